From an optimization exercise on the open Yosys and OpenROAD flow, aimed at small area and a short achievable clock period; shortcuts taken in it are not production practice.
At most, simulation tests tie the RTL to the original design; equivalence was not proved.
Runs are listed by start time; runs that overlapped did not see each other's results, and the first one shown may already differ from the original design.
Some runs may be left out. An edit can pass the tests and still lose a function that they never use.
The RTL of runs 3 to 11, 15 and 17 was laid out without a check of its function.

`flow/design.v`:
```
module adder(
    input  [15:0] A,
    input  [15:0] B,
    output [31:0] Result
);
    assign Result = A + B;
endmodule
module subtractor(
    input  [15:0] A,
    input  [15:0] B,
    output [31:0] Result
);
    assign Result = A - B;
endmodule
module multiplier(
    input  [15:0] A,
    input  [15:0] B,
    output [31:0] Result
);
    assign Result = A * B;
endmodule
module dividor(
    input  [15:0] A,
    input  [15:0] B,
    output [31:0] Result
);
    assign Result = (B != 0) ? A / B : 32'b0;   
endmodule
module modolu(
    input  [15:0] A,
    input  [15:0] B,
    output [31:0] Result
);
    assign Result = (B != 0) ? A % B : 32'b0;   
endmodule
module andoperation(
    input  [15:0] A,
    input  [15:0] B,
    output [31:0] Result
);
    assign Result = A & B;
endmodule
module leftshift(
    input  [15:0] A,
    input  [15:0] B,
    output [31:0] Result
);
    assign Result = A << B;
endmodule
module rightshift(
    input  [15:0] A,
    input  [15:0] B,
    output [31:0] Result
);
    assign Result = A >> B;
endmodule
`timescale 1ns / 1ps
module Verticle_Partition_ALU(
input [15:0] A, B,
input [2:0] op, 
input clk, 
input reset, 
output reg [31:0] sol 
    );
    wire [31:0] add_result;
    wire [31:0] sub_result;
    wire [31:0] mul_result;
    wire [31:0] div_result;
    wire [31:0] mod_result;
    wire [31:0] and_result;
    wire [31:0] lshift_result;
    wire [31:0] rshift_result;
    adder       u_adder      (.A(A), .B(B), .Result(add_result));
    subtractor  u_subtractor (.A(A), .B(B), .Result(sub_result));
    multiplier  u_multiplier (.A(A), .B(B), .Result(mul_result));
    dividor     u_dividor    (.A(A), .B(B), .Result(div_result));
    modolu      u_modolu     (.A(A), .B(B), .Result(mod_result));
    andoperation u_and       (.A(A), .B(B), .Result(and_result));
    leftshift   u_leftshift  (.A(A), .B(B), .Result(lshift_result));
    rightshift  u_rightshift (.A(A), .B(B), .Result(rshift_result));
 reg [31:0] temp_sol; 
    always @(posedge clk)
    begin 
    if(reset) 
        begin 
        sol <= 32'b0;
        end 
     else begin 
     case(op)
        3'b000: sol <= add_result;
        3'b001: sol <= sub_result;
        3'b010: sol <= mul_result;
        3'b011: sol <= rshift_result;
        3'b100: sol <= lshift_result;
        3'b101: sol <= mod_result;
        3'b110: sol <= div_result;
        3'b111: sol <= and_result;
        default: sol <= 32'b0;
     endcase
     end 
     end 
endmodule
```
`flow/run.sh`:
```
#!/bin/bash
# synth_recipe.tcl (not shown) runs the flow's synth.tcl, then flattens the netlist and writes it again
# the make line also repeats each setting of config.mk as NAME=value (left out here)
make -C /OpenROAD-flow-scripts/flow DESIGN_CONFIG=/design/flow/config.mk WORK_HOME=/design/flow/orfs CLKGATE_MAP_FILE= SYNTH_SCRIPT=/design/flow/synth_recipe.tcl finish
```
`flow/config.mk`:
```
export PLATFORM = sky130hd
export DESIGN_NAME = Verticle_Partition_ALU
export DESIGN_NICKNAME = Verticle_Partition_ALU
export VERILOG_FILES = /design/flow/design.v
export SDC_FILE = /design/flow/constraint.sdc
export NUM_CORES = 4
export LEC_CHECK = 0
export CAP_MARGIN = 20
export CORE_MARGIN = 2
export CORE_UTILIZATION = 40
export SLEW_MARGIN = 20
```
`flow/constraint.sdc`:
```
create_clock -name core_clock -period 110.0 [get_ports {clk}]
set_input_delay 22.0000 -clock core_clock [delete_from_list [all_inputs] [get_ports {clk}]]
set_output_delay 22.0000 -clock core_clock [all_outputs]
set_load 0.01 [all_outputs]
```
==> metrics.cfg, run 1 <==
[route]
viasPerCell=6.13
route.detailed.drc=0
vias=38714
routedWlPerCell_um=22.0
dr.pass1.iters=6
antenna_left=0
drt_iter0_drc=3155
wirelength_um=139000

[timing]
post-route-period-util_pct=96.3
finalSetupViolations=0
slew_headroom_pct=25.4
period_minus_slack_ns=105.92
hold_slack_ns=22.69
drv_slew=0
worst_pin_slew_ns=1.11
fmax_mhz=9.44
hold_violations=0

[setup_path]
critPathRequiredTime_ns=110.21
cp_top_family=compound AO/OA/AOI/OAI gates
path_class=primary input to flip-flop
cpPeakStageDelay_ns=0.61
crit_slowest_cell=or4_4
worstPathMaxFanout=34
end_kind=flip-flop
crit_top_cell=o21a_1
path_buf_inv=19
startpoint_type=primary input
arrival_ns=106.13

[logic_synthesis]
synthTopCellsByCount=nand2_1, ha_1, nor2_1
yosysMostFrequentCell=nand2_1
seq_area_frac_synth_pct=1.79
synthesis.area_um2=35800
yosys-top-cells-area=ha_1, fa_1, nand2_1
synth_flop_cell=dfxtp_1
synth_cells=4966
yosysTopAreaCellShare_pct=18.5
synth.distinct_cells=129
yosysTopAreaCell=ha_1
ys_ff_latch=32
synthArstFlopShare_pct=0
synth_warnings=1
synth-edff-count=0
synth.avg_cell_area_um2=7.21

[global_routing]
grt_pass1_vias=36043
grt_overflow=0
grt_start_max_net_pins=54
antenna_found_initial=2
grt_pass1_wl_um=210000
grt_use_total_pct=29.0

[min_path]
hold_class=primary input to flip-flop

[clock_tree]
cts_tree=yes
h-tree-depth=2
numCtsBuffers=5
clock-sinks=32
clk_pin_slew_worst_paths_ns=0.06
cts_buffer_depth=2
cts_root_buf=clkbuf_16

[placed_design]
port-buffer-count=68
dp_hpwl_um=109000
routabilityCongestion=1.01

[floorplanning]
die_w_um=303
io_pins=69
rows=109
dieArea_um2=92000
fp.dieH_um=303
core_um2=88500
start_util_pct=40.5

[finish]
fin_nets=5913
regMostFlops=sol
syn_to_final_growth_pct=14.2
reg_top3=sol x32
fillCellCount=9119
diodes=0
drive_gt1_share_pct=13.7
largest_register_ffs=32

[run_status]
status=complete, no violations

[flow_run]
cap_viol_max_count=0

through the flow:
| step | utilization, % | setup WS [ns] | setup TNS [ns] | instance area [um2] | instances |
|---|---|---|---|---|---|
| 6_report | 46.2 | 4.08 | 0 | 40900 | 6315 |
| 5_1_grt | 46.2 | -0.555 | -4.72 | 40900 | 6315 |
| 2_1_floorplan | - | 0.0551 | 0 | 36000 | 4981 |
| 4_1_cts | 44.4 | 0.0367 | 0 | 39300 | 6243 |
| 3_5_place_dp | 44.0 | -2.21 | -51.71 | 38900 | 6226 |
| 3_3_place_gp | 44.0 | -0.788 | -6.78 | 38900 | 6226 |
per-layer routing:
| metal | global-route usage, % | up-vias | wire, um | part of all wire, % |
|---|---|---|---|---|
| li1 | - | 18482 | - | - |
| met1 | 39.9 | 18650 | 62600 | 45 |
| met2 | 47.4 | 1371 | 62100 | 45 |
| met3 | 3.85 | 209 | 9890 | 7.1 |
| met4 | 8.27 | 2 | 4560 | 3.3 |
| met5 | 0 | - | 13 | 0.0093 |
worst min-delay path, stage by stage:
cell and delay (ns):
clkdlybuf4s50_1 0.46, buf_4 0.27, a221o_1 0.16, a21oi_1 0.04
what timing repair did:
action / 4_1_cts / 5_1_grt
gates resized for setup: 39 / 240
buffers inserted: 8 / 71
hold buffers: 0 / 0
gates cloned: 1 / 1
endpoints found under the setup margin: 32 / 32
pin swaps: 7 / 81
final cells by class:
class / instances / area (um2) / area share (%)
multi-input cells: 4397 / 34400 / 84.0
repair buffers: 369 / 2990 / 7.31
well taps: 1165 / 1460 / 3.56
inverters: 344 / 1290 / 3.16
flip-flops and latches: 32 / 641 / 1.57
clock buffers: 5 / 125 / 0.306
clock inverters: 3 / 42.5 / 0.104
layout by cell type (no fill, tap or decap), types with 50 or more instances in the layout:
| master | instances |
|---|---|
| o31ai_1 | 129 |
| nand2_1 | 548 |
| xor2_1 | 91 |
| nand2b_1 | 50 |
| inv_1 | 331 |
| a21oi_1 | 319 |
| or3_1 | 52 |
| buf_4 | 290 |
| o21ai_0 | 180 |
| mux2_2 | 80 |
| mux2i_1 | 52 |
| nor2_1 | 426 |
| o21a_1 | 186 |
| and2_1 | 68 |
| xnor2_1 | 161 |
| fa_1 | 197 |
| clkdlybuf4s50_1 | 61 |
| nand3_1 | 82 |
| a21o_1 | 100 |
| nor3_1 | 227 |
| ha_1 | 514 |
path summary, 6_finish.rpt:
check,slack [ns],end,startpoint,depth (start not counted)
hold / removal,22.69,sol[5],reset,4
setup / recovery,4.08,sol[31],B[4],410
logic make-up after synthesis:
group,synth area share [%]
fa+ha+maj,29.6
buf+inv,5.93
mux,4.39
flops,1.79
simple gates,24.0
xor+xnor,6.25
other cells,0.0105
compound gates,28.1
Power of run 1 is left out: the tool's default activity adds up to more than one toggle a clock period on the data nets, which glitch-free logic cannot reach.
==> run 2: changes to the inputs <==
==> flow/design.v (replaced) <==
module dividor(
    input  [15:0] A,
    input  [15:0] B,
    output [15:0] Q,
    output [15:0] R
);
    wire [15:0] r [0:16];
    assign r[16] = A;
    genvar i, j;
    generate
        for (i = 15; i >= 0; i = i - 1) begin : row
            localparam W = 16 - i;
            wire [W-1:0] x = r[i+1][15:i];
            wire [W:0]   d = {1'b0, x} - {1'b0, B[W-1:0]};
            wire hz;
            if (i == 0) begin : g0
                assign hz = 1'b1;
            end else begin : gn
                assign hz = ~|B[15:W];
            end
            assign Q[i] = hz & ~d[W];
            for (j = 0; j < 16; j = j + 1) begin : col
                if (j < i) begin : lo
                    assign r[i][j] = r[i+1][j];
                end else begin : hi
                    assign r[i][j] = Q[i] ? d[j-i] : r[i+1][j];
                end
            end
        end
    endgenerate
    assign R = r[0];
endmodule
`timescale 1ns / 1ps
module Verticle_Partition_ALU(
input [15:0] A, B,
input [2:0] op,
input clk,
input reset,
output reg [31:0] sol
    );
    wire        sub = (op == 3'b001);
    wire [16:0] as  = {1'b0, A} + {1'b0, B ^ {16{sub}}} + {16'd0, sub};
    wire        shl = (op == 3'b100);
    wire        shr = (op == 3'b011);
    wire [3:0]  sa  = shr ? (4'd0 - B[3:0]) : B[3:0];
    wire [15:0] mb  = (shl | shr) ? (16'd1 << sa) : B;
    wire [31:0] p   = A * mb;
    wire [31:0] shl_res = (|B[15:5]) ? 32'd0 : (B[4] ? {p[15:0], 16'd0} : p);
    wire [15:0] shr_res = (|B[15:4]) ? 16'd0 : ((B[3:0] == 4'd0) ? A : p[31:16]);
    wire [15:0] q, r;
    dividor u_div (.A(A), .B(B), .Q(q), .R(r));
    wire        nz = |B;
    always @(posedge clk) begin
        if (reset)
            sol <= 32'b0;
        else begin
            case (op)
                3'b000: sol <= {15'd0, as};
                3'b001: sol <= {{16{~as[16]}}, as[15:0]};
                3'b010: sol <= p;
                3'b011: sol <= {16'd0, shr_res};
                3'b100: sol <= shl_res;
                3'b101: sol <= {16'd0, nz ? r : 16'd0};
                3'b110: sol <= {16'd0, nz ? q : 16'd0};
                3'b111: sol <= {16'd0, A & B};
            endcase
        end
    end
endmodule
==> run 2 against run 1 <==
Against the previous run: sequential share of layout area increased by 1.5 points; routed wire length fell by 47%; critical path depth is 297 lower; largest cell class unchanged.
==> metrics.cfg, run 2 <==
[run_status]
status=complete, no violations

[floorplanning]
io_pins=69
rows=80
fp.dieH_um=225
die_w_um=225
start_util_pct=40.7
dieArea_um2=50500
core_um2=47800

[route]
viasPerCell=6.08
dr.pass1.iters=6
routedWlPerCell_um=23.1
route.detailed.drc=0
drt_iter0_drc=2120
antenna_left=0
wirelength_um=74100
vias=19541

[logic_synthesis]
yosysTopAreaCell=fa_1
synth_cells=2571
yosysMostFrequentCell=nand2_1
synth.avg_cell_area_um2=7.57
ys_ff_latch=32
yosysTopAreaCellShare_pct=21.6
synthTopCellsByCount=nand2_1, inv_1, ha_1
synthesis.area_um2=19500
synth.distinct_cells=81
synth_warnings=2
synth-edff-count=0
synth_flop_cell=dfxtp_1
seq_area_frac_synth_pct=3.29
yosys-top-cells-area=fa_1, ha_1, nand2_1
synthArstFlopShare_pct=0

[global_routing]
grt_overflow=0
grt_pass1_wl_um=114000
grt_start_max_net_pins=29
grt_use_total_pct=29.4
grt_pass1_vias=18914
antenna_found_initial=1

[timing]
hold_violations=0
drv_slew=0
slew_headroom_pct=30.2
fin_tns_setup_ns=0
worst_pin_slew_ns=1.05
rsz0062_at_grt=false
period_minus_slack_ns=55.44
finalSetupViolations=0
fmax_mhz=18.0
post-route-period-util_pct=50.4

[clock_tree]
cts_resized=0
clk_pin_slew_worst_paths_ns=0.06
postCtsSetupBuffers=0
cts_buffer_depth=2
numCtsBuffers=5
cts_root_buf=clkbuf_16
h-tree-depth=2
cts_tree=yes
clock-sinks=32
postCtsHoldBufs=0

[finish]
reg_top3=sol x32
fillCellCount=4917
drive_gt1_share_pct=4.20
mostFrequentLayoutCells=nand2_1, inv_1, ha_1, fa_1, a21oi_1
syn_to_final_growth_pct=8.46
largest_register_ffs=32
final_common_cell=nand2_1
diodes=0
fin_nets=3101
regMostFlops=sol

[setup_path]
critPathRequiredTime_ns=110.14
cp_top_family=compound AO/OA/AOI/OAI gates
crit_slowest_cell=or4_1
crit_top_cell=ha_1
path_buf_inv=7
end_kind=flip-flop
cpPeakStageDelay_ns=0.84
arrival_ns=55.59
path_class=primary input to flip-flop
worstPathMaxFanout=21
startpoint_type=primary input

[placed_design]
dp_hpwl_um=58300
port-buffer-count=68
routabilityCongestion=0.965

[flow_run]
cap_viol_max_count=0

[min_path]
hold_class=primary input to flip-flop

[power]
peakVddDrop_mv=0.0452
p_per_area_nw_per_um2=24.8
total_leakage_power_nw=9.73
finalPower_w=0.000523

==> run 2: per-layer routing <==
| metal | up-vias | wire, um | global-route usage (%) |
|---|---|---|---|
| met5 | - | 13 | 0 |
| met4 | 2 | 2310 | 8.37 |
| met3 | 155 | 7380 | 4.68 |
| met2 | 967 | 31100 | 44.6 |
| met1 | 9492 | 33300 | 43.0 |
| li1 | 8925 | - | - |
==> run 2: logic make-up (layout without fill, tap and decap cells) <==
kind of cell,Yosys count,in the layout,share of synthesized area (%)
compound gates,689,689,23.6
xor+xnor,123,123,5.53
fa+ha+maj,468,468,38.2
buf+inv,405,431,7.88
flops,32,32,3.29
mux,29,29,1.56
simple gates,825,825,19.9
==> run 2: report_power, final <==
part	total, W	switching, W	internal, W
clock	0.0000167	0.00000605	0.0000107
sequential	0.0000160	0.00000166	0.0000143
combinational	0.000491	0.000315	0.000176
==> run 2: final timing paths <==
path,start,to,slack (ns),cells past startpoint
hold / removal,reset,sol[8],22.58,3
setup / recovery,B[12],sol[12],54.56,113
==> run 2: area by class of cell <==
type / instances / area [um2] / share of cell area [%]
inverters: 305 / 1140 / 5.42
clock buffers: 5 / 125 / 0.593
multi-input cells: 2134 / 17300 / 82.1
flip-flops and latches: 32 / 641 / 3.03
repair buffers: 118 / 1060 / 5.00
clock inverters: 3 / 42.5 / 0.201
well taps: 615 / 769 / 3.64
==> run 2: worst min-delay path, cell delays in order <==
cell             delay [ns]
clkdlybuf4s50_1        0.46
buf_4                  0.26
a211oi_1               0.08
==> run 2: per-stage QoR <==
| step | cell area, um2 | std cells | util (%) | hold slack [ns] | setup slack (ns) |
|---|---|---|---|---|---|
| global placement | 20900 | 3204 | 43.8 | 22.74 | 56.16 |
| CTS | 21100 | 3212 | 44.1 | 22.55 | 55.37 |
| floorplan | 19500 | 2571 | - | 22.25 | 60.98 |
| finish | 21100 | 3212 | 44.1 | 22.58 | 54.56 |
| global route | 21100 | 3212 | 44.1 | 22.60 | 52.05 |
| detailed placement | 20900 | 3204 | 43.8 | 22.74 | 55.13 |
==> run 3: changes to the inputs <==
--- a/flow/design.v
+++ b/flow/design.v
@@ -1,2 +1,56 @@
+module adder(input [15:0] A, input [15:0] B, input sub, output [16:0] S);
+    wire [16:0] c;
+    assign c[0] = sub;
+    genvar k;
+    generate
+        for (k = 0; k < 16; k = k + 1) begin : fa
+            wire b = B[k] ^ sub;
+            assign S[k]   = A[k] ^ b ^ c[k];
+            assign c[k+1] = (A[k] & b) | (A[k] & c[k]) | (b & c[k]);
+        end
+    endgenerate
+    assign S[16] = c[16];
+endmodule
+module multiplier(input [15:0] A, input [15:0] B, output [31:0] P);
+    wire [31:0] S [0:15];
+    wire [32:0] C [0:15];
+    genvar i, j, k;
+    generate
+        for (k = 0; k < 32; k = k + 1) begin : r0
+            if (k < 16) begin : in
+                assign S[0][k] = A[k] & B[0];
+            end else begin : out
+                assign S[0][k] = 1'b0;
+            end
+        end
+        assign C[0] = 33'd0;
+        for (j = 1; j < 16; j = j + 1) begin : row
+            for (k = 0; k < 33; k = k + 1) begin : col
+                if (k < 32 && (k < j || k > j + 15)) begin : pass
+                    assign S[j][k] = S[j-1][k];
+                end
+                if (k <= j || k > j + 16) begin : pc
+                    assign C[j][k] = (k <= j) ? 1'b0 : C[j-1][k];
+                end
+                if (k >= j && k <= j + 15) begin : add
+                    wire a = A[k-j] & B[j];
+                    wire b = S[j-1][k];
+                    wire c = C[j-1][k];
+                    assign S[j][k]   = a ^ b ^ c;
+                    assign C[j][k+1] = (a & b) | (a & c) | (b & c);
+                end
+            end
+        end
+        wire [16:0] rc;
+        assign rc[0] = 1'b0;
+        for (k = 0; k < 16; k = k + 1) begin : fin
+            assign P[k] = S[15][k];
+            wire a = S[15][k+16];
+            wire b = C[15][k+16];
+            assign P[k+16] = a ^ b ^ rc[k];
+            assign rc[k+1] = (a & b) | (a & rc[k]) | (b & rc[k]);
+        end
+    endgenerate
+endmodule
 module dividor(
     input  [15:0] A,
@@ -40,10 +94,10 @@
     );
     wire        sub = (op == 3'b001);
-    wire [16:0] as  = {1'b0, A} + {1'b0, B ^ {16{sub}}} + {16'd0, sub};
+    wire [16:0] as; adder u_add(.A(A), .B(B), .sub(sub), .S(as));
     wire        shl = (op == 3'b100);
     wire        shr = (op == 3'b011);
     wire [3:0]  sa  = shr ? (4'd0 - B[3:0]) : B[3:0];
     wire [15:0] mb  = (shl | shr) ? (16'd1 << sa) : B;
-    wire [31:0] p   = A * mb;
+    wire [31:0] p; multiplier u_mul(.A(A), .B(mb), .P(p));
     wire [31:0] shl_res = (|B[15:5]) ? 32'd0 : (B[4] ? {p[15:0], 16'd0} : p);
     wire [15:0] shr_res = (|B[15:4]) ? 16'd0 : ((B[3:0] == 4'd0) ? A : p[31:16]);
--- a/flow/config.mk
+++ b/flow/config.mk
@@ -6,6 +6,6 @@
 export NUM_CORES = 4
 export LEC_CHECK = 0
-export CAP_MARGIN = 20
+export CAP_MARGIN = 80
 export CORE_MARGIN = 2
 export CORE_UTILIZATION = 40
-export SLEW_MARGIN = 20
+export SLEW_MARGIN = 80
==> run 3 against run 2 <==
Against the previous run: still clean on timing, DRC and antenna; synthesized cell count decreased by 18%; non-clock buffer count increased by 86; via count decreased by 16%; first-iteration DRC count decreased by 37%; routed wire length decreased by 16%; count of clock-buffer cells in the layout unchanged; critical endpoint is now sol[15]; largest cell class unchanged; highest routed layer unchanged.
==> metrics.cfg, run 3 <==
[run_status]
status=complete, no violations

[floorplanning]
io_pins=69
dieArea_um2=44300
fp.dieH_um=210
die_w_um=210
rows=75
core_um2=41900
start_util_pct=40.6

[setup_path]
end_kind=flip-flop
cp_top_family=compound AO/OA/AOI/OAI gates
startpoint_type=primary input
path_buf_inv=27
crit_path_end=sol[15]
crit_top_cell=ha_1
crit_slowest_cell=clkdlybuf4s50_1
critPathLaunch=A[15]
arrival_ns=54.14
cpPeakStageDelay_ns=0.60
critPathRequiredTime_ns=110.20
cp_num_cells=130
path_class=primary input to flip-flop
worstPathMaxFanout=21

[global_routing]
antenna_found_initial=2
top_usage_layer=met2
grt_start_max_net_pins=31
grt_overflow=0
grtUsageMet2_pct=49.4
grt_pass1_vias=16674
grt_use_total_pct=28.4
grt_pass1_wl_um=97000
met3_usage_pct=2.21
met1_usage_pct=36.4

[clock_tree]
numCtsBuffers=5
cts_resized=0
cts_root_buf=clkbuf_16
cts_buffer_depth=2
cts_tree=yes
postCtsSetupBuffers=0
clk_pin_slew_worst_paths_ns=0.06
postCtsHoldBufs=0
clock-sinks=32
h-tree-depth=2

[logic_synthesis]
synth-edff-count=0
synth-simple-area-share_pct=21.1
synthMuxAreaShare_pct=3.00
yosysTopAreaCellShare_pct=29.8
synth_warnings=3
yosysMostFrequentCell=fa_1
synth_top_family_by_area=adder cells
yosysTopAreaCell=fa_1
seq_area_frac_synth_pct=3.76
ys_ff_latch=32
synthTopCellsByCount=fa_1, nor2_1, inv_1
synth.avg_cell_area_um2=8.07
synth_cells=2112
synthesis.area_um2=17000
synthArstFlopShare_pct=0
synth-adder-area-share_pct=41.2
yosys-top-cells-area=fa_1, ha_1, and2_1
synth-xor-area-share_pct=4.94
synth_flop_cell=dfxtp_1
synth.distinct_cells=78
synth_compound_area_share_pct=19.3

[finish]
seq_area_um2=641
largest_register_ffs=32
regMostFlops=sol
diodes=0
final_core_util_pct=49.9
reg_top3=sol x32
fin_nets=2679
drive_gt1_share_pct=17.3
syn_to_final_growth_pct=22.9
final_common_cell=fa_1
mostFrequentLayoutCells=fa_1, inv_1, nor2_1, and2_1, nand2_1
multi_input_area_um2=16900
fillCellCount=4049

[placed_design]
routabilityCongestion=0.986
port-buffer-count=68
dp_hpwl_um=49700

[timing]
fmax_mhz=18.5
drv_slew=0
post-route-period-util_pct=49.0
rsz0062_at_grt=false
slew_headroom_pct=79.1
period_minus_slack_ns=53.94
worst_pin_slew_ns=0.311
finalSetupViolations=0
fin_tns_setup_ns=0
hold_violations=0

[route]
routedWlPerCell_um=22.6
viasPerCell=5.89
vias=16340
drt_iter0_drc=1335
route.detailed.drc=0
dr.pass1.iters=6
antenna_left=0
wirelength_um=62500

[min_path]
hold_class=primary input to flip-flop

[flow_run]
cap_viol_max_count=0

-- run 3: cell types whose count changed after synthesis, sizes merged, moves of 22 or more --
cell / before / now
ha: 258 / 155
a21o: 43 / 21
fa: 210 / 254
nor2: 166 / 215
and2: 102 / 181
inv: 305 / 209
nand2: 323 / 164
o21ai: 141 / 118
a21oi: 169 / 108
a211oi: 39 / 16
o21a: 60 / 37
-- run 3: final cells by class --
type	count	area share (%)
Sequential cell	32	3.06
Inverter	209	3.76
Clock inverter	3	0.203
Clock buffer	5	0.598
Multi-Input combinational cell	1781	80.9
Timing Repair Buffer	204	8.23
Tap cell	539	3.22
-- run 3: worst min-delay path by stage --
stage                     cells past startpoint  slack [ns]       to  startpoint
after global placement                        1       22.74   sol[0]      sol[0]
after CTS                                     2       22.05  sol[16]       reset
final                                         2       22.05  sol[12]       reset
after global routing                          2       22.07  sol[12]       reset
after detailed placement                      2       22.34  sol[16]       reset
after floorplan                               2       22.26   sol[0]        B[0]
-- run 3: kinds of logic (layout without fill, tap and decap cells) --
kind of cell             after synthesis  in the layout
AND/OR/NAND/NOR                      732            732
adder cells (fa/ha/maj)              409            409
flip-flops                            32             32
XOR/XNOR                              96             96
multiplexers                          48             48
buffers and inverters                299            421
AO/OA/AOI/OAI                        496            496
-- run 3: metrics by stage --
stage / worst slack, ns / area [um2] / cells / hold WS (ns)
global placement: 55.63 / 18400 / 2678 / 22.74
detailed placement: 55.52 / 20100 / 2752 / 22.34
CTS: 55.70 / 20300 / 2760 / 22.05
finish: 56.06 / 20900 / 2773 / 22.05
floorplan: 61.02 / 17000 / 2112 / 22.26
global route: 54.49 / 20900 / 2773 / 22.07
-- run 3: per-layer routing --
| metal | share of wire (%) | vias to the layer above |
|---|---|---|
| met5 | 0.040 | - |
| met4 | 5.1 | 4 |
| met3 | 5.2 | 167 |
| met2 | 48 | 588 |
| met1 | 42 | 8126 |
| li1 | - | 7455 |
Power of run 3 is left out: the tool's default activity adds up to more than one toggle a clock period on the data nets, which glitch-free logic cannot reach.
==> run 4: changes to the inputs <==
--- a/flow/config.mk
+++ b/flow/config.mk
@@ -6,5 +6,5 @@
 export NUM_CORES = 4
 export LEC_CHECK = 0
-export CAP_MARGIN = 80
+export CAP_MARGIN = 20
 export CORE_MARGIN = 2
 export CORE_UTILIZATION = 40
==> run 4 against run 3 <==
Against the previous run: still clean; via count down 0.26%; global-route usage up 0.085 points; core utilization down 0.093 points; synthesized area unchanged; design area down 0.19%; final cell count up 0.11%; count of clock-buffer cells in the layout unchanged; non-clock buffer count up 3; sequential share of layout area about the same; first-iteration DRC count down 11%; flip-flop and latch count unchanged.
==> metrics.cfg, run 4 <==
[logic_synthesis]
yosys-top-cells-area=fa_1, ha_1, and2_1
synth_compound_area_share_pct=19.3
synth-edff-count=0
synthMuxAreaShare_pct=3.00
synth_top_family_by_area=adder cells
synth-adder-area-share_pct=41.2
synth.distinct_cells=78
synth.avg_cell_area_um2=8.07
yosysMostFrequentCell=fa_1
synthArstFlopShare_pct=0
synth-simple-area-share_pct=21.1
seq_area_frac_synth_pct=3.76
synth_cells=2112
yosysTopAreaCellShare_pct=29.8
synthesis.area_um2=17000
ys_ff_latch=32
yosysTopAreaCell=fa_1
synth_flop_cell=dfxtp_1
synth_warnings=3
synth-xor-area-share_pct=4.94
synthTopCellsByCount=fa_1, nor2_1, inv_1

[setup_path]
arrival_ns=56.76
worstPathMaxFanout=18
critPathLaunch=B[12]
path_class=primary input to flip-flop
cpPeakStageDelay_ns=0.59
startpoint_type=primary input
end_kind=flip-flop
critPathRequiredTime_ns=110.18
crit_slowest_cell=clkdlybuf4s50_1

[global_routing]
grt_start_max_net_pins=31
grt_overflow=0
grt_pass1_wl_um=97300
grt_use_total_pct=28.4
grt_pass1_vias=16882
antenna_found_initial=0

[finish]
final_common_cell=fa_1
mostFrequentLayoutCells=fa_1, inv_1, nor2_1, and2_1, nand2_1
syn_to_final_growth_pct=22.7
fillCellCount=4016
regMostFlops=sol
seq_area_um2=641
largest_register_ffs=32
reg_top3=sol x32
drive_gt1_share_pct=17.0
fin_nets=2682
multi_input_area_um2=16900
diodes=0

[timing]
worst_slack_ns=53.41
finalSetupViolations=0
post-route-period-util_pct=51.4
hold_violations=0
worst_pin_slew_ns=0.333
fmax_mhz=17.7
slew_headroom_pct=77.7
drv_slew=0
period_minus_slack_ns=56.59
fin_tns_setup_ns=0
rsz0062_at_grt=false

[clock_tree]
postCtsSetupBuffers=0
clk_pin_slew_worst_paths_ns=0.06
numCtsBuffers=5
cts_root_buf=clkbuf_16
h-tree-depth=2
cts_tree=yes
clock-sinks=32
cts_resized=0
cts_buffer_depth=2
postCtsHoldBufs=0

[placed_design]
routabilityCongestion=0.986
dp_hpwl_um=49900
port-buffer-count=68
dp_slack_ns=52.93

[route]
viasPerCell=5.87
wirelength_um=62100
dr.pass1.iters=6
antenna_left=0
route.detailed.drc=0
vias=16297
drt_iter0_drc=1182
routedWlPerCell_um=22.4

[floorplanning]
dieArea_um2=44300
core_um2=41900
io_pins=69
die_w_um=210
rows=75
start_util_pct=40.6
fp.dieH_um=210

[min_path]
hold_path_depth=2
worstHoldStart=reset
hold_class=primary input to flip-flop
worstHoldEndpoint=sol[12]

[run_status]
status=complete, no violations

[flow_run]
cap_viol_max_count=0

==> run 4: cell count changes in the layout (fill, tap and decap cells not counted), moves of 3 or more <==
cell | before | now
clkdlybuf4s50_1 | 65 | 72
a21oi_2 | 18 | 21
buf_2 | 31 | 28
o21ai_2 | 13 | 10
==> run 4: cell families after synthesis <==
kind of cell | after synthesis
xor gates and xnor gates | 96
DFF | 32
adders and majority gates | 409
AOI/OAI and AO/OA | 496
buffers and inverters | 299
and+or+nand+nor | 732
muxes | 48
==> run 4: layout make-up <==
cell class,instances,area share [%]
Multi-Input combinational cell,1781,80.7
Timing Repair Buffer,207,8.39
Inverter,209,3.77
Tap cell,539,3.23
Sequential cell,32,3.06
Clock buffer,5,0.599
Clock inverter,3,0.204
==> run 4: worst max-delay path: cells and delay by family <==
kind	cells	cell delay [ns]
multiplexers	5	1.46
AO/OA/AOI/OAI	58	11.27
AND/OR/NAND/NOR	30	5.57
adder cells (fa/ha/maj)	15	5.15
buffers and inverters	34	11.26
==> run 4: layer usage <==
metal | up-vias | wire length, um | GRT usage, %
met5 | - | 0 | 0
met4 | 0 | 3250 | 12.3
met3 | 172 | 3030 | 2.23
met2 | 556 | 30000 | 49.2
met1 | 8113 | 25900 | 36.5
li1 | 7456 | - | -
==> run 4: worst max path at each step <==
stage | to | slack [ns] | cells past startpoint
final | sol[10] | 53.41 | 142
after global routing | sol[10] | 51.81 | 140
after CTS | sol[10] | 53.12 | 135
after detailed placement | sol[10] | 52.93 | 135
after global placement | sol[10] | 55.63 | 113
after floorplan | sol[4] | 61.02 | 128
==> run 4: stage by stage <==
stage	cell area, um2	util, %	instances	hold slack (ns)
after floorplan	17000	-	2112	22.26
after global placement	18400	44.0	2678	22.74
after detailed placement	20200	48.2	2758	22.34
after CTS	20400	48.6	2766	22.05
after global routing	20900	49.8	2776	22.07
final	20900	49.8	2776	22.05
Power of run 4 is left out for the same reason.
==> run 5: changes to the inputs <==
--- a/flow/config.mk
+++ b/flow/config.mk
@@ -9,3 +9,3 @@
 export CORE_MARGIN = 2
 export CORE_UTILIZATION = 40
-export SLEW_MARGIN = 80
+export SLEW_MARGIN = 20
==> run 5 against run 4 <==
Against the previous run: still clean; count of clock-buffer cells in the layout stayed put; synthesized cell count stayed put; flip-flop and latch count stayed put; first-iteration DRC count is 2.4% lower; hold slack better by 0.51 ns; critical path type unchanged; critical endpoint unchanged; largest cell class unchanged.
==> metrics.cfg, run 5 <==
[clock_tree]
cts_tree=yes
clk_pin_slew_worst_paths_ns=0.06
cts_buffer_depth=2
cts_root_buf=clkbuf_16
postCtsHoldBufs=0
h-tree-depth=2
clock-sinks=32
postCtsSetupBuffers=0
cts_resized=0
numCtsBuffers=5

[logic_synthesis]
ys_ff_latch=32
synth_warnings=3
synth-edff-count=0
yosysTopAreaCell=fa_1
seq_area_frac_synth_pct=3.76
synth_cells=2112
synth.distinct_cells=78
yosys-top-cells-area=fa_1, ha_1, and2_1
synth.avg_cell_area_um2=8.07
synthTopCellsByCount=fa_1, nor2_1, inv_1
yosysMostFrequentCell=fa_1
synth_flop_cell=dfxtp_1
synthesis.area_um2=17000
synthArstFlopShare_pct=0
yosysTopAreaCellShare_pct=29.8

[finish]
mostFrequentLayoutCells=fa_1, nor2_1, inv_1, and2_1, nand2_1
syn_to_final_growth_pct=9.25
diodes=0
largest_register_ffs=32
reg_top3=sol x32
fin_nets=2592
drive_gt1_share_pct=4.94
regMostFlops=sol
final_common_cell=fa_1

[global_routing]
grt_overflow=0
top_usage_layer=met2
grt_pass1_vias=16169
grtUsageMet2_pct=48.0
met3_usage_pct=1.82
grt_start_max_net_pins=31
grt_pass1_wl_um=94200
grt_use_total_pct=27.6
antenna_found_initial=0
met1_usage_pct=35.7

[timing]
worst_pin_slew_ns=1.05
finalSetupViolations=0
slew_headroom_pct=29.7
period_minus_slack_ns=55.08
rsz0062_at_grt=false
fin_tns_setup_ns=0
drv_slew=0
hold_violations=0
fmax_mhz=18.2
post-route-period-util_pct=50.1

[floorplanning]
io_pins=69
die_w_um=210
core_um2=41900
fp.dieH_um=210
start_util_pct=40.6
rows=75
dieArea_um2=44300

[min_path]
hold_path_depth=4
hold_class=primary input to flip-flop
worstHoldEndpoint=sol[0]
worstHoldStart=A[0]

[setup_path]
worstPathMaxFanout=22
end_kind=flip-flop
crit_slowest_cell=nor4b_1
cpPeakStageDelay_ns=0.77
startpoint_type=primary input
critPathRequiredTime_ns=110.14
path_class=primary input to flip-flop
arrival_ns=55.22

[route]
viasPerCell=5.89
dr.pass1.iters=5
wirelength_um=60200
vias=15812
route.detailed.drc=0
drt_iter0_drc=1154
antenna_left=0
routedWlPerCell_um=22.4

[run_status]
status=complete, no violations

[placed_design]
routabilityCongestion=0.986
port-buffer-count=68
dp_hpwl_um=48100

[flow_run]
cap_viol_max_count=0

[run 5: cell counts after synthesis]
Identical to the previous run, type by type.
[run 5: worst max-delay path by stage]
stage	startpoint	to	slack, ns	cells past startpoint
CTS	B[15]	sol[10]	55.11	110
global route	B[15]	sol[7]	52.03	116
detailed placement	B[15]	sol[10]	54.90	110
floorplan	A[15]	sol[4]	61.02	128
global placement	B[15]	sol[10]	55.63	113
finish	B[15]	sol[10]	54.92	110
[run 5: stage by stage]
| step | setup WS, ns | util [%] | hold slack, ns | instances | area, um2 |
|---|---|---|---|---|---|
| 2_1_floorplan | 61.02 | - | 22.26 | 2112 | 17000 |
| 3_3_place_gp | 55.63 | 44.0 | 22.74 | 2678 | 18400 |
| 3_5_place_dp | 54.90 | 44.0 | 22.74 | 2678 | 18400 |
| 4_1_cts | 55.11 | 44.4 | 22.56 | 2686 | 18600 |
| 5_1_grt | 52.03 | 44.4 | 22.60 | 2686 | 18600 |
| 6_report | 54.92 | 44.4 | 22.56 | 2686 | 18600 |
[run 5: cell families (layout without fill, tap and decap cells)]
kind of cell | Yosys count | after routing | share of synthesized area [%]
mux | 48 | 48 | 3.00
fa+ha+maj | 409 | 409 | 41.2
simple gates | 732 | 732 | 21.1
flops | 32 | 32 | 3.76
xor+xnor | 96 | 96 | 4.94
compound gates | 496 | 496 | 19.3
buf+inv | 299 | 334 | 6.65
[run 5: cell type report]
class	instances	area, um2
Clock inverter	3	42.5
Clock buffer	5	125
Tap cell	539	674
Fill cell	4212	23300
Multi-Input combinational cell	1781	15300
Timing Repair Buffer	117	1050
Inverter	209	785
Sequential cell	32	641
[run 5: metal layers]
metal	vias to the layer above	share of wire (%)
met5	-	0
met2	593	48
li1	7275	-
met1	7798	42
met4	0	5.0
met3	146	5.4
[run 5: critical path, delay by kind of cell]
| kind | cells | cell delay, ns |
|---|---|---|
| fa+ha+maj | 15 | 5.26 |
| simple gates | 26 | 7.22 |
| compound gates | 58 | 17.49 |
| mux | 6 | 2.02 |
| buf+inv | 5 | 1.10 |
Power of run 5 is left out for the same reason.
==> run 6: changes to the inputs <==
==> flow/flow/run.sh (new file) <==
#!/bin/bash
# Standard layout (standard.sh), with repair_timing aiming for
# 60 ns of setup slack instead of 0, so that it sizes the critical paths.
set -e
bash standard.sh SETUP_SLACK_MARGIN=60 finish > standard.log 2>&1
==> flow/standard.sh (new file) <==
#!/bin/bash
# synth_recipe.tcl (not shown) runs the flow's synth.tcl, then flattens the netlist and writes it again
# the make line also repeats each setting of config.mk as NAME=value (left out here)
make -C /OpenROAD-flow-scripts/flow DESIGN_CONFIG=/design/flow/config.mk WORK_HOME=/design/flow/orfs CLKGATE_MAP_FILE= SYNTH_SCRIPT=/design/flow/synth_recipe.tcl "${@:-finish}"
removed: flow/run.sh
==> run 6 against run 5 <==
Against the previous run: non-clock buffer count is 62 higher; first-iteration DRC count is 0.52% higher; critical path type unchanged; still clean on timing, DRC and antenna; sequential share of layout area is 0.20 points lower.
==> metrics.cfg, run 6 <==
[run_status]
status=complete, no violations

[global_routing]
grt_use_total_pct=27.8
antenna_found_initial=0
grt_overflow=0
grt_pass1_vias=16411
grt_pass1_wl_um=95000
grt_start_max_net_pins=31

[placed_design]
placed_cell_area_um2=18400
port-buffer-count=68
dp_hpwl_um=48100
routabilityCongestion=0.986

[finish]
mostFrequentLayoutCells=fa_1, inv_1, nor2_1, and2_1, nand2_1
largest_register_ffs=32
drive_gt1_share_pct=11.6
regMostFlops=sol
diodes=0
reg_top3=sol x32
fin_nets=2656
stdcell_area_um2=19700
final_common_cell=fa_1
syn_to_final_growth_pct=15.8

[min_path]
hold_class=primary input to flip-flop
worstHoldStart=A[0]
hold_path_depth=4
worstHoldEndpoint=sol[0]

[route]
antenna_left=0
drt_iter0_drc=1160
dr.pass1.iters=7
routedWlPerCell_um=22.5
viasPerCell=5.87
route.detailed.drc=0
wirelength_um=61800
vias=16154

[setup_path]
cpPeakStageDelay_ns=0.67
path_buf_inv=7
critPathRequiredTime_ns=110.15
crit_top_cell=ha_1
arrival_ns=49.17
startpoint_type=primary input
crit_slowest_cell=clkdlybuf4s50_1
end_kind=flip-flop
cp_top_family=compound AO/OA/AOI/OAI gates
worstPathMaxFanout=15
path_class=primary input to flip-flop

[logic_synthesis]
seq_area_frac_synth_pct=3.76
synthTopCellsByCount=fa_1, nor2_1, inv_1
ys_ff_latch=32
synth_cells=2112
synthArstFlopShare_pct=0
yosysTopAreaCell=fa_1
yosysTopAreaCellShare_pct=29.8
yosysMostFrequentCell=fa_1
synth_warnings=3
synthesis.area_um2=17000
synth.avg_cell_area_um2=8.07
synth.distinct_cells=78
yosys-top-cells-area=fa_1, ha_1, and2_1
synth_flop_cell=dfxtp_1
synth-edff-count=0

[clock_tree]
h-tree-depth=2
cts_tree=yes
cts_buffer_depth=2
cts_root_buf=clkbuf_16
clk_pin_slew_worst_paths_ns=0.06
postCtsHoldBufs=0
numCtsBuffers=5
clock-sinks=32

[timing]
finalSetupViolations=0
post-route-period-util_pct=44.6
fin_tns_setup_ns=0
hold_violations=0
fmax_mhz=20.4
slew_headroom_pct=26.4
worst_pin_slew_ns=1.10
rsz0062_at_grt=false
period_minus_slack_ns=49.02
drv_slew=0

[flow_run]
cap_viol_max_count=0

[floorplanning]
rows=75
fp.dieH_um=210
dieArea_um2=44300
die_w_um=210
start_util_pct=40.6
core_um2=41900
io_pins=69

==> run 6: logic make-up (layout without fill, tap and decap cells) <==
| logic type | after synthesis | after routing | synth area share (%) |
|---|---|---|---|
| AO/OA/AOI/OAI | 496 | 497 | 19.3 |
| buffers and inverters | 299 | 396 | 6.65 |
| AND/OR/NAND/NOR | 732 | 733 | 21.1 |
| multiplexers | 48 | 48 | 3.00 |
| adder cells (fa/ha/maj) | 409 | 409 | 41.2 |
| XOR/XNOR | 96 | 96 | 4.94 |
| flip-flops | 32 | 32 | 3.76 |
==> run 6: timing repair <==
| action | CTS | global route |
|---|---|---|
| resized for setup | 56 | 98 |
| buffers inserted | 10 | 50 |
| setup endpoints to repair | 16 | 16 |
| gates cloned | 0 | 4 |
| pin swaps | 7 | 35 |
==> run 6: area by class of cell <==
cell class / instances / area [um2]
fillers: 4140 / 22200
clock buffers: 5 / 125
clock inverters: 3 / 42.5
inverters: 209 / 785
well taps: 539 / 674
multi-input cells: 1783 / 15900
repair buffers: 179 / 1560
flip-flops and latches: 32 / 641
==> run 6: worst max path at each step <==
stage,startpoint,endpoint,cells past startpoint
finish,B[7],sol[1],109
global route,B[12],sol[1],123
CTS,B[6],sol[14],115
detailed placement,B[15],sol[10],110
global placement,B[15],sol[10],113
floorplan,A[15],sol[4],128
==> run 6: metrics by stage <==
step / setup slack (ns) / hold WS, ns / cells / utilization [%]
final: 60.98 / 22.56 / 2750 / 47.0
after global routing: 59.75 / 22.60 / 2750 / 47.0
after CTS: 60.00 / 22.56 / 2696 / 45.1
after detailed placement: 54.90 / 22.74 / 2678 / 44.0
after global placement: 55.63 / 22.74 / 2678 / 44.0
after floorplan: 61.02 / 22.26 / 2112 / -
==> run 6: metal layers <==
layer  vias up  track usage [%]  wire length, um
met5         -                0                0
met4         0             12.1             3210
met3       176             2.35             3440
met2       611             48.0            29500
met1      7951             35.7            25700
li1       7416                -                -
==> run 6: worst min-delay path: cells and delay by family <==
family / cells / cell delay [ns]
buffers and inverters: 2 / 0.60
AND/OR/NAND/NOR: 1 / 0.09
AO/OA/AOI/OAI: 1 / 0.08
Power of run 6 is not shown: the default activity estimate is doubtful for this run.
==> run 7: changes to the inputs <==
==> flow/flow/run.sh (replaced) <==
#!/bin/bash
# Standard layout (standard.sh), with repair_timing aiming for
# 90 ns of setup slack instead of 0, so that it sizes the critical paths.
set -e
bash standard.sh SETUP_SLACK_MARGIN=90 finish > standard.log 2>&1
==> run 7 against run 6 <==
Against the previous run: flip-flop and latch count unchanged; count of clock-buffer cells in the layout increased by 2; hold slack worse by 0.10 ns; global-route usage increased by 2.9 points; sequential share of layout area decreased by 0.37 points; routed wire length increased by 11%; core utilization up 9.5 points; via count up 10%; worst setup slack better by 2.3 ns.
==> metrics.cfg, run 7 <==
[min_path]
worstHoldStart=op[2]
worstHoldEndpoint=sol[16]
hold_path_depth=3
hold_class=primary input to flip-flop

[clock_tree]
h-tree-depth=2
clk_pin_slew_worst_paths_ns=0.06
cts_root_buf=clkbuf_16
cts_buffer_depth=2
numCtsBuffers=5
clock-sinks=32
cts_tree=yes

[logic_synthesis]
yosys-top-cells-area=fa_1, ha_1, and2_1
synth_warnings=3
synth_cells=2112
synth-edff-count=0
synthesis.area_um2=17000
yosysTopAreaCellShare_pct=29.8
synthArstFlopShare_pct=0
yosysTopAreaCell=fa_1
seq_area_frac_synth_pct=3.76
yosysMostFrequentCell=fa_1
synthTopCellsByCount=fa_1, nor2_1, inv_1
synth.distinct_cells=78
synth.avg_cell_area_um2=8.07
synth_flop_cell=dfxtp_1
ys_ff_latch=32

[finish]
drive_gt1_share_pct=33.0
fin_nets=2880
mostFrequentLayoutCells=buf_4, fa_1, inv_1, nor2_1, and2_1
regMostFlops=sol
final_common_cell=buf_4
multi_input_area_um2=17800
seq_area_um2=682
reg_top3=sol x32
final_core_util_pct=56.5
syn_to_final_growth_pct=39.2
fillCellCount=3637
largest_register_ffs=32

[timing]
fin_tns_setup_ns=0
fmax_mhz=21.4
finalSetupViolations=0
rsz0062_at_grt=true
slew_headroom_pct=8.72
post-route-period-util_pct=42.4
hold_violations=0
worst_slack_ns=63.32
drv_slew=0
worst_pin_slew_ns=1.36
period_minus_slack_ns=46.68

[run_status]
status=complete, no violations

[global_routing]
grt_use_total_pct=30.7
grt_pass1_vias=18340
grt_overflow=0
grt_start_max_net_pins=31
antenna_found_initial=1
grt_pass1_wl_um=105000

[floorplanning]
core_um2=41900
dieArea_um2=44300
rows=75
start_util_pct=40.6
fp.dieH_um=210
die_w_um=210
io_pins=69

[setup_path]
end_kind=flip-flop
startpoint_type=primary input
critPathLaunch=B[5]
cp_top_family=compound AO/OA/AOI/OAI gates
crit_top_cell=buf_4
path_buf_inv=20
path_class=primary input to flip-flop
cpPeakStageDelay_ns=0.52
arrival_ns=46.81
critPathRequiredTime_ns=110.13
crit_slowest_cell=or4_4
worstPathMaxFanout=6

[route]
vias=17792
route.detailed.drc=0
routedWlPerCell_um=23.0
viasPerCell=5.98
dr.pass1.iters=6
drt_iter0_drc=1509
wirelength_um=68500
antenna_left=0

[placed_design]
routabilityCongestion=1.00
dp_slack_ns=56.74
dp_hpwl_um=47300
port-buffer-count=68

[flow_run]
cap_viol_max_count=0

-- run 7: cell types whose count changed in the layout (fill, tap and decap cells not counted), moves of 30 or more --
cell / before / now
buf_6: 4 / 60
buf_4: 102 / 283
dfxtp_1: 32 / 1
ha_1: 153 / 107
dfxtp_2: 0 / 30
ha_4: 0 / 39
clkdlybuf4s50_1: 63 / 15
-- run 7: through the flow --
stage               instance area (um2)  std cells  hold WS (ns)
floorplan                         17800       2112         22.25
global placement                  18900       2662         22.74
detailed placement                18900       2662         22.74
CTS                               22600       2912         22.42
global route                      23700       2975         22.48
finish                            23700       2975         22.45
-- run 7: area by class of cell --
class / count / share of cell area [%]
clock inverters: 1 / 0.127
inverters: 209 / 3.38
repair buffers: 398 / 15.1
multi-input cells: 1787 / 75.0
flip-flops and latches: 32 / 2.88
well taps: 539 / 2.84
clock buffers: 7 / 0.644
diodes: 1 / 0.0106
repair inverters: 1 / 0.0317
-- run 7: layer usage --
metal	track usage, %	vias up	wire length [um]
li1	-	7884	-
met1	38.3	8897	26700
met2	53.4	780	32700
met3	3.11	231	4720
met4	14.4	0	4430
met5	0	-	0
-- run 7: kinds of logic after synthesis --
kind of cell	synth area share [%]
flip-flops	3.76
multiplexers	3.00
adder cells (fa/ha/maj)	41.2
XOR/XNOR	4.94
AO/OA/AOI/OAI	19.3
buffers and inverters	6.65
AND/OR/NAND/NOR	21.1
-- run 7: how the worst max path moves through the flow --
stage / end / slack, ns / cells after the start
CTS: sol[12] / 64.37 / 118
detailed placement: sol[7] / 56.74 / 112
floorplan: sol[7] / 64.33 / 121
global route: sol[3] / 62.62 / 127
finish: sol[3] / 63.32 / 121
global placement: sol[7] / 57.27 / 110
-- run 7: timing repair --
| item | CTS | global route |
|---|---|---|
| cloned | 14 | 0 |
| resized for setup | 536 | 153 |
| buffers inserted | 228 | 62 |
| pin swaps | 159 | 117 |
| setup endpoints to repair | 64 | 64 |
| hold buffers | 0 | 0 |
Power of run 7 is not shown: the default activity estimate is doubtful for this run.
==> run 8: changes to the inputs <==
==> flow/flow/run.sh (replaced) <==
#!/bin/bash
# Standard layout (standard.sh), with repair_timing aiming for
# 75 ns of setup slack instead of 0, so that it sizes the critical paths.
set -e
bash standard.sh SETUP_SLACK_MARGIN=75 finish > standard.log 2>&1
==> run 8 against run 7 <==
Against the previous run: first-iteration DRC count decreased by 7.7%; hold slack got worse by 0.025 ns; non-clock buffer count rose by 2; via count shrank 0.42%; final cell count about the same; synthesized cell count is the same; design area increased by 0.63%; critical endpoint is now sol[14]; count of clock-buffer cells in the layout shrank 1; critical path depth increased by 21; global-route usage up 0.45 points; still clean; flip-flop and latch count stayed put; die area is the same.
==> metrics.cfg, run 8 <==
[run_status]
status=complete, no violations

[logic_synthesis]
synth_flop_cell=dfxtp_1
synth.distinct_cells=78
synthTopCellsByCount=fa_1, nor2_1, inv_1
seq_area_frac_synth_pct=3.76
synthArstFlopShare_pct=0
yosys-top-cells-area=fa_1, ha_1, and2_1
synthesis.area_um2=17000
synth-edff-count=0
yosysTopAreaCell=fa_1
yosysTopAreaCellShare_pct=29.8
synth_warnings=3
yosysMostFrequentCell=fa_1
synth.avg_cell_area_um2=8.07
synth_cells=2112
ys_ff_latch=32

[timing]
post-route-period-util_pct=42.2
hold_slack_ns=22.43
finalSetupViolations=0
fmax_mhz=21.5
period_minus_slack_ns=46.45
rsz0062_at_grt=true
fin_tns_setup_ns=0
drv_slew=0
slew_headroom_pct=23.6
worst_pin_slew_ns=1.13
hold_violations=0

[finish]
regMostFlops=sol
fin_cells=2976
syn_to_final_growth_pct=40.1
largest_register_ffs=32
fin_nets=2881
fillCellCount=3683
final_common_cell=buf_4
drive_gt1_share_pct=31.3
mostFrequentLayoutCells=buf_4, fa_1, inv_1, nor2_1, and2_1
reg_top3=sol x32
final_core_util_pct=56.9

[global_routing]
grt_pass1_vias=18446
grt_pass1_wl_um=106000
grt_use_total_pct=31.1
grt_start_max_net_pins=29
grtUsageMet2_pct=52.5
top_usage_layer=met2
met3_usage_pct=4.07
met1_usage_pct=38.4
antenna_found_initial=1
grt_overflow=0

[clock_tree]
cts_buffer_depth=2
postCtsHoldBufs=0
cts_root_buf=clkbuf_16
clock-sinks=32
h-tree-depth=2
cts_tree=yes
numCtsBuffers=5
clk_pin_slew_worst_paths_ns=0.06

[route]
routedWlPerCell_um=23.3
wirelength_um=69200
viasPerCell=5.95
dr.pass1.iters=5
drt_iter0_drc=1393
route.detailed.drc=0
vias=17717
antenna_left=0

[floorplanning]
io_pins=69
rows=75
core_um2=41900
dieArea_um2=44300
die_w_um=210
start_util_pct=40.6
fp.dieH_um=210

[min_path]
hold_path_depth=4
worstHoldEndpoint=sol[16]
worstHoldStart=B[4]
hold_class=primary input to flip-flop

[setup_path]
path_buf_inv=47
crit_top_cell=buf_4
startpoint_type=primary input
cp_top_family=compound AO/OA/AOI/OAI gates
crit_slowest_cell=or4_4
end_kind=flip-flop
cpPeakStageDelay_ns=0.51
critPathRequiredTime_ns=110.24
arrival_ns=46.69
worstPathMaxFanout=7
path_class=primary input to flip-flop

[flow_run]
cap_viol_max_count=0

[placed_design]
port-buffer-count=68
dp_hpwl_um=47800
routabilityCongestion=0.953
placed_cells=2667

==> run 8: cell counts after synthesis <==
No cell type changed its count.
==> run 8: through the flow <==
step                worst slack [ns]  area (um2)
detailed placement             56.55       18900
global placement               56.96       18900
global route                   62.69       23900
CTS                            64.47       22700
floorplan                      64.33       17800
finish                         63.55       23900
==> run 8: kinds of logic (layout without fill, tap and decap cells) <==
| group | count (synthesis) | after routing | synth area share [%] |
|---|---|---|---|
| multiplexers | 48 | 48 | 3.00 |
| flip-flops | 32 | 32 | 3.76 |
| AO/OA/AOI/OAI | 496 | 501 | 19.3 |
| buffers and inverters | 299 | 617 | 6.65 |
| other | 0 | 1 | 0 |
| AND/OR/NAND/NOR | 732 | 733 | 21.1 |
| XOR/XNOR | 96 | 96 | 4.94 |
| adder cells (fa/ha/maj) | 409 | 409 | 41.2 |
==> run 8: routing by layer <==
metal | share of wire (%) | up-vias | wire length (um)
met4 | 7.5 | 0 | 5190
met2 | 47 | 830 | 32500
met1 | 39 | 8745 | 26700
met5 | 0 | - | 0
li1 | - | 7877 | -
met3 | 7.0 | 265 | 4860
==> run 8: timing repair <==
item / CTS / global route
buffers inserted: 222 / 64
resized for setup: 429 / 140
gates cloned: 14 / 0
pin swaps: 163 / 128
endpoints found under the setup margin: 25 / 24
==> run 8: layout make-up <==
| class | instances | area [um2] | area share [%] |
|---|---|---|---|
| Tap cell | 539 | 674 | 2.83 |
| Sequential cell | 32 | 641 | 2.68 |
| Timing Repair Buffer | 400 | 3560 | 14.9 |
| Inverter | 209 | 806 | 3.38 |
| Clock buffer | 6 | 129 | 0.540 |
| Antenna cell | 1 | 2.50 | 0.0105 |
| Clock inverter | 2 | 35.0 | 0.147 |
| Multi-Input combinational cell | 1787 | 18000 | 75.5 |
==> run 8: how the worst max path moves through the flow <==
stage	start	end	slack, ns	cells past startpoint
6_report	B[5]	sol[14]	63.55	142
5_1_grt	B[13]	sol[12]	62.69	129
4_1_cts	B[15]	sol[2]	64.47	137
3_5_place_dp	B[6]	sol[7]	56.55	112
3_3_place_gp	B[6]	sol[7]	56.96	113
2_1_floorplan	B[12]	sol[7]	64.33	121
Power of run 8 is not shown: the default activity estimate is doubtful for this run.
==> run 9: changes to the inputs <==
==> flow/design.v (replaced) <==
module adder(input [15:0] A, input [15:0] B, input sub, output [16:0] S);
    wire [16:0] c;
    assign c[0] = sub;
    genvar k;
    generate
        for (k = 0; k < 16; k = k + 1) begin : fa
            wire b = B[k] ^ sub;
            assign S[k]   = A[k] ^ b ^ c[k];
            assign c[k+1] = (A[k] & b) | (A[k] & c[k]) | (b & c[k]);
        end
    endgenerate
    assign S[16] = c[16];
endmodule
module multiplier(input [15:0] A, input [15:0] B, output [31:0] P);
    wire [31:0] S [0:15];
    wire [32:0] C [0:15];
    genvar i, j, k;
    generate
        for (k = 0; k < 32; k = k + 1) begin : r0
            if (k < 16) begin : in
                assign S[0][k] = A[k] & B[0];
            end else begin : out
                assign S[0][k] = 1'b0;
            end
        end
        assign C[0] = 33'd0;
        for (j = 1; j < 16; j = j + 1) begin : row
            for (k = 0; k < 33; k = k + 1) begin : col
                if (k < 32 && (k < j || k > j + 15)) begin : pass
                    assign S[j][k] = S[j-1][k];
                end
                if (k <= j || k > j + 16) begin : pc
                    assign C[j][k] = (k <= j) ? 1'b0 : C[j-1][k];
                end
                if (k >= j && k <= j + 15) begin : add
                    wire a = A[k-j] & B[j];
                    wire b = S[j-1][k];
                    wire c = C[j-1][k];
                    assign S[j][k]   = a ^ b ^ c;
                    assign C[j][k+1] = (a & b) | (a & c) | (b & c);
                end
            end
        end
        wire [16:0] rc;
        assign rc[0] = 1'b0;
        for (k = 0; k < 16; k = k + 1) begin : fin
            assign P[k] = S[15][k];
            wire a = S[15][k+16];
            wire b = C[15][k+16];
            assign P[k+16] = a ^ b ^ rc[k];
            assign rc[k+1] = (a & b) | (a & rc[k]) | (b & rc[k]);
        end
    endgenerate
endmodule
module dividor(
    input  [15:0] A,
    input  [15:0] B,
    output [15:0] Q,
    output [15:0] R
);
    wire [15:0] nb = ~B;
    wire [15:0] r16 = A;
    wire [0:0] x15 = r16[15:15];
    wire [0:0] p15 = x15 ^ nb[0:0];
    wire [0:0] g15_0;
    assign g15_0[0] = x15[0] | nb[0];
    wire [0:0] d15;
    assign d15[0] = ~p15[0];
    assign Q[15] = ~|B[15:1] & g15_0[0];
    wire [15:0] r15 = {Q[15] ? d15 : x15, r16[14:0]};
    wire [1:0] x14 = r15[15:14];
    wire [1:0] p14 = x14 ^ nb[1:0];
    wire [1:0] g14_0;
    assign g14_0[0] = x14[0] | nb[0];
    assign g14_0[1:1] = x14[1:1] & nb[1:1];
    wire G14_0 = g14_0[1] | (p14[1] & g14_0[0]);
    wire [1:0] d14;
    assign d14[0] = ~p14[0];
    assign d14[1] = p14[1] ^ g14_0[0];
    assign Q[14] = ~|B[15:2] & G14_0;
    wire [15:0] r14 = {Q[14] ? d14 : x14, r15[13:0]};
    wire [2:0] x13 = r14[15:13];
    wire [2:0] p13 = x13 ^ nb[2:0];
    wire [2:0] g13_0;
    assign g13_0[0] = x13[0] | nb[0];
    assign g13_0[2:1] = x13[2:1] & nb[2:1];
    wire G13_0 = g13_0[1] | (p13[1] & g13_0[0]);
    wire G13_1 = g13_0[2] | (p13[2] & g13_0[1]);
    wire P13_1 = p13[2] & p13[1];
    wire G13_2 = G13_1 | (P13_1 & g13_0[0]);
    wire [2:0] d13;
    assign d13[0] = ~p13[0];
    assign d13[1] = p13[1] ^ g13_0[0];
    assign d13[2] = p13[2] ^ G13_0;
    assign Q[13] = ~|B[15:3] & G13_2;
    wire [15:0] r13 = {Q[13] ? d13 : x13, r14[12:0]};
    wire [3:0] x12 = r13[15:12];
    wire [3:0] p12 = x12 ^ nb[3:0];
    wire [3:0] g12_0;
    assign g12_0[0] = x12[0] | nb[0];
    assign g12_0[3:1] = x12[3:1] & nb[3:1];
    wire G12_0 = g12_0[1] | (p12[1] & g12_0[0]);
    wire G12_1 = g12_0[2] | (p12[2] & g12_0[1]);
    wire P12_1 = p12[2] & p12[1];
    wire G12_2 = g12_0[3] | (p12[3] & g12_0[2]);
    wire P12_2 = p12[3] & p12[2];
    wire G12_3 = G12_1 | (P12_1 & g12_0[0]);
    wire G12_4 = G12_2 | (P12_2 & G12_0);
    wire [3:0] d12;
    assign d12[0] = ~p12[0];
    assign d12[1] = p12[1] ^ g12_0[0];
    assign d12[2] = p12[2] ^ G12_0;
    assign d12[3] = p12[3] ^ G12_3;
    assign Q[12] = ~|B[15:4] & G12_4;
    wire [15:0] r12 = {Q[12] ? d12 : x12, r13[11:0]};
    wire [4:0] x11 = r12[15:11];
    wire [4:0] p11 = x11 ^ nb[4:0];
    wire [4:0] g11_0;
    assign g11_0[0] = x11[0] | nb[0];
    assign g11_0[4:1] = x11[4:1] & nb[4:1];
    wire G11_0 = g11_0[1] | (p11[1] & g11_0[0]);
    wire G11_1 = g11_0[2] | (p11[2] & g11_0[1]);
    wire P11_1 = p11[2] & p11[1];
    wire G11_2 = g11_0[3] | (p11[3] & g11_0[2]);
    wire P11_2 = p11[3] & p11[2];
    wire G11_3 = g11_0[4] | (p11[4] & g11_0[3]);
    wire P11_3 = p11[4] & p11[3];
    wire G11_4 = G11_1 | (P11_1 & g11_0[0]);
    wire G11_5 = G11_2 | (P11_2 & G11_0);
    wire G11_6 = G11_3 | (P11_3 & G11_1);
    wire P11_6 = P11_3 & P11_1;
    wire G11_7 = G11_6 | (P11_6 & g11_0[0]);
    wire [4:0] d11;
    assign d11[0] = ~p11[0];
    assign d11[1] = p11[1] ^ g11_0[0];
    assign d11[2] = p11[2] ^ G11_0;
    assign d11[3] = p11[3] ^ G11_4;
    assign d11[4] = p11[4] ^ G11_5;
    assign Q[11] = ~|B[15:5] & G11_7;
    wire [15:0] r11 = {Q[11] ? d11 : x11, r12[10:0]};
    wire [5:0] x10 = r11[15:10];
    wire [5:0] p10 = x10 ^ nb[5:0];
    wire [5:0] g10_0;
    assign g10_0[0] = x10[0] | nb[0];
    assign g10_0[5:1] = x10[5:1] & nb[5:1];
    wire G10_0 = g10_0[1] | (p10[1] & g10_0[0]);
    wire G10_1 = g10_0[2] | (p10[2] & g10_0[1]);
    wire P10_1 = p10[2] & p10[1];
    wire G10_2 = g10_0[3] | (p10[3] & g10_0[2]);
    wire P10_2 = p10[3] & p10[2];
    wire G10_3 = g10_0[4] | (p10[4] & g10_0[3]);
    wire P10_3 = p10[4] & p10[3];
    wire G10_4 = g10_0[5] | (p10[5] & g10_0[4]);
    wire P10_4 = p10[5] & p10[4];
    wire G10_5 = G10_1 | (P10_1 & g10_0[0]);
    wire G10_6 = G10_2 | (P10_2 & G10_0);
    wire G10_7 = G10_3 | (P10_3 & G10_1);
    wire P10_7 = P10_3 & P10_1;
    wire G10_8 = G10_4 | (P10_4 & G10_2);
    wire P10_8 = P10_4 & P10_2;
    wire G10_9 = G10_7 | (P10_7 & g10_0[0]);
    wire G10_10 = G10_8 | (P10_8 & G10_0);
    wire [5:0] d10;
    assign d10[0] = ~p10[0];
    assign d10[1] = p10[1] ^ g10_0[0];
    assign d10[2] = p10[2] ^ G10_0;
    assign d10[3] = p10[3] ^ G10_5;
    assign d10[4] = p10[4] ^ G10_6;
    assign d10[5] = p10[5] ^ G10_9;
    assign Q[10] = ~|B[15:6] & G10_10;
    wire [15:0] r10 = {Q[10] ? d10 : x10, r11[9:0]};
    wire [6:0] x9 = r10[15:9];
    wire [6:0] p9 = x9 ^ nb[6:0];
    wire [6:0] g9_0;
    assign g9_0[0] = x9[0] | nb[0];
    assign g9_0[6:1] = x9[6:1] & nb[6:1];
    wire G9_0 = g9_0[1] | (p9[1] & g9_0[0]);
    wire G9_1 = g9_0[2] | (p9[2] & g9_0[1]);
    wire P9_1 = p9[2] & p9[1];
    wire G9_2 = g9_0[3] | (p9[3] & g9_0[2]);
    wire P9_2 = p9[3] & p9[2];
    wire G9_3 = g9_0[4] | (p9[4] & g9_0[3]);
    wire P9_3 = p9[4] & p9[3];
    wire G9_4 = g9_0[5] | (p9[5] & g9_0[4]);
    wire P9_4 = p9[5] & p9[4];
    wire G9_5 = g9_0[6] | (p9[6] & g9_0[5]);
    wire P9_5 = p9[6] & p9[5];
    wire G9_6 = G9_1 | (P9_1 & g9_0[0]);
    wire G9_7 = G9_2 | (P9_2 & G9_0);
    wire G9_8 = G9_3 | (P9_3 & G9_1);
    wire P9_8 = P9_3 & P9_1;
    wire G9_9 = G9_4 | (P9_4 & G9_2);
    wire P9_9 = P9_4 & P9_2;
    wire G9_10 = G9_5 | (P9_5 & G9_3);
    wire P9_10 = P9_5 & P9_3;
    wire G9_11 = G9_8 | (P9_8 & g9_0[0]);
    wire G9_12 = G9_9 | (P9_9 & G9_0);
    wire G9_13 = G9_10 | (P9_10 & G9_6);
    wire [6:0] d9;
    assign d9[0] = ~p9[0];
    assign d9[1] = p9[1] ^ g9_0[0];
    assign d9[2] = p9[2] ^ G9_0;
    assign d9[3] = p9[3] ^ G9_6;
    assign d9[4] = p9[4] ^ G9_7;
    assign d9[5] = p9[5] ^ G9_11;
    assign d9[6] = p9[6] ^ G9_12;
    assign Q[9] = ~|B[15:7] & G9_13;
    wire [15:0] r9 = {Q[9] ? d9 : x9, r10[8:0]};
    wire [7:0] x8 = r9[15:8];
    wire [7:0] p8 = x8 ^ nb[7:0];
    wire [7:0] g8_0;
    assign g8_0[0] = x8[0] | nb[0];
    assign g8_0[7:1] = x8[7:1] & nb[7:1];
    wire G8_0 = g8_0[1] | (p8[1] & g8_0[0]);
    wire G8_1 = g8_0[2] | (p8[2] & g8_0[1]);
    wire P8_1 = p8[2] & p8[1];
    wire G8_2 = g8_0[3] | (p8[3] & g8_0[2]);
    wire P8_2 = p8[3] & p8[2];
    wire G8_3 = g8_0[4] | (p8[4] & g8_0[3]);
    wire P8_3 = p8[4] & p8[3];
    wire G8_4 = g8_0[5] | (p8[5] & g8_0[4]);
    wire P8_4 = p8[5] & p8[4];
    wire G8_5 = g8_0[6] | (p8[6] & g8_0[5]);
    wire P8_5 = p8[6] & p8[5];
    wire G8_6 = g8_0[7] | (p8[7] & g8_0[6]);
    wire P8_6 = p8[7] & p8[6];
    wire G8_7 = G8_1 | (P8_1 & g8_0[0]);
    wire G8_8 = G8_2 | (P8_2 & G8_0);
    wire G8_9 = G8_3 | (P8_3 & G8_1);
    wire P8_9 = P8_3 & P8_1;
    wire G8_10 = G8_4 | (P8_4 & G8_2);
    wire P8_10 = P8_4 & P8_2;
    wire G8_11 = G8_5 | (P8_5 & G8_3);
    wire P8_11 = P8_5 & P8_3;
    wire G8_12 = G8_6 | (P8_6 & G8_4);
    wire P8_12 = P8_6 & P8_4;
    wire G8_13 = G8_9 | (P8_9 & g8_0[0]);
    wire G8_14 = G8_10 | (P8_10 & G8_0);
    wire G8_15 = G8_11 | (P8_11 & G8_7);
    wire G8_16 = G8_12 | (P8_12 & G8_8);
    wire [7:0] d8;
    assign d8[0] = ~p8[0];
    assign d8[1] = p8[1] ^ g8_0[0];
    assign d8[2] = p8[2] ^ G8_0;
    assign d8[3] = p8[3] ^ G8_7;
    assign d8[4] = p8[4] ^ G8_8;
    assign d8[5] = p8[5] ^ G8_13;
    assign d8[6] = p8[6] ^ G8_14;
    assign d8[7] = p8[7] ^ G8_15;
    assign Q[8] = ~|B[15:8] & G8_16;
    wire [15:0] r8 = {Q[8] ? d8 : x8, r9[7:0]};
    wire [8:0] x7 = r8[15:7];
    wire [8:0] p7 = x7 ^ nb[8:0];
    wire [8:0] g7_0;
    assign g7_0[0] = x7[0] | nb[0];
    assign g7_0[8:1] = x7[8:1] & nb[8:1];
    wire G7_0 = g7_0[1] | (p7[1] & g7_0[0]);
    wire G7_1 = g7_0[2] | (p7[2] & g7_0[1]);
    wire P7_1 = p7[2] & p7[1];
    wire G7_2 = g7_0[3] | (p7[3] & g7_0[2]);
    wire P7_2 = p7[3] & p7[2];
    wire G7_3 = g7_0[4] | (p7[4] & g7_0[3]);
    wire P7_3 = p7[4] & p7[3];
    wire G7_4 = g7_0[5] | (p7[5] & g7_0[4]);
    wire P7_4 = p7[5] & p7[4];
    wire G7_5 = g7_0[6] | (p7[6] & g7_0[5]);
    wire P7_5 = p7[6] & p7[5];
    wire G7_6 = g7_0[7] | (p7[7] & g7_0[6]);
    wire P7_6 = p7[7] & p7[6];
    wire G7_7 = g7_0[8] | (p7[8] & g7_0[7]);
    wire P7_7 = p7[8] & p7[7];
    wire G7_8 = G7_1 | (P7_1 & g7_0[0]);
    wire G7_9 = G7_2 | (P7_2 & G7_0);
    wire G7_10 = G7_3 | (P7_3 & G7_1);
    wire P7_10 = P7_3 & P7_1;
    wire G7_11 = G7_4 | (P7_4 & G7_2);
    wire P7_11 = P7_4 & P7_2;
    wire G7_12 = G7_5 | (P7_5 & G7_3);
    wire P7_12 = P7_5 & P7_3;
    wire G7_13 = G7_6 | (P7_6 & G7_4);
    wire P7_13 = P7_6 & P7_4;
    wire G7_14 = G7_7 | (P7_7 & G7_5);
    wire P7_14 = P7_7 & P7_5;
    wire G7_15 = G7_10 | (P7_10 & g7_0[0]);
    wire G7_16 = G7_11 | (P7_11 & G7_0);
    wire G7_17 = G7_12 | (P7_12 & G7_8);
    wire G7_18 = G7_13 | (P7_13 & G7_9);
    wire G7_19 = G7_14 | (P7_14 & G7_10);
    wire P7_19 = P7_14 & P7_10;
    wire G7_20 = G7_19 | (P7_19 & g7_0[0]);
    wire [8:0] d7;
    assign d7[0] = ~p7[0];
    assign d7[1] = p7[1] ^ g7_0[0];
    assign d7[2] = p7[2] ^ G7_0;
    assign d7[3] = p7[3] ^ G7_8;
    assign d7[4] = p7[4] ^ G7_9;
    assign d7[5] = p7[5] ^ G7_15;
    assign d7[6] = p7[6] ^ G7_16;
    assign d7[7] = p7[7] ^ G7_17;
    assign d7[8] = p7[8] ^ G7_18;
    assign Q[7] = ~|B[15:9] & G7_20;
    wire [15:0] r7 = {Q[7] ? d7 : x7, r8[6:0]};
    wire [9:0] x6 = r7[15:6];
    wire [9:0] p6 = x6 ^ nb[9:0];
    wire [9:0] g6_0;
    assign g6_0[0] = x6[0] | nb[0];
    assign g6_0[9:1] = x6[9:1] & nb[9:1];
    wire G6_0 = g6_0[1] | (p6[1] & g6_0[0]);
    wire G6_1 = g6_0[2] | (p6[2] & g6_0[1]);
    wire P6_1 = p6[2] & p6[1];
    wire G6_2 = g6_0[3] | (p6[3] & g6_0[2]);
    wire P6_2 = p6[3] & p6[2];
    wire G6_3 = g6_0[4] | (p6[4] & g6_0[3]);
    wire P6_3 = p6[4] & p6[3];
    wire G6_4 = g6_0[5] | (p6[5] & g6_0[4]);
    wire P6_4 = p6[5] & p6[4];
    wire G6_5 = g6_0[6] | (p6[6] & g6_0[5]);
    wire P6_5 = p6[6] & p6[5];
    wire G6_6 = g6_0[7] | (p6[7] & g6_0[6]);
    wire P6_6 = p6[7] & p6[6];
    wire G6_7 = g6_0[8] | (p6[8] & g6_0[7]);
    wire P6_7 = p6[8] & p6[7];
    wire G6_8 = g6_0[9] | (p6[9] & g6_0[8]);
    wire P6_8 = p6[9] & p6[8];
    wire G6_9 = G6_1 | (P6_1 & g6_0[0]);
    wire G6_10 = G6_2 | (P6_2 & G6_0);
    wire G6_11 = G6_3 | (P6_3 & G6_1);
    wire P6_11 = P6_3 & P6_1;
    wire G6_12 = G6_4 | (P6_4 & G6_2);
    wire P6_12 = P6_4 & P6_2;
    wire G6_13 = G6_5 | (P6_5 & G6_3);
    wire P6_13 = P6_5 & P6_3;
    wire G6_14 = G6_6 | (P6_6 & G6_4);
    wire P6_14 = P6_6 & P6_4;
    wire G6_15 = G6_7 | (P6_7 & G6_5);
    wire P6_15 = P6_7 & P6_5;
    wire G6_16 = G6_8 | (P6_8 & G6_6);
    wire P6_16 = P6_8 & P6_6;
    wire G6_17 = G6_11 | (P6_11 & g6_0[0]);
    wire G6_18 = G6_12 | (P6_12 & G6_0);
    wire G6_19 = G6_13 | (P6_13 & G6_9);
    wire G6_20 = G6_14 | (P6_14 & G6_10);
    wire G6_21 = G6_15 | (P6_15 & G6_11);
    wire P6_21 = P6_15 & P6_11;
    wire G6_22 = G6_16 | (P6_16 & G6_12);
    wire P6_22 = P6_16 & P6_12;
    wire G6_23 = G6_21 | (P6_21 & g6_0[0]);
    wire G6_24 = G6_22 | (P6_22 & G6_0);
    wire [9:0] d6;
    assign d6[0] = ~p6[0];
    assign d6[1] = p6[1] ^ g6_0[0];
    assign d6[2] = p6[2] ^ G6_0;
    assign d6[3] = p6[3] ^ G6_9;
    assign d6[4] = p6[4] ^ G6_10;
    assign d6[5] = p6[5] ^ G6_17;
    assign d6[6] = p6[6] ^ G6_18;
    assign d6[7] = p6[7] ^ G6_19;
    assign d6[8] = p6[8] ^ G6_20;
    assign d6[9] = p6[9] ^ G6_23;
    assign Q[6] = ~|B[15:10] & G6_24;
    wire [15:0] r6 = {Q[6] ? d6 : x6, r7[5:0]};
    wire [10:0] x5 = r6[15:5];
    wire [10:0] p5 = x5 ^ nb[10:0];
    wire [10:0] g5_0;
    assign g5_0[0] = x5[0] | nb[0];
    assign g5_0[10:1] = x5[10:1] & nb[10:1];
    wire G5_0 = g5_0[1] | (p5[1] & g5_0[0]);
    wire G5_1 = g5_0[2] | (p5[2] & g5_0[1]);
    wire P5_1 = p5[2] & p5[1];
    wire G5_2 = g5_0[3] | (p5[3] & g5_0[2]);
    wire P5_2 = p5[3] & p5[2];
    wire G5_3 = g5_0[4] | (p5[4] & g5_0[3]);
    wire P5_3 = p5[4] & p5[3];
    wire G5_4 = g5_0[5] | (p5[5] & g5_0[4]);
    wire P5_4 = p5[5] & p5[4];
    wire G5_5 = g5_0[6] | (p5[6] & g5_0[5]);
    wire P5_5 = p5[6] & p5[5];
    wire G5_6 = g5_0[7] | (p5[7] & g5_0[6]);
    wire P5_6 = p5[7] & p5[6];
    wire G5_7 = g5_0[8] | (p5[8] & g5_0[7]);
    wire P5_7 = p5[8] & p5[7];
    wire G5_8 = g5_0[9] | (p5[9] & g5_0[8]);
    wire P5_8 = p5[9] & p5[8];
    wire G5_9 = g5_0[10] | (p5[10] & g5_0[9]);
    wire P5_9 = p5[10] & p5[9];
    wire G5_10 = G5_1 | (P5_1 & g5_0[0]);
    wire G5_11 = G5_2 | (P5_2 & G5_0);
    wire G5_12 = G5_3 | (P5_3 & G5_1);
    wire P5_12 = P5_3 & P5_1;
    wire G5_13 = G5_4 | (P5_4 & G5_2);
    wire P5_13 = P5_4 & P5_2;
    wire G5_14 = G5_5 | (P5_5 & G5_3);
    wire P5_14 = P5_5 & P5_3;
    wire G5_15 = G5_6 | (P5_6 & G5_4);
    wire P5_15 = P5_6 & P5_4;
    wire G5_16 = G5_7 | (P5_7 & G5_5);
    wire P5_16 = P5_7 & P5_5;
    wire G5_17 = G5_8 | (P5_8 & G5_6);
    wire P5_17 = P5_8 & P5_6;
    wire G5_18 = G5_9 | (P5_9 & G5_7);
    wire P5_18 = P5_9 & P5_7;
    wire G5_19 = G5_12 | (P5_12 & g5_0[0]);
    wire G5_20 = G5_13 | (P5_13 & G5_0);
    wire G5_21 = G5_14 | (P5_14 & G5_10);
    wire G5_22 = G5_15 | (P5_15 & G5_11);
    wire G5_23 = G5_16 | (P5_16 & G5_12);
    wire P5_23 = P5_16 & P5_12;
    wire G5_24 = G5_17 | (P5_17 & G5_13);
    wire P5_24 = P5_17 & P5_13;
    wire G5_25 = G5_18 | (P5_18 & G5_14);
    wire P5_25 = P5_18 & P5_14;
    wire G5_26 = G5_23 | (P5_23 & g5_0[0]);
    wire G5_27 = G5_24 | (P5_24 & G5_0);
    wire G5_28 = G5_25 | (P5_25 & G5_10);
    wire [10:0] d5;
    assign d5[0] = ~p5[0];
    assign d5[1] = p5[1] ^ g5_0[0];
    assign d5[2] = p5[2] ^ G5_0;
    assign d5[3] = p5[3] ^ G5_10;
    assign d5[4] = p5[4] ^ G5_11;
    assign d5[5] = p5[5] ^ G5_19;
    assign d5[6] = p5[6] ^ G5_20;
    assign d5[7] = p5[7] ^ G5_21;
    assign d5[8] = p5[8] ^ G5_22;
    assign d5[9] = p5[9] ^ G5_26;
    assign d5[10] = p5[10] ^ G5_27;
    assign Q[5] = ~|B[15:11] & G5_28;
    wire [15:0] r5 = {Q[5] ? d5 : x5, r6[4:0]};
    wire [11:0] x4 = r5[15:4];
    wire [11:0] p4 = x4 ^ nb[11:0];
    wire [11:0] g4_0;
    assign g4_0[0] = x4[0] | nb[0];
    assign g4_0[11:1] = x4[11:1] & nb[11:1];
    wire G4_0 = g4_0[1] | (p4[1] & g4_0[0]);
    wire G4_1 = g4_0[2] | (p4[2] & g4_0[1]);
    wire P4_1 = p4[2] & p4[1];
    wire G4_2 = g4_0[3] | (p4[3] & g4_0[2]);
    wire P4_2 = p4[3] & p4[2];
    wire G4_3 = g4_0[4] | (p4[4] & g4_0[3]);
    wire P4_3 = p4[4] & p4[3];
    wire G4_4 = g4_0[5] | (p4[5] & g4_0[4]);
    wire P4_4 = p4[5] & p4[4];
    wire G4_5 = g4_0[6] | (p4[6] & g4_0[5]);
    wire P4_5 = p4[6] & p4[5];
    wire G4_6 = g4_0[7] | (p4[7] & g4_0[6]);
    wire P4_6 = p4[7] & p4[6];
    wire G4_7 = g4_0[8] | (p4[8] & g4_0[7]);
    wire P4_7 = p4[8] & p4[7];
    wire G4_8 = g4_0[9] | (p4[9] & g4_0[8]);
    wire P4_8 = p4[9] & p4[8];
    wire G4_9 = g4_0[10] | (p4[10] & g4_0[9]);
    wire P4_9 = p4[10] & p4[9];
    wire G4_10 = g4_0[11] | (p4[11] & g4_0[10]);
    wire P4_10 = p4[11] & p4[10];
    wire G4_11 = G4_1 | (P4_1 & g4_0[0]);
    wire G4_12 = G4_2 | (P4_2 & G4_0);
    wire G4_13 = G4_3 | (P4_3 & G4_1);
    wire P4_13 = P4_3 & P4_1;
    wire G4_14 = G4_4 | (P4_4 & G4_2);
    wire P4_14 = P4_4 & P4_2;
    wire G4_15 = G4_5 | (P4_5 & G4_3);
    wire P4_15 = P4_5 & P4_3;
    wire G4_16 = G4_6 | (P4_6 & G4_4);
    wire P4_16 = P4_6 & P4_4;
    wire G4_17 = G4_7 | (P4_7 & G4_5);
    wire P4_17 = P4_7 & P4_5;
    wire G4_18 = G4_8 | (P4_8 & G4_6);
    wire P4_18 = P4_8 & P4_6;
    wire G4_19 = G4_9 | (P4_9 & G4_7);
    wire P4_19 = P4_9 & P4_7;
    wire G4_20 = G4_10 | (P4_10 & G4_8);
    wire P4_20 = P4_10 & P4_8;
    wire G4_21 = G4_13 | (P4_13 & g4_0[0]);
    wire G4_22 = G4_14 | (P4_14 & G4_0);
    wire G4_23 = G4_15 | (P4_15 & G4_11);
    wire G4_24 = G4_16 | (P4_16 & G4_12);
    wire G4_25 = G4_17 | (P4_17 & G4_13);
    wire P4_25 = P4_17 & P4_13;
    wire G4_26 = G4_18 | (P4_18 & G4_14);
    wire P4_26 = P4_18 & P4_14;
    wire G4_27 = G4_19 | (P4_19 & G4_15);
    wire P4_27 = P4_19 & P4_15;
    wire G4_28 = G4_20 | (P4_20 & G4_16);
    wire P4_28 = P4_20 & P4_16;
    wire G4_29 = G4_25 | (P4_25 & g4_0[0]);
    wire G4_30 = G4_26 | (P4_26 & G4_0);
    wire G4_31 = G4_27 | (P4_27 & G4_11);
    wire G4_32 = G4_28 | (P4_28 & G4_12);
    wire [11:0] d4;
    assign d4[0] = ~p4[0];
    assign d4[1] = p4[1] ^ g4_0[0];
    assign d4[2] = p4[2] ^ G4_0;
    assign d4[3] = p4[3] ^ G4_11;
    assign d4[4] = p4[4] ^ G4_12;
    assign d4[5] = p4[5] ^ G4_21;
    assign d4[6] = p4[6] ^ G4_22;
    assign d4[7] = p4[7] ^ G4_23;
    assign d4[8] = p4[8] ^ G4_24;
    assign d4[9] = p4[9] ^ G4_29;
    assign d4[10] = p4[10] ^ G4_30;
    assign d4[11] = p4[11] ^ G4_31;
    assign Q[4] = ~|B[15:12] & G4_32;
    wire [15:0] r4 = {Q[4] ? d4 : x4, r5[3:0]};
    wire [12:0] x3 = r4[15:3];
    wire [12:0] p3 = x3 ^ nb[12:0];
    wire [12:0] g3_0;
    assign g3_0[0] = x3[0] | nb[0];
    assign g3_0[12:1] = x3[12:1] & nb[12:1];
    wire G3_0 = g3_0[1] | (p3[1] & g3_0[0]);
    wire G3_1 = g3_0[2] | (p3[2] & g3_0[1]);
    wire P3_1 = p3[2] & p3[1];
    wire G3_2 = g3_0[3] | (p3[3] & g3_0[2]);
    wire P3_2 = p3[3] & p3[2];
    wire G3_3 = g3_0[4] | (p3[4] & g3_0[3]);
    wire P3_3 = p3[4] & p3[3];
    wire G3_4 = g3_0[5] | (p3[5] & g3_0[4]);
    wire P3_4 = p3[5] & p3[4];
    wire G3_5 = g3_0[6] | (p3[6] & g3_0[5]);
    wire P3_5 = p3[6] & p3[5];
    wire G3_6 = g3_0[7] | (p3[7] & g3_0[6]);
    wire P3_6 = p3[7] & p3[6];
    wire G3_7 = g3_0[8] | (p3[8] & g3_0[7]);
    wire P3_7 = p3[8] & p3[7];
    wire G3_8 = g3_0[9] | (p3[9] & g3_0[8]);
    wire P3_8 = p3[9] & p3[8];
    wire G3_9 = g3_0[10] | (p3[10] & g3_0[9]);
    wire P3_9 = p3[10] & p3[9];
    wire G3_10 = g3_0[11] | (p3[11] & g3_0[10]);
    wire P3_10 = p3[11] & p3[10];
    wire G3_11 = g3_0[12] | (p3[12] & g3_0[11]);
    wire P3_11 = p3[12] & p3[11];
    wire G3_12 = G3_1 | (P3_1 & g3_0[0]);
    wire G3_13 = G3_2 | (P3_2 & G3_0);
    wire G3_14 = G3_3 | (P3_3 & G3_1);
    wire P3_14 = P3_3 & P3_1;
    wire G3_15 = G3_4 | (P3_4 & G3_2);
    wire P3_15 = P3_4 & P3_2;
    wire G3_16 = G3_5 | (P3_5 & G3_3);
    wire P3_16 = P3_5 & P3_3;
    wire G3_17 = G3_6 | (P3_6 & G3_4);
    wire P3_17 = P3_6 & P3_4;
    wire G3_18 = G3_7 | (P3_7 & G3_5);
    wire P3_18 = P3_7 & P3_5;
    wire G3_19 = G3_8 | (P3_8 & G3_6);
    wire P3_19 = P3_8 & P3_6;
    wire G3_20 = G3_9 | (P3_9 & G3_7);
    wire P3_20 = P3_9 & P3_7;
    wire G3_21 = G3_10 | (P3_10 & G3_8);
    wire P3_21 = P3_10 & P3_8;
    wire G3_22 = G3_11 | (P3_11 & G3_9);
    wire P3_22 = P3_11 & P3_9;
    wire G3_23 = G3_14 | (P3_14 & g3_0[0]);
    wire G3_24 = G3_15 | (P3_15 & G3_0);
    wire G3_25 = G3_16 | (P3_16 & G3_12);
    wire G3_26 = G3_17 | (P3_17 & G3_13);
    wire G3_27 = G3_18 | (P3_18 & G3_14);
    wire P3_27 = P3_18 & P3_14;
    wire G3_28 = G3_19 | (P3_19 & G3_15);
    wire P3_28 = P3_19 & P3_15;
    wire G3_29 = G3_20 | (P3_20 & G3_16);
    wire P3_29 = P3_20 & P3_16;
    wire G3_30 = G3_21 | (P3_21 & G3_17);
    wire P3_30 = P3_21 & P3_17;
    wire G3_31 = G3_22 | (P3_22 & G3_18);
    wire P3_31 = P3_22 & P3_18;
    wire G3_32 = G3_27 | (P3_27 & g3_0[0]);
    wire G3_33 = G3_28 | (P3_28 & G3_0);
    wire G3_34 = G3_29 | (P3_29 & G3_12);
    wire G3_35 = G3_30 | (P3_30 & G3_13);
    wire G3_36 = G3_31 | (P3_31 & G3_23);
    wire [12:0] d3;
    assign d3[0] = ~p3[0];
    assign d3[1] = p3[1] ^ g3_0[0];
    assign d3[2] = p3[2] ^ G3_0;
    assign d3[3] = p3[3] ^ G3_12;
    assign d3[4] = p3[4] ^ G3_13;
    assign d3[5] = p3[5] ^ G3_23;
    assign d3[6] = p3[6] ^ G3_24;
    assign d3[7] = p3[7] ^ G3_25;
    assign d3[8] = p3[8] ^ G3_26;
    assign d3[9] = p3[9] ^ G3_32;
    assign d3[10] = p3[10] ^ G3_33;
    assign d3[11] = p3[11] ^ G3_34;
    assign d3[12] = p3[12] ^ G3_35;
    assign Q[3] = ~|B[15:13] & G3_36;
    wire [15:0] r3 = {Q[3] ? d3 : x3, r4[2:0]};
    wire [13:0] x2 = r3[15:2];
    wire [13:0] p2 = x2 ^ nb[13:0];
    wire [13:0] g2_0;
    assign g2_0[0] = x2[0] | nb[0];
    assign g2_0[13:1] = x2[13:1] & nb[13:1];
    wire G2_0 = g2_0[1] | (p2[1] & g2_0[0]);
    wire G2_1 = g2_0[2] | (p2[2] & g2_0[1]);
    wire P2_1 = p2[2] & p2[1];
    wire G2_2 = g2_0[3] | (p2[3] & g2_0[2]);
    wire P2_2 = p2[3] & p2[2];
    wire G2_3 = g2_0[4] | (p2[4] & g2_0[3]);
    wire P2_3 = p2[4] & p2[3];
    wire G2_4 = g2_0[5] | (p2[5] & g2_0[4]);
    wire P2_4 = p2[5] & p2[4];
    wire G2_5 = g2_0[6] | (p2[6] & g2_0[5]);
    wire P2_5 = p2[6] & p2[5];
    wire G2_6 = g2_0[7] | (p2[7] & g2_0[6]);
    wire P2_6 = p2[7] & p2[6];
    wire G2_7 = g2_0[8] | (p2[8] & g2_0[7]);
    wire P2_7 = p2[8] & p2[7];
    wire G2_8 = g2_0[9] | (p2[9] & g2_0[8]);
    wire P2_8 = p2[9] & p2[8];
    wire G2_9 = g2_0[10] | (p2[10] & g2_0[9]);
    wire P2_9 = p2[10] & p2[9];
    wire G2_10 = g2_0[11] | (p2[11] & g2_0[10]);
    wire P2_10 = p2[11] & p2[10];
    wire G2_11 = g2_0[12] | (p2[12] & g2_0[11]);
    wire P2_11 = p2[12] & p2[11];
    wire G2_12 = g2_0[13] | (p2[13] & g2_0[12]);
    wire P2_12 = p2[13] & p2[12];
    wire G2_13 = G2_1 | (P2_1 & g2_0[0]);
    wire G2_14 = G2_2 | (P2_2 & G2_0);
    wire G2_15 = G2_3 | (P2_3 & G2_1);
    wire P2_15 = P2_3 & P2_1;
    wire G2_16 = G2_4 | (P2_4 & G2_2);
    wire P2_16 = P2_4 & P2_2;
    wire G2_17 = G2_5 | (P2_5 & G2_3);
    wire P2_17 = P2_5 & P2_3;
    wire G2_18 = G2_6 | (P2_6 & G2_4);
    wire P2_18 = P2_6 & P2_4;
    wire G2_19 = G2_7 | (P2_7 & G2_5);
    wire P2_19 = P2_7 & P2_5;
    wire G2_20 = G2_8 | (P2_8 & G2_6);
    wire P2_20 = P2_8 & P2_6;
    wire G2_21 = G2_9 | (P2_9 & G2_7);
    wire P2_21 = P2_9 & P2_7;
    wire G2_22 = G2_10 | (P2_10 & G2_8);
    wire P2_22 = P2_10 & P2_8;
    wire G2_23 = G2_11 | (P2_11 & G2_9);
    wire P2_23 = P2_11 & P2_9;
    wire G2_24 = G2_12 | (P2_12 & G2_10);
    wire P2_24 = P2_12 & P2_10;
    wire G2_25 = G2_15 | (P2_15 & g2_0[0]);
    wire G2_26 = G2_16 | (P2_16 & G2_0);
    wire G2_27 = G2_17 | (P2_17 & G2_13);
    wire G2_28 = G2_18 | (P2_18 & G2_14);
    wire G2_29 = G2_19 | (P2_19 & G2_15);
    wire P2_29 = P2_19 & P2_15;
    wire G2_30 = G2_20 | (P2_20 & G2_16);
    wire P2_30 = P2_20 & P2_16;
    wire G2_31 = G2_21 | (P2_21 & G2_17);
    wire P2_31 = P2_21 & P2_17;
    wire G2_32 = G2_22 | (P2_22 & G2_18);
    wire P2_32 = P2_22 & P2_18;
    wire G2_33 = G2_23 | (P2_23 & G2_19);
    wire P2_33 = P2_23 & P2_19;
    wire G2_34 = G2_24 | (P2_24 & G2_20);
    wire P2_34 = P2_24 & P2_20;
    wire G2_35 = G2_29 | (P2_29 & g2_0[0]);
    wire G2_36 = G2_30 | (P2_30 & G2_0);
    wire G2_37 = G2_31 | (P2_31 & G2_13);
    wire G2_38 = G2_32 | (P2_32 & G2_14);
    wire G2_39 = G2_33 | (P2_33 & G2_25);
    wire G2_40 = G2_34 | (P2_34 & G2_26);
    wire [13:0] d2;
    assign d2[0] = ~p2[0];
    assign d2[1] = p2[1] ^ g2_0[0];
    assign d2[2] = p2[2] ^ G2_0;
    assign d2[3] = p2[3] ^ G2_13;
    assign d2[4] = p2[4] ^ G2_14;
    assign d2[5] = p2[5] ^ G2_25;
    assign d2[6] = p2[6] ^ G2_26;
    assign d2[7] = p2[7] ^ G2_27;
    assign d2[8] = p2[8] ^ G2_28;
    assign d2[9] = p2[9] ^ G2_35;
    assign d2[10] = p2[10] ^ G2_36;
    assign d2[11] = p2[11] ^ G2_37;
    assign d2[12] = p2[12] ^ G2_38;
    assign d2[13] = p2[13] ^ G2_39;
    assign Q[2] = ~|B[15:14] & G2_40;
    wire [15:0] r2 = {Q[2] ? d2 : x2, r3[1:0]};
    wire [14:0] x1 = r2[15:1];
    wire [14:0] p1 = x1 ^ nb[14:0];
    wire [14:0] g1_0;
    assign g1_0[0] = x1[0] | nb[0];
    assign g1_0[14:1] = x1[14:1] & nb[14:1];
    wire G1_0 = g1_0[1] | (p1[1] & g1_0[0]);
    wire G1_1 = g1_0[2] | (p1[2] & g1_0[1]);
    wire P1_1 = p1[2] & p1[1];
    wire G1_2 = g1_0[3] | (p1[3] & g1_0[2]);
    wire P1_2 = p1[3] & p1[2];
    wire G1_3 = g1_0[4] | (p1[4] & g1_0[3]);
    wire P1_3 = p1[4] & p1[3];
    wire G1_4 = g1_0[5] | (p1[5] & g1_0[4]);
    wire P1_4 = p1[5] & p1[4];
    wire G1_5 = g1_0[6] | (p1[6] & g1_0[5]);
    wire P1_5 = p1[6] & p1[5];
    wire G1_6 = g1_0[7] | (p1[7] & g1_0[6]);
    wire P1_6 = p1[7] & p1[6];
    wire G1_7 = g1_0[8] | (p1[8] & g1_0[7]);
    wire P1_7 = p1[8] & p1[7];
    wire G1_8 = g1_0[9] | (p1[9] & g1_0[8]);
    wire P1_8 = p1[9] & p1[8];
    wire G1_9 = g1_0[10] | (p1[10] & g1_0[9]);
    wire P1_9 = p1[10] & p1[9];
    wire G1_10 = g1_0[11] | (p1[11] & g1_0[10]);
    wire P1_10 = p1[11] & p1[10];
    wire G1_11 = g1_0[12] | (p1[12] & g1_0[11]);
    wire P1_11 = p1[12] & p1[11];
    wire G1_12 = g1_0[13] | (p1[13] & g1_0[12]);
    wire P1_12 = p1[13] & p1[12];
    wire G1_13 = g1_0[14] | (p1[14] & g1_0[13]);
    wire P1_13 = p1[14] & p1[13];
    wire G1_14 = G1_1 | (P1_1 & g1_0[0]);
    wire G1_15 = G1_2 | (P1_2 & G1_0);
    wire G1_16 = G1_3 | (P1_3 & G1_1);
    wire P1_16 = P1_3 & P1_1;
    wire G1_17 = G1_4 | (P1_4 & G1_2);
    wire P1_17 = P1_4 & P1_2;
    wire G1_18 = G1_5 | (P1_5 & G1_3);
    wire P1_18 = P1_5 & P1_3;
    wire G1_19 = G1_6 | (P1_6 & G1_4);
    wire P1_19 = P1_6 & P1_4;
    wire G1_20 = G1_7 | (P1_7 & G1_5);
    wire P1_20 = P1_7 & P1_5;
    wire G1_21 = G1_8 | (P1_8 & G1_6);
    wire P1_21 = P1_8 & P1_6;
    wire G1_22 = G1_9 | (P1_9 & G1_7);
    wire P1_22 = P1_9 & P1_7;
    wire G1_23 = G1_10 | (P1_10 & G1_8);
    wire P1_23 = P1_10 & P1_8;
    wire G1_24 = G1_11 | (P1_11 & G1_9);
    wire P1_24 = P1_11 & P1_9;
    wire G1_25 = G1_12 | (P1_12 & G1_10);
    wire P1_25 = P1_12 & P1_10;
    wire G1_26 = G1_13 | (P1_13 & G1_11);
    wire P1_26 = P1_13 & P1_11;
    wire G1_27 = G1_16 | (P1_16 & g1_0[0]);
    wire G1_28 = G1_17 | (P1_17 & G1_0);
    wire G1_29 = G1_18 | (P1_18 & G1_14);
    wire G1_30 = G1_19 | (P1_19 & G1_15);
    wire G1_31 = G1_20 | (P1_20 & G1_16);
    wire P1_31 = P1_20 & P1_16;
    wire G1_32 = G1_21 | (P1_21 & G1_17);
    wire P1_32 = P1_21 & P1_17;
    wire G1_33 = G1_22 | (P1_22 & G1_18);
    wire P1_33 = P1_22 & P1_18;
    wire G1_34 = G1_23 | (P1_23 & G1_19);
    wire P1_34 = P1_23 & P1_19;
    wire G1_35 = G1_24 | (P1_24 & G1_20);
    wire P1_35 = P1_24 & P1_20;
    wire G1_36 = G1_25 | (P1_25 & G1_21);
    wire P1_36 = P1_25 & P1_21;
    wire G1_37 = G1_26 | (P1_26 & G1_22);
    wire P1_37 = P1_26 & P1_22;
    wire G1_38 = G1_31 | (P1_31 & g1_0[0]);
    wire G1_39 = G1_32 | (P1_32 & G1_0);
    wire G1_40 = G1_33 | (P1_33 & G1_14);
    wire G1_41 = G1_34 | (P1_34 & G1_15);
    wire G1_42 = G1_35 | (P1_35 & G1_27);
    wire G1_43 = G1_36 | (P1_36 & G1_28);
    wire G1_44 = G1_37 | (P1_37 & G1_29);
    wire [14:0] d1;
    assign d1[0] = ~p1[0];
    assign d1[1] = p1[1] ^ g1_0[0];
    assign d1[2] = p1[2] ^ G1_0;
    assign d1[3] = p1[3] ^ G1_14;
    assign d1[4] = p1[4] ^ G1_15;
    assign d1[5] = p1[5] ^ G1_27;
    assign d1[6] = p1[6] ^ G1_28;
    assign d1[7] = p1[7] ^ G1_29;
    assign d1[8] = p1[8] ^ G1_30;
    assign d1[9] = p1[9] ^ G1_38;
    assign d1[10] = p1[10] ^ G1_39;
    assign d1[11] = p1[11] ^ G1_40;
    assign d1[12] = p1[12] ^ G1_41;
    assign d1[13] = p1[13] ^ G1_42;
    assign d1[14] = p1[14] ^ G1_43;
    assign Q[1] = ~|B[15:15] & G1_44;
    wire [15:0] r1 = {Q[1] ? d1 : x1, r2[0:0]};
    wire [15:0] x0 = r1[15:0];
    wire [15:0] p0 = x0 ^ nb[15:0];
    wire [15:0] g0_0;
    assign g0_0[0] = x0[0] | nb[0];
    assign g0_0[15:1] = x0[15:1] & nb[15:1];
    wire G0_0 = g0_0[1] | (p0[1] & g0_0[0]);
    wire G0_1 = g0_0[2] | (p0[2] & g0_0[1]);
    wire P0_1 = p0[2] & p0[1];
    wire G0_2 = g0_0[3] | (p0[3] & g0_0[2]);
    wire P0_2 = p0[3] & p0[2];
    wire G0_3 = g0_0[4] | (p0[4] & g0_0[3]);
    wire P0_3 = p0[4] & p0[3];
    wire G0_4 = g0_0[5] | (p0[5] & g0_0[4]);
    wire P0_4 = p0[5] & p0[4];
    wire G0_5 = g0_0[6] | (p0[6] & g0_0[5]);
    wire P0_5 = p0[6] & p0[5];
    wire G0_6 = g0_0[7] | (p0[7] & g0_0[6]);
    wire P0_6 = p0[7] & p0[6];
    wire G0_7 = g0_0[8] | (p0[8] & g0_0[7]);
    wire P0_7 = p0[8] & p0[7];
    wire G0_8 = g0_0[9] | (p0[9] & g0_0[8]);
    wire P0_8 = p0[9] & p0[8];
    wire G0_9 = g0_0[10] | (p0[10] & g0_0[9]);
    wire P0_9 = p0[10] & p0[9];
    wire G0_10 = g0_0[11] | (p0[11] & g0_0[10]);
    wire P0_10 = p0[11] & p0[10];
    wire G0_11 = g0_0[12] | (p0[12] & g0_0[11]);
    wire P0_11 = p0[12] & p0[11];
    wire G0_12 = g0_0[13] | (p0[13] & g0_0[12]);
    wire P0_12 = p0[13] & p0[12];
    wire G0_13 = g0_0[14] | (p0[14] & g0_0[13]);
    wire P0_13 = p0[14] & p0[13];
    wire G0_14 = g0_0[15] | (p0[15] & g0_0[14]);
    wire P0_14 = p0[15] & p0[14];
    wire G0_15 = G0_1 | (P0_1 & g0_0[0]);
    wire G0_16 = G0_2 | (P0_2 & G0_0);
    wire G0_17 = G0_3 | (P0_3 & G0_1);
    wire P0_17 = P0_3 & P0_1;
    wire G0_18 = G0_4 | (P0_4 & G0_2);
    wire P0_18 = P0_4 & P0_2;
    wire G0_19 = G0_5 | (P0_5 & G0_3);
    wire P0_19 = P0_5 & P0_3;
    wire G0_20 = G0_6 | (P0_6 & G0_4);
    wire P0_20 = P0_6 & P0_4;
    wire G0_21 = G0_7 | (P0_7 & G0_5);
    wire P0_21 = P0_7 & P0_5;
    wire G0_22 = G0_8 | (P0_8 & G0_6);
    wire P0_22 = P0_8 & P0_6;
    wire G0_23 = G0_9 | (P0_9 & G0_7);
    wire P0_23 = P0_9 & P0_7;
    wire G0_24 = G0_10 | (P0_10 & G0_8);
    wire P0_24 = P0_10 & P0_8;
    wire G0_25 = G0_11 | (P0_11 & G0_9);
    wire P0_25 = P0_11 & P0_9;
    wire G0_26 = G0_12 | (P0_12 & G0_10);
    wire P0_26 = P0_12 & P0_10;
    wire G0_27 = G0_13 | (P0_13 & G0_11);
    wire P0_27 = P0_13 & P0_11;
    wire G0_28 = G0_14 | (P0_14 & G0_12);
    wire P0_28 = P0_14 & P0_12;
    wire G0_29 = G0_17 | (P0_17 & g0_0[0]);
    wire G0_30 = G0_18 | (P0_18 & G0_0);
    wire G0_31 = G0_19 | (P0_19 & G0_15);
    wire G0_32 = G0_20 | (P0_20 & G0_16);
    wire G0_33 = G0_21 | (P0_21 & G0_17);
    wire P0_33 = P0_21 & P0_17;
    wire G0_34 = G0_22 | (P0_22 & G0_18);
    wire P0_34 = P0_22 & P0_18;
    wire G0_35 = G0_23 | (P0_23 & G0_19);
    wire P0_35 = P0_23 & P0_19;
    wire G0_36 = G0_24 | (P0_24 & G0_20);
    wire P0_36 = P0_24 & P0_20;
    wire G0_37 = G0_25 | (P0_25 & G0_21);
    wire P0_37 = P0_25 & P0_21;
    wire G0_38 = G0_26 | (P0_26 & G0_22);
    wire P0_38 = P0_26 & P0_22;
    wire G0_39 = G0_27 | (P0_27 & G0_23);
    wire P0_39 = P0_27 & P0_23;
    wire G0_40 = G0_28 | (P0_28 & G0_24);
    wire P0_40 = P0_28 & P0_24;
    wire G0_41 = G0_33 | (P0_33 & g0_0[0]);
    wire G0_42 = G0_34 | (P0_34 & G0_0);
    wire G0_43 = G0_35 | (P0_35 & G0_15);
    wire G0_44 = G0_36 | (P0_36 & G0_16);
    wire G0_45 = G0_37 | (P0_37 & G0_29);
    wire G0_46 = G0_38 | (P0_38 & G0_30);
    wire G0_47 = G0_39 | (P0_39 & G0_31);
    wire G0_48 = G0_40 | (P0_40 & G0_32);
    wire [15:0] d0;
    assign d0[0] = ~p0[0];
    assign d0[1] = p0[1] ^ g0_0[0];
    assign d0[2] = p0[2] ^ G0_0;
    assign d0[3] = p0[3] ^ G0_15;
    assign d0[4] = p0[4] ^ G0_16;
    assign d0[5] = p0[5] ^ G0_29;
    assign d0[6] = p0[6] ^ G0_30;
    assign d0[7] = p0[7] ^ G0_31;
    assign d0[8] = p0[8] ^ G0_32;
    assign d0[9] = p0[9] ^ G0_41;
    assign d0[10] = p0[10] ^ G0_42;
    assign d0[11] = p0[11] ^ G0_43;
    assign d0[12] = p0[12] ^ G0_44;
    assign d0[13] = p0[13] ^ G0_45;
    assign d0[14] = p0[14] ^ G0_46;
    assign d0[15] = p0[15] ^ G0_47;
    assign Q[0] = 1'b1 & G0_48;
    wire [15:0] r0 = Q[0] ? d0 : x0;
    assign R = r0;
endmodule
`timescale 1ns / 1ps
module Verticle_Partition_ALU(
input [15:0] A, B,
input [2:0] op,
input clk,
input reset,
output reg [31:0] sol
    );
    wire op_add = (op == 3'b000);
    wire op_sub = (op == 3'b001);
    wire op_mul = (op == 3'b010);
    wire op_shr = (op == 3'b011);
    wire op_shl = (op == 3'b100);
    wire op_mod = (op == 3'b101);
    wire op_div = (op == 3'b110);
    wire op_and = (op == 3'b111);
    wire [16:0] as;
    adder u_add (.A(A), .B(B), .sub(op_sub), .S(as));
    wire        sh   = op_shl | op_shr;
    wire [3:0]  sa   = op_shr ? (4'd0 - B[3:0]) : B[3:0];
    wire [15:0] mb   = sh ? (16'd1 << sa) : B;
    wire [31:0] p;
    multiplier u_mul (.A(A), .B(mb), .P(p));
    wire [15:0] q, r;
    dividor u_div (.A(A), .B(B), .Q(q), .R(r));
    wire b_lt16 = ~|B[15:4];
    wire b_lt32 = ~|B[15:5];
    wire s_zero = ~|B[3:0];
    wire b_nz   = ~(b_lt16 & s_zero);
    wire run    = ~reset;
    wire lo_as  = run & (op_add | op_sub);
    wire lo_plo = run & (op_mul | (op_shl & b_lt32 & ~B[4]) | (op_shr & b_lt16 & s_zero));
    wire lo_phi = run & op_shr & b_lt16 & ~s_zero;
    wire lo_r   = run & op_mod & b_nz;
    wire lo_q   = run & op_div & b_nz;
    wire lo_and = run & op_and;
    wire hi_add = run & op_add;
    wire hi_sub = run & op_sub & ~as[16];
    wire hi_phi = run & (op_mul | (op_shl & b_lt32 & ~B[4]));
    wire hi_plo = run & op_shl & b_lt32 & B[4];
    wire [31:0] d;
    assign d[15:0]  = ({16{lo_as}}  & as[15:0])
                    | ({16{lo_plo}} & p[15:0])
                    | ({16{lo_phi}} & p[31:16])
                    | ({16{lo_r}}   & r)
                    | ({16{lo_q}}   & q)
                    | ({16{lo_and}} & (A & B));
    assign d[16]    = (hi_add & as[16]) | hi_sub | (hi_phi & p[16]) | (hi_plo & p[0]);
    assign d[31:17] = {15{hi_sub}} | ({15{hi_phi}} & p[31:17]) | ({15{hi_plo}} & p[15:1]);
    always @(posedge clk)
        sol <= d;
endmodule
==> flow/flow/run.sh (replaced) <==
#!/bin/bash
# Standard layout (standard.sh), with repair_timing aiming for
# 60 ns of setup slack instead of 0, so that it sizes the critical paths.
set -e
bash standard.sh SETUP_SLACK_MARGIN=60 finish > standard.log 2>&1
==> run 9 against run 8 <==
Against the previous run: worst setup slack got worse by 2.2 ns; core utilization fell by 11 points; flip-flop and latch count did not move; critical endpoint is now sol[8]; routed wire length fell by 21%; synthesized area fell by 3.0%; count of clock-buffer cells in the layout fell by 1; fmax fell by 4.5%; hold slack improved by 0.34 ns; critical path type unchanged; sequential share of layout area rose by 0.74 points.
==> metrics.cfg, run 9 <==
[run_status]
status=complete, no violations

[setup_path]
critPathLaunch=B[8]
critPathRequiredTime_ns=110.16
worstPathMaxFanout=16
crit_path_end=sol[8]
cpPeakStageDelay_ns=0.61
end_kind=flip-flop
path_class=primary input to flip-flop
crit_top_cell=ha_1
startpoint_type=primary input
crit_slowest_cell=clkdlybuf4s50_1
arrival_ns=48.80

[floorplanning]
dieArea_um2=43000
core_um2=40800
die_w_um=207
io_pins=69
rows=74
start_util_pct=40.5
fp.dieH_um=207

[finish]
fin_nets=2450
largest_register_ffs=32
mostFrequentLayoutCells=fa_1, inv_1, and2_1, ha_1, nor2_1
syn_to_final_growth_pct=13.3
regMostFlops=sol
final_common_cell=fa_1
reg_top3=sol x32
drive_gt1_share_pct=10.3

[logic_synthesis]
yosys-top-cells-area=fa_1, ha_1, and2_1
synthesis.area_um2=16500
synth.distinct_cells=84
synth-edff-count=0
synthArstFlopShare_pct=0
synth_flop_cell=dfxtp_1
yosysTopAreaCell=fa_1
synth.avg_cell_area_um2=8.54
synth_warnings=2
synth_cells=1935
ys_ff_latch=32
yosysTopAreaCellShare_pct=30.8
synthTopCellsByCount=fa_1, inv_1, and2_1
seq_area_frac_synth_pct=3.88
yosysMostFrequentCell=fa_1

[placed_design]
dp_hpwl_um=44200
port-buffer-count=68
routabilityCongestion=0.964

[min_path]
hold_class=primary input to flip-flop
worstHoldStart=op[0]

[clock_tree]
cts_tree=yes
h-tree-depth=2
clock-sinks=32
cts_buffer_depth=2
numCtsBuffers=5
cts_root_buf=clkbuf_16
clk_pin_slew_worst_paths_ns=0.06

[route]
drt_iter0_drc=1175
antenna_left=0
route.detailed.drc=0
vias=14770
dr.pass1.iters=5
viasPerCell=5.82
wirelength_um=54800
routedWlPerCell_um=21.6

[global_routing]
grt_use_total_pct=25.3
grt_start_max_net_pins=31
met3_usage_pct=1.57
grt_pass1_wl_um=85900
grtUsageMet2_pct=44.0
top_usage_layer=met2
grt_overflow=0
met1_usage_pct=33.4
antenna_found_initial=1
grt_pass1_vias=15113

[timing]
slew_headroom_pct=35.1
hold_violations=0
worst_pin_slew_ns=0.973
rsz0062_at_grt=false
post-route-period-util_pct=44.2
finalSetupViolations=0
fin_tns_setup_ns=0
drv_slew=0
fmax_mhz=20.6
period_minus_slack_ns=48.64

[flow_run]
cap_viol_max_count=0

==> run 9: worst min-delay path by stage <==
| stage | to | depth (start not counted) | slack [ns] |
|---|---|---|---|
| 2_1_floorplan | sol[16] | 3 | 22.20 |
| 3_3_place_gp | sol[2] | 1 | 22.74 |
| 3_5_place_dp | sol[2] | 1 | 22.74 |
| 4_1_cts | sol[16] | 4 | 22.76 |
| 5_1_grt | sol[14] | 4 | 22.77 |
| 6_report | sol[16] | 4 | 22.77 |
==> run 9: cell type report <==
| type | instances | area (um2) |
|---|---|---|
| fillers | 4019 | 22100 |
| well taps | 532 | 666 |
| clock buffers | 5 | 125 |
| diodes | 2 | 5.00 |
| multi-input cells | 1623 | 15300 |
| repair buffers | 134 | 1210 |
| clock inverters | 3 | 18.8 |
| inverters | 208 | 783 |
| flip-flops and latches | 32 | 641 |
==> run 9: cell families after synthesis <==
kind of cell | share of synthesized area, %
adder cells (fa/ha/maj) | 42.5
flip-flops | 3.88
multiplexers | 3.22
buffers and inverters | 6.47
AND/OR/NAND/NOR | 19.4
XOR/XNOR | 5.25
AO/OA/AOI/OAI | 19.2
==> run 9: per-stage QoR <==
stage / area (um2) / instances / hold WS (ns) / util, % / worst slack, ns
2_1_floorplan: 16500 / 1935 / 22.20 / - / 61.19
3_3_place_gp: 17800 / 2484 / 22.74 / 43.6 / 57.39
3_5_place_dp: 17800 / 2484 / 22.74 / 43.6 / 56.55
4_1_cts: 18200 / 2511 / 22.76 / 44.5 / 60.03
5_1_grt: 18700 / 2537 / 22.77 / 45.8 / 59.88
6_report: 18700 / 2539 / 22.77 / 45.8 / 61.36
==> run 9: critical path: cells and delay by family <==
| kind | cells | cell delay [ns] |
|---|---|---|
| AOI/OAI and AO/OA | 49 | 10.29 |
| and+or+nand+nor | 30 | 6.58 |
| adders and majority gates | 15 | 4.72 |
| muxes | 9 | 2.93 |
| buffers and inverters | 11 | 2.15 |
| xor gates and xnor gates | 1 | 0.11 |
==> run 9: repair_timing <==
action                     in CTS  in global routing
gates resized for setup        29                 74
gates cloned                    0                  2
setup endpoints to repair      16                 16
pin swaps                       6                 13
buffers inserted               19                 24
hold buffers                    0                  0
==> run 9: routing by layer <==
| metal | vias to the layer above | wire length [um] |
|---|---|---|
| met1 | 7437 | 23600 |
| li1 | 6808 | - |
| met3 | 99 | 2540 |
| met2 | 426 | 26400 |
| met4 | 0 | 2180 |
| met5 | - | 0 |
Power of run 9 is not shown: the default activity estimate is doubtful for this run.
==> run 10: changes to the inputs <==
==> flow/design.v (replaced) <==
module adder(input [15:0] A, input [15:0] B, input sub, output [16:0] S);
    wire [16:0] c;
    assign c[0] = sub;
    genvar k;
    generate
        for (k = 0; k < 16; k = k + 1) begin : fa
            wire b = B[k] ^ sub;
            assign S[k]   = A[k] ^ b ^ c[k];
            assign c[k+1] = (A[k] & b) | (A[k] & c[k]) | (b & c[k]);
        end
    endgenerate
    assign S[16] = c[16];
endmodule
module multiplier(input [15:0] A, input [15:0] B, output [31:0] P);
    wire [31:0] S [0:15];
    wire [32:0] C [0:15];
    genvar i, j, k;
    generate
        for (k = 0; k < 32; k = k + 1) begin : r0
            if (k < 16) begin : in
                assign S[0][k] = A[k] & B[0];
            end else begin : out
                assign S[0][k] = 1'b0;
            end
        end
        assign C[0] = 33'd0;
        for (j = 1; j < 16; j = j + 1) begin : row
            for (k = 0; k < 33; k = k + 1) begin : col
                if (k < 32 && (k < j || k > j + 15)) begin : pass
                    assign S[j][k] = S[j-1][k];
                end
                if (k <= j || k > j + 16) begin : pc
                    assign C[j][k] = (k <= j) ? 1'b0 : C[j-1][k];
                end
                if (k >= j && k <= j + 15) begin : add
                    wire a = A[k-j] & B[j];
                    wire b = S[j-1][k];
                    wire c = C[j-1][k];
                    assign S[j][k]   = a ^ b ^ c;
                    assign C[j][k+1] = (a & b) | (a & c) | (b & c);
                end
            end
        end
        wire [16:0] rc;
        assign rc[0] = 1'b0;
        for (k = 0; k < 16; k = k + 1) begin : fin
            assign P[k] = S[15][k];
            wire a = S[15][k+16];
            wire b = C[15][k+16];
            assign P[k+16] = a ^ b ^ rc[k];
            assign rc[k+1] = (a & b) | (a & rc[k]) | (b & rc[k]);
        end
    endgenerate
endmodule
module dividor(
    input  [15:0] A,
    input  [15:0] B,
    output [15:0] Q,
    output [15:0] R
);
    wire [15:0] nb = ~B;
    wire [15:0] r16 = A;
    wire [0:0] x15 = r16[15:15];
    wire [0:0] p15 = x15 ^ nb[0:0];
    wire [0:0] g15_0;
    assign g15_0[0] = x15[0] | nb[0];
    wire [0:0] d15;
    assign d15[0] = ~p15[0];
    assign Q[15] = ~|B[15:1] & g15_0[0];
    wire [15:0] r15 = {Q[15] ? d15 : x15, r16[14:0]};
    wire [1:0] x14 = r15[15:14];
    wire [1:0] p14 = x14 ^ nb[1:0];
    wire [1:0] g14_0;
    assign g14_0[0] = x14[0] | nb[0];
    assign g14_0[1:1] = x14[1:1] & nb[1:1];
    wire G14_0 = g14_0[1] | (p14[1] & g14_0[0]);
    wire [1:0] d14;
    assign d14[0] = ~p14[0];
    assign d14[1] = p14[1] ^ g14_0[0];
    assign Q[14] = ~|B[15:2] & G14_0;
    wire [15:0] r14 = {Q[14] ? d14 : x14, r15[13:0]};
    wire [2:0] x13 = r14[15:13];
    wire [2:0] p13 = x13 ^ nb[2:0];
    wire [2:0] g13_0;
    assign g13_0[0] = x13[0] | nb[0];
    assign g13_0[2:1] = x13[2:1] & nb[2:1];
    wire G13_0 = g13_0[1] | (p13[1] & g13_0[0]);
    wire G13_1 = g13_0[2] | (p13[2] & G13_0);
    wire [2:0] d13;
    assign d13[0] = ~p13[0];
    assign d13[1] = p13[1] ^ g13_0[0];
    assign d13[2] = p13[2] ^ G13_0;
    assign Q[13] = ~|B[15:3] & G13_1;
    wire [15:0] r13 = {Q[13] ? d13 : x13, r14[12:0]};
    wire [3:0] x12 = r13[15:12];
    wire [3:0] p12 = x12 ^ nb[3:0];
    wire [3:0] g12_0;
    assign g12_0[0] = x12[0] | nb[0];
    assign g12_0[3:1] = x12[3:1] & nb[3:1];
    wire G12_0 = g12_0[1] | (p12[1] & g12_0[0]);
    wire G12_1 = g12_0[3] | (p12[3] & g12_0[2]);
    wire P12_1 = p12[3] & p12[2];
    wire G12_2 = g12_0[2] | (p12[2] & G12_0);
    wire G12_3 = G12_1 | (P12_1 & G12_0);
    wire [3:0] d12;
    assign d12[0] = ~p12[0];
    assign d12[1] = p12[1] ^ g12_0[0];
    assign d12[2] = p12[2] ^ G12_0;
    assign d12[3] = p12[3] ^ G12_2;
    assign Q[12] = ~|B[15:4] & G12_3;
    wire [15:0] r12 = {Q[12] ? d12 : x12, r13[11:0]};
    wire [4:0] x11 = r12[15:11];
    wire [4:0] p11 = x11 ^ nb[4:0];
    wire [4:0] g11_0;
    assign g11_0[0] = x11[0] | nb[0];
    assign g11_0[4:1] = x11[4:1] & nb[4:1];
    wire G11_0 = g11_0[1] | (p11[1] & g11_0[0]);
    wire G11_1 = g11_0[3] | (p11[3] & g11_0[2]);
    wire P11_1 = p11[3] & p11[2];
    wire G11_2 = g11_0[2] | (p11[2] & G11_0);
    wire G11_3 = G11_1 | (P11_1 & G11_0);
    wire G11_4 = g11_0[4] | (p11[4] & G11_3);
    wire [4:0] d11;
    assign d11[0] = ~p11[0];
    assign d11[1] = p11[1] ^ g11_0[0];
    assign d11[2] = p11[2] ^ G11_0;
    assign d11[3] = p11[3] ^ G11_2;
    assign d11[4] = p11[4] ^ G11_3;
    assign Q[11] = ~|B[15:5] & G11_4;
    wire [15:0] r11 = {Q[11] ? d11 : x11, r12[10:0]};
    wire [5:0] x10 = r11[15:10];
    wire [5:0] p10 = x10 ^ nb[5:0];
    wire [5:0] g10_0;
    assign g10_0[0] = x10[0] | nb[0];
    assign g10_0[5:1] = x10[5:1] & nb[5:1];
    wire G10_0 = g10_0[1] | (p10[1] & g10_0[0]);
    wire G10_1 = g10_0[3] | (p10[3] & g10_0[2]);
    wire P10_1 = p10[3] & p10[2];
    wire G10_2 = g10_0[5] | (p10[5] & g10_0[4]);
    wire P10_2 = p10[5] & p10[4];
    wire G10_3 = g10_0[2] | (p10[2] & G10_0);
    wire G10_4 = G10_1 | (P10_1 & G10_0);
    wire G10_5 = g10_0[4] | (p10[4] & G10_4);
    wire G10_6 = G10_2 | (P10_2 & G10_4);
    wire [5:0] d10;
    assign d10[0] = ~p10[0];
    assign d10[1] = p10[1] ^ g10_0[0];
    assign d10[2] = p10[2] ^ G10_0;
    assign d10[3] = p10[3] ^ G10_3;
    assign d10[4] = p10[4] ^ G10_4;
    assign d10[5] = p10[5] ^ G10_5;
    assign Q[10] = ~|B[15:6] & G10_6;
    wire [15:0] r10 = {Q[10] ? d10 : x10, r11[9:0]};
    wire [6:0] x9 = r10[15:9];
    wire [6:0] p9 = x9 ^ nb[6:0];
    wire [6:0] g9_0;
    assign g9_0[0] = x9[0] | nb[0];
    assign g9_0[6:1] = x9[6:1] & nb[6:1];
    wire G9_0 = g9_0[1] | (p9[1] & g9_0[0]);
    wire G9_1 = g9_0[3] | (p9[3] & g9_0[2]);
    wire P9_1 = p9[3] & p9[2];
    wire G9_2 = g9_0[5] | (p9[5] & g9_0[4]);
    wire P9_2 = p9[5] & p9[4];
    wire G9_3 = g9_0[2] | (p9[2] & G9_0);
    wire G9_4 = G9_1 | (P9_1 & G9_0);
    wire G9_5 = g9_0[6] | (p9[6] & G9_2);
    wire P9_5 = p9[6] & P9_2;
    wire G9_6 = g9_0[4] | (p9[4] & G9_4);
    wire G9_7 = G9_2 | (P9_2 & G9_4);
    wire G9_8 = G9_5 | (P9_5 & G9_4);
    wire [6:0] d9;
    assign d9[0] = ~p9[0];
    assign d9[1] = p9[1] ^ g9_0[0];
    assign d9[2] = p9[2] ^ G9_0;
    assign d9[3] = p9[3] ^ G9_3;
    assign d9[4] = p9[4] ^ G9_4;
    assign d9[5] = p9[5] ^ G9_6;
    assign d9[6] = p9[6] ^ G9_7;
    assign Q[9] = ~|B[15:7] & G9_8;
    wire [15:0] r9 = {Q[9] ? d9 : x9, r10[8:0]};
    wire [7:0] x8 = r9[15:8];
    wire [7:0] p8 = x8 ^ nb[7:0];
    wire [7:0] g8_0;
    assign g8_0[0] = x8[0] | nb[0];
    assign g8_0[7:1] = x8[7:1] & nb[7:1];
    wire G8_0 = g8_0[1] | (p8[1] & g8_0[0]);
    wire G8_1 = g8_0[3] | (p8[3] & g8_0[2]);
    wire P8_1 = p8[3] & p8[2];
    wire G8_2 = g8_0[5] | (p8[5] & g8_0[4]);
    wire P8_2 = p8[5] & p8[4];
    wire G8_3 = g8_0[7] | (p8[7] & g8_0[6]);
    wire P8_3 = p8[7] & p8[6];
    wire G8_4 = g8_0[2] | (p8[2] & G8_0);
    wire G8_5 = G8_1 | (P8_1 & G8_0);
    wire G8_6 = g8_0[6] | (p8[6] & G8_2);
    wire P8_6 = p8[6] & P8_2;
    wire G8_7 = G8_3 | (P8_3 & G8_2);
    wire P8_7 = P8_3 & P8_2;
    wire G8_8 = g8_0[4] | (p8[4] & G8_5);
    wire G8_9 = G8_2 | (P8_2 & G8_5);
    wire G8_10 = G8_6 | (P8_6 & G8_5);
    wire G8_11 = G8_7 | (P8_7 & G8_5);
    wire [7:0] d8;
    assign d8[0] = ~p8[0];
    assign d8[1] = p8[1] ^ g8_0[0];
    assign d8[2] = p8[2] ^ G8_0;
    assign d8[3] = p8[3] ^ G8_4;
    assign d8[4] = p8[4] ^ G8_5;
    assign d8[5] = p8[5] ^ G8_8;
    assign d8[6] = p8[6] ^ G8_9;
    assign d8[7] = p8[7] ^ G8_10;
    assign Q[8] = ~|B[15:8] & G8_11;
    wire [15:0] r8 = {Q[8] ? d8 : x8, r9[7:0]};
    wire [8:0] x7 = r8[15:7];
    wire [8:0] p7 = x7 ^ nb[8:0];
    wire [8:0] g7_0;
    assign g7_0[0] = x7[0] | nb[0];
    assign g7_0[8:1] = x7[8:1] & nb[8:1];
    wire G7_0 = g7_0[1] | (p7[1] & g7_0[0]);
    wire G7_1 = g7_0[3] | (p7[3] & g7_0[2]);
    wire P7_1 = p7[3] & p7[2];
    wire G7_2 = g7_0[5] | (p7[5] & g7_0[4]);
    wire P7_2 = p7[5] & p7[4];
    wire G7_3 = g7_0[7] | (p7[7] & g7_0[6]);
    wire P7_3 = p7[7] & p7[6];
    wire G7_4 = g7_0[2] | (p7[2] & G7_0);
    wire G7_5 = G7_1 | (P7_1 & G7_0);
    wire G7_6 = g7_0[6] | (p7[6] & G7_2);
    wire P7_6 = p7[6] & P7_2;
    wire G7_7 = G7_3 | (P7_3 & G7_2);
    wire P7_7 = P7_3 & P7_2;
    wire G7_8 = g7_0[4] | (p7[4] & G7_5);
    wire G7_9 = G7_2 | (P7_2 & G7_5);
    wire G7_10 = G7_6 | (P7_6 & G7_5);
    wire G7_11 = G7_7 | (P7_7 & G7_5);
    wire G7_12 = g7_0[8] | (p7[8] & G7_11);
    wire [8:0] d7;
    assign d7[0] = ~p7[0];
    assign d7[1] = p7[1] ^ g7_0[0];
    assign d7[2] = p7[2] ^ G7_0;
    assign d7[3] = p7[3] ^ G7_4;
    assign d7[4] = p7[4] ^ G7_5;
    assign d7[5] = p7[5] ^ G7_8;
    assign d7[6] = p7[6] ^ G7_9;
    assign d7[7] = p7[7] ^ G7_10;
    assign d7[8] = p7[8] ^ G7_11;
    assign Q[7] = ~|B[15:9] & G7_12;
    wire [15:0] r7 = {Q[7] ? d7 : x7, r8[6:0]};
    wire [9:0] x6 = r7[15:6];
    wire [9:0] p6 = x6 ^ nb[9:0];
    wire [9:0] g6_0;
    assign g6_0[0] = x6[0] | nb[0];
    assign g6_0[9:1] = x6[9:1] & nb[9:1];
    wire G6_0 = g6_0[1] | (p6[1] & g6_0[0]);
    wire G6_1 = g6_0[3] | (p6[3] & g6_0[2]);
    wire P6_1 = p6[3] & p6[2];
    wire G6_2 = g6_0[5] | (p6[5] & g6_0[4]);
    wire P6_2 = p6[5] & p6[4];
    wire G6_3 = g6_0[7] | (p6[7] & g6_0[6]);
    wire P6_3 = p6[7] & p6[6];
    wire G6_4 = g6_0[9] | (p6[9] & g6_0[8]);
    wire P6_4 = p6[9] & p6[8];
    wire G6_5 = g6_0[2] | (p6[2] & G6_0);
    wire G6_6 = G6_1 | (P6_1 & G6_0);
    wire G6_7 = g6_0[6] | (p6[6] & G6_2);
    wire P6_7 = p6[6] & P6_2;
    wire G6_8 = G6_3 | (P6_3 & G6_2);
    wire P6_8 = P6_3 & P6_2;
    wire G6_9 = g6_0[4] | (p6[4] & G6_6);
    wire G6_10 = G6_2 | (P6_2 & G6_6);
    wire G6_11 = G6_7 | (P6_7 & G6_6);
    wire G6_12 = G6_8 | (P6_8 & G6_6);
    wire G6_13 = g6_0[8] | (p6[8] & G6_12);
    wire G6_14 = G6_4 | (P6_4 & G6_12);
    wire [9:0] d6;
    assign d6[0] = ~p6[0];
    assign d6[1] = p6[1] ^ g6_0[0];
    assign d6[2] = p6[2] ^ G6_0;
    assign d6[3] = p6[3] ^ G6_5;
    assign d6[4] = p6[4] ^ G6_6;
    assign d6[5] = p6[5] ^ G6_9;
    assign d6[6] = p6[6] ^ G6_10;
    assign d6[7] = p6[7] ^ G6_11;
    assign d6[8] = p6[8] ^ G6_12;
    assign d6[9] = p6[9] ^ G6_13;
    assign Q[6] = ~|B[15:10] & G6_14;
    wire [15:0] r6 = {Q[6] ? d6 : x6, r7[5:0]};
    wire [10:0] x5 = r6[15:5];
    wire [10:0] p5 = x5 ^ nb[10:0];
    wire [10:0] g5_0;
    assign g5_0[0] = x5[0] | nb[0];
    assign g5_0[10:1] = x5[10:1] & nb[10:1];
    wire G5_0 = g5_0[1] | (p5[1] & g5_0[0]);
    wire G5_1 = g5_0[3] | (p5[3] & g5_0[2]);
    wire P5_1 = p5[3] & p5[2];
    wire G5_2 = g5_0[5] | (p5[5] & g5_0[4]);
    wire P5_2 = p5[5] & p5[4];
    wire G5_3 = g5_0[7] | (p5[7] & g5_0[6]);
    wire P5_3 = p5[7] & p5[6];
    wire G5_4 = g5_0[9] | (p5[9] & g5_0[8]);
    wire P5_4 = p5[9] & p5[8];
    wire G5_5 = g5_0[2] | (p5[2] & G5_0);
    wire G5_6 = G5_1 | (P5_1 & G5_0);
    wire G5_7 = g5_0[6] | (p5[6] & G5_2);
    wire P5_7 = p5[6] & P5_2;
    wire G5_8 = G5_3 | (P5_3 & G5_2);
    wire P5_8 = P5_3 & P5_2;
    wire G5_9 = g5_0[10] | (p5[10] & G5_4);
    wire P5_9 = p5[10] & P5_4;
    wire G5_10 = g5_0[4] | (p5[4] & G5_6);
    wire G5_11 = G5_2 | (P5_2 & G5_6);
    wire G5_12 = G5_7 | (P5_7 & G5_6);
    wire G5_13 = G5_8 | (P5_8 & G5_6);
    wire G5_14 = g5_0[8] | (p5[8] & G5_13);
    wire G5_15 = G5_4 | (P5_4 & G5_13);
    wire G5_16 = G5_9 | (P5_9 & G5_13);
    wire [10:0] d5;
    assign d5[0] = ~p5[0];
    assign d5[1] = p5[1] ^ g5_0[0];
    assign d5[2] = p5[2] ^ G5_0;
    assign d5[3] = p5[3] ^ G5_5;
    assign d5[4] = p5[4] ^ G5_6;
    assign d5[5] = p5[5] ^ G5_10;
    assign d5[6] = p5[6] ^ G5_11;
    assign d5[7] = p5[7] ^ G5_12;
    assign d5[8] = p5[8] ^ G5_13;
    assign d5[9] = p5[9] ^ G5_14;
    assign d5[10] = p5[10] ^ G5_15;
    assign Q[5] = ~|B[15:11] & G5_16;
    wire [15:0] r5 = {Q[5] ? d5 : x5, r6[4:0]};
    wire [11:0] x4 = r5[15:4];
    wire [11:0] p4 = x4 ^ nb[11:0];
    wire [11:0] g4_0;
    assign g4_0[0] = x4[0] | nb[0];
    assign g4_0[11:1] = x4[11:1] & nb[11:1];
    wire G4_0 = g4_0[1] | (p4[1] & g4_0[0]);
    wire G4_1 = g4_0[3] | (p4[3] & g4_0[2]);
    wire P4_1 = p4[3] & p4[2];
    wire G4_2 = g4_0[5] | (p4[5] & g4_0[4]);
    wire P4_2 = p4[5] & p4[4];
    wire G4_3 = g4_0[7] | (p4[7] & g4_0[6]);
    wire P4_3 = p4[7] & p4[6];
    wire G4_4 = g4_0[9] | (p4[9] & g4_0[8]);
    wire P4_4 = p4[9] & p4[8];
    wire G4_5 = g4_0[11] | (p4[11] & g4_0[10]);
    wire P4_5 = p4[11] & p4[10];
    wire G4_6 = g4_0[2] | (p4[2] & G4_0);
    wire G4_7 = G4_1 | (P4_1 & G4_0);
    wire G4_8 = g4_0[6] | (p4[6] & G4_2);
    wire P4_8 = p4[6] & P4_2;
    wire G4_9 = G4_3 | (P4_3 & G4_2);
    wire P4_9 = P4_3 & P4_2;
    wire G4_10 = g4_0[10] | (p4[10] & G4_4);
    wire P4_10 = p4[10] & P4_4;
    wire G4_11 = G4_5 | (P4_5 & G4_4);
    wire P4_11 = P4_5 & P4_4;
    wire G4_12 = g4_0[4] | (p4[4] & G4_7);
    wire G4_13 = G4_2 | (P4_2 & G4_7);
    wire G4_14 = G4_8 | (P4_8 & G4_7);
    wire G4_15 = G4_9 | (P4_9 & G4_7);
    wire G4_16 = g4_0[8] | (p4[8] & G4_15);
    wire G4_17 = G4_4 | (P4_4 & G4_15);
    wire G4_18 = G4_10 | (P4_10 & G4_15);
    wire G4_19 = G4_11 | (P4_11 & G4_15);
    wire [11:0] d4;
    assign d4[0] = ~p4[0];
    assign d4[1] = p4[1] ^ g4_0[0];
    assign d4[2] = p4[2] ^ G4_0;
    assign d4[3] = p4[3] ^ G4_6;
    assign d4[4] = p4[4] ^ G4_7;
    assign d4[5] = p4[5] ^ G4_12;
    assign d4[6] = p4[6] ^ G4_13;
    assign d4[7] = p4[7] ^ G4_14;
    assign d4[8] = p4[8] ^ G4_15;
    assign d4[9] = p4[9] ^ G4_16;
    assign d4[10] = p4[10] ^ G4_17;
    assign d4[11] = p4[11] ^ G4_18;
    assign Q[4] = ~|B[15:12] & G4_19;
    wire [15:0] r4 = {Q[4] ? d4 : x4, r5[3:0]};
    wire [12:0] x3 = r4[15:3];
    wire [12:0] p3 = x3 ^ nb[12:0];
    wire [12:0] g3_0;
    assign g3_0[0] = x3[0] | nb[0];
    assign g3_0[12:1] = x3[12:1] & nb[12:1];
    wire G3_0 = g3_0[1] | (p3[1] & g3_0[0]);
    wire G3_1 = g3_0[3] | (p3[3] & g3_0[2]);
    wire P3_1 = p3[3] & p3[2];
    wire G3_2 = g3_0[5] | (p3[5] & g3_0[4]);
    wire P3_2 = p3[5] & p3[4];
    wire G3_3 = g3_0[7] | (p3[7] & g3_0[6]);
    wire P3_3 = p3[7] & p3[6];
    wire G3_4 = g3_0[9] | (p3[9] & g3_0[8]);
    wire P3_4 = p3[9] & p3[8];
    wire G3_5 = g3_0[11] | (p3[11] & g3_0[10]);
    wire P3_5 = p3[11] & p3[10];
    wire G3_6 = g3_0[2] | (p3[2] & G3_0);
    wire G3_7 = G3_1 | (P3_1 & G3_0);
    wire G3_8 = g3_0[6] | (p3[6] & G3_2);
    wire P3_8 = p3[6] & P3_2;
    wire G3_9 = G3_3 | (P3_3 & G3_2);
    wire P3_9 = P3_3 & P3_2;
    wire G3_10 = g3_0[10] | (p3[10] & G3_4);
    wire P3_10 = p3[10] & P3_4;
    wire G3_11 = G3_5 | (P3_5 & G3_4);
    wire P3_11 = P3_5 & P3_4;
    wire G3_12 = g3_0[4] | (p3[4] & G3_7);
    wire G3_13 = G3_2 | (P3_2 & G3_7);
    wire G3_14 = G3_8 | (P3_8 & G3_7);
    wire G3_15 = G3_9 | (P3_9 & G3_7);
    wire G3_16 = g3_0[12] | (p3[12] & G3_11);
    wire P3_16 = p3[12] & P3_11;
    wire G3_17 = g3_0[8] | (p3[8] & G3_15);
    wire G3_18 = G3_4 | (P3_4 & G3_15);
    wire G3_19 = G3_10 | (P3_10 & G3_15);
    wire G3_20 = G3_11 | (P3_11 & G3_15);
    wire G3_21 = G3_16 | (P3_16 & G3_15);
    wire [12:0] d3;
    assign d3[0] = ~p3[0];
    assign d3[1] = p3[1] ^ g3_0[0];
    assign d3[2] = p3[2] ^ G3_0;
    assign d3[3] = p3[3] ^ G3_6;
    assign d3[4] = p3[4] ^ G3_7;
    assign d3[5] = p3[5] ^ G3_12;
    assign d3[6] = p3[6] ^ G3_13;
    assign d3[7] = p3[7] ^ G3_14;
    assign d3[8] = p3[8] ^ G3_15;
    assign d3[9] = p3[9] ^ G3_17;
    assign d3[10] = p3[10] ^ G3_18;
    assign d3[11] = p3[11] ^ G3_19;
    assign d3[12] = p3[12] ^ G3_20;
    assign Q[3] = ~|B[15:13] & G3_21;
    wire [15:0] r3 = {Q[3] ? d3 : x3, r4[2:0]};
    wire [13:0] x2 = r3[15:2];
    wire [13:0] p2 = x2 ^ nb[13:0];
    wire [13:0] g2_0;
    assign g2_0[0] = x2[0] | nb[0];
    assign g2_0[13:1] = x2[13:1] & nb[13:1];
    wire G2_0 = g2_0[1] | (p2[1] & g2_0[0]);
    wire G2_1 = g2_0[3] | (p2[3] & g2_0[2]);
    wire P2_1 = p2[3] & p2[2];
    wire G2_2 = g2_0[5] | (p2[5] & g2_0[4]);
    wire P2_2 = p2[5] & p2[4];
    wire G2_3 = g2_0[7] | (p2[7] & g2_0[6]);
    wire P2_3 = p2[7] & p2[6];
    wire G2_4 = g2_0[9] | (p2[9] & g2_0[8]);
    wire P2_4 = p2[9] & p2[8];
    wire G2_5 = g2_0[11] | (p2[11] & g2_0[10]);
    wire P2_5 = p2[11] & p2[10];
    wire G2_6 = g2_0[13] | (p2[13] & g2_0[12]);
    wire P2_6 = p2[13] & p2[12];
    wire G2_7 = g2_0[2] | (p2[2] & G2_0);
    wire G2_8 = G2_1 | (P2_1 & G2_0);
    wire G2_9 = g2_0[6] | (p2[6] & G2_2);
    wire P2_9 = p2[6] & P2_2;
    wire G2_10 = G2_3 | (P2_3 & G2_2);
    wire P2_10 = P2_3 & P2_2;
    wire G2_11 = g2_0[10] | (p2[10] & G2_4);
    wire P2_11 = p2[10] & P2_4;
    wire G2_12 = G2_5 | (P2_5 & G2_4);
    wire P2_12 = P2_5 & P2_4;
    wire G2_13 = g2_0[4] | (p2[4] & G2_8);
    wire G2_14 = G2_2 | (P2_2 & G2_8);
    wire G2_15 = G2_9 | (P2_9 & G2_8);
    wire G2_16 = G2_10 | (P2_10 & G2_8);
    wire G2_17 = g2_0[12] | (p2[12] & G2_12);
    wire P2_17 = p2[12] & P2_12;
    wire G2_18 = G2_6 | (P2_6 & G2_12);
    wire P2_18 = P2_6 & P2_12;
    wire G2_19 = g2_0[8] | (p2[8] & G2_16);
    wire G2_20 = G2_4 | (P2_4 & G2_16);
    wire G2_21 = G2_11 | (P2_11 & G2_16);
    wire G2_22 = G2_12 | (P2_12 & G2_16);
    wire G2_23 = G2_17 | (P2_17 & G2_16);
    wire G2_24 = G2_18 | (P2_18 & G2_16);
    wire [13:0] d2;
    assign d2[0] = ~p2[0];
    assign d2[1] = p2[1] ^ g2_0[0];
    assign d2[2] = p2[2] ^ G2_0;
    assign d2[3] = p2[3] ^ G2_7;
    assign d2[4] = p2[4] ^ G2_8;
    assign d2[5] = p2[5] ^ G2_13;
    assign d2[6] = p2[6] ^ G2_14;
    assign d2[7] = p2[7] ^ G2_15;
    assign d2[8] = p2[8] ^ G2_16;
    assign d2[9] = p2[9] ^ G2_19;
    assign d2[10] = p2[10] ^ G2_20;
    assign d2[11] = p2[11] ^ G2_21;
    assign d2[12] = p2[12] ^ G2_22;
    assign d2[13] = p2[13] ^ G2_23;
    assign Q[2] = ~|B[15:14] & G2_24;
    wire [15:0] r2 = {Q[2] ? d2 : x2, r3[1:0]};
    wire [14:0] x1 = r2[15:1];
    wire [14:0] p1 = x1 ^ nb[14:0];
    wire [14:0] g1_0;
    assign g1_0[0] = x1[0] | nb[0];
    assign g1_0[14:1] = x1[14:1] & nb[14:1];
    wire G1_0 = g1_0[1] | (p1[1] & g1_0[0]);
    wire G1_1 = g1_0[3] | (p1[3] & g1_0[2]);
    wire P1_1 = p1[3] & p1[2];
    wire G1_2 = g1_0[5] | (p1[5] & g1_0[4]);
    wire P1_2 = p1[5] & p1[4];
    wire G1_3 = g1_0[7] | (p1[7] & g1_0[6]);
    wire P1_3 = p1[7] & p1[6];
    wire G1_4 = g1_0[9] | (p1[9] & g1_0[8]);
    wire P1_4 = p1[9] & p1[8];
    wire G1_5 = g1_0[11] | (p1[11] & g1_0[10]);
    wire P1_5 = p1[11] & p1[10];
    wire G1_6 = g1_0[13] | (p1[13] & g1_0[12]);
    wire P1_6 = p1[13] & p1[12];
    wire G1_7 = g1_0[2] | (p1[2] & G1_0);
    wire G1_8 = G1_1 | (P1_1 & G1_0);
    wire G1_9 = g1_0[6] | (p1[6] & G1_2);
    wire P1_9 = p1[6] & P1_2;
    wire G1_10 = G1_3 | (P1_3 & G1_2);
    wire P1_10 = P1_3 & P1_2;
    wire G1_11 = g1_0[10] | (p1[10] & G1_4);
    wire P1_11 = p1[10] & P1_4;
    wire G1_12 = G1_5 | (P1_5 & G1_4);
    wire P1_12 = P1_5 & P1_4;
    wire G1_13 = g1_0[14] | (p1[14] & G1_6);
    wire P1_13 = p1[14] & P1_6;
    wire G1_14 = g1_0[4] | (p1[4] & G1_8);
    wire G1_15 = G1_2 | (P1_2 & G1_8);
    wire G1_16 = G1_9 | (P1_9 & G1_8);
    wire G1_17 = G1_10 | (P1_10 & G1_8);
    wire G1_18 = g1_0[12] | (p1[12] & G1_12);
    wire P1_18 = p1[12] & P1_12;
    wire G1_19 = G1_6 | (P1_6 & G1_12);
    wire P1_19 = P1_6 & P1_12;
    wire G1_20 = G1_13 | (P1_13 & G1_12);
    wire P1_20 = P1_13 & P1_12;
    wire G1_21 = g1_0[8] | (p1[8] & G1_17);
    wire G1_22 = G1_4 | (P1_4 & G1_17);
    wire G1_23 = G1_11 | (P1_11 & G1_17);
    wire G1_24 = G1_12 | (P1_12 & G1_17);
    wire G1_25 = G1_18 | (P1_18 & G1_17);
    wire G1_26 = G1_19 | (P1_19 & G1_17);
    wire G1_27 = G1_20 | (P1_20 & G1_17);
    wire [14:0] d1;
    assign d1[0] = ~p1[0];
    assign d1[1] = p1[1] ^ g1_0[0];
    assign d1[2] = p1[2] ^ G1_0;
    assign d1[3] = p1[3] ^ G1_7;
    assign d1[4] = p1[4] ^ G1_8;
    assign d1[5] = p1[5] ^ G1_14;
    assign d1[6] = p1[6] ^ G1_15;
    assign d1[7] = p1[7] ^ G1_16;
    assign d1[8] = p1[8] ^ G1_17;
    assign d1[9] = p1[9] ^ G1_21;
    assign d1[10] = p1[10] ^ G1_22;
    assign d1[11] = p1[11] ^ G1_23;
    assign d1[12] = p1[12] ^ G1_24;
    assign d1[13] = p1[13] ^ G1_25;
    assign d1[14] = p1[14] ^ G1_26;
    assign Q[1] = ~|B[15:15] & G1_27;
    wire [15:0] r1 = {Q[1] ? d1 : x1, r2[0:0]};
    wire [15:0] x0 = r1[15:0];
    wire [15:0] p0 = x0 ^ nb[15:0];
    wire [15:0] g0_0;
    assign g0_0[0] = x0[0] | nb[0];
    assign g0_0[15:1] = x0[15:1] & nb[15:1];
    wire G0_0 = g0_0[1] | (p0[1] & g0_0[0]);
    wire G0_1 = g0_0[3] | (p0[3] & g0_0[2]);
    wire P0_1 = p0[3] & p0[2];
    wire G0_2 = g0_0[5] | (p0[5] & g0_0[4]);
    wire P0_2 = p0[5] & p0[4];
    wire G0_3 = g0_0[7] | (p0[7] & g0_0[6]);
    wire P0_3 = p0[7] & p0[6];
    wire G0_4 = g0_0[9] | (p0[9] & g0_0[8]);
    wire P0_4 = p0[9] & p0[8];
    wire G0_5 = g0_0[11] | (p0[11] & g0_0[10]);
    wire P0_5 = p0[11] & p0[10];
    wire G0_6 = g0_0[13] | (p0[13] & g0_0[12]);
    wire P0_6 = p0[13] & p0[12];
    wire G0_7 = g0_0[15] | (p0[15] & g0_0[14]);
    wire P0_7 = p0[15] & p0[14];
    wire G0_8 = g0_0[2] | (p0[2] & G0_0);
    wire G0_9 = G0_1 | (P0_1 & G0_0);
    wire G0_10 = g0_0[6] | (p0[6] & G0_2);
    wire P0_10 = p0[6] & P0_2;
    wire G0_11 = G0_3 | (P0_3 & G0_2);
    wire P0_11 = P0_3 & P0_2;
    wire G0_12 = g0_0[10] | (p0[10] & G0_4);
    wire P0_12 = p0[10] & P0_4;
    wire G0_13 = G0_5 | (P0_5 & G0_4);
    wire P0_13 = P0_5 & P0_4;
    wire G0_14 = g0_0[14] | (p0[14] & G0_6);
    wire P0_14 = p0[14] & P0_6;
    wire G0_15 = G0_7 | (P0_7 & G0_6);
    wire P0_15 = P0_7 & P0_6;
    wire G0_16 = g0_0[4] | (p0[4] & G0_9);
    wire G0_17 = G0_2 | (P0_2 & G0_9);
    wire G0_18 = G0_10 | (P0_10 & G0_9);
    wire G0_19 = G0_11 | (P0_11 & G0_9);
    wire G0_20 = g0_0[12] | (p0[12] & G0_13);
    wire P0_20 = p0[12] & P0_13;
    wire G0_21 = G0_6 | (P0_6 & G0_13);
    wire P0_21 = P0_6 & P0_13;
    wire G0_22 = G0_14 | (P0_14 & G0_13);
    wire P0_22 = P0_14 & P0_13;
    wire G0_23 = G0_15 | (P0_15 & G0_13);
    wire P0_23 = P0_15 & P0_13;
    wire G0_24 = g0_0[8] | (p0[8] & G0_19);
    wire G0_25 = G0_4 | (P0_4 & G0_19);
    wire G0_26 = G0_12 | (P0_12 & G0_19);
    wire G0_27 = G0_13 | (P0_13 & G0_19);
    wire G0_28 = G0_20 | (P0_20 & G0_19);
    wire G0_29 = G0_21 | (P0_21 & G0_19);
    wire G0_30 = G0_22 | (P0_22 & G0_19);
    wire G0_31 = G0_23 | (P0_23 & G0_19);
    wire [15:0] d0;
    assign d0[0] = ~p0[0];
    assign d0[1] = p0[1] ^ g0_0[0];
    assign d0[2] = p0[2] ^ G0_0;
    assign d0[3] = p0[3] ^ G0_8;
    assign d0[4] = p0[4] ^ G0_9;
    assign d0[5] = p0[5] ^ G0_16;
    assign d0[6] = p0[6] ^ G0_17;
    assign d0[7] = p0[7] ^ G0_18;
    assign d0[8] = p0[8] ^ G0_19;
    assign d0[9] = p0[9] ^ G0_24;
    assign d0[10] = p0[10] ^ G0_25;
    assign d0[11] = p0[11] ^ G0_26;
    assign d0[12] = p0[12] ^ G0_27;
    assign d0[13] = p0[13] ^ G0_28;
    assign d0[14] = p0[14] ^ G0_29;
    assign d0[15] = p0[15] ^ G0_30;
    assign Q[0] = 1'b1 & G0_31;
    wire [15:0] r0 = Q[0] ? d0 : x0;
    assign R = r0;
endmodule
`timescale 1ns / 1ps
module Verticle_Partition_ALU(
input [15:0] A, B,
input [2:0] op,
input clk,
input reset,
output reg [31:0] sol
    );
    wire op_add = (op == 3'b000);
    wire op_sub = (op == 3'b001);
    wire op_mul = (op == 3'b010);
    wire op_shr = (op == 3'b011);
    wire op_shl = (op == 3'b100);
    wire op_mod = (op == 3'b101);
    wire op_div = (op == 3'b110);
    wire op_and = (op == 3'b111);
    wire [16:0] as;
    adder u_add (.A(A), .B(B), .sub(op_sub), .S(as));
    wire        sh   = op_shl | op_shr;
    wire [3:0]  sa   = op_shr ? (4'd0 - B[3:0]) : B[3:0];
    wire [15:0] mb   = sh ? (16'd1 << sa) : B;
    wire [31:0] p;
    multiplier u_mul (.A(A), .B(mb), .P(p));
    wire [15:0] q, r;
    dividor u_div (.A(A), .B(B), .Q(q), .R(r));
    wire b_lt16 = ~|B[15:4];
    wire b_lt32 = ~|B[15:5];
    wire s_zero = ~|B[3:0];
    wire b_nz   = ~(b_lt16 & s_zero);
    wire run    = ~reset;
    wire lo_as  = run & (op_add | op_sub);
    wire lo_plo = run & (op_mul | (op_shl & b_lt32 & ~B[4]) | (op_shr & b_lt16 & s_zero));
    wire lo_phi = run & op_shr & b_lt16 & ~s_zero;
    wire lo_r   = run & op_mod & b_nz;
    wire lo_q   = run & op_div & b_nz;
    wire lo_and = run & op_and;
    wire hi_add = run & op_add;
    wire hi_sub = run & op_sub & ~as[16];
    wire hi_phi = run & (op_mul | (op_shl & b_lt32 & ~B[4]));
    wire hi_plo = run & op_shl & b_lt32 & B[4];
    wire [31:0] d;
    assign d[15:0]  = ({16{lo_as}}  & as[15:0])
                    | ({16{lo_plo}} & p[15:0])
                    | ({16{lo_phi}} & p[31:16])
                    | ({16{lo_r}}   & r)
                    | ({16{lo_q}}   & q)
                    | ({16{lo_and}} & (A & B));
    assign d[16]    = (hi_add & as[16]) | hi_sub | (hi_phi & p[16]) | (hi_plo & p[0]);
    assign d[31:17] = {15{hi_sub}} | ({15{hi_phi}} & p[31:17]) | ({15{hi_plo}} & p[15:1]);
    always @(posedge clk)
        sol <= d;
endmodule
==> run 10 against run 9 <==
Against the previous run: still clean; design area rose by 2.5%; final cell count shrank 2.5%; core utilization grew 2.1 points; global-route usage rose by 1.4 points; synthesized cell count fell by 5.6%; fmax fell by 1.1%; flip-flop and latch count unchanged; critical path type unchanged; critical endpoint is now sol[9]; largest cell class unchanged.
==> metrics.cfg, run 10 <==
[logic_synthesis]
yosys-top-cells-area=fa_1, ha_1, and2_1
yosysTopAreaCellShare_pct=35.3
synthesis.area_um2=16300
synth.distinct_cells=89
synth-edff-count=0
ys_ff_latch=32
synth_warnings=2
yosysMostFrequentCell=fa_1
yosysTopAreaCell=fa_1
seq_area_frac_synth_pct=3.93
synth.avg_cell_area_um2=8.93
synth_cells=1827
synthTopCellsByCount=fa_1, inv_1, and2_1
synthArstFlopShare_pct=0
synth_flop_cell=dfxtp_1

[global_routing]
grt_pass1_wl_um=86800
grt_use_total_pct=26.7
grt_overflow=0
antenna_found_initial=2
grt_start_max_net_pins=22
grt_pass1_vias=15157

[finish]
stdcell_area_um2=19200
largest_register_ffs=32
mostFrequentLayoutCells=fa_1, inv_1, and2_1, ha_1, nor2_1
fin_nets=2411
regMostFlops=sol
fillCellCount=3885
reg_top3=sol x32
drive_gt1_share_pct=16.6
syn_to_final_growth_pct=17.6
final_common_cell=fa_1

[floorplanning]
die_w_um=206
rows=73
start_util_pct=40.8
dieArea_um2=42400
fp.dieH_um=206
io_pins=69
core_um2=40000

[route]
route.detailed.drc=0
wirelength_um=55900
viasPerCell=5.97
dr.pass1.iters=5
vias=14779
routedWlPerCell_um=22.6
drt_iter0_drc=1022
antenna_left=0

[timing]
period_minus_slack_ns=49.18
post-route-period-util_pct=44.7
slew_headroom_pct=31.0
fmax_mhz=20.3
hold_violations=0
worst_pin_slew_ns=1.03
drv_slew=0
hold_slack_ns=22.41
rsz0062_at_grt=false
fin_tns_setup_ns=0
finalSetupViolations=0

[setup_path]
worstPathMaxFanout=8
critPathLaunch=B[6]
path_class=primary input to flip-flop
cpPeakStageDelay_ns=0.59
crit_slowest_cell=o211ai_1
startpoint_type=primary input
end_kind=flip-flop
critPathRequiredTime_ns=110.21
arrival_ns=49.39
crit_top_cell=ha_1

[placed_design]
port-buffer-count=68
routabilityCongestion=0.959
placed_cell_area_um2=17500
dp_hpwl_um=42800

[clock_tree]
h-tree-depth=2
numCtsBuffers=5
cts_root_buf=clkbuf_16
cts_buffer_depth=2
clk_pin_slew_worst_paths_ns=0.06
cts_tree=yes
clock-sinks=32

[min_path]
worstHoldStart=B[15]
worstHoldEndpoint=sol[15]
hold_path_depth=3
hold_class=primary input to flip-flop

[run_status]
status=complete, no violations

[flow_run]
cap_viol_max_count=0

-- run 10: logic make-up (layout without fill, tap and decap cells) --
group	count (synthesis)	count (layout)	share of synthesized area (%)
xor+xnor	72	72	3.87
buf+inv	272	392	6.85
compound gates	424	426	19.1
other cells	0	2	0
simple gates	567	567	18.0
flops	32	32	3.93
mux	34	34	2.26
fa+ha+maj	426	426	45.9
-- run 10: worst max-delay path, delay by kind of cell --
family | cells | cell delay (ns)
AO/OA/AOI/OAI | 49 | 10.07
adder cells (fa/ha/maj) | 20 | 7.04
AND/OR/NAND/NOR | 33 | 6.63
multiplexers | 6 | 1.88
buffers and inverters | 8 | 1.59
XOR/XNOR | 1 | 0.19
-- run 10: how the worst max path moves through the flow --
stage | slack, ns | depth (start not counted) | endpoint
after floorplan | 60.03 | 125 | sol[10]
after global placement | 55.77 | 119 | sol[10]
after detailed placement | 55.18 | 119 | sol[10]
after CTS | 60.03 | 127 | sol[10]
after global routing | 59.78 | 123 | sol[0]
final | 60.82 | 117 | sol[9]
-- run 10: metrics by stage --
| step | util, % | setup slack (ns) | std cells |
|---|---|---|---|
| final | 47.9 | 60.82 | 2476 |
| after global routing | 47.9 | 59.78 | 2475 |
| after CTS | 45.7 | 60.03 | 2418 |
| after detailed placement | 43.8 | 55.18 | 2372 |
| after global placement | 43.8 | 55.77 | 2372 |
| after floorplan | - | 60.03 | 1827 |
-- run 10: cell type report --
cell class	count	area, um2	share of cell area (%)
flip-flops and latches	32	641	3.34
clock inverters	3	18.8	0.0979
inverters	195	736	3.84
diodes	2	5.00	0.0261
repair buffers	189	1630	8.51
multi-input cells	1525	15400	80.1
clock buffers	5	125	0.652
well taps	525	657	3.43
-- run 10: what timing repair did --
action | in CTS | in global routing
buffers inserted | 36 | 55
endpoints found under the setup margin | 16 | 16
hold buffers | 0 | 0
pin swaps | 16 | 45
gates cloned | 2 | 1
gates resized for setup | 100 | 107
-- run 10: metal layers --
| metal | routed length [um] | GRT usage [%] | share of wire, % |
|---|---|---|---|
| met5 | 13 | 0 | 0.023 |
| met3 | 3240 | 2.35 | 5.8 |
| met1 | 22500 | 34.2 | 40 |
| met4 | 2890 | 10.8 | 5.2 |
| met2 | 27200 | 46.5 | 49 |
Power of run 10 is not shown: the default activity estimate is doubtful for this run.
==> run 11: changes to the inputs <==
==> flow/design.v (replaced) <==
module adder(input [15:0] A, input [15:0] B, input sub, output [16:0] S);
    wire [16:0] c;
    assign c[0] = sub;
    genvar k;
    generate
        for (k = 0; k < 16; k = k + 1) begin : fa
            wire b = B[k] ^ sub;
            assign S[k]   = A[k] ^ b ^ c[k];
            assign c[k+1] = (A[k] & b) | (A[k] & c[k]) | (b & c[k]);
        end
    endgenerate
    assign S[16] = c[16];
endmodule
module multiplier(input [15:0] A, input [15:0] B, output [31:0] P);
    wire [31:0] S [0:15];
    wire [32:0] C [0:15];
    genvar i, j, k;
    generate
        for (k = 0; k < 32; k = k + 1) begin : r0
            if (k < 16) begin : in
                assign S[0][k] = A[k] & B[0];
            end else begin : out
                assign S[0][k] = 1'b0;
            end
        end
        assign C[0] = 33'd0;
        for (j = 1; j < 16; j = j + 1) begin : row
            for (k = 0; k < 33; k = k + 1) begin : col
                if (k < 32 && (k < j || k > j + 15)) begin : pass
                    assign S[j][k] = S[j-1][k];
                end
                if (k <= j || k > j + 16) begin : pc
                    assign C[j][k] = (k <= j) ? 1'b0 : C[j-1][k];
                end
                if (k >= j && k <= j + 15) begin : add
                    wire a = A[k-j] & B[j];
                    wire b = S[j-1][k];
                    wire c = C[j-1][k];
                    assign S[j][k]   = a ^ b ^ c;
                    assign C[j][k+1] = (a & b) | (a & c) | (b & c);
                end
            end
        end
        wire [16:0] rc;
        assign rc[0] = 1'b0;
        for (k = 0; k < 16; k = k + 1) begin : fin
            assign P[k] = S[15][k];
            wire a = S[15][k+16];
            wire b = C[15][k+16];
            assign P[k+16] = a ^ b ^ rc[k];
            assign rc[k+1] = (a & b) | (a & rc[k]) | (b & rc[k]);
        end
    endgenerate
endmodule
module dividor(
    input  [15:0] A,
    input  [15:0] B,
    output [15:0] Q,
    output [15:0] R
);
    wire [17:0] b1 = {2'b00, B};
    wire [17:0] b2 = {1'b0, B, 1'b0};
    wire [17:0] b3 = b1 + b2;
    wire [17:0] nb1 = ~b1;
    wire [17:0] nb2 = ~b2;
    wire [17:0] nb3 = ~b3;
    wire [15:0] r16 = A;
    wire [1:0] x14 = r16[15:14];
    wire [1:0] y14m1 = nb1[1:0];
    wire [1:0] p14m1 = x14 ^ y14m1;
    wire [1:0] g14m1;
    assign g14m1[0] = x14[0] | y14m1[0];
    assign g14m1[1:1] = x14[1:1] & y14m1[1:1];
    wire G14m1_0 = g14m1[1] | (p14m1[1] & g14m1[0]);
    wire [1:0] d14m1;
    assign d14m1[0] = ~p14m1[0];
    assign d14m1[1] = p14m1[1] ^ g14m1[0];
    wire ge14m1 = (B <= 16'd3) & G14m1_0;
    wire [1:0] y14m2 = nb2[1:0];
    wire [1:0] p14m2 = x14 ^ y14m2;
    wire [1:0] g14m2;
    assign g14m2[0] = x14[0] | y14m2[0];
    assign g14m2[1:1] = x14[1:1] & y14m2[1:1];
    wire G14m2_0 = g14m2[1] | (p14m2[1] & g14m2[0]);
    wire [1:0] d14m2;
    assign d14m2[0] = ~p14m2[0];
    assign d14m2[1] = p14m2[1] ^ g14m2[0];
    wire ge14m2 = (B <= 16'd1) & G14m2_0;
    wire [1:0] y14m3 = nb3[1:0];
    wire [1:0] p14m3 = x14 ^ y14m3;
    wire [1:0] g14m3;
    assign g14m3[0] = x14[0] | y14m3[0];
    assign g14m3[1:1] = x14[1:1] & y14m3[1:1];
    wire G14m3_0 = g14m3[1] | (p14m3[1] & g14m3[0]);
    wire [1:0] d14m3;
    assign d14m3[0] = ~p14m3[0];
    assign d14m3[1] = p14m3[1] ^ g14m3[0];
    wire ge14m3 = (B <= 16'd1) & G14m3_0;
    wire s14m3 = ge14m3;
    wire s14m2 = ge14m2 & ~ge14m3;
    wire s14m1 = ge14m1 & ~ge14m2;
    wire s14m0 = ~ge14m1;
    assign Q[15] = ge14m2;
    assign Q[14] = ge14m3 | s14m1;
    wire [1:0] n14 = ({2{s14m3}} & d14m3) | ({2{s14m2}} & d14m2) | ({2{s14m1}} & d14m1) | ({2{s14m0}} & x14);
    wire [15:0] r14 = {n14, r16[13:0]};
    wire [3:0] x12 = r14[15:12];
    wire [3:0] y12m1 = nb1[3:0];
    wire [3:0] p12m1 = x12 ^ y12m1;
    wire [3:0] g12m1;
    assign g12m1[0] = x12[0] | y12m1[0];
    assign g12m1[3:1] = x12[3:1] & y12m1[3:1];
    wire G12m1_0 = g12m1[1] | (p12m1[1] & g12m1[0]);
    wire G12m1_1 = g12m1[2] | (p12m1[2] & g12m1[1]);
    wire P12m1_1 = p12m1[2] & p12m1[1];
    wire G12m1_2 = g12m1[3] | (p12m1[3] & g12m1[2]);
    wire P12m1_2 = p12m1[3] & p12m1[2];
    wire G12m1_3 = G12m1_1 | (P12m1_1 & g12m1[0]);
    wire G12m1_4 = G12m1_2 | (P12m1_2 & G12m1_0);
    wire [3:0] d12m1;
    assign d12m1[0] = ~p12m1[0];
    assign d12m1[1] = p12m1[1] ^ g12m1[0];
    assign d12m1[2] = p12m1[2] ^ G12m1_0;
    assign d12m1[3] = p12m1[3] ^ G12m1_3;
    wire ge12m1 = (B <= 16'd15) & G12m1_4;
    wire [3:0] y12m2 = nb2[3:0];
    wire [3:0] p12m2 = x12 ^ y12m2;
    wire [3:0] g12m2;
    assign g12m2[0] = x12[0] | y12m2[0];
    assign g12m2[3:1] = x12[3:1] & y12m2[3:1];
    wire G12m2_0 = g12m2[1] | (p12m2[1] & g12m2[0]);
    wire G12m2_1 = g12m2[2] | (p12m2[2] & g12m2[1]);
    wire P12m2_1 = p12m2[2] & p12m2[1];
    wire G12m2_2 = g12m2[3] | (p12m2[3] & g12m2[2]);
    wire P12m2_2 = p12m2[3] & p12m2[2];
    wire G12m2_3 = G12m2_1 | (P12m2_1 & g12m2[0]);
    wire G12m2_4 = G12m2_2 | (P12m2_2 & G12m2_0);
    wire [3:0] d12m2;
    assign d12m2[0] = ~p12m2[0];
    assign d12m2[1] = p12m2[1] ^ g12m2[0];
    assign d12m2[2] = p12m2[2] ^ G12m2_0;
    assign d12m2[3] = p12m2[3] ^ G12m2_3;
    wire ge12m2 = (B <= 16'd7) & G12m2_4;
    wire [3:0] y12m3 = nb3[3:0];
    wire [3:0] p12m3 = x12 ^ y12m3;
    wire [3:0] g12m3;
    assign g12m3[0] = x12[0] | y12m3[0];
    assign g12m3[3:1] = x12[3:1] & y12m3[3:1];
    wire G12m3_0 = g12m3[1] | (p12m3[1] & g12m3[0]);
    wire G12m3_1 = g12m3[2] | (p12m3[2] & g12m3[1]);
    wire P12m3_1 = p12m3[2] & p12m3[1];
    wire G12m3_2 = g12m3[3] | (p12m3[3] & g12m3[2]);
    wire P12m3_2 = p12m3[3] & p12m3[2];
    wire G12m3_3 = G12m3_1 | (P12m3_1 & g12m3[0]);
    wire G12m3_4 = G12m3_2 | (P12m3_2 & G12m3_0);
    wire [3:0] d12m3;
    assign d12m3[0] = ~p12m3[0];
    assign d12m3[1] = p12m3[1] ^ g12m3[0];
    assign d12m3[2] = p12m3[2] ^ G12m3_0;
    assign d12m3[3] = p12m3[3] ^ G12m3_3;
    wire ge12m3 = (B <= 16'd5) & G12m3_4;
    wire s12m3 = ge12m3;
    wire s12m2 = ge12m2 & ~ge12m3;
    wire s12m1 = ge12m1 & ~ge12m2;
    wire s12m0 = ~ge12m1;
    assign Q[13] = ge12m2;
    assign Q[12] = ge12m3 | s12m1;
    wire [3:0] n12 = ({4{s12m3}} & d12m3) | ({4{s12m2}} & d12m2) | ({4{s12m1}} & d12m1) | ({4{s12m0}} & x12);
    wire [15:0] r12 = {n12, r14[11:0]};
    wire [5:0] x10 = r12[15:10];
    wire [5:0] y10m1 = nb1[5:0];
    wire [5:0] p10m1 = x10 ^ y10m1;
    wire [5:0] g10m1;
    assign g10m1[0] = x10[0] | y10m1[0];
    assign g10m1[5:1] = x10[5:1] & y10m1[5:1];
    wire G10m1_0 = g10m1[1] | (p10m1[1] & g10m1[0]);
    wire G10m1_1 = g10m1[2] | (p10m1[2] & g10m1[1]);
    wire P10m1_1 = p10m1[2] & p10m1[1];
    wire G10m1_2 = g10m1[3] | (p10m1[3] & g10m1[2]);
    wire P10m1_2 = p10m1[3] & p10m1[2];
    wire G10m1_3 = g10m1[4] | (p10m1[4] & g10m1[3]);
    wire P10m1_3 = p10m1[4] & p10m1[3];
    wire G10m1_4 = g10m1[5] | (p10m1[5] & g10m1[4]);
    wire P10m1_4 = p10m1[5] & p10m1[4];
    wire G10m1_5 = G10m1_1 | (P10m1_1 & g10m1[0]);
    wire G10m1_6 = G10m1_2 | (P10m1_2 & G10m1_0);
    wire G10m1_7 = G10m1_3 | (P10m1_3 & G10m1_1);
    wire P10m1_7 = P10m1_3 & P10m1_1;
    wire G10m1_8 = G10m1_4 | (P10m1_4 & G10m1_2);
    wire P10m1_8 = P10m1_4 & P10m1_2;
    wire G10m1_9 = G10m1_7 | (P10m1_7 & g10m1[0]);
    wire G10m1_10 = G10m1_8 | (P10m1_8 & G10m1_0);
    wire [5:0] d10m1;
    assign d10m1[0] = ~p10m1[0];
    assign d10m1[1] = p10m1[1] ^ g10m1[0];
    assign d10m1[2] = p10m1[2] ^ G10m1_0;
    assign d10m1[3] = p10m1[3] ^ G10m1_5;
    assign d10m1[4] = p10m1[4] ^ G10m1_6;
    assign d10m1[5] = p10m1[5] ^ G10m1_9;
    wire ge10m1 = (B <= 16'd63) & G10m1_10;
    wire [5:0] y10m2 = nb2[5:0];
    wire [5:0] p10m2 = x10 ^ y10m2;
    wire [5:0] g10m2;
    assign g10m2[0] = x10[0] | y10m2[0];
    assign g10m2[5:1] = x10[5:1] & y10m2[5:1];
    wire G10m2_0 = g10m2[1] | (p10m2[1] & g10m2[0]);
    wire G10m2_1 = g10m2[2] | (p10m2[2] & g10m2[1]);
    wire P10m2_1 = p10m2[2] & p10m2[1];
    wire G10m2_2 = g10m2[3] | (p10m2[3] & g10m2[2]);
    wire P10m2_2 = p10m2[3] & p10m2[2];
    wire G10m2_3 = g10m2[4] | (p10m2[4] & g10m2[3]);
    wire P10m2_3 = p10m2[4] & p10m2[3];
    wire G10m2_4 = g10m2[5] | (p10m2[5] & g10m2[4]);
    wire P10m2_4 = p10m2[5] & p10m2[4];
    wire G10m2_5 = G10m2_1 | (P10m2_1 & g10m2[0]);
    wire G10m2_6 = G10m2_2 | (P10m2_2 & G10m2_0);
    wire G10m2_7 = G10m2_3 | (P10m2_3 & G10m2_1);
    wire P10m2_7 = P10m2_3 & P10m2_1;
    wire G10m2_8 = G10m2_4 | (P10m2_4 & G10m2_2);
    wire P10m2_8 = P10m2_4 & P10m2_2;
    wire G10m2_9 = G10m2_7 | (P10m2_7 & g10m2[0]);
    wire G10m2_10 = G10m2_8 | (P10m2_8 & G10m2_0);
    wire [5:0] d10m2;
    assign d10m2[0] = ~p10m2[0];
    assign d10m2[1] = p10m2[1] ^ g10m2[0];
    assign d10m2[2] = p10m2[2] ^ G10m2_0;
    assign d10m2[3] = p10m2[3] ^ G10m2_5;
    assign d10m2[4] = p10m2[4] ^ G10m2_6;
    assign d10m2[5] = p10m2[5] ^ G10m2_9;
    wire ge10m2 = (B <= 16'd31) & G10m2_10;
    wire [5:0] y10m3 = nb3[5:0];
    wire [5:0] p10m3 = x10 ^ y10m3;
    wire [5:0] g10m3;
    assign g10m3[0] = x10[0] | y10m3[0];
    assign g10m3[5:1] = x10[5:1] & y10m3[5:1];
    wire G10m3_0 = g10m3[1] | (p10m3[1] & g10m3[0]);
    wire G10m3_1 = g10m3[2] | (p10m3[2] & g10m3[1]);
    wire P10m3_1 = p10m3[2] & p10m3[1];
    wire G10m3_2 = g10m3[3] | (p10m3[3] & g10m3[2]);
    wire P10m3_2 = p10m3[3] & p10m3[2];
    wire G10m3_3 = g10m3[4] | (p10m3[4] & g10m3[3]);
    wire P10m3_3 = p10m3[4] & p10m3[3];
    wire G10m3_4 = g10m3[5] | (p10m3[5] & g10m3[4]);
    wire P10m3_4 = p10m3[5] & p10m3[4];
    wire G10m3_5 = G10m3_1 | (P10m3_1 & g10m3[0]);
    wire G10m3_6 = G10m3_2 | (P10m3_2 & G10m3_0);
    wire G10m3_7 = G10m3_3 | (P10m3_3 & G10m3_1);
    wire P10m3_7 = P10m3_3 & P10m3_1;
    wire G10m3_8 = G10m3_4 | (P10m3_4 & G10m3_2);
    wire P10m3_8 = P10m3_4 & P10m3_2;
    wire G10m3_9 = G10m3_7 | (P10m3_7 & g10m3[0]);
    wire G10m3_10 = G10m3_8 | (P10m3_8 & G10m3_0);
    wire [5:0] d10m3;
    assign d10m3[0] = ~p10m3[0];
    assign d10m3[1] = p10m3[1] ^ g10m3[0];
    assign d10m3[2] = p10m3[2] ^ G10m3_0;
    assign d10m3[3] = p10m3[3] ^ G10m3_5;
    assign d10m3[4] = p10m3[4] ^ G10m3_6;
    assign d10m3[5] = p10m3[5] ^ G10m3_9;
    wire ge10m3 = (B <= 16'd21) & G10m3_10;
    wire s10m3 = ge10m3;
    wire s10m2 = ge10m2 & ~ge10m3;
    wire s10m1 = ge10m1 & ~ge10m2;
    wire s10m0 = ~ge10m1;
    assign Q[11] = ge10m2;
    assign Q[10] = ge10m3 | s10m1;
    wire [5:0] n10 = ({6{s10m3}} & d10m3) | ({6{s10m2}} & d10m2) | ({6{s10m1}} & d10m1) | ({6{s10m0}} & x10);
    wire [15:0] r10 = {n10, r12[9:0]};
    wire [7:0] x8 = r10[15:8];
    wire [7:0] y8m1 = nb1[7:0];
    wire [7:0] p8m1 = x8 ^ y8m1;
    wire [7:0] g8m1;
    assign g8m1[0] = x8[0] | y8m1[0];
    assign g8m1[7:1] = x8[7:1] & y8m1[7:1];
    wire G8m1_0 = g8m1[1] | (p8m1[1] & g8m1[0]);
    wire G8m1_1 = g8m1[2] | (p8m1[2] & g8m1[1]);
    wire P8m1_1 = p8m1[2] & p8m1[1];
    wire G8m1_2 = g8m1[3] | (p8m1[3] & g8m1[2]);
    wire P8m1_2 = p8m1[3] & p8m1[2];
    wire G8m1_3 = g8m1[4] | (p8m1[4] & g8m1[3]);
    wire P8m1_3 = p8m1[4] & p8m1[3];
    wire G8m1_4 = g8m1[5] | (p8m1[5] & g8m1[4]);
    wire P8m1_4 = p8m1[5] & p8m1[4];
    wire G8m1_5 = g8m1[6] | (p8m1[6] & g8m1[5]);
    wire P8m1_5 = p8m1[6] & p8m1[5];
    wire G8m1_6 = g8m1[7] | (p8m1[7] & g8m1[6]);
    wire P8m1_6 = p8m1[7] & p8m1[6];
    wire G8m1_7 = G8m1_1 | (P8m1_1 & g8m1[0]);
    wire G8m1_8 = G8m1_2 | (P8m1_2 & G8m1_0);
    wire G8m1_9 = G8m1_3 | (P8m1_3 & G8m1_1);
    wire P8m1_9 = P8m1_3 & P8m1_1;
    wire G8m1_10 = G8m1_4 | (P8m1_4 & G8m1_2);
    wire P8m1_10 = P8m1_4 & P8m1_2;
    wire G8m1_11 = G8m1_5 | (P8m1_5 & G8m1_3);
    wire P8m1_11 = P8m1_5 & P8m1_3;
    wire G8m1_12 = G8m1_6 | (P8m1_6 & G8m1_4);
    wire P8m1_12 = P8m1_6 & P8m1_4;
    wire G8m1_13 = G8m1_9 | (P8m1_9 & g8m1[0]);
    wire G8m1_14 = G8m1_10 | (P8m1_10 & G8m1_0);
    wire G8m1_15 = G8m1_11 | (P8m1_11 & G8m1_7);
    wire G8m1_16 = G8m1_12 | (P8m1_12 & G8m1_8);
    wire [7:0] d8m1;
    assign d8m1[0] = ~p8m1[0];
    assign d8m1[1] = p8m1[1] ^ g8m1[0];
    assign d8m1[2] = p8m1[2] ^ G8m1_0;
    assign d8m1[3] = p8m1[3] ^ G8m1_7;
    assign d8m1[4] = p8m1[4] ^ G8m1_8;
    assign d8m1[5] = p8m1[5] ^ G8m1_13;
    assign d8m1[6] = p8m1[6] ^ G8m1_14;
    assign d8m1[7] = p8m1[7] ^ G8m1_15;
    wire ge8m1 = (B <= 16'd255) & G8m1_16;
    wire [7:0] y8m2 = nb2[7:0];
    wire [7:0] p8m2 = x8 ^ y8m2;
    wire [7:0] g8m2;
    assign g8m2[0] = x8[0] | y8m2[0];
    assign g8m2[7:1] = x8[7:1] & y8m2[7:1];
    wire G8m2_0 = g8m2[1] | (p8m2[1] & g8m2[0]);
    wire G8m2_1 = g8m2[2] | (p8m2[2] & g8m2[1]);
    wire P8m2_1 = p8m2[2] & p8m2[1];
    wire G8m2_2 = g8m2[3] | (p8m2[3] & g8m2[2]);
    wire P8m2_2 = p8m2[3] & p8m2[2];
    wire G8m2_3 = g8m2[4] | (p8m2[4] & g8m2[3]);
    wire P8m2_3 = p8m2[4] & p8m2[3];
    wire G8m2_4 = g8m2[5] | (p8m2[5] & g8m2[4]);
    wire P8m2_4 = p8m2[5] & p8m2[4];
    wire G8m2_5 = g8m2[6] | (p8m2[6] & g8m2[5]);
    wire P8m2_5 = p8m2[6] & p8m2[5];
    wire G8m2_6 = g8m2[7] | (p8m2[7] & g8m2[6]);
    wire P8m2_6 = p8m2[7] & p8m2[6];
    wire G8m2_7 = G8m2_1 | (P8m2_1 & g8m2[0]);
    wire G8m2_8 = G8m2_2 | (P8m2_2 & G8m2_0);
    wire G8m2_9 = G8m2_3 | (P8m2_3 & G8m2_1);
    wire P8m2_9 = P8m2_3 & P8m2_1;
    wire G8m2_10 = G8m2_4 | (P8m2_4 & G8m2_2);
    wire P8m2_10 = P8m2_4 & P8m2_2;
    wire G8m2_11 = G8m2_5 | (P8m2_5 & G8m2_3);
    wire P8m2_11 = P8m2_5 & P8m2_3;
    wire G8m2_12 = G8m2_6 | (P8m2_6 & G8m2_4);
    wire P8m2_12 = P8m2_6 & P8m2_4;
    wire G8m2_13 = G8m2_9 | (P8m2_9 & g8m2[0]);
    wire G8m2_14 = G8m2_10 | (P8m2_10 & G8m2_0);
    wire G8m2_15 = G8m2_11 | (P8m2_11 & G8m2_7);
    wire G8m2_16 = G8m2_12 | (P8m2_12 & G8m2_8);
    wire [7:0] d8m2;
    assign d8m2[0] = ~p8m2[0];
    assign d8m2[1] = p8m2[1] ^ g8m2[0];
    assign d8m2[2] = p8m2[2] ^ G8m2_0;
    assign d8m2[3] = p8m2[3] ^ G8m2_7;
    assign d8m2[4] = p8m2[4] ^ G8m2_8;
    assign d8m2[5] = p8m2[5] ^ G8m2_13;
    assign d8m2[6] = p8m2[6] ^ G8m2_14;
    assign d8m2[7] = p8m2[7] ^ G8m2_15;
    wire ge8m2 = (B <= 16'd127) & G8m2_16;
    wire [7:0] y8m3 = nb3[7:0];
    wire [7:0] p8m3 = x8 ^ y8m3;
    wire [7:0] g8m3;
    assign g8m3[0] = x8[0] | y8m3[0];
    assign g8m3[7:1] = x8[7:1] & y8m3[7:1];
    wire G8m3_0 = g8m3[1] | (p8m3[1] & g8m3[0]);
    wire G8m3_1 = g8m3[2] | (p8m3[2] & g8m3[1]);
    wire P8m3_1 = p8m3[2] & p8m3[1];
    wire G8m3_2 = g8m3[3] | (p8m3[3] & g8m3[2]);
    wire P8m3_2 = p8m3[3] & p8m3[2];
    wire G8m3_3 = g8m3[4] | (p8m3[4] & g8m3[3]);
    wire P8m3_3 = p8m3[4] & p8m3[3];
    wire G8m3_4 = g8m3[5] | (p8m3[5] & g8m3[4]);
    wire P8m3_4 = p8m3[5] & p8m3[4];
    wire G8m3_5 = g8m3[6] | (p8m3[6] & g8m3[5]);
    wire P8m3_5 = p8m3[6] & p8m3[5];
    wire G8m3_6 = g8m3[7] | (p8m3[7] & g8m3[6]);
    wire P8m3_6 = p8m3[7] & p8m3[6];
    wire G8m3_7 = G8m3_1 | (P8m3_1 & g8m3[0]);
    wire G8m3_8 = G8m3_2 | (P8m3_2 & G8m3_0);
    wire G8m3_9 = G8m3_3 | (P8m3_3 & G8m3_1);
    wire P8m3_9 = P8m3_3 & P8m3_1;
    wire G8m3_10 = G8m3_4 | (P8m3_4 & G8m3_2);
    wire P8m3_10 = P8m3_4 & P8m3_2;
    wire G8m3_11 = G8m3_5 | (P8m3_5 & G8m3_3);
    wire P8m3_11 = P8m3_5 & P8m3_3;
    wire G8m3_12 = G8m3_6 | (P8m3_6 & G8m3_4);
    wire P8m3_12 = P8m3_6 & P8m3_4;
    wire G8m3_13 = G8m3_9 | (P8m3_9 & g8m3[0]);
    wire G8m3_14 = G8m3_10 | (P8m3_10 & G8m3_0);
    wire G8m3_15 = G8m3_11 | (P8m3_11 & G8m3_7);
    wire G8m3_16 = G8m3_12 | (P8m3_12 & G8m3_8);
    wire [7:0] d8m3;
    assign d8m3[0] = ~p8m3[0];
    assign d8m3[1] = p8m3[1] ^ g8m3[0];
    assign d8m3[2] = p8m3[2] ^ G8m3_0;
    assign d8m3[3] = p8m3[3] ^ G8m3_7;
    assign d8m3[4] = p8m3[4] ^ G8m3_8;
    assign d8m3[5] = p8m3[5] ^ G8m3_13;
    assign d8m3[6] = p8m3[6] ^ G8m3_14;
    assign d8m3[7] = p8m3[7] ^ G8m3_15;
    wire ge8m3 = (B <= 16'd85) & G8m3_16;
    wire s8m3 = ge8m3;
    wire s8m2 = ge8m2 & ~ge8m3;
    wire s8m1 = ge8m1 & ~ge8m2;
    wire s8m0 = ~ge8m1;
    assign Q[9] = ge8m2;
    assign Q[8] = ge8m3 | s8m1;
    wire [7:0] n8 = ({8{s8m3}} & d8m3) | ({8{s8m2}} & d8m2) | ({8{s8m1}} & d8m1) | ({8{s8m0}} & x8);
    wire [15:0] r8 = {n8, r10[7:0]};
    wire [9:0] x6 = r8[15:6];
    wire [9:0] y6m1 = nb1[9:0];
    wire [9:0] p6m1 = x6 ^ y6m1;
    wire [9:0] g6m1;
    assign g6m1[0] = x6[0] | y6m1[0];
    assign g6m1[9:1] = x6[9:1] & y6m1[9:1];
    wire G6m1_0 = g6m1[1] | (p6m1[1] & g6m1[0]);
    wire G6m1_1 = g6m1[2] | (p6m1[2] & g6m1[1]);
    wire P6m1_1 = p6m1[2] & p6m1[1];
    wire G6m1_2 = g6m1[3] | (p6m1[3] & g6m1[2]);
    wire P6m1_2 = p6m1[3] & p6m1[2];
    wire G6m1_3 = g6m1[4] | (p6m1[4] & g6m1[3]);
    wire P6m1_3 = p6m1[4] & p6m1[3];
    wire G6m1_4 = g6m1[5] | (p6m1[5] & g6m1[4]);
    wire P6m1_4 = p6m1[5] & p6m1[4];
    wire G6m1_5 = g6m1[6] | (p6m1[6] & g6m1[5]);
    wire P6m1_5 = p6m1[6] & p6m1[5];
    wire G6m1_6 = g6m1[7] | (p6m1[7] & g6m1[6]);
    wire P6m1_6 = p6m1[7] & p6m1[6];
    wire G6m1_7 = g6m1[8] | (p6m1[8] & g6m1[7]);
    wire P6m1_7 = p6m1[8] & p6m1[7];
    wire G6m1_8 = g6m1[9] | (p6m1[9] & g6m1[8]);
    wire P6m1_8 = p6m1[9] & p6m1[8];
    wire G6m1_9 = G6m1_1 | (P6m1_1 & g6m1[0]);
    wire G6m1_10 = G6m1_2 | (P6m1_2 & G6m1_0);
    wire G6m1_11 = G6m1_3 | (P6m1_3 & G6m1_1);
    wire P6m1_11 = P6m1_3 & P6m1_1;
    wire G6m1_12 = G6m1_4 | (P6m1_4 & G6m1_2);
    wire P6m1_12 = P6m1_4 & P6m1_2;
    wire G6m1_13 = G6m1_5 | (P6m1_5 & G6m1_3);
    wire P6m1_13 = P6m1_5 & P6m1_3;
    wire G6m1_14 = G6m1_6 | (P6m1_6 & G6m1_4);
    wire P6m1_14 = P6m1_6 & P6m1_4;
    wire G6m1_15 = G6m1_7 | (P6m1_7 & G6m1_5);
    wire P6m1_15 = P6m1_7 & P6m1_5;
    wire G6m1_16 = G6m1_8 | (P6m1_8 & G6m1_6);
    wire P6m1_16 = P6m1_8 & P6m1_6;
    wire G6m1_17 = G6m1_11 | (P6m1_11 & g6m1[0]);
    wire G6m1_18 = G6m1_12 | (P6m1_12 & G6m1_0);
    wire G6m1_19 = G6m1_13 | (P6m1_13 & G6m1_9);
    wire G6m1_20 = G6m1_14 | (P6m1_14 & G6m1_10);
    wire G6m1_21 = G6m1_15 | (P6m1_15 & G6m1_11);
    wire P6m1_21 = P6m1_15 & P6m1_11;
    wire G6m1_22 = G6m1_16 | (P6m1_16 & G6m1_12);
    wire P6m1_22 = P6m1_16 & P6m1_12;
    wire G6m1_23 = G6m1_21 | (P6m1_21 & g6m1[0]);
    wire G6m1_24 = G6m1_22 | (P6m1_22 & G6m1_0);
    wire [9:0] d6m1;
    assign d6m1[0] = ~p6m1[0];
    assign d6m1[1] = p6m1[1] ^ g6m1[0];
    assign d6m1[2] = p6m1[2] ^ G6m1_0;
    assign d6m1[3] = p6m1[3] ^ G6m1_9;
    assign d6m1[4] = p6m1[4] ^ G6m1_10;
    assign d6m1[5] = p6m1[5] ^ G6m1_17;
    assign d6m1[6] = p6m1[6] ^ G6m1_18;
    assign d6m1[7] = p6m1[7] ^ G6m1_19;
    assign d6m1[8] = p6m1[8] ^ G6m1_20;
    assign d6m1[9] = p6m1[9] ^ G6m1_23;
    wire ge6m1 = (B <= 16'd1023) & G6m1_24;
    wire [9:0] y6m2 = nb2[9:0];
    wire [9:0] p6m2 = x6 ^ y6m2;
    wire [9:0] g6m2;
    assign g6m2[0] = x6[0] | y6m2[0];
    assign g6m2[9:1] = x6[9:1] & y6m2[9:1];
    wire G6m2_0 = g6m2[1] | (p6m2[1] & g6m2[0]);
    wire G6m2_1 = g6m2[2] | (p6m2[2] & g6m2[1]);
    wire P6m2_1 = p6m2[2] & p6m2[1];
    wire G6m2_2 = g6m2[3] | (p6m2[3] & g6m2[2]);
    wire P6m2_2 = p6m2[3] & p6m2[2];
    wire G6m2_3 = g6m2[4] | (p6m2[4] & g6m2[3]);
    wire P6m2_3 = p6m2[4] & p6m2[3];
    wire G6m2_4 = g6m2[5] | (p6m2[5] & g6m2[4]);
    wire P6m2_4 = p6m2[5] & p6m2[4];
    wire G6m2_5 = g6m2[6] | (p6m2[6] & g6m2[5]);
    wire P6m2_5 = p6m2[6] & p6m2[5];
    wire G6m2_6 = g6m2[7] | (p6m2[7] & g6m2[6]);
    wire P6m2_6 = p6m2[7] & p6m2[6];
    wire G6m2_7 = g6m2[8] | (p6m2[8] & g6m2[7]);
    wire P6m2_7 = p6m2[8] & p6m2[7];
    wire G6m2_8 = g6m2[9] | (p6m2[9] & g6m2[8]);
    wire P6m2_8 = p6m2[9] & p6m2[8];
    wire G6m2_9 = G6m2_1 | (P6m2_1 & g6m2[0]);
    wire G6m2_10 = G6m2_2 | (P6m2_2 & G6m2_0);
    wire G6m2_11 = G6m2_3 | (P6m2_3 & G6m2_1);
    wire P6m2_11 = P6m2_3 & P6m2_1;
    wire G6m2_12 = G6m2_4 | (P6m2_4 & G6m2_2);
    wire P6m2_12 = P6m2_4 & P6m2_2;
    wire G6m2_13 = G6m2_5 | (P6m2_5 & G6m2_3);
    wire P6m2_13 = P6m2_5 & P6m2_3;
    wire G6m2_14 = G6m2_6 | (P6m2_6 & G6m2_4);
    wire P6m2_14 = P6m2_6 & P6m2_4;
    wire G6m2_15 = G6m2_7 | (P6m2_7 & G6m2_5);
    wire P6m2_15 = P6m2_7 & P6m2_5;
    wire G6m2_16 = G6m2_8 | (P6m2_8 & G6m2_6);
    wire P6m2_16 = P6m2_8 & P6m2_6;
    wire G6m2_17 = G6m2_11 | (P6m2_11 & g6m2[0]);
    wire G6m2_18 = G6m2_12 | (P6m2_12 & G6m2_0);
    wire G6m2_19 = G6m2_13 | (P6m2_13 & G6m2_9);
    wire G6m2_20 = G6m2_14 | (P6m2_14 & G6m2_10);
    wire G6m2_21 = G6m2_15 | (P6m2_15 & G6m2_11);
    wire P6m2_21 = P6m2_15 & P6m2_11;
    wire G6m2_22 = G6m2_16 | (P6m2_16 & G6m2_12);
    wire P6m2_22 = P6m2_16 & P6m2_12;
    wire G6m2_23 = G6m2_21 | (P6m2_21 & g6m2[0]);
    wire G6m2_24 = G6m2_22 | (P6m2_22 & G6m2_0);
    wire [9:0] d6m2;
    assign d6m2[0] = ~p6m2[0];
    assign d6m2[1] = p6m2[1] ^ g6m2[0];
    assign d6m2[2] = p6m2[2] ^ G6m2_0;
    assign d6m2[3] = p6m2[3] ^ G6m2_9;
    assign d6m2[4] = p6m2[4] ^ G6m2_10;
    assign d6m2[5] = p6m2[5] ^ G6m2_17;
    assign d6m2[6] = p6m2[6] ^ G6m2_18;
    assign d6m2[7] = p6m2[7] ^ G6m2_19;
    assign d6m2[8] = p6m2[8] ^ G6m2_20;
    assign d6m2[9] = p6m2[9] ^ G6m2_23;
    wire ge6m2 = (B <= 16'd511) & G6m2_24;
    wire [9:0] y6m3 = nb3[9:0];
    wire [9:0] p6m3 = x6 ^ y6m3;
    wire [9:0] g6m3;
    assign g6m3[0] = x6[0] | y6m3[0];
    assign g6m3[9:1] = x6[9:1] & y6m3[9:1];
    wire G6m3_0 = g6m3[1] | (p6m3[1] & g6m3[0]);
    wire G6m3_1 = g6m3[2] | (p6m3[2] & g6m3[1]);
    wire P6m3_1 = p6m3[2] & p6m3[1];
    wire G6m3_2 = g6m3[3] | (p6m3[3] & g6m3[2]);
    wire P6m3_2 = p6m3[3] & p6m3[2];
    wire G6m3_3 = g6m3[4] | (p6m3[4] & g6m3[3]);
    wire P6m3_3 = p6m3[4] & p6m3[3];
    wire G6m3_4 = g6m3[5] | (p6m3[5] & g6m3[4]);
    wire P6m3_4 = p6m3[5] & p6m3[4];
    wire G6m3_5 = g6m3[6] | (p6m3[6] & g6m3[5]);
    wire P6m3_5 = p6m3[6] & p6m3[5];
    wire G6m3_6 = g6m3[7] | (p6m3[7] & g6m3[6]);
    wire P6m3_6 = p6m3[7] & p6m3[6];
    wire G6m3_7 = g6m3[8] | (p6m3[8] & g6m3[7]);
    wire P6m3_7 = p6m3[8] & p6m3[7];
    wire G6m3_8 = g6m3[9] | (p6m3[9] & g6m3[8]);
    wire P6m3_8 = p6m3[9] & p6m3[8];
    wire G6m3_9 = G6m3_1 | (P6m3_1 & g6m3[0]);
    wire G6m3_10 = G6m3_2 | (P6m3_2 & G6m3_0);
    wire G6m3_11 = G6m3_3 | (P6m3_3 & G6m3_1);
    wire P6m3_11 = P6m3_3 & P6m3_1;
    wire G6m3_12 = G6m3_4 | (P6m3_4 & G6m3_2);
    wire P6m3_12 = P6m3_4 & P6m3_2;
    wire G6m3_13 = G6m3_5 | (P6m3_5 & G6m3_3);
    wire P6m3_13 = P6m3_5 & P6m3_3;
    wire G6m3_14 = G6m3_6 | (P6m3_6 & G6m3_4);
    wire P6m3_14 = P6m3_6 & P6m3_4;
    wire G6m3_15 = G6m3_7 | (P6m3_7 & G6m3_5);
    wire P6m3_15 = P6m3_7 & P6m3_5;
    wire G6m3_16 = G6m3_8 | (P6m3_8 & G6m3_6);
    wire P6m3_16 = P6m3_8 & P6m3_6;
    wire G6m3_17 = G6m3_11 | (P6m3_11 & g6m3[0]);
    wire G6m3_18 = G6m3_12 | (P6m3_12 & G6m3_0);
    wire G6m3_19 = G6m3_13 | (P6m3_13 & G6m3_9);
    wire G6m3_20 = G6m3_14 | (P6m3_14 & G6m3_10);
    wire G6m3_21 = G6m3_15 | (P6m3_15 & G6m3_11);
    wire P6m3_21 = P6m3_15 & P6m3_11;
    wire G6m3_22 = G6m3_16 | (P6m3_16 & G6m3_12);
    wire P6m3_22 = P6m3_16 & P6m3_12;
    wire G6m3_23 = G6m3_21 | (P6m3_21 & g6m3[0]);
    wire G6m3_24 = G6m3_22 | (P6m3_22 & G6m3_0);
    wire [9:0] d6m3;
    assign d6m3[0] = ~p6m3[0];
    assign d6m3[1] = p6m3[1] ^ g6m3[0];
    assign d6m3[2] = p6m3[2] ^ G6m3_0;
    assign d6m3[3] = p6m3[3] ^ G6m3_9;
    assign d6m3[4] = p6m3[4] ^ G6m3_10;
    assign d6m3[5] = p6m3[5] ^ G6m3_17;
    assign d6m3[6] = p6m3[6] ^ G6m3_18;
    assign d6m3[7] = p6m3[7] ^ G6m3_19;
    assign d6m3[8] = p6m3[8] ^ G6m3_20;
    assign d6m3[9] = p6m3[9] ^ G6m3_23;
    wire ge6m3 = (B <= 16'd341) & G6m3_24;
    wire s6m3 = ge6m3;
    wire s6m2 = ge6m2 & ~ge6m3;
    wire s6m1 = ge6m1 & ~ge6m2;
    wire s6m0 = ~ge6m1;
    assign Q[7] = ge6m2;
    assign Q[6] = ge6m3 | s6m1;
    wire [9:0] n6 = ({10{s6m3}} & d6m3) | ({10{s6m2}} & d6m2) | ({10{s6m1}} & d6m1) | ({10{s6m0}} & x6);
    wire [15:0] r6 = {n6, r8[5:0]};
    wire [11:0] x4 = r6[15:4];
    wire [11:0] y4m1 = nb1[11:0];
    wire [11:0] p4m1 = x4 ^ y4m1;
    wire [11:0] g4m1;
    assign g4m1[0] = x4[0] | y4m1[0];
    assign g4m1[11:1] = x4[11:1] & y4m1[11:1];
    wire G4m1_0 = g4m1[1] | (p4m1[1] & g4m1[0]);
    wire G4m1_1 = g4m1[2] | (p4m1[2] & g4m1[1]);
    wire P4m1_1 = p4m1[2] & p4m1[1];
    wire G4m1_2 = g4m1[3] | (p4m1[3] & g4m1[2]);
    wire P4m1_2 = p4m1[3] & p4m1[2];
    wire G4m1_3 = g4m1[4] | (p4m1[4] & g4m1[3]);
    wire P4m1_3 = p4m1[4] & p4m1[3];
    wire G4m1_4 = g4m1[5] | (p4m1[5] & g4m1[4]);
    wire P4m1_4 = p4m1[5] & p4m1[4];
    wire G4m1_5 = g4m1[6] | (p4m1[6] & g4m1[5]);
    wire P4m1_5 = p4m1[6] & p4m1[5];
    wire G4m1_6 = g4m1[7] | (p4m1[7] & g4m1[6]);
    wire P4m1_6 = p4m1[7] & p4m1[6];
    wire G4m1_7 = g4m1[8] | (p4m1[8] & g4m1[7]);
    wire P4m1_7 = p4m1[8] & p4m1[7];
    wire G4m1_8 = g4m1[9] | (p4m1[9] & g4m1[8]);
    wire P4m1_8 = p4m1[9] & p4m1[8];
    wire G4m1_9 = g4m1[10] | (p4m1[10] & g4m1[9]);
    wire P4m1_9 = p4m1[10] & p4m1[9];
    wire G4m1_10 = g4m1[11] | (p4m1[11] & g4m1[10]);
    wire P4m1_10 = p4m1[11] & p4m1[10];
    wire G4m1_11 = G4m1_1 | (P4m1_1 & g4m1[0]);
    wire G4m1_12 = G4m1_2 | (P4m1_2 & G4m1_0);
    wire G4m1_13 = G4m1_3 | (P4m1_3 & G4m1_1);
    wire P4m1_13 = P4m1_3 & P4m1_1;
    wire G4m1_14 = G4m1_4 | (P4m1_4 & G4m1_2);
    wire P4m1_14 = P4m1_4 & P4m1_2;
    wire G4m1_15 = G4m1_5 | (P4m1_5 & G4m1_3);
    wire P4m1_15 = P4m1_5 & P4m1_3;
    wire G4m1_16 = G4m1_6 | (P4m1_6 & G4m1_4);
    wire P4m1_16 = P4m1_6 & P4m1_4;
    wire G4m1_17 = G4m1_7 | (P4m1_7 & G4m1_5);
    wire P4m1_17 = P4m1_7 & P4m1_5;
    wire G4m1_18 = G4m1_8 | (P4m1_8 & G4m1_6);
    wire P4m1_18 = P4m1_8 & P4m1_6;
    wire G4m1_19 = G4m1_9 | (P4m1_9 & G4m1_7);
    wire P4m1_19 = P4m1_9 & P4m1_7;
    wire G4m1_20 = G4m1_10 | (P4m1_10 & G4m1_8);
    wire P4m1_20 = P4m1_10 & P4m1_8;
    wire G4m1_21 = G4m1_13 | (P4m1_13 & g4m1[0]);
    wire G4m1_22 = G4m1_14 | (P4m1_14 & G4m1_0);
    wire G4m1_23 = G4m1_15 | (P4m1_15 & G4m1_11);
    wire G4m1_24 = G4m1_16 | (P4m1_16 & G4m1_12);
    wire G4m1_25 = G4m1_17 | (P4m1_17 & G4m1_13);
    wire P4m1_25 = P4m1_17 & P4m1_13;
    wire G4m1_26 = G4m1_18 | (P4m1_18 & G4m1_14);
    wire P4m1_26 = P4m1_18 & P4m1_14;
    wire G4m1_27 = G4m1_19 | (P4m1_19 & G4m1_15);
    wire P4m1_27 = P4m1_19 & P4m1_15;
    wire G4m1_28 = G4m1_20 | (P4m1_20 & G4m1_16);
    wire P4m1_28 = P4m1_20 & P4m1_16;
    wire G4m1_29 = G4m1_25 | (P4m1_25 & g4m1[0]);
    wire G4m1_30 = G4m1_26 | (P4m1_26 & G4m1_0);
    wire G4m1_31 = G4m1_27 | (P4m1_27 & G4m1_11);
    wire G4m1_32 = G4m1_28 | (P4m1_28 & G4m1_12);
    wire [11:0] d4m1;
    assign d4m1[0] = ~p4m1[0];
    assign d4m1[1] = p4m1[1] ^ g4m1[0];
    assign d4m1[2] = p4m1[2] ^ G4m1_0;
    assign d4m1[3] = p4m1[3] ^ G4m1_11;
    assign d4m1[4] = p4m1[4] ^ G4m1_12;
    assign d4m1[5] = p4m1[5] ^ G4m1_21;
    assign d4m1[6] = p4m1[6] ^ G4m1_22;
    assign d4m1[7] = p4m1[7] ^ G4m1_23;
    assign d4m1[8] = p4m1[8] ^ G4m1_24;
    assign d4m1[9] = p4m1[9] ^ G4m1_29;
    assign d4m1[10] = p4m1[10] ^ G4m1_30;
    assign d4m1[11] = p4m1[11] ^ G4m1_31;
    wire ge4m1 = (B <= 16'd4095) & G4m1_32;
    wire [11:0] y4m2 = nb2[11:0];
    wire [11:0] p4m2 = x4 ^ y4m2;
    wire [11:0] g4m2;
    assign g4m2[0] = x4[0] | y4m2[0];
    assign g4m2[11:1] = x4[11:1] & y4m2[11:1];
    wire G4m2_0 = g4m2[1] | (p4m2[1] & g4m2[0]);
    wire G4m2_1 = g4m2[2] | (p4m2[2] & g4m2[1]);
    wire P4m2_1 = p4m2[2] & p4m2[1];
    wire G4m2_2 = g4m2[3] | (p4m2[3] & g4m2[2]);
    wire P4m2_2 = p4m2[3] & p4m2[2];
    wire G4m2_3 = g4m2[4] | (p4m2[4] & g4m2[3]);
    wire P4m2_3 = p4m2[4] & p4m2[3];
    wire G4m2_4 = g4m2[5] | (p4m2[5] & g4m2[4]);
    wire P4m2_4 = p4m2[5] & p4m2[4];
    wire G4m2_5 = g4m2[6] | (p4m2[6] & g4m2[5]);
    wire P4m2_5 = p4m2[6] & p4m2[5];
    wire G4m2_6 = g4m2[7] | (p4m2[7] & g4m2[6]);
    wire P4m2_6 = p4m2[7] & p4m2[6];
    wire G4m2_7 = g4m2[8] | (p4m2[8] & g4m2[7]);
    wire P4m2_7 = p4m2[8] & p4m2[7];
    wire G4m2_8 = g4m2[9] | (p4m2[9] & g4m2[8]);
    wire P4m2_8 = p4m2[9] & p4m2[8];
    wire G4m2_9 = g4m2[10] | (p4m2[10] & g4m2[9]);
    wire P4m2_9 = p4m2[10] & p4m2[9];
    wire G4m2_10 = g4m2[11] | (p4m2[11] & g4m2[10]);
    wire P4m2_10 = p4m2[11] & p4m2[10];
    wire G4m2_11 = G4m2_1 | (P4m2_1 & g4m2[0]);
    wire G4m2_12 = G4m2_2 | (P4m2_2 & G4m2_0);
    wire G4m2_13 = G4m2_3 | (P4m2_3 & G4m2_1);
    wire P4m2_13 = P4m2_3 & P4m2_1;
    wire G4m2_14 = G4m2_4 | (P4m2_4 & G4m2_2);
    wire P4m2_14 = P4m2_4 & P4m2_2;
    wire G4m2_15 = G4m2_5 | (P4m2_5 & G4m2_3);
    wire P4m2_15 = P4m2_5 & P4m2_3;
    wire G4m2_16 = G4m2_6 | (P4m2_6 & G4m2_4);
    wire P4m2_16 = P4m2_6 & P4m2_4;
    wire G4m2_17 = G4m2_7 | (P4m2_7 & G4m2_5);
    wire P4m2_17 = P4m2_7 & P4m2_5;
    wire G4m2_18 = G4m2_8 | (P4m2_8 & G4m2_6);
    wire P4m2_18 = P4m2_8 & P4m2_6;
    wire G4m2_19 = G4m2_9 | (P4m2_9 & G4m2_7);
    wire P4m2_19 = P4m2_9 & P4m2_7;
    wire G4m2_20 = G4m2_10 | (P4m2_10 & G4m2_8);
    wire P4m2_20 = P4m2_10 & P4m2_8;
    wire G4m2_21 = G4m2_13 | (P4m2_13 & g4m2[0]);
    wire G4m2_22 = G4m2_14 | (P4m2_14 & G4m2_0);
    wire G4m2_23 = G4m2_15 | (P4m2_15 & G4m2_11);
    wire G4m2_24 = G4m2_16 | (P4m2_16 & G4m2_12);
    wire G4m2_25 = G4m2_17 | (P4m2_17 & G4m2_13);
    wire P4m2_25 = P4m2_17 & P4m2_13;
    wire G4m2_26 = G4m2_18 | (P4m2_18 & G4m2_14);
    wire P4m2_26 = P4m2_18 & P4m2_14;
    wire G4m2_27 = G4m2_19 | (P4m2_19 & G4m2_15);
    wire P4m2_27 = P4m2_19 & P4m2_15;
    wire G4m2_28 = G4m2_20 | (P4m2_20 & G4m2_16);
    wire P4m2_28 = P4m2_20 & P4m2_16;
    wire G4m2_29 = G4m2_25 | (P4m2_25 & g4m2[0]);
    wire G4m2_30 = G4m2_26 | (P4m2_26 & G4m2_0);
    wire G4m2_31 = G4m2_27 | (P4m2_27 & G4m2_11);
    wire G4m2_32 = G4m2_28 | (P4m2_28 & G4m2_12);
    wire [11:0] d4m2;
    assign d4m2[0] = ~p4m2[0];
    assign d4m2[1] = p4m2[1] ^ g4m2[0];
    assign d4m2[2] = p4m2[2] ^ G4m2_0;
    assign d4m2[3] = p4m2[3] ^ G4m2_11;
    assign d4m2[4] = p4m2[4] ^ G4m2_12;
    assign d4m2[5] = p4m2[5] ^ G4m2_21;
    assign d4m2[6] = p4m2[6] ^ G4m2_22;
    assign d4m2[7] = p4m2[7] ^ G4m2_23;
    assign d4m2[8] = p4m2[8] ^ G4m2_24;
    assign d4m2[9] = p4m2[9] ^ G4m2_29;
    assign d4m2[10] = p4m2[10] ^ G4m2_30;
    assign d4m2[11] = p4m2[11] ^ G4m2_31;
    wire ge4m2 = (B <= 16'd2047) & G4m2_32;
    wire [11:0] y4m3 = nb3[11:0];
    wire [11:0] p4m3 = x4 ^ y4m3;
    wire [11:0] g4m3;
    assign g4m3[0] = x4[0] | y4m3[0];
    assign g4m3[11:1] = x4[11:1] & y4m3[11:1];
    wire G4m3_0 = g4m3[1] | (p4m3[1] & g4m3[0]);
    wire G4m3_1 = g4m3[2] | (p4m3[2] & g4m3[1]);
    wire P4m3_1 = p4m3[2] & p4m3[1];
    wire G4m3_2 = g4m3[3] | (p4m3[3] & g4m3[2]);
    wire P4m3_2 = p4m3[3] & p4m3[2];
    wire G4m3_3 = g4m3[4] | (p4m3[4] & g4m3[3]);
    wire P4m3_3 = p4m3[4] & p4m3[3];
    wire G4m3_4 = g4m3[5] | (p4m3[5] & g4m3[4]);
    wire P4m3_4 = p4m3[5] & p4m3[4];
    wire G4m3_5 = g4m3[6] | (p4m3[6] & g4m3[5]);
    wire P4m3_5 = p4m3[6] & p4m3[5];
    wire G4m3_6 = g4m3[7] | (p4m3[7] & g4m3[6]);
    wire P4m3_6 = p4m3[7] & p4m3[6];
    wire G4m3_7 = g4m3[8] | (p4m3[8] & g4m3[7]);
    wire P4m3_7 = p4m3[8] & p4m3[7];
    wire G4m3_8 = g4m3[9] | (p4m3[9] & g4m3[8]);
    wire P4m3_8 = p4m3[9] & p4m3[8];
    wire G4m3_9 = g4m3[10] | (p4m3[10] & g4m3[9]);
    wire P4m3_9 = p4m3[10] & p4m3[9];
    wire G4m3_10 = g4m3[11] | (p4m3[11] & g4m3[10]);
    wire P4m3_10 = p4m3[11] & p4m3[10];
    wire G4m3_11 = G4m3_1 | (P4m3_1 & g4m3[0]);
    wire G4m3_12 = G4m3_2 | (P4m3_2 & G4m3_0);
    wire G4m3_13 = G4m3_3 | (P4m3_3 & G4m3_1);
    wire P4m3_13 = P4m3_3 & P4m3_1;
    wire G4m3_14 = G4m3_4 | (P4m3_4 & G4m3_2);
    wire P4m3_14 = P4m3_4 & P4m3_2;
    wire G4m3_15 = G4m3_5 | (P4m3_5 & G4m3_3);
    wire P4m3_15 = P4m3_5 & P4m3_3;
    wire G4m3_16 = G4m3_6 | (P4m3_6 & G4m3_4);
    wire P4m3_16 = P4m3_6 & P4m3_4;
    wire G4m3_17 = G4m3_7 | (P4m3_7 & G4m3_5);
    wire P4m3_17 = P4m3_7 & P4m3_5;
    wire G4m3_18 = G4m3_8 | (P4m3_8 & G4m3_6);
    wire P4m3_18 = P4m3_8 & P4m3_6;
    wire G4m3_19 = G4m3_9 | (P4m3_9 & G4m3_7);
    wire P4m3_19 = P4m3_9 & P4m3_7;
    wire G4m3_20 = G4m3_10 | (P4m3_10 & G4m3_8);
    wire P4m3_20 = P4m3_10 & P4m3_8;
    wire G4m3_21 = G4m3_13 | (P4m3_13 & g4m3[0]);
    wire G4m3_22 = G4m3_14 | (P4m3_14 & G4m3_0);
    wire G4m3_23 = G4m3_15 | (P4m3_15 & G4m3_11);
    wire G4m3_24 = G4m3_16 | (P4m3_16 & G4m3_12);
    wire G4m3_25 = G4m3_17 | (P4m3_17 & G4m3_13);
    wire P4m3_25 = P4m3_17 & P4m3_13;
    wire G4m3_26 = G4m3_18 | (P4m3_18 & G4m3_14);
    wire P4m3_26 = P4m3_18 & P4m3_14;
    wire G4m3_27 = G4m3_19 | (P4m3_19 & G4m3_15);
    wire P4m3_27 = P4m3_19 & P4m3_15;
    wire G4m3_28 = G4m3_20 | (P4m3_20 & G4m3_16);
    wire P4m3_28 = P4m3_20 & P4m3_16;
    wire G4m3_29 = G4m3_25 | (P4m3_25 & g4m3[0]);
    wire G4m3_30 = G4m3_26 | (P4m3_26 & G4m3_0);
    wire G4m3_31 = G4m3_27 | (P4m3_27 & G4m3_11);
    wire G4m3_32 = G4m3_28 | (P4m3_28 & G4m3_12);
    wire [11:0] d4m3;
    assign d4m3[0] = ~p4m3[0];
    assign d4m3[1] = p4m3[1] ^ g4m3[0];
    assign d4m3[2] = p4m3[2] ^ G4m3_0;
    assign d4m3[3] = p4m3[3] ^ G4m3_11;
    assign d4m3[4] = p4m3[4] ^ G4m3_12;
    assign d4m3[5] = p4m3[5] ^ G4m3_21;
    assign d4m3[6] = p4m3[6] ^ G4m3_22;
    assign d4m3[7] = p4m3[7] ^ G4m3_23;
    assign d4m3[8] = p4m3[8] ^ G4m3_24;
    assign d4m3[9] = p4m3[9] ^ G4m3_29;
    assign d4m3[10] = p4m3[10] ^ G4m3_30;
    assign d4m3[11] = p4m3[11] ^ G4m3_31;
    wire ge4m3 = (B <= 16'd1365) & G4m3_32;
    wire s4m3 = ge4m3;
    wire s4m2 = ge4m2 & ~ge4m3;
    wire s4m1 = ge4m1 & ~ge4m2;
    wire s4m0 = ~ge4m1;
    assign Q[5] = ge4m2;
    assign Q[4] = ge4m3 | s4m1;
    wire [11:0] n4 = ({12{s4m3}} & d4m3) | ({12{s4m2}} & d4m2) | ({12{s4m1}} & d4m1) | ({12{s4m0}} & x4);
    wire [15:0] r4 = {n4, r6[3:0]};
    wire [13:0] x2 = r4[15:2];
    wire [13:0] y2m1 = nb1[13:0];
    wire [13:0] p2m1 = x2 ^ y2m1;
    wire [13:0] g2m1;
    assign g2m1[0] = x2[0] | y2m1[0];
    assign g2m1[13:1] = x2[13:1] & y2m1[13:1];
    wire G2m1_0 = g2m1[1] | (p2m1[1] & g2m1[0]);
    wire G2m1_1 = g2m1[2] | (p2m1[2] & g2m1[1]);
    wire P2m1_1 = p2m1[2] & p2m1[1];
    wire G2m1_2 = g2m1[3] | (p2m1[3] & g2m1[2]);
    wire P2m1_2 = p2m1[3] & p2m1[2];
    wire G2m1_3 = g2m1[4] | (p2m1[4] & g2m1[3]);
    wire P2m1_3 = p2m1[4] & p2m1[3];
    wire G2m1_4 = g2m1[5] | (p2m1[5] & g2m1[4]);
    wire P2m1_4 = p2m1[5] & p2m1[4];
    wire G2m1_5 = g2m1[6] | (p2m1[6] & g2m1[5]);
    wire P2m1_5 = p2m1[6] & p2m1[5];
    wire G2m1_6 = g2m1[7] | (p2m1[7] & g2m1[6]);
    wire P2m1_6 = p2m1[7] & p2m1[6];
    wire G2m1_7 = g2m1[8] | (p2m1[8] & g2m1[7]);
    wire P2m1_7 = p2m1[8] & p2m1[7];
    wire G2m1_8 = g2m1[9] | (p2m1[9] & g2m1[8]);
    wire P2m1_8 = p2m1[9] & p2m1[8];
    wire G2m1_9 = g2m1[10] | (p2m1[10] & g2m1[9]);
    wire P2m1_9 = p2m1[10] & p2m1[9];
    wire G2m1_10 = g2m1[11] | (p2m1[11] & g2m1[10]);
    wire P2m1_10 = p2m1[11] & p2m1[10];
    wire G2m1_11 = g2m1[12] | (p2m1[12] & g2m1[11]);
    wire P2m1_11 = p2m1[12] & p2m1[11];
    wire G2m1_12 = g2m1[13] | (p2m1[13] & g2m1[12]);
    wire P2m1_12 = p2m1[13] & p2m1[12];
    wire G2m1_13 = G2m1_1 | (P2m1_1 & g2m1[0]);
    wire G2m1_14 = G2m1_2 | (P2m1_2 & G2m1_0);
    wire G2m1_15 = G2m1_3 | (P2m1_3 & G2m1_1);
    wire P2m1_15 = P2m1_3 & P2m1_1;
    wire G2m1_16 = G2m1_4 | (P2m1_4 & G2m1_2);
    wire P2m1_16 = P2m1_4 & P2m1_2;
    wire G2m1_17 = G2m1_5 | (P2m1_5 & G2m1_3);
    wire P2m1_17 = P2m1_5 & P2m1_3;
    wire G2m1_18 = G2m1_6 | (P2m1_6 & G2m1_4);
    wire P2m1_18 = P2m1_6 & P2m1_4;
    wire G2m1_19 = G2m1_7 | (P2m1_7 & G2m1_5);
    wire P2m1_19 = P2m1_7 & P2m1_5;
    wire G2m1_20 = G2m1_8 | (P2m1_8 & G2m1_6);
    wire P2m1_20 = P2m1_8 & P2m1_6;
    wire G2m1_21 = G2m1_9 | (P2m1_9 & G2m1_7);
    wire P2m1_21 = P2m1_9 & P2m1_7;
    wire G2m1_22 = G2m1_10 | (P2m1_10 & G2m1_8);
    wire P2m1_22 = P2m1_10 & P2m1_8;
    wire G2m1_23 = G2m1_11 | (P2m1_11 & G2m1_9);
    wire P2m1_23 = P2m1_11 & P2m1_9;
    wire G2m1_24 = G2m1_12 | (P2m1_12 & G2m1_10);
    wire P2m1_24 = P2m1_12 & P2m1_10;
    wire G2m1_25 = G2m1_15 | (P2m1_15 & g2m1[0]);
    wire G2m1_26 = G2m1_16 | (P2m1_16 & G2m1_0);
    wire G2m1_27 = G2m1_17 | (P2m1_17 & G2m1_13);
    wire G2m1_28 = G2m1_18 | (P2m1_18 & G2m1_14);
    wire G2m1_29 = G2m1_19 | (P2m1_19 & G2m1_15);
    wire P2m1_29 = P2m1_19 & P2m1_15;
    wire G2m1_30 = G2m1_20 | (P2m1_20 & G2m1_16);
    wire P2m1_30 = P2m1_20 & P2m1_16;
    wire G2m1_31 = G2m1_21 | (P2m1_21 & G2m1_17);
    wire P2m1_31 = P2m1_21 & P2m1_17;
    wire G2m1_32 = G2m1_22 | (P2m1_22 & G2m1_18);
    wire P2m1_32 = P2m1_22 & P2m1_18;
    wire G2m1_33 = G2m1_23 | (P2m1_23 & G2m1_19);
    wire P2m1_33 = P2m1_23 & P2m1_19;
    wire G2m1_34 = G2m1_24 | (P2m1_24 & G2m1_20);
    wire P2m1_34 = P2m1_24 & P2m1_20;
    wire G2m1_35 = G2m1_29 | (P2m1_29 & g2m1[0]);
    wire G2m1_36 = G2m1_30 | (P2m1_30 & G2m1_0);
    wire G2m1_37 = G2m1_31 | (P2m1_31 & G2m1_13);
    wire G2m1_38 = G2m1_32 | (P2m1_32 & G2m1_14);
    wire G2m1_39 = G2m1_33 | (P2m1_33 & G2m1_25);
    wire G2m1_40 = G2m1_34 | (P2m1_34 & G2m1_26);
    wire [13:0] d2m1;
    assign d2m1[0] = ~p2m1[0];
    assign d2m1[1] = p2m1[1] ^ g2m1[0];
    assign d2m1[2] = p2m1[2] ^ G2m1_0;
    assign d2m1[3] = p2m1[3] ^ G2m1_13;
    assign d2m1[4] = p2m1[4] ^ G2m1_14;
    assign d2m1[5] = p2m1[5] ^ G2m1_25;
    assign d2m1[6] = p2m1[6] ^ G2m1_26;
    assign d2m1[7] = p2m1[7] ^ G2m1_27;
    assign d2m1[8] = p2m1[8] ^ G2m1_28;
    assign d2m1[9] = p2m1[9] ^ G2m1_35;
    assign d2m1[10] = p2m1[10] ^ G2m1_36;
    assign d2m1[11] = p2m1[11] ^ G2m1_37;
    assign d2m1[12] = p2m1[12] ^ G2m1_38;
    assign d2m1[13] = p2m1[13] ^ G2m1_39;
    wire ge2m1 = (B <= 16'd16383) & G2m1_40;
    wire [13:0] y2m2 = nb2[13:0];
    wire [13:0] p2m2 = x2 ^ y2m2;
    wire [13:0] g2m2;
    assign g2m2[0] = x2[0] | y2m2[0];
    assign g2m2[13:1] = x2[13:1] & y2m2[13:1];
    wire G2m2_0 = g2m2[1] | (p2m2[1] & g2m2[0]);
    wire G2m2_1 = g2m2[2] | (p2m2[2] & g2m2[1]);
    wire P2m2_1 = p2m2[2] & p2m2[1];
    wire G2m2_2 = g2m2[3] | (p2m2[3] & g2m2[2]);
    wire P2m2_2 = p2m2[3] & p2m2[2];
    wire G2m2_3 = g2m2[4] | (p2m2[4] & g2m2[3]);
    wire P2m2_3 = p2m2[4] & p2m2[3];
    wire G2m2_4 = g2m2[5] | (p2m2[5] & g2m2[4]);
    wire P2m2_4 = p2m2[5] & p2m2[4];
    wire G2m2_5 = g2m2[6] | (p2m2[6] & g2m2[5]);
    wire P2m2_5 = p2m2[6] & p2m2[5];
    wire G2m2_6 = g2m2[7] | (p2m2[7] & g2m2[6]);
    wire P2m2_6 = p2m2[7] & p2m2[6];
    wire G2m2_7 = g2m2[8] | (p2m2[8] & g2m2[7]);
    wire P2m2_7 = p2m2[8] & p2m2[7];
    wire G2m2_8 = g2m2[9] | (p2m2[9] & g2m2[8]);
    wire P2m2_8 = p2m2[9] & p2m2[8];
    wire G2m2_9 = g2m2[10] | (p2m2[10] & g2m2[9]);
    wire P2m2_9 = p2m2[10] & p2m2[9];
    wire G2m2_10 = g2m2[11] | (p2m2[11] & g2m2[10]);
    wire P2m2_10 = p2m2[11] & p2m2[10];
    wire G2m2_11 = g2m2[12] | (p2m2[12] & g2m2[11]);
    wire P2m2_11 = p2m2[12] & p2m2[11];
    wire G2m2_12 = g2m2[13] | (p2m2[13] & g2m2[12]);
    wire P2m2_12 = p2m2[13] & p2m2[12];
    wire G2m2_13 = G2m2_1 | (P2m2_1 & g2m2[0]);
    wire G2m2_14 = G2m2_2 | (P2m2_2 & G2m2_0);
    wire G2m2_15 = G2m2_3 | (P2m2_3 & G2m2_1);
    wire P2m2_15 = P2m2_3 & P2m2_1;
    wire G2m2_16 = G2m2_4 | (P2m2_4 & G2m2_2);
    wire P2m2_16 = P2m2_4 & P2m2_2;
    wire G2m2_17 = G2m2_5 | (P2m2_5 & G2m2_3);
    wire P2m2_17 = P2m2_5 & P2m2_3;
    wire G2m2_18 = G2m2_6 | (P2m2_6 & G2m2_4);
    wire P2m2_18 = P2m2_6 & P2m2_4;
    wire G2m2_19 = G2m2_7 | (P2m2_7 & G2m2_5);
    wire P2m2_19 = P2m2_7 & P2m2_5;
    wire G2m2_20 = G2m2_8 | (P2m2_8 & G2m2_6);
    wire P2m2_20 = P2m2_8 & P2m2_6;
    wire G2m2_21 = G2m2_9 | (P2m2_9 & G2m2_7);
    wire P2m2_21 = P2m2_9 & P2m2_7;
    wire G2m2_22 = G2m2_10 | (P2m2_10 & G2m2_8);
    wire P2m2_22 = P2m2_10 & P2m2_8;
    wire G2m2_23 = G2m2_11 | (P2m2_11 & G2m2_9);
    wire P2m2_23 = P2m2_11 & P2m2_9;
    wire G2m2_24 = G2m2_12 | (P2m2_12 & G2m2_10);
    wire P2m2_24 = P2m2_12 & P2m2_10;
    wire G2m2_25 = G2m2_15 | (P2m2_15 & g2m2[0]);
    wire G2m2_26 = G2m2_16 | (P2m2_16 & G2m2_0);
    wire G2m2_27 = G2m2_17 | (P2m2_17 & G2m2_13);
    wire G2m2_28 = G2m2_18 | (P2m2_18 & G2m2_14);
    wire G2m2_29 = G2m2_19 | (P2m2_19 & G2m2_15);
    wire P2m2_29 = P2m2_19 & P2m2_15;
    wire G2m2_30 = G2m2_20 | (P2m2_20 & G2m2_16);
    wire P2m2_30 = P2m2_20 & P2m2_16;
    wire G2m2_31 = G2m2_21 | (P2m2_21 & G2m2_17);
    wire P2m2_31 = P2m2_21 & P2m2_17;
    wire G2m2_32 = G2m2_22 | (P2m2_22 & G2m2_18);
    wire P2m2_32 = P2m2_22 & P2m2_18;
    wire G2m2_33 = G2m2_23 | (P2m2_23 & G2m2_19);
    wire P2m2_33 = P2m2_23 & P2m2_19;
    wire G2m2_34 = G2m2_24 | (P2m2_24 & G2m2_20);
    wire P2m2_34 = P2m2_24 & P2m2_20;
    wire G2m2_35 = G2m2_29 | (P2m2_29 & g2m2[0]);
    wire G2m2_36 = G2m2_30 | (P2m2_30 & G2m2_0);
    wire G2m2_37 = G2m2_31 | (P2m2_31 & G2m2_13);
    wire G2m2_38 = G2m2_32 | (P2m2_32 & G2m2_14);
    wire G2m2_39 = G2m2_33 | (P2m2_33 & G2m2_25);
    wire G2m2_40 = G2m2_34 | (P2m2_34 & G2m2_26);
    wire [13:0] d2m2;
    assign d2m2[0] = ~p2m2[0];
    assign d2m2[1] = p2m2[1] ^ g2m2[0];
    assign d2m2[2] = p2m2[2] ^ G2m2_0;
    assign d2m2[3] = p2m2[3] ^ G2m2_13;
    assign d2m2[4] = p2m2[4] ^ G2m2_14;
    assign d2m2[5] = p2m2[5] ^ G2m2_25;
    assign d2m2[6] = p2m2[6] ^ G2m2_26;
    assign d2m2[7] = p2m2[7] ^ G2m2_27;
    assign d2m2[8] = p2m2[8] ^ G2m2_28;
    assign d2m2[9] = p2m2[9] ^ G2m2_35;
    assign d2m2[10] = p2m2[10] ^ G2m2_36;
    assign d2m2[11] = p2m2[11] ^ G2m2_37;
    assign d2m2[12] = p2m2[12] ^ G2m2_38;
    assign d2m2[13] = p2m2[13] ^ G2m2_39;
    wire ge2m2 = (B <= 16'd8191) & G2m2_40;
    wire [13:0] y2m3 = nb3[13:0];
    wire [13:0] p2m3 = x2 ^ y2m3;
    wire [13:0] g2m3;
    assign g2m3[0] = x2[0] | y2m3[0];
    assign g2m3[13:1] = x2[13:1] & y2m3[13:1];
    wire G2m3_0 = g2m3[1] | (p2m3[1] & g2m3[0]);
    wire G2m3_1 = g2m3[2] | (p2m3[2] & g2m3[1]);
    wire P2m3_1 = p2m3[2] & p2m3[1];
    wire G2m3_2 = g2m3[3] | (p2m3[3] & g2m3[2]);
    wire P2m3_2 = p2m3[3] & p2m3[2];
    wire G2m3_3 = g2m3[4] | (p2m3[4] & g2m3[3]);
    wire P2m3_3 = p2m3[4] & p2m3[3];
    wire G2m3_4 = g2m3[5] | (p2m3[5] & g2m3[4]);
    wire P2m3_4 = p2m3[5] & p2m3[4];
    wire G2m3_5 = g2m3[6] | (p2m3[6] & g2m3[5]);
    wire P2m3_5 = p2m3[6] & p2m3[5];
    wire G2m3_6 = g2m3[7] | (p2m3[7] & g2m3[6]);
    wire P2m3_6 = p2m3[7] & p2m3[6];
    wire G2m3_7 = g2m3[8] | (p2m3[8] & g2m3[7]);
    wire P2m3_7 = p2m3[8] & p2m3[7];
    wire G2m3_8 = g2m3[9] | (p2m3[9] & g2m3[8]);
    wire P2m3_8 = p2m3[9] & p2m3[8];
    wire G2m3_9 = g2m3[10] | (p2m3[10] & g2m3[9]);
    wire P2m3_9 = p2m3[10] & p2m3[9];
    wire G2m3_10 = g2m3[11] | (p2m3[11] & g2m3[10]);
    wire P2m3_10 = p2m3[11] & p2m3[10];
    wire G2m3_11 = g2m3[12] | (p2m3[12] & g2m3[11]);
    wire P2m3_11 = p2m3[12] & p2m3[11];
    wire G2m3_12 = g2m3[13] | (p2m3[13] & g2m3[12]);
    wire P2m3_12 = p2m3[13] & p2m3[12];
    wire G2m3_13 = G2m3_1 | (P2m3_1 & g2m3[0]);
    wire G2m3_14 = G2m3_2 | (P2m3_2 & G2m3_0);
    wire G2m3_15 = G2m3_3 | (P2m3_3 & G2m3_1);
    wire P2m3_15 = P2m3_3 & P2m3_1;
    wire G2m3_16 = G2m3_4 | (P2m3_4 & G2m3_2);
    wire P2m3_16 = P2m3_4 & P2m3_2;
    wire G2m3_17 = G2m3_5 | (P2m3_5 & G2m3_3);
    wire P2m3_17 = P2m3_5 & P2m3_3;
    wire G2m3_18 = G2m3_6 | (P2m3_6 & G2m3_4);
    wire P2m3_18 = P2m3_6 & P2m3_4;
    wire G2m3_19 = G2m3_7 | (P2m3_7 & G2m3_5);
    wire P2m3_19 = P2m3_7 & P2m3_5;
    wire G2m3_20 = G2m3_8 | (P2m3_8 & G2m3_6);
    wire P2m3_20 = P2m3_8 & P2m3_6;
    wire G2m3_21 = G2m3_9 | (P2m3_9 & G2m3_7);
    wire P2m3_21 = P2m3_9 & P2m3_7;
    wire G2m3_22 = G2m3_10 | (P2m3_10 & G2m3_8);
    wire P2m3_22 = P2m3_10 & P2m3_8;
    wire G2m3_23 = G2m3_11 | (P2m3_11 & G2m3_9);
    wire P2m3_23 = P2m3_11 & P2m3_9;
    wire G2m3_24 = G2m3_12 | (P2m3_12 & G2m3_10);
    wire P2m3_24 = P2m3_12 & P2m3_10;
    wire G2m3_25 = G2m3_15 | (P2m3_15 & g2m3[0]);
    wire G2m3_26 = G2m3_16 | (P2m3_16 & G2m3_0);
    wire G2m3_27 = G2m3_17 | (P2m3_17 & G2m3_13);
    wire G2m3_28 = G2m3_18 | (P2m3_18 & G2m3_14);
    wire G2m3_29 = G2m3_19 | (P2m3_19 & G2m3_15);
    wire P2m3_29 = P2m3_19 & P2m3_15;
    wire G2m3_30 = G2m3_20 | (P2m3_20 & G2m3_16);
    wire P2m3_30 = P2m3_20 & P2m3_16;
    wire G2m3_31 = G2m3_21 | (P2m3_21 & G2m3_17);
    wire P2m3_31 = P2m3_21 & P2m3_17;
    wire G2m3_32 = G2m3_22 | (P2m3_22 & G2m3_18);
    wire P2m3_32 = P2m3_22 & P2m3_18;
    wire G2m3_33 = G2m3_23 | (P2m3_23 & G2m3_19);
    wire P2m3_33 = P2m3_23 & P2m3_19;
    wire G2m3_34 = G2m3_24 | (P2m3_24 & G2m3_20);
    wire P2m3_34 = P2m3_24 & P2m3_20;
    wire G2m3_35 = G2m3_29 | (P2m3_29 & g2m3[0]);
    wire G2m3_36 = G2m3_30 | (P2m3_30 & G2m3_0);
    wire G2m3_37 = G2m3_31 | (P2m3_31 & G2m3_13);
    wire G2m3_38 = G2m3_32 | (P2m3_32 & G2m3_14);
    wire G2m3_39 = G2m3_33 | (P2m3_33 & G2m3_25);
    wire G2m3_40 = G2m3_34 | (P2m3_34 & G2m3_26);
    wire [13:0] d2m3;
    assign d2m3[0] = ~p2m3[0];
    assign d2m3[1] = p2m3[1] ^ g2m3[0];
    assign d2m3[2] = p2m3[2] ^ G2m3_0;
    assign d2m3[3] = p2m3[3] ^ G2m3_13;
    assign d2m3[4] = p2m3[4] ^ G2m3_14;
    assign d2m3[5] = p2m3[5] ^ G2m3_25;
    assign d2m3[6] = p2m3[6] ^ G2m3_26;
    assign d2m3[7] = p2m3[7] ^ G2m3_27;
    assign d2m3[8] = p2m3[8] ^ G2m3_28;
    assign d2m3[9] = p2m3[9] ^ G2m3_35;
    assign d2m3[10] = p2m3[10] ^ G2m3_36;
    assign d2m3[11] = p2m3[11] ^ G2m3_37;
    assign d2m3[12] = p2m3[12] ^ G2m3_38;
    assign d2m3[13] = p2m3[13] ^ G2m3_39;
    wire ge2m3 = (B <= 16'd5461) & G2m3_40;
    wire s2m3 = ge2m3;
    wire s2m2 = ge2m2 & ~ge2m3;
    wire s2m1 = ge2m1 & ~ge2m2;
    wire s2m0 = ~ge2m1;
    assign Q[3] = ge2m2;
    assign Q[2] = ge2m3 | s2m1;
    wire [13:0] n2 = ({14{s2m3}} & d2m3) | ({14{s2m2}} & d2m2) | ({14{s2m1}} & d2m1) | ({14{s2m0}} & x2);
    wire [15:0] r2 = {n2, r4[1:0]};
    wire [15:0] x0 = r2[15:0];
    wire [15:0] y0m1 = nb1[15:0];
    wire [15:0] p0m1 = x0 ^ y0m1;
    wire [15:0] g0m1;
    assign g0m1[0] = x0[0] | y0m1[0];
    assign g0m1[15:1] = x0[15:1] & y0m1[15:1];
    wire G0m1_0 = g0m1[1] | (p0m1[1] & g0m1[0]);
    wire G0m1_1 = g0m1[2] | (p0m1[2] & g0m1[1]);
    wire P0m1_1 = p0m1[2] & p0m1[1];
    wire G0m1_2 = g0m1[3] | (p0m1[3] & g0m1[2]);
    wire P0m1_2 = p0m1[3] & p0m1[2];
    wire G0m1_3 = g0m1[4] | (p0m1[4] & g0m1[3]);
    wire P0m1_3 = p0m1[4] & p0m1[3];
    wire G0m1_4 = g0m1[5] | (p0m1[5] & g0m1[4]);
    wire P0m1_4 = p0m1[5] & p0m1[4];
    wire G0m1_5 = g0m1[6] | (p0m1[6] & g0m1[5]);
    wire P0m1_5 = p0m1[6] & p0m1[5];
    wire G0m1_6 = g0m1[7] | (p0m1[7] & g0m1[6]);
    wire P0m1_6 = p0m1[7] & p0m1[6];
    wire G0m1_7 = g0m1[8] | (p0m1[8] & g0m1[7]);
    wire P0m1_7 = p0m1[8] & p0m1[7];
    wire G0m1_8 = g0m1[9] | (p0m1[9] & g0m1[8]);
    wire P0m1_8 = p0m1[9] & p0m1[8];
    wire G0m1_9 = g0m1[10] | (p0m1[10] & g0m1[9]);
    wire P0m1_9 = p0m1[10] & p0m1[9];
    wire G0m1_10 = g0m1[11] | (p0m1[11] & g0m1[10]);
    wire P0m1_10 = p0m1[11] & p0m1[10];
    wire G0m1_11 = g0m1[12] | (p0m1[12] & g0m1[11]);
    wire P0m1_11 = p0m1[12] & p0m1[11];
    wire G0m1_12 = g0m1[13] | (p0m1[13] & g0m1[12]);
    wire P0m1_12 = p0m1[13] & p0m1[12];
    wire G0m1_13 = g0m1[14] | (p0m1[14] & g0m1[13]);
    wire P0m1_13 = p0m1[14] & p0m1[13];
    wire G0m1_14 = g0m1[15] | (p0m1[15] & g0m1[14]);
    wire P0m1_14 = p0m1[15] & p0m1[14];
    wire G0m1_15 = G0m1_1 | (P0m1_1 & g0m1[0]);
    wire G0m1_16 = G0m1_2 | (P0m1_2 & G0m1_0);
    wire G0m1_17 = G0m1_3 | (P0m1_3 & G0m1_1);
    wire P0m1_17 = P0m1_3 & P0m1_1;
    wire G0m1_18 = G0m1_4 | (P0m1_4 & G0m1_2);
    wire P0m1_18 = P0m1_4 & P0m1_2;
    wire G0m1_19 = G0m1_5 | (P0m1_5 & G0m1_3);
    wire P0m1_19 = P0m1_5 & P0m1_3;
    wire G0m1_20 = G0m1_6 | (P0m1_6 & G0m1_4);
    wire P0m1_20 = P0m1_6 & P0m1_4;
    wire G0m1_21 = G0m1_7 | (P0m1_7 & G0m1_5);
    wire P0m1_21 = P0m1_7 & P0m1_5;
    wire G0m1_22 = G0m1_8 | (P0m1_8 & G0m1_6);
    wire P0m1_22 = P0m1_8 & P0m1_6;
    wire G0m1_23 = G0m1_9 | (P0m1_9 & G0m1_7);
    wire P0m1_23 = P0m1_9 & P0m1_7;
    wire G0m1_24 = G0m1_10 | (P0m1_10 & G0m1_8);
    wire P0m1_24 = P0m1_10 & P0m1_8;
    wire G0m1_25 = G0m1_11 | (P0m1_11 & G0m1_9);
    wire P0m1_25 = P0m1_11 & P0m1_9;
    wire G0m1_26 = G0m1_12 | (P0m1_12 & G0m1_10);
    wire P0m1_26 = P0m1_12 & P0m1_10;
    wire G0m1_27 = G0m1_13 | (P0m1_13 & G0m1_11);
    wire P0m1_27 = P0m1_13 & P0m1_11;
    wire G0m1_28 = G0m1_14 | (P0m1_14 & G0m1_12);
    wire P0m1_28 = P0m1_14 & P0m1_12;
    wire G0m1_29 = G0m1_17 | (P0m1_17 & g0m1[0]);
    wire G0m1_30 = G0m1_18 | (P0m1_18 & G0m1_0);
    wire G0m1_31 = G0m1_19 | (P0m1_19 & G0m1_15);
    wire G0m1_32 = G0m1_20 | (P0m1_20 & G0m1_16);
    wire G0m1_33 = G0m1_21 | (P0m1_21 & G0m1_17);
    wire P0m1_33 = P0m1_21 & P0m1_17;
    wire G0m1_34 = G0m1_22 | (P0m1_22 & G0m1_18);
    wire P0m1_34 = P0m1_22 & P0m1_18;
    wire G0m1_35 = G0m1_23 | (P0m1_23 & G0m1_19);
    wire P0m1_35 = P0m1_23 & P0m1_19;
    wire G0m1_36 = G0m1_24 | (P0m1_24 & G0m1_20);
    wire P0m1_36 = P0m1_24 & P0m1_20;
    wire G0m1_37 = G0m1_25 | (P0m1_25 & G0m1_21);
    wire P0m1_37 = P0m1_25 & P0m1_21;
    wire G0m1_38 = G0m1_26 | (P0m1_26 & G0m1_22);
    wire P0m1_38 = P0m1_26 & P0m1_22;
    wire G0m1_39 = G0m1_27 | (P0m1_27 & G0m1_23);
    wire P0m1_39 = P0m1_27 & P0m1_23;
    wire G0m1_40 = G0m1_28 | (P0m1_28 & G0m1_24);
    wire P0m1_40 = P0m1_28 & P0m1_24;
    wire G0m1_41 = G0m1_33 | (P0m1_33 & g0m1[0]);
    wire G0m1_42 = G0m1_34 | (P0m1_34 & G0m1_0);
    wire G0m1_43 = G0m1_35 | (P0m1_35 & G0m1_15);
    wire G0m1_44 = G0m1_36 | (P0m1_36 & G0m1_16);
    wire G0m1_45 = G0m1_37 | (P0m1_37 & G0m1_29);
    wire G0m1_46 = G0m1_38 | (P0m1_38 & G0m1_30);
    wire G0m1_47 = G0m1_39 | (P0m1_39 & G0m1_31);
    wire G0m1_48 = G0m1_40 | (P0m1_40 & G0m1_32);
    wire [15:0] d0m1;
    assign d0m1[0] = ~p0m1[0];
    assign d0m1[1] = p0m1[1] ^ g0m1[0];
    assign d0m1[2] = p0m1[2] ^ G0m1_0;
    assign d0m1[3] = p0m1[3] ^ G0m1_15;
    assign d0m1[4] = p0m1[4] ^ G0m1_16;
    assign d0m1[5] = p0m1[5] ^ G0m1_29;
    assign d0m1[6] = p0m1[6] ^ G0m1_30;
    assign d0m1[7] = p0m1[7] ^ G0m1_31;
    assign d0m1[8] = p0m1[8] ^ G0m1_32;
    assign d0m1[9] = p0m1[9] ^ G0m1_41;
    assign d0m1[10] = p0m1[10] ^ G0m1_42;
    assign d0m1[11] = p0m1[11] ^ G0m1_43;
    assign d0m1[12] = p0m1[12] ^ G0m1_44;
    assign d0m1[13] = p0m1[13] ^ G0m1_45;
    assign d0m1[14] = p0m1[14] ^ G0m1_46;
    assign d0m1[15] = p0m1[15] ^ G0m1_47;
    wire ge0m1 = 1'b1 & G0m1_48;
    wire [15:0] y0m2 = nb2[15:0];
    wire [15:0] p0m2 = x0 ^ y0m2;
    wire [15:0] g0m2;
    assign g0m2[0] = x0[0] | y0m2[0];
    assign g0m2[15:1] = x0[15:1] & y0m2[15:1];
    wire G0m2_0 = g0m2[1] | (p0m2[1] & g0m2[0]);
    wire G0m2_1 = g0m2[2] | (p0m2[2] & g0m2[1]);
    wire P0m2_1 = p0m2[2] & p0m2[1];
    wire G0m2_2 = g0m2[3] | (p0m2[3] & g0m2[2]);
    wire P0m2_2 = p0m2[3] & p0m2[2];
    wire G0m2_3 = g0m2[4] | (p0m2[4] & g0m2[3]);
    wire P0m2_3 = p0m2[4] & p0m2[3];
    wire G0m2_4 = g0m2[5] | (p0m2[5] & g0m2[4]);
    wire P0m2_4 = p0m2[5] & p0m2[4];
    wire G0m2_5 = g0m2[6] | (p0m2[6] & g0m2[5]);
    wire P0m2_5 = p0m2[6] & p0m2[5];
    wire G0m2_6 = g0m2[7] | (p0m2[7] & g0m2[6]);
    wire P0m2_6 = p0m2[7] & p0m2[6];
    wire G0m2_7 = g0m2[8] | (p0m2[8] & g0m2[7]);
    wire P0m2_7 = p0m2[8] & p0m2[7];
    wire G0m2_8 = g0m2[9] | (p0m2[9] & g0m2[8]);
    wire P0m2_8 = p0m2[9] & p0m2[8];
    wire G0m2_9 = g0m2[10] | (p0m2[10] & g0m2[9]);
    wire P0m2_9 = p0m2[10] & p0m2[9];
    wire G0m2_10 = g0m2[11] | (p0m2[11] & g0m2[10]);
    wire P0m2_10 = p0m2[11] & p0m2[10];
    wire G0m2_11 = g0m2[12] | (p0m2[12] & g0m2[11]);
    wire P0m2_11 = p0m2[12] & p0m2[11];
    wire G0m2_12 = g0m2[13] | (p0m2[13] & g0m2[12]);
    wire P0m2_12 = p0m2[13] & p0m2[12];
    wire G0m2_13 = g0m2[14] | (p0m2[14] & g0m2[13]);
    wire P0m2_13 = p0m2[14] & p0m2[13];
    wire G0m2_14 = g0m2[15] | (p0m2[15] & g0m2[14]);
    wire P0m2_14 = p0m2[15] & p0m2[14];
    wire G0m2_15 = G0m2_1 | (P0m2_1 & g0m2[0]);
    wire G0m2_16 = G0m2_2 | (P0m2_2 & G0m2_0);
    wire G0m2_17 = G0m2_3 | (P0m2_3 & G0m2_1);
    wire P0m2_17 = P0m2_3 & P0m2_1;
    wire G0m2_18 = G0m2_4 | (P0m2_4 & G0m2_2);
    wire P0m2_18 = P0m2_4 & P0m2_2;
    wire G0m2_19 = G0m2_5 | (P0m2_5 & G0m2_3);
    wire P0m2_19 = P0m2_5 & P0m2_3;
    wire G0m2_20 = G0m2_6 | (P0m2_6 & G0m2_4);
    wire P0m2_20 = P0m2_6 & P0m2_4;
    wire G0m2_21 = G0m2_7 | (P0m2_7 & G0m2_5);
    wire P0m2_21 = P0m2_7 & P0m2_5;
    wire G0m2_22 = G0m2_8 | (P0m2_8 & G0m2_6);
    wire P0m2_22 = P0m2_8 & P0m2_6;
    wire G0m2_23 = G0m2_9 | (P0m2_9 & G0m2_7);
    wire P0m2_23 = P0m2_9 & P0m2_7;
    wire G0m2_24 = G0m2_10 | (P0m2_10 & G0m2_8);
    wire P0m2_24 = P0m2_10 & P0m2_8;
    wire G0m2_25 = G0m2_11 | (P0m2_11 & G0m2_9);
    wire P0m2_25 = P0m2_11 & P0m2_9;
    wire G0m2_26 = G0m2_12 | (P0m2_12 & G0m2_10);
    wire P0m2_26 = P0m2_12 & P0m2_10;
    wire G0m2_27 = G0m2_13 | (P0m2_13 & G0m2_11);
    wire P0m2_27 = P0m2_13 & P0m2_11;
    wire G0m2_28 = G0m2_14 | (P0m2_14 & G0m2_12);
    wire P0m2_28 = P0m2_14 & P0m2_12;
    wire G0m2_29 = G0m2_17 | (P0m2_17 & g0m2[0]);
    wire G0m2_30 = G0m2_18 | (P0m2_18 & G0m2_0);
    wire G0m2_31 = G0m2_19 | (P0m2_19 & G0m2_15);
    wire G0m2_32 = G0m2_20 | (P0m2_20 & G0m2_16);
    wire G0m2_33 = G0m2_21 | (P0m2_21 & G0m2_17);
    wire P0m2_33 = P0m2_21 & P0m2_17;
    wire G0m2_34 = G0m2_22 | (P0m2_22 & G0m2_18);
    wire P0m2_34 = P0m2_22 & P0m2_18;
    wire G0m2_35 = G0m2_23 | (P0m2_23 & G0m2_19);
    wire P0m2_35 = P0m2_23 & P0m2_19;
    wire G0m2_36 = G0m2_24 | (P0m2_24 & G0m2_20);
    wire P0m2_36 = P0m2_24 & P0m2_20;
    wire G0m2_37 = G0m2_25 | (P0m2_25 & G0m2_21);
    wire P0m2_37 = P0m2_25 & P0m2_21;
    wire G0m2_38 = G0m2_26 | (P0m2_26 & G0m2_22);
    wire P0m2_38 = P0m2_26 & P0m2_22;
    wire G0m2_39 = G0m2_27 | (P0m2_27 & G0m2_23);
    wire P0m2_39 = P0m2_27 & P0m2_23;
    wire G0m2_40 = G0m2_28 | (P0m2_28 & G0m2_24);
    wire P0m2_40 = P0m2_28 & P0m2_24;
    wire G0m2_41 = G0m2_33 | (P0m2_33 & g0m2[0]);
    wire G0m2_42 = G0m2_34 | (P0m2_34 & G0m2_0);
    wire G0m2_43 = G0m2_35 | (P0m2_35 & G0m2_15);
    wire G0m2_44 = G0m2_36 | (P0m2_36 & G0m2_16);
    wire G0m2_45 = G0m2_37 | (P0m2_37 & G0m2_29);
    wire G0m2_46 = G0m2_38 | (P0m2_38 & G0m2_30);
    wire G0m2_47 = G0m2_39 | (P0m2_39 & G0m2_31);
    wire G0m2_48 = G0m2_40 | (P0m2_40 & G0m2_32);
    wire [15:0] d0m2;
    assign d0m2[0] = ~p0m2[0];
    assign d0m2[1] = p0m2[1] ^ g0m2[0];
    assign d0m2[2] = p0m2[2] ^ G0m2_0;
    assign d0m2[3] = p0m2[3] ^ G0m2_15;
    assign d0m2[4] = p0m2[4] ^ G0m2_16;
    assign d0m2[5] = p0m2[5] ^ G0m2_29;
    assign d0m2[6] = p0m2[6] ^ G0m2_30;
    assign d0m2[7] = p0m2[7] ^ G0m2_31;
    assign d0m2[8] = p0m2[8] ^ G0m2_32;
    assign d0m2[9] = p0m2[9] ^ G0m2_41;
    assign d0m2[10] = p0m2[10] ^ G0m2_42;
    assign d0m2[11] = p0m2[11] ^ G0m2_43;
    assign d0m2[12] = p0m2[12] ^ G0m2_44;
    assign d0m2[13] = p0m2[13] ^ G0m2_45;
    assign d0m2[14] = p0m2[14] ^ G0m2_46;
    assign d0m2[15] = p0m2[15] ^ G0m2_47;
    wire ge0m2 = (B <= 16'd32767) & G0m2_48;
    wire [15:0] y0m3 = nb3[15:0];
    wire [15:0] p0m3 = x0 ^ y0m3;
    wire [15:0] g0m3;
    assign g0m3[0] = x0[0] | y0m3[0];
    assign g0m3[15:1] = x0[15:1] & y0m3[15:1];
    wire G0m3_0 = g0m3[1] | (p0m3[1] & g0m3[0]);
    wire G0m3_1 = g0m3[2] | (p0m3[2] & g0m3[1]);
    wire P0m3_1 = p0m3[2] & p0m3[1];
    wire G0m3_2 = g0m3[3] | (p0m3[3] & g0m3[2]);
    wire P0m3_2 = p0m3[3] & p0m3[2];
    wire G0m3_3 = g0m3[4] | (p0m3[4] & g0m3[3]);
    wire P0m3_3 = p0m3[4] & p0m3[3];
    wire G0m3_4 = g0m3[5] | (p0m3[5] & g0m3[4]);
    wire P0m3_4 = p0m3[5] & p0m3[4];
    wire G0m3_5 = g0m3[6] | (p0m3[6] & g0m3[5]);
    wire P0m3_5 = p0m3[6] & p0m3[5];
    wire G0m3_6 = g0m3[7] | (p0m3[7] & g0m3[6]);
    wire P0m3_6 = p0m3[7] & p0m3[6];
    wire G0m3_7 = g0m3[8] | (p0m3[8] & g0m3[7]);
    wire P0m3_7 = p0m3[8] & p0m3[7];
    wire G0m3_8 = g0m3[9] | (p0m3[9] & g0m3[8]);
    wire P0m3_8 = p0m3[9] & p0m3[8];
    wire G0m3_9 = g0m3[10] | (p0m3[10] & g0m3[9]);
    wire P0m3_9 = p0m3[10] & p0m3[9];
    wire G0m3_10 = g0m3[11] | (p0m3[11] & g0m3[10]);
    wire P0m3_10 = p0m3[11] & p0m3[10];
    wire G0m3_11 = g0m3[12] | (p0m3[12] & g0m3[11]);
    wire P0m3_11 = p0m3[12] & p0m3[11];
    wire G0m3_12 = g0m3[13] | (p0m3[13] & g0m3[12]);
    wire P0m3_12 = p0m3[13] & p0m3[12];
    wire G0m3_13 = g0m3[14] | (p0m3[14] & g0m3[13]);
    wire P0m3_13 = p0m3[14] & p0m3[13];
    wire G0m3_14 = g0m3[15] | (p0m3[15] & g0m3[14]);
    wire P0m3_14 = p0m3[15] & p0m3[14];
    wire G0m3_15 = G0m3_1 | (P0m3_1 & g0m3[0]);
    wire G0m3_16 = G0m3_2 | (P0m3_2 & G0m3_0);
    wire G0m3_17 = G0m3_3 | (P0m3_3 & G0m3_1);
    wire P0m3_17 = P0m3_3 & P0m3_1;
    wire G0m3_18 = G0m3_4 | (P0m3_4 & G0m3_2);
    wire P0m3_18 = P0m3_4 & P0m3_2;
    wire G0m3_19 = G0m3_5 | (P0m3_5 & G0m3_3);
    wire P0m3_19 = P0m3_5 & P0m3_3;
    wire G0m3_20 = G0m3_6 | (P0m3_6 & G0m3_4);
    wire P0m3_20 = P0m3_6 & P0m3_4;
    wire G0m3_21 = G0m3_7 | (P0m3_7 & G0m3_5);
    wire P0m3_21 = P0m3_7 & P0m3_5;
    wire G0m3_22 = G0m3_8 | (P0m3_8 & G0m3_6);
    wire P0m3_22 = P0m3_8 & P0m3_6;
    wire G0m3_23 = G0m3_9 | (P0m3_9 & G0m3_7);
    wire P0m3_23 = P0m3_9 & P0m3_7;
    wire G0m3_24 = G0m3_10 | (P0m3_10 & G0m3_8);
    wire P0m3_24 = P0m3_10 & P0m3_8;
    wire G0m3_25 = G0m3_11 | (P0m3_11 & G0m3_9);
    wire P0m3_25 = P0m3_11 & P0m3_9;
    wire G0m3_26 = G0m3_12 | (P0m3_12 & G0m3_10);
    wire P0m3_26 = P0m3_12 & P0m3_10;
    wire G0m3_27 = G0m3_13 | (P0m3_13 & G0m3_11);
    wire P0m3_27 = P0m3_13 & P0m3_11;
    wire G0m3_28 = G0m3_14 | (P0m3_14 & G0m3_12);
    wire P0m3_28 = P0m3_14 & P0m3_12;
    wire G0m3_29 = G0m3_17 | (P0m3_17 & g0m3[0]);
    wire G0m3_30 = G0m3_18 | (P0m3_18 & G0m3_0);
    wire G0m3_31 = G0m3_19 | (P0m3_19 & G0m3_15);
    wire G0m3_32 = G0m3_20 | (P0m3_20 & G0m3_16);
    wire G0m3_33 = G0m3_21 | (P0m3_21 & G0m3_17);
    wire P0m3_33 = P0m3_21 & P0m3_17;
    wire G0m3_34 = G0m3_22 | (P0m3_22 & G0m3_18);
    wire P0m3_34 = P0m3_22 & P0m3_18;
    wire G0m3_35 = G0m3_23 | (P0m3_23 & G0m3_19);
    wire P0m3_35 = P0m3_23 & P0m3_19;
    wire G0m3_36 = G0m3_24 | (P0m3_24 & G0m3_20);
    wire P0m3_36 = P0m3_24 & P0m3_20;
    wire G0m3_37 = G0m3_25 | (P0m3_25 & G0m3_21);
    wire P0m3_37 = P0m3_25 & P0m3_21;
    wire G0m3_38 = G0m3_26 | (P0m3_26 & G0m3_22);
    wire P0m3_38 = P0m3_26 & P0m3_22;
    wire G0m3_39 = G0m3_27 | (P0m3_27 & G0m3_23);
    wire P0m3_39 = P0m3_27 & P0m3_23;
    wire G0m3_40 = G0m3_28 | (P0m3_28 & G0m3_24);
    wire P0m3_40 = P0m3_28 & P0m3_24;
    wire G0m3_41 = G0m3_33 | (P0m3_33 & g0m3[0]);
    wire G0m3_42 = G0m3_34 | (P0m3_34 & G0m3_0);
    wire G0m3_43 = G0m3_35 | (P0m3_35 & G0m3_15);
    wire G0m3_44 = G0m3_36 | (P0m3_36 & G0m3_16);
    wire G0m3_45 = G0m3_37 | (P0m3_37 & G0m3_29);
    wire G0m3_46 = G0m3_38 | (P0m3_38 & G0m3_30);
    wire G0m3_47 = G0m3_39 | (P0m3_39 & G0m3_31);
    wire G0m3_48 = G0m3_40 | (P0m3_40 & G0m3_32);
    wire [15:0] d0m3;
    assign d0m3[0] = ~p0m3[0];
    assign d0m3[1] = p0m3[1] ^ g0m3[0];
    assign d0m3[2] = p0m3[2] ^ G0m3_0;
    assign d0m3[3] = p0m3[3] ^ G0m3_15;
    assign d0m3[4] = p0m3[4] ^ G0m3_16;
    assign d0m3[5] = p0m3[5] ^ G0m3_29;
    assign d0m3[6] = p0m3[6] ^ G0m3_30;
    assign d0m3[7] = p0m3[7] ^ G0m3_31;
    assign d0m3[8] = p0m3[8] ^ G0m3_32;
    assign d0m3[9] = p0m3[9] ^ G0m3_41;
    assign d0m3[10] = p0m3[10] ^ G0m3_42;
    assign d0m3[11] = p0m3[11] ^ G0m3_43;
    assign d0m3[12] = p0m3[12] ^ G0m3_44;
    assign d0m3[13] = p0m3[13] ^ G0m3_45;
    assign d0m3[14] = p0m3[14] ^ G0m3_46;
    assign d0m3[15] = p0m3[15] ^ G0m3_47;
    wire ge0m3 = (B <= 16'd21845) & G0m3_48;
    wire s0m3 = ge0m3;
    wire s0m2 = ge0m2 & ~ge0m3;
    wire s0m1 = ge0m1 & ~ge0m2;
    wire s0m0 = ~ge0m1;
    assign Q[1] = ge0m2;
    assign Q[0] = ge0m3 | s0m1;
    wire [15:0] n0 = ({16{s0m3}} & d0m3) | ({16{s0m2}} & d0m2) | ({16{s0m1}} & d0m1) | ({16{s0m0}} & x0);
    wire [15:0] r0 = {n0};
    assign R = r0;
endmodule
`timescale 1ns / 1ps
module Verticle_Partition_ALU(
input [15:0] A, B,
input [2:0] op,
input clk,
input reset,
output reg [31:0] sol
    );
    wire op_add = (op == 3'b000);
    wire op_sub = (op == 3'b001);
    wire op_mul = (op == 3'b010);
    wire op_shr = (op == 3'b011);
    wire op_shl = (op == 3'b100);
    wire op_mod = (op == 3'b101);
    wire op_div = (op == 3'b110);
    wire op_and = (op == 3'b111);
    wire [16:0] as;
    adder u_add (.A(A), .B(B), .sub(op_sub), .S(as));
    wire        sh   = op_shl | op_shr;
    wire [3:0]  sa   = op_shr ? (4'd0 - B[3:0]) : B[3:0];
    wire [15:0] mb   = sh ? (16'd1 << sa) : B;
    wire [31:0] p;
    multiplier u_mul (.A(A), .B(mb), .P(p));
    wire [15:0] q, r;
    dividor u_div (.A(A), .B(B), .Q(q), .R(r));
    wire b_lt16 = ~|B[15:4];
    wire b_lt32 = ~|B[15:5];
    wire s_zero = ~|B[3:0];
    wire b_nz   = ~(b_lt16 & s_zero);
    wire run    = ~reset;
    wire lo_as  = run & (op_add | op_sub);
    wire lo_plo = run & (op_mul | (op_shl & b_lt32 & ~B[4]) | (op_shr & b_lt16 & s_zero));
    wire lo_phi = run & op_shr & b_lt16 & ~s_zero;
    wire lo_r   = run & op_mod & b_nz;
    wire lo_q   = run & op_div & b_nz;
    wire lo_and = run & op_and;
    wire hi_add = run & op_add;
    wire hi_sub = run & op_sub & ~as[16];
    wire hi_phi = run & (op_mul | (op_shl & b_lt32 & ~B[4]));
    wire hi_plo = run & op_shl & b_lt32 & B[4];
    wire [31:0] d;
    assign d[15:0]  = ({16{lo_as}}  & as[15:0])
                    | ({16{lo_plo}} & p[15:0])
                    | ({16{lo_phi}} & p[31:16])
                    | ({16{lo_r}}   & r)
                    | ({16{lo_q}}   & q)
                    | ({16{lo_and}} & (A & B));
    assign d[16]    = (hi_add & as[16]) | hi_sub | (hi_phi & p[16]) | (hi_plo & p[0]);
    assign d[31:17] = {15{hi_sub}} | ({15{hi_phi}} & p[31:17]) | ({15{hi_plo}} & p[15:1]);
    always @(posedge clk)
        sol <= d;
endmodule
==> flow/flow/run.sh (replaced) <==
#!/bin/bash
# Standard layout (standard.sh), with repair_timing aiming for
# 68 ns of setup slack instead of 0, so that it sizes the critical paths.
set -e
bash standard.sh SETUP_SLACK_MARGIN=68 finish > standard.log 2>&1
==> run 11 against run 10 <==
Against the previous run: worst setup slack better by 8.0 ns; hold slack gained 0.30 ns; flip-flop and latch count unchanged; synthesized area grew 25%; fmax is 19% higher; highest routed layer is now met4; core utilization fell by 3.0 points; synthesized cell count increased by 36%; die area is 24% higher; largest cell class unchanged; via count increased by 33%; still clean on timing, DRC and antenna; final cell count up 30%; global-route usage rose by 3.1 points; design area rose by 18%.
==> metrics.cfg, run 11 <==
[run_status]
status=complete, no violations

[logic_synthesis]
ys_ff_latch=32
seq_area_frac_synth_pct=3.14
synth_compound_area_share_pct=23.8
yosysTopAreaCell=fa_1
synth-adder-area-share_pct=41.3
synthTopCellsByCount=ha_1, fa_1, nor2_1
synth_flop_cell=dfxtp_1
yosys-top-cells-area=fa_1, ha_1, xnor2_1
synth-simple-area-share_pct=19.5
synth.distinct_cells=80
synth_top_family_by_area=adder cells
synth_cells=2481
synthesis.area_um2=20400
synth-xor-area-share_pct=6.62
yosysMostFrequentCell=ha_1
synthArstFlopShare_pct=0
yosysTopAreaCellShare_pct=25.2
synth_warnings=2
synthMuxAreaShare_pct=0.454
synth.avg_cell_area_um2=8.21
synth-edff-count=0

[route]
dr.pass1.iters=8
wl_met2_um=35400
route.detailed.drc=0
routedWlPerCell_um=24.8
antenna_left=0
topRoutingLayerUsed=met4
vias=19721
drt_iter0_drc=1711
wirelength_met1_um=34500
viasPerCell=6.12
met3WireLength_um=6200
wirelength_um=79800

[setup_path]
crit_top_cell=ha_1
path_class=primary input to flip-flop
crit_slowest_cell=clkdlybuf4s50_1
cpPeakStageDelay_ns=0.83
worstPathMaxFanout=11
arrival_ns=41.45
startpoint_type=primary input
end_kind=flip-flop
critPathRequiredTime_ns=110.22

[global_routing]
antenna_found_initial=2
grt_start_max_net_pins=24
grt_pass1_vias=19890
grt_overflow=0
grt_use_total_pct=29.8
grt_pass1_wl_um=121000

[floorplanning]
start_util_pct=40.6
io_pins=69
dieArea_um2=52800
die_w_um=230
core_um2=50200
fp.dieH_um=230
rows=82

[finish]
fin_nets=3104
regMostFlops=sol
mostFrequentLayoutCells=ha_1, fa_1, nor2_1, inv_1, nand2_1
final_common_cell=ha_1
largest_register_ffs=32
drive_gt1_share_pct=6.28
syn_to_final_growth_pct=10.8
reg_top3=sol x32
fin_cells=3223

[placed_design]
routabilityCongestion=0.992
placed_cells=3193
dp_hpwl_um=64200
port-buffer-count=68

[timing]
worst_pin_slew_ns=1.08
hold_violations=0
rsz0062_at_grt=false
fin_tns_setup_ns=0
slew_headroom_pct=27.4
finalSetupViolations=0
drv_slew=0
fmax_mhz=24.3
post-route-period-util_pct=37.5
period_minus_slack_ns=41.22

[clock_tree]
cts_tree=yes
clk_pin_slew_worst_paths_ns=0.06
cts_root_buf=clkbuf_16
clock-sinks=32
numCtsBuffers=5
cts_buffer_depth=2
h-tree-depth=2

[flow_run]
cap_viol_max_count=0

[min_path]
hold_class=primary input to flip-flop

-- run 11: cell count changes after synthesis, sizes merged, moves of 16 or more --
cell | previous run | this run
ha | 138 | 263
nor2 | 126 | 229
xnor2 | 45 | 112
o21ai | 69 | 131
nand2 | 117 | 168
a21oi | 77 | 124
fa | 288 | 256
nor2b | 13 | 45
and2 | 175 | 144
nand2b | 18 | 42
nor3 | 32 | 50
a22oi | 4 | 20
o21a | 34 | 50
-- run 11: timing repair --
action | CTS | global route
hold buffers | 0 | 0
buffers inserted | 15 | 5
gates resized for setup | 29 | 37
pin swaps | 1 | 1
cloned | 0 | 0
setup endpoints to repair | 16 | 16
-- run 11: final timing paths --
kind / start / end / depth (start not counted)
worst max-delay path: B[8] / sol[8] / 69
worst min-delay path: A[0] / sol[16] / 3
-- run 11: cell type report --
class	instances	area (um2)
multi-input combinational	2172	18900
sequential	32	641
clock inverter	3	42.5
clock buffer	5	125
inverter	206	810
tap	672	841
antenna	2	5.00
fill	5064	27600
timing repair buffer	131	1170
-- run 11: worst max-delay path: cells and delay by family --
family / cells / cell delay, ns
buffers and inverters: 5 / 1.54
AOI/OAI and AO/OA: 41 / 11.50
adders and majority gates: 8 / 2.77
and+or+nand+nor: 15 / 3.59
-- run 11: kinds of logic after synthesis --
group	Yosys count
AND/OR/NAND/NOR	803
AO/OA/AOI/OAI	687
adder cells (fa/ha/maj)	519
buffers and inverters	277
XOR/XNOR	154
flip-flops	32
multiplexers	9
-- run 11: stage by stage --
stage	area, um2	hold WS (ns)	setup WS, ns	utilization (%)
after floorplan	20400	22.14	72.02	-
after global placement	22000	22.74	64.91	43.8
after detailed placement	22000	22.73	65.25	43.8
after CTS	22400	22.72	68.02	44.6
after global routing	22600	22.71	68.02	45.0
final	22600	22.70	68.78	45.0
-- run 11: per-layer routing --
layer	GRT usage (%)	vias to the layer above
met5	0	-
met4	11.7	0
met3	3.55	178
met2	48.3	812
met1	40.6	9768
li1	-	8963
Power of run 11 is not shown: the default activity estimate is doubtful for this run.
==> run 12: changes to the inputs <==
==> flow/design.v (replaced) <==
module adder(input [15:0] A, input [15:0] B, input sub, output [16:0] S);
    wire [16:0] c;
    assign c[0] = sub;
    genvar k;
    generate
        for (k = 0; k < 16; k = k + 1) begin : fa
            wire b = B[k] ^ sub;
            assign S[k]   = A[k] ^ b ^ c[k];
            assign c[k+1] = (A[k] & b) | (A[k] & c[k]) | (b & c[k]);
        end
    endgenerate
    assign S[16] = c[16];
endmodule
module multiplier(input [15:0] A, input [15:0] B, output [31:0] P);
    wire [31:0] S [0:15];
    wire [32:0] C [0:15];
    genvar i, j, k;
    generate
        for (k = 0; k < 32; k = k + 1) begin : r0
            if (k < 16) begin : in
                assign S[0][k] = A[k] & B[0];
            end else begin : out
                assign S[0][k] = 1'b0;
            end
        end
        assign C[0] = 33'd0;
        for (j = 1; j < 16; j = j + 1) begin : row
            for (k = 0; k < 33; k = k + 1) begin : col
                if (k < 32 && (k < j || k > j + 15)) begin : pass
                    assign S[j][k] = S[j-1][k];
                end
                if (k <= j || k > j + 16) begin : pc
                    assign C[j][k] = (k <= j) ? 1'b0 : C[j-1][k];
                end
                if (k >= j && k <= j + 15) begin : add
                    wire a = A[k-j] & B[j];
                    wire b = S[j-1][k];
                    wire c = C[j-1][k];
                    assign S[j][k]   = a ^ b ^ c;
                    assign C[j][k+1] = (a & b) | (a & c) | (b & c);
                end
            end
        end
        wire [16:0] rc;
        assign rc[0] = 1'b0;
        for (k = 0; k < 16; k = k + 1) begin : fin
            assign P[k] = S[15][k];
            wire a = S[15][k+16];
            wire b = C[15][k+16];
            assign P[k+16] = a ^ b ^ rc[k];
            assign rc[k+1] = (a & b) | (a & rc[k]) | (b & rc[k]);
        end
    endgenerate
endmodule
module dividor(
    input  [15:0] A,
    input  [15:0] B,
    output [15:0] Q,
    output [15:0] R
);
    wire [17:0] b1 = {2'b00, B};
    wire [17:0] b2 = {1'b0, B, 1'b0};
    wire [17:0] b3 = b1 + b2;
    wire [17:0] nb1 = ~b1;
    wire [17:0] nb2 = ~b2;
    wire [17:0] nb3 = ~b3;
    wire [15:0] r16 = A;
    wire [1:0] x14 = r16[15:14];
    wire [1:0] y14m1 = nb1[1:0];
    wire [1:0] p14m1 = x14 ^ y14m1;
    wire [1:0] g14m1;
    assign g14m1[0] = x14[0] | y14m1[0];
    assign g14m1[1:1] = x14[1:1] & y14m1[1:1];
    wire G14m1_0 = g14m1[1] | (p14m1[1] & g14m1[0]);
    wire [1:0] d14m1;
    assign d14m1[0] = ~p14m1[0];
    assign d14m1[1] = p14m1[1] ^ g14m1[0];
    wire ge14m1 = (B <= 16'd3) & G14m1_0;
    wire [1:0] y14m2 = nb2[1:0];
    wire [1:0] p14m2 = x14 ^ y14m2;
    wire [1:0] g14m2;
    assign g14m2[0] = x14[0] | y14m2[0];
    assign g14m2[1:1] = x14[1:1] & y14m2[1:1];
    wire G14m2_0 = g14m2[1] | (p14m2[1] & g14m2[0]);
    wire [1:0] d14m2;
    assign d14m2[0] = ~p14m2[0];
    assign d14m2[1] = p14m2[1] ^ g14m2[0];
    wire ge14m2 = (B <= 16'd1) & G14m2_0;
    wire [1:0] y14m3 = nb3[1:0];
    wire [1:0] p14m3 = x14 ^ y14m3;
    wire [1:0] g14m3;
    assign g14m3[0] = x14[0] | y14m3[0];
    assign g14m3[1:1] = x14[1:1] & y14m3[1:1];
    wire G14m3_0 = g14m3[1] | (p14m3[1] & g14m3[0]);
    wire [1:0] d14m3;
    assign d14m3[0] = ~p14m3[0];
    assign d14m3[1] = p14m3[1] ^ g14m3[0];
    wire ge14m3 = (B <= 16'd1) & G14m3_0;
    wire s14m3 = ge14m3;
    wire s14m2 = ge14m2 & ~ge14m3;
    wire s14m1 = ge14m1 & ~ge14m2;
    wire s14m0 = ~ge14m1;
    assign Q[15] = ge14m2;
    assign Q[14] = ge14m3 | s14m1;
    wire [1:0] n14 = ({2{s14m3}} & d14m3) | ({2{s14m2}} & d14m2) | ({2{s14m1}} & d14m1) | ({2{s14m0}} & x14);
    wire [15:0] r14 = {n14, r16[13:0]};
    wire [3:0] x12 = r14[15:12];
    wire [3:0] y12m1 = nb1[3:0];
    wire [3:0] p12m1 = x12 ^ y12m1;
    wire [3:0] g12m1;
    assign g12m1[0] = x12[0] | y12m1[0];
    assign g12m1[3:1] = x12[3:1] & y12m1[3:1];
    wire G12m1_0 = g12m1[1] | (p12m1[1] & g12m1[0]);
    wire G12m1_1 = g12m1[3] | (p12m1[3] & g12m1[2]);
    wire P12m1_1 = p12m1[3] & p12m1[2];
    wire G12m1_2 = G12m1_1 | (P12m1_1 & G12m1_0);
    wire G12m1_3 = g12m1[2] | (p12m1[2] & G12m1_0);
    wire [3:0] d12m1;
    assign d12m1[0] = ~p12m1[0];
    assign d12m1[1] = p12m1[1] ^ g12m1[0];
    assign d12m1[2] = p12m1[2] ^ G12m1_0;
    assign d12m1[3] = p12m1[3] ^ G12m1_3;
    wire ge12m1 = (B <= 16'd15) & G12m1_2;
    wire [3:0] y12m2 = nb2[3:0];
    wire [3:0] p12m2 = x12 ^ y12m2;
    wire [3:0] g12m2;
    assign g12m2[0] = x12[0] | y12m2[0];
    assign g12m2[3:1] = x12[3:1] & y12m2[3:1];
    wire G12m2_0 = g12m2[1] | (p12m2[1] & g12m2[0]);
    wire G12m2_1 = g12m2[3] | (p12m2[3] & g12m2[2]);
    wire P12m2_1 = p12m2[3] & p12m2[2];
    wire G12m2_2 = G12m2_1 | (P12m2_1 & G12m2_0);
    wire G12m2_3 = g12m2[2] | (p12m2[2] & G12m2_0);
    wire [3:0] d12m2;
    assign d12m2[0] = ~p12m2[0];
    assign d12m2[1] = p12m2[1] ^ g12m2[0];
    assign d12m2[2] = p12m2[2] ^ G12m2_0;
    assign d12m2[3] = p12m2[3] ^ G12m2_3;
    wire ge12m2 = (B <= 16'd7) & G12m2_2;
    wire [3:0] y12m3 = nb3[3:0];
    wire [3:0] p12m3 = x12 ^ y12m3;
    wire [3:0] g12m3;
    assign g12m3[0] = x12[0] | y12m3[0];
    assign g12m3[3:1] = x12[3:1] & y12m3[3:1];
    wire G12m3_0 = g12m3[1] | (p12m3[1] & g12m3[0]);
    wire G12m3_1 = g12m3[3] | (p12m3[3] & g12m3[2]);
    wire P12m3_1 = p12m3[3] & p12m3[2];
    wire G12m3_2 = G12m3_1 | (P12m3_1 & G12m3_0);
    wire G12m3_3 = g12m3[2] | (p12m3[2] & G12m3_0);
    wire [3:0] d12m3;
    assign d12m3[0] = ~p12m3[0];
    assign d12m3[1] = p12m3[1] ^ g12m3[0];
    assign d12m3[2] = p12m3[2] ^ G12m3_0;
    assign d12m3[3] = p12m3[3] ^ G12m3_3;
    wire ge12m3 = (B <= 16'd5) & G12m3_2;
    wire s12m3 = ge12m3;
    wire s12m2 = ge12m2 & ~ge12m3;
    wire s12m1 = ge12m1 & ~ge12m2;
    wire s12m0 = ~ge12m1;
    assign Q[13] = ge12m2;
    assign Q[12] = ge12m3 | s12m1;
    wire [3:0] n12 = ({4{s12m3}} & d12m3) | ({4{s12m2}} & d12m2) | ({4{s12m1}} & d12m1) | ({4{s12m0}} & x12);
    wire [15:0] r12 = {n12, r14[11:0]};
    wire [5:0] x10 = r12[15:10];
    wire [5:0] y10m1 = nb1[5:0];
    wire [5:0] p10m1 = x10 ^ y10m1;
    wire [5:0] g10m1;
    assign g10m1[0] = x10[0] | y10m1[0];
    assign g10m1[5:1] = x10[5:1] & y10m1[5:1];
    wire G10m1_0 = g10m1[1] | (p10m1[1] & g10m1[0]);
    wire G10m1_1 = g10m1[3] | (p10m1[3] & g10m1[2]);
    wire P10m1_1 = p10m1[3] & p10m1[2];
    wire G10m1_2 = g10m1[5] | (p10m1[5] & g10m1[4]);
    wire P10m1_2 = p10m1[5] & p10m1[4];
    wire G10m1_3 = G10m1_1 | (P10m1_1 & G10m1_0);
    wire G10m1_4 = G10m1_2 | (P10m1_2 & G10m1_3);
    wire G10m1_5 = g10m1[2] | (p10m1[2] & G10m1_0);
    wire G10m1_6 = g10m1[4] | (p10m1[4] & G10m1_3);
    wire [5:0] d10m1;
    assign d10m1[0] = ~p10m1[0];
    assign d10m1[1] = p10m1[1] ^ g10m1[0];
    assign d10m1[2] = p10m1[2] ^ G10m1_0;
    assign d10m1[3] = p10m1[3] ^ G10m1_5;
    assign d10m1[4] = p10m1[4] ^ G10m1_3;
    assign d10m1[5] = p10m1[5] ^ G10m1_6;
    wire ge10m1 = (B <= 16'd63) & G10m1_4;
    wire [5:0] y10m2 = nb2[5:0];
    wire [5:0] p10m2 = x10 ^ y10m2;
    wire [5:0] g10m2;
    assign g10m2[0] = x10[0] | y10m2[0];
    assign g10m2[5:1] = x10[5:1] & y10m2[5:1];
    wire G10m2_0 = g10m2[1] | (p10m2[1] & g10m2[0]);
    wire G10m2_1 = g10m2[3] | (p10m2[3] & g10m2[2]);
    wire P10m2_1 = p10m2[3] & p10m2[2];
    wire G10m2_2 = g10m2[5] | (p10m2[5] & g10m2[4]);
    wire P10m2_2 = p10m2[5] & p10m2[4];
    wire G10m2_3 = G10m2_1 | (P10m2_1 & G10m2_0);
    wire G10m2_4 = G10m2_2 | (P10m2_2 & G10m2_3);
    wire G10m2_5 = g10m2[2] | (p10m2[2] & G10m2_0);
    wire G10m2_6 = g10m2[4] | (p10m2[4] & G10m2_3);
    wire [5:0] d10m2;
    assign d10m2[0] = ~p10m2[0];
    assign d10m2[1] = p10m2[1] ^ g10m2[0];
    assign d10m2[2] = p10m2[2] ^ G10m2_0;
    assign d10m2[3] = p10m2[3] ^ G10m2_5;
    assign d10m2[4] = p10m2[4] ^ G10m2_3;
    assign d10m2[5] = p10m2[5] ^ G10m2_6;
    wire ge10m2 = (B <= 16'd31) & G10m2_4;
    wire [5:0] y10m3 = nb3[5:0];
    wire [5:0] p10m3 = x10 ^ y10m3;
    wire [5:0] g10m3;
    assign g10m3[0] = x10[0] | y10m3[0];
    assign g10m3[5:1] = x10[5:1] & y10m3[5:1];
    wire G10m3_0 = g10m3[1] | (p10m3[1] & g10m3[0]);
    wire G10m3_1 = g10m3[3] | (p10m3[3] & g10m3[2]);
    wire P10m3_1 = p10m3[3] & p10m3[2];
    wire G10m3_2 = g10m3[5] | (p10m3[5] & g10m3[4]);
    wire P10m3_2 = p10m3[5] & p10m3[4];
    wire G10m3_3 = G10m3_1 | (P10m3_1 & G10m3_0);
    wire G10m3_4 = G10m3_2 | (P10m3_2 & G10m3_3);
    wire G10m3_5 = g10m3[2] | (p10m3[2] & G10m3_0);
    wire G10m3_6 = g10m3[4] | (p10m3[4] & G10m3_3);
    wire [5:0] d10m3;
    assign d10m3[0] = ~p10m3[0];
    assign d10m3[1] = p10m3[1] ^ g10m3[0];
    assign d10m3[2] = p10m3[2] ^ G10m3_0;
    assign d10m3[3] = p10m3[3] ^ G10m3_5;
    assign d10m3[4] = p10m3[4] ^ G10m3_3;
    assign d10m3[5] = p10m3[5] ^ G10m3_6;
    wire ge10m3 = (B <= 16'd21) & G10m3_4;
    wire s10m3 = ge10m3;
    wire s10m2 = ge10m2 & ~ge10m3;
    wire s10m1 = ge10m1 & ~ge10m2;
    wire s10m0 = ~ge10m1;
    assign Q[11] = ge10m2;
    assign Q[10] = ge10m3 | s10m1;
    wire [5:0] n10 = ({6{s10m3}} & d10m3) | ({6{s10m2}} & d10m2) | ({6{s10m1}} & d10m1) | ({6{s10m0}} & x10);
    wire [15:0] r10 = {n10, r12[9:0]};
    wire [7:0] x8 = r10[15:8];
    wire [7:0] y8m1 = nb1[7:0];
    wire [7:0] p8m1 = x8 ^ y8m1;
    wire [7:0] g8m1;
    assign g8m1[0] = x8[0] | y8m1[0];
    assign g8m1[7:1] = x8[7:1] & y8m1[7:1];
    wire G8m1_0 = g8m1[1] | (p8m1[1] & g8m1[0]);
    wire G8m1_1 = g8m1[3] | (p8m1[3] & g8m1[2]);
    wire P8m1_1 = p8m1[3] & p8m1[2];
    wire G8m1_2 = g8m1[5] | (p8m1[5] & g8m1[4]);
    wire P8m1_2 = p8m1[5] & p8m1[4];
    wire G8m1_3 = g8m1[7] | (p8m1[7] & g8m1[6]);
    wire P8m1_3 = p8m1[7] & p8m1[6];
    wire G8m1_4 = G8m1_1 | (P8m1_1 & G8m1_0);
    wire G8m1_5 = G8m1_3 | (P8m1_3 & G8m1_2);
    wire P8m1_5 = P8m1_3 & P8m1_2;
    wire G8m1_6 = G8m1_5 | (P8m1_5 & G8m1_4);
    wire G8m1_7 = G8m1_2 | (P8m1_2 & G8m1_4);
    wire G8m1_8 = g8m1[2] | (p8m1[2] & G8m1_0);
    wire G8m1_9 = g8m1[4] | (p8m1[4] & G8m1_4);
    wire G8m1_10 = g8m1[6] | (p8m1[6] & G8m1_7);
    wire [7:0] d8m1;
    assign d8m1[0] = ~p8m1[0];
    assign d8m1[1] = p8m1[1] ^ g8m1[0];
    assign d8m1[2] = p8m1[2] ^ G8m1_0;
    assign d8m1[3] = p8m1[3] ^ G8m1_8;
    assign d8m1[4] = p8m1[4] ^ G8m1_4;
    assign d8m1[5] = p8m1[5] ^ G8m1_9;
    assign d8m1[6] = p8m1[6] ^ G8m1_7;
    assign d8m1[7] = p8m1[7] ^ G8m1_10;
    wire ge8m1 = (B <= 16'd255) & G8m1_6;
    wire [7:0] y8m2 = nb2[7:0];
    wire [7:0] p8m2 = x8 ^ y8m2;
    wire [7:0] g8m2;
    assign g8m2[0] = x8[0] | y8m2[0];
    assign g8m2[7:1] = x8[7:1] & y8m2[7:1];
    wire G8m2_0 = g8m2[1] | (p8m2[1] & g8m2[0]);
    wire G8m2_1 = g8m2[3] | (p8m2[3] & g8m2[2]);
    wire P8m2_1 = p8m2[3] & p8m2[2];
    wire G8m2_2 = g8m2[5] | (p8m2[5] & g8m2[4]);
    wire P8m2_2 = p8m2[5] & p8m2[4];
    wire G8m2_3 = g8m2[7] | (p8m2[7] & g8m2[6]);
    wire P8m2_3 = p8m2[7] & p8m2[6];
    wire G8m2_4 = G8m2_1 | (P8m2_1 & G8m2_0);
    wire G8m2_5 = G8m2_3 | (P8m2_3 & G8m2_2);
    wire P8m2_5 = P8m2_3 & P8m2_2;
    wire G8m2_6 = G8m2_5 | (P8m2_5 & G8m2_4);
    wire G8m2_7 = G8m2_2 | (P8m2_2 & G8m2_4);
    wire G8m2_8 = g8m2[2] | (p8m2[2] & G8m2_0);
    wire G8m2_9 = g8m2[4] | (p8m2[4] & G8m2_4);
    wire G8m2_10 = g8m2[6] | (p8m2[6] & G8m2_7);
    wire [7:0] d8m2;
    assign d8m2[0] = ~p8m2[0];
    assign d8m2[1] = p8m2[1] ^ g8m2[0];
    assign d8m2[2] = p8m2[2] ^ G8m2_0;
    assign d8m2[3] = p8m2[3] ^ G8m2_8;
    assign d8m2[4] = p8m2[4] ^ G8m2_4;
    assign d8m2[5] = p8m2[5] ^ G8m2_9;
    assign d8m2[6] = p8m2[6] ^ G8m2_7;
    assign d8m2[7] = p8m2[7] ^ G8m2_10;
    wire ge8m2 = (B <= 16'd127) & G8m2_6;
    wire [7:0] y8m3 = nb3[7:0];
    wire [7:0] p8m3 = x8 ^ y8m3;
    wire [7:0] g8m3;
    assign g8m3[0] = x8[0] | y8m3[0];
    assign g8m3[7:1] = x8[7:1] & y8m3[7:1];
    wire G8m3_0 = g8m3[1] | (p8m3[1] & g8m3[0]);
    wire G8m3_1 = g8m3[3] | (p8m3[3] & g8m3[2]);
    wire P8m3_1 = p8m3[3] & p8m3[2];
    wire G8m3_2 = g8m3[5] | (p8m3[5] & g8m3[4]);
    wire P8m3_2 = p8m3[5] & p8m3[4];
    wire G8m3_3 = g8m3[7] | (p8m3[7] & g8m3[6]);
    wire P8m3_3 = p8m3[7] & p8m3[6];
    wire G8m3_4 = G8m3_1 | (P8m3_1 & G8m3_0);
    wire G8m3_5 = G8m3_3 | (P8m3_3 & G8m3_2);
    wire P8m3_5 = P8m3_3 & P8m3_2;
    wire G8m3_6 = G8m3_5 | (P8m3_5 & G8m3_4);
    wire G8m3_7 = G8m3_2 | (P8m3_2 & G8m3_4);
    wire G8m3_8 = g8m3[2] | (p8m3[2] & G8m3_0);
    wire G8m3_9 = g8m3[4] | (p8m3[4] & G8m3_4);
    wire G8m3_10 = g8m3[6] | (p8m3[6] & G8m3_7);
    wire [7:0] d8m3;
    assign d8m3[0] = ~p8m3[0];
    assign d8m3[1] = p8m3[1] ^ g8m3[0];
    assign d8m3[2] = p8m3[2] ^ G8m3_0;
    assign d8m3[3] = p8m3[3] ^ G8m3_8;
    assign d8m3[4] = p8m3[4] ^ G8m3_4;
    assign d8m3[5] = p8m3[5] ^ G8m3_9;
    assign d8m3[6] = p8m3[6] ^ G8m3_7;
    assign d8m3[7] = p8m3[7] ^ G8m3_10;
    wire ge8m3 = (B <= 16'd85) & G8m3_6;
    wire s8m3 = ge8m3;
    wire s8m2 = ge8m2 & ~ge8m3;
    wire s8m1 = ge8m1 & ~ge8m2;
    wire s8m0 = ~ge8m1;
    assign Q[9] = ge8m2;
    assign Q[8] = ge8m3 | s8m1;
    wire [7:0] n8 = ({8{s8m3}} & d8m3) | ({8{s8m2}} & d8m2) | ({8{s8m1}} & d8m1) | ({8{s8m0}} & x8);
    wire [15:0] r8 = {n8, r10[7:0]};
    wire [9:0] x6 = r8[15:6];
    wire [9:0] y6m1 = nb1[9:0];
    wire [9:0] p6m1 = x6 ^ y6m1;
    wire [9:0] g6m1;
    assign g6m1[0] = x6[0] | y6m1[0];
    assign g6m1[9:1] = x6[9:1] & y6m1[9:1];
    wire G6m1_0 = g6m1[1] | (p6m1[1] & g6m1[0]);
    wire G6m1_1 = g6m1[3] | (p6m1[3] & g6m1[2]);
    wire P6m1_1 = p6m1[3] & p6m1[2];
    wire G6m1_2 = g6m1[5] | (p6m1[5] & g6m1[4]);
    wire P6m1_2 = p6m1[5] & p6m1[4];
    wire G6m1_3 = g6m1[7] | (p6m1[7] & g6m1[6]);
    wire P6m1_3 = p6m1[7] & p6m1[6];
    wire G6m1_4 = g6m1[9] | (p6m1[9] & g6m1[8]);
    wire P6m1_4 = p6m1[9] & p6m1[8];
    wire G6m1_5 = G6m1_1 | (P6m1_1 & G6m1_0);
    wire G6m1_6 = G6m1_3 | (P6m1_3 & G6m1_2);
    wire P6m1_6 = P6m1_3 & P6m1_2;
    wire G6m1_7 = G6m1_6 | (P6m1_6 & G6m1_5);
    wire G6m1_8 = G6m1_2 | (P6m1_2 & G6m1_5);
    wire G6m1_9 = G6m1_4 | (P6m1_4 & G6m1_7);
    wire G6m1_10 = g6m1[2] | (p6m1[2] & G6m1_0);
    wire G6m1_11 = g6m1[4] | (p6m1[4] & G6m1_5);
    wire G6m1_12 = g6m1[6] | (p6m1[6] & G6m1_8);
    wire G6m1_13 = g6m1[8] | (p6m1[8] & G6m1_7);
    wire [9:0] d6m1;
    assign d6m1[0] = ~p6m1[0];
    assign d6m1[1] = p6m1[1] ^ g6m1[0];
    assign d6m1[2] = p6m1[2] ^ G6m1_0;
    assign d6m1[3] = p6m1[3] ^ G6m1_10;
    assign d6m1[4] = p6m1[4] ^ G6m1_5;
    assign d6m1[5] = p6m1[5] ^ G6m1_11;
    assign d6m1[6] = p6m1[6] ^ G6m1_8;
    assign d6m1[7] = p6m1[7] ^ G6m1_12;
    assign d6m1[8] = p6m1[8] ^ G6m1_7;
    assign d6m1[9] = p6m1[9] ^ G6m1_13;
    wire ge6m1 = (B <= 16'd1023) & G6m1_9;
    wire [9:0] y6m2 = nb2[9:0];
    wire [9:0] p6m2 = x6 ^ y6m2;
    wire [9:0] g6m2;
    assign g6m2[0] = x6[0] | y6m2[0];
    assign g6m2[9:1] = x6[9:1] & y6m2[9:1];
    wire G6m2_0 = g6m2[1] | (p6m2[1] & g6m2[0]);
    wire G6m2_1 = g6m2[3] | (p6m2[3] & g6m2[2]);
    wire P6m2_1 = p6m2[3] & p6m2[2];
    wire G6m2_2 = g6m2[5] | (p6m2[5] & g6m2[4]);
    wire P6m2_2 = p6m2[5] & p6m2[4];
    wire G6m2_3 = g6m2[7] | (p6m2[7] & g6m2[6]);
    wire P6m2_3 = p6m2[7] & p6m2[6];
    wire G6m2_4 = g6m2[9] | (p6m2[9] & g6m2[8]);
    wire P6m2_4 = p6m2[9] & p6m2[8];
    wire G6m2_5 = G6m2_1 | (P6m2_1 & G6m2_0);
    wire G6m2_6 = G6m2_3 | (P6m2_3 & G6m2_2);
    wire P6m2_6 = P6m2_3 & P6m2_2;
    wire G6m2_7 = G6m2_6 | (P6m2_6 & G6m2_5);
    wire G6m2_8 = G6m2_2 | (P6m2_2 & G6m2_5);
    wire G6m2_9 = G6m2_4 | (P6m2_4 & G6m2_7);
    wire G6m2_10 = g6m2[2] | (p6m2[2] & G6m2_0);
    wire G6m2_11 = g6m2[4] | (p6m2[4] & G6m2_5);
    wire G6m2_12 = g6m2[6] | (p6m2[6] & G6m2_8);
    wire G6m2_13 = g6m2[8] | (p6m2[8] & G6m2_7);
    wire [9:0] d6m2;
    assign d6m2[0] = ~p6m2[0];
    assign d6m2[1] = p6m2[1] ^ g6m2[0];
    assign d6m2[2] = p6m2[2] ^ G6m2_0;
    assign d6m2[3] = p6m2[3] ^ G6m2_10;
    assign d6m2[4] = p6m2[4] ^ G6m2_5;
    assign d6m2[5] = p6m2[5] ^ G6m2_11;
    assign d6m2[6] = p6m2[6] ^ G6m2_8;
    assign d6m2[7] = p6m2[7] ^ G6m2_12;
    assign d6m2[8] = p6m2[8] ^ G6m2_7;
    assign d6m2[9] = p6m2[9] ^ G6m2_13;
    wire ge6m2 = (B <= 16'd511) & G6m2_9;
    wire [9:0] y6m3 = nb3[9:0];
    wire [9:0] p6m3 = x6 ^ y6m3;
    wire [9:0] g6m3;
    assign g6m3[0] = x6[0] | y6m3[0];
    assign g6m3[9:1] = x6[9:1] & y6m3[9:1];
    wire G6m3_0 = g6m3[1] | (p6m3[1] & g6m3[0]);
    wire G6m3_1 = g6m3[3] | (p6m3[3] & g6m3[2]);
    wire P6m3_1 = p6m3[3] & p6m3[2];
    wire G6m3_2 = g6m3[5] | (p6m3[5] & g6m3[4]);
    wire P6m3_2 = p6m3[5] & p6m3[4];
    wire G6m3_3 = g6m3[7] | (p6m3[7] & g6m3[6]);
    wire P6m3_3 = p6m3[7] & p6m3[6];
    wire G6m3_4 = g6m3[9] | (p6m3[9] & g6m3[8]);
    wire P6m3_4 = p6m3[9] & p6m3[8];
    wire G6m3_5 = G6m3_1 | (P6m3_1 & G6m3_0);
    wire G6m3_6 = G6m3_3 | (P6m3_3 & G6m3_2);
    wire P6m3_6 = P6m3_3 & P6m3_2;
    wire G6m3_7 = G6m3_6 | (P6m3_6 & G6m3_5);
    wire G6m3_8 = G6m3_2 | (P6m3_2 & G6m3_5);
    wire G6m3_9 = G6m3_4 | (P6m3_4 & G6m3_7);
    wire G6m3_10 = g6m3[2] | (p6m3[2] & G6m3_0);
    wire G6m3_11 = g6m3[4] | (p6m3[4] & G6m3_5);
    wire G6m3_12 = g6m3[6] | (p6m3[6] & G6m3_8);
    wire G6m3_13 = g6m3[8] | (p6m3[8] & G6m3_7);
    wire [9:0] d6m3;
    assign d6m3[0] = ~p6m3[0];
    assign d6m3[1] = p6m3[1] ^ g6m3[0];
    assign d6m3[2] = p6m3[2] ^ G6m3_0;
    assign d6m3[3] = p6m3[3] ^ G6m3_10;
    assign d6m3[4] = p6m3[4] ^ G6m3_5;
    assign d6m3[5] = p6m3[5] ^ G6m3_11;
    assign d6m3[6] = p6m3[6] ^ G6m3_8;
    assign d6m3[7] = p6m3[7] ^ G6m3_12;
    assign d6m3[8] = p6m3[8] ^ G6m3_7;
    assign d6m3[9] = p6m3[9] ^ G6m3_13;
    wire ge6m3 = (B <= 16'd341) & G6m3_9;
    wire s6m3 = ge6m3;
    wire s6m2 = ge6m2 & ~ge6m3;
    wire s6m1 = ge6m1 & ~ge6m2;
    wire s6m0 = ~ge6m1;
    assign Q[7] = ge6m2;
    assign Q[6] = ge6m3 | s6m1;
    wire [9:0] n6 = ({10{s6m3}} & d6m3) | ({10{s6m2}} & d6m2) | ({10{s6m1}} & d6m1) | ({10{s6m0}} & x6);
    wire [15:0] r6 = {n6, r8[5:0]};
    wire [11:0] x4 = r6[15:4];
    wire [11:0] y4m1 = nb1[11:0];
    wire [11:0] p4m1 = x4 ^ y4m1;
    wire [11:0] g4m1;
    assign g4m1[0] = x4[0] | y4m1[0];
    assign g4m1[11:1] = x4[11:1] & y4m1[11:1];
    wire G4m1_0 = g4m1[1] | (p4m1[1] & g4m1[0]);
    wire G4m1_1 = g4m1[3] | (p4m1[3] & g4m1[2]);
    wire P4m1_1 = p4m1[3] & p4m1[2];
    wire G4m1_2 = g4m1[5] | (p4m1[5] & g4m1[4]);
    wire P4m1_2 = p4m1[5] & p4m1[4];
    wire G4m1_3 = g4m1[7] | (p4m1[7] & g4m1[6]);
    wire P4m1_3 = p4m1[7] & p4m1[6];
    wire G4m1_4 = g4m1[9] | (p4m1[9] & g4m1[8]);
    wire P4m1_4 = p4m1[9] & p4m1[8];
    wire G4m1_5 = g4m1[11] | (p4m1[11] & g4m1[10]);
    wire P4m1_5 = p4m1[11] & p4m1[10];
    wire G4m1_6 = G4m1_1 | (P4m1_1 & G4m1_0);
    wire G4m1_7 = G4m1_3 | (P4m1_3 & G4m1_2);
    wire P4m1_7 = P4m1_3 & P4m1_2;
    wire G4m1_8 = G4m1_5 | (P4m1_5 & G4m1_4);
    wire P4m1_8 = P4m1_5 & P4m1_4;
    wire G4m1_9 = G4m1_7 | (P4m1_7 & G4m1_6);
    wire G4m1_10 = G4m1_8 | (P4m1_8 & G4m1_9);
    wire G4m1_11 = G4m1_2 | (P4m1_2 & G4m1_6);
    wire G4m1_12 = G4m1_4 | (P4m1_4 & G4m1_9);
    wire G4m1_13 = g4m1[2] | (p4m1[2] & G4m1_0);
    wire G4m1_14 = g4m1[4] | (p4m1[4] & G4m1_6);
    wire G4m1_15 = g4m1[6] | (p4m1[6] & G4m1_11);
    wire G4m1_16 = g4m1[8] | (p4m1[8] & G4m1_9);
    wire G4m1_17 = g4m1[10] | (p4m1[10] & G4m1_12);
    wire [11:0] d4m1;
    assign d4m1[0] = ~p4m1[0];
    assign d4m1[1] = p4m1[1] ^ g4m1[0];
    assign d4m1[2] = p4m1[2] ^ G4m1_0;
    assign d4m1[3] = p4m1[3] ^ G4m1_13;
    assign d4m1[4] = p4m1[4] ^ G4m1_6;
    assign d4m1[5] = p4m1[5] ^ G4m1_14;
    assign d4m1[6] = p4m1[6] ^ G4m1_11;
    assign d4m1[7] = p4m1[7] ^ G4m1_15;
    assign d4m1[8] = p4m1[8] ^ G4m1_9;
    assign d4m1[9] = p4m1[9] ^ G4m1_16;
    assign d4m1[10] = p4m1[10] ^ G4m1_12;
    assign d4m1[11] = p4m1[11] ^ G4m1_17;
    wire ge4m1 = (B <= 16'd4095) & G4m1_10;
    wire [11:0] y4m2 = nb2[11:0];
    wire [11:0] p4m2 = x4 ^ y4m2;
    wire [11:0] g4m2;
    assign g4m2[0] = x4[0] | y4m2[0];
    assign g4m2[11:1] = x4[11:1] & y4m2[11:1];
    wire G4m2_0 = g4m2[1] | (p4m2[1] & g4m2[0]);
    wire G4m2_1 = g4m2[3] | (p4m2[3] & g4m2[2]);
    wire P4m2_1 = p4m2[3] & p4m2[2];
    wire G4m2_2 = g4m2[5] | (p4m2[5] & g4m2[4]);
    wire P4m2_2 = p4m2[5] & p4m2[4];
    wire G4m2_3 = g4m2[7] | (p4m2[7] & g4m2[6]);
    wire P4m2_3 = p4m2[7] & p4m2[6];
    wire G4m2_4 = g4m2[9] | (p4m2[9] & g4m2[8]);
    wire P4m2_4 = p4m2[9] & p4m2[8];
    wire G4m2_5 = g4m2[11] | (p4m2[11] & g4m2[10]);
    wire P4m2_5 = p4m2[11] & p4m2[10];
    wire G4m2_6 = G4m2_1 | (P4m2_1 & G4m2_0);
    wire G4m2_7 = G4m2_3 | (P4m2_3 & G4m2_2);
    wire P4m2_7 = P4m2_3 & P4m2_2;
    wire G4m2_8 = G4m2_5 | (P4m2_5 & G4m2_4);
    wire P4m2_8 = P4m2_5 & P4m2_4;
    wire G4m2_9 = G4m2_7 | (P4m2_7 & G4m2_6);
    wire G4m2_10 = G4m2_8 | (P4m2_8 & G4m2_9);
    wire G4m2_11 = G4m2_2 | (P4m2_2 & G4m2_6);
    wire G4m2_12 = G4m2_4 | (P4m2_4 & G4m2_9);
    wire G4m2_13 = g4m2[2] | (p4m2[2] & G4m2_0);
    wire G4m2_14 = g4m2[4] | (p4m2[4] & G4m2_6);
    wire G4m2_15 = g4m2[6] | (p4m2[6] & G4m2_11);
    wire G4m2_16 = g4m2[8] | (p4m2[8] & G4m2_9);
    wire G4m2_17 = g4m2[10] | (p4m2[10] & G4m2_12);
    wire [11:0] d4m2;
    assign d4m2[0] = ~p4m2[0];
    assign d4m2[1] = p4m2[1] ^ g4m2[0];
    assign d4m2[2] = p4m2[2] ^ G4m2_0;
    assign d4m2[3] = p4m2[3] ^ G4m2_13;
    assign d4m2[4] = p4m2[4] ^ G4m2_6;
    assign d4m2[5] = p4m2[5] ^ G4m2_14;
    assign d4m2[6] = p4m2[6] ^ G4m2_11;
    assign d4m2[7] = p4m2[7] ^ G4m2_15;
    assign d4m2[8] = p4m2[8] ^ G4m2_9;
    assign d4m2[9] = p4m2[9] ^ G4m2_16;
    assign d4m2[10] = p4m2[10] ^ G4m2_12;
    assign d4m2[11] = p4m2[11] ^ G4m2_17;
    wire ge4m2 = (B <= 16'd2047) & G4m2_10;
    wire [11:0] y4m3 = nb3[11:0];
    wire [11:0] p4m3 = x4 ^ y4m3;
    wire [11:0] g4m3;
    assign g4m3[0] = x4[0] | y4m3[0];
    assign g4m3[11:1] = x4[11:1] & y4m3[11:1];
    wire G4m3_0 = g4m3[1] | (p4m3[1] & g4m3[0]);
    wire G4m3_1 = g4m3[3] | (p4m3[3] & g4m3[2]);
    wire P4m3_1 = p4m3[3] & p4m3[2];
    wire G4m3_2 = g4m3[5] | (p4m3[5] & g4m3[4]);
    wire P4m3_2 = p4m3[5] & p4m3[4];
    wire G4m3_3 = g4m3[7] | (p4m3[7] & g4m3[6]);
    wire P4m3_3 = p4m3[7] & p4m3[6];
    wire G4m3_4 = g4m3[9] | (p4m3[9] & g4m3[8]);
    wire P4m3_4 = p4m3[9] & p4m3[8];
    wire G4m3_5 = g4m3[11] | (p4m3[11] & g4m3[10]);
    wire P4m3_5 = p4m3[11] & p4m3[10];
    wire G4m3_6 = G4m3_1 | (P4m3_1 & G4m3_0);
    wire G4m3_7 = G4m3_3 | (P4m3_3 & G4m3_2);
    wire P4m3_7 = P4m3_3 & P4m3_2;
    wire G4m3_8 = G4m3_5 | (P4m3_5 & G4m3_4);
    wire P4m3_8 = P4m3_5 & P4m3_4;
    wire G4m3_9 = G4m3_7 | (P4m3_7 & G4m3_6);
    wire G4m3_10 = G4m3_8 | (P4m3_8 & G4m3_9);
    wire G4m3_11 = G4m3_2 | (P4m3_2 & G4m3_6);
    wire G4m3_12 = G4m3_4 | (P4m3_4 & G4m3_9);
    wire G4m3_13 = g4m3[2] | (p4m3[2] & G4m3_0);
    wire G4m3_14 = g4m3[4] | (p4m3[4] & G4m3_6);
    wire G4m3_15 = g4m3[6] | (p4m3[6] & G4m3_11);
    wire G4m3_16 = g4m3[8] | (p4m3[8] & G4m3_9);
    wire G4m3_17 = g4m3[10] | (p4m3[10] & G4m3_12);
    wire [11:0] d4m3;
    assign d4m3[0] = ~p4m3[0];
    assign d4m3[1] = p4m3[1] ^ g4m3[0];
    assign d4m3[2] = p4m3[2] ^ G4m3_0;
    assign d4m3[3] = p4m3[3] ^ G4m3_13;
    assign d4m3[4] = p4m3[4] ^ G4m3_6;
    assign d4m3[5] = p4m3[5] ^ G4m3_14;
    assign d4m3[6] = p4m3[6] ^ G4m3_11;
    assign d4m3[7] = p4m3[7] ^ G4m3_15;
    assign d4m3[8] = p4m3[8] ^ G4m3_9;
    assign d4m3[9] = p4m3[9] ^ G4m3_16;
    assign d4m3[10] = p4m3[10] ^ G4m3_12;
    assign d4m3[11] = p4m3[11] ^ G4m3_17;
    wire ge4m3 = (B <= 16'd1365) & G4m3_10;
    wire s4m3 = ge4m3;
    wire s4m2 = ge4m2 & ~ge4m3;
    wire s4m1 = ge4m1 & ~ge4m2;
    wire s4m0 = ~ge4m1;
    assign Q[5] = ge4m2;
    assign Q[4] = ge4m3 | s4m1;
    wire [11:0] n4 = ({12{s4m3}} & d4m3) | ({12{s4m2}} & d4m2) | ({12{s4m1}} & d4m1) | ({12{s4m0}} & x4);
    wire [15:0] r4 = {n4, r6[3:0]};
    wire [13:0] x2 = r4[15:2];
    wire [13:0] y2m1 = nb1[13:0];
    wire [13:0] p2m1 = x2 ^ y2m1;
    wire [13:0] g2m1;
    assign g2m1[0] = x2[0] | y2m1[0];
    assign g2m1[13:1] = x2[13:1] & y2m1[13:1];
    wire G2m1_0 = g2m1[1] | (p2m1[1] & g2m1[0]);
    wire G2m1_1 = g2m1[3] | (p2m1[3] & g2m1[2]);
    wire P2m1_1 = p2m1[3] & p2m1[2];
    wire G2m1_2 = g2m1[5] | (p2m1[5] & g2m1[4]);
    wire P2m1_2 = p2m1[5] & p2m1[4];
    wire G2m1_3 = g2m1[7] | (p2m1[7] & g2m1[6]);
    wire P2m1_3 = p2m1[7] & p2m1[6];
    wire G2m1_4 = g2m1[9] | (p2m1[9] & g2m1[8]);
    wire P2m1_4 = p2m1[9] & p2m1[8];
    wire G2m1_5 = g2m1[11] | (p2m1[11] & g2m1[10]);
    wire P2m1_5 = p2m1[11] & p2m1[10];
    wire G2m1_6 = g2m1[13] | (p2m1[13] & g2m1[12]);
    wire P2m1_6 = p2m1[13] & p2m1[12];
    wire G2m1_7 = G2m1_1 | (P2m1_1 & G2m1_0);
    wire G2m1_8 = G2m1_3 | (P2m1_3 & G2m1_2);
    wire P2m1_8 = P2m1_3 & P2m1_2;
    wire G2m1_9 = G2m1_5 | (P2m1_5 & G2m1_4);
    wire P2m1_9 = P2m1_5 & P2m1_4;
    wire G2m1_10 = G2m1_8 | (P2m1_8 & G2m1_7);
    wire G2m1_11 = G2m1_9 | (P2m1_9 & G2m1_10);
    wire G2m1_12 = G2m1_2 | (P2m1_2 & G2m1_7);
    wire G2m1_13 = G2m1_4 | (P2m1_4 & G2m1_10);
    wire G2m1_14 = G2m1_6 | (P2m1_6 & G2m1_11);
    wire G2m1_15 = g2m1[2] | (p2m1[2] & G2m1_0);
    wire G2m1_16 = g2m1[4] | (p2m1[4] & G2m1_7);
    wire G2m1_17 = g2m1[6] | (p2m1[6] & G2m1_12);
    wire G2m1_18 = g2m1[8] | (p2m1[8] & G2m1_10);
    wire G2m1_19 = g2m1[10] | (p2m1[10] & G2m1_13);
    wire G2m1_20 = g2m1[12] | (p2m1[12] & G2m1_11);
    wire [13:0] d2m1;
    assign d2m1[0] = ~p2m1[0];
    assign d2m1[1] = p2m1[1] ^ g2m1[0];
    assign d2m1[2] = p2m1[2] ^ G2m1_0;
    assign d2m1[3] = p2m1[3] ^ G2m1_15;
    assign d2m1[4] = p2m1[4] ^ G2m1_7;
    assign d2m1[5] = p2m1[5] ^ G2m1_16;
    assign d2m1[6] = p2m1[6] ^ G2m1_12;
    assign d2m1[7] = p2m1[7] ^ G2m1_17;
    assign d2m1[8] = p2m1[8] ^ G2m1_10;
    assign d2m1[9] = p2m1[9] ^ G2m1_18;
    assign d2m1[10] = p2m1[10] ^ G2m1_13;
    assign d2m1[11] = p2m1[11] ^ G2m1_19;
    assign d2m1[12] = p2m1[12] ^ G2m1_11;
    assign d2m1[13] = p2m1[13] ^ G2m1_20;
    wire ge2m1 = (B <= 16'd16383) & G2m1_14;
    wire [13:0] y2m2 = nb2[13:0];
    wire [13:0] p2m2 = x2 ^ y2m2;
    wire [13:0] g2m2;
    assign g2m2[0] = x2[0] | y2m2[0];
    assign g2m2[13:1] = x2[13:1] & y2m2[13:1];
    wire G2m2_0 = g2m2[1] | (p2m2[1] & g2m2[0]);
    wire G2m2_1 = g2m2[3] | (p2m2[3] & g2m2[2]);
    wire P2m2_1 = p2m2[3] & p2m2[2];
    wire G2m2_2 = g2m2[5] | (p2m2[5] & g2m2[4]);
    wire P2m2_2 = p2m2[5] & p2m2[4];
    wire G2m2_3 = g2m2[7] | (p2m2[7] & g2m2[6]);
    wire P2m2_3 = p2m2[7] & p2m2[6];
    wire G2m2_4 = g2m2[9] | (p2m2[9] & g2m2[8]);
    wire P2m2_4 = p2m2[9] & p2m2[8];
    wire G2m2_5 = g2m2[11] | (p2m2[11] & g2m2[10]);
    wire P2m2_5 = p2m2[11] & p2m2[10];
    wire G2m2_6 = g2m2[13] | (p2m2[13] & g2m2[12]);
    wire P2m2_6 = p2m2[13] & p2m2[12];
    wire G2m2_7 = G2m2_1 | (P2m2_1 & G2m2_0);
    wire G2m2_8 = G2m2_3 | (P2m2_3 & G2m2_2);
    wire P2m2_8 = P2m2_3 & P2m2_2;
    wire G2m2_9 = G2m2_5 | (P2m2_5 & G2m2_4);
    wire P2m2_9 = P2m2_5 & P2m2_4;
    wire G2m2_10 = G2m2_8 | (P2m2_8 & G2m2_7);
    wire G2m2_11 = G2m2_9 | (P2m2_9 & G2m2_10);
    wire G2m2_12 = G2m2_2 | (P2m2_2 & G2m2_7);
    wire G2m2_13 = G2m2_4 | (P2m2_4 & G2m2_10);
    wire G2m2_14 = G2m2_6 | (P2m2_6 & G2m2_11);
    wire G2m2_15 = g2m2[2] | (p2m2[2] & G2m2_0);
    wire G2m2_16 = g2m2[4] | (p2m2[4] & G2m2_7);
    wire G2m2_17 = g2m2[6] | (p2m2[6] & G2m2_12);
    wire G2m2_18 = g2m2[8] | (p2m2[8] & G2m2_10);
    wire G2m2_19 = g2m2[10] | (p2m2[10] & G2m2_13);
    wire G2m2_20 = g2m2[12] | (p2m2[12] & G2m2_11);
    wire [13:0] d2m2;
    assign d2m2[0] = ~p2m2[0];
    assign d2m2[1] = p2m2[1] ^ g2m2[0];
    assign d2m2[2] = p2m2[2] ^ G2m2_0;
    assign d2m2[3] = p2m2[3] ^ G2m2_15;
    assign d2m2[4] = p2m2[4] ^ G2m2_7;
    assign d2m2[5] = p2m2[5] ^ G2m2_16;
    assign d2m2[6] = p2m2[6] ^ G2m2_12;
    assign d2m2[7] = p2m2[7] ^ G2m2_17;
    assign d2m2[8] = p2m2[8] ^ G2m2_10;
    assign d2m2[9] = p2m2[9] ^ G2m2_18;
    assign d2m2[10] = p2m2[10] ^ G2m2_13;
    assign d2m2[11] = p2m2[11] ^ G2m2_19;
    assign d2m2[12] = p2m2[12] ^ G2m2_11;
    assign d2m2[13] = p2m2[13] ^ G2m2_20;
    wire ge2m2 = (B <= 16'd8191) & G2m2_14;
    wire [13:0] y2m3 = nb3[13:0];
    wire [13:0] p2m3 = x2 ^ y2m3;
    wire [13:0] g2m3;
    assign g2m3[0] = x2[0] | y2m3[0];
    assign g2m3[13:1] = x2[13:1] & y2m3[13:1];
    wire G2m3_0 = g2m3[1] | (p2m3[1] & g2m3[0]);
    wire G2m3_1 = g2m3[3] | (p2m3[3] & g2m3[2]);
    wire P2m3_1 = p2m3[3] & p2m3[2];
    wire G2m3_2 = g2m3[5] | (p2m3[5] & g2m3[4]);
    wire P2m3_2 = p2m3[5] & p2m3[4];
    wire G2m3_3 = g2m3[7] | (p2m3[7] & g2m3[6]);
    wire P2m3_3 = p2m3[7] & p2m3[6];
    wire G2m3_4 = g2m3[9] | (p2m3[9] & g2m3[8]);
    wire P2m3_4 = p2m3[9] & p2m3[8];
    wire G2m3_5 = g2m3[11] | (p2m3[11] & g2m3[10]);
    wire P2m3_5 = p2m3[11] & p2m3[10];
    wire G2m3_6 = g2m3[13] | (p2m3[13] & g2m3[12]);
    wire P2m3_6 = p2m3[13] & p2m3[12];
    wire G2m3_7 = G2m3_1 | (P2m3_1 & G2m3_0);
    wire G2m3_8 = G2m3_3 | (P2m3_3 & G2m3_2);
    wire P2m3_8 = P2m3_3 & P2m3_2;
    wire G2m3_9 = G2m3_5 | (P2m3_5 & G2m3_4);
    wire P2m3_9 = P2m3_5 & P2m3_4;
    wire G2m3_10 = G2m3_8 | (P2m3_8 & G2m3_7);
    wire G2m3_11 = G2m3_9 | (P2m3_9 & G2m3_10);
    wire G2m3_12 = G2m3_2 | (P2m3_2 & G2m3_7);
    wire G2m3_13 = G2m3_4 | (P2m3_4 & G2m3_10);
    wire G2m3_14 = G2m3_6 | (P2m3_6 & G2m3_11);
    wire G2m3_15 = g2m3[2] | (p2m3[2] & G2m3_0);
    wire G2m3_16 = g2m3[4] | (p2m3[4] & G2m3_7);
    wire G2m3_17 = g2m3[6] | (p2m3[6] & G2m3_12);
    wire G2m3_18 = g2m3[8] | (p2m3[8] & G2m3_10);
    wire G2m3_19 = g2m3[10] | (p2m3[10] & G2m3_13);
    wire G2m3_20 = g2m3[12] | (p2m3[12] & G2m3_11);
    wire [13:0] d2m3;
    assign d2m3[0] = ~p2m3[0];
    assign d2m3[1] = p2m3[1] ^ g2m3[0];
    assign d2m3[2] = p2m3[2] ^ G2m3_0;
    assign d2m3[3] = p2m3[3] ^ G2m3_15;
    assign d2m3[4] = p2m3[4] ^ G2m3_7;
    assign d2m3[5] = p2m3[5] ^ G2m3_16;
    assign d2m3[6] = p2m3[6] ^ G2m3_12;
    assign d2m3[7] = p2m3[7] ^ G2m3_17;
    assign d2m3[8] = p2m3[8] ^ G2m3_10;
    assign d2m3[9] = p2m3[9] ^ G2m3_18;
    assign d2m3[10] = p2m3[10] ^ G2m3_13;
    assign d2m3[11] = p2m3[11] ^ G2m3_19;
    assign d2m3[12] = p2m3[12] ^ G2m3_11;
    assign d2m3[13] = p2m3[13] ^ G2m3_20;
    wire ge2m3 = (B <= 16'd5461) & G2m3_14;
    wire s2m3 = ge2m3;
    wire s2m2 = ge2m2 & ~ge2m3;
    wire s2m1 = ge2m1 & ~ge2m2;
    wire s2m0 = ~ge2m1;
    assign Q[3] = ge2m2;
    assign Q[2] = ge2m3 | s2m1;
    wire [13:0] n2 = ({14{s2m3}} & d2m3) | ({14{s2m2}} & d2m2) | ({14{s2m1}} & d2m1) | ({14{s2m0}} & x2);
    wire [15:0] r2 = {n2, r4[1:0]};
    wire [15:0] x0 = r2[15:0];
    wire [15:0] y0m1 = nb1[15:0];
    wire [15:0] p0m1 = x0 ^ y0m1;
    wire [15:0] g0m1;
    assign g0m1[0] = x0[0] | y0m1[0];
    assign g0m1[15:1] = x0[15:1] & y0m1[15:1];
    wire G0m1_0 = g0m1[1] | (p0m1[1] & g0m1[0]);
    wire G0m1_1 = g0m1[3] | (p0m1[3] & g0m1[2]);
    wire P0m1_1 = p0m1[3] & p0m1[2];
    wire G0m1_2 = g0m1[5] | (p0m1[5] & g0m1[4]);
    wire P0m1_2 = p0m1[5] & p0m1[4];
    wire G0m1_3 = g0m1[7] | (p0m1[7] & g0m1[6]);
    wire P0m1_3 = p0m1[7] & p0m1[6];
    wire G0m1_4 = g0m1[9] | (p0m1[9] & g0m1[8]);
    wire P0m1_4 = p0m1[9] & p0m1[8];
    wire G0m1_5 = g0m1[11] | (p0m1[11] & g0m1[10]);
    wire P0m1_5 = p0m1[11] & p0m1[10];
    wire G0m1_6 = g0m1[13] | (p0m1[13] & g0m1[12]);
    wire P0m1_6 = p0m1[13] & p0m1[12];
    wire G0m1_7 = g0m1[15] | (p0m1[15] & g0m1[14]);
    wire P0m1_7 = p0m1[15] & p0m1[14];
    wire G0m1_8 = G0m1_1 | (P0m1_1 & G0m1_0);
    wire G0m1_9 = G0m1_3 | (P0m1_3 & G0m1_2);
    wire P0m1_9 = P0m1_3 & P0m1_2;
    wire G0m1_10 = G0m1_5 | (P0m1_5 & G0m1_4);
    wire P0m1_10 = P0m1_5 & P0m1_4;
    wire G0m1_11 = G0m1_7 | (P0m1_7 & G0m1_6);
    wire P0m1_11 = P0m1_7 & P0m1_6;
    wire G0m1_12 = G0m1_9 | (P0m1_9 & G0m1_8);
    wire G0m1_13 = G0m1_11 | (P0m1_11 & G0m1_10);
    wire P0m1_13 = P0m1_11 & P0m1_10;
    wire G0m1_14 = G0m1_13 | (P0m1_13 & G0m1_12);
    wire G0m1_15 = G0m1_10 | (P0m1_10 & G0m1_12);
    wire G0m1_16 = G0m1_2 | (P0m1_2 & G0m1_8);
    wire G0m1_17 = G0m1_4 | (P0m1_4 & G0m1_12);
    wire G0m1_18 = G0m1_6 | (P0m1_6 & G0m1_15);
    wire G0m1_19 = g0m1[2] | (p0m1[2] & G0m1_0);
    wire G0m1_20 = g0m1[4] | (p0m1[4] & G0m1_8);
    wire G0m1_21 = g0m1[6] | (p0m1[6] & G0m1_16);
    wire G0m1_22 = g0m1[8] | (p0m1[8] & G0m1_12);
    wire G0m1_23 = g0m1[10] | (p0m1[10] & G0m1_17);
    wire G0m1_24 = g0m1[12] | (p0m1[12] & G0m1_15);
    wire G0m1_25 = g0m1[14] | (p0m1[14] & G0m1_18);
    wire [15:0] d0m1;
    assign d0m1[0] = ~p0m1[0];
    assign d0m1[1] = p0m1[1] ^ g0m1[0];
    assign d0m1[2] = p0m1[2] ^ G0m1_0;
    assign d0m1[3] = p0m1[3] ^ G0m1_19;
    assign d0m1[4] = p0m1[4] ^ G0m1_8;
    assign d0m1[5] = p0m1[5] ^ G0m1_20;
    assign d0m1[6] = p0m1[6] ^ G0m1_16;
    assign d0m1[7] = p0m1[7] ^ G0m1_21;
    assign d0m1[8] = p0m1[8] ^ G0m1_12;
    assign d0m1[9] = p0m1[9] ^ G0m1_22;
    assign d0m1[10] = p0m1[10] ^ G0m1_17;
    assign d0m1[11] = p0m1[11] ^ G0m1_23;
    assign d0m1[12] = p0m1[12] ^ G0m1_15;
    assign d0m1[13] = p0m1[13] ^ G0m1_24;
    assign d0m1[14] = p0m1[14] ^ G0m1_18;
    assign d0m1[15] = p0m1[15] ^ G0m1_25;
    wire ge0m1 = 1'b1 & G0m1_14;
    wire [15:0] y0m2 = nb2[15:0];
    wire [15:0] p0m2 = x0 ^ y0m2;
    wire [15:0] g0m2;
    assign g0m2[0] = x0[0] | y0m2[0];
    assign g0m2[15:1] = x0[15:1] & y0m2[15:1];
    wire G0m2_0 = g0m2[1] | (p0m2[1] & g0m2[0]);
    wire G0m2_1 = g0m2[3] | (p0m2[3] & g0m2[2]);
    wire P0m2_1 = p0m2[3] & p0m2[2];
    wire G0m2_2 = g0m2[5] | (p0m2[5] & g0m2[4]);
    wire P0m2_2 = p0m2[5] & p0m2[4];
    wire G0m2_3 = g0m2[7] | (p0m2[7] & g0m2[6]);
    wire P0m2_3 = p0m2[7] & p0m2[6];
    wire G0m2_4 = g0m2[9] | (p0m2[9] & g0m2[8]);
    wire P0m2_4 = p0m2[9] & p0m2[8];
    wire G0m2_5 = g0m2[11] | (p0m2[11] & g0m2[10]);
    wire P0m2_5 = p0m2[11] & p0m2[10];
    wire G0m2_6 = g0m2[13] | (p0m2[13] & g0m2[12]);
    wire P0m2_6 = p0m2[13] & p0m2[12];
    wire G0m2_7 = g0m2[15] | (p0m2[15] & g0m2[14]);
    wire P0m2_7 = p0m2[15] & p0m2[14];
    wire G0m2_8 = G0m2_1 | (P0m2_1 & G0m2_0);
    wire G0m2_9 = G0m2_3 | (P0m2_3 & G0m2_2);
    wire P0m2_9 = P0m2_3 & P0m2_2;
    wire G0m2_10 = G0m2_5 | (P0m2_5 & G0m2_4);
    wire P0m2_10 = P0m2_5 & P0m2_4;
    wire G0m2_11 = G0m2_7 | (P0m2_7 & G0m2_6);
    wire P0m2_11 = P0m2_7 & P0m2_6;
    wire G0m2_12 = G0m2_9 | (P0m2_9 & G0m2_8);
    wire G0m2_13 = G0m2_11 | (P0m2_11 & G0m2_10);
    wire P0m2_13 = P0m2_11 & P0m2_10;
    wire G0m2_14 = G0m2_13 | (P0m2_13 & G0m2_12);
    wire G0m2_15 = G0m2_10 | (P0m2_10 & G0m2_12);
    wire G0m2_16 = G0m2_2 | (P0m2_2 & G0m2_8);
    wire G0m2_17 = G0m2_4 | (P0m2_4 & G0m2_12);
    wire G0m2_18 = G0m2_6 | (P0m2_6 & G0m2_15);
    wire G0m2_19 = g0m2[2] | (p0m2[2] & G0m2_0);
    wire G0m2_20 = g0m2[4] | (p0m2[4] & G0m2_8);
    wire G0m2_21 = g0m2[6] | (p0m2[6] & G0m2_16);
    wire G0m2_22 = g0m2[8] | (p0m2[8] & G0m2_12);
    wire G0m2_23 = g0m2[10] | (p0m2[10] & G0m2_17);
    wire G0m2_24 = g0m2[12] | (p0m2[12] & G0m2_15);
    wire G0m2_25 = g0m2[14] | (p0m2[14] & G0m2_18);
    wire [15:0] d0m2;
    assign d0m2[0] = ~p0m2[0];
    assign d0m2[1] = p0m2[1] ^ g0m2[0];
    assign d0m2[2] = p0m2[2] ^ G0m2_0;
    assign d0m2[3] = p0m2[3] ^ G0m2_19;
    assign d0m2[4] = p0m2[4] ^ G0m2_8;
    assign d0m2[5] = p0m2[5] ^ G0m2_20;
    assign d0m2[6] = p0m2[6] ^ G0m2_16;
    assign d0m2[7] = p0m2[7] ^ G0m2_21;
    assign d0m2[8] = p0m2[8] ^ G0m2_12;
    assign d0m2[9] = p0m2[9] ^ G0m2_22;
    assign d0m2[10] = p0m2[10] ^ G0m2_17;
    assign d0m2[11] = p0m2[11] ^ G0m2_23;
    assign d0m2[12] = p0m2[12] ^ G0m2_15;
    assign d0m2[13] = p0m2[13] ^ G0m2_24;
    assign d0m2[14] = p0m2[14] ^ G0m2_18;
    assign d0m2[15] = p0m2[15] ^ G0m2_25;
    wire ge0m2 = (B <= 16'd32767) & G0m2_14;
    wire [15:0] y0m3 = nb3[15:0];
    wire [15:0] p0m3 = x0 ^ y0m3;
    wire [15:0] g0m3;
    assign g0m3[0] = x0[0] | y0m3[0];
    assign g0m3[15:1] = x0[15:1] & y0m3[15:1];
    wire G0m3_0 = g0m3[1] | (p0m3[1] & g0m3[0]);
    wire G0m3_1 = g0m3[3] | (p0m3[3] & g0m3[2]);
    wire P0m3_1 = p0m3[3] & p0m3[2];
    wire G0m3_2 = g0m3[5] | (p0m3[5] & g0m3[4]);
    wire P0m3_2 = p0m3[5] & p0m3[4];
    wire G0m3_3 = g0m3[7] | (p0m3[7] & g0m3[6]);
    wire P0m3_3 = p0m3[7] & p0m3[6];
    wire G0m3_4 = g0m3[9] | (p0m3[9] & g0m3[8]);
    wire P0m3_4 = p0m3[9] & p0m3[8];
    wire G0m3_5 = g0m3[11] | (p0m3[11] & g0m3[10]);
    wire P0m3_5 = p0m3[11] & p0m3[10];
    wire G0m3_6 = g0m3[13] | (p0m3[13] & g0m3[12]);
    wire P0m3_6 = p0m3[13] & p0m3[12];
    wire G0m3_7 = g0m3[15] | (p0m3[15] & g0m3[14]);
    wire P0m3_7 = p0m3[15] & p0m3[14];
    wire G0m3_8 = G0m3_1 | (P0m3_1 & G0m3_0);
    wire G0m3_9 = G0m3_3 | (P0m3_3 & G0m3_2);
    wire P0m3_9 = P0m3_3 & P0m3_2;
    wire G0m3_10 = G0m3_5 | (P0m3_5 & G0m3_4);
    wire P0m3_10 = P0m3_5 & P0m3_4;
    wire G0m3_11 = G0m3_7 | (P0m3_7 & G0m3_6);
    wire P0m3_11 = P0m3_7 & P0m3_6;
    wire G0m3_12 = G0m3_9 | (P0m3_9 & G0m3_8);
    wire G0m3_13 = G0m3_11 | (P0m3_11 & G0m3_10);
    wire P0m3_13 = P0m3_11 & P0m3_10;
    wire G0m3_14 = G0m3_13 | (P0m3_13 & G0m3_12);
    wire G0m3_15 = G0m3_10 | (P0m3_10 & G0m3_12);
    wire G0m3_16 = G0m3_2 | (P0m3_2 & G0m3_8);
    wire G0m3_17 = G0m3_4 | (P0m3_4 & G0m3_12);
    wire G0m3_18 = G0m3_6 | (P0m3_6 & G0m3_15);
    wire G0m3_19 = g0m3[2] | (p0m3[2] & G0m3_0);
    wire G0m3_20 = g0m3[4] | (p0m3[4] & G0m3_8);
    wire G0m3_21 = g0m3[6] | (p0m3[6] & G0m3_16);
    wire G0m3_22 = g0m3[8] | (p0m3[8] & G0m3_12);
    wire G0m3_23 = g0m3[10] | (p0m3[10] & G0m3_17);
    wire G0m3_24 = g0m3[12] | (p0m3[12] & G0m3_15);
    wire G0m3_25 = g0m3[14] | (p0m3[14] & G0m3_18);
    wire [15:0] d0m3;
    assign d0m3[0] = ~p0m3[0];
    assign d0m3[1] = p0m3[1] ^ g0m3[0];
    assign d0m3[2] = p0m3[2] ^ G0m3_0;
    assign d0m3[3] = p0m3[3] ^ G0m3_19;
    assign d0m3[4] = p0m3[4] ^ G0m3_8;
    assign d0m3[5] = p0m3[5] ^ G0m3_20;
    assign d0m3[6] = p0m3[6] ^ G0m3_16;
    assign d0m3[7] = p0m3[7] ^ G0m3_21;
    assign d0m3[8] = p0m3[8] ^ G0m3_12;
    assign d0m3[9] = p0m3[9] ^ G0m3_22;
    assign d0m3[10] = p0m3[10] ^ G0m3_17;
    assign d0m3[11] = p0m3[11] ^ G0m3_23;
    assign d0m3[12] = p0m3[12] ^ G0m3_15;
    assign d0m3[13] = p0m3[13] ^ G0m3_24;
    assign d0m3[14] = p0m3[14] ^ G0m3_18;
    assign d0m3[15] = p0m3[15] ^ G0m3_25;
    wire ge0m3 = (B <= 16'd21845) & G0m3_14;
    wire s0m3 = ge0m3;
    wire s0m2 = ge0m2 & ~ge0m3;
    wire s0m1 = ge0m1 & ~ge0m2;
    wire s0m0 = ~ge0m1;
    assign Q[1] = ge0m2;
    assign Q[0] = ge0m3 | s0m1;
    wire [15:0] n0 = ({16{s0m3}} & d0m3) | ({16{s0m2}} & d0m2) | ({16{s0m1}} & d0m1) | ({16{s0m0}} & x0);
    wire [15:0] r0 = {n0};
    assign R = r0;
endmodule
`timescale 1ns / 1ps
module Verticle_Partition_ALU(
input [15:0] A, B,
input [2:0] op,
input clk,
input reset,
output reg [31:0] sol
    );
    wire op_add = (op == 3'b000);
    wire op_sub = (op == 3'b001);
    wire op_mul = (op == 3'b010);
    wire op_shr = (op == 3'b011);
    wire op_shl = (op == 3'b100);
    wire op_mod = (op == 3'b101);
    wire op_div = (op == 3'b110);
    wire op_and = (op == 3'b111);
    wire [16:0] as;
    adder u_add (.A(A), .B(B), .sub(op_sub), .S(as));
    wire        sh   = op_shl | op_shr;
    wire [3:0]  sa   = op_shr ? (4'd0 - B[3:0]) : B[3:0];
    wire [15:0] mb   = sh ? (16'd1 << sa) : B;
    wire [31:0] p;
    multiplier u_mul (.A(A), .B(mb), .P(p));
    wire [15:0] q, r;
    dividor u_div (.A(A), .B(B), .Q(q), .R(r));
    wire b_lt16 = ~|B[15:4];
    wire b_lt32 = ~|B[15:5];
    wire s_zero = ~|B[3:0];
    wire b_nz   = ~(b_lt16 & s_zero);
    wire run    = ~reset;
    wire lo_as  = run & (op_add | op_sub);
    wire lo_plo = run & (op_mul | (op_shl & b_lt32 & ~B[4]) | (op_shr & b_lt16 & s_zero));
    wire lo_phi = run & op_shr & b_lt16 & ~s_zero;
    wire lo_r   = run & op_mod & b_nz;
    wire lo_q   = run & op_div & b_nz;
    wire lo_and = run & op_and;
    wire hi_add = run & op_add;
    wire hi_sub = run & op_sub & ~as[16];
    wire hi_phi = run & (op_mul | (op_shl & b_lt32 & ~B[4]));
    wire hi_plo = run & op_shl & b_lt32 & B[4];
    wire [31:0] d;
    assign d[15:0]  = ({16{lo_as}}  & as[15:0])
                    | ({16{lo_plo}} & p[15:0])
                    | ({16{lo_phi}} & p[31:16])
                    | ({16{lo_r}}   & r)
                    | ({16{lo_q}}   & q)
                    | ({16{lo_and}} & (A & B));
    assign d[16]    = (hi_add & as[16]) | hi_sub | (hi_phi & p[16]) | (hi_plo & p[0]);
    assign d[31:17] = {15{hi_sub}} | ({15{hi_phi}} & p[31:17]) | ({15{hi_plo}} & p[15:1]);
    always @(posedge clk)
        sol <= d;
endmodule
==> flow/flow/run.sh (replaced) <==
#!/bin/bash
# Standard layout (standard.sh), with repair_timing aiming for
# 66 ns of setup slack instead of 0, so that it sizes the critical paths.
set -e
bash standard.sh SETUP_SLACK_MARGIN=66 finish > standard.log 2>&1
--- a/flow/config.mk
+++ b/flow/config.mk
@@ -8,4 +8,5 @@
 export CAP_MARGIN = 20
 export CORE_MARGIN = 2
-export CORE_UTILIZATION = 40
+export CORE_UTILIZATION = 65
+export PLACE_DENSITY = 0.75
 export SLEW_MARGIN = 20
==> run 12 against run 11 <==
Against the previous run: still clean; final cell count is 17% lower; fmax is 3.8% lower; critical path depth is 3 lower; core utilization is 26 points higher; routed wire length is 9.6% lower; sequential share of layout area is 0.17 points higher; synthesized cell count is 11% lower; die area is 40% lower; highest routed layer unchanged.
==> metrics.cfg, run 12 <==
[route]
wl_met2_um=29700
vias=18564
wirelength_met1_um=27300
topRoutingLayerUsed=met4
antenna_left=0
routedWlPerCell_um=27.1
met3WireLength_um=10100
dr.pass1.iters=8
drt_iter0_drc=2348
viasPerCell=6.98
wirelength_um=72200
route.detailed.drc=0

[finish]
multi_input_area_um2=18000
final_core_util_pct=71.5
syn_to_final_growth_pct=7.58
fillCellCount=2260
mostFrequentLayoutCells=fa_1, ha_1, inv_1, nor2_1, and2_1
reg_top3=sol x32
diodes=0
drive_gt1_share_pct=4.98
final_common_cell=fa_1
fin_nets=2889
seq_area_um2=641
largest_register_ffs=32
regMostFlops=sol

[setup_path]
path_class=primary input to flip-flop
critPathRequiredTime_ns=110.17
cpPeakStageDelay_ns=0.65
crit_slowest_cell=a221oi_1
crit_path_end=sol[13]
end_kind=flip-flop
crit_top_cell=ha_1
critPathLaunch=B[6]
startpoint_type=primary input
arrival_ns=43.04
worstPathMaxFanout=20

[floorplanning]
start_util_pct=66.4
io_pins=69
core_um2=29800
rows=63
fp.dieH_um=179
die_w_um=179
dieArea_um2=31900

[run_status]
status=complete, no violations

[logic_synthesis]
seq_area_frac_synth_pct=3.24
synthTopCellsByCount=fa_1, ha_1, inv_1
yosys-top-cells-area=fa_1, ha_1, and2_1
synth.distinct_cells=89
yosysTopAreaCell=fa_1
synth.avg_cell_area_um2=8.94
synth_cells=2215
yosysMostFrequentCell=fa_1
synth_warnings=2
synth_flop_cell=dfxtp_1
synthArstFlopShare_pct=0
yosysTopAreaCellShare_pct=34.4
synth-edff-count=0
synthesis.area_um2=19800
ys_ff_latch=32

[timing]
hold_slack_ns=22.71
hold_violations=0
worst_slack_ns=67.13
fin_tns_setup_ns=0
worst_pin_slew_ns=1.12
period_minus_slack_ns=42.87
finalSetupViolations=0
rsz0062_at_grt=false
post-route-period-util_pct=39.0
drv_slew=0
fmax_mhz=23.3
slew_headroom_pct=24.9

[clock_tree]
cts_tree=yes
cts_buffer_depth=2
postCtsHoldBufs=0
h-tree-depth=2
clock-sinks=32
cts_root_buf=clkbuf_16
numCtsBuffers=5
clk_pin_slew_worst_paths_ns=0.06

[global_routing]
grt_pass1_vias=18651
grt_use_total_pct=46.1
grt_pass1_wl_um=109000
grt_start_max_net_pins=23
grt_overflow=0
antenna_found_initial=0

[placed_design]
dp_hpwl_um=58100
port-buffer-count=68
routabilityCongestion=1.09
dp_slack_ns=66.77

[min_path]
hold_class=primary input to flip-flop

[flow_run]
cap_viol_max_count=0

-- run 12: final cells by class --
type / count / area share [%]
multi-input combinational: 1876 / 84.7
timing repair buffer: 122 / 5.10
tap: 390 / 2.29
inverter: 233 / 4.12
clock inverter: 3 / 0.200
sequential: 32 / 3.01
clock buffer: 5 / 0.588
-- run 12: worst min path at each step --
stage / startpoint / endpoint / slack (ns) / cells past startpoint
after CTS: A[0] / sol[16] / 22.70 / 3
after global routing: A[0] / sol[16] / 22.75 / 3
after floorplan: A[0] / sol[16] / 22.14 / 2
after detailed placement: sol[2] / sol[2] / 22.74 / 1
after global placement: sol[1] / sol[1] / 22.74 / 1
final: A[0] / sol[16] / 22.71 / 3
-- run 12: what timing repair did --
action / 4_1_cts / 5_1_grt
buffers inserted: 0 / 4
endpoints found under the setup margin: 0 / 16
endpoints found under the hold margin: 0 / 0
gates resized for setup: 0 / 4
-- run 12: layer usage --
metal / up-vias / track usage (%)
met4: 0 / 25.7
met5: - / 0
met2: 1442 / 67.0
li1: 7780 / -
met1: 8973 / 61.9
met3: 369 / 13.3
-- run 12: critical path: cells and delay by family --
family | cells | cell delay, ns
fa+ha+maj | 8 | 2.46
mux | 1 | 0.19
compound gates | 31 | 10.70
buf+inv | 8 | 2.37
simple gates | 18 | 5.27
-- run 12: per-stage QoR --
step	cell area, um2	cells
finish	21300	2661
global route	21300	2661
CTS	21200	2656
detailed placement	21100	2648
global placement	21100	2648
floorplan	19800	2215
-- run 12: cells by family (layout without fill, tap and decap cells) --
kind of cell | Yosys count | in the layout | synth area share (%)
muxes | 10 | 10 | 0.518
adders and majority gates | 582 | 582 | 49.7
buffers and inverters | 307 | 363 | 5.99
xor gates and xnor gates | 115 | 115 | 5.09
and+or+nand+nor | 645 | 645 | 16.6
DFF | 32 | 32 | 3.24
AOI/OAI and AO/OA | 524 | 524 | 18.9
Power of run 12 is not shown: the default activity estimate is doubtful for this run.
==> run 13: changes to the inputs <==
==> flow/run.sh (new file) <==
#!/bin/bash
# synth_recipe.tcl (not shown) runs the flow's synth.tcl, then flattens the netlist and writes it again
# the make line also repeats each setting of config.mk as NAME=value (left out here)
make -C /OpenROAD-flow-scripts/flow DESIGN_CONFIG=/design/flow/config.mk WORK_HOME=/design/flow/orfs CLKGATE_MAP_FILE= SYNTH_SCRIPT=/design/flow/synth_recipe.tcl finish
removed: flow/flow/run.sh
removed: flow/standard.sh
==> run 13 against run 12 <==
Against the previous run: still clean; hold slack improved by 0.0049 ns; critical path depth rose by 3; synthesized cell count did not move; first-iteration DRC count fell by 2.2%; die area did not move; flip-flop and latch count did not move; worst setup slack got worse by 0.72 ns; routed wire length rose by 0.11%; via count rose by 0.20%; critical path type unchanged; critical endpoint unchanged; largest cell class unchanged; highest routed layer unchanged.
==> metrics.cfg, run 13 <==
[timing]
fin_tns_setup_ns=0
hold_violations=0
worst_pin_slew_ns=1.19
slew_headroom_pct=20.2
drv_slew=0
worst_slack_ns=66.41
post-route-period-util_pct=39.6
fmax_mhz=22.9
rsz0062_at_grt=false
finalSetupViolations=0
hold_slack_ns=22.71
period_minus_slack_ns=43.59

[finish]
regMostFlops=sol
reg_top3=sol x32
syn_to_final_growth_pct=7.31
fin_nets=2885
diodes=0
mostFrequentLayoutCells=fa_1, ha_1, inv_1, nor2_1, and2_1
drive_gt1_share_pct=4.72
largest_register_ffs=32
final_common_cell=fa_1
fillCellCount=2267
stdcell_area_um2=21200

[global_routing]
met3_usage_pct=13.3
antenna_found_initial=0
grt_pass1_wl_um=109000
top_usage_layer=met2
grt_pass1_vias=18651
grt_overflow=0
grt_use_total_pct=46.1
grtUsageMet2_pct=67.0
met1_usage_pct=61.9
grt_start_max_net_pins=23

[floorplanning]
rows=63
start_util_pct=66.4
core_um2=29800
fp.dieH_um=179
dieArea_um2=31900
die_w_um=179
io_pins=69

[clock_tree]
cts_resized=0
postCtsHoldBufs=0
h-tree-depth=2
cts_buffer_depth=2
numCtsBuffers=5
postCtsSetupBuffers=0
cts_tree=yes
clock-sinks=32
cts_root_buf=clkbuf_16
clk_pin_slew_worst_paths_ns=0.06

[logic_synthesis]
synth_top_family_by_area=adder cells
synthMuxAreaShare_pct=0.518
synth.distinct_cells=89
synthArstFlopShare_pct=0
yosysTopAreaCell=fa_1
ys_ff_latch=32
yosysMostFrequentCell=fa_1
synth_compound_area_share_pct=18.9
synth-simple-area-share_pct=16.6
synthesis.area_um2=19800
synth-xor-area-share_pct=5.09
synth.avg_cell_area_um2=8.94
synth-adder-area-share_pct=49.7
yosysTopAreaCellShare_pct=34.4
synth_flop_cell=dfxtp_1
yosys-top-cells-area=fa_1, ha_1, and2_1
synth_warnings=2
seq_area_frac_synth_pct=3.24
synth-edff-count=0
synthTopCellsByCount=fa_1, ha_1, inv_1
synth_cells=2215

[placed_design]
port-buffer-count=68
routabilityCongestion=1.09
dp_hpwl_um=58100
placed_cell_area_um2=21100
dp_slack_ns=66.77

[route]
drt_iter0_drc=2297
dr.pass1.iters=7
viasPerCell=7.00
routedWlPerCell_um=27.2
vias=18602
route.detailed.drc=0
wirelength_um=72300
antenna_left=0

[run_status]
status=complete, no violations

[flow_run]
cap_viol_max_count=0

[setup_path]
arrival_ns=43.76
crit_top_cell=ha_1
crit_slowest_cell=inv_1
path_class=primary input to flip-flop
startpoint_type=primary input
critPathRequiredTime_ns=110.17
end_kind=flip-flop
cpPeakStageDelay_ns=0.84
worstPathMaxFanout=14

[min_path]
hold_class=primary input to flip-flop

[run 13: changes by cell type in the layout (fill, tap and decap cells not counted), sizes merged]
cell | previous run | this run
buf | 54 | 50
clkinvlp | 2 | 1
inv | 232 | 233
[run 13: path summary, 6_finish.rpt]
kind	start	end	cells past startpoint
max	B[6]	sol[13]	69
min	A[0]	sol[16]	3
[run 13: per-layer routing]
layer	part of all wire, %	vias up
li1	-	7779
met1	38	9025
met2	41	1464
met3	14	334
met4	6.8	0
met5	0	-
[run 13: final cells by class]
class                      count  area, um2  area share (%)
timing repair buffer         118       1060            4.97
inverter                     233        875            4.12
clock inverter                 3       42.5           0.200
sequential                    32        641            3.02
tap                          390        488            2.30
multi-input combinational   1876      18000            84.8
clock buffer                   5        125           0.589
[run 13: logic make-up after synthesis]
| family | count (synthesis) |
|---|---|
| flip-flops | 32 |
| AND/OR/NAND/NOR | 645 |
| adder cells (fa/ha/maj) | 582 |
| multiplexers | 10 |
| XOR/XNOR | 115 |
| buffers and inverters | 307 |
| AO/OA/AOI/OAI | 524 |
[run 13: through the flow]
| step | instances | utilization (%) |
|---|---|---|
| 6_report | 2657 | 71.3 |
| 5_1_grt | 2657 | 71.3 |
| 4_1_cts | 2656 | 71.2 |
| 3_5_place_dp | 2648 | 70.7 |
| 3_3_place_gp | 2648 | 70.7 |
| 2_1_floorplan | 2215 | - |
[run 13: worst max-delay path: cells and delay by family]
kind | cells | cell delay [ns]
AO/OA/AOI/OAI | 36 | 11.64
adder cells (fa/ha/maj) | 8 | 2.60
buffers and inverters | 8 | 2.39
multiplexers | 1 | 0.19
AND/OR/NAND/NOR | 16 | 4.83
Power of run 13 is not shown: the default activity estimate is doubtful for this run.
==> run 14: changes to the inputs <==
==> flow/flow/run.sh (new file) <==
#!/bin/bash
# Standard layout (standard.sh), with repair_timing aiming for
# 71 ns of setup slack instead of 0, so that it sizes the critical paths.
set -e
bash standard.sh SETUP_SLACK_MARGIN=71 finish > standard.log 2>&1
==> flow/standard.sh (new file) <==
#!/bin/bash
# synth_recipe.tcl (not shown) runs the flow's synth.tcl, then flattens the netlist and writes it again
# the make line also repeats each setting of config.mk as NAME=value (left out here)
make -C /OpenROAD-flow-scripts/flow DESIGN_CONFIG=/design/flow/config.mk WORK_HOME=/design/flow/orfs CLKGATE_MAP_FILE= SYNTH_SCRIPT=/design/flow/synth_recipe.tcl "${@:-finish}"
--- a/flow/config.mk
+++ b/flow/config.mk
@@ -8,5 +8,4 @@
 export CAP_MARGIN = 20
 export CORE_MARGIN = 2
-export CORE_UTILIZATION = 65
-export PLACE_DENSITY = 0.75
+export CORE_UTILIZATION = 40
 export SLEW_MARGIN = 20
removed: flow/run.sh
==> run 14 against run 13 <==
Against the previous run: final cell count grew 14%; highest routed layer is now met5; count of clock-buffer cells in the layout increased by 2; routed wire length increased by 10%; sequential share of layout area decreased by 0.27 points; non-clock buffer count is 96 higher.
==> metrics.cfg, run 14 <==
[run_status]
status=complete, no violations

[timing]
drv_slew=0
worst_slack_ns=71.41
rsz0062_at_grt=false
finalSetupViolations=0
fmax_mhz=25.9
slew_headroom_pct=24.1
period_minus_slack_ns=38.59
worst_pin_slew_ns=1.13
post-route-period-util_pct=35.1
fin_tns_setup_ns=0
hold_violations=0

[finish]
diodes=0
regMostFlops=sol
final_common_cell=fa_1
fin_cells=3029
fin_nets=2983
syn_to_final_growth_pct=17.7
drive_gt1_share_pct=13.9
stdcell_area_um2=23300
largest_register_ffs=32
fillCellCount=4748
mostFrequentLayoutCells=fa_1, ha_1, inv_1, nor2_1, and2_1
reg_top3=sol x32

[placed_design]
port-buffer-count=68
dp_hpwl_um=62100
routabilityCongestion=1.01
dp_slack_ns=66.63
placed_cells=2930
placed_cell_area_um2=21500

[route]
dr.pass1.iters=5
vias=18545
wirelength_um=79500
route.detailed.drc=0
drt_iter0_drc=1964
viasPerCell=6.12
antenna_left=0
routedWlPerCell_um=26.2

[setup_path]
critPathRequiredTime_ns=110.18
crit_top_cell=ha_1
startpoint_type=primary input
cpPeakStageDelay_ns=0.56
path_class=primary input to flip-flop
crit_slowest_cell=or4_1
worstPathMaxFanout=11
end_kind=flip-flop
arrival_ns=38.77

[global_routing]
grt_overflow=0
grt_start_max_net_pins=23
grt_pass1_vias=18493
antenna_found_initial=2
grt_use_total_pct=31.0
grt_pass1_wl_um=117000

[logic_synthesis]
synth.avg_cell_area_um2=8.94
yosysTopAreaCell=fa_1
yosysTopAreaCellShare_pct=34.4
seq_area_frac_synth_pct=3.24
synth-edff-count=0
ys_ff_latch=32
synthesis.area_um2=19800
synthArstFlopShare_pct=0
synthTopCellsByCount=fa_1, ha_1, inv_1
synth_flop_cell=dfxtp_1
yosysMostFrequentCell=fa_1
synth.distinct_cells=89
synth_warnings=2
synth_cells=2215
yosys-top-cells-area=fa_1, ha_1, and2_1

[clock_tree]
h-tree-depth=2
cts_root_buf=clkbuf_16
clock-sinks=32
cts_buffer_depth=2
numCtsBuffers=5
clk_pin_slew_worst_paths_ns=0.05
cts_tree=yes

[floorplanning]
start_util_pct=40.5
dieArea_um2=51300
io_pins=69
rows=81
fp.dieH_um=226
core_um2=48800
die_w_um=226

[min_path]
hold_class=primary input to flip-flop

[flow_run]
cap_viol_max_count=0

run 14: cell counts after synthesis:
No cell type changed its count.
run 14: worst max-delay path: cells and delay by family:
kind	cells	cell delay, ns
fa+ha+maj	9	2.54
simple gates	21	5.25
compound gates	27	6.71
mux	2	0.54
xor+xnor	1	0.20
buf+inv	7	1.48
run 14: kinds of logic after synthesis:
logic type	share of synthesized area [%]
flops	3.24
xor+xnor	5.09
compound gates	18.9
mux	0.518
fa+ha+maj	49.7
simple gates	16.6
buf+inv	5.99
run 14: final cells by class:
cell class              instances  area [um2]  share of cell area, %
repair buffers                214        1940                   8.32
clock buffers                   7         153                  0.655
inverters                     233         907                   3.89
multi-input cells            1878       18800                   80.7
well taps                     664         831                   3.57
flip-flops and latches         32         641                   2.75
clock inverters                 1        30.0                  0.129
run 14: metrics by stage:
stage / util, % / hold slack, ns
3_5_place_dp: 44.0 / 22.74
2_1_floorplan: - / 22.14
5_1_grt: 47.7 / 22.76
6_report: 47.7 / 22.73
4_1_cts: 45.5 / 22.80
3_3_place_gp: 44.0 / 22.74
run 14: repair_timing:
| item | in CTS | in global routing |
|---|---|---|
| setup buffers | 30 | 58 |
| pin swaps | 13 | 24 |
| endpoints found under the setup margin | 16 | 16 |
| hold buffers | 0 | 0 |
| cloned | 0 | 3 |
| gates resized for setup | 79 | 137 |
run 14: final timing paths:
path,startpoint,endpoint,slack [ns],cells after the start
min,B[0],sol[0],22.73,5
max,B[11],sol[13],71.41,67
run 14: metal layers:
layer	vias up	track usage (%)	part of all wire [%]
li1	7976	-	-
met1	9401	43.7	43
met2	930	47.4	43
met3	234	5.35	9.2
met4	4	12.0	5.0
met5	-	0	0.029
Power of run 14 is not shown: the default activity estimate is doubtful for this run.
==> run 15: changes to the inputs <==
--- a/flow/design.v
+++ b/flow/design.v
@@ -37,6 +37,7 @@
                     wire b = S[j-1][k];
                     wire c = C[j-1][k];
-                    assign S[j][k]   = a ^ b ^ c;
-                    assign C[j][k+1] = (a & b) | (a & c) | (b & c);
+                    wire h = a ^ b;
+                    assign S[j][k]   = h ^ c;
+                    assign C[j][k+1] = (a & b) | (h & c);
                 end
             end
@@ -48,6 +49,7 @@
             wire a = S[15][k+16];
             wire b = C[15][k+16];
-            assign P[k+16] = a ^ b ^ rc[k];
-            assign rc[k+1] = (a & b) | (a & rc[k]) | (b & rc[k]);
+            wire h = a ^ b;
+            assign P[k+16] = h ^ rc[k];
+            assign rc[k+1] = (a & b) | (h & rc[k]);
         end
     endgenerate
==> flow/flow/run.sh (replaced) <==
#!/bin/bash
# Standard layout (standard.sh), with repair_timing aiming for
# 68 ns of setup slack instead of 0, so that it sizes the critical paths.
set -e
bash standard.sh SETUP_SLACK_MARGIN=68 finish > standard.log 2>&1
==> run 15 against run 14 <==
Against the previous run: sequential share of layout area up 0.24 points; via count down 3.4%; critical endpoint is now sol[6]; critical path depth up 3.
==> metrics.cfg, run 15 <==
[clock_tree]
postCtsHoldBufs=0
cts_buffer_depth=2
cts_root_buf=clkbuf_16
clk_pin_slew_worst_paths_ns=0.05
clock-sinks=32
cts_tree=yes
h-tree-depth=2
numCtsBuffers=5

[min_path]
hold_path_depth=4
worstHoldEndpoint=sol[16]
worstHoldStart=op[0]
hold_class=primary input to flip-flop

[timing]
rsz0062_at_grt=false
worst_slack_ns=69.04
period_minus_slack_ns=40.96
post-route-period-util_pct=37.2
worst_pin_slew_ns=1.16
fmax_mhz=24.4
finalSetupViolations=0
drv_slew=0
fin_tns_setup_ns=0
slew_headroom_pct=22.4
hold_violations=0

[logic_synthesis]
synth.avg_cell_area_um2=8.76
synthArstFlopShare_pct=0
yosysMostFrequentCell=fa_1
synthesis.area_um2=19500
yosysTopAreaCellShare_pct=35.0
synth-edff-count=0
synth.distinct_cells=84
yosysTopAreaCell=fa_1
synthTopCellsByCount=fa_1, nand2_1, ha_1
ys_ff_latch=32
synth_cells=2221
yosys-top-cells-area=fa_1, ha_1, nand2_1
seq_area_frac_synth_pct=3.29
synth_warnings=2
synth_flop_cell=dfxtp_1

[global_routing]
grt_pass1_vias=18365
antenna_found_initial=4
grt_pass1_wl_um=113000
grt_overflow=0
grt_use_total_pct=29.7
grt_start_max_net_pins=23

[route]
drt_iter0_drc=1211
topRoutingLayerUsed=met5
wl_met2_um=35000
routedWlPerCell_um=25.5
vias=17918
dr.pass1.iters=6
wirelength_met1_um=28500
met3WireLength_um=5120
wirelength_um=74100
antenna_left=0
viasPerCell=6.17
route.detailed.drc=0

[finish]
largest_register_ffs=32
syn_to_final_growth_pct=10.1
reg_top3=sol x32
multi_input_area_um2=17800
mostFrequentLayoutCells=fa_1, nand2_1, ha_1, inv_1, nor2_1
regMostFlops=sol
final_common_cell=fa_1
final_core_util_pct=44.8
seq_area_um2=641
fin_nets=2908
drive_gt1_share_pct=6.42
fillCellCount=4782

[setup_path]
crit_slowest_cell=o21ai_0
worstPathMaxFanout=15
cpPeakStageDelay_ns=0.57
crit_top_cell=ha_1
cp_top_family=compound AO/OA/AOI/OAI gates
path_class=primary input to flip-flop
arrival_ns=41.11
end_kind=flip-flop
path_buf_inv=8
critPathRequiredTime_ns=110.14
startpoint_type=primary input

[placed_design]
port-buffer-count=68
routabilityCongestion=1.04
dp_slack_ns=66.32
dp_hpwl_um=60200

[floorplanning]
start_util_pct=40.7
io_pins=69
core_um2=47800
dieArea_um2=50400
die_w_um=225
fp.dieH_um=225
rows=80

[flow_run]
cap_viol_max_count=0

[run_status]
status=complete, no violations

==> run 15: cell types whose count changed after synthesis, moves of 12 or more <==
cell and delta:
nand2_1 +156, and2_1 -87, nor2_1 -51, nand3_1 -16, o21ai_1 +15, nand2b_1 -14
a21oi_1 +12, inv_1 -12
==> run 15: cell type report <==
cell class	count	area share [%]
multi-input combinational	1888	83.1
timing repair buffer	141	5.75
inverter	221	3.94
tap	615	3.59
sequential	32	2.99
clock buffer	5	0.584
clock inverter	2	0.0584
antenna	1	0.0117
==> run 15: tightest hold or removal path: stages <==
cell and delay, ns:
clkdlybuf4s50_1 0.57, xor2_1 0.19, a22oi_1 0.08, o21ai_0 0.10
==> run 15: logic make-up after synthesis <==
kind of cell | count (synthesis) | synth area share [%]
AND/OR/NAND/NOR | 636 | 15.3
multiplexers | 3 | 0.167
flip-flops | 32 | 3.29
AO/OA/AOI/OAI | 552 | 19.7
adder cells (fa/ha/maj) | 582 | 50.5
buffers and inverters | 301 | 5.91
XOR/XNOR | 115 | 5.17
==> run 15: worst max-delay path by stage <==
| stage | start | end | slack, ns | cells past startpoint |
|---|---|---|---|---|
| floorplan | B[1] | sol[11] | 71.74 | 70 |
| global placement | B[10] | sol[11] | 66.84 | 63 |
| detailed placement | B[10] | sol[11] | 66.32 | 66 |
| CTS | B[15] | sol[11] | 68.04 | 68 |
| global route | B[8] | sol[14] | 67.98 | 67 |
| finish | B[12] | sol[6] | 69.04 | 70 |
==> run 15: timing repair <==
item                       4_1_cts  5_1_grt
gates resized for setup          6       26
pin swaps                        2        1
setup endpoints to repair       16       16
buffers inserted                 3        1
==> run 15: metrics by stage <==
stage | cells | hold slack (ns) | instance area [um2]
2_1_floorplan | 2221 | 22.14 | 19500
3_3_place_gp | 2890 | 22.75 | 21100
3_5_place_dp | 2893 | 22.74 | 21100
4_1_cts | 2903 | 22.68 | 21300
5_1_grt | 2904 | 22.73 | 21400
6_report | 2905 | 22.71 | 21400
==> run 15: per-layer routing <==
metal	up-vias	global-route usage, %
met5	-	0
met4	2	17.1
met3	261	4.22
met2	804	50.1
met1	9021	36.4
li1	7830	-
Power of run 15 is not shown: the default activity estimate is doubtful for this run.
==> run 16: changes to the inputs <==
--- a/flow/design.v
+++ b/flow/design.v
@@ -37,7 +37,6 @@
                     wire b = S[j-1][k];
                     wire c = C[j-1][k];
-                    wire h = a ^ b;
-                    assign S[j][k]   = h ^ c;
-                    assign C[j][k+1] = (a & b) | (h & c);
+                    assign S[j][k]   = a ^ b ^ c;
+                    assign C[j][k+1] = (a & b) | (a & c) | (b & c);
                 end
             end
@@ -49,7 +48,6 @@
             wire a = S[15][k+16];
             wire b = C[15][k+16];
-            wire h = a ^ b;
-            assign P[k+16] = h ^ rc[k];
-            assign rc[k+1] = (a & b) | (h & rc[k]);
+            assign P[k+16] = a ^ b ^ rc[k];
+            assign rc[k+1] = (a & b) | (a & rc[k]) | (b & rc[k]);
         end
     endgenerate
==> run 16 against run 15 <==
Against the previous run: global-route usage up 1.0 points; flip-flop and latch count unchanged; die area up 1.7%; fmax down 0.67%; design area up 2.2%; synthesized area up 1.7%; via count up 0.64%; sequential share of layout area down 0.064 points; hold slack better by 0.066 ns.
==> metrics.cfg, run 16 <==
[run_status]
status=complete, no violations

[logic_synthesis]
synth-edff-count=0
synth.avg_cell_area_um2=8.94
yosysMostFrequentCell=fa_1
synth_warnings=2
yosys-top-cells-area=fa_1, ha_1, and2_1
synth.distinct_cells=89
synth_cells=2215
seq_area_frac_synth_pct=3.24
synth-simple-area-share_pct=16.6
synth_flop_cell=dfxtp_1
synthArstFlopShare_pct=0
synth-adder-area-share_pct=49.7
synth-xor-area-share_pct=5.09
ys_ff_latch=32
synthMuxAreaShare_pct=0.518
synth_top_family_by_area=adder cells
synthesis.area_um2=19800
yosysTopAreaCell=fa_1
synth_compound_area_share_pct=18.9
yosysTopAreaCellShare_pct=34.4
synthTopCellsByCount=fa_1, ha_1, inv_1

[finish]
mostFrequentLayoutCells=fa_1, ha_1, inv_1, nor2_1, and2_1
reg_top3=sol x32
largest_register_ffs=32
stdcell_area_um2=21900
syn_to_final_growth_pct=10.6
drive_gt1_share_pct=6.61
fin_nets=2904
final_common_cell=fa_1
regMostFlops=sol
diodes=0

[timing]
worst_pin_slew_ns=1.15
period_minus_slack_ns=41.24
hold_violations=0
drv_slew=0
finalSetupViolations=0
fmax_mhz=24.2
post-route-period-util_pct=37.5
rsz0062_at_grt=false
fin_tns_setup_ns=0
slew_headroom_pct=22.4

[clock_tree]
clk_pin_slew_worst_paths_ns=0.08
h-tree-depth=2
cts_root_buf=clkbuf_16
cts_buffer_depth=2
cts_tree=yes
clock-sinks=32
numCtsBuffers=5

[floorplanning]
dieArea_um2=51300
die_w_um=226
core_um2=48800
fp.dieH_um=226
rows=81
start_util_pct=40.5
io_pins=69

[setup_path]
cpPeakStageDelay_ns=0.75
crit_slowest_cell=o21ai_0
crit_top_cell=ha_1
startpoint_type=primary input
path_class=primary input to flip-flop
worstPathMaxFanout=20
critPathRequiredTime_ns=110.18
arrival_ns=41.42
end_kind=flip-flop

[route]
drt_iter0_drc=2064
dr.pass1.iters=6
antenna_left=0
routedWlPerCell_um=26.3
viasPerCell=6.11
route.detailed.drc=0
wirelength_um=77600
vias=18033

[global_routing]
antenna_found_initial=2
top_usage_layer=met2
met1_usage_pct=43.4
grt_overflow=0
grtUsageMet2_pct=46.9
grt_pass1_vias=18211
grt_pass1_wl_um=116000
met3_usage_pct=5.31
grt_start_max_net_pins=23
grt_use_total_pct=30.7

[placed_design]
routabilityCongestion=1.01
dp_hpwl_um=62100
port-buffer-count=68
placed_cell_area_um2=21500

[min_path]
hold_class=primary input to flip-flop

[flow_run]
cap_viol_max_count=0

-- run 16: final timing paths --
check / cells after the start / start / endpoint
max: 68 / B[6] / sol[13]
min: 3 / A[0] / sol[16]
-- run 16: cell type report --
class                           count  area, um2
Fill cell                        4817      27000
Multi-Input combinational cell   1878      18200
Timing Repair Buffer              135       1180
Inverter                          233        890
Tap cell                          664        831
Sequential cell                    32        641
Clock buffer                        7        153
Clock inverter                      1       30.0
-- run 16: logic make-up after synthesis --
kind of cell    Yosys count
simple gates            645
fa+ha+maj               582
compound gates          524
buf+inv                 307
xor+xnor                115
flops                    32
mux                      10
-- run 16: metal layers --
metal  part of all wire [%]  vias up
met3                    9.4      186
li1                       -     7811
met4                    4.3        4
met1                     43     9133
met5                  0.031        -
met2                     44      899
-- run 16: per-stage QoR --
stage          hold WS [ns]  worst slack, ns  utilization, %  cells
2_1_floorplan         22.14            71.57               -   2215
3_3_place_gp          22.74            66.95            44.0   2930
3_5_place_dp          22.74            66.63            44.0   2930
4_1_cts               22.80            68.10            44.4   2939
5_1_grt               22.84            68.06            44.8   2950
6_report              22.77            68.76            44.8   2950
-- run 16: worst max-delay path, delay by kind of cell --
| kind | cells | cell delay, ns |
|---|---|---|
| fa+ha+maj | 8 | 2.34 |
| compound gates | 30 | 9.30 |
| buf+inv | 11 | 2.49 |
| simple gates | 17 | 4.73 |
| mux | 2 | 0.47 |
-- run 16: what timing repair did --
| action | in CTS | in global routing |
|---|---|---|
| endpoints found under the setup margin | 16 | 16 |
| hold buffers | 0 | 0 |
| pin swaps | 1 | 3 |
| setup buffers | 1 | 9 |
| cloned | 0 | 2 |
| resized for setup | 8 | 21 |
Power of run 16 is not shown: the default activity estimate is doubtful for this run.
==> run 17: changes to the inputs <==
--- a/flow/design.v
+++ b/flow/design.v
@@ -37,6 +37,7 @@
                     wire b = S[j-1][k];
                     wire c = C[j-1][k];
-                    assign S[j][k]   = a ^ b ^ c;
-                    assign C[j][k+1] = (a & b) | (a & c) | (b & c);
+                    wire h = a ^ b;
+                    assign S[j][k]   = h ^ c;
+                    assign C[j][k+1] = (a & b) | (h & c);
                 end
             end
@@ -48,6 +49,7 @@
             wire a = S[15][k+16];
             wire b = C[15][k+16];
-            assign P[k+16] = a ^ b ^ rc[k];
-            assign rc[k+1] = (a & b) | (a & rc[k]) | (b & rc[k]);
+            wire h = a ^ b;
+            assign P[k+16] = h ^ rc[k];
+            assign rc[k+1] = (a & b) | (h & rc[k]);
         end
     endgenerate
@@ -990,5 +992,5 @@
                     | ({16{lo_r}}   & r)
                     | ({16{lo_q}}   & q)
-                    | ({16{lo_and}} & (A & B));
+                    | ({16{lo_and}} & (A & mb));    
     assign d[16]    = (hi_add & as[16]) | hi_sub | (hi_phi & p[16]) | (hi_plo & p[0]);
     assign d[31:17] = {15{hi_sub}} | ({15{hi_phi}} & p[31:17]) | ({15{hi_plo}} & p[15:1]);
==> flow/flow/run.sh (replaced) <==
#!/bin/bash
# Standard layout (standard.sh) with two changes:
#  - repair_timing aims for 68 ns of setup slack instead of 0, so that it
#    sizes the critical paths;
#  - the port buffers are sky130_fd_sc_hd__buf_1 (every port still gets one).
set -e
bash standard.sh SETUP_SLACK_MARGIN=68 "BUFFER_PORTS_ARGS=-buffer_cell sky130_fd_sc_hd__buf_1" finish > standard.log 2>&1
==> run 17 against run 16 <==
Against the previous run: worst setup slack improved by 0.084 ns; flip-flop and latch count unchanged; first-iteration DRC count up 2.3%; sequential share of layout area is 0.079 points higher; critical endpoint is now sol[15]; count of clock-buffer cells in the layout shrank 2.
==> metrics.cfg, run 17 <==
[setup_path]
cp_top_family=compound AO/OA/AOI/OAI gates
path_class=primary input to flip-flop
worstPathMaxFanout=15
end_kind=flip-flop
arrival_ns=41.30
path_buf_inv=6
crit_slowest_cell=a2111oi_2
startpoint_type=primary input
cpPeakStageDelay_ns=0.63
critPathRequiredTime_ns=110.14

[route]
viasPerCell=6.03
dr.pass1.iters=6
wirelength_um=75900
topRoutingLayerUsed=met4
antenna_left=0
wl_met2_um=32900
routedWlPerCell_um=25.4
vias=18047
route.detailed.drc=0
drt_iter0_drc=2112
met3WireLength_um=7020
wirelength_met1_um=33200

[global_routing]
antenna_found_initial=2
grt_start_max_net_pins=26
grt_overflow=0
grt_use_total_pct=30.1
grt_pass1_vias=17894
grt_pass1_wl_um=114000

[run_status]
status=complete, no violations

[clock_tree]
clk_pin_slew_worst_paths_ns=0.06
cts_buffer_depth=2
numCtsBuffers=5
h-tree-depth=2
cts_root_buf=clkbuf_16
clock-sinks=32
cts_tree=yes
postCtsHoldBufs=0

[floorplanning]
start_util_pct=40.4
rows=81
core_um2=48800
die_w_um=226
fp.dieH_um=226
io_pins=69
dieArea_um2=51100

[placed_design]
dp_hpwl_um=61300
routabilityCongestion=0.982
port-buffer-count=68

[timing]
drv_slew=0
finalSetupViolations=0
fmax_mhz=24.3
rsz0062_at_grt=false
hold_violations=0
worst_pin_slew_ns=1.08
hold_slack_ns=22.26
post-route-period-util_pct=37.4
fin_tns_setup_ns=0
slew_headroom_pct=28.1
period_minus_slack_ns=41.16

[finish]
syn_to_final_growth_pct=8.03
fin_nets=2941
mostFrequentLayoutCells=fa_1, nand2_1, inv_1, ha_1, nor2_1
reg_top3=sol x32
final_common_cell=fa_1
largest_register_ffs=32
drive_gt1_share_pct=6.15
regMostFlops=sol

[logic_synthesis]
synth.avg_cell_area_um2=8.73
ys_ff_latch=32
yosysTopAreaCell=fa_1
synth_flop_cell=dfxtp_1
synthesis.area_um2=19700
synth.distinct_cells=95
synthArstFlopShare_pct=0
yosysTopAreaCellShare_pct=34.5
synthTopCellsByCount=fa_1, nand2_1, inv_1
yosys-top-cells-area=fa_1, ha_1, nand2_1
synth-edff-count=0
synth_cells=2261
synth_warnings=2
yosysMostFrequentCell=fa_1
seq_area_frac_synth_pct=3.25

[flow_run]
cap_viol_max_count=0

[min_path]
hold_class=primary input to flip-flop

## run 17: cell count changes in the layout (fill, tap and decap cells not counted), moves of 8 or more
cell and change:
and2_1 -83, clkdlybuf4s50_1 -68, nor3_1 +11, nand2b_1 -14, inv_1 +21, nand2_1 +141
o21ai_0 -11, a21oi_1 +17, nor2_1 -45, buf_1 +68, a211oi_1 +8
## run 17: path summary, 6_finish.rpt
path  start  slack, ns  cells after the start  endpoint
max    B[7]      68.84                     69   sol[15]
min   op[0]      22.26                      4   sol[16]
## run 17: timing repair
item                       CTS  global route
setup buffers                0             9
gates resized for setup     10            25
setup endpoints to repair   16            16
gates cloned                 0             0
pin swaps                    0             2
## run 17: cell type report
cell class                      count  area (um2)
Clock inverter                      3        18.8
Sequential cell                    32         641
Fill cell                        4962       27500
Tap cell                          664         831
Timing Repair Buffer              133         743
Antenna cell                        2        5.00
Inverter                          254         961
Clock buffer                        5         125
Multi-Input combinational cell   1898       18000
## run 17: cells by family (layout without fill, tap and decap cells)
| family | after synthesis | after routing | synth area share, % |
|---|---|---|---|
| AOI/OAI and AO/OA | 547 | 547 | 19.8 |
| and+or+nand+nor | 650 | 650 | 15.4 |
| other | 0 | 2 | 0 |
| xor gates and xnor gates | 114 | 114 | 5.06 |
| muxes | 7 | 7 | 0.368 |
| DFF | 32 | 32 | 3.25 |
| buffers and inverters | 331 | 395 | 6.44 |
| adders and majority gates | 580 | 580 | 49.7 |
## run 17: metrics by stage
step / cells / util (%) / cell area, um2 / setup slack, ns
after global placement: 2972 / 42.9 / 20900 / 66.54
after detailed placement: 2972 / 42.9 / 21000 / 66.05
after floorplan: 2261 / - / 19700 / 71.03
after CTS: 2980 / 43.3 / 21100 / 68.01
final: 2991 / 43.6 / 21300 / 68.84
after global routing: 2989 / 43.6 / 21300 / 68.06
## run 17: worst min-delay path: stages
cell and delay, ns:
buf_1 0.19, xor2_1 0.17, a22oi_1 0.08, o31ai_1 0.07
## run 17: per-layer routing
layer	up-vias	GRT usage, %
li1	7935	-
met1	9031	43.4
met2	925	46.6
met3	156	4.50
met4	0	8.62
met5	-	0
Power of run 17 is not shown: the default activity estimate is doubtful for this run.
==> run 18: changes to the inputs <==
--- a/flow/design.v
+++ b/flow/design.v
@@ -43,15 +43,80 @@
             end
         end
-        wire [16:0] rc;
-        assign rc[0] = 1'b0;
-        for (k = 0; k < 16; k = k + 1) begin : fin
+        for (k = 0; k < 16; k = k + 1) begin : lo
             assign P[k] = S[15][k];
-            wire a = S[15][k+16];
-            wire b = C[15][k+16];
-            wire h = a ^ b;
-            assign P[k+16] = h ^ rc[k];
-            assign rc[k+1] = (a & b) | (h & rc[k]);
         end
     endgenerate
+    wire [15:0] x = S[15][31:16];
+    wire [15:0] y = C[15][31:16];
+    wire [15:0] g = x & y;
+    wire [15:0] p = x ^ y;
+    wire G0 = g[1] | (p[1] & g[0]);
+    wire Q0 = p[1] & p[0];
+    wire G1 = g[3] | (p[3] & g[2]);
+    wire Q1 = p[3] & p[2];
+    wire G2 = g[5] | (p[5] & g[4]);
+    wire Q2 = p[5] & p[4];
+    wire G3 = g[7] | (p[7] & g[6]);
+    wire Q3 = p[7] & p[6];
+    wire G4 = g[9] | (p[9] & g[8]);
+    wire Q4 = p[9] & p[8];
+    wire G5 = g[11] | (p[11] & g[10]);
+    wire Q5 = p[11] & p[10];
+    wire G6 = g[13] | (p[13] & g[12]);
+    wire Q6 = p[13] & p[12];
+    wire G7 = g[15] | (p[15] & g[14]);
+    wire Q7 = p[15] & p[14];
+    wire G8 = G1 | (Q1 & G0);
+    wire Q8 = Q1 & Q0;
+    wire G9 = G3 | (Q3 & G2);
+    wire Q9 = Q3 & Q2;
+    wire G10 = G5 | (Q5 & G4);
+    wire Q10 = Q5 & Q4;
+    wire G11 = G7 | (Q7 & G6);
+    wire Q11 = Q7 & Q6;
+    wire G12 = G9 | (Q9 & G8);
+    wire Q12 = Q9 & Q8;
+    wire G13 = G11 | (Q11 & G10);
+    wire Q13 = Q11 & Q10;
+    wire G14 = G13 | (Q13 & G12);
+    wire Q14 = Q13 & Q12;
+    wire G15 = G10 | (Q10 & G12);
+    wire Q15 = Q10 & Q12;
+    wire G16 = G2 | (Q2 & G8);
+    wire Q16 = Q2 & Q8;
+    wire G17 = G4 | (Q4 & G12);
+    wire Q17 = Q4 & Q12;
+    wire G18 = G6 | (Q6 & G15);
+    wire Q18 = Q6 & Q15;
+    wire G19 = g[2] | (p[2] & G0);
+    wire Q19 = p[2] & Q0;
+    wire G20 = g[4] | (p[4] & G8);
+    wire Q20 = p[4] & Q8;
+    wire G21 = g[6] | (p[6] & G16);
+    wire Q21 = p[6] & Q16;
+    wire G22 = g[8] | (p[8] & G12);
+    wire Q22 = p[8] & Q12;
+    wire G23 = g[10] | (p[10] & G17);
+    wire Q23 = p[10] & Q17;
+    wire G24 = g[12] | (p[12] & G15);
+    wire Q24 = p[12] & Q15;
+    wire G25 = g[14] | (p[14] & G18);
+    wire Q25 = p[14] & Q18;
+    assign P[16] = p[0];
+    assign P[17] = p[1] ^ g[0];
+    assign P[18] = p[2] ^ G0;
+    assign P[19] = p[3] ^ G19;
+    assign P[20] = p[4] ^ G8;
+    assign P[21] = p[5] ^ G20;
+    assign P[22] = p[6] ^ G16;
+    assign P[23] = p[7] ^ G21;
+    assign P[24] = p[8] ^ G12;
+    assign P[25] = p[9] ^ G22;
+    assign P[26] = p[10] ^ G17;
+    assign P[27] = p[11] ^ G23;
+    assign P[28] = p[12] ^ G15;
+    assign P[29] = p[13] ^ G24;
+    assign P[30] = p[14] ^ G18;
+    assign P[31] = p[15] ^ G25;
 endmodule
 module dividor(
==> flow/flow/run.sh (replaced) <==
#!/bin/bash
# Standard layout (standard.sh) with two changes:
#  - repair_timing aims for 74 ns of setup slack instead of 0, so that it
#    sizes the critical paths;
#  - the port buffers are sky130_fd_sc_hd__buf_1 (every port still gets one).
set -e
bash standard.sh SETUP_SLACK_MARGIN=74 "BUFFER_PORTS_ARGS=-buffer_cell sky130_fd_sc_hd__buf_1" finish > standard.log 2>&1
==> run 18 against run 17 <==
Against the previous run: synthesized area up 0.29%; first-iteration DRC count increased by 4.3%; synthesized cell count grew 0.18%; flip-flop and latch count unchanged; core utilization up 12 points; die area rose by 0.28%; critical path type unchanged.
==> metrics.cfg, run 18 <==
[min_path]
worstHoldEndpoint=sol[16]
hold_path_depth=4
worstHoldStart=op[0]
hold_class=primary input to flip-flop

[run_status]
status=complete, no violations

[floorplanning]
dieArea_um2=51300
start_util_pct=40.5
rows=81
fp.dieH_um=226
die_w_um=226
core_um2=48800
io_pins=69

[route]
vias=20002
route.detailed.drc=0
routedWlPerCell_um=25.7
wirelength_um=85400
viasPerCell=6.02
antenna_left=0
drt_iter0_drc=2203
dr.pass1.iters=8

[logic_synthesis]
synth_cells=2265
synthArstFlopShare_pct=0
synth_flop_cell=dfxtp_1
yosysMostFrequentCell=fa_1
synth-edff-count=0
synth_warnings=2
yosysTopAreaCell=fa_1
synth-adder-area-share_pct=49.7
synth.distinct_cells=91
seq_area_frac_synth_pct=3.24
ys_ff_latch=32
synth_compound_area_share_pct=20.4
synthMuxAreaShare_pct=0.101
synthTopCellsByCount=fa_1, nand2_1, ha_1
synth-xor-area-share_pct=5.27
yosys-top-cells-area=fa_1, ha_1, nand2_1
synth-simple-area-share_pct=14.9
yosysTopAreaCellShare_pct=33.8
synth_top_family_by_area=adder cells
synth.avg_cell_area_um2=8.74
synthesis.area_um2=19800

[finish]
fin_nets=3278
mostFrequentLayoutCells=fa_1, buf_4, nand2_1, inv_1, ha_1
regMostFlops=sol
final_common_cell=fa_1
syn_to_final_growth_pct=38.2
seq_area_um2=641
fillCellCount=4306
multi_input_area_um2=21000
reg_top3=sol x32
largest_register_ffs=32
drive_gt1_share_pct=31.4

[setup_path]
startpoint_type=primary input
crit_slowest_cell=or4_4
arrival_ns=36.75
cpPeakStageDelay_ns=0.51
path_class=primary input to flip-flop
worstPathMaxFanout=8
end_kind=flip-flop
critPathRequiredTime_ns=110.10

[clock_tree]
cts_buffer_depth=2
numCtsBuffers=5
h-tree-depth=2
cts_tree=yes
cts_root_buf=clkbuf_16
clk_pin_slew_worst_paths_ns=0.06
clock-sinks=32

[placed_design]
port-buffer-count=68
dp_hpwl_um=62000
dp_slack_ns=68.27
routabilityCongestion=1.04

[timing]
finalSetupViolations=0
fin_tns_setup_ns=0
worst_pin_slew_ns=1.12
period_minus_slack_ns=36.65
drv_slew=0
slew_headroom_pct=24.9
post-route-period-util_pct=33.3
rsz0062_at_grt=true
fmax_mhz=27.3
hold_violations=0
worst_slack_ns=73.35

[global_routing]
grt_overflow=0
grt_pass1_vias=20169
antenna_found_initial=2
grt_use_total_pct=33.0
grt_pass1_wl_um=126000
grt_start_max_net_pins=21

[flow_run]
cap_viol_max_count=0

run 18: layout make-up:
class,instances,area share (%)
multi-input combinational,1910,76.9
timing repair buffer,455,13.5
inverter,251,3.57
tap,664,3.04
sequential,32,2.34
clock buffer,7,0.558
clock inverter,1,0.110
antenna,1,0.00915
run 18: worst max-delay path by stage:
stage / from / endpoint / slack, ns / cells after the start
6_report: B[0] / sol[15] / 73.35 / 73
5_1_grt: B[9] / sol[15] / 73.00 / 73
4_1_cts: B[12] / sol[15] / 73.74 / 69
3_5_place_dp: B[9] / sol[0] / 68.27 / 67
3_3_place_gp: B[9] / sol[0] / 68.13 / 68
2_1_floorplan: B[1] / sol[15] / 73.74 / 72
run 18: critical path: cells and delay by family:
family,cells,cell delay [ns]
xor gates and xnor gates,2,0.32
and+or+nand+nor,12,2.49
adders and majority gates,10,2.67
muxes,1,0.27
buffers and inverters,12,1.65
AOI/OAI and AO/OA,36,7.30
run 18: timing repair:
| action | 4_1_cts | 5_1_grt |
|---|---|---|
| setup buffers | 233 | 86 |
| resized for setup | 378 | 202 |
| pin swaps | 139 | 134 |
| endpoints found under the setup margin | 16 | 16 |
| cloned | 10 | 1 |
| hold buffers | 0 | 0 |
run 18: cell families (layout without fill, tap and decap cells):
kind of cell | after synthesis | count (layout)
compound gates | 569 | 574
xor+xnor | 119 | 119
fa+ha+maj | 586 | 586
buf+inv | 331 | 714
flops | 32 | 32
mux | 2 | 2
other cells | 0 | 1
simple gates | 626 | 629
run 18: layer usage:
| layer | share of wire [%] | GRT usage [%] |
|---|---|---|
| met1 | 41 | 46.2 |
| met5 | 0.015 | 0 |
| met2 | 42 | 49.4 |
| met4 | 5.3 | 13.3 |
| met3 | 11 | 7.20 |
run 18: metrics by stage:
stage	hold WS, ns	instance area [um2]	std cells	util [%]
floorplan	22.25	20300	2265	-
global placement	22.39	21500	2980	44.0
detailed placement	22.38	21500	2982	44.1
CTS	22.30	25600	3233	52.3
global route	22.34	27300	3320	56.0
finish	22.34	27300	3321	56.0
Power of run 18 is not shown: the default activity estimate is doubtful for this run.
==> run 19: changes to the inputs <==
==> flow/flow/run.sh (replaced) <==
#!/bin/bash
# Standard layout (standard.sh) with two changes:
#  - repair_timing aims for 71 ns of setup slack instead of 0, so that it
#    sizes the critical paths;
#  - the port buffers are sky130_fd_sc_hd__buf_1 (every port still gets one).
set -e
bash standard.sh SETUP_SLACK_MARGIN=71 "BUFFER_PORTS_ARGS=-buffer_cell sky130_fd_sc_hd__buf_1" finish > standard.log 2>&1
==> run 19 against run 18 <==
Against the previous run: design area fell by 18%; still clean on timing, DRC and antenna; via count fell by 7.6%; routed wire length fell by 7.8%; global-route usage fell by 2.1 points; die area did not move; hold slack got worse by 0.021 ns; core utilization fell by 10 points; worst setup slack got worse by 1.8 ns.
==> metrics.cfg, run 19 <==
[setup_path]
cpPeakStageDelay_ns=0.51
arrival_ns=38.58
crit_slowest_cell=or4_1
path_buf_inv=9
worstPathMaxFanout=16
path_class=primary input to flip-flop
end_kind=flip-flop
startpoint_type=primary input
critPathRequiredTime_ns=110.17
crit_top_cell=ha_1
critPathLaunch=B[14]
cp_top_family=compound AO/OA/AOI/OAI gates

[clock_tree]
clk_pin_slew_worst_paths_ns=0.07
clock-sinks=32
cts_root_buf=clkbuf_16
cts_tree=yes
cts_buffer_depth=2
numCtsBuffers=5
h-tree-depth=2

[floorplanning]
die_w_um=226
io_pins=69
fp.dieH_um=226
rows=81
start_util_pct=40.5
core_um2=48800
dieArea_um2=51300

[placed_design]
dp_hpwl_um=62100
port-buffer-count=68
routabilityCongestion=1.01

[global_routing]
met3_usage_pct=5.30
grt_overflow=0
grt_pass1_vias=18446
grt_use_total_pct=30.9
met1_usage_pct=44.8
antenna_found_initial=2
grtUsageMet2_pct=47.1
grt_pass1_wl_um=118000
top_usage_layer=met2
grt_start_max_net_pins=23

[route]
vias=18483
wirelength_um=78800
route.detailed.drc=0
routedWlPerCell_um=25.8
viasPerCell=6.05
dr.pass1.iters=6
antenna_left=0
drt_iter0_drc=1987

[timing]
period_minus_slack_ns=38.41
hold_violations=0
rsz0062_at_grt=false
finalSetupViolations=0
drv_slew=0
slew_headroom_pct=30.8
worst_pin_slew_ns=1.03
fmax_mhz=26.0
fin_tns_setup_ns=0
post-route-period-util_pct=34.9

[logic_synthesis]
synth-edff-count=0
synth_top_family_by_area=adder cells
yosysTopAreaCellShare_pct=33.8
synth-xor-area-share_pct=5.27
synthArstFlopShare_pct=0
synth.avg_cell_area_um2=8.74
synthTopCellsByCount=fa_1, nand2_1, ha_1
synthMuxAreaShare_pct=0.101
synth-simple-area-share_pct=14.9
synthesis.area_um2=19800
synth_warnings=2
yosysMostFrequentCell=fa_1
yosys-top-cells-area=fa_1, ha_1, nand2_1
ys_ff_latch=32
seq_area_frac_synth_pct=3.24
synth_cells=2265
synth-adder-area-share_pct=49.7
yosysTopAreaCell=fa_1
synth_flop_cell=dfxtp_1
synth_compound_area_share_pct=20.4
synth.distinct_cells=91

[finish]
syn_to_final_growth_pct=13.5
regMostFlops=sol
fillCellCount=4849
final_common_cell=fa_1
fin_nets=3015
largest_register_ffs=32
reg_top3=sol x32
mostFrequentLayoutCells=fa_1, nand2_1, ha_1, inv_1, buf_4
drive_gt1_share_pct=11.6

[flow_run]
cap_viol_max_count=0

[min_path]
hold_class=primary input to flip-flop
worstHoldStart=op[0]

[run_status]
status=complete, no violations

[run 19: kinds of logic after synthesis]
family | count (synthesis)
adders and majority gates | 586
AOI/OAI and AO/OA | 569
buffers and inverters | 331
and+or+nand+nor | 626
DFF | 32
muxes | 2
xor gates and xnor gates | 119
[run 19: layout make-up]
type                       instances  area, um2  share of cell area [%]
antenna                            1       2.50                  0.0111
timing repair buffer             199       1290                    5.73
tap                              664        831                    3.70
sequential                        32        641                    2.85
inverter                         251        972                    4.33
clock buffer                       7        153                   0.679
multi-input combinational       1903      18600                    82.7
[run 19: metal layers]
| layer | up-vias | wire length (um) | share of wire, % |
|---|---|---|---|
| li1 | 8094 | - | - |
| met1 | 9229 | 34400 | 44 |
| met2 | 1010 | 33900 | 43 |
| met3 | 148 | 7900 | 10 |
| met4 | 2 | 2590 | 3.3 |
| met5 | - | 13 | 0.017 |
[run 19: path summary, 6_finish.rpt]
path	slack (ns)	to	cells past startpoint
setup / recovery	71.59	sol[9]	75
hold / removal	22.32	sol[16]	4
[run 19: what timing repair did]
action                                  in CTS  in global routing
pin swaps                                    8                 20
resized for setup                           78                 78
endpoints found under the setup margin      16                 16
hold buffers                                 0                  0
gates cloned                                 1                  0
buffers inserted                            15                 46
[run 19: metrics by stage]
| stage | hold slack (ns) | instances | setup slack, ns | instance area (um2) | util [%] |
|---|---|---|---|---|---|
| 3_5_place_dp | 22.39 | 2987 | 66.15 | 21100 | 43.2 |
| 5_1_grt | 22.35 | 3057 | 70.96 | 22500 | 46.0 |
| 6_report | 22.32 | 3057 | 71.59 | 22500 | 46.0 |
| 3_3_place_gp | 22.39 | 2986 | 66.62 | 21100 | 43.2 |
| 4_1_cts | 22.28 | 3010 | 71.02 | 21800 | 44.5 |
| 2_1_floorplan | 22.25 | 2265 | 71.42 | 19800 | - |
[run 19: worst min-delay path: cells and delay by family]
kind / cells / cell delay [ns]
xor gates and xnor gates: 1 / 0.20
AOI/OAI and AO/OA: 1 / 0.08
buffers and inverters: 1 / 0.21
and+or+nand+nor: 1 / 0.07
Power of run 19 is not shown: the default activity estimate is doubtful for this run.
==> run 20: changes to the inputs <==
--- a/flow/config.mk
+++ b/flow/config.mk
@@ -6,6 +6,6 @@
 export NUM_CORES = 4
 export LEC_CHECK = 0
-export CAP_MARGIN = 20
+export CAP_MARGIN = 0
 export CORE_MARGIN = 2
-export CORE_UTILIZATION = 40
-export SLEW_MARGIN = 20
+export CORE_UTILIZATION = 60
+export SLEW_MARGIN = 0
==> run 20 against run 19 <==
Against the previous run: design area shrank 3.0%; first-iteration DRC count grew 3.2%; fmax shrank 0.17%; still clean; synthesized area is the same; critical path depth shrank 3; highest routed layer unchanged; critical path type unchanged.
==> metrics.cfg, run 20 <==
[timing]
hold_violations=0
worst_pin_slew_ns=1.27
rsz0062_at_grt=false
fin_tns_setup_ns=0
post-route-period-util_pct=35.0
fmax_mhz=26.0
drv_slew=0
slew_headroom_pct=15.6
worst_slack_ns=71.52
period_minus_slack_ns=38.48
finalSetupViolations=0

[finish]
syn_to_final_growth_pct=10.1
drive_gt1_share_pct=9.63
fin_nets=2979
reg_top3=sol x32
multi_input_area_um2=18400
seq_area_um2=641
fillCellCount=2749
final_common_cell=fa_1
largest_register_ffs=32
regMostFlops=sol
mostFrequentLayoutCells=fa_1, nand2_1, ha_1, inv_1, nor2_1
fin_cells=2802

[floorplanning]
fp.dieH_um=186
die_w_um=186
io_pins=69
dieArea_um2=34500
core_um2=32500
start_util_pct=60.8
rows=66

[setup_path]
cp_top_family=compound AO/OA/AOI/OAI gates
arrival_ns=38.65
critPathRequiredTime_ns=110.17
crit_top_cell=ha_1
cpPeakStageDelay_ns=0.52
end_kind=flip-flop
worstPathMaxFanout=12
startpoint_type=primary input
path_buf_inv=7
crit_slowest_cell=or4_1
path_class=primary input to flip-flop

[logic_synthesis]
yosys-top-cells-area=fa_1, ha_1, nand2_1
synth-edff-count=0
synthesis.area_um2=19800
yosysTopAreaCellShare_pct=33.8
synthArstFlopShare_pct=0
seq_area_frac_synth_pct=3.24
synth_flop_cell=dfxtp_1
synth_cells=2265
synth_warnings=2
ys_ff_latch=32
synth.distinct_cells=91
yosysTopAreaCell=fa_1
synthTopCellsByCount=fa_1, nand2_1, ha_1
synth.avg_cell_area_um2=8.74
yosysMostFrequentCell=fa_1

[placed_design]
routabilityCongestion=1.08
placed_cells=2763
port-buffer-count=68
dp_hpwl_um=59400
dp_slack_ns=67.01

[route]
viasPerCell=6.77
drt_iter0_drc=2050
antenna_left=0
route.detailed.drc=0
vias=18983
routedWlPerCell_um=27.4
wirelength_um=76800
dr.pass1.iters=8

[clock_tree]
clk_pin_slew_worst_paths_ns=0.06
cts_buffer_depth=2
cts_root_buf=clkbuf_16
cts_tree=yes
h-tree-depth=2
numCtsBuffers=5
clock-sinks=32
postCtsHoldBufs=0

[min_path]
worstHoldEndpoint=sol[2]
hold_path_depth=4
hold_class=primary input to flip-flop
worstHoldStart=A[2]

[global_routing]
grt_overflow=0
antenna_found_initial=4
grt_pass1_vias=19235
grt_start_max_net_pins=23
grt_pass1_wl_um=115000
grt_use_total_pct=45.1

[flow_run]
cap_viol_max_count=0

[run_status]
status=complete, no violations

## run 20: cell count changes in the layout (fill, tap and decap cells not counted), sizes merged
cell	before	now
a21oi	102	101
buf	198	164
bufinv	0	1
clkbuf	8	5
clkinv	0	1
clkinvlp	8	6
diode	1	3
inv	243	246
## run 20: final cells by class
type                            instances  share of cell area, %
Multi-Input combinational cell       1902                   84.7
Clock inverter                          3                  0.195
Inverter                              251                   4.41
Tap cell                              442                   2.54
Sequential cell                        32                   2.94
Antenna cell                            3                 0.0345
Clock buffer                            5                  0.574
Timing Repair Buffer                  164                   4.62
## run 20: kinds of logic after synthesis
kind of cell | count (synthesis) | share of synthesized area, %
compound gates | 569 | 20.4
xor+xnor | 119 | 5.27
fa+ha+maj | 586 | 49.7
buf+inv | 331 | 6.37
flops | 32 | 3.24
mux | 2 | 0.101
simple gates | 626 | 14.9
## run 20: timing repair
action / in CTS / in global routing
gates resized for setup: 73 / 66
endpoints found under the setup margin: 16 / 16
gates cloned: 0 / 0
pin swaps: 8 / 15
buffers inserted: 15 / 13
## run 20: worst max path at each step
| stage | start | end | slack, ns | cells past startpoint |
|---|---|---|---|---|
| 4_1_cts | B[10] | sol[12] | 71.00 | 72 |
| 5_1_grt | B[12] | sol[15] | 70.95 | 77 |
| 3_5_place_dp | B[8] | sol[12] | 67.01 | 72 |
| 2_1_floorplan | B[1] | sol[13] | 71.42 | 68 |
| 6_report | B[12] | sol[12] | 71.52 | 72 |
| 3_3_place_gp | B[8] | sol[12] | 67.56 | 71 |
## run 20: metal layers
layer | routed length, um | global-route usage [%]
met5 | 12 | 0
met4 | 6420 | 31.0
met3 | 7680 | 8.78
met2 | 34400 | 71.3
met1 | 28300 | 56.0
## run 20: per-stage QoR
step | hold WS [ns] | instance area (um2) | util (%)
after floorplan | 22.25 | 19800 | -
after global placement | 22.39 | 20800 | 64.0
after detailed placement | 22.39 | 20800 | 64.0
after CTS | 22.34 | 21400 | 65.8
after global routing | 22.38 | 21800 | 66.9
final | 22.36 | 21800 | 67.0
Power of run 20 is not shown: the default activity estimate is doubtful for this run.
==> run 21: changes to the inputs <==
--- a/flow/config.mk
+++ b/flow/config.mk
@@ -6,6 +6,7 @@
 export NUM_CORES = 4
 export LEC_CHECK = 0
-export CAP_MARGIN = 0
+export CAP_MARGIN = 20
 export CORE_MARGIN = 2
-export CORE_UTILIZATION = 60
-export SLEW_MARGIN = 0
+export CORE_UTILIZATION = 70
+export PLACE_DENSITY = 0.72
+export SLEW_MARGIN = 20
==> run 21 against run 20 <==
Against the previous run: synthesized area unchanged; fmax is 2.1% lower; non-clock buffer count is the same.
==> metrics.cfg, run 21 <==
[timing]
worst_pin_slew_ns=1.28
finalSetupViolations=0
slew_headroom_pct=14.6
fmax_mhz=25.4
fin_tns_setup_ns=0
drv_slew=0
post-route-period-util_pct=35.7
period_minus_slack_ns=39.30
worst_slack_ns=70.70
rsz0062_at_grt=true
hold_violations=0

[setup_path]
worstPathMaxFanout=12
end_kind=flip-flop
crit_top_cell=buf_4
crit_path_end=sol[14]
critPathLaunch=B[8]
arrival_ns=39.41
crit_slowest_cell=a22oi_1
startpoint_type=primary input
path_class=primary input to flip-flop
cpPeakStageDelay_ns=0.52
critPathRequiredTime_ns=110.12

[global_routing]
grt_start_max_net_pins=23
grt_overflow=0
grt_pass1_vias=19896
antenna_found_initial=6
grt_use_total_pct=52.5
grt_pass1_wl_um=114000

[clock_tree]
postCtsHoldBufs=0
cts_tree=yes
h-tree-depth=2
cts_buffer_depth=2
clock-sinks=32
clk_pin_slew_worst_paths_ns=0.06
numCtsBuffers=5
cts_root_buf=clkbuf_16

[run_status]
status=complete, no violations

[logic_synthesis]
synth_flop_cell=dfxtp_1
seq_area_frac_synth_pct=3.24
synth_warnings=2
synth.distinct_cells=91
synthArstFlopShare_pct=0
synth_cells=2265
synthTopCellsByCount=fa_1, nand2_1, ha_1
yosysTopAreaCellShare_pct=33.8
synth-edff-count=0
yosysTopAreaCell=fa_1
synth.avg_cell_area_um2=8.74
ys_ff_latch=32
synthesis.area_um2=19800
yosysMostFrequentCell=fa_1
yosys-top-cells-area=fa_1, ha_1, nand2_1

[route]
vias=20131
routedWlPerCell_um=28.6
viasPerCell=7.34
drt_iter0_drc=3294
wirelength_um=78400
route.detailed.drc=0
dr.pass1.iters=12
antenna_left=0

[finish]
reg_top3=sol x32
final_core_util_pct=78.5
final_common_cell=fa_1
mostFrequentLayoutCells=fa_1, nand2_1, ha_1, inv_1, nor2_1
drive_gt1_share_pct=10.6
largest_register_ffs=32
fillCellCount=1808
regMostFlops=sol
syn_to_final_growth_pct=10.2
fin_nets=2980

[floorplanning]
fp.dieH_um=172
die_w_um=172
io_pins=69
rows=61
dieArea_um2=29600
start_util_pct=71.2
core_um2=27800

[placed_design]
port-buffer-count=68
routabilityCongestion=1.07
dp_hpwl_um=59900
dp_slack_ns=67.16

[flow_run]
cap_viol_max_count=0

[min_path]
hold_class=primary input to flip-flop

[run 21: cell types whose count changed in the layout (fill, tap and decap cells not counted), sizes merged]
cell      delta
buf          -4
clkinv       -1
diode        +3
clkbuf       +7
o22ai        +1
clkinvlp     +2
bufinv       -1
inv          -3
[run 21: worst max-delay path, delay by kind of cell]
kind / cells / cell delay [ns]
AO/OA/AOI/OAI: 39 / 8.79
AND/OR/NAND/NOR: 17 / 3.55
adder cells (fa/ha/maj): 9 / 2.86
buffers and inverters: 12 / 2.16
[run 21: worst min path at each step]
stage,from,cells past startpoint,endpoint
2_1_floorplan,op[0],3,sol[16]
6_report,op[0],4,sol[16]
3_5_place_dp,sol[30],1,sol[30]
4_1_cts,op[0],4,sol[16]
5_1_grt,op[0],4,sol[16]
3_3_place_gp,sol[18],1,sol[18]
[run 21: layout make-up]
type	count	area, um2	area share, %
sequential	32	641	2.94
inverter	251	972	4.46
tap	378	473	2.17
multi-input combinational	1903	18500	85.0
clock buffer	8	146	0.671
antenna	6	15.0	0.0688
timing repair buffer	164	1020	4.70
[run 21: layer usage]
layer  wire length [um]  up-vias  global-route usage (%)
met5                  0        -                    1.91
met2              31600     1985                    76.2
li1                   -     8052                       -
met1              25800     9444                    62.2
met4               7740        0                    37.9
met3              13300      650                    22.4
[run 21: cell families after synthesis]
group	Yosys count	share of synthesized area, %
flops	32	3.24
xor+xnor	119	5.27
simple gates	626	14.9
mux	2	0.101
buf+inv	331	6.37
compound gates	569	20.4
fa+ha+maj	586	49.7
[run 21: timing repair]
| item | in CTS | in global routing |
|---|---|---|
| resized for setup | 76 | 77 |
| endpoints found under the hold margin | 0 | 0 |
| setup buffers | 17 | 22 |
| pin swaps | 14 | 17 |
| gates cloned | 0 | 1 |
| setup endpoints to repair | 16 | 16 |
[run 21: stage by stage]
step / hold WS (ns) / instance area, um2 / std cells
3_5_place_dp: 22.39 / 20700 / 2688
4_1_cts: 22.28 / 21300 / 2713
2_1_floorplan: 22.25 / 19800 / 2265
6_report: 22.33 / 21800 / 2742
5_1_grt: 22.35 / 21800 / 2739
3_3_place_gp: 22.39 / 20700 / 2688
Power of run 21 is left out: the tool's default activity adds up to more than one toggle a clock period on the data nets, which glitch-free logic cannot reach.
==> run 22: changes to the inputs <==
==> flow/flow/run.sh (replaced) <==
#!/bin/bash
# Standard layout (standard.sh) with two changes:
#  - repair_timing aims for 70 ns of setup slack instead of 0, so that it
#    sizes the critical paths;
#  - the port buffers are sky130_fd_sc_hd__buf_1 (every port still gets one).
set -e
bash standard.sh SETUP_SLACK_MARGIN=70 "BUFFER_PORTS_ARGS=-buffer_cell sky130_fd_sc_hd__buf_1" finish > standard.log 2>&1
--- a/flow/config.mk
+++ b/flow/config.mk
@@ -8,5 +8,4 @@
 export CAP_MARGIN = 20
 export CORE_MARGIN = 2
-export CORE_UTILIZATION = 70
-export PLACE_DENSITY = 0.72
+export CORE_UTILIZATION = 60
 export SLEW_MARGIN = 20
==> run 22 against run 21 <==
Against the previous run: still clean on timing, DRC and antenna; sequential share of layout area is essentially flat; via count shrank 6.1%; synthesized cell count is the same; design area shrank 1.1%; non-clock buffer count shrank 4; global-route usage shrank 7.6 points; first-iteration DRC count shrank 45%; routed wire length shrank 2.6%; count of clock-buffer cells in the layout shrank 3; hold slack gained 0.050 ns; critical path type unchanged; largest cell class unchanged.
==> metrics.cfg, run 22 <==
[min_path]
worstHoldStart=A[2]
hold_class=primary input to flip-flop

[logic_synthesis]
synth_cells=2265
synth-edff-count=0
yosysMostFrequentCell=fa_1
synthTopCellsByCount=fa_1, nand2_1, ha_1
synth.distinct_cells=91
ys_ff_latch=32
seq_area_frac_synth_pct=3.24
yosysTopAreaCellShare_pct=33.8
synth_flop_cell=dfxtp_1
yosys-top-cells-area=fa_1, ha_1, nand2_1
synthesis.area_um2=19800
synth_warnings=2
yosysTopAreaCell=fa_1
synthArstFlopShare_pct=0
synth.avg_cell_area_um2=8.74

[finish]
diodes=0
fin_nets=2975
reg_top3=sol x32
syn_to_final_growth_pct=9.02
drive_gt1_share_pct=8.63
fillCellCount=2760
mostFrequentLayoutCells=fa_1, nand2_1, ha_1, inv_1, nor2_1
largest_register_ffs=32
regMostFlops=sol
final_common_cell=fa_1

[placed_design]
routabilityCongestion=1.08
dp_hpwl_um=59400
port-buffer-count=68

[timing]
finalSetupViolations=0
period_minus_slack_ns=39.36
fin_tns_setup_ns=0
worst_pin_slew_ns=1.20
drv_slew=0
slew_headroom_pct=19.9
hold_violations=0
fmax_mhz=25.4
post-route-period-util_pct=35.8
rsz0062_at_grt=false

[route]
viasPerCell=6.76
dr.pass1.iters=6
antenna_left=0
drt_iter0_drc=1812
vias=18906
wirelength_um=76400
route.detailed.drc=0
routedWlPerCell_um=27.3

[floorplanning]
core_um2=32500
io_pins=69
dieArea_um2=34500
fp.dieH_um=186
rows=66
start_util_pct=60.8
die_w_um=186

[clock_tree]
cts_tree=yes
cts_root_buf=clkbuf_16
clk_pin_slew_worst_paths_ns=0.06
clock-sinks=32
cts_buffer_depth=2
numCtsBuffers=5
h-tree-depth=2

[global_routing]
grt_use_total_pct=44.9
grt_pass1_vias=19128
met1_usage_pct=55.9
top_usage_layer=met2
grtUsageMet2_pct=70.8
grt_overflow=0
grt_pass1_wl_um=114000
grt_start_max_net_pins=23
met3_usage_pct=8.45
antenna_found_initial=2

[run_status]
status=complete, no violations

[setup_path]
arrival_ns=39.54
startpoint_type=primary input
cpPeakStageDelay_ns=0.52
critPathRequiredTime_ns=110.18
crit_slowest_cell=or4_1
end_kind=flip-flop
path_class=primary input to flip-flop
crit_top_cell=ha_1
critPathLaunch=B[14]
worstPathMaxFanout=12

[flow_run]
cap_viol_max_count=0

-- run 22: critical path: cells and delay by family --
kind                     cells  cell delay (ns)
buffers and inverters        8             1.70
AND/OR/NAND/NOR             20             4.74
AO/OA/AOI/OAI               36             8.45
adder cells (fa/ha/maj)      8             2.58
-- run 22: area by class of cell --
| cell class | instances | area [um2] | area share (%) |
|---|---|---|---|
| multi-input cells | 1902 | 18300 | 84.8 |
| clock buffers | 5 | 125 | 0.580 |
| repair buffers | 160 | 958 | 4.44 |
| clock inverters | 3 | 42.5 | 0.197 |
| flip-flops and latches | 32 | 641 | 2.97 |
| inverters | 251 | 961 | 4.45 |
| well taps | 442 | 553 | 2.56 |
-- run 22: worst paths after layout --
| kind | to | slack [ns] | cells after the start |
|---|---|---|---|
| setup / recovery | sol[10] | 70.64 | 72 |
| hold / removal | sol[2] | 22.38 | 4 |
-- run 22: cell families after synthesis --
| group | count (synthesis) | share of synthesized area (%) |
|---|---|---|
| muxes | 2 | 0.101 |
| DFF | 32 | 3.24 |
| AOI/OAI and AO/OA | 569 | 20.4 |
| and+or+nand+nor | 626 | 14.9 |
| buffers and inverters | 331 | 6.37 |
| xor gates and xnor gates | 119 | 5.27 |
| adders and majority gates | 586 | 49.7 |
-- run 22: timing repair --
action,4_1_cts,5_1_grt
buffers inserted,6,18
hold buffers,0,0
gates resized for setup,48,51
endpoints found under the setup margin,16,16
pin swaps,2,7
-- run 22: stage by stage --
stage	worst slack, ns	hold WS (ns)	utilization (%)	instance area (um2)	cells
global placement	67.56	22.39	64.0	20800	2763
finish	70.64	22.38	66.3	21600	2795
global route	70.00	22.38	66.3	21600	2795
detailed placement	67.01	22.39	64.0	20800	2763
floorplan	71.42	22.25	-	19800	2265
CTS	70.04	22.34	65.2	21200	2777
-- run 22: routing by layer --
metal / share of wire (%) / vias up
li1: - / 8020
met3: 10 / 377
met2: 45 / 1232
met5: 0.022 / -
met1: 37 / 9275
met4: 8.5 / 2
Power of run 22 is not shown: the default activity estimate is doubtful for this run.
==> run 23: changes to the inputs <==
==> flow/flow/run.sh (replaced) <==
#!/bin/bash
# Standard layout (standard.sh) with two changes:
#  - repair_timing aims for 71 ns of setup slack instead of 0, so that it
#    sizes the critical paths;
#  - the port buffers are sky130_fd_sc_hd__buf_1 (every port still gets one).
set -e
bash standard.sh SETUP_SLACK_MARGIN=71 "BUFFER_PORTS_ARGS=-buffer_cell sky130_fd_sc_hd__buf_1" finish > standard.log 2>&1
==> run 23 against run 22 <==
Against the previous run: still clean; critical path depth down 4; count of clock-buffer cells in the layout unchanged; core utilization up 0.66 points; hold slack worse by 0.0099 ns; fmax up 2.3%; via count down 0.11%; design area up 0.99%; synthesized area unchanged; non-clock buffer count up 4; sequential share of layout area about the same; first-iteration DRC count up 6.2%; critical path type unchanged; largest cell class unchanged.
==> metrics.cfg, run 23 <==
[finish]
syn_to_final_growth_pct=10.1
mostFrequentLayoutCells=fa_1, nand2_1, ha_1, inv_1, nor2_1
largest_register_ffs=32
final_core_util_pct=67.0
reg_top3=sol x32
fin_cells=2802
final_common_cell=fa_1
drive_gt1_share_pct=9.67
fin_nets=2979
fillCellCount=2748
regMostFlops=sol

[logic_synthesis]
synth_compound_area_share_pct=20.4
synth_flop_cell=dfxtp_1
yosysMostFrequentCell=fa_1
synthTopCellsByCount=fa_1, nand2_1, ha_1
synth-edff-count=0
synth-simple-area-share_pct=14.9
synth_warnings=2
yosys-top-cells-area=fa_1, ha_1, nand2_1
synth-adder-area-share_pct=49.7
synthMuxAreaShare_pct=0.101
synthArstFlopShare_pct=0
yosysTopAreaCellShare_pct=33.8
ys_ff_latch=32
seq_area_frac_synth_pct=3.24
synth.distinct_cells=91
synthesis.area_um2=19800
synth_cells=2265
synth-xor-area-share_pct=5.27
synth.avg_cell_area_um2=8.74
yosysTopAreaCell=fa_1
synth_top_family_by_area=adder cells

[global_routing]
grt_pass1_wl_um=115000
grt_overflow=0
grt_use_total_pct=45.1
antenna_found_initial=4
grt_start_max_net_pins=23
grt_pass1_vias=19235

[setup_path]
startpoint_type=primary input
cpPeakStageDelay_ns=0.48
path_class=primary input to flip-flop
end_kind=flip-flop
critPathRequiredTime_ns=110.18
arrival_ns=38.66
worstPathMaxFanout=12
crit_slowest_cell=o41ai_2
crit_top_cell=ha_1

[run_status]
status=complete, no violations

[timing]
worst_pin_slew_ns=1.18
post-route-period-util_pct=35.0
fmax_mhz=26.0
slew_headroom_pct=20.0
hold_violations=0
drv_slew=0
worst_slack_ns=71.53
period_minus_slack_ns=38.47
finalSetupViolations=0
fin_tns_setup_ns=0
rsz0062_at_grt=false

[placed_design]
placed_cells=2763
dp_hpwl_um=59400
dp_slack_ns=67.01
routabilityCongestion=1.08
port-buffer-count=68

[clock_tree]
numCtsBuffers=5
cts_tree=yes
cts_root_buf=clkbuf_16
clock-sinks=32
h-tree-depth=2
cts_buffer_depth=2
clk_pin_slew_worst_paths_ns=0.06
postCtsHoldBufs=0

[route]
viasPerCell=6.74
wirelength_um=76500
route.detailed.drc=0
drt_iter0_drc=1924
routedWlPerCell_um=27.3
dr.pass1.iters=7
vias=18885
antenna_left=0

[floorplanning]
die_w_um=186
dieArea_um2=34500
io_pins=69
start_util_pct=60.8
core_um2=32500
rows=66
fp.dieH_um=186

[flow_run]
cap_viol_max_count=0

[min_path]
hold_class=primary input to flip-flop

## run 23: layout make-up
cell class	instances	area, um2	area share [%]
inverter	251	961	4.41
sequential	32	641	2.94
antenna	3	7.51	0.0345
tap	442	553	2.54
multi-input combinational	1902	18400	84.7
clock buffer	5	125	0.574
timing repair buffer	164	1010	4.63
clock inverter	3	42.5	0.195
## run 23: per-layer routing
layer	part of all wire (%)	GRT usage, %
met1	37	56.0
met2	45	71.3
met3	9.7	8.78
met4	8.3	31.0
met5	0.035	0
## run 23: per-stage QoR
stage,hold slack (ns),instance area (um2)
6_report,22.37,21800
2_1_floorplan,22.25,19800
3_5_place_dp,22.39,20800
4_1_cts,22.34,21400
5_1_grt,22.38,21800
3_3_place_gp,22.39,20800
## run 23: worst paths after layout
check	from	endpoint	slack, ns	cells after the start
worst max-delay path	B[12]	sol[10]	71.53	68
worst min-delay path	op[0]	sol[16]	22.37	4
## run 23: repair_timing
item                                    in CTS  in global routing
endpoints found under the hold margin        0                  0
pin swaps                                    8                 15
endpoints found under the setup margin      16                 16
resized for setup                           73                 66
setup buffers                               15                 13
## run 23: kinds of logic after synthesis
kind of cell | count (synthesis)
simple gates | 626
fa+ha+maj | 586
mux | 2
buf+inv | 331
flops | 32
xor+xnor | 119
compound gates | 569
## run 23: worst max-delay path, delay by kind of cell
kind	cells	cell delay, ns
fa+ha+maj	9	3.24
mux	1	0.25
compound gates	33	8.26
simple gates	20	3.91
buf+inv	5	0.94
Power of run 23 is not shown: the default activity estimate is doubtful for this run.
==> run 24: changes to the inputs <==
--- a/flow/config.mk
+++ b/flow/config.mk
@@ -8,4 +8,4 @@
 export CAP_MARGIN = 20
 export CORE_MARGIN = 2
-export CORE_UTILIZATION = 60
+export CORE_UTILIZATION = 50
 export SLEW_MARGIN = 20
==> run 24 against run 23 <==
Against the previous run: still clean; via count shrank 2.5%; final cell count rose by 3.3%; count of clock-buffer cells in the layout grew 2; synthesized area did not move; critical path type unchanged.
==> metrics.cfg, run 24 <==
[setup_path]
crit_slowest_cell=or4_1
startpoint_type=primary input
worstPathMaxFanout=16
cpPeakStageDelay_ns=0.54
critPathRequiredTime_ns=110.18
path_class=primary input to flip-flop
end_kind=flip-flop
crit_top_cell=ha_1
arrival_ns=38.59

[route]
wirelength_um=78300
routedWlPerCell_um=27.1
dr.pass1.iters=8
viasPerCell=6.37
vias=18421
antenna_left=0
route.detailed.drc=0
drt_iter0_drc=1625

[floorplanning]
dieArea_um2=41200
fp.dieH_um=203
die_w_um=203
rows=72
io_pins=69
core_um2=38800
start_util_pct=51.0

[finish]
regMostFlops=sol
drive_gt1_share_pct=11.0
fin_nets=2997
final_common_cell=fa_1
largest_register_ffs=32
syn_to_final_growth_pct=11.8
mostFrequentLayoutCells=fa_1, nand2_1, ha_1, inv_1, nor2_1
reg_top3=sol x32

[timing]
hold_violations=0
finalSetupViolations=0
drv_slew=0
rsz0062_at_grt=false
post-route-period-util_pct=34.9
worst_pin_slew_ns=1.20
fmax_mhz=26.0
slew_headroom_pct=19.1
fin_tns_setup_ns=0
period_minus_slack_ns=38.41

[global_routing]
grt_start_max_net_pins=23
grt_overflow=0
grt_pass1_vias=18666
antenna_found_initial=3
grt_use_total_pct=38.5
grt_pass1_wl_um=118000

[logic_synthesis]
ys_ff_latch=32
yosysTopAreaCellShare_pct=33.8
synth-edff-count=0
seq_area_frac_synth_pct=3.24
yosysTopAreaCell=fa_1
synth.avg_cell_area_um2=8.74
synthTopCellsByCount=fa_1, nand2_1, ha_1
yosys-top-cells-area=fa_1, ha_1, nand2_1
synth.distinct_cells=91
synthArstFlopShare_pct=0
synth_flop_cell=dfxtp_1
synth_cells=2265
synthesis.area_um2=19800
synth_warnings=2
yosysMostFrequentCell=fa_1

[run_status]
status=complete, no violations

[clock_tree]
cts_root_buf=clkbuf_16
h-tree-depth=2
numCtsBuffers=5
cts_buffer_depth=2
clock-sinks=32
cts_tree=yes
postCtsHoldBufs=0
clk_pin_slew_worst_paths_ns=0.06

[placed_design]
routabilityCongestion=1.03
port-buffer-count=68
dp_hpwl_um=62500

[min_path]
hold_class=primary input to flip-flop

[flow_run]
cap_viol_max_count=0

==> run 24: cell types whose count changed in the layout (fill, tap and decap cells not counted), moves of 3 or more <==
cell,previous run,this run
a21oi_2,8,11
buf_1,64,67
buf_4,91,104
nand3_1,30,27
nand3_2,1,4
o21ai_2,9,6
o22ai_1,37,34
o31ai_2,1,4
==> run 24: repair_timing <==
action,4_1_cts,5_1_grt
pin swaps,10,13
gates resized for setup,86,66
hold endpoints to repair,0,0
setup buffers,17,25
setup endpoints to repair,16,16
==> run 24: cell families after synthesis <==
kind of cell | Yosys count | share of synthesized area (%)
AO/OA/AOI/OAI | 569 | 20.4
buffers and inverters | 331 | 6.37
XOR/XNOR | 119 | 5.27
multiplexers | 2 | 0.101
flip-flops | 32 | 3.24
adder cells (fa/ha/maj) | 586 | 49.7
AND/OR/NAND/NOR | 626 | 14.9
==> run 24: worst paths after layout <==
check             cells after the start  start  slack, ns      end
setup / recovery                     68   B[3]      71.59  sol[10]
hold / removal                        4  op[0]      22.26  sol[16]
==> run 24: cell type report <==
| class | instances | area [um2] |
|---|---|---|
| diodes | 1 | 2.50 |
| clock buffers | 7 | 153 |
| clock inverters | 1 | 30.0 |
| fillers | 3593 | 16700 |
| inverters | 251 | 968 |
| multi-input cells | 1902 | 18500 |
| flip-flops and latches | 32 | 641 |
| well taps | 518 | 648 |
| repair buffers | 182 | 1170 |
==> run 24: worst max-delay path, delay by kind of cell <==
family / cells / cell delay (ns)
buffers and inverters: 9 / 1.67
adders and majority gates: 8 / 2.67
and+or+nand+nor: 17 / 4.16
AOI/OAI and AO/OA: 34 / 8.04
==> run 24: stage by stage <==
step | hold WS [ns] | setup WS, ns | instances | area, um2 | utilization (%)
2_1_floorplan | 22.25 | 71.42 | 2265 | 19800 | -
3_3_place_gp | 22.39 | 66.44 | 2840 | 20900 | 53.9
3_5_place_dp | 22.39 | 65.99 | 2840 | 20900 | 53.9
4_1_cts | 22.24 | 71.00 | 2865 | 21600 | 55.7
5_1_grt | 22.28 | 70.88 | 2894 | 22100 | 57.0
6_report | 22.26 | 71.59 | 2894 | 22100 | 57.0
==> run 24: routing by layer <==
layer	vias to the layer above	share of wire [%]	global-route usage, %
met4	2	5.2	17.4
met1	9187	42	54.2
li1	8058	-	-
met2	992	43	57.8
met3	182	10	7.00
met5	-	0.014	0
Power of run 24 is not shown: the default activity estimate is doubtful for this run.
==> run 25: changes to the inputs <==
==> flow/flow/run.sh (replaced) <==
#!/bin/bash
# Standard layout (standard.sh) with two changes:
#  - repair_timing aims for 72 ns of setup slack instead of 0, so that it
#    sizes the critical paths;
#  - the port buffers are sky130_fd_sc_hd__buf_1 (every port still gets one).
set -e
bash standard.sh SETUP_SLACK_MARGIN=72 "BUFFER_PORTS_ARGS=-buffer_cell sky130_fd_sc_hd__buf_1" finish > standard.log 2>&1
--- a/flow/config.mk
+++ b/flow/config.mk
@@ -8,4 +8,4 @@
 export CAP_MARGIN = 20
 export CORE_MARGIN = 2
-export CORE_UTILIZATION = 50
+export CORE_UTILIZATION = 60
 export SLEW_MARGIN = 20
==> run 25 against run 24 <==
Against the previous run: global-route usage is 6.9 points higher; first-iteration DRC count is 41% higher; count of clock-buffer cells in the layout stayed put; non-clock buffer count is 50 higher; largest cell class unchanged.
==> metrics.cfg, run 25 <==
[run_status]
status=complete, no violations

[timing]
post-route-period-util_pct=34.5
hold_violations=0
drv_slew=0
rsz0062_at_grt=true
finalSetupViolations=0
worst_pin_slew_ns=1.19
fin_tns_setup_ns=0
period_minus_slack_ns=37.92
fmax_mhz=26.4
slew_headroom_pct=20.1

[clock_tree]
clk_pin_slew_worst_paths_ns=0.06
cts_tree=yes
clock-sinks=32
h-tree-depth=2
cts_root_buf=clkbuf_16
postCtsHoldBufs=0
numCtsBuffers=5
cts_buffer_depth=2

[route]
route.detailed.drc=0
drt_iter0_drc=2292
dr.pass1.iters=8
viasPerCell=6.80
vias=19520
antenna_left=0
routedWlPerCell_um=27.3
wirelength_um=78300

[floorplanning]
dieArea_um2=34500
io_pins=69
rows=66
start_util_pct=60.8
core_um2=32500
fp.dieH_um=186
die_w_um=186

[logic_synthesis]
yosysTopAreaCellShare_pct=33.8
synthesis.area_um2=19800
ys_ff_latch=32
synth_flop_cell=dfxtp_1
synthTopCellsByCount=fa_1, nand2_1, ha_1
synth_warnings=2
synth.avg_cell_area_um2=8.74
yosysMostFrequentCell=fa_1
yosysTopAreaCell=fa_1
yosys-top-cells-area=fa_1, ha_1, nand2_1
seq_area_frac_synth_pct=3.24
synthArstFlopShare_pct=0
synth-edff-count=0
synth.distinct_cells=91
synth_cells=2265

[finish]
drive_gt1_share_pct=15.5
final_common_cell=fa_1
reg_top3=sol x32
regMostFlops=sol
fillCellCount=2656
mostFrequentLayoutCells=fa_1, nand2_1, inv_1, ha_1, buf_4
largest_register_ffs=32
fin_nets=3049
syn_to_final_growth_pct=16.0

[min_path]
worstHoldEndpoint=sol[16]
worstHoldStart=op[0]
hold_path_depth=4
hold_class=primary input to flip-flop

[global_routing]
grt_pass1_wl_um=115000
antenna_found_initial=1
grt_overflow=0
grt_pass1_vias=19365
grt_use_total_pct=45.4
grt_start_max_net_pins=23

[setup_path]
cpPeakStageDelay_ns=0.57
crit_slowest_cell=o31ai_1
path_buf_inv=11
startpoint_type=primary input
end_kind=flip-flop
crit_top_cell=buf_4
arrival_ns=38.12
worstPathMaxFanout=12
path_class=primary input to flip-flop
cp_top_family=compound AO/OA/AOI/OAI gates
critPathRequiredTime_ns=110.20

[placed_design]
routabilityCongestion=1.04
port-buffer-count=68
dp_hpwl_um=59600

[flow_run]
cap_viol_max_count=0

-- run 25: worst max path at each step --
stage	start	end	slack, ns	cells after the start
2_1_floorplan	B[1]	sol[13]	72.06	69
3_3_place_gp	B[1]	sol[12]	66.49	67
3_5_place_dp	B[13]	sol[12]	66.30	67
4_1_cts	B[1]	sol[12]	71.99	77
5_1_grt	B[2]	sol[10]	71.78	77
6_report	B[7]	sol[11]	72.08	72
-- run 25: final cells by class --
class	instances	area, um2	share of cell area [%]
diodes	1	2.50	0.0109
clock buffers	7	153	0.665
inverters	251	968	4.22
multi-input cells	1904	19000	82.9
flip-flops and latches	32	641	2.79
well taps	442	553	2.41
repair buffers	232	1620	7.05
-- run 25: routing by layer --
| layer | wire length [um] | GRT usage (%) | vias up | share of wire [%] |
|---|---|---|---|---|
| met2 | 33000 | 68.7 | 1424 | 42 |
| met1 | 29000 | 58.2 | 9516 | 37 |
| met5 | 0 | 0.593 | - | 0 |
| li1 | - | - | 8166 | - |
| met3 | 10000 | 12.3 | 414 | 13 |
| met4 | 6300 | 27.1 | 0 | 8.0 |
-- run 25: stage by stage --
step	hold WS [ns]	instance area (um2)	utilization, %	setup WS (ns)	std cells
2_1_floorplan	22.25	19800	-	72.06	2265
3_3_place_gp	22.39	20800	63.9	66.49	2758
3_5_place_dp	22.39	20800	63.9	66.30	2758
4_1_cts	22.26	21800	67.1	71.99	2796
5_1_grt	22.31	23000	70.6	71.78	2869
6_report	22.29	23000	70.6	72.08	2869
-- run 25: cells by family (layout without fill, tap and decap cells) --
group	count (synthesis)	after routing	synth area share, %
compound gates	569	571	20.4
xor+xnor	119	119	5.27
fa+ha+maj	586	586	49.7
buf+inv	331	490	6.37
flops	32	32	3.24
mux	2	2	0.101
other cells	0	1	0
simple gates	626	626	14.9
-- run 25: what timing repair did --
action / in CTS / in global routing
buffers inserted: 30 / 70
gates resized for setup: 146 / 116
pin swaps: 24 / 43
endpoints found under the setup margin: 16 / 16
gates cloned: 1 / 2
Power of run 25 is not shown: the default activity estimate is doubtful for this run.

==> separate check: timing with driven ports <==
The results above use ideal ports. As a check the final layouts listed here were re-extracted and re-timed, cells and wires unchanged.
Step 1 (the two cells are an assumption about what drives the block):
set clk [get_ports {clk}]
set_driving_cell -lib_cell sky130_fd_sc_hd__clkbuf_16 $clk
set_driving_cell -lib_cell sky130_fd_sc_hd__buf_2 [delete_from_list [all_inputs] $clk]
Step 2 times the ports against the registers' clock, not the clock port: input delays grow and output delays shrink by t, the midpoint of the rising clock arrivals with the driver on.
Slacks: ideal / step 1 / step 2; pairs: ideal / step 1.
| run | shift t [ns] | setup slack, ns | worst register clock-pin slew, ns | pins driven straight from the clock port |
|---|---|---|---|---|
| run 1 | 0.326 | 4.083 / 4.102 / 3.776 | 0.06 / 0.06 | 1 |
| run 2 | 0.332 | 54.557 / 54.578 / 54.247 | 0.06 / 0.06 | 1 |
| run 3 | 0.320 | 56.057 / 55.995 / 55.675 | 0.06 / 0.06 | 1 |
| run 4 | 0.323 | 53.412 / 53.418 / 53.095 | 0.06 / 0.06 | 1 |
| run 5 | 0.318 | 54.925 / 54.929 / 54.611 | 0.06 / 0.06 | 1 |
| run 6 | 0.317 | 60.980 / 60.936 / 60.619 | 0.06 / 0.06 | 1 |
| run 7 | 0.316 | 63.320 / 63.331 / 63.015 | 0.06 / 0.06 | 1 |
| run 8 | 0.331 | 63.546 / 63.485 / 63.155 | 0.06 / 0.06 | 1 |
| run 9 | 0.315 | 61.360 / 61.336 / 61.022 | 0.06 / 0.06 | 1 |
| run 10 | 0.317 | 60.823 / 60.844 / 60.527 | 0.06 / 0.06 | 1 |
| run 11 | 0.319 | 68.780 / 68.786 / 68.467 | 0.06 / 0.06 | 1 |
| run 12 | 0.321 | 67.130 / 67.137 / 66.816 | 0.07 / 0.07 | 1 |
| run 13 | 0.318 | 66.406 / 66.418 / 66.100 | 0.06 / 0.06 | 1 |
| run 14 | 0.348 | 71.409 / 71.434 / 71.086 | 0.08 / 0.08 | 1 |
| run 15 | 0.308 | 69.037 / 69.040 / 68.731 | 0.06 / 0.06 | 1 |
| run 16 | 0.349 | 68.761 / 68.792 / 68.443 | 0.08 / 0.08 | 1 |
| run 17 | 0.322 | 68.845 / 68.860 / 68.539 | 0.07 / 0.07 | 1 |
| run 18 | 0.325 | 73.351 / 73.359 / 73.034 | 0.06 / 0.06 | 1 |
| run 19 | 0.330 | 71.589 / 71.609 / 71.279 | 0.07 / 0.07 | 1 |
| run 20 | 0.316 | 71.525 / 71.526 / 71.210 | 0.06 / 0.06 | 1 |
| run 21 | 0.317 | 70.705 / 70.714 / 70.397 | 0.06 / 0.06 | 1 |
| run 22 | 0.317 | 70.638 / 70.641 / 70.324 | 0.06 / 0.06 | 1 |
| run 23 | 0.316 | 71.525 / 71.526 / 71.210 | 0.06 / 0.06 | 1 |
| run 24 | 0.325 | 71.588 / 71.602 / 71.277 | 0.06 / 0.06 | 1 |
| run 25 | 0.310 | 72.085 / 72.094 / 71.783 | 0.06 / 0.06 | 1 |
After both steps every run listed still meets setup and hold. The setup slack of run 8, which loses most, moves by -0.061 ns with the drivers and by -0.391 ns with both steps.
